This design comes from an exercise in tuning for small area, a short achievable clock period and few clock cycles per item on the open sky130 flow, not from production work.
Where RTL was checked, it was by simulation tests only, not by an equivalence proof against the original.
The runs stand in the order in which they began. Some may have run side by side, so a run need not build on the results above it, and the first need not be the original design.
Not every run is shown, and edits may drop behaviour that the tests do not exercise.
Function not checked in runs 2 to 7, 10 to 13, 23 and 30: the RTL went through the layout flow alone.

==> flow/design.v <==
`timescale 1ns / 1ps
module gain_core #(
    parameter integer DWIDTH = 16,  
    parameter integer GWIDTH = 16,  
    parameter integer FBITS  = 12   
)(
    input  wire                     clk,
    input  wire                     rst_n,      
    input  wire                     ce,         
    input  wire                     en,         
    input  wire signed [DWIDTH-1:0] data_i,     
    input  wire signed [GWIDTH-1:0] data_gain,  
    output reg  signed [DWIDTH-1:0] data_o      
);
    wire signed [DWIDTH+GWIDTH-1:0] mult_raw;
    wire signed [DWIDTH+GWIDTH-1:0] mult_rounded;
    wire signed [DWIDTH+GWIDTH-1-FBITS:0] mult_scaled;
    localparam signed [DWIDTH-1:0] MAX_VAL = {1'b0, {(DWIDTH-1){1'b1}}};  
    localparam signed [DWIDTH-1:0] MIN_VAL = {1'b1, {(DWIDTH-1){1'b0}}};  
    assign mult_raw = data_i * data_gain;
    assign mult_rounded = mult_raw + (1 << (FBITS-1));
    assign mult_scaled = mult_rounded >>> FBITS;
    always @(posedge clk) begin
        if (!rst_n) begin
            data_o <= 0;
        end else if (ce) begin
            if (!en) begin
                data_o <= data_i;
            end else begin
                if (mult_scaled > MAX_VAL) begin
                    data_o <= MAX_VAL;
                end else if (mult_scaled < MIN_VAL) begin
                    data_o <= MIN_VAL;
                end else begin
                    data_o <= mult_scaled[DWIDTH-1:0];
                end
            end
        end
    end
endmodule
`timescale 1ns / 1ps
module axis_gain_wrapper #(
    parameter integer C_S_AXI_DATA_WIDTH = 32,
    parameter integer C_S_AXI_ADDR_WIDTH = 4,
    parameter integer AUDIO_WIDTH        = 16,
    parameter integer GAIN_FBITS         = 12
)(
    input  wire aclk,
    input  wire aresetn,
    input  wire [31:0] s_axis_tdata,
    input  wire        s_axis_tlast,
    input  wire        s_axis_tvalid,
    output wire        s_axis_tready,
    output wire [31:0] m_axis_tdata,
    output wire        m_axis_tlast,
    output wire        m_axis_tvalid,
    input  wire        m_axis_tready,
    input  wire [C_S_AXI_ADDR_WIDTH-1:0] s_axi_awaddr,
    input  wire                          s_axi_awvalid,
    output reg                           s_axi_awready,
    input  wire [C_S_AXI_DATA_WIDTH-1:0] s_axi_wdata,
    input  wire [3:0]                    s_axi_wstrb,
    input  wire                          s_axi_wvalid,
    output reg                           s_axi_wready,
    output reg  [1:0]                    s_axi_bresp,
    output reg                           s_axi_bvalid,
    input  wire                          s_axi_bready,
    input  wire [C_S_AXI_ADDR_WIDTH-1:0] s_axi_araddr,
    input  wire                          s_axi_arvalid,
    output reg                           s_axi_arready,
    output reg  [C_S_AXI_DATA_WIDTH-1:0] s_axi_rdata,
    output reg  [1:0]                    s_axi_rresp,
    output reg                           s_axi_rvalid,
    input  wire                          s_axi_rready
);
    reg [31:0] reg_control;
    reg [31:0] reg_gain_l;
    reg [31:0] reg_gain_r;
    wire [1:0] addr_w = s_axi_awaddr[3:2];
    wire [1:0] addr_r = s_axi_araddr[3:2];
    always @(posedge aclk) begin
        if (!aresetn) begin
            s_axi_awready <= 1'b0;
            s_axi_wready  <= 1'b0;
            s_axi_bvalid  <= 1'b0;
            s_axi_bresp   <= 2'b00;
            reg_control <= 32'b0;
            reg_gain_l  <= 32'h0000_1000;  
            reg_gain_r  <= 32'h0000_1000;
        end else begin
            if (!s_axi_awready && s_axi_awvalid && s_axi_wvalid) begin
                s_axi_awready <= 1'b1;
                s_axi_wready  <= 1'b1;
                case (addr_w)
                    2'h0: reg_control <= s_axi_wdata;
                    2'h1: reg_gain_l  <= s_axi_wdata;
                    2'h2: reg_gain_r  <= s_axi_wdata;
                    default: ;
                endcase
            end else begin
                s_axi_awready <= 1'b0;
                s_axi_wready  <= 1'b0;
            end
            if (s_axi_awready && !s_axi_bvalid) begin
                s_axi_bvalid <= 1'b1;
                s_axi_bresp  <= 2'b00;
            end else if (s_axi_bready) begin
                s_axi_bvalid <= 1'b0;
            end
        end
    end
    always @(posedge aclk) begin
        if (!aresetn) begin
            s_axi_arready <= 1'b0;
            s_axi_rvalid  <= 1'b0;
            s_axi_rdata   <= 32'b0;
            s_axi_rresp   <= 2'b00;
        end else begin
            if (!s_axi_arready && s_axi_arvalid) begin
                s_axi_arready <= 1'b1;
                s_axi_rvalid  <= 1'b1;
                case (addr_r)
                    2'h0: s_axi_rdata <= reg_control;
                    2'h1: s_axi_rdata <= reg_gain_l;
                    2'h2: s_axi_rdata <= reg_gain_r;
                    default: s_axi_rdata <= 32'b0;
                endcase
            end else begin
                s_axi_arready <= 1'b0;
                if (s_axi_rvalid && s_axi_rready)
                    s_axi_rvalid <= 1'b0;
            end
        end
    end
    reg valid_d;
    reg last_d;
    wire stream_ready = m_axis_tready || !valid_d;
    assign s_axis_tready = stream_ready;
    assign m_axis_tvalid = valid_d;
    assign m_axis_tlast  = last_d;
    wire core_ce     = stream_ready;
    wire gain_enable = reg_control[0];
    gain_core #(
        .DWIDTH(AUDIO_WIDTH),
        .GWIDTH(16),
        .FBITS (GAIN_FBITS)
    ) u_gain_l (
        .clk       (aclk),
        .rst_n     (aresetn),
        .ce        (core_ce),
        .en        (gain_enable),
        .data_i    (s_axis_tdata[15:0]),
        .data_gain (reg_gain_l[15:0]),
        .data_o    (m_axis_tdata[15:0])
    );
    gain_core #(
        .DWIDTH(AUDIO_WIDTH),
        .GWIDTH(16),
        .FBITS (GAIN_FBITS)
    ) u_gain_r (
        .clk       (aclk),
        .rst_n     (aresetn),
        .ce        (core_ce),
        .en        (gain_enable),
        .data_i    (s_axis_tdata[31:16]),
        .data_gain (reg_gain_r[15:0]),
        .data_o    (m_axis_tdata[31:16])
    );
    always @(posedge aclk) begin
        if (!aresetn) begin
            valid_d <= 1'b0;
            last_d  <= 1'b0;
        end else if (stream_ready) begin
            valid_d <= s_axis_tvalid;
            last_d  <= s_axis_tlast;
        end
    end
endmodule
==> flow/run.sh <==
#!/bin/bash
# synth_recipe.tcl (not shown) runs the flow's synth.tcl, then flattens the netlist and writes it again
# the make line also repeats each setting of config.mk as NAME=value (left out here)
make -C /OpenROAD-flow-scripts/flow DESIGN_CONFIG=/design/flow/config.mk WORK_HOME=/design/flow/orfs CLKGATE_MAP_FILE= SYNTH_SCRIPT=/design/flow/synth_recipe.tcl finish
==> flow/config.mk <==
export PLATFORM = sky130hd
export DESIGN_NAME = axis_gain_wrapper
export DESIGN_NICKNAME = axis_gain_wrapper
export VERILOG_FILES = /design/flow/design.v
export SDC_FILE = /design/flow/constraint.sdc
export NUM_CORES = 4
export LEC_CHECK = 0
export CAP_MARGIN = 20
export CORE_MARGIN = 2
export CORE_UTILIZATION = 40
export SLEW_MARGIN = 20
==> flow/constraint.sdc <==
create_clock -name core_clock -period 8.0 [get_ports {aclk}]
set_input_delay 1.6000 -clock core_clock [delete_from_list [all_inputs] [get_ports {aclk}]]
set_output_delay 1.6000 -clock core_clock [all_outputs]
set_load 0.01 [all_outputs]
==> results of run 1 <==
[per-layer routing]
| layer | share of wire | global-route usage | up-vias |
|---|---|---|---|
| met3 | 0.054 | 0.0344 | 86 |
| li1 | - | - | 9632 |
| met1 | 0.45 | 0.300 | 10200 |
| met2 | 0.47 | 0.354 | 482 |
| met4 | 0.025 | 0.0639 | 6 |
| met5 | 0.00066 | 0 | - |
[area by class of cell]
cell class,count,area share
inverters,581,0.0705
diodes,1,0.0000808
multi-input cells,2092,0.647
clock buffers,19,0.0143
well taps,855,0.0345
repair buffers,422,0.122
clock inverters,12,0.00440
flip-flops and latches,166,0.107
[kinds of logic after synthesis]
group,after synthesis
buf+inv,747
compound gates,396
xor+xnor,62
mux,34
fa+ha+maj,678
flops,166
simple gates,918
other cells,1
[sequential cells by signal, indices dropped and copies added (netlist names)]
name	flops
reg_control	32
u_gain_l.data_o	16
s_axi_arready	1
s_axi_wready	1
valid_d	1
s_axi_bvalid	1
s_axi_rdata	32
reg_gain_l	32
reg_gain_r	32
s_axi_rvalid	1
u_gain_r.data_o	16
last_d	1
[worst reg2reg max path, delay by kind of cell, from the launching register on]
family	cells	cell delay, ns
compound gates	5	0.95
xor+xnor	1	0.15
fa+ha+maj	7	3.36
buf+inv	6	0.63
flops	1	0.88
simple gates	3	0.85
[worst paths after layout]
path / depth (start not counted) / startpoint / slack [ns] / end
worst max-delay path: 25 / s_axis_tdata[7] / 0.28 / u_gain_l.data_o[1]
worst max register to register: 22 / reg_gain_l[4] / 1.07 / u_gain_l.data_o[1]
worst min-delay path: 2 / u_gain_l.data_o[7] / 0.45 / u_gain_l.data_o[7]
worst min register to register: 2 / u_gain_l.data_o[7] / 0.45 / u_gain_l.data_o[7]
[stage by stage]
stage / util / setup slack [ns] / std cells / setup TNS [ns] / instance area, sq um
finish: 0.481 / 0.281 / 4148 / 0 / 31000
floorplan: - / 0.0105 / 3005 / 0 / 26100
CTS: 0.478 / 0.103 / 4144 / 0 / 30800
global route: 0.481 / -0.0306 / 4147 / -0.115 / 31000
detailed placement: 0.469 / -0.405 / 4113 / -9.81 / 30200
global placement: 0.469 / -0.363 / 4113 / -9.20 / 30200
[cells in the mapped netlist (21+ instances only)]
library cell	number
inv_1	581
fa_1	524
nand2_1	490
and2_1	237
a21oi_1	188
dfxtp_1	166
ha_1	154
clkbuf_1	149
nor2_1	118
o21ai_0	52
xnor2_1	43
a211oi_1	39
mux2i_1	34
a21o_1	24
o21ai_1	21
[layout by cell type, fill, tap and decap left out, types with 5 or more instances in the layout]
master             n
inv_1            578
fa_1             522
nand2_1          489
buf_4            248
and2_1           237
a21oi_1          188
dfxtp_1          166
ha_1             154
clkdlybuf4s50_1  144
nor2_1           115
o21ai_0           49
xnor2_1           41
a211oi_1          38
mux2i_1           34
a21o_1            24
o21ai_1           22
xor2_1            19
clkbuf_16         17
o21a_1            16
nand2b_1          14
nand4_1           14
buf_12            14
nand3_1           12
a31oi_1            9
buf_6              9
or2_2              7
o211ai_1           6
o21bai_1           5
[timing repair]
action	4_1_cts	5_1_grt
endpoints found under the setup margin	0	32
setup buffers	0	4
resized for setup	0	39
hold endpoints to repair	0	0
==> flow_metrics.env, run 1 <==
export IMPL_yosysWarnings=2
export IMPL_grt_max_degree=53
export IMPL_row_count=93
export IMPL_clockRootBuffer="clkbuf_16"
export IMPL_fin_crit_sh=0.965
export IMPL_status="timing/DRC/antenna clean"
export IMPL_yosys_area_share_simple=0.162
export IMPL_start_util=0.405
export IMPL_crit_type="input pin to register"
export IMPL_grt_pass1_vias=21300
export IMPL_cts_tree="built"
export IMPL_hold_viol=0
export IMPL_routed_via_density=4.91
export IMPL_hold_class="register to register"
export IMPL_netlist_top_cells_area="fa_1 (40%), dfxtp_1 (13%), inv_1 (8.4%)"
export IMPL_via_count=20400
export IMPL_cts_sinks=166
export IMPL_cp_common_cell="fa_1"
export IMPL_min_period_ns=7.72
export IMPL_cts_max_path_buffers=2
export IMPL_synth_compound_area_frac=0.0920
export IMPL_cp_top_family="adder cells"
export IMPL_ys_flop_type="dfxtp_1"
export IMPL_slew_viol_final=0
export IMPL_startpoint_type="input pin"
export IMPL_totalWireLength_microns=69700
export IMPL_crit_fanout=11
export IMPL_fin_skew_ns=0.0206
export IMPL_worst_setup_path_end_kind="register"
export IMPL_tightestPinTransition_ns=0.897
export IMPL_synthXorXnorAreaFrac=0.0208
export IMPL_syn_area_sq_um=26100
export IMPL_worst_path_buf_inv=9
export IMPL_multi_input_area_sq_um=20100
export IMPL_synthAdderAreaFrac=0.475
export IMPL_routedWlPerCell_microns=16.8
export IMPL_synthCells=3002
export IMPL_core_sq_um=64500
export IMPL_port_buffers=149
export IMPL_regArea_sq_um=3320
export IMPL_dr_pass1_iters=5
export IMPL_max_stage_delay_ns=0.54
export IMPL_place_congestion=0.860
export IMPL_area_growth_pct=18.6
export IMPL_drtIter0Drc=1001
export IMPL_grt_use_total=0.218
export IMPL_path_clk_slew_ns=0.07
export IMPL_dieHeight_microns=260
export IMPL_overflow=0
export IMPL_synth_top_cell_area_share=0.402
export IMPL_dieWidth_microns=260
export IMPL_ys_seq_elements=166
export IMPL_h_tree_depth=4
export IMPL_antenna_found_initial=4
export IMPL_dp_hpwl_microns=56300
export IMPL_n_fill_cell=6228
export IMPL_synth_largest_area_cell="fa_1"
export IMPL_cp_arrival_ns=8.08
export IMPL_fin_hold_ws_ns=0.449
export IMPL_synth_mux_area_frac=0.0130
export IMPL_critPathSlowestCell="or4_1"
export IMPL_io_pins=162
export IMPL_dieArea_sq_um=67300
export IMPL_fmax_mhz=130
export IMPL_maxCapViolCount=0
export IMPL_syn_avg_cell_area_sq_um=8.70
export IMPL_synth_edff_count=0
export IMPL_drive_above_1_share=0.107
export IMPL_synth_top_family_by_area="adder cells"
export IMPL_synth_cell_types=64
export IMPL_nets=4044
export IMPL_ant_nets=0
export IMPL_drc=0
export IMPL_seq_area_frac_synth=0.127
export IMPL_clk_latency_ns=0.49
export IMPL_async_flop_share=0
export IMPL_cp_data_required_time_ns=8.36
export IMPL_grt_pass1_wl_microns=115000
export IMPL_setup_violations=0
export IMPL_numCtsBuffers=17
export IMPL_maxSlewHeadroom=0.402
export IMPL_ctsHoldBuffers=0
Testbench counts, summed over its fixed seeds: cycles 16,416, samples 16,384.
Power of run 1 is not shown: the default activity estimate is doubtful for this run.
==> inputs of run 2 (changes only) <==
==> flow/design.v (replaced) <==
`timescale 1ns / 1ps
module gain_core (
    input  wire [15:0] data_i,
    input  wire [15:0] gain_i,
    output wire [15:0] data_o
);
    wire [16:0] gx = {gain_i, 1'b0};
    wire [16:0] dx = {data_i[15], data_i};
    reg [31:0] acc;
    reg [31:0] k;
    reg [17:0] row;
    reg        neg, one, two;
    integer    j;
    always @* begin
        k = 32'd2048;
        for (j = 0; j < 8; j = j + 1) k = k - (32'd1 << (17 + 2*j));
        acc = k;
        for (j = 0; j < 8; j = j + 1) begin
            neg = gx[2*j+2];
            one = gx[2*j+1] ^ gx[2*j];
            two = (gx[2*j+2] & ~gx[2*j+1] & ~gx[2*j]) | (~gx[2*j+2] & gx[2*j+1] & gx[2*j]);
            row = ({18{one}} & {dx[16], dx}) | ({18{two}} & {dx, 1'b0});
            row = row ^ {18{neg}};
            row[17] = ~row[17];
            acc = acc + ({14'd0, row} << (2*j)) + ({31'd0, neg} << (2*j));
        end
    end
    wire ovf = ~(&acc[31:27] | ~|acc[31:27]);
    assign data_o = ovf ? {acc[31], {15{~acc[31]}}} : acc[27:12];
endmodule
`timescale 1ns / 1ps
module axis_gain_wrapper #(
    parameter integer C_S_AXI_DATA_WIDTH = 32,
    parameter integer C_S_AXI_ADDR_WIDTH = 4,
    parameter integer AUDIO_WIDTH        = 16,
    parameter integer GAIN_FBITS         = 12
)(
    input  wire aclk,
    input  wire aresetn,
    input  wire [31:0] s_axis_tdata,
    input  wire        s_axis_tlast,
    input  wire        s_axis_tvalid,
    output wire        s_axis_tready,
    output wire [31:0] m_axis_tdata,
    output wire        m_axis_tlast,
    output wire        m_axis_tvalid,
    input  wire        m_axis_tready,
    input  wire [C_S_AXI_ADDR_WIDTH-1:0] s_axi_awaddr,
    input  wire                          s_axi_awvalid,
    output wire                          s_axi_awready,
    input  wire [C_S_AXI_DATA_WIDTH-1:0] s_axi_wdata,
    input  wire [3:0]                    s_axi_wstrb,
    input  wire                          s_axi_wvalid,
    output wire                          s_axi_wready,
    output wire [1:0]                    s_axi_bresp,
    output reg                           s_axi_bvalid,
    input  wire                          s_axi_bready,
    input  wire [C_S_AXI_ADDR_WIDTH-1:0] s_axi_araddr,
    input  wire                          s_axi_arvalid,
    output wire                          s_axi_arready,
    output reg  [C_S_AXI_DATA_WIDTH-1:0] s_axi_rdata,
    output wire [1:0]                    s_axi_rresp,
    output reg                           s_axi_rvalid,
    input  wire                          s_axi_rready
);
    reg [31:0] reg_control;
    reg [31:0] reg_gain_l;
    reg [31:0] reg_gain_r;
    reg        wack;       
    reg [1:0]  rsel;       
    assign s_axi_awready = wack;
    assign s_axi_wready  = wack;
    assign s_axi_bresp   = 2'b00;
    assign s_axi_rresp   = 2'b00;
    assign s_axi_arready = !s_axi_rvalid;
    wire wgo = s_axi_awvalid && s_axi_wvalid && !wack && !s_axi_bvalid && !s_axi_rvalid;
    wire [1:0] addr_w = s_axi_awaddr[3:2];
    wire [31:0] wd_ctl = s_axi_wdata & {32{aresetn}};
    wire [31:0] wd_gn  = {wd_ctl[31:13], s_axi_wdata[12] | !aresetn, wd_ctl[11:0]};
    wire we_ctl = (wgo && addr_w == 2'd0) || !aresetn;
    wire we_gl  = (wgo && addr_w == 2'd1) || !aresetn;
    wire we_gr  = (wgo && addr_w == 2'd2) || !aresetn;
    always @(posedge aclk) begin
        if (we_ctl) reg_control <= wd_ctl;
        if (we_gl)  reg_gain_l  <= wd_gn;
        if (we_gr)  reg_gain_r  <= wd_gn;
    end
    always @(posedge aclk) begin
        if (!aresetn) begin
            wack         <= 1'b0;
            s_axi_bvalid <= 1'b0;
        end else begin
            wack <= wgo;
            if (wack)
                s_axi_bvalid <= 1'b1;
            else if (s_axi_bready)
                s_axi_bvalid <= 1'b0;
        end
    end
    wire rgo = s_axi_arvalid && !s_axi_rvalid;
    always @(posedge aclk) begin
        if (!aresetn) begin
            s_axi_rvalid <= 1'b0;
        end else begin
            if (rgo)
                s_axi_rvalid <= 1'b1;
            else if (s_axi_rready)
                s_axi_rvalid <= 1'b0;
        end
    end
    always @(posedge aclk) begin
        if (rgo) rsel <= s_axi_araddr[3:2];
    end
    always @* begin
        case (rsel)
            2'd0:    s_axi_rdata = reg_control;
            2'd1:    s_axi_rdata = reg_gain_l;
            2'd2:    s_axi_rdata = reg_gain_r;
            default: s_axi_rdata = 32'b0;
        endcase
    end
    reg        v0, l0;
    reg [31:0] d0;
    reg [15:0] g0l, g0r;    
    reg        v1, l1;
    reg [31:0] o1;
    wire ce = m_axis_tready || !v1;
    assign s_axis_tready = ce;
    assign m_axis_tvalid = v1;
    assign m_axis_tlast  = l1;
    assign m_axis_tdata  = o1;
    wire [15:0] res_l, res_r;
    gain_core u_gain_l (.data_i(d0[15:0]),  .gain_i(g0l), .data_o(res_l));
    gain_core u_gain_r (.data_i(d0[31:16]), .gain_i(g0r), .data_o(res_r));
    always @(posedge aclk) begin
        if (ce) begin
            d0  <= s_axis_tdata;
            l0  <= s_axis_tlast;
            g0l <= reg_control[0] ? reg_gain_l[15:0] : 16'h1000;
            g0r <= reg_control[0] ? reg_gain_r[15:0] : 16'h1000;
            o1  <= {res_r, res_l};
            l1  <= l0;
        end
    end
    always @(posedge aclk) begin
        if (!aresetn) begin
            v0 <= 1'b0;
            v1 <= 1'b0;
        end else if (ce) begin
            v0 <= s_axis_tvalid;
            v1 <= v0;
        end
    end
endmodule
==> run 2 against run 1 <==
Net effect: cell area decreased by 12%; sequential share of layout area increased by 11 points; register-to-register slack got worse by 0.34 ns; critical endpoint is now o1[1].
==> flow_metrics.env, run 2 <==
export IMPL_grt_most_used_layer="met2"
export IMPL_synth_top_cell_area_share=0.240
export IMPL_port_buffers=149
export IMPL_ctsHoldBuffers=0
export IMPL_cp_arrival_ns=7.59
export IMPL_n_antenna_cell=0
export IMPL_dieArea_sq_um=63200
export IMPL_grt_setup_unrepaired="no"
export IMPL_critPathSlowestCell="edfxtp_1"
export IMPL_use_met3=0.0230
export IMPL_globalRouteMet2Util=0.369
export IMPL_hold_end="l1"
export IMPL_clockRootBuffer="clkbuf_16"
export IMPL_yosys_area_share_simple=0.136
export IMPL_syn_area_sq_um=24500
export IMPL_synthCells=2955
export IMPL_numCtsBuffers=25
export IMPL_dp_hpwl_microns=51100
export IMPL_grt_max_degree=72
export IMPL_async_flop_share=0
export IMPL_synth_compound_area_frac=0.230
export IMPL_cts_resized=0
export IMPL_regArea_sq_um=5990
export IMPL_regToRegSetupSlack_ns=0.73
export IMPL_final_util=0.452
export IMPL_syn_avg_cell_area_sq_um=8.29
export IMPL_cp_common_cell="fa_1"
export IMPL_crit_reg2reg_capture="o1[1]"
export IMPL_fin_crit_sh=0.909
export IMPL_tightestPinTransition_ns=1.08
export IMPL_ant_nets=0
export IMPL_crit_type="register to register"
export IMPL_drtIter0Drc=1889
export IMPL_synth_cell_types=70
export IMPL_ff2ff_path_depth=20
export IMPL_dieWidth_microns=251
export IMPL_ys_flop_type="edfxtp_1"
export IMPL_cp_data_required_time_ns=8.32
export IMPL_area_growth_pct=11.5
export IMPL_grt_pass1_wl_microns=111000
export IMPL_path_clk_slew_ns=0.06
export IMPL_antenna_found_initial=0
export IMPL_cts_setup_buffers=0
export IMPL_critical_path_cell_chain="xor2_1 > and2_1 > a221oi_1 > fa_1 > fa_1 > fa_1 > inv_1 > fa_1 > inv_1 > ha_1 > a21oi_1 > and3_1 > a221o_1 > nor4_1 > o21ai_0 > o21ai_0 > a21oi_1 > xnor2_1 > a31o_2 > a31o_2"
export IMPL_worst_setup_path_end_kind="register"
export IMPL_startpoint_type="register"
export IMPL_dieHeight_microns=251
export IMPL_synth_top_family_by_area="adder cells"
export IMPL_synth_largest_area_cell="edfxtp_1"
export IMPL_routedWlPerCell_microns=18.6
export IMPL_holdPathStages=0
export IMPL_h_tree_depth=1
export IMPL_min_period_ns=7.27
export IMPL_synthXorXnorAreaFrac=0.0229
export IMPL_via_count=21500
export IMPL_final_cell_mix="nand2_1 (314), a21oi_1 (280), inv_1 (246)"
export IMPL_layout_commonest_cell="nand2_1"
export IMPL_min_from="l0"
export IMPL_hold_class="register to register"
export IMPL_totalWireLength_microns=69100
export IMPL_maxSlewHeadroom=0.277
export IMPL_grt_util_met1=0.278
export IMPL_max_stage_delay_ns=0.77
export IMPL_overflow=0
export IMPL_synth_commonest_cells="nand2_1 (314), a21oi_1 (280), clkbuf_1 (259)"
export IMPL_netlist_top_cells_area="edfxtp_1 (24%), fa_1 (15%), ha_1 (7.8%)"
export IMPL_slew_viol_final=0
export IMPL_dr_pass1_iters=6
export IMPL_drc=0
export IMPL_fin_skew_ns=0.0179
export IMPL_status="timing/DRC/antenna clean"
export IMPL_cts_sinks=201
export IMPL_setup_violations=0
export IMPL_worstReg2RegStart="g0l[10]"
export IMPL_grt_use_total=0.214
export IMPL_start_util=0.405
export IMPL_nets=3322
export IMPL_ys_seq_elements=201
export IMPL_cts_tree="built"
export IMPL_crit_fanout=18
export IMPL_fmax_mhz=137
export IMPL_grt_pass1_vias=20800
export IMPL_row_count=90
export IMPL_io_pins=162
export IMPL_tns_ns=0
export IMPL_maxCapViolCount=0
export IMPL_synth_mux_area_frac=0.0293
export IMPL_clk_latency_ns=0.58
export IMPL_hold_viol=0
export IMPL_synth_edff_count=196
export IMPL_synth_most_common_cell="nand2_1"
export IMPL_multi_input_area_sq_um=16300
export IMPL_seq_area_frac_synth=0.244
export IMPL_core_sq_um=60500
export IMPL_place_congestion=0.910
export IMPL_routed_via_density=5.79
export IMPL_drive_above_1_share=0.0550
export IMPL_cts_max_path_buffers=3
export IMPL_n_fill_cell=5833
export IMPL_synthAdderAreaFrac=0.247
export IMPL_yosysWarnings=2
## run 2: cell types whose count changed after synthesis, moves of 75 or more
cell	change
o22ai_1	+117
clkbuf_1	+110
edfxtp_1	+196
a221oi_1	+86
dfxtp_1	-161
a22oi_1	+75
and2_1	-156
nand2_1	-176
fa_1	-346
nor2_1	+118
a21oi_1	+92
o21ai_0	+135
inv_1	-335
## run 2: per-stage QoR
| stage | hold slack, ns | cells | cell area (sq um) | setup slack (ns) |
|---|---|---|---|---|
| 2_1_floorplan | 0.400 | 2958 | 24500 | 1.77 |
| 3_3_place_gp | 0.402 | 3660 | 26400 | 0.885 |
| 3_5_place_dp | 0.407 | 3660 | 26400 | 0.796 |
| 4_1_cts | 0.422 | 3706 | 27300 | 0.779 |
| 5_1_grt | 0.428 | 3707 | 27300 | 0.263 |
| 6_report | 0.424 | 3707 | 27300 | 0.727 |
## run 2: worst max-delay path, delay by kind of cell, from the launching register on
family                     cells  cell delay (ns)
and+or+nand+nor                3             1.23
adders and majority gates      5             2.42
AOI/OAI and AO/OA              8             2.09
xor gates and xnor gates       2             0.41
buffers and inverters          2             0.09
DFF                            1             0.77
## run 2: worst max-delay path by stage
stage            start     end
3_5_place_dp   g0l[10]   o1[1]
4_1_cts         g0l[1]   o1[1]
5_1_grt         g0r[1]  o1[21]
2_1_floorplan   g0l[7]  o1[10]
3_3_place_gp    g0l[1]   o1[1]
6_report       g0l[10]   o1[1]
## run 2: area by class of cell
cell class / count / area share
clock buffers: 34 / 0.0252
inverters: 247 / 0.0339
repair buffers: 247 / 0.0818
well taps: 782 / 0.0358
clock inverters: 12 / 0.00586
flip-flops and latches: 201 / 0.219
multi-input cells: 2184 / 0.598
## run 2: metal layers
| metal | vias up | part of all wire |
|---|---|---|
| li1 | 10200 | - |
| met1 | 10400 | 0.43 |
| met2 | 712 | 0.48 |
| met3 | 120 | 0.053 |
| met4 | 0 | 0.037 |
| met5 | - | 0 |
## run 2: logic make-up after synthesis
| kind of cell | Yosys count |
|---|---|
| DFF | 201 |
| adders and majority gates | 388 |
| and+or+nand+nor | 756 |
| xor gates and xnor gates | 64 |
| muxes | 71 |
| AOI/OAI and AO/OA | 901 |
| buffers and inverters | 573 |
| other | 1 |
Power of run 2 is not shown: the default activity estimate is doubtful for this run.
==> inputs of run 3 (changes only) <==
--- a/flow/config.mk
+++ b/flow/config.mk
@@ -7,2 +7,3 @@
 export LEC_CHECK = 0
+export ABC_AREA = 1
 export CAP_MARGIN = 20
==> run 3 against run 2 <==
Net effect: global-route usage shrank 1.0 points; cell area shrank 11%; largest cell class unchanged; die area shrank 13%; register-to-register slack gained 0.68 ns; cell count shrank 12%; worst setup slack gained 0.68 ns; still clean; sequential cell count is the same; clock skew shrank 0.0078 ns; via count shrank 20%.
==> flow_metrics.env, run 3 <==
export IMPL_min_from="l0"
export IMPL_final_design_area_no_fill_sq_um=24200
export IMPL_start_util=0.406
export IMPL_grt_pass1_wl_microns=91800
export IMPL_port_buffers=149
export IMPL_crit_type="register to register"
export IMPL_antenna_found_initial=2
export IMPL_place_congestion=0.945
export IMPL_synth_most_common_cell="nand2_1"
export IMPL_dieHeight_microns=235
export IMPL_synth_compound_area_frac=0.113
export IMPL_grt_setup_unrepaired="no"
export IMPL_layout_commonest_cell="nand2_1"
export IMPL_dieArea_sq_um=55300
export IMPL_dr_pass1_iters=5
export IMPL_tightestPinTransition_ns=0.958
export IMPL_setup_violations=0
export IMPL_tns_ns=0
export IMPL_synth_mux_area_frac=0
export IMPL_startpoint_type="register"
export IMPL_cts_max_path_buffers=3
export IMPL_holdPathStages=0
export IMPL_grt_pass1_vias=17200
export IMPL_core_sq_um=52700
export IMPL_syn_avg_cell_area_sq_um=8.64
export IMPL_dieWidth_microns=235
export IMPL_fmax_mhz=152
export IMPL_drc=0
export IMPL_numCtsBuffers=24
export IMPL_totalWireLength_microns=57600
export IMPL_drtIter0Drc=1580
export IMPL_fin_skew_ns=0.0101
export IMPL_synthXorXnorAreaFrac=0.114
export IMPL_synthAdderAreaFrac=0.256
export IMPL_min_period_ns=6.59
export IMPL_hold_end="l1"
export IMPL_synth_commonest_cells="nand2_1 (470), inv_1 (416), xor2_1 (260)"
export IMPL_postPlaceCellArea_sq_um=23500
export IMPL_ant_nets=0
export IMPL_final_cell_mix="nand2_1 (470), inv_1 (415), xor2_1 (260)"
export IMPL_maxSlewHeadroom=0.361
export IMPL_slew_viol_final=0
export IMPL_overflow=0
export IMPL_yosys_area_share_simple=0.137
export IMPL_syn_area_sq_um=21400
export IMPL_worst_setup_path_end_kind="register"
export IMPL_cts_tree="built"
export IMPL_nets=2972
export IMPL_via_count=17100
export IMPL_ys_seq_elements=201
export IMPL_clk_latency_ns=0.55
export IMPL_crit_fanout=15
export IMPL_cp_data_required_time_ns=8.30
export IMPL_synth_cell_types=41
export IMPL_crit_reg2reg_capture="o1[22]"
export IMPL_maxCapViolCount=0
export IMPL_cp_arrival_ns=6.89
export IMPL_hold_viol=0
export IMPL_h_tree_depth=1
export IMPL_synth_top_family_by_area="adder cells"
export IMPL_cts_resized=0
export IMPL_async_flop_share=0
export IMPL_synth_top_cell_area_share=0.275
export IMPL_yosysWarnings=2
export IMPL_clockRootBuffer="clkbuf_16"
export IMPL_n_antenna_cell=0
export IMPL_synth_largest_area_cell="edfxtp_1"
export IMPL_grt_max_degree=52
export IMPL_cts_sinks=201
export IMPL_ys_flop_type="edfxtp_1"
export IMPL_synth_edff_count=196
export IMPL_hold_class="register to register"
export IMPL_drive_above_1_share=0.0416
export IMPL_netlist_top_cells_area="edfxtp_1 (28%), fa_1 (17%), xor2_1 (11%)"
export IMPL_row_count=84
export IMPL_status="timing/DRC/antenna clean"
export IMPL_seq_area_frac_synth=0.280
export IMPL_routedWlPerCell_microns=17.7
export IMPL_path_clk_slew_ns=0.06
export IMPL_ff2ff_path_depth=24
export IMPL_cts_setup_buffers=0
export IMPL_dp_hpwl_microns=43800
export IMPL_ctsHoldBuffers=0
export IMPL_io_pins=162
export IMPL_regToRegSetupSlack_ns=1.41
export IMPL_final_util=0.460
export IMPL_synthCells=2474
export IMPL_grt_use_total=0.204
export IMPL_area_growth_pct=13.2
export IMPL_routed_via_density=5.24
export IMPL_fin_crit_sh=0.824
export IMPL_worstReg2RegStart="g0r[11]"
export IMPL_critPathLaunch="g0r[11]"
[run 3: cell count changes in the layout (fill, tap and decap cells not counted), sizes merged, moves of 66 or more]
cell / delta
a21oi: -211
a221oi: -90
a22oi: -75
and2: -81
buf: -75
inv: +187
mux2i: -66
nand2: +171
nor2: -129
o21ai: -136
o22ai: +114
xor2: +228
[run 3: cells by family (layout without fill, tap and decap cells)]
family / count (synthesis) / in the layout
AND/OR/NAND/NOR: 707 / 707
adder cells (fa/ha/maj): 330 / 330
flip-flops: 201 / 201
buffers and inverters: 554 / 648
other: 1 / 4
AO/OA/AOI/OAI: 404 / 404
XOR/XNOR: 277 / 277
[run 3: stage by stage]
step                      hold slack, ns  setup slack (ns)  cells
after floorplan                    0.400              2.31   2477
after global placement             0.407              1.33   3218
after detailed placement           0.411              1.32   3218
after CTS                          0.426              1.31   3259
after global routing               0.441             0.968   3259
final                              0.422              1.41   3259
[run 3: layout make-up]
type,instances,area (sq um)
Inverter,435,1640
Fill cell,5080,28500
Clock buffer,28,616
Sequential cell,201,5990
Multi-Input combinational cell,1722,13300
Tap cell,688,861
Clock inverter,13,125
Timing Repair Buffer,172,1660
[run 3: how the worst max path moves through the flow]
stage | to | cells after the start | slack, ns
finish | o1[22] | 24 | 1.41
global placement | o1[11] | 24 | 1.33
CTS | o1[0] | 24 | 1.31
floorplan | o1[10] | 26 | 2.31
global route | o1[24] | 27 | 0.97
detailed placement | o1[0] | 24 | 1.32
[run 3: layer usage]
layer / vias to the layer above / global-route usage / share of wire / wire [microns]
li1: 8232 / - / - / -
met1: 8093 / 0.280 / 0.45 / 25800
met2: 661 / 0.324 / 0.44 / 25600
met3: 94 / 0.0444 / 0.084 / 4820
met4: 4 / 0.0554 / 0.024 / 1370
met5: - / 0 / 0.00050 / 29
[run 3: worst max-delay path, cell delays in order, from the launching register on]
cell and delay, ns:
edfxtp_1 0.90, nor2_1 0.19, o21ai_1 0.50, buf_4 0.27, o22ai_1 0.10, xor2_1 0.20
fa_1 0.52, inv_1 0.06, fa_1 0.54, inv_1 0.07, fa_1 0.48, inv_1 0.05
fa_1 0.52, inv_1 0.05, ha_1 0.36, a21oi_1 0.28, o21a_1 0.19, o21ai_0 0.14
a21oi_1 0.22, nand3_1 0.10, nand2_1 0.08, and2_0 0.12, nand2_1 0.07, nand2_2 0.22
nand2_1 0.10
Power of run 3 is left out: the tool's default activity adds up to more than one toggle a clock period on the data nets, which glitch-free logic cannot reach.
==> inputs of run 4 (changes only) <==
--- a/flow/config.mk
+++ b/flow/config.mk
@@ -7,3 +7,3 @@
 export LEC_CHECK = 0
-export ABC_AREA = 1
+export ABC_CLOCK_PERIOD_IN_PS = 4000
 export CAP_MARGIN = 20
@@ -11,2 +11,3 @@
 export CORE_UTILIZATION = 40
+export SETUP_SLACK_MARGIN = 4
 export SLEW_MARGIN = 20
==> run 4 against run 3 <==
Net effect: hold slack gained 0.013 ns; sequential share of layout area decreased by 5.5 points; clock skew increased by 0.029 ns; die area increased by 14%; cell area grew 28%; routed wire length is 39% higher; highest routed layer unchanged.
==> flow_metrics.env, run 4 <==
export IMPL_holdPathStages=0
export IMPL_synth_top_cell_area_share=0.240
export IMPL_drc=0
export IMPL_fmax_mhz=161
export IMPL_crit_reg2reg_capture="o1[16]"
export IMPL_cp_arrival_ns=6.54
export IMPL_totalWireLength_microns=79900
export IMPL_cts_max_path_buffers=3
export IMPL_fin_skew_ns=0.0393
export IMPL_synth_commonest_cells="nand2_1 (314), a21oi_1 (280), clkbuf_1 (259)"
export IMPL_cts_sinks=201
export IMPL_grt_max_degree=82
export IMPL_n_fill_cell=5413
export IMPL_syn_area_sq_um=24500
export IMPL_dieArea_sq_um=63200
export IMPL_synth_most_common_cell="nand2_1"
export IMPL_dr_pass1_iters=7
export IMPL_core_sq_um=60500
export IMPL_critical_path_cell_chain="buf_6 > buf_12 > and2_4 > buf_6 > a221oi_4 > fa_1 > fa_1 > fa_1 > ha_4 > ha_4 > nand4b_1 > or4_4 > a211oi_4 > o21ai_4 > a21boi_2 > o21ai_2 > o21ai_2 > xor2_2 > o41a_1 > buf_6 > a31o_2"
export IMPL_multi_input_area_sq_um=17700
export IMPL_drive_above_1_share=0.190
export IMPL_nets=3562
export IMPL_numCtsBuffers=25
export IMPL_path_clk_slew_ns=0.06
export IMPL_yosysWarnings=2
export IMPL_port_buffers=149
export IMPL_antenna_found_initial=1
export IMPL_routedWlPerCell_microns=20.2
export IMPL_hold_viol=0
export IMPL_via_count=23300
export IMPL_dp_hpwl_microns=50200
export IMPL_place_congestion=0.871
export IMPL_synthCells=2955
export IMPL_drtIter0Drc=2249
export IMPL_area_growth_pct=26.7
export IMPL_ff2ff_path_depth=21
export IMPL_final_design_area_no_fill_sq_um=31000
export IMPL_ys_flop_type="edfxtp_1"
export IMPL_fin_crit_sh=0.777
export IMPL_clockRootBuffer="clkbuf_16"
export IMPL_final_cell_count_no_fill=3945
export IMPL_fin_hold_ws_ns=0.435
export IMPL_startpoint_type="register"
export IMPL_crit_type="register to register"
export IMPL_dieHeight_microns=251
export IMPL_start_util=0.405
export IMPL_io_pins=162
export IMPL_overflow=0
export IMPL_seq_area_frac_synth=0.244
export IMPL_critPathSlowestCell="fa_1"
export IMPL_grt_pass1_vias=22300
export IMPL_syn_avg_cell_area_sq_um=8.29
export IMPL_postPlaceCellArea_sq_um=26600
export IMPL_critPathLaunch="g0r[3]"
export IMPL_h_tree_depth=1
export IMPL_setup_violations=0
export IMPL_n_antenna_cell=0
export IMPL_dieWidth_microns=251
export IMPL_worst_setup_path_end_kind="register"
export IMPL_max_stage_delay_ns=0.55
export IMPL_min_period_ns=6.22
export IMPL_worstReg2RegStart="g0r[3]"
export IMPL_netlist_top_cells_area="edfxtp_1 (24%), fa_1 (15%), ha_1 (7.8%)"
export IMPL_regArea_sq_um=5990
export IMPL_slew_viol_final=0
export IMPL_grt_use_total=0.242
export IMPL_synth_cell_types=70
export IMPL_status="timing/DRC/antenna clean"
export IMPL_tightestPinTransition_ns=0.916
export IMPL_grt_pass1_wl_microns=123000
export IMPL_maxCapViolCount=0
export IMPL_ant_nets=0
export IMPL_cp_data_required_time_ns=8.32
export IMPL_row_count=90
export IMPL_synth_edff_count=196
export IMPL_async_flop_share=0
export IMPL_maxSlewHeadroom=0.389
export IMPL_crit_fanout=8
export IMPL_cts_tree="built"
export IMPL_synth_largest_area_cell="edfxtp_1"
export IMPL_final_cell_mix="nand2_1 (300), a21oi_1 (264), buf_4 (249)"
export IMPL_grt_setup_unrepaired="yes"
export IMPL_routed_via_density=5.91
export IMPL_tns_ns=0
export IMPL_hold_class="register to register"
export IMPL_ys_seq_elements=201
export IMPL_clk_latency_ns=0.59
export IMPL_layout_commonest_cell="nand2_1"
export IMPL_regToRegSetupSlack_ns=1.78
export IMPL_dpl_cell_count=3646
export IMPL_endpoint="o1[16]"
==> run 4: worst min-delay path by stage <==
stage,start,endpoint,slack (ns)
floorplan,l0,l1,0.40
global placement,l0,l1,0.42
detailed placement,l0,l1,0.43
CTS,l0,l1,0.44
global route,l0,l1,0.44
finish,l0,l1,0.44
==> run 4: final cells by class <==
cell class                 instances  share of cell area
clock inverter                    15             0.00605
multi-input combinational       2192               0.571
clock buffer                      29              0.0206
timing repair buffer             479               0.148
sequential                       201               0.193
inverter                         247              0.0301
tap                              782              0.0315
==> run 4: critical path, delay by kind of cell, from the launching register on <==
kind	cells	cell delay, ns
xor gates and xnor gates	1	0.13
and+or+nand+nor	3	0.81
AOI/OAI and AO/OA	8	1.82
adders and majority gates	5	2.00
DFF	1	0.51
buffers and inverters	4	0.64
==> run 4: per-stage QoR <==
step / util / setup slack (ns)
after global placement: 0.440 / 1.12
after global routing: 0.513 / 1.65
after floorplan: - / 2.09
final: 0.513 / 1.78
after detailed placement: 0.440 / 1.01
after CTS: 0.500 / 1.85
==> run 4: cells by family (layout without fill, tap and decap cells) <==
family | count (synthesis) | in the layout | synth area share
muxes | 71 | 71 | 0.0293
buffers and inverters | 573 | 770 | 0.0902
adders and majority gates | 388 | 388 | 0.247
and+or+nand+nor | 756 | 761 | 0.136
xor gates and xnor gates | 64 | 64 | 0.0229
other | 1 | 4 | 0.000153
DFF | 201 | 201 | 0.244
AOI/OAI and AO/OA | 901 | 904 | 0.230
==> run 4: timing repair <==
action | 4_1_cts | 5_1_grt
hold buffers | 0 | 0
gates resized for setup | 230 | 116
pin swaps | 44 | 41
cloned | 11 | 4
endpoints found under the hold margin | 0 | 0
setup endpoints to repair | 65 | 38
buffers inserted | 204 | 36
==> run 4: routing by layer <==
layer / GRT usage / share of wire / vias to the layer above
met3: 0.0383 / 0.091 / 193
li1: - / - / 10700
met4: 0.0765 / 0.033 / 2
met5: 0 / 0.00016 / -
met1: 0.330 / 0.42 / 11200
met2: 0.394 / 0.46 / 1157
Power of run 4 is not shown: the default activity estimate is doubtful for this run.
==> inputs of run 5 (changes only) <==
--- a/flow/config.mk
+++ b/flow/config.mk
@@ -7,3 +7,3 @@
 export LEC_CHECK = 0
-export ABC_CLOCK_PERIOD_IN_PS = 4000
+export ABC_AREA = 1
 export CAP_MARGIN = 20
==> run 5 against run 4 <==
Net effect: still clean; fmax is 12% higher; sequential share of layout area up 1.9 points; clock skew shrank 0.015 ns; cell count shrank 12%; synthesized cell count shrank 16%.
==> flow_metrics.env, run 5 <==
export IMPL_drive_above_1_share=0.233
export IMPL_regToRegSetupSlack_ns=2.45
export IMPL_crit_reg2reg_capture="o1[1]"
export IMPL_drtIter0Drc=1422
export IMPL_dieWidth_microns=235
export IMPL_row_count=84
export IMPL_ant_nets=0
export IMPL_path_clk_slew_ns=0.06
export IMPL_worst_setup_path_end_kind="register"
export IMPL_grt_setup_unrepaired="yes"
export IMPL_tns_ns=0
export IMPL_grt_pass1_vias=18800
export IMPL_grt_pass1_wl_microns=102000
export IMPL_ys_flop_type="edfxtp_1"
export IMPL_cts_max_path_buffers=3
export IMPL_regArea_sq_um=5990
export IMPL_multi_input_area_sq_um=15200
export IMPL_overflow=0
export IMPL_startpoint_type="register"
export IMPL_crit_type="register to register"
export IMPL_drc=0
export IMPL_cts_tree="built"
export IMPL_ff2ff_path_depth=24
export IMPL_synthCells=2474
export IMPL_final_cell_count_no_fill=3480
export IMPL_yosysWarnings=2
export IMPL_hold_viol=0
export IMPL_dp_hpwl_microns=44300
export IMPL_final_cell_mix="inv_1 (368), nand2_1 (360), xor2_1 (256)"
export IMPL_status="timing/DRC/antenna clean"
export IMPL_crit_fanout=16
export IMPL_synth_top_cell_area_share=0.275
export IMPL_critPathLaunch="d0[7]"
export IMPL_synth_largest_area_cell="edfxtp_1"
export IMPL_routed_via_density=5.39
export IMPL_fin_crit_sh=0.693
export IMPL_dieArea_sq_um=55300
export IMPL_netlist_top_cells_area="edfxtp_1 (28%), fa_1 (17%), xor2_1 (11%)"
export IMPL_core_sq_um=52700
export IMPL_routedWlPerCell_microns=18.6
export IMPL_area_growth_pct=32.2
export IMPL_setup_violations=0
export IMPL_cp_data_required_time_ns=8.32
export IMPL_ys_seq_elements=201
export IMPL_port_buffers=149
export IMPL_nets=3191
export IMPL_dr_pass1_iters=5
export IMPL_n_fill_cell=4677
export IMPL_io_pins=162
export IMPL_synth_cell_types=41
export IMPL_place_ws_ns=1.59
export IMPL_dieHeight_microns=235
export IMPL_maxSlewHeadroom=0.502
export IMPL_clockRootBuffer="clkbuf_16"
export IMPL_cp_arrival_ns=5.86
export IMPL_maxCapViolCount=0
export IMPL_place_congestion=0.919
export IMPL_grt_max_degree=50
export IMPL_synth_most_common_cell="nand2_1"
export IMPL_slew_viol_final=0
export IMPL_syn_avg_cell_area_sq_um=8.64
export IMPL_layout_commonest_cell="inv_1"
export IMPL_tightestPinTransition_ns=0.748
export IMPL_clk_latency_ns=0.57
export IMPL_via_count=18800
export IMPL_setup_ws_ns=2.45
export IMPL_fin_hold_ws_ns=0.424
export IMPL_synth_commonest_cells="nand2_1 (470), inv_1 (416), xor2_1 (260)"
export IMPL_hold_class="register to register"
export IMPL_totalWireLength_microns=64800
export IMPL_numCtsBuffers=25
export IMPL_seq_area_frac_synth=0.280
export IMPL_h_tree_depth=1
export IMPL_synth_edff_count=196
export IMPL_start_util=0.406
export IMPL_syn_area_sq_um=21400
export IMPL_antenna_found_initial=0
export IMPL_min_period_ns=5.55
export IMPL_endpoint="o1[1]"
export IMPL_fin_skew_ns=0.0246
export IMPL_async_flop_share=0
export IMPL_n_antenna_cell=0
export IMPL_dpl_cell_count=3205
export IMPL_worstReg2RegStart="d0[7]"
export IMPL_grt_use_total=0.228
export IMPL_cts_sinks=201
export IMPL_fmax_mhz=180
==> run 5: how the worst min path moves through the flow <==
| stage | startpoint | to | slack (ns) | cells past startpoint |
|---|---|---|---|---|
| global route | l0 | l1 | 0.44 | 0 |
| CTS | l0 | l1 | 0.42 | 0 |
| finish | l0 | l1 | 0.42 | 0 |
| global placement | l0 | l1 | 0.41 | 0 |
| floorplan | l0 | l1 | 0.40 | 0 |
| detailed placement | l0 | l1 | 0.42 | 0 |
==> run 5: worst max-delay path: stages (launching register included) <==
cell,delay (ns)
edfxtp_1,0.37
inv_1,0.51
o22ai_1,0.23
xor2_1,0.21
fa_1,0.56
inv_2,0.05
fa_1,0.51
fa_1,0.52
inv_1,0.05
fa_1,0.47
inv_1,0.06
ha_4,0.26
nand2_1,0.08
nand2_2,0.06
o21bai_4,0.18
a21oi_2,0.16
nor2_1,0.06
nor2_1,0.16
nand2_1,0.09
nand2_1,0.06
nand2_1,0.06
a21oi_2,0.16
nand3_4,0.16
nand3_4,0.18
nand2_1,0.07
==> run 5: per-layer routing <==
| layer | vias to the layer above | wire length (microns) | global-route usage |
|---|---|---|---|
| met5 | - | 0 | 0 |
| met4 | 0 | 2370 | 0.0779 |
| met3 | 165 | 5310 | 0.0352 |
| met2 | 896 | 30100 | 0.377 |
| met1 | 8981 | 27100 | 0.306 |
| li1 | 8727 | - | - |
==> run 5: final cells by class <==
class                      count  share of cell area
clock buffer                  30              0.0228
clock inverter                14             0.00483
inverter                     435              0.0642
multi-input combinational   1733               0.539
sequential                   201               0.212
tap                          688              0.0305
timing repair buffer         378               0.126
timing repair inverter         1            0.000310
==> run 5: what timing repair did <==
action,in CTS,in global routing
hold buffers,0,0
gates cloned,13,1
endpoints found under the setup margin,65,46
buffers inserted,180,37
pin swaps,159,115
resized for setup,271,106
==> run 5: cells by family after synthesis <==
logic type                 Yosys count  share of synthesized area
AOI/OAI and AO/OA                  404                      0.113
xor gates and xnor gates           277                      0.114
adders and majority gates          330                      0.256
buffers and inverters              554                      0.100
DFF                                201                      0.280
other                                1                   0.000176
and+or+nand+nor                    707                      0.137
==> run 5: through the flow <==
step	utilization	area, sq um
2_1_floorplan	-	22300
3_3_place_gp	0.455	24000
3_5_place_dp	0.455	24000
4_1_cts	0.521	27400
5_1_grt	0.536	28200
6_report	0.536	28200
Power of run 5 is not shown: default switching activity piles up to over one toggle a cycle in this logic, so the estimate is an artifact.
==> inputs of run 6 (changes only) <==
--- a/flow/design.v
+++ b/flow/design.v
@@ -1,2 +1,523 @@
 `timescale 1ns / 1ps
+module gain_core_s1 (
+    input  wire [15:0] d,
+    input  wire [15:0] g,
+    output wire [19:0] ra,
+    output wire [19:0] rb,
+    output wire        cin
+);
+    wire neg0 = g[1];
+    wire one0 = g[0] ^ 1'b0;
+    wire two0 = (g[1] & ~g[0] & ~1'b0) | (~g[1] & g[0] & 1'b0);
+    wire neg1 = g[3];
+    wire one1 = g[2] ^ g[1];
+    wire two1 = (g[3] & ~g[2] & ~g[1]) | (~g[3] & g[2] & g[1]);
+    wire neg2 = g[5];
+    wire one2 = g[4] ^ g[3];
+    wire two2 = (g[5] & ~g[4] & ~g[3]) | (~g[5] & g[4] & g[3]);
+    wire neg3 = g[7];
+    wire one3 = g[6] ^ g[5];
+    wire two3 = (g[7] & ~g[6] & ~g[5]) | (~g[7] & g[6] & g[5]);
+    wire neg4 = g[9];
+    wire one4 = g[8] ^ g[7];
+    wire two4 = (g[9] & ~g[8] & ~g[7]) | (~g[9] & g[8] & g[7]);
+    wire neg5 = g[11];
+    wire one5 = g[10] ^ g[9];
+    wire two5 = (g[11] & ~g[10] & ~g[9]) | (~g[11] & g[10] & g[9]);
+    wire neg6 = g[13];
+    wire one6 = g[12] ^ g[11];
+    wire two6 = (g[13] & ~g[12] & ~g[11]) | (~g[13] & g[12] & g[11]);
+    wire neg7 = g[15];
+    wire one7 = g[14] ^ g[13];
+    wire two7 = (g[15] & ~g[14] & ~g[13]) | (~g[15] & g[14] & g[13]);
+    wire [16:0] dx = {d[15], d};
+    wire pp0_0 = (one0 & dx[0]) ^ neg0;
+    wire pp0_1 = ((one0 & dx[1]) | (two0 & dx[0])) ^ neg0;
+    wire pp0_2 = ((one0 & dx[2]) | (two0 & dx[1])) ^ neg0;
+    wire pp0_3 = ((one0 & dx[3]) | (two0 & dx[2])) ^ neg0;
+    wire pp0_4 = ((one0 & dx[4]) | (two0 & dx[3])) ^ neg0;
+    wire pp0_5 = ((one0 & dx[5]) | (two0 & dx[4])) ^ neg0;
+    wire pp0_6 = ((one0 & dx[6]) | (two0 & dx[5])) ^ neg0;
+    wire pp0_7 = ((one0 & dx[7]) | (two0 & dx[6])) ^ neg0;
+    wire pp0_8 = ((one0 & dx[8]) | (two0 & dx[7])) ^ neg0;
+    wire pp0_9 = ((one0 & dx[9]) | (two0 & dx[8])) ^ neg0;
+    wire pp0_10 = ((one0 & dx[10]) | (two0 & dx[9])) ^ neg0;
+    wire pp0_11 = ((one0 & dx[11]) | (two0 & dx[10])) ^ neg0;
+    wire pp0_12 = ((one0 & dx[12]) | (two0 & dx[11])) ^ neg0;
+    wire pp0_13 = ((one0 & dx[13]) | (two0 & dx[12])) ^ neg0;
+    wire pp0_14 = ((one0 & dx[14]) | (two0 & dx[13])) ^ neg0;
+    wire pp0_15 = ((one0 & dx[15]) | (two0 & dx[14])) ^ neg0;
+    wire pp0_16 = ~(((one0 & dx[16]) | (two0 & dx[15])) ^ neg0);
+    wire pp1_0 = (one1 & dx[0]) ^ neg1;
+    wire pp1_1 = ((one1 & dx[1]) | (two1 & dx[0])) ^ neg1;
+    wire pp1_2 = ((one1 & dx[2]) | (two1 & dx[1])) ^ neg1;
+    wire pp1_3 = ((one1 & dx[3]) | (two1 & dx[2])) ^ neg1;
+    wire pp1_4 = ((one1 & dx[4]) | (two1 & dx[3])) ^ neg1;
+    wire pp1_5 = ((one1 & dx[5]) | (two1 & dx[4])) ^ neg1;
+    wire pp1_6 = ((one1 & dx[6]) | (two1 & dx[5])) ^ neg1;
+    wire pp1_7 = ((one1 & dx[7]) | (two1 & dx[6])) ^ neg1;
+    wire pp1_8 = ((one1 & dx[8]) | (two1 & dx[7])) ^ neg1;
+    wire pp1_9 = ((one1 & dx[9]) | (two1 & dx[8])) ^ neg1;
+    wire pp1_10 = ((one1 & dx[10]) | (two1 & dx[9])) ^ neg1;
+    wire pp1_11 = ((one1 & dx[11]) | (two1 & dx[10])) ^ neg1;
+    wire pp1_12 = ((one1 & dx[12]) | (two1 & dx[11])) ^ neg1;
+    wire pp1_13 = ((one1 & dx[13]) | (two1 & dx[12])) ^ neg1;
+    wire pp1_14 = ((one1 & dx[14]) | (two1 & dx[13])) ^ neg1;
+    wire pp1_15 = ((one1 & dx[15]) | (two1 & dx[14])) ^ neg1;
+    wire pp1_16 = ~(((one1 & dx[16]) | (two1 & dx[15])) ^ neg1);
+    wire pp2_0 = (one2 & dx[0]) ^ neg2;
+    wire pp2_1 = ((one2 & dx[1]) | (two2 & dx[0])) ^ neg2;
+    wire pp2_2 = ((one2 & dx[2]) | (two2 & dx[1])) ^ neg2;
+    wire pp2_3 = ((one2 & dx[3]) | (two2 & dx[2])) ^ neg2;
+    wire pp2_4 = ((one2 & dx[4]) | (two2 & dx[3])) ^ neg2;
+    wire pp2_5 = ((one2 & dx[5]) | (two2 & dx[4])) ^ neg2;
+    wire pp2_6 = ((one2 & dx[6]) | (two2 & dx[5])) ^ neg2;
+    wire pp2_7 = ((one2 & dx[7]) | (two2 & dx[6])) ^ neg2;
+    wire pp2_8 = ((one2 & dx[8]) | (two2 & dx[7])) ^ neg2;
+    wire pp2_9 = ((one2 & dx[9]) | (two2 & dx[8])) ^ neg2;
+    wire pp2_10 = ((one2 & dx[10]) | (two2 & dx[9])) ^ neg2;
+    wire pp2_11 = ((one2 & dx[11]) | (two2 & dx[10])) ^ neg2;
+    wire pp2_12 = ((one2 & dx[12]) | (two2 & dx[11])) ^ neg2;
+    wire pp2_13 = ((one2 & dx[13]) | (two2 & dx[12])) ^ neg2;
+    wire pp2_14 = ((one2 & dx[14]) | (two2 & dx[13])) ^ neg2;
+    wire pp2_15 = ((one2 & dx[15]) | (two2 & dx[14])) ^ neg2;
+    wire pp2_16 = ~(((one2 & dx[16]) | (two2 & dx[15])) ^ neg2);
+    wire pp3_0 = (one3 & dx[0]) ^ neg3;
+    wire pp3_1 = ((one3 & dx[1]) | (two3 & dx[0])) ^ neg3;
+    wire pp3_2 = ((one3 & dx[2]) | (two3 & dx[1])) ^ neg3;
+    wire pp3_3 = ((one3 & dx[3]) | (two3 & dx[2])) ^ neg3;
+    wire pp3_4 = ((one3 & dx[4]) | (two3 & dx[3])) ^ neg3;
+    wire pp3_5 = ((one3 & dx[5]) | (two3 & dx[4])) ^ neg3;
+    wire pp3_6 = ((one3 & dx[6]) | (two3 & dx[5])) ^ neg3;
+    wire pp3_7 = ((one3 & dx[7]) | (two3 & dx[6])) ^ neg3;
+    wire pp3_8 = ((one3 & dx[8]) | (two3 & dx[7])) ^ neg3;
+    wire pp3_9 = ((one3 & dx[9]) | (two3 & dx[8])) ^ neg3;
+    wire pp3_10 = ((one3 & dx[10]) | (two3 & dx[9])) ^ neg3;
+    wire pp3_11 = ((one3 & dx[11]) | (two3 & dx[10])) ^ neg3;
+    wire pp3_12 = ((one3 & dx[12]) | (two3 & dx[11])) ^ neg3;
+    wire pp3_13 = ((one3 & dx[13]) | (two3 & dx[12])) ^ neg3;
+    wire pp3_14 = ((one3 & dx[14]) | (two3 & dx[13])) ^ neg3;
+    wire pp3_15 = ((one3 & dx[15]) | (two3 & dx[14])) ^ neg3;
+    wire pp3_16 = ~(((one3 & dx[16]) | (two3 & dx[15])) ^ neg3);
+    wire pp4_0 = (one4 & dx[0]) ^ neg4;
+    wire pp4_1 = ((one4 & dx[1]) | (two4 & dx[0])) ^ neg4;
+    wire pp4_2 = ((one4 & dx[2]) | (two4 & dx[1])) ^ neg4;
+    wire pp4_3 = ((one4 & dx[3]) | (two4 & dx[2])) ^ neg4;
+    wire pp4_4 = ((one4 & dx[4]) | (two4 & dx[3])) ^ neg4;
+    wire pp4_5 = ((one4 & dx[5]) | (two4 & dx[4])) ^ neg4;
+    wire pp4_6 = ((one4 & dx[6]) | (two4 & dx[5])) ^ neg4;
+    wire pp4_7 = ((one4 & dx[7]) | (two4 & dx[6])) ^ neg4;
+    wire pp4_8 = ((one4 & dx[8]) | (two4 & dx[7])) ^ neg4;
+    wire pp4_9 = ((one4 & dx[9]) | (two4 & dx[8])) ^ neg4;
+    wire pp4_10 = ((one4 & dx[10]) | (two4 & dx[9])) ^ neg4;
+    wire pp4_11 = ((one4 & dx[11]) | (two4 & dx[10])) ^ neg4;
+    wire pp4_12 = ((one4 & dx[12]) | (two4 & dx[11])) ^ neg4;
+    wire pp4_13 = ((one4 & dx[13]) | (two4 & dx[12])) ^ neg4;
+    wire pp4_14 = ((one4 & dx[14]) | (two4 & dx[13])) ^ neg4;
+    wire pp4_15 = ((one4 & dx[15]) | (two4 & dx[14])) ^ neg4;
+    wire pp4_16 = ~(((one4 & dx[16]) | (two4 & dx[15])) ^ neg4);
+    wire pp5_0 = (one5 & dx[0]) ^ neg5;
+    wire pp5_1 = ((one5 & dx[1]) | (two5 & dx[0])) ^ neg5;
+    wire pp5_2 = ((one5 & dx[2]) | (two5 & dx[1])) ^ neg5;
+    wire pp5_3 = ((one5 & dx[3]) | (two5 & dx[2])) ^ neg5;
+    wire pp5_4 = ((one5 & dx[4]) | (two5 & dx[3])) ^ neg5;
+    wire pp5_5 = ((one5 & dx[5]) | (two5 & dx[4])) ^ neg5;
+    wire pp5_6 = ((one5 & dx[6]) | (two5 & dx[5])) ^ neg5;
+    wire pp5_7 = ((one5 & dx[7]) | (two5 & dx[6])) ^ neg5;
+    wire pp5_8 = ((one5 & dx[8]) | (two5 & dx[7])) ^ neg5;
+    wire pp5_9 = ((one5 & dx[9]) | (two5 & dx[8])) ^ neg5;
+    wire pp5_10 = ((one5 & dx[10]) | (two5 & dx[9])) ^ neg5;
+    wire pp5_11 = ((one5 & dx[11]) | (two5 & dx[10])) ^ neg5;
+    wire pp5_12 = ((one5 & dx[12]) | (two5 & dx[11])) ^ neg5;
+    wire pp5_13 = ((one5 & dx[13]) | (two5 & dx[12])) ^ neg5;
+    wire pp5_14 = ((one5 & dx[14]) | (two5 & dx[13])) ^ neg5;
+    wire pp5_15 = ((one5 & dx[15]) | (two5 & dx[14])) ^ neg5;
+    wire pp5_16 = ~(((one5 & dx[16]) | (two5 & dx[15])) ^ neg5);
+    wire pp6_0 = (one6 & dx[0]) ^ neg6;
+    wire pp6_1 = ((one6 & dx[1]) | (two6 & dx[0])) ^ neg6;
+    wire pp6_2 = ((one6 & dx[2]) | (two6 & dx[1])) ^ neg6;
+    wire pp6_3 = ((one6 & dx[3]) | (two6 & dx[2])) ^ neg6;
+    wire pp6_4 = ((one6 & dx[4]) | (two6 & dx[3])) ^ neg6;
+    wire pp6_5 = ((one6 & dx[5]) | (two6 & dx[4])) ^ neg6;
+    wire pp6_6 = ((one6 & dx[6]) | (two6 & dx[5])) ^ neg6;
+    wire pp6_7 = ((one6 & dx[7]) | (two6 & dx[6])) ^ neg6;
+    wire pp6_8 = ((one6 & dx[8]) | (two6 & dx[7])) ^ neg6;
+    wire pp6_9 = ((one6 & dx[9]) | (two6 & dx[8])) ^ neg6;
+    wire pp6_10 = ((one6 & dx[10]) | (two6 & dx[9])) ^ neg6;
+    wire pp6_11 = ((one6 & dx[11]) | (two6 & dx[10])) ^ neg6;
+    wire pp6_12 = ((one6 & dx[12]) | (two6 & dx[11])) ^ neg6;
+    wire pp6_13 = ((one6 & dx[13]) | (two6 & dx[12])) ^ neg6;
+    wire pp6_14 = ((one6 & dx[14]) | (two6 & dx[13])) ^ neg6;
+    wire pp6_15 = ((one6 & dx[15]) | (two6 & dx[14])) ^ neg6;
+    wire pp6_16 = ~(((one6 & dx[16]) | (two6 & dx[15])) ^ neg6);
+    wire pp7_0 = (one7 & dx[0]) ^ neg7;
+    wire pp7_1 = ((one7 & dx[1]) | (two7 & dx[0])) ^ neg7;
+    wire pp7_2 = ((one7 & dx[2]) | (two7 & dx[1])) ^ neg7;
+    wire pp7_3 = ((one7 & dx[3]) | (two7 & dx[2])) ^ neg7;
+    wire pp7_4 = ((one7 & dx[4]) | (two7 & dx[3])) ^ neg7;
+    wire pp7_5 = ((one7 & dx[5]) | (two7 & dx[4])) ^ neg7;
+    wire pp7_6 = ((one7 & dx[6]) | (two7 & dx[5])) ^ neg7;
+    wire pp7_7 = ((one7 & dx[7]) | (two7 & dx[6])) ^ neg7;
+    wire pp7_8 = ((one7 & dx[8]) | (two7 & dx[7])) ^ neg7;
+    wire pp7_9 = ((one7 & dx[9]) | (two7 & dx[8])) ^ neg7;
+    wire pp7_10 = ((one7 & dx[10]) | (two7 & dx[9])) ^ neg7;
+    wire pp7_11 = ((one7 & dx[11]) | (two7 & dx[10])) ^ neg7;
+    wire pp7_12 = ((one7 & dx[12]) | (two7 & dx[11])) ^ neg7;
+    wire pp7_13 = ((one7 & dx[13]) | (two7 & dx[12])) ^ neg7;
+    wire pp7_14 = ((one7 & dx[14]) | (two7 & dx[13])) ^ neg7;
+    wire pp7_15 = ((one7 & dx[15]) | (two7 & dx[14])) ^ neg7;
+    wire pp7_16 = ~(((one7 & dx[16]) | (two7 & dx[15])) ^ neg7);
+    wire s1, c2;
+    assign s1 = pp0_10 ^ pp1_8;
+    assign c2 = pp0_10 & pp1_8;
+    wire s3, c4;
+    assign s3 = pp0_11 ^ pp1_9 ^ pp2_7;
+    assign c4 = (pp0_11 & pp1_9) | (pp2_7 & (pp0_11 ^ pp1_9));
+    wire s5, c6;
+    assign s5 = pp0_12 ^ pp1_10 ^ pp2_8;
+    assign c6 = (pp0_12 & pp1_10) | (pp2_8 & (pp0_12 ^ pp1_10));
+    wire s7, c8;
+    assign s7 = pp3_6 ^ pp4_4;
+    assign c8 = pp3_6 & pp4_4;
+    wire s9, c10;
+    assign s9 = pp0_13 ^ pp1_11 ^ pp2_9;
+    assign c10 = (pp0_13 & pp1_11) | (pp2_9 & (pp0_13 ^ pp1_11));
+    wire s11, c12;
+    assign s11 = pp3_7 ^ pp4_5;
+    assign c12 = pp3_7 & pp4_5;
+    wire s13, c14;
+    assign s13 = pp0_14 ^ pp1_12 ^ pp2_10;
+    assign c14 = (pp0_14 & pp1_12) | (pp2_10 & (pp0_14 ^ pp1_12));
+    wire s15, c16;
+    assign s15 = pp3_8 ^ pp4_6 ^ pp5_4;
+    assign c16 = (pp3_8 & pp4_6) | (pp5_4 & (pp3_8 ^ pp4_6));
+    wire s17, c18;
+    assign s17 = pp6_2 ^ pp7_0;
+    assign c18 = pp6_2 & pp7_0;
+    wire s19, c20;
+    assign s19 = pp0_15 ^ pp1_13 ^ pp2_11;
+    assign c20 = (pp0_15 & pp1_13) | (pp2_11 & (pp0_15 ^ pp1_13));
+    wire s21, c22;
+    assign s21 = pp3_9 ^ pp4_7 ^ pp5_5;
+    assign c22 = (pp3_9 & pp4_7) | (pp5_5 & (pp3_9 ^ pp4_7));
+    wire s23, c24;
+    assign s23 = pp6_3 ^ pp7_1;
+    assign c24 = pp6_3 & pp7_1;
+    wire s25, c26;
+    assign s25 = pp0_16 ^ pp1_14 ^ pp2_12;
+    assign c26 = (pp0_16 & pp1_14) | (pp2_12 & (pp0_16 ^ pp1_14));
+    wire s27, c28;
+    assign s27 = pp3_10 ^ pp4_8 ^ pp5_6;
+    assign c28 = (pp3_10 & pp4_8) | (pp5_6 & (pp3_10 ^ pp4_8));
+    wire s29, c30;
+    assign s29 = pp6_4 ^ pp7_2 ^ 1'b1;
+    assign c30 = (pp6_4 & pp7_2) | (1'b1 & (pp6_4 ^ pp7_2));
+    wire s31, c32;
+    assign s31 = pp1_15 ^ pp2_13 ^ pp3_11;
+    assign c32 = (pp1_15 & pp2_13) | (pp3_11 & (pp1_15 ^ pp2_13));
+    wire s33, c34;
+    assign s33 = pp4_9 ^ pp5_7 ^ pp6_5;
+    assign c34 = (pp4_9 & pp5_7) | (pp6_5 & (pp4_9 ^ pp5_7));
+    wire s35, c36;
+    assign s35 = pp7_3 ^ 1'b1;
+    assign c36 = pp7_3 & 1'b1;
+    wire s37, c38;
+    assign s37 = pp1_16 ^ pp2_14 ^ pp3_12;
+    assign c38 = (pp1_16 & pp2_14) | (pp3_12 & (pp1_16 ^ pp2_14));
+    wire s39, c40;
+    assign s39 = pp4_10 ^ pp5_8 ^ pp6_6;
+    assign c40 = (pp4_10 & pp5_8) | (pp6_6 & (pp4_10 ^ pp5_8));
+    wire s41, c42;
+    assign s41 = pp2_15 ^ pp3_13 ^ pp4_11;
+    assign c42 = (pp2_15 & pp3_13) | (pp4_11 & (pp2_15 ^ pp3_13));
+    wire s43, c44;
+    assign s43 = pp5_9 ^ pp6_7;
+    assign c44 = pp5_9 & pp6_7;
+    wire s45, c46;
+    assign s45 = pp2_16 ^ pp3_14 ^ pp4_12;
+    assign c46 = (pp2_16 & pp3_14) | (pp4_12 & (pp2_16 ^ pp3_14));
+    wire s47, c48;
+    assign s47 = pp3_15 ^ pp4_13;
+    assign c48 = pp3_15 & pp4_13;
+    wire s49, c50;
+    assign s49 = pp0_6 ^ pp1_4;
+    assign c50 = pp0_6 & pp1_4;
+    wire s51, c52;
+    assign s51 = pp0_7 ^ pp1_5;
+    assign c52 = pp0_7 & pp1_5;
+    wire s53, c54;
+    assign s53 = pp0_8 ^ pp1_6 ^ pp2_4;
+    assign c54 = (pp0_8 & pp1_6) | (pp2_4 & (pp0_8 ^ pp1_6));
+    wire s55, c56;
+    assign s55 = pp3_2 ^ pp4_0;
+    assign c56 = pp3_2 & pp4_0;
+    wire s57, c58;
+    assign s57 = pp0_9 ^ pp1_7 ^ pp2_5;
+    assign c58 = (pp0_9 & pp1_7) | (pp2_5 & (pp0_9 ^ pp1_7));
+    wire s59, c60;
+    assign s59 = pp3_3 ^ pp4_1;
+    assign c60 = pp3_3 & pp4_1;
+    wire s61, c62;
+    assign s61 = s1 ^ pp2_6 ^ pp3_4;
+    assign c62 = (s1 & pp2_6) | (pp3_4 & (s1 ^ pp2_6));
+    wire s63, c64;
+    assign s63 = pp4_2 ^ pp5_0 ^ neg5;
+    assign c64 = (pp4_2 & pp5_0) | (neg5 & (pp4_2 ^ pp5_0));
+    wire s65, c66;
+    assign s65 = c2 ^ s3 ^ pp3_5;
+    assign c66 = (c2 & s3) | (pp3_5 & (c2 ^ s3));
+    wire s67, c68;
+    assign s67 = pp4_3 ^ pp5_1 ^ 1'b1;
+    assign c68 = (pp4_3 & pp5_1) | (1'b1 & (pp4_3 ^ pp5_1));
+    wire s69, c70;
+    assign s69 = c4 ^ s5 ^ s7;
+    assign c70 = (c4 & s5) | (s7 & (c4 ^ s5));
+    wire s71, c72;
+    assign s71 = pp5_2 ^ pp6_0 ^ neg6;
+    assign c72 = (pp5_2 & pp6_0) | (neg6 & (pp5_2 ^ pp6_0));
+    wire s73, c74;
+    assign s73 = c6 ^ c8 ^ s9;
+    assign c74 = (c6 & c8) | (s9 & (c6 ^ c8));
+    wire s75, c76;
+    assign s75 = s11 ^ pp5_3 ^ pp6_1;
+    assign c76 = (s11 & pp5_3) | (pp6_1 & (s11 ^ pp5_3));
+    wire s77, c78;
+    assign s77 = c10 ^ c12 ^ s13;
+    assign c78 = (c10 & c12) | (s13 & (c10 ^ c12));
+    wire s79, c80;
+    assign s79 = s15 ^ s17 ^ neg7;
+    assign c80 = (s15 & s17) | (neg7 & (s15 ^ s17));
+    wire s81, c82;
+    assign s81 = c14 ^ c16 ^ c18;
+    assign c82 = (c14 & c16) | (c18 & (c14 ^ c16));
+    wire s83, c84;
+    assign s83 = s19 ^ s21 ^ s23;
+    assign c84 = (s19 & s21) | (s23 & (s19 ^ s21));
+    wire s85, c86;
+    assign s85 = c20 ^ c22 ^ c24;
+    assign c86 = (c20 & c22) | (c24 & (c20 ^ c22));
+    wire s87, c88;
+    assign s87 = s25 ^ s27 ^ s29;
+    assign c88 = (s25 & s27) | (s29 & (s25 ^ s27));
+    wire s89, c90;
+    assign s89 = c26 ^ c28 ^ c30;
+    assign c90 = (c26 & c28) | (c30 & (c26 ^ c28));
+    wire s91, c92;
+    assign s91 = s31 ^ s33 ^ s35;
+    assign c92 = (s31 & s33) | (s35 & (s31 ^ s33));
+    wire s93, c94;
+    assign s93 = c32 ^ c34 ^ c36;
+    assign c94 = (c32 & c34) | (c36 & (c32 ^ c34));
+    wire s95, c96;
+    assign s95 = s37 ^ s39 ^ pp7_4;
+    assign c96 = (s37 & s39) | (pp7_4 & (s37 ^ s39));
+    wire s97, c98;
+    assign s97 = c38 ^ c40 ^ s41;
+    assign c98 = (c38 & c40) | (s41 & (c38 ^ c40));
+    wire s99, c100;
+    assign s99 = s43 ^ pp7_5 ^ 1'b1;
+    assign c100 = (s43 & pp7_5) | (1'b1 & (s43 ^ pp7_5));
+    wire s101, c102;
+    assign s101 = c42 ^ c44 ^ s45;
+    assign c102 = (c42 & c44) | (s45 & (c42 ^ c44));
+    wire s103, c104;
+    assign s103 = pp5_10 ^ pp6_8 ^ pp7_6;
+    assign c104 = (pp5_10 & pp6_8) | (pp7_6 & (pp5_10 ^ pp6_8));
+    wire s105, c106;
+    assign s105 = c46 ^ s47 ^ pp5_11;
+    assign c106 = (c46 & s47) | (pp5_11 & (c46 ^ s47));
+    wire s107, c108;
+    assign s107 = pp6_9 ^ pp7_7 ^ 1'b1;
+    assign c108 = (pp6_9 & pp7_7) | (1'b1 & (pp6_9 ^ pp7_7));
+    wire s109, c110;
+    assign s109 = c48 ^ pp3_16 ^ pp4_14;
+    assign c110 = (c48 & pp3_16) | (pp4_14 & (c48 ^ pp3_16));
+    wire s111, c112;
+    assign s111 = pp5_12 ^ pp6_10 ^ pp7_8;
+    assign c112 = (pp5_12 & pp6_10) | (pp7_8 & (pp5_12 ^ pp6_10));
+    wire s113, c114;
+    assign s113 = pp4_15 ^ pp5_13 ^ pp6_11;
+    assign c114 = (pp4_15 & pp5_13) | (pp6_11 & (pp4_15 ^ pp5_13));
+    wire s115, c116;
+    assign s115 = pp7_9 ^ 1'b1;
+    assign c116 = pp7_9 & 1'b1;
+    wire s117, c118;
+    assign s117 = pp4_16 ^ pp5_14 ^ pp6_12;
+    assign c118 = (pp4_16 & pp5_14) | (pp6_12 & (pp4_16 ^ pp5_14));
+    wire s119, c120;
+    assign s119 = pp5_15 ^ pp6_13;
+    assign c120 = pp5_15 & pp6_13;
+    wire s121, c122;
+    assign s121 = pp0_4 ^ pp1_2;
+    assign c122 = pp0_4 & pp1_2;
+    wire s123, c124;
+    assign s123 = pp0_5 ^ pp1_3;
+    assign c124 = pp0_5 & pp1_3;
+    wire s125, c126;
+    assign s125 = s49 ^ pp2_2 ^ pp3_0;
+    assign c126 = (s49 & pp2_2) | (pp3_0 & (s49 ^ pp2_2));
+    wire s127, c128;
+    assign s127 = c50 ^ s51 ^ pp2_3;
+    assign c128 = (c50 & s51) | (pp2_3 & (c50 ^ s51));
+    wire s129, c130;
+    assign s129 = c52 ^ s53 ^ s55;
+    assign c130 = (c52 & s53) | (s55 & (c52 ^ s53));
+    wire s131, c132;
+    assign s131 = c54 ^ c56 ^ s57;
+    assign c132 = (c54 & c56) | (s57 & (c54 ^ c56));
+    wire s133, c134;
+    assign s133 = c58 ^ c60 ^ s61;
+    assign c134 = (c58 & c60) | (s61 & (c58 ^ c60));
+    wire s135, c136;
+    assign s135 = c62 ^ c64 ^ s65;
+    assign c136 = (c62 & c64) | (s65 & (c62 ^ c64));
+    wire s137, c138;
+    assign s137 = c66 ^ c68 ^ s69;
+    assign c138 = (c66 & c68) | (s69 & (c66 ^ c68));
+    wire s139, c140;
+    assign s139 = c70 ^ c72 ^ s73;
+    assign c140 = (c70 & c72) | (s73 & (c70 ^ c72));
+    wire s141, c142;
+    assign s141 = c74 ^ c76 ^ s77;
+    assign c142 = (c74 & c76) | (s77 & (c74 ^ c76));
+    wire s143, c144;
+    assign s143 = c78 ^ c80 ^ s81;
+    assign c144 = (c78 & c80) | (s81 & (c78 ^ c80));
+    wire s145, c146;
+    assign s145 = c82 ^ c84 ^ s85;
+    assign c146 = (c82 & c84) | (s85 & (c82 ^ c84));
+    wire s147, c148;
+    assign s147 = c86 ^ c88 ^ s89;
+    assign c148 = (c86 & c88) | (s89 & (c86 ^ c88));
+    wire s149, c150;
+    assign s149 = c90 ^ c92 ^ s93;
+    assign c150 = (c90 & c92) | (s93 & (c90 ^ c92));
+    wire s151, c152;
+    assign s151 = c94 ^ c96 ^ s97;
+    assign c152 = (c94 & c96) | (s97 & (c94 ^ c96));
+    wire s153, c154;
+    assign s153 = c98 ^ c100 ^ s101;
+    assign c154 = (c98 & c100) | (s101 & (c98 ^ c100));
+    wire s155, c156;
+    assign s155 = c102 ^ c104 ^ s105;
+    assign c156 = (c102 & c104) | (s105 & (c102 ^ c104));
+    wire s157, c158;
+    assign s157 = c106 ^ c108 ^ s109;
+    assign c158 = (c106 & c108) | (s109 & (c106 ^ c108));
+    wire s159, c160;
+    assign s159 = c110 ^ c112 ^ s113;
+    assign c160 = (c110 & c112) | (s113 & (c110 ^ c112));
+    wire s161, c162;
+    assign s161 = c114 ^ c116 ^ s117;
+    assign c162 = (c114 & c116) | (s117 & (c114 ^ c116));
+    wire s163, c164;
+    assign s163 = c118 ^ s119 ^ pp7_11;
+    assign c164 = (c118 & s119) | (pp7_11 & (c118 ^ s119));
+    wire s165, c166;
+    assign s165 = c120 ^ pp5_16 ^ pp6_14;
+    assign c166 = (c120 & pp5_16) | (pp6_14 & (c120 ^ pp5_16));
+    wire s167, c168;
+    assign s167 = pp6_15 ^ pp7_13;
+    assign c168 = pp6_15 & pp7_13;
+    wire s169, c170;
+    assign s169 = pp0_2 ^ pp1_0;
+    assign c170 = pp0_2 & pp1_0;
+    wire s171, c172;
+    assign s171 = pp0_3 ^ pp1_1;
+    assign c172 = pp0_3 & pp1_1;
+    wire s173, c174;
+    assign s173 = s121 ^ pp2_0 ^ neg2;
+    assign c174 = (s121 & pp2_0) | (neg2 & (s121 ^ pp2_0));
+    wire s175, c176;
+    assign s175 = c122 ^ s123 ^ pp2_1;
+    assign c176 = (c122 & s123) | (pp2_1 & (c122 ^ s123));
+    wire s177, c178;
+    assign s177 = c124 ^ s125 ^ neg3;
+    assign c178 = (c124 & s125) | (neg3 & (c124 ^ s125));
+    wire s179, c180;
+    assign s179 = c126 ^ s127 ^ pp3_1;
+    assign c180 = (c126 & s127) | (pp3_1 & (c126 ^ s127));
+    wire s181, c182;
+    assign s181 = c128 ^ s129 ^ neg4;
+    assign c182 = (c128 & s129) | (neg4 & (c128 ^ s129));
+    wire s183, c184;
+    assign s183 = c130 ^ s131 ^ s59;
+    assign c184 = (c130 & s131) | (s59 & (c130 ^ s131));
+    wire s185, c186;
+    assign s185 = c132 ^ s133 ^ s63;
+    assign c186 = (c132 & s133) | (s63 & (c132 ^ s133));
+    wire s187, c188;
+    assign s187 = c134 ^ s135 ^ s67;
+    assign c188 = (c134 & s135) | (s67 & (c134 ^ s135));
+    wire s189, c190;
+    assign s189 = c136 ^ s137 ^ s71;
+    assign c190 = (c136 & s137) | (s71 & (c136 ^ s137));
+    wire s191, c192;
+    assign s191 = c138 ^ s139 ^ s75;
+    assign c192 = (c138 & s139) | (s75 & (c138 ^ s139));
+    wire s193, c194;
+    assign s193 = c140 ^ s141 ^ s79;
+    assign c194 = (c140 & s141) | (s79 & (c140 ^ s141));
+    wire s195, c196;
+    assign s195 = c142 ^ s143 ^ s83;
+    assign c196 = (c142 & s143) | (s83 & (c142 ^ s143));
+    wire s197, c198;
+    assign s197 = c144 ^ s145 ^ s87;
+    assign c198 = (c144 & s145) | (s87 & (c144 ^ s145));
+    wire s199, c200;
+    assign s199 = c146 ^ s147 ^ s91;
+    assign c200 = (c146 & s147) | (s91 & (c146 ^ s147));
+    wire s201, c202;
+    assign s201 = c148 ^ s149 ^ s95;
+    assign c202 = (c148 & s149) | (s95 & (c148 ^ s149));
+    wire s203, c204;
+    assign s203 = c150 ^ s151 ^ s99;
+    assign c204 = (c150 & s151) | (s99 & (c150 ^ s151));
+    wire s205, c206;
+    assign s205 = c152 ^ s153 ^ s103;
+    assign c206 = (c152 & s153) | (s103 & (c152 ^ s153));
+    wire s207, c208;
+    assign s207 = c154 ^ s155 ^ s107;
+    assign c208 = (c154 & s155) | (s107 & (c154 ^ s155));
+    wire s209, c210;
+    assign s209 = c156 ^ s157 ^ s111;
+    assign c210 = (c156 & s157) | (s111 & (c156 ^ s157));
+    wire s211, c212;
+    assign s211 = c158 ^ s159 ^ s115;
+    assign c212 = (c158 & s159) | (s115 & (c158 ^ s159));
+    wire s213, c214;
+    assign s213 = c160 ^ s161 ^ pp7_10;
+    assign c214 = (c160 & s161) | (pp7_10 & (c160 ^ s161));
+    wire s215, c216;
+    assign s215 = c162 ^ s163 ^ 1'b1;
+    assign c216 = (c162 & s163) | (1'b1 & (c162 ^ s163));
+    wire s217, c218;
+    assign s217 = c164 ^ s165 ^ pp7_12;
+    assign c218 = (c164 & s165) | (pp7_12 & (c164 ^ s165));
+    wire s219, c220;
+    assign s219 = c166 ^ s167 ^ 1'b1;
+    assign c220 = (c166 & s167) | (1'b1 & (c166 ^ s167));
+    wire s221, c222;
+    assign s221 = c168 ^ pp6_16 ^ pp7_14;
+    assign c222 = (c168 & pp6_16) | (pp7_14 & (c168 ^ pp6_16));
+    wire s223, c224;
+    assign s223 = pp7_15 ^ 1'b1;
+    assign c224 = pp7_15 & 1'b1;
+    wire [11:0] la = {c186, c184, c182, c180, c178, c176, c174, c172, c170, s169, pp0_1, pp0_0};
+    wire [11:0] lb = {s187, s185, s183, s181, s179, s177, s175, s173, s171, neg1, 1'b0, neg0};
+    wire [12:0] ls = {1'b0, la} + {1'b0, lb};
+    assign cin = ls[12];
+    assign ra = {1'b1, c224, c222, c220, c218, c216, c214, c212, c210, c208, c206, c204, c202, c200, c198, c196, c194, c192, c190, c188};
+    assign rb = {1'b0, pp7_16, s223, s221, s219, s217, s215, s213, s211, s209, s207, s205, s203, s201, s199, s197, s195, s193, s191, s189};
+endmodule
+module gain_core_s2 (
+    input  wire [19:0] ra,
+    input  wire [19:0] rb,
+    input  wire        cin,
+    output wire [15:0] data_o
+);
+    wire [19:0] r = ra + rb + {19'd0, cin};
+    wire ovf = ~(&r[19:15] | ~|r[19:15]);
+    assign data_o = ovf ? {r[19], {15{~r[19]}}} : r[15:0];
+endmodule
 module gain_core (
@@ -6,25 +527,6 @@
 );
-    wire [16:0] gx = {gain_i, 1'b0};
-    wire [16:0] dx = {data_i[15], data_i};
-    reg [31:0] acc;
-    reg [31:0] k;
-    reg [17:0] row;
-    reg        neg, one, two;
-    integer    j;
-    always @* begin
-        k = 32'd2048;
-        for (j = 0; j < 8; j = j + 1) k = k - (32'd1 << (17 + 2*j));
-        acc = k;
-        for (j = 0; j < 8; j = j + 1) begin
-            neg = gx[2*j+2];
-            one = gx[2*j+1] ^ gx[2*j];
-            two = (gx[2*j+2] & ~gx[2*j+1] & ~gx[2*j]) | (~gx[2*j+2] & gx[2*j+1] & gx[2*j]);
-            row = ({18{one}} & {dx[16], dx}) | ({18{two}} & {dx, 1'b0});
-            row = row ^ {18{neg}};
-            row[17] = ~row[17];
-            acc = acc + ({14'd0, row} << (2*j)) + ({31'd0, neg} << (2*j));
-        end
-    end
-    wire ovf = ~(&acc[31:27] | ~|acc[31:27]);
-    assign data_o = ovf ? {acc[31], {15{~acc[31]}}} : acc[27:12];
+    wire [19:0] ra, rb;
+    wire cin;
+    gain_core_s1 u_s1 (.d(data_i), .g(gain_i), .ra(ra), .rb(rb), .cin(cin));
+    gain_core_s2 u_s2 (.ra(ra), .rb(rb), .cin(cin), .data_o(data_o));
 endmodule
@@ -125,3 +627,4 @@
     reg        v1, l1;
-    reg [31:0] o1;
+    reg [19:0] ral, rbl, rar, rbr;    
+    reg        cil, cir;
     wire ce = m_axis_tready || !v1;
@@ -130,6 +633,8 @@
     assign m_axis_tlast  = l1;
-    assign m_axis_tdata  = o1;
-    wire [15:0] res_l, res_r;
-    gain_core u_gain_l (.data_i(d0[15:0]),  .gain_i(g0l), .data_o(res_l));
-    gain_core u_gain_r (.data_i(d0[31:16]), .gain_i(g0r), .data_o(res_r));
+    wire [19:0] ral_d, rbl_d, rar_d, rbr_d;
+    wire        cil_d, cir_d;
+    gain_core_s1 u_s1_l (.d(d0[15:0]),  .g(g0l), .ra(ral_d), .rb(rbl_d), .cin(cil_d));
+    gain_core_s1 u_s1_r (.d(d0[31:16]), .g(g0r), .ra(rar_d), .rb(rbr_d), .cin(cir_d));
+    gain_core_s2 u_s2_l (.ra(ral), .rb(rbl), .cin(cil), .data_o(m_axis_tdata[15:0]));
+    gain_core_s2 u_s2_r (.ra(rar), .rb(rbr), .cin(cir), .data_o(m_axis_tdata[31:16]));
     always @(posedge aclk) begin
@@ -140,3 +645,8 @@
             g0r <= reg_control[0] ? reg_gain_r[15:0] : 16'h1000;
-            o1  <= {res_r, res_l};
+            ral <= ral_d;
+            rbl <= rbl_d;
+            cil <= cil_d;
+            rar <= rar_d;
+            rbr <= rbr_d;
+            cir <= cir_d;
             l1  <= l0;
--- a/flow/config.mk
+++ b/flow/config.mk
@@ -11,3 +11,3 @@
 export CORE_UTILIZATION = 40
-export SETUP_SLACK_MARGIN = 4
+export SETUP_SLACK_MARGIN = 4.5
 export SLEW_MARGIN = 20
==> run 6 against run 5 <==
Net effect: still clean on timing, DRC and antenna; synthesized area up 0.50%; non-clock buffer count up 35; critical path depth down 4; clock skew up 0.0029 ns; sequential cell count up 46; clock-buffer cell count down 1; utilization up 0.40 points; worst setup slack better by 0.86 ns; critical endpoint is now m_axis_tdata[23]; highest routed layer is now met5.
==> flow_metrics.env, run 6 <==
export IMPL_hold_class="register to register"
export IMPL_worst_setup_path_end_kind="primary output"
export IMPL_fin_crit_sh=0.585
export IMPL_place_congestion=0.872
export IMPL_ys_flop_type="edfxtp_1"
export IMPL_cts_max_path_buffers=3
export IMPL_via_count=17600
export IMPL_routed_wl_met2_microns=29100
export IMPL_dp_hpwl_microns=39400
export IMPL_totalWireLength_microns=61500
export IMPL_drtIter0Drc=1293
export IMPL_dieWidth_microns=236
export IMPL_crit_type="register to primary output"
export IMPL_min_period_ns=4.68
export IMPL_nets=2992
export IMPL_dieArea_sq_um=55600
export IMPL_synth_commonest_cells="inv_1 (449), nand2_1 (363), xor2_1 (264)"
export IMPL_n_antenna_cell=0
export IMPL_synth_most_common_cell="inv_1"
export IMPL_synth_edff_count=242
export IMPL_port_buffers=149
export IMPL_ant_nets=0
export IMPL_synth_top_cell_area_share=0.338
export IMPL_crit_fanout=3
export IMPL_cp_arrival_ns=3.08
export IMPL_dieHeight_microns=236
export IMPL_fmax_mhz=214
export IMPL_maxCapViolCount=0
export IMPL_dr_pass1_iters=6
export IMPL_clk_latency_ns=0.59
export IMPL_setup_violations=0
export IMPL_grt_pass1_wl_microns=96900
export IMPL_overflow=0
export IMPL_hold_viol=0
export IMPL_maxSlewHeadroom=0.513
export IMPL_area_growth_pct=33.1
export IMPL_cts_sinks=247
export IMPL_routed_via_density=5.25
export IMPL_route_met3_wl_microns=4300
export IMPL_drive_above_1_share=0.297
export IMPL_fin_skew_ns=0.0276
export IMPL_io_pins=162
export IMPL_tightestPinTransition_ns=0.730
export IMPL_startpoint_type="register"
export IMPL_tns_ns=0
export IMPL_core_sq_um=52900
export IMPL_synth_largest_area_cell="edfxtp_1"
export IMPL_grt_use_total=0.216
export IMPL_path_clk_slew_ns=0.07
export IMPL_synthCells=2307
export IMPL_multi_input_area_sq_um=13600
export IMPL_yosysWarnings=1
export IMPL_antenna_found_initial=3
export IMPL_clockRootBuffer="clkbuf_16"
export IMPL_routed_top_layer="met5"
export IMPL_slew_viol_final=0
export IMPL_numCtsBuffers=27
export IMPL_final_util=0.540
export IMPL_syn_area_sq_um=21500
export IMPL_grt_pass1_vias=17900
export IMPL_n_fill_cell=4565
export IMPL_grt_max_degree=73
export IMPL_regToRegSetupSlack_ns=3.76
export IMPL_wl_met1_microns=25500
export IMPL_cts_tree="built"
export IMPL_netlist_top_cells_area="edfxtp_1 (34%), fa_1 (16%), xor2_1 (11%)"
export IMPL_start_util=0.406
export IMPL_ys_seq_elements=247
export IMPL_syn_avg_cell_area_sq_um=9.31
export IMPL_status="timing/DRC/antenna clean"
export IMPL_row_count=84
export IMPL_regArea_sq_um=7370
export IMPL_h_tree_depth=1
export IMPL_seq_area_frac_synth=0.343
export IMPL_layout_commonest_cell="inv_1"
export IMPL_final_cell_mix="inv_1 (373), nand2_1 (249), xor2_1 (247)"
export IMPL_drc=0
export IMPL_async_flop_share=0
export IMPL_routedWlPerCell_microns=18.4
export IMPL_synth_cell_types=44
export IMPL_grt_setup_unrepaired="yes"
export IMPL_cp_data_required_time_ns=6.40
==> run 6: changes by cell type after synthesis, sizes merged, moves of 13 or more <==
| cell | previous run | this run |
|---|---|---|
| a21oi | 71 | 52 |
| inv | 432 | 458 |
| buf | 22 | 45 |
| nand3 | 87 | 74 |
| nand2 | 485 | 386 |
| nor2 | 108 | 61 |
| clkbuf | 97 | 80 |
| edfxtp | 196 | 242 |
| o211ai | 3 | 32 |
| ha | 152 | 102 |
==> run 6: cells by family (layout without fill, tap and decap cells) <==
logic type	Yosys count	after routing	share of synthesized area
fa+ha+maj	272	272	0.218
buf+inv	585	923	0.106
simple gates	538	544	0.107
xor+xnor	274	274	0.112
other cells	1	4	0.000175
compound gates	388	389	0.112
mux	2	2	0.000932
flops	247	247	0.343
==> run 6: repair_timing <==
action                     CTS  global route
gates cloned                 9             2
pin swaps                  154           131
hold buffers                 0             0
gates resized for setup    574           159
setup endpoints to repair  202           186
buffers inserted           187            56
==> run 6: path summary, 6_finish.rpt <==
path / startpoint / cells past startpoint / end
max: cir / 20 / m_axis_tdata[23]
min: l0 / 0 / l1
max reg2reg: d0[26] / 15 / cir
min reg2reg: l0 / 0 / l1
==> run 6: routing by layer <==
layer / vias up / track usage
li1: 8189 / -
met1: 8507 / 0.276
met2: 695 / 0.361
met3: 165 / 0.0419
met4: 6 / 0.0845
met5: - / 0
==> run 6: worst max-delay path, stage by stage (launching register included) <==
cell and delay [ns]:
edfxtp_1 0.46, inv_2 0.09, fa_2 0.21, inv_2 0.05, fa_2 0.36, nand3_2 0.07
nand3_2 0.08, nand2_2 0.07, nand2_2 0.07, nand2_2 0.07, nand2_1 0.05, nand2_1 0.07
nand2_2 0.08, nor2_4 0.10, nand3_4 0.15, nand2_4 0.13, buf_4 0.11, buf_6 0.08
nand2_2 0.04, nand2_2 0.06, buf_6 0.09
==> run 6: layout make-up <==
type	instances	area share
clock buffers	29	0.0239
clock inverters	21	0.00731
inverters	460	0.0649
multi-input cells	1485	0.474
flip-flops and latches	247	0.258
well taps	688	0.0301
repair buffers	413	0.142
==> run 6: metrics by stage <==
stage          area, sq um  setup slack [ns]  hold slack [ns]  std cells
3_3_place_gp         23900              2.89            0.404       3039
5_1_grt              28600              3.15            0.423       3343
2_1_floorplan        22200              3.04            0.400       2310
3_5_place_dp         23900              2.85            0.409       3039
6_report             28600              3.32            0.421       3343
4_1_cts              27400              3.20            0.424       3285
Power of run 6 is not shown: the default activity estimate is doubtful for this run.
==> inputs of run 7 (changes only) <==
--- a/flow/config.mk
+++ b/flow/config.mk
@@ -11,3 +11,2 @@
 export CORE_UTILIZATION = 40
-export SETUP_SLACK_MARGIN = 4.5
 export SLEW_MARGIN = 20
==> run 7 against run 6 <==
Net effect: synthesized area did not move; global-route usage fell by 2.5 points; clock-buffer cell count rose by 1; non-clock buffer count fell by 242; sequential share of layout area rose by 4.3 points; first-iteration DRC count fell by 4.5%; still clean on timing, DRC and antenna; critical path type is now register to register; register-to-register slack got worse by 1.1 ns; clock skew fell by 0.013 ns; sequential cell count did not move.
==> flow_metrics.env, run 7 <==
export IMPL_final_cell_mix="inv_1 (448), nand2_1 (363), xor2_1 (264)"
export IMPL_synth_commonest_cells="inv_1 (449), nand2_1 (363), xor2_1 (264)"
export IMPL_cts_max_path_buffers=3
export IMPL_fin_skew_ns=0.0141
export IMPL_dieArea_sq_um=55600
export IMPL_syn_area_sq_um=21500
export IMPL_cp_data_required_time_ns=8.41
export IMPL_synth_compound_area_frac=0.112
export IMPL_n_fill_cell=4960
export IMPL_fin_crit_sh=0.665
export IMPL_layout_commonest_cell="inv_1"
export IMPL_synthXorXnorAreaFrac=0.112
export IMPL_totalWireLength_microns=53000
export IMPL_synth_mux_area_frac=0.000932
export IMPL_slew_viol_final=0
export IMPL_async_flop_share=0
export IMPL_grt_pass1_vias=16500
export IMPL_drtIter0Drc=1235
export IMPL_area_growth_pct=14.1
export IMPL_yosysWarnings=1
export IMPL_route_met3_wl_microns=3590
export IMPL_dr_pass1_iters=6
export IMPL_via_count=15900
export IMPL_grt_setup_unrepaired="no"
export IMPL_cts_sinks=247
export IMPL_grt_max_degree=70
export IMPL_seq_area_frac_synth=0.343
export IMPL_synth_top_family_by_area="adder cells"
export IMPL_grt_use_total=0.191
export IMPL_min_period_ns=5.32
export IMPL_dp_hpwl_microns=39000
export IMPL_routed_via_density=5.13
export IMPL_cts_setup_buffers=0
export IMPL_crit_fanout=15
export IMPL_grt_pass1_wl_microns=86800
export IMPL_startpoint_type="register"
export IMPL_synth_largest_area_cell="edfxtp_1"
export IMPL_core_sq_um=52900
export IMPL_maxSlewHeadroom=0.394
export IMPL_ys_seq_elements=247
export IMPL_synth_cell_types=44
export IMPL_routed_wl_met2_microns=24700
export IMPL_numCtsBuffers=28
export IMPL_cts_tree="built"
export IMPL_status="timing/DRC/antenna clean"
export IMPL_crit_type="register to register"
export IMPL_cp_arrival_ns=5.73
export IMPL_path_clk_slew_ns=0.06
export IMPL_setup_violations=0
export IMPL_critical_path_cell_chain="inv_1 > o21ai_1 > buf_4 > o22ai_1 > xor2_1 > fa_1 > fa_1 > inv_1 > fa_1 > inv_1 > fa_1 > inv_1 > ha_1 > nand2_1 > nor4_1 > o21ai_0 > o2111ai_1"
export IMPL_ys_flop_type="edfxtp_1"
export IMPL_netlist_top_cells_area="edfxtp_1 (34%), fa_1 (16%), xor2_1 (11%)"
export IMPL_n_antenna_cell=0
export IMPL_hold_class="register to register"
export IMPL_maxCapViolCount=0
export IMPL_worst_setup_path_end_kind="register"
export IMPL_dieWidth_microns=236
export IMPL_drive_above_1_share=0.0556
export IMPL_syn_avg_cell_area_sq_um=9.31
export IMPL_routedWlPerCell_microns=17.1
export IMPL_nets=2744
export IMPL_drc=0
export IMPL_ctsHoldBuffers=0
export IMPL_cp_top_family="adder cells"
export IMPL_antenna_found_initial=2
export IMPL_fmax_mhz=188
export IMPL_port_buffers=149
export IMPL_clk_latency_ns=0.57
export IMPL_yosys_area_share_simple=0.107
export IMPL_critPathSlowestCell="edfxtp_1"
export IMPL_synthAdderAreaFrac=0.218
export IMPL_row_count=84
export IMPL_tightestPinTransition_ns=0.909
export IMPL_max_stage_delay_ns=0.76
export IMPL_synthCells=2307
export IMPL_place_congestion=0.863
export IMPL_h_tree_depth=1
export IMPL_synth_edff_count=242
export IMPL_ant_nets=0
export IMPL_cts_resized=0
export IMPL_io_pins=162
export IMPL_hold_viol=0
export IMPL_routed_top_layer="met5"
export IMPL_worst_path_buf_inv=5
export IMPL_synth_top_cell_area_share=0.338
export IMPL_tns_ns=0
export IMPL_start_util=0.406
export IMPL_wl_met1_microns=23400
export IMPL_overflow=0
export IMPL_synth_most_common_cell="inv_1"
export IMPL_clockRootBuffer="clkbuf_16"
export IMPL_dieHeight_microns=236
## run 7: cell counts after synthesis
No cell type changed its count.
## run 7: worst register-to-register path, stage by stage (launching register included)
cell	delay, ns
edfxtp_1	0.76
inv_1	0.44
o21ai_1	0.23
buf_4	0.25
o22ai_1	0.11
xor2_1	0.19
fa_1	0.55
fa_1	0.53
inv_1	0.06
fa_1	0.53
inv_1	0.05
fa_1	0.51
inv_1	0.06
ha_1	0.29
nand2_1	0.09
nor4_1	0.29
o21ai_0	0.13
o2111ai_1	0.09
## run 7: cell type report
cell class                 instances  area, sq um  share of cell area
inverter                         460         1730              0.0706
multi-input combinational       1478        11900               0.485
clock inverter                    22          289              0.0118
tap                              688          861              0.0351
sequential                       247         7370               0.301
clock buffer                      30          729              0.0298
timing repair buffer             171         1660              0.0676
## run 7: final timing paths
kind,startpoint,cells after the start,to,slack (ns)
setup / recovery,g0l[5],17,cil,2.68
hold / removal,l0,0,l1,0.42
setup reg to reg,g0l[5],17,cil,2.68
hold reg to reg,l0,0,l1,0.42
## run 7: cell families (layout without fill, tap and decap cells)
logic type / after synthesis / in the layout
adders and majority gates: 272 / 272
and+or+nand+nor: 538 / 538
xor gates and xnor gates: 274 / 274
DFF: 247 / 247
AOI/OAI and AO/OA: 388 / 388
other: 1 / 4
buffers and inverters: 585 / 683
muxes: 2 / 2
## run 7: metal layers
layer  vias up  global-route usage
li1       7693                   -
met1      7653               0.247
met2       449               0.320
met3        82              0.0423
met4         4              0.0558
met5         -                   0
## run 7: per-stage QoR
stage	setup slack, ns	util	instances	hold WS (ns)	instance area [sq um]
finish	2.68	0.464	3096	0.421	24500
global route	2.38	0.464	3096	0.429	24500
CTS	2.66	0.464	3096	0.426	24500
detailed placement	2.75	0.444	3044	0.409	23500
global placement	2.83	0.444	3044	0.403	23500
floorplan	1.90	-	2310	0.400	21500
Power of run 7 is not shown: the default activity estimate is doubtful for this run.
==> inputs of run 8 (changes only) <==
--- a/flow/design.v
+++ b/flow/design.v
@@ -3,3 +3,3 @@
     input  wire [15:0] d,
-    input  wire [15:0] g,
+    input  wire [23:0] bg,      
     output wire [19:0] ra,
@@ -8,26 +8,26 @@
 );
-    wire neg0 = g[1];
-    wire one0 = g[0] ^ 1'b0;
-    wire two0 = (g[1] & ~g[0] & ~1'b0) | (~g[1] & g[0] & 1'b0);
-    wire neg1 = g[3];
-    wire one1 = g[2] ^ g[1];
-    wire two1 = (g[3] & ~g[2] & ~g[1]) | (~g[3] & g[2] & g[1]);
-    wire neg2 = g[5];
-    wire one2 = g[4] ^ g[3];
-    wire two2 = (g[5] & ~g[4] & ~g[3]) | (~g[5] & g[4] & g[3]);
-    wire neg3 = g[7];
-    wire one3 = g[6] ^ g[5];
-    wire two3 = (g[7] & ~g[6] & ~g[5]) | (~g[7] & g[6] & g[5]);
-    wire neg4 = g[9];
-    wire one4 = g[8] ^ g[7];
-    wire two4 = (g[9] & ~g[8] & ~g[7]) | (~g[9] & g[8] & g[7]);
-    wire neg5 = g[11];
-    wire one5 = g[10] ^ g[9];
-    wire two5 = (g[11] & ~g[10] & ~g[9]) | (~g[11] & g[10] & g[9]);
-    wire neg6 = g[13];
-    wire one6 = g[12] ^ g[11];
-    wire two6 = (g[13] & ~g[12] & ~g[11]) | (~g[13] & g[12] & g[11]);
-    wire neg7 = g[15];
-    wire one7 = g[14] ^ g[13];
-    wire two7 = (g[15] & ~g[14] & ~g[13]) | (~g[15] & g[14] & g[13]);
+    wire neg0 = bg[2];
+    wire two0 = bg[1];
+    wire one0 = bg[0];
+    wire neg1 = bg[5];
+    wire two1 = bg[4];
+    wire one1 = bg[3];
+    wire neg2 = bg[8];
+    wire two2 = bg[7];
+    wire one2 = bg[6];
+    wire neg3 = bg[11];
+    wire two3 = bg[10];
+    wire one3 = bg[9];
+    wire neg4 = bg[14];
+    wire two4 = bg[13];
+    wire one4 = bg[12];
+    wire neg5 = bg[17];
+    wire two5 = bg[16];
+    wire one5 = bg[15];
+    wire neg6 = bg[20];
+    wire two6 = bg[19];
+    wire one6 = bg[18];
+    wire neg7 = bg[23];
+    wire two7 = bg[22];
+    wire one7 = bg[21];
     wire [16:0] dx = {d[15], d};
@@ -512,2 +512,31 @@
 endmodule
+module gain_recode (
+    input  wire [15:0] g,
+    output wire [23:0] bg
+);
+    assign bg[2] = g[1];
+    assign bg[1] = (g[1] & ~g[0] & ~1'b0) | (~g[1] & g[0] & 1'b0);
+    assign bg[0] = g[0] ^ 1'b0;
+    assign bg[5] = g[3];
+    assign bg[4] = (g[3] & ~g[2] & ~g[1]) | (~g[3] & g[2] & g[1]);
+    assign bg[3] = g[2] ^ g[1];
+    assign bg[8] = g[5];
+    assign bg[7] = (g[5] & ~g[4] & ~g[3]) | (~g[5] & g[4] & g[3]);
+    assign bg[6] = g[4] ^ g[3];
+    assign bg[11] = g[7];
+    assign bg[10] = (g[7] & ~g[6] & ~g[5]) | (~g[7] & g[6] & g[5]);
+    assign bg[9] = g[6] ^ g[5];
+    assign bg[14] = g[9];
+    assign bg[13] = (g[9] & ~g[8] & ~g[7]) | (~g[9] & g[8] & g[7]);
+    assign bg[12] = g[8] ^ g[7];
+    assign bg[17] = g[11];
+    assign bg[16] = (g[11] & ~g[10] & ~g[9]) | (~g[11] & g[10] & g[9]);
+    assign bg[15] = g[10] ^ g[9];
+    assign bg[20] = g[13];
+    assign bg[19] = (g[13] & ~g[12] & ~g[11]) | (~g[13] & g[12] & g[11]);
+    assign bg[18] = g[12] ^ g[11];
+    assign bg[23] = g[15];
+    assign bg[22] = (g[15] & ~g[14] & ~g[13]) | (~g[15] & g[14] & g[13]);
+    assign bg[21] = g[14] ^ g[13];
+endmodule
 module gain_core_s2 (
@@ -529,3 +558,5 @@
     wire cin;
-    gain_core_s1 u_s1 (.d(data_i), .g(gain_i), .ra(ra), .rb(rb), .cin(cin));
+    wire [23:0] bg;
+    gain_recode  u_rc (.g(gain_i), .bg(bg));
+    gain_core_s1 u_s1 (.d(data_i), .bg(bg), .ra(ra), .rb(rb), .cin(cin));
     gain_core_s2 u_s2 (.ra(ra), .rb(rb), .cin(cin), .data_o(data_o));
@@ -625,3 +656,3 @@
     reg [31:0] d0;
-    reg [15:0] g0l, g0r;    
+    reg [23:0] b0l, b0r;              
     reg        v1, l1;
@@ -629,12 +660,21 @@
     reg        cil, cir;
-    wire ce = m_axis_tready || !v1;
+    reg        v2, l2;
+    reg [31:0] o2;
+    wire ce = m_axis_tready || !v2;
     assign s_axis_tready = ce;
-    assign m_axis_tvalid = v1;
-    assign m_axis_tlast  = l1;
+    assign m_axis_tvalid = v2;
+    assign m_axis_tlast  = l2;
+    assign m_axis_tdata  = o2;
+    wire [15:0] gl = reg_control[0] ? reg_gain_l[15:0] : 16'h1000;
+    wire [15:0] gr = reg_control[0] ? reg_gain_r[15:0] : 16'h1000;
+    wire [23:0] bgl, bgr;
+    gain_recode u_rc_l (.g(gl), .bg(bgl));
+    gain_recode u_rc_r (.g(gr), .bg(bgr));
     wire [19:0] ral_d, rbl_d, rar_d, rbr_d;
     wire        cil_d, cir_d;
-    gain_core_s1 u_s1_l (.d(d0[15:0]),  .g(g0l), .ra(ral_d), .rb(rbl_d), .cin(cil_d));
-    gain_core_s1 u_s1_r (.d(d0[31:16]), .g(g0r), .ra(rar_d), .rb(rbr_d), .cin(cir_d));
-    gain_core_s2 u_s2_l (.ra(ral), .rb(rbl), .cin(cil), .data_o(m_axis_tdata[15:0]));
-    gain_core_s2 u_s2_r (.ra(rar), .rb(rbr), .cin(cir), .data_o(m_axis_tdata[31:16]));
+    wire [15:0] ol_d, or_d;
+    gain_core_s1 u_s1_l (.d(d0[15:0]),  .bg(b0l), .ra(ral_d), .rb(rbl_d), .cin(cil_d));
+    gain_core_s1 u_s1_r (.d(d0[31:16]), .bg(b0r), .ra(rar_d), .rb(rbr_d), .cin(cir_d));
+    gain_core_s2 u_s2_l (.ra(ral), .rb(rbl), .cin(cil), .data_o(ol_d));
+    gain_core_s2 u_s2_r (.ra(rar), .rb(rbr), .cin(cir), .data_o(or_d));
     always @(posedge aclk) begin
@@ -643,4 +683,4 @@
             l0  <= s_axis_tlast;
-            g0l <= reg_control[0] ? reg_gain_l[15:0] : 16'h1000;
-            g0r <= reg_control[0] ? reg_gain_r[15:0] : 16'h1000;
+            b0l <= bgl;
+            b0r <= bgr;
             ral <= ral_d;
@@ -652,2 +692,4 @@
             l1  <= l0;
+            o2  <= {or_d, ol_d};
+            l2  <= l1;
         end
@@ -658,2 +700,3 @@
             v1 <= 1'b0;
+            v2 <= 1'b0;
         end else if (ce) begin
@@ -661,2 +704,3 @@
             v1 <= v0;
+            v2 <= v1;
         end
==> run 8 against run 7 <==
Net effect: utilization increased by 0.11 points; cell count increased by 3.7%; hold slack got worse by 0.0015 ns; die area increased by 6.5%; register-to-register slack improved by 0.47 ns; sequential cell count increased by 50; sequential share of layout area increased by 3.7 points; non-clock buffer count decreased by 12; first-iteration DRC count decreased by 9.0%.
==> flow_metrics.env, run 8 <==
export IMPL_holdPathStages=0
export IMPL_ys_seq_elements=297
export IMPL_crit_type="input pin to primary output"
export IMPL_synth_top_family_by_area="adder cells"
export IMPL_io_pins=162
export IMPL_syn_area_sq_um=22900
export IMPL_dr_pass1_iters=6
export IMPL_hold_viol=0
export IMPL_synth_cell_types=45
export IMPL_path_clk_slew_ns=0.06
export IMPL_critPathLaunch="m_axis_tready"
export IMPL_grt_use_total=0.190
export IMPL_place_congestion=0.878
export IMPL_synthCells=2336
export IMPL_start_util=0.405
export IMPL_row_count=87
export IMPL_routedWlPerCell_microns=17.3
export IMPL_worst_path_buf_inv=3
export IMPL_worstReg2RegStart="b0l[2]"
export IMPL_n_antenna_cell=0
export IMPL_cp_top_family="buffers and inverters"
export IMPL_port_buffers=149
export IMPL_synth_most_common_cell="inv_1"
export IMPL_yosysWarnings=1
export IMPL_critPathSlowestCell="clkdlybuf4s50_1"
export IMPL_ys_flop_type="edfxtp_1"
export IMPL_synthAdderAreaFrac=0.204
export IMPL_h_tree_depth=2
export IMPL_clockRootBuffer="clkbuf_16"
export IMPL_dieArea_sq_um=59200
export IMPL_drtIter0Drc=1124
export IMPL_setup_violations=0
export IMPL_ff2ff_path_depth=14
export IMPL_async_flop_share=0
export IMPL_synth_compound_area_frac=0.109
export IMPL_fmax_mhz=205
export IMPL_min_period_ns=4.88
export IMPL_grt_pass1_wl_microns=90500
export IMPL_yosys_area_share_simple=0.0882
export IMPL_ant_nets=0
export IMPL_synthXorXnorAreaFrac=0.112
export IMPL_core_sq_um=56500
export IMPL_cts_tree="built"
export IMPL_cts_resized=0
export IMPL_final_cell_mix="inv_1 (466), nand2_1 (324), edfxtp_1 (291)"
export IMPL_max_stage_delay_ns=0.56
export IMPL_layout_commonest_cell="inv_1"
export IMPL_dp_hpwl_microns=40900
export IMPL_synth_edff_count=291
export IMPL_netlist_top_cells_area="edfxtp_1 (38%), fa_1 (15%), xor2_1 (11%)"
export IMPL_cts_max_path_buffers=3
export IMPL_synth_commonest_cells="inv_1 (467), nand2_1 (324), edfxtp_1 (291)"
export IMPL_synth_top_cell_area_share=0.382
export IMPL_synth_largest_area_cell="edfxtp_1"
export IMPL_final_design_area_no_fill_sq_um=26300
export IMPL_syn_avg_cell_area_sq_um=9.80
export IMPL_fin_skew_ns=0.0284
export IMPL_grt_pass1_vias=16800
export IMPL_maxSlewHeadroom=0.354
export IMPL_nets=2785
export IMPL_postPlaceCellArea_sq_um=25000
export IMPL_crit_fanout=58
export IMPL_overflow=0
export IMPL_via_count=16400
export IMPL_ctsHoldBuffers=0
export IMPL_grt_max_degree=78
export IMPL_tightestPinTransition_ns=0.968
export IMPL_cp_data_required_time_ns=6.40
export IMPL_synth_mux_area_frac=0
export IMPL_antenna_found_initial=0
export IMPL_n_fill_cell=5274
export IMPL_totalWireLength_microns=55400
export IMPL_startpoint_type="input pin"
export IMPL_tns_ns=0
export IMPL_drc=0
export IMPL_cts_sinks=297
export IMPL_cp_common_cell="clkdlybuf4s50_1"
export IMPL_grt_setup_unrepaired="no"
export IMPL_min_from="l1"
export IMPL_seq_area_frac_synth=0.387
export IMPL_cp_arrival_ns=3.28
export IMPL_cts_setup_buffers=0
export IMPL_dieHeight_microns=243
export IMPL_area_growth_pct=14.7
export IMPL_status="timing/DRC/antenna clean"
export IMPL_dpl_cell_count=3143
export IMPL_maxCapViolCount=0
export IMPL_multi_input_area_sq_um=11800
export IMPL_clk_latency_ns=0.56
export IMPL_numCtsBuffers=38
export IMPL_critical_path_cell_chain="clkdlybuf4s50_1 > nor2_1 > inv_8 > clkdlybuf4s50_1"
export IMPL_dieWidth_microns=243
export IMPL_final_cell_count_no_fill=3211
export IMPL_slew_viol_final=0
export IMPL_routed_via_density=5.10
export IMPL_worst_setup_path_end_kind="primary output"
export IMPL_fin_crit_sh=0.610
export IMPL_drive_above_1_share=0.0444
export IMPL_hold_class="register to register"
export IMPL_path_depth=4
export IMPL_regArea_sq_um=8860
run 8: area by class of cell:
class	instances	area share
Multi-Input combinational cell	1449	0.449
Clock inverter	22	0.0101
Timing Repair Buffer	159	0.0597
Sequential cell	297	0.337
Tap cell	756	0.0360
Clock buffer	46	0.0385
Inverter	482	0.0692
run 8: per-layer routing:
metal | wire, microns | GRT usage | vias to the layer above
met5 | 0 | 0 | -
met4 | 1760 | 0.0696 | 0
met3 | 4030 | 0.0427 | 118
met2 | 24700 | 0.297 | 572
met1 | 24900 | 0.257 | 7787
li1 | - | - | 7891
run 8: cell families after synthesis:
| kind of cell | Yosys count |
|---|---|
| XOR/XNOR | 292 |
| AO/OA/AOI/OAI | 399 |
| adder cells (fa/ha/maj) | 272 |
| other | 1 |
| AND/OR/NAND/NOR | 482 |
| flip-flops | 297 |
| buffers and inverters | 593 |
run 8: path summary, 6_finish.rpt:
kind                                       to  slack [ns]
worst max-delay path            s_axis_tready        3.12
worst min-delay path                       l2        0.42
worst max register to register            cil        3.15
worst min register to register             l2        0.42
run 8: worst register-to-register path, stage by stage, from the launching register on:
cell and delay (ns):
edfxtp_1 0.70, clkinv_1 0.41, xor2_1 0.28, fa_1 0.49
fa_1 0.53, inv_1 0.06, fa_1 0.52, inv_1 0.06
fa_1 0.52, inv_1 0.06, ha_1 0.28, nand2_1 0.09
nor4_1 0.27, o21ai_0 0.14, o2111ai_1 0.19
run 8: stage by stage:
stage                     hold WS (ns)   util  setup WS [ns]
after floorplan                  0.400      -          0.932
after global placement           0.408  0.442           3.12
after detailed placement         0.405  0.442           3.08
after CTS                        0.422  0.465           3.07
after global routing             0.433  0.465           2.83
final                            0.419  0.465           3.12
Testbench counts for the RTL of run 8, summed over its fixed seeds: cycles 16,480, samples 16,384.
Power of run 8 is not shown: the default activity estimate is doubtful for this run.
==> inputs of run 9 (changes only) <==
--- a/flow/config.mk
+++ b/flow/config.mk
@@ -11,2 +11,3 @@
 export CORE_UTILIZATION = 40
+export SETUP_SLACK_MARGIN = 4.2
 export SLEW_MARGIN = 20
==> run 9 against run 8 <==
Net effect: die area stayed put; via count rose by 2.1%; still clean; highest routed layer unchanged; utilization up 1.3 points; critical path depth grew 11; cell count increased by 2.0%; routed wire length grew 5.2%; cell area up 2.8%; synthesized cell count is the same; global-route usage is 0.71 points higher; fmax up 20%; sequential cell count is the same; hold slack better by 0.00085 ns.
==> flow_metrics.env, run 9 <==
export IMPL_synth_largest_area_cell="edfxtp_1"
export IMPL_tns_ns=0
export IMPL_routed_via_density=5.10
export IMPL_clk_latency_ns=0.56
export IMPL_final_cell_mix="inv_1 (434), nand2_1 (321), edfxtp_1 (291)"
export IMPL_dr_pass1_iters=5
export IMPL_cts_max_path_buffers=3
export IMPL_ctsHoldBuffers=0
export IMPL_regToRegSetupSlack_ns=3.94
export IMPL_row_count=87
export IMPL_cp_arrival_ns=4.39
export IMPL_place_congestion=0.886
export IMPL_syn_area_sq_um=22900
export IMPL_crit_reg2reg_capture="cil"
export IMPL_tightestPinTransition_ns=0.808
export IMPL_synth_most_common_cell="inv_1"
export IMPL_ff2ff_path_depth=15
export IMPL_h_tree_depth=2
export IMPL_setup_violations=0
export IMPL_routedWlPerCell_microns=17.8
export IMPL_syn_avg_cell_area_sq_um=9.80
export IMPL_port_buffers=149
export IMPL_hold_class="register to register"
export IMPL_synth_cell_types=45
export IMPL_synth_commonest_cells="inv_1 (467), nand2_1 (324), edfxtp_1 (291)"
export IMPL_numCtsBuffers=37
export IMPL_n_fill_cell=5264
export IMPL_fin_hold_ws_ns=0.420
export IMPL_grt_pass1_vias=17300
export IMPL_totalWireLength_microns=58300
export IMPL_start_util=0.405
export IMPL_clockRootBuffer="clkbuf_16"
export IMPL_layout_commonest_cell="inv_1"
export IMPL_worst_setup_path_end_kind="register"
export IMPL_async_flop_share=0
export IMPL_path_clk_slew_ns=0.06
export IMPL_cp_data_required_time_ns=8.33
export IMPL_dieHeight_microns=243
export IMPL_ys_flop_type="edfxtp_1"
export IMPL_slew_viol_final=0
export IMPL_crit_fanout=3
export IMPL_dieArea_sq_um=59200
export IMPL_hold_end="l2"
export IMPL_drtIter0Drc=1202
export IMPL_synth_top_cell_area_share=0.382
export IMPL_area_growth_pct=18.0
export IMPL_io_pins=162
export IMPL_synth_edff_count=291
export IMPL_final_cell_count_no_fill=3276
export IMPL_grt_use_total=0.197
export IMPL_maxCapViolCount=0
export IMPL_dpl_cell_count=3143
export IMPL_min_from="l1"
export IMPL_overflow=0
export IMPL_crit_type="register to register"
export IMPL_maxSlewHeadroom=0.461
export IMPL_core_sq_um=56500
export IMPL_grt_setup_unrepaired="yes"
export IMPL_holdPathStages=0
export IMPL_ant_nets=0
export IMPL_min_period_ns=4.06
export IMPL_antenna_found_initial=3
export IMPL_synthCells=2336
export IMPL_dp_hpwl_microns=41000
export IMPL_drive_above_1_share=0.0953
export IMPL_cts_sinks=297
export IMPL_drc=0
export IMPL_seq_area_frac_synth=0.387
export IMPL_grt_max_degree=143
export IMPL_cts_tree="built"
export IMPL_grt_pass1_wl_microns=93800
export IMPL_hold_viol=0
export IMPL_yosysWarnings=1
export IMPL_fmax_mhz=246
export IMPL_nets=2849
export IMPL_dieWidth_microns=243
export IMPL_status="timing/DRC/antenna clean"
export IMPL_worstReg2RegStart="b0l[4]"
export IMPL_via_count=16700
export IMPL_fin_crit_sh=0.508
export IMPL_netlist_top_cells_area="edfxtp_1 (38%), fa_1 (15%), xor2_1 (11%)"
export IMPL_startpoint_type="register"
export IMPL_fin_skew_ns=0.0243
export IMPL_ys_seq_elements=297
run 9: critical path, stage by stage, from the launching register on:
cell	delay, ns
edfxtp_1	0.39
clkinvlp_4	0.14
o22ai_2	0.12
xor2_1	0.19
fa_1	0.47
fa_1	0.50
inv_1	0.05
fa_1	0.47
inv_1	0.05
fa_1	0.55
inv_1	0.08
ha_4	0.27
nand2_2	0.07
nor4_2	0.18
o21ai_1	0.13
o2111ai_2	0.16
run 9: stage by stage:
step           utilization  setup slack (ns)  area [sq um]
3_3_place_gp         0.443              3.23         25000
2_1_floorplan            -              2.50         23100
3_5_place_dp         0.443              3.22         25000
5_1_grt              0.478              3.77         27000
4_1_cts              0.475              3.92         26900
6_report             0.478              3.94         27000
run 9: layout make-up:
class                      instances  area (sq um)  share of cell area
multi-input combinational       1451         12000               0.444
sequential                       297          8860               0.328
timing repair buffer             222          2050              0.0760
inverter                         482          1920              0.0711
clock buffer                      47           973              0.0361
tap                              756           946              0.0350
clock inverter                    20           267             0.00987
antenna                            1          2.50           0.0000927
run 9: kinds of logic (layout without fill, tap and decap cells):
family	count (synthesis)	count (layout)	share of synthesized area
flops	297	297	0.387
simple gates	482	484	0.0882
buf+inv	593	771	0.0997
compound gates	399	399	0.109
other cells	1	5	0.000164
xor+xnor	292	292	0.112
fa+ha+maj	272	272	0.204
run 9: how the worst max path moves through the flow:
stage / from / endpoint / slack, ns / depth (start not counted)
6_report: b0l[4] / cil / 3.94 / 15
5_1_grt: b0l[0] / cil / 3.77 / 15
4_1_cts: m_axis_tready / s_axis_tready / 3.92 / 5
3_5_place_dp: m_axis_tready / s_axis_tready / 3.22 / 4
3_3_place_gp: m_axis_tready / s_axis_tready / 3.23 / 4
2_1_floorplan: m_axis_tready / s_axis_tready / 2.50 / 2
run 9: routing by layer:
metal,global-route usage,wire (microns),vias up
li1,-,-,8012
met1,0.264,26100,8038
met2,0.311,26400,572
met3,0.0499,4440,91
met4,0.0637,1410,0
met5,0,0,-
run 9: timing repair:
action | in CTS | in global routing
endpoints found under the hold margin | 0 | 0
setup buffers | 52 | 11
setup endpoints to repair | 37 | 21
gates cloned | 2 | 0
pin swaps | 14 | 6
gates resized for setup | 93 | 40
Power of run 9 is not shown: the default activity estimate is doubtful for this run.
==> inputs of run 10 (changes only) <==
--- a/flow/design.v
+++ b/flow/design.v
@@ -6,3 +6,3 @@
     output wire [19:0] rb,
-    output wire        cin
+    output wire [2:0]  cin      
 );
@@ -507,4 +507,8 @@
     wire [11:0] lb = {s187, s185, s183, s181, s179, s177, s175, s173, s171, neg1, 1'b0, neg0};
-    wire [12:0] ls = {1'b0, la} + {1'b0, lb};
-    assign cin = ls[12];
+    wire [8:0] ls = {1'b0, la[7:0]} + {1'b0, lb[7:0]};
+    assign cin[0] = ls[8];
+    wire [3:0] lg = la[11:8] & lb[11:8];
+    wire [3:0] lp = la[11:8] ^ lb[11:8];
+    assign cin[1] = lg[3] | (lp[3] & lg[2]) | (lp[3] & lp[2] & lg[1]) | (lp[3] & lp[2] & lp[1] & lg[0]);
+    assign cin[2] = &lp;
     assign ra = {1'b1, c224, c222, c220, c218, c216, c214, c212, c210, c208, c206, c204, c202, c200, c198, c196, c194, c192, c190, c188};
@@ -544,6 +548,7 @@
     input  wire [19:0] rb,
-    input  wire        cin,
+    input  wire [2:0]  cin,
     output wire [15:0] data_o
 );
-    wire [19:0] r = ra + rb + {19'd0, cin};
+    wire c = cin[1] | (cin[2] & cin[0]);
+    wire [19:0] r = ra + rb + {19'd0, c};
     wire ovf = ~(&r[19:15] | ~|r[19:15]);
@@ -557,3 +562,3 @@
     wire [19:0] ra, rb;
-    wire cin;
+    wire [2:0] cin;
     wire [23:0] bg;
@@ -659,3 +664,3 @@
     reg [19:0] ral, rbl, rar, rbr;    
-    reg        cil, cir;
+    reg [2:0]  cil, cir;      
     reg        v2, l2;
@@ -673,3 +678,3 @@
     wire [19:0] ral_d, rbl_d, rar_d, rbr_d;
-    wire        cil_d, cir_d;
+    wire [2:0]  cil_d, cir_d;
     wire [15:0] ol_d, or_d;
--- a/flow/config.mk
+++ b/flow/config.mk
@@ -11,3 +11,3 @@
 export CORE_UTILIZATION = 40
-export SETUP_SLACK_MARGIN = 4.2
+export SETUP_SLACK_MARGIN = 4.3
 export SLEW_MARGIN = 20
==> run 10 against run 9 <==
Net effect: non-clock buffer count rose by 32; via count rose by 1.6%; utilization rose by 0.36 points; largest cell class unchanged.
==> flow_metrics.env, run 10 <==
export IMPL_area_growth_pct=19.7
export IMPL_ant_nets=0
export IMPL_ys_flop_type="edfxtp_1"
export IMPL_async_flop_share=0
export IMPL_seq_area_frac_synth=0.389
export IMPL_routedWlPerCell_microns=18.1
export IMPL_grt_setup_unrepaired="yes"
export IMPL_synthCells=2328
export IMPL_max_stage_delay_ns=0.19
export IMPL_grt_use_total=0.200
export IMPL_synth_top_cell_area_share=0.384
export IMPL_place_congestion=0.875
export IMPL_clockRootBuffer="clkbuf_16"
export IMPL_tns_ns=0
export IMPL_via_count=17000
export IMPL_synth_edff_count=295
export IMPL_cp_top_family="buffers and inverters"
export IMPL_regArea_sq_um=8980
export IMPL_cp_arrival_ns=2.20
export IMPL_worst_path_buf_inv=3
export IMPL_crit_fanout=2
export IMPL_grt_max_degree=136
export IMPL_path_clk_slew_ns=0.05
export IMPL_overflow=0
export IMPL_fin_crit_sh=0.475
export IMPL_maxCapViolCount=0
export IMPL_io_pins=162
export IMPL_row_count=88
export IMPL_h_tree_depth=2
export IMPL_n_antenna_cell=0
export IMPL_min_period_ns=3.80
export IMPL_setup_violations=0
export IMPL_cp_data_required_time_ns=6.40
export IMPL_syn_avg_cell_area_sq_um=9.91
export IMPL_worst_setup_path_end_kind="primary output"
export IMPL_fmax_mhz=263
export IMPL_multi_input_area_sq_um=12100
export IMPL_cts_sinks=301
export IMPL_tightestPinTransition_ns=0.870
export IMPL_nets=2875
export IMPL_cp_common_cell="buf_6"
export IMPL_cts_tree="built"
export IMPL_crit_type="input pin to primary output"
export IMPL_drtIter0Drc=1261
export IMPL_status="timing/DRC/antenna clean"
export IMPL_maxSlewHeadroom=0.420
export IMPL_synth_cell_types=46
export IMPL_critical_path_cell_chain="buf_6 > nor2_4 > clkinvlp_4 > buf_6"
export IMPL_grt_pass1_wl_microns=94800
export IMPL_routed_via_density=5.13
export IMPL_ys_seq_elements=301
export IMPL_start_util=0.402
export IMPL_drive_above_1_share=0.119
export IMPL_startpoint_type="input pin"
export IMPL_numCtsBuffers=38
export IMPL_dr_pass1_iters=7
export IMPL_final_cell_mix="inv_1 (412), nand2_1 (309), edfxtp_1 (295)"
export IMPL_n_fill_cell=5324
export IMPL_synth_most_common_cell="inv_1"
export IMPL_layout_commonest_cell="inv_1"
export IMPL_netlist_top_cells_area="edfxtp_1 (38%), fa_1 (15%), xor2_1 (11%)"
export IMPL_drc=0
export IMPL_syn_area_sq_um=23100
export IMPL_slew_viol_final=0
export IMPL_antenna_found_initial=2
export IMPL_clk_latency_ns=0.56
export IMPL_critPathSlowestCell="clkinvlp_4"
export IMPL_grt_pass1_vias=17400
export IMPL_synth_largest_area_cell="edfxtp_1"
export IMPL_hold_class="register to register"
export IMPL_ctsHoldBuffers=0
export IMPL_dieArea_sq_um=59600
export IMPL_synth_commonest_cells="inv_1 (445), nand2_1 (310), edfxtp_1 (295)"
export IMPL_cts_max_path_buffers=3
export IMPL_yosysWarnings=1
export IMPL_dp_hpwl_microns=42100
export IMPL_hold_viol=0
export IMPL_totalWireLength_microns=59900
export IMPL_dieHeight_microns=244
export IMPL_fin_skew_ns=0.0120
export IMPL_dieWidth_microns=244
export IMPL_port_buffers=149
export IMPL_core_sq_um=57400
run 10: worst paths after layout:
kind,start,to,slack [ns],depth (start not counted)
setup / recovery,m_axis_tready,s_axis_tready,4.20,4
hold / removal,l1,l2,0.42,0
setup reg to reg,b0r[3],cir[1],4.33,11
hold reg to reg,l1,l2,0.42,0
run 10: cells by family after synthesis:
group,synth area share
mux,0.000488
other cells,0.000163
simple gates,0.0900
compound gates,0.110
fa+ha+maj,0.203
flops,0.389
buf+inv,0.0960
xor+xnor,0.111
run 10: per-layer routing:
layer | vias up | global-route usage | wire length [microns]
met5 | - | 0 | 29
met4 | 4 | 0.0622 | 1560
met3 | 115 | 0.0475 | 3990
met2 | 490 | 0.322 | 27700
met1 | 8273 | 0.265 | 26600
li1 | 8093 | - | -
run 10: area by class of cell:
cell class                 instances  area share
multi-input combinational       1458       0.439
timing repair inverter             1    0.000181
clock inverter                    21     0.00911
clock buffer                      49      0.0382
timing repair buffer             254      0.0855
inverter                         463      0.0677
sequential                       301       0.325
tap                              765      0.0347
run 10: timing repair:
action                                  CTS  global route
gates resized for setup                 138            48
endpoints found under the setup margin   45            49
hold endpoints to repair                  0             0
cloned                                    4             3
pin swaps                                 8            20
buffers inserted                         58            33
run 10: per-stage QoR:
stage	setup slack, ns	cell area (sq um)	hold slack, ns	util	std cells
after global routing	4.18	27600	0.424	0.481	3312
final	4.20	27600	0.419	0.481	3312
after global placement	3.28	25200	0.409	0.439	3144
after CTS	4.16	27200	0.423	0.474	3276
after floorplan	2.46	23200	0.400	-	2331
after detailed placement	3.27	25200	0.408	0.439	3144
Power of run 10 is not shown: the default activity estimate is doubtful for this run.
==> inputs of run 11 (changes only) <==
--- a/flow/config.mk
+++ b/flow/config.mk
@@ -11,2 +11,3 @@
 export CORE_UTILIZATION = 40
+export CTS_BUF_LIST = sky130_fd_sc_hd__clkbuf_4 sky130_fd_sc_hd__clkbuf_8
 export SETUP_SLACK_MARGIN = 4.3
==> run 11 against run 10 <==
Net effect: sequential cell count unchanged; critical endpoint unchanged; global-route usage up 0.17 points; clock skew up 0.022 ns; utilization down 0.39 points; non-clock buffer count up 4; via count up 1.2%; fmax up 0.24%; largest cell class unchanged; first-iteration DRC count down 0.56%; synthesized cell count unchanged; highest routed layer unchanged; worst setup slack better by 0.0089 ns; cell count up 1.1%.
==> flow_metrics.env, run 11 <==
export IMPL_status="timing/DRC/antenna clean"
export IMPL_layout_commonest_cell="inv_1"
export IMPL_seq_area_frac_synth=0.389
export IMPL_setup_ws_ns=4.21
export IMPL_grt_pass1_vias=17600
export IMPL_wl_met1_microns=26500
export IMPL_cp_top_family="buffers and inverters"
export IMPL_dieArea_sq_um=59600
export IMPL_crit_type="input pin to primary output"
export IMPL_synth_largest_area_cell="edfxtp_1"
export IMPL_place_congestion=0.875
export IMPL_netlist_top_cells_area="edfxtp_1 (38%), fa_1 (15%), xor2_1 (11%)"
export IMPL_grt_pass1_wl_microns=95600
export IMPL_hold_class="register to register"
export IMPL_port_buffers=149
export IMPL_routed_top_layer="met5"
export IMPL_core_sq_um=57400
export IMPL_path_depth=4
export IMPL_dieHeight_microns=244
export IMPL_grt_max_degree=136
export IMPL_grt_setup_unrepaired="yes"
export IMPL_dr_pass1_iters=6
export IMPL_startpoint_type="input pin"
export IMPL_clk_latency_ns=0.66
export IMPL_overflow=0
export IMPL_drive_above_1_share=0.136
export IMPL_final_design_area_no_fill_sq_um=27400
export IMPL_routed_via_density=5.13
export IMPL_ant_nets=0
export IMPL_tns_ns=0
export IMPL_cts_max_path_buffers=3
export IMPL_cp_common_cell="buf_6"
export IMPL_min_from="l1"
export IMPL_routed_wl_met2_microns=27800
export IMPL_dieWidth_microns=244
export IMPL_row_count=88
export IMPL_postPlaceCellArea_sq_um=25200
export IMPL_dp_hpwl_microns=42100
export IMPL_crit_fanout=2
export IMPL_slew_viol_final=0
export IMPL_dpl_cell_count=3144
export IMPL_worst_path_buf_inv=3
export IMPL_maxSlewHeadroom=0.423
export IMPL_ff2ff_path_depth=11
export IMPL_via_count=17200
export IMPL_io_pins=162
export IMPL_ys_seq_elements=301
export IMPL_nets=2895
export IMPL_holdPathStages=0
export IMPL_setup_violations=0
export IMPL_worst_setup_path_end_kind="primary output"
export IMPL_totalWireLength_microns=60300
export IMPL_syn_area_sq_um=23100
export IMPL_critPathLaunch="m_axis_tready"
export IMPL_grt_use_total=0.201
export IMPL_yosysWarnings=1
export IMPL_path_clk_slew_ns=0.05
export IMPL_tightestPinTransition_ns=0.865
export IMPL_final_cell_count_no_fill=3348
export IMPL_synthCells=2328
export IMPL_n_fill_cell=5348
export IMPL_hold_viol=0
export IMPL_cp_data_required_time_ns=6.40
export IMPL_final_cell_mix="inv_1 (412), nand2_1 (309), edfxtp_1 (295)"
export IMPL_fin_crit_sh=0.474
export IMPL_multi_input_area_sq_um=12100
export IMPL_fin_skew_ns=0.0340
export IMPL_maxCapViolCount=0
export IMPL_regArea_sq_um=8980
export IMPL_place_ws_ns=3.27
export IMPL_critPathSlowestCell="clkinvlp_4"
export IMPL_drtIter0Drc=1254
export IMPL_synth_edff_count=295
export IMPL_max_stage_delay_ns=0.19
export IMPL_h_tree_depth=2
export IMPL_ys_flop_type="edfxtp_1"
export IMPL_fmax_mhz=264
export IMPL_drc=0
export IMPL_antenna_found_initial=3
export IMPL_async_flop_share=0
export IMPL_cts_tree="built"
export IMPL_min_period_ns=3.79
export IMPL_ctsHoldBuffers=0
export IMPL_clockRootBuffer="clkbuf_8"
export IMPL_synth_top_cell_area_share=0.384
export IMPL_regToRegSetupSlack_ns=4.31
export IMPL_syn_avg_cell_area_sq_um=9.91
export IMPL_routedWlPerCell_microns=18.0
export IMPL_synth_cell_types=46
export IMPL_cp_arrival_ns=2.19
export IMPL_critical_path_cell_chain="buf_6 > nor2_4 > clkinvlp_4 > buf_6"
export IMPL_route_met3_wl_microns=4390
export IMPL_numCtsBuffers=54
export IMPL_worstReg2RegStart="b0r[3]"
export IMPL_cts_sinks=301
export IMPL_start_util=0.402
export IMPL_area_growth_pct=18.8
export IMPL_synth_commonest_cells="inv_1 (445), nand2_1 (310), edfxtp_1 (295)"
export IMPL_synth_most_common_cell="inv_1"
## run 11: cell counts after synthesis
No cell type changed its count.
## run 11: cell type report
type                       count  share of cell area
multi-input combinational   1458               0.442
timing repair buffer         258              0.0877
tap                          765              0.0349
inverter                     463              0.0683
clock buffer                  76              0.0332
clock inverter                24             0.00530
antenna                        2            0.000183
sequential                   301               0.328
timing repair inverter         1            0.000183
## run 11: path summary, 6_finish.rpt
kind,end
max,s_axis_tready
min,l2
min reg2reg,l2
max reg2reg,cir[1]
## run 11: cell families after synthesis
logic type               after synthesis  synth area share
AO/OA/AOI/OAI                        408             0.110
XOR/XNOR                             292             0.111
adder cells (fa/ha/maj)              272             0.203
buffers and inverters                574            0.0960
flip-flops                           301             0.389
multiplexers                           1          0.000488
other                                  1          0.000163
AND/OR/NAND/NOR                      479            0.0900
## run 11: repair_timing
action | in CTS | in global routing
gates cloned | 6 | 1
setup endpoints to repair | 43 | 54
buffers inserted | 63 | 32
pin swaps | 12 | 18
gates resized for setup | 200 | 31
## run 11: per-stage QoR
step                utilization  hold slack (ns)
floorplan                     -            0.400
global placement          0.439            0.409
detailed placement        0.439            0.408
CTS                       0.471            0.422
global route              0.477            0.423
finish                    0.477            0.418
## run 11: per-layer routing
| metal | vias to the layer above | global-route usage |
|---|---|---|
| met5 | - | 0 |
| met4 | 4 | 0.0689 |
| met3 | 120 | 0.0475 |
| met2 | 622 | 0.325 |
| met1 | 8281 | 0.266 |
| li1 | 8149 | - |
Power of run 11 is not shown: the default activity estimate is doubtful for this run.
==> inputs of run 12 (changes only) <==
--- a/flow/config.mk
+++ b/flow/config.mk
@@ -11,3 +11,3 @@
 export CORE_UTILIZATION = 40
-export CTS_BUF_LIST = sky130_fd_sc_hd__clkbuf_4 sky130_fd_sc_hd__clkbuf_8
+export CTS_BUF_LIST = sky130_fd_sc_hd__clkbuf_2 sky130_fd_sc_hd__clkbuf_4
 export SETUP_SLACK_MARGIN = 4.3
==> run 12 against run 11 <==
Net effect: first-iteration DRC count increased by 2.6%; still clean on timing, DRC and antenna; highest routed layer unchanged; non-clock buffer count increased by 4; fmax decreased by 1.8%; cell count increased by 1.3%.
==> flow_metrics.env, run 12 <==
export IMPL_status="timing/DRC/antenna clean"
export IMPL_seq_area_frac_synth=0.389
export IMPL_final_cell_count_no_fill=3393
export IMPL_drtIter0Drc=1286
export IMPL_grt_max_degree=136
export IMPL_grt_pass1_wl_microns=95900
export IMPL_grt_pass1_vias=17800
export IMPL_synth_cell_types=46
export IMPL_place_ws_ns=3.27
export IMPL_tightestPinTransition_ns=0.869
export IMPL_use_met3=0.0520
export IMPL_fmax_mhz=259
export IMPL_hold_class="register to register"
export IMPL_yosys_area_share_simple=0.0900
export IMPL_ys_flop_type="edfxtp_1"
export IMPL_ant_nets=0
export IMPL_tns_ns=0
export IMPL_synth_compound_area_frac=0.110
export IMPL_final_design_area_no_fill_sq_um=27600
export IMPL_worst_setup_path_end_kind="primary output"
export IMPL_antenna_found_initial=3
export IMPL_min_period_ns=3.86
export IMPL_synthXorXnorAreaFrac=0.111
export IMPL_netlist_top_cells_area="edfxtp_1 (38%), fa_1 (15%), xor2_1 (11%)"
export IMPL_cp_arrival_ns=2.26
export IMPL_startpoint_type="register"
export IMPL_synth_top_family_by_area="adder cells"
export IMPL_place_congestion=0.875
export IMPL_ctsHoldBuffers=0
export IMPL_async_flop_share=0
export IMPL_synth_edff_count=295
export IMPL_synthCells=2328
export IMPL_grt_setup_unrepaired="yes"
export IMPL_start_util=0.402
export IMPL_maxCapViolCount=0
export IMPL_cts_tree="built"
export IMPL_slew_viol_final=0
export IMPL_layout_commonest_cell="inv_1"
export IMPL_drc=0
export IMPL_path_clk_slew_ns=0.07
export IMPL_fin_crit_sh=0.483
export IMPL_grt_most_used_layer="met2"
export IMPL_synthAdderAreaFrac=0.203
export IMPL_grt_util_met1=0.265
export IMPL_syn_area_sq_um=23100
export IMPL_synth_most_common_cell="inv_1"
export IMPL_overflow=0
export IMPL_drive_above_1_share=0.158
export IMPL_maxSlewHeadroom=0.421
export IMPL_yosysWarnings=1
export IMPL_crit_type="register to primary output"
export IMPL_synth_commonest_cells="inv_1 (445), nand2_1 (310), edfxtp_1 (295)"
export IMPL_n_fill_cell=5355
export IMPL_postPlaceCellArea_sq_um=25200
export IMPL_setup_violations=0
export IMPL_numCtsBuffers=82
export IMPL_crit_fanout=7
export IMPL_core_sq_um=57400
export IMPL_clockRootBuffer="clkbuf_4"
export IMPL_io_pins=162
export IMPL_dpl_cell_count=3144
export IMPL_final_cell_mix="inv_1 (410), nand2_1 (299), edfxtp_1 (295)"
export IMPL_synth_largest_area_cell="edfxtp_1"
export IMPL_hold_viol=0
export IMPL_synth_mux_area_frac=0.000488
export IMPL_fin_skew_ns=0.0717
export IMPL_setup_ws_ns=4.14
export IMPL_via_count=17300
export IMPL_area_growth_pct=19.5
export IMPL_port_buffers=149
export IMPL_routedWlPerCell_microns=17.8
export IMPL_dieHeight_microns=244
export IMPL_dieWidth_microns=244
export IMPL_clk_latency_ns=0.81
export IMPL_grt_use_total=0.202
export IMPL_ys_seq_elements=301
export IMPL_row_count=88
export IMPL_cts_sinks=301
export IMPL_dieArea_sq_um=59600
export IMPL_dr_pass1_iters=6
export IMPL_globalRouteMet2Util=0.324
export IMPL_nets=2926
export IMPL_cp_data_required_time_ns=6.40
export IMPL_totalWireLength_microns=60300
export IMPL_routed_via_density=5.11
export IMPL_cts_max_path_buffers=3
export IMPL_h_tree_depth=3
export IMPL_synth_top_cell_area_share=0.384
export IMPL_syn_avg_cell_area_sq_um=9.91
export IMPL_dp_hpwl_microns=42100
-- run 12: cell count changes in the layout (fill, tap and decap cells not counted), sizes merged --
cell           before  now
buf               137  145
bufinv              1    2
clkbuf             76  119
clkdlybuf4s15       4    0
clkinvlp           38   35
diode               2    3
inv               426  425
-- run 12: layout make-up --
type,instances,area [sq um],share of cell area
clock inverters,22,166,0.00604
flip-flops and latches,301,8980,0.326
multi-input cells,1458,12200,0.444
inverters,463,1870,0.0680
well taps,765,957,0.0347
diodes,3,7.51,0.000272
clock buffers,119,893,0.0324
repair buffers,262,2450,0.0890
-- run 12: cells by family (layout without fill, tap and decap cells) --
| logic type | count (synthesis) | in the layout |
|---|---|---|
| other cells | 1 | 7 |
| buf+inv | 574 | 866 |
| fa+ha+maj | 272 | 272 |
| simple gates | 479 | 481 |
| xor+xnor | 292 | 292 |
| compound gates | 408 | 408 |
| mux | 1 | 1 |
| flops | 301 | 301 |
-- run 12: critical path: stages, from the launching register on --
cell and delay, ns:
edfxtp_1 0.44, buf_12 0.17, or2_4 0.29, buf_6 0.14, o211ai_1 0.23, buf_2 0.19
-- run 12: repair_timing --
item	4_1_cts	5_1_grt
endpoints found under the setup margin	45	57
buffers inserted	65	33
pin swaps	14	27
cloned	7	0
gates resized for setup	212	58
hold endpoints to repair	0	0
-- run 12: path summary, 6_finish.rpt --
path / from / end / slack [ns] / depth (start not counted)
setup reg to reg: b0r[3] / cir[1] / 4.31 / 11
hold / removal: l1 / l2 / 0.42 / 0
hold reg to reg: l1 / l2 / 0.42 / 0
setup / recovery: rsel[0] / s_axi_rdata[30] / 4.14 / 5
-- run 12: routing by layer --
layer	wire, microns	vias to the layer above
li1	-	8252
met1	26000	8309
met2	27800	645
met3	4900	118
met4	1650	2
met5	14	-
-- run 12: stage by stage --
| step | util | hold slack [ns] |
|---|---|---|
| 2_1_floorplan | - | 0.400 |
| 3_3_place_gp | 0.439 | 0.409 |
| 3_5_place_dp | 0.439 | 0.408 |
| 4_1_cts | 0.473 | 0.425 |
| 5_1_grt | 0.480 | 0.428 |
| 6_report | 0.480 | 0.422 |
Power of run 12 is not shown: the default activity estimate is doubtful for this run.
==> inputs of run 13 (changes only) <==
==> flow/flow/run.sh (new file) <==
#!/bin/bash
set -euo pipefail
export BUFFER_PORTS_ARGS="-buffer_cell sky130_fd_sc_hd__buf_1"
bash standard.sh > standard_flow.log 2>&1
==> flow/standard.sh (new file) <==
#!/bin/bash
# synth_recipe.tcl (not shown) runs the flow's synth.tcl, then flattens the netlist and writes it again
# the make line also repeats each setting of config.mk as NAME=value (left out here)
make -C /OpenROAD-flow-scripts/flow DESIGN_CONFIG=/design/flow/config.mk WORK_HOME=/design/flow/orfs CLKGATE_MAP_FILE= SYNTH_SCRIPT=/design/flow/synth_recipe.tcl "${@:-finish}"
--- a/flow/config.mk
+++ b/flow/config.mk
@@ -11,3 +11,3 @@
 export CORE_UTILIZATION = 40
-export CTS_BUF_LIST = sky130_fd_sc_hd__clkbuf_2 sky130_fd_sc_hd__clkbuf_4
+export CTS_BUF_LIST = sky130_fd_sc_hd__clkbuf_4 sky130_fd_sc_hd__clkbuf_8
 export SETUP_SLACK_MARGIN = 4.3
removed: flow/run.sh
==> run 13 against run 12 <==
Net effect: still clean on timing, DRC and antenna; critical path depth unchanged; sequential cell count unchanged; cell area down 2.6%; synthesized cell count unchanged; via count down 0.77%; register-to-register slack worse by 0.06 ns; critical endpoint is now s_axis_tready; highest routed layer unchanged.
==> flow_metrics.env, run 13 <==
export IMPL_routedWlPerCell_microns=18.0
export IMPL_postPlaceCellArea_sq_um=24300
export IMPL_port_buffers=149
export IMPL_slew_viol_final=0
export IMPL_fin_hold_ws_ns=0.421
export IMPL_yosysWarnings=1
export IMPL_place_congestion=0.892
export IMPL_final_design_area_no_fill_sq_um=26900
export IMPL_ys_seq_elements=301
export IMPL_routed_via_density=5.14
export IMPL_totalWireLength_microns=60400
export IMPL_dieHeight_microns=244
export IMPL_antenna_found_initial=4
export IMPL_async_flop_share=0
export IMPL_clk_latency_ns=0.67
export IMPL_syn_area_sq_um=23100
export IMPL_synth_most_common_cell="inv_1"
export IMPL_cp_top_family="buffers and inverters"
export IMPL_ys_flop_type="edfxtp_1"
export IMPL_cp_data_required_time_ns=6.40
export IMPL_final_util=0.468
export IMPL_io_pins=162
export IMPL_via_count=17200
export IMPL_synth_largest_area_cell="edfxtp_1"
export IMPL_cp_common_cell="buf_6"
export IMPL_cp_arrival_ns=2.19
export IMPL_final_cell_mix="inv_1 (413), nand2_1 (303), edfxtp_1 (295)"
export IMPL_start_util=0.402
export IMPL_min_period_ns=3.79
export IMPL_layout_commonest_cell="inv_1"
export IMPL_crit_fanout=2
export IMPL_nets=2897
export IMPL_cts_max_path_buffers=3
export IMPL_critPathSlowestCell="buf_12"
export IMPL_regToRegSetupSlack_ns=4.25
export IMPL_overflow=0
export IMPL_clockRootBuffer="clkbuf_8"
export IMPL_dr_pass1_iters=5
export IMPL_netlist_top_cells_area="edfxtp_1 (38%), fa_1 (15%), xor2_1 (11%)"
export IMPL_synthCells=2328
export IMPL_critical_path_cell_chain="buf_6 > nor2_4 > clkinvlp_4 > buf_12 > buf_6"
export IMPL_grt_pass1_wl_microns=95700
export IMPL_n_fill_cell=5301
export IMPL_drive_above_1_share=0.143
export IMPL_startpoint_type="input pin"
export IMPL_worst_path_buf_inv=4
export IMPL_drc=0
export IMPL_dieArea_sq_um=59600
export IMPL_grt_use_total=0.201
export IMPL_synth_top_cell_area_share=0.384
export IMPL_status="timing/DRC/antenna clean"
export IMPL_cts_sinks=301
export IMPL_ant_nets=0
export IMPL_max_stage_delay_ns=0.15
export IMPL_syn_avg_cell_area_sq_um=9.91
export IMPL_synth_cell_types=46
export IMPL_core_sq_um=57400
export IMPL_worst_setup_path_end_kind="primary output"
export IMPL_maxSlewHeadroom=0.367
export IMPL_path_clk_slew_ns=0.06
export IMPL_drtIter0Drc=1171
export IMPL_h_tree_depth=2
export IMPL_grt_pass1_vias=17500
export IMPL_maxCapViolCount=0
export IMPL_tightestPinTransition_ns=0.949
export IMPL_numCtsBuffers=54
export IMPL_hold_class="register to register"
export IMPL_grt_max_degree=122
export IMPL_fin_crit_sh=0.474
export IMPL_dp_hpwl_microns=41800
export IMPL_fin_skew_ns=0.0382
export IMPL_synth_edff_count=295
export IMPL_synth_commonest_cells="inv_1 (445), nand2_1 (310), edfxtp_1 (295)"
export IMPL_seq_area_frac_synth=0.389
export IMPL_tns_ns=0
export IMPL_crit_type="input pin to primary output"
export IMPL_grt_setup_unrepaired="yes"
export IMPL_row_count=88
export IMPL_area_growth_pct=16.4
export IMPL_setup_violations=0
export IMPL_dieWidth_microns=244
export IMPL_cts_tree="built"
export IMPL_fmax_mhz=264
export IMPL_hold_viol=0
-- run 13: changes by cell type in the layout (fill, tap and decap cells not counted), sizes merged --
cell,delta
buf,+109
clkbuf,-39
clkdlybuf4s50,-115
clkinv,-5
clkinvlp,+1
diode,-2
inv,+4
-- run 13: worst register-to-register path, stage by stage, from the launching register on --
cell and delay (ns):
edfxtp_1 0.41, clkinvlp_4 0.16, o22ai_2 0.22, xor2_2 0.10, fa_1 0.54, inv_1 0.05, fa_1 0.53, fa_1 0.46
fa_2 0.60, ha_4 0.22, a21oi_2 0.12, nand3_1 0.08
-- run 13: kinds of logic after synthesis --
logic type | count (synthesis) | synth area share
AO/OA/AOI/OAI | 408 | 0.110
flip-flops | 301 | 0.389
multiplexers | 1 | 0.000488
other | 1 | 0.000163
adder cells (fa/ha/maj) | 272 | 0.203
XOR/XNOR | 292 | 0.111
AND/OR/NAND/NOR | 479 | 0.0900
buffers and inverters | 574 | 0.0960
-- run 13: area by class of cell --
type | count | area [sq um] | share of cell area
inverters | 463 | 1870 | 0.0697
clock buffers | 76 | 946 | 0.0352
well taps | 765 | 957 | 0.0356
repair inverters | 1 | 5.00 | 0.000186
diodes | 1 | 2.50 | 0.0000932
repair buffers | 260 | 1650 | 0.0614
flip-flops and latches | 301 | 8980 | 0.334
clock inverters | 21 | 165 | 0.00615
multi-input cells | 1458 | 12300 | 0.457
-- run 13: what timing repair did --
action / 4_1_cts / 5_1_grt
buffers inserted: 66 / 31
gates cloned: 6 / 1
gates resized for setup: 95 / 47
endpoints found under the hold margin: 0 / 0
setup endpoints to repair: 42 / 59
pin swaps: 18 / 37
hold buffers: 0 / 0
-- run 13: final timing paths --
path                      start       endpoint  cells past startpoint
hold / removal               l1             l2                      0
setup / recovery  m_axis_tready  s_axis_tready                      5
setup reg to reg         b0l[6]         cil[1]                     11
hold reg to reg              l1             l2                      0
-- run 13: per-layer routing --
layer  part of all wire  vias to the layer above  GRT usage
met2               0.46                      607      0.319
met1               0.44                     8316      0.271
met3              0.075                      123     0.0487
li1                   -                     8141          -
met4              0.027                        6     0.0653
met5            0.00068                        -          0
-- run 13: metrics by stage --
step,std cells,setup slack (ns)
6_report,3346,4.21
5_1_grt,3346,4.17
2_1_floorplan,2331,2.46
4_1_cts,3313,4.18
3_5_place_dp,3144,3.81
3_3_place_gp,3144,3.86
Power of run 13 is not shown: the default activity estimate is doubtful for this run.
==> inputs of run 14 (changes only) <==
--- a/flow/design.v
+++ b/flow/design.v
@@ -507,4 +507,34 @@
     wire [11:0] lb = {s187, s185, s183, s181, s179, s177, s175, s173, s171, neg1, 1'b0, neg0};
-    wire [8:0] ls = {1'b0, la[7:0]} + {1'b0, lb[7:0]};
-    assign cin[0] = ls[8];
+    wire lgi0 = la[0] & lb[0];
+    wire lpi0 = la[0] ^ lb[0];
+    wire lgi1 = la[1] & lb[1];
+    wire lpi1 = la[1] ^ lb[1];
+    wire lgi2 = la[2] & lb[2];
+    wire lpi2 = la[2] ^ lb[2];
+    wire lgi3 = la[3] & lb[3];
+    wire lpi3 = la[3] ^ lb[3];
+    wire lgi4 = la[4] & lb[4];
+    wire lpi4 = la[4] ^ lb[4];
+    wire lgi5 = la[5] & lb[5];
+    wire lpi5 = la[5] ^ lb[5];
+    wire lgi6 = la[6] & lb[6];
+    wire lpi6 = la[6] ^ lb[6];
+    wire lgi7 = la[7] & lb[7];
+    wire lpi7 = la[7] ^ lb[7];
+    wire qgu0_1 = lgi1 | (lpi1 & lgi0);
+    wire qgu0_3 = lgi3 | (lpi3 & lgi2);
+    wire qpu0_3 = lpi3 & lpi2;
+    wire qgu0_5 = lgi5 | (lpi5 & lgi4);
+    wire qpu0_5 = lpi5 & lpi4;
+    wire qgu0_7 = lgi7 | (lpi7 & lgi6);
+    wire qpu0_7 = lpi7 & lpi6;
+    wire qgu1_3 = qgu0_3 | (qpu0_3 & qgu0_1);
+    wire qgu1_7 = qgu0_7 | (qpu0_7 & qgu0_5);
+    wire qpu1_7 = qpu0_7 & qpu0_5;
+    wire qgu2_7 = qgu1_7 | (qpu1_7 & qgu1_3);
+    wire qgd4_5 = qgu0_5 | (qpu0_5 & qgu1_3);
+    wire qgd5_2 = lgi2 | (lpi2 & qgu0_1);
+    wire qgd5_4 = lgi4 | (lpi4 & qgu1_3);
+    wire qgd5_6 = lgi6 | (lpi6 & qgd4_5);
+    assign cin[0] = qgu2_7;
     wire [3:0] lg = la[11:8] & lb[11:8];
@@ -521,25 +551,25 @@
     assign bg[2] = g[1];
-    assign bg[1] = (g[1] & ~g[0] & ~1'b0) | (~g[1] & g[0] & 1'b0);
-    assign bg[0] = g[0] ^ 1'b0;
+    assign bg[1] = ((g[1] & ~g[0] & ~1'b0) | (~g[1] & g[0] & 1'b0));
+    assign bg[0] = (g[0] ^ 1'b0);
     assign bg[5] = g[3];
-    assign bg[4] = (g[3] & ~g[2] & ~g[1]) | (~g[3] & g[2] & g[1]);
-    assign bg[3] = g[2] ^ g[1];
+    assign bg[4] = ((g[3] & ~g[2] & ~g[1]) | (~g[3] & g[2] & g[1]));
+    assign bg[3] = (g[2] ^ g[1]);
     assign bg[8] = g[5];
-    assign bg[7] = (g[5] & ~g[4] & ~g[3]) | (~g[5] & g[4] & g[3]);
-    assign bg[6] = g[4] ^ g[3];
+    assign bg[7] = ((g[5] & ~g[4] & ~g[3]) | (~g[5] & g[4] & g[3]));
+    assign bg[6] = (g[4] ^ g[3]);
     assign bg[11] = g[7];
-    assign bg[10] = (g[7] & ~g[6] & ~g[5]) | (~g[7] & g[6] & g[5]);
-    assign bg[9] = g[6] ^ g[5];
+    assign bg[10] = ((g[7] & ~g[6] & ~g[5]) | (~g[7] & g[6] & g[5]));
+    assign bg[9] = (g[6] ^ g[5]);
     assign bg[14] = g[9];
-    assign bg[13] = (g[9] & ~g[8] & ~g[7]) | (~g[9] & g[8] & g[7]);
-    assign bg[12] = g[8] ^ g[7];
+    assign bg[13] = ((g[9] & ~g[8] & ~g[7]) | (~g[9] & g[8] & g[7]));
+    assign bg[12] = (g[8] ^ g[7]);
     assign bg[17] = g[11];
-    assign bg[16] = (g[11] & ~g[10] & ~g[9]) | (~g[11] & g[10] & g[9]);
-    assign bg[15] = g[10] ^ g[9];
+    assign bg[16] = ((g[11] & ~g[10] & ~g[9]) | (~g[11] & g[10] & g[9]));
+    assign bg[15] = (g[10] ^ g[9]);
     assign bg[20] = g[13];
-    assign bg[19] = (g[13] & ~g[12] & ~g[11]) | (~g[13] & g[12] & g[11]);
-    assign bg[18] = g[12] ^ g[11];
+    assign bg[19] = ((g[13] & ~g[12] & ~g[11]) | (~g[13] & g[12] & g[11]));
+    assign bg[18] = (g[12] ^ g[11]);
     assign bg[23] = g[15];
-    assign bg[22] = (g[15] & ~g[14] & ~g[13]) | (~g[15] & g[14] & g[13]);
-    assign bg[21] = g[14] ^ g[13];
+    assign bg[22] = ((g[15] & ~g[14] & ~g[13]) | (~g[15] & g[14] & g[13]));
+    assign bg[21] = (g[14] ^ g[13]);
 endmodule
@@ -552,3 +582,111 @@
     wire c = cin[1] | (cin[2] & cin[0]);
-    wire [19:0] r = ra + rb + {19'd0, c};
+    wire g0 = ra[0] & rb[0];
+    wire p0 = ra[0] ^ rb[0];
+    wire g1 = ra[1] & rb[1];
+    wire p1 = ra[1] ^ rb[1];
+    wire g2 = ra[2] & rb[2];
+    wire p2 = ra[2] ^ rb[2];
+    wire g3 = ra[3] & rb[3];
+    wire p3 = ra[3] ^ rb[3];
+    wire g4 = ra[4] & rb[4];
+    wire p4 = ra[4] ^ rb[4];
+    wire g5 = ra[5] & rb[5];
+    wire p5 = ra[5] ^ rb[5];
+    wire g6 = ra[6] & rb[6];
+    wire p6 = ra[6] ^ rb[6];
+    wire g7 = ra[7] & rb[7];
+    wire p7 = ra[7] ^ rb[7];
+    wire g8 = ra[8] & rb[8];
+    wire p8 = ra[8] ^ rb[8];
+    wire g9 = ra[9] & rb[9];
+    wire p9 = ra[9] ^ rb[9];
+    wire g10 = ra[10] & rb[10];
+    wire p10 = ra[10] ^ rb[10];
+    wire g11 = ra[11] & rb[11];
+    wire p11 = ra[11] ^ rb[11];
+    wire g12 = ra[12] & rb[12];
+    wire p12 = ra[12] ^ rb[12];
+    wire g13 = ra[13] & rb[13];
+    wire p13 = ra[13] ^ rb[13];
+    wire g14 = ra[14] & rb[14];
+    wire p14 = ra[14] ^ rb[14];
+    wire g15 = ra[15] & rb[15];
+    wire p15 = ra[15] ^ rb[15];
+    wire g16 = ra[16] & rb[16];
+    wire p16 = ra[16] ^ rb[16];
+    wire g17 = ra[17] & rb[17];
+    wire p17 = ra[17] ^ rb[17];
+    wire g18 = ra[18] & rb[18];
+    wire p18 = ra[18] ^ rb[18];
+    wire g19 = ra[19] & rb[19];
+    wire p19 = ra[19] ^ rb[19];
+    wire kgu0_1 = g0 | (p0 & c);
+    wire kgu0_3 = g2 | (p2 & g1);
+    wire kpu0_3 = p2 & p1;
+    wire kgu0_5 = g4 | (p4 & g3);
+    wire kpu0_5 = p4 & p3;
+    wire kgu0_7 = g6 | (p6 & g5);
+    wire kpu0_7 = p6 & p5;
+    wire kgu0_9 = g8 | (p8 & g7);
+    wire kpu0_9 = p8 & p7;
+    wire kgu0_11 = g10 | (p10 & g9);
+    wire kpu0_11 = p10 & p9;
+    wire kgu0_13 = g12 | (p12 & g11);
+    wire kpu0_13 = p12 & p11;
+    wire kgu0_15 = g14 | (p14 & g13);
+    wire kpu0_15 = p14 & p13;
+    wire kgu0_17 = g16 | (p16 & g15);
+    wire kpu0_17 = p16 & p15;
+    wire kgu0_19 = g18 | (p18 & g17);
+    wire kpu0_19 = p18 & p17;
+    wire kgu1_3 = kgu0_3 | (kpu0_3 & kgu0_1);
+    wire kgu1_7 = kgu0_7 | (kpu0_7 & kgu0_5);
+    wire kpu1_7 = kpu0_7 & kpu0_5;
+    wire kgu1_11 = kgu0_11 | (kpu0_11 & kgu0_9);
+    wire kpu1_11 = kpu0_11 & kpu0_9;
+    wire kgu1_15 = kgu0_15 | (kpu0_15 & kgu0_13);
+    wire kpu1_15 = kpu0_15 & kpu0_13;
+    wire kgu1_19 = kgu0_19 | (kpu0_19 & kgu0_17);
+    wire kpu1_19 = kpu0_19 & kpu0_17;
+    wire kgu2_7 = kgu1_7 | (kpu1_7 & kgu1_3);
+    wire kgu2_15 = kgu1_15 | (kpu1_15 & kgu1_11);
+    wire kpu2_15 = kpu1_15 & kpu1_11;
+    wire kgu3_15 = kgu2_15 | (kpu2_15 & kgu2_7);
+    wire kgd7_11 = kgu1_11 | (kpu1_11 & kgu2_7);
+    wire kgd7_19 = kgu1_19 | (kpu1_19 & kgu3_15);
+    wire kgd8_5 = kgu0_5 | (kpu0_5 & kgu1_3);
+    wire kgd8_9 = kgu0_9 | (kpu0_9 & kgu2_7);
+    wire kgd8_13 = kgu0_13 | (kpu0_13 & kgd7_11);
+    wire kgd8_17 = kgu0_17 | (kpu0_17 & kgu3_15);
+    wire kgd9_2 = g1 | (p1 & kgu0_1);
+    wire kgd9_4 = g3 | (p3 & kgu1_3);
+    wire kgd9_6 = g5 | (p5 & kgd8_5);
+    wire kgd9_8 = g7 | (p7 & kgu2_7);
+    wire kgd9_10 = g9 | (p9 & kgd8_9);
+    wire kgd9_12 = g11 | (p11 & kgd7_11);
+    wire kgd9_14 = g13 | (p13 & kgd8_13);
+    wire kgd9_16 = g15 | (p15 & kgu3_15);
+    wire kgd9_18 = g17 | (p17 & kgd8_17);
+    wire kgd9_20 = g19 | (p19 & kgd7_19);
+    wire [19:0] r;
+    assign r[0] = p0 ^ c;
+    assign r[1] = p1 ^ kgu0_1;
+    assign r[2] = p2 ^ kgd9_2;
+    assign r[3] = p3 ^ kgu1_3;
+    assign r[4] = p4 ^ kgd9_4;
+    assign r[5] = p5 ^ kgd8_5;
+    assign r[6] = p6 ^ kgd9_6;
+    assign r[7] = p7 ^ kgu2_7;
+    assign r[8] = p8 ^ kgd9_8;
+    assign r[9] = p9 ^ kgd8_9;
+    assign r[10] = p10 ^ kgd9_10;
+    assign r[11] = p11 ^ kgd7_11;
+    assign r[12] = p12 ^ kgd9_12;
+    assign r[13] = p13 ^ kgd8_13;
+    assign r[14] = p14 ^ kgd9_14;
+    assign r[15] = p15 ^ kgu3_15;
+    assign r[16] = p16 ^ kgd9_16;
+    assign r[17] = p17 ^ kgd8_17;
+    assign r[18] = p18 ^ kgd9_18;
+    assign r[19] = p19 ^ kgd7_19;
     wire ovf = ~(&r[19:15] | ~|r[19:15]);
--- a/flow/config.mk
+++ b/flow/config.mk
@@ -11,3 +11,5 @@
 export CORE_UTILIZATION = 40
-export CTS_BUF_LIST = sky130_fd_sc_hd__clkbuf_4 sky130_fd_sc_hd__clkbuf_8
+export CTS_BUF_LIST = sky130_fd_sc_hd__clkbuf_8 sky130_fd_sc_hd__clkbuf_16
+export CTS_CLUSTER_DIAMETER = 50
+export CTS_CLUSTER_SIZE = 20
 export SETUP_SLACK_MARGIN = 4.3
==> run 14 against run 13 <==
Net effect: still clean; synthesized cell count is 8.3% lower; die area is 2.7% lower; critical path depth is 6 higher; synthesized area is 2.8% lower; first-iteration DRC count is 2.9% lower; cell area is 1.8% lower; routed wire length is 10% lower; sequential cell count stayed put; hold slack worse by 0.0026 ns; cell count is 6.9% lower; highest routed layer unchanged.
==> flow_metrics.env, run 14 <==
export IMPL_critical_path_cell_chain="clkinvlp_4 > o22ai_2 > xor2_1 > fa_1 > inv_1 > fa_1 > fa_1 > fa_1 > ha_4 > a21oi_1 > nand3_1"
export IMPL_syn_area_sq_um=22400
export IMPL_cts_sinks=301
export IMPL_regToRegSetupSlack_ns=4.26
export IMPL_holdPathStages=0
export IMPL_fin_skew_ns=0.0452
export IMPL_crit_reg2reg_capture="cil[1]"
export IMPL_cp_common_cell="fa_1"
export IMPL_maxCapViolCount=0
export IMPL_grt_pass1_wl_microns=86300
export IMPL_synth_commonest_cells="inv_1 (435), edfxtp_1 (295), xor2_1 (274)"
export IMPL_dieWidth_microns=241
export IMPL_max_stage_delay_ns=0.56
export IMPL_seq_area_frac_synth=0.400
export IMPL_final_util=0.477
export IMPL_hold_class="register to register"
export IMPL_setup_violations=0
export IMPL_grt_setup_unrepaired="yes"
export IMPL_grt_use_total=0.188
export IMPL_yosysWarnings=1
export IMPL_min_period_ns=3.74
export IMPL_ctsHoldBuffers=0
export IMPL_place_congestion=0.876
export IMPL_drive_above_1_share=0.129
export IMPL_drtIter0Drc=1137
export IMPL_port_buffers=149
export IMPL_min_from="l1"
export IMPL_critPathSlowestCell="fa_1"
export IMPL_dieHeight_microns=241
export IMPL_status="timing/DRC/antenna clean"
export IMPL_numCtsBuffers=40
export IMPL_dpl_cell_count=2931
export IMPL_cts_tree="built"
export IMPL_grt_pass1_vias=15800
export IMPL_worst_setup_path_end_kind="register"
export IMPL_dp_hpwl_microns=37900
export IMPL_routed_via_density=5.10
export IMPL_via_count=15900
export IMPL_grt_max_degree=89
export IMPL_cp_arrival_ns=4.06
export IMPL_io_pins=162
export IMPL_final_cell_count_no_fill=3116
export IMPL_nets=2709
export IMPL_hold_end="l2"
export IMPL_startpoint_type="register"
export IMPL_syn_avg_cell_area_sq_um=10.5
export IMPL_cp_data_required_time_ns=8.32
export IMPL_maxSlewHeadroom=0.375
export IMPL_ys_flop_type="edfxtp_1"
export IMPL_path_clk_slew_ns=0.07
export IMPL_overflow=0
export IMPL_synth_largest_area_cell="edfxtp_1"
export IMPL_synth_most_common_cell="inv_1"
export IMPL_h_tree_depth=2
export IMPL_area_growth_pct=17.6
export IMPL_routedWlPerCell_microns=17.4
export IMPL_layout_commonest_cell="inv_1"
export IMPL_async_flop_share=0
export IMPL_slew_viol_final=0
export IMPL_core_sq_um=55300
export IMPL_clk_latency_ns=0.58
export IMPL_cts_max_path_buffers=3
export IMPL_row_count=86
export IMPL_synth_edff_count=295
export IMPL_postPlaceCellArea_sq_um=23600
export IMPL_synth_cell_types=42
export IMPL_totalWireLength_microns=54200
export IMPL_dieArea_sq_um=58000
export IMPL_final_cell_mix="inv_1 (388), edfxtp_1 (295), xor2_1 (273)"
export IMPL_start_util=0.406
export IMPL_antenna_found_initial=4
export IMPL_fmax_mhz=267
export IMPL_dr_pass1_iters=5
export IMPL_crit_type="register to register"
export IMPL_crit_fanout=4
export IMPL_ys_seq_elements=301
export IMPL_final_design_area_no_fill_sq_um=26400
export IMPL_hold_viol=0
export IMPL_ff2ff_path_depth=11
export IMPL_synth_top_cell_area_share=0.395
export IMPL_drc=0
export IMPL_worstReg2RegStart="b0l[0]"
export IMPL_fin_crit_sh=0.468
export IMPL_synthCells=2135
export IMPL_ant_nets=0
export IMPL_tns_ns=0
export IMPL_tightestPinTransition_ns=0.938
export IMPL_netlist_top_cells_area="edfxtp_1 (39%), fa_1 (17%), xor2_1 (11%)"
export IMPL_clockRootBuffer="clkbuf_16"
run 14: changes by cell type after synthesis, sizes merged, moves of 9 or more:
cell / delta
nand2: -122
nor2: -26
a21oi: -20
fa: +16
inv: -15
buf: +13
clkbuf: -11
o21ai: -9
run 14: critical path: cells and delay by family (launching register included):
family / cells / cell delay, ns
compound gates: 2 / 0.33
xor+xnor: 1 / 0.11
fa+ha+maj: 5 / 2.30
buf+inv: 2 / 0.22
flops: 1 / 0.42
simple gates: 1 / 0.10
run 14: cells by family after synthesis:
group                      Yosys count  synth area share
buffers and inverters              562            0.0972
AOI/OAI and AO/OA                  382             0.107
other                                1          0.000167
muxes                                1          0.000502
xor gates and xnor gates           284             0.111
adders and majority gates          288             0.223
and+or+nand+nor                    316            0.0610
DFF                                301             0.400
run 14: area by class of cell:
| cell class | instances | area [sq um] |
|---|---|---|
| Inverter | 449 | 1870 |
| Antenna cell | 1 | 2.50 |
| Sequential cell | 301 | 8980 |
| Clock buffer | 42 | 1050 |
| Fill cell | 5109 | 28900 |
| Timing Repair Buffer | 265 | 1560 |
| Multi-Input combinational cell | 1277 | 11500 |
| Timing Repair inverter | 1 | 5.00 |
| Tap cell | 748 | 936 |
| Clock inverter | 32 | 445 |
run 14: how the worst max path moves through the flow:
| stage | startpoint | endpoint | slack (ns) | cells past startpoint |
|---|---|---|---|---|
| 2_1_floorplan | m_axis_tready | s_axis_tready | 2.46 | 2 |
| 3_3_place_gp | m_axis_tready | o2[17] | 3.44 | 6 |
| 3_5_place_dp | m_axis_tready | rbr[0] | 3.37 | 6 |
| 4_1_cts | b0l[0] | cil[1] | 4.24 | 11 |
| 5_1_grt | d0[23] | cir[1] | 4.09 | 11 |
| 6_report | b0l[0] | cil[1] | 4.26 | 11 |
run 14: repair_timing:
item,CTS,global route
endpoints found under the setup margin,168,72
buffers inserted,50,56
resized for setup,56,46
pin swaps,4,13
gates cloned,3,1
run 14: routing by layer:
layer	routed length, microns	up-vias	part of all wire	track usage
met3	4570	105	0.084	0.0463
met5	37	-	0.00068	0
li1	-	7516	-	-
met4	1540	6	0.028	0.0679
met2	24600	642	0.45	0.293
met1	23500	7633	0.43	0.256
run 14: metrics by stage:
| stage | hold slack, ns | setup slack, ns |
|---|---|---|
| 4_1_cts | 0.420 | 4.24 |
| 2_1_floorplan | 0.400 | 2.46 |
| 3_5_place_dp | 0.409 | 3.37 |
| 5_1_grt | 0.434 | 4.09 |
| 3_3_place_gp | 0.407 | 3.44 |
| 6_report | 0.418 | 4.26 |
Testbench counts for the RTL of run 14, summed over its fixed seeds: cycles 16,480, samples 16,384.
Power of run 14 is not shown: the default activity estimate is doubtful for this run.
==> inputs of run 15 (changes only) <==
--- a/flow/config.mk
+++ b/flow/config.mk
@@ -11,5 +11,3 @@
 export CORE_UTILIZATION = 40
-export CTS_BUF_LIST = sky130_fd_sc_hd__clkbuf_8 sky130_fd_sc_hd__clkbuf_16
-export CTS_CLUSTER_DIAMETER = 50
-export CTS_CLUSTER_SIZE = 20
+export CTS_BUF_LIST = sky130_fd_sc_hd__clkbuf_4 sky130_fd_sc_hd__clkbuf_8
 export SETUP_SLACK_MARGIN = 4.3
==> run 15 against run 14 <==
Net effect: still clean; cell count is 0.71% higher; utilization is 0.42 points lower; via count is 0.48% higher; first-iteration DRC count is 2.6% higher; fmax is 0.61% lower; synthesized area stayed put; largest cell class unchanged.
==> flow_metrics.env, run 15 <==
export IMPL_async_flop_share=0
export IMPL_routed_via_density=5.09
export IMPL_dr_pass1_iters=5
export IMPL_synthXorXnorAreaFrac=0.111
export IMPL_syn_avg_cell_area_sq_um=10.5
export IMPL_synth_edff_count=295
export IMPL_min_period_ns=3.76
export IMPL_hold_viol=0
export IMPL_netlist_top_cells_area="edfxtp_1 (39%), fa_1 (17%), xor2_1 (11%)"
export IMPL_multi_input_area_sq_um=11600
export IMPL_crit_fanout=6
export IMPL_dieArea_sq_um=58000
export IMPL_ctsHoldBuffers=0
export IMPL_synth_top_cell_area_share=0.395
export IMPL_start_util=0.406
export IMPL_grt_pass1_vias=15900
export IMPL_synthAdderAreaFrac=0.223
export IMPL_synth_commonest_cells="inv_1 (435), edfxtp_1 (295), xor2_1 (274)"
export IMPL_n_fill_cell=5156
export IMPL_grt_use_total=0.190
export IMPL_slew_viol_final=0
export IMPL_startpoint_type="register"
export IMPL_final_cell_mix="inv_1 (393), edfxtp_1 (295), xor2_1 (273)"
export IMPL_drc=0
export IMPL_clockRootBuffer="clkbuf_8"
export IMPL_row_count=86
export IMPL_regArea_sq_um=8980
export IMPL_grt_setup_unrepaired="yes"
export IMPL_place_congestion=0.876
export IMPL_fin_hold_ws_ns=0.419
export IMPL_nets=2719
export IMPL_yosysWarnings=1
export IMPL_numCtsBuffers=55
export IMPL_grt_pass1_wl_microns=86900
export IMPL_final_util=0.473
export IMPL_synth_compound_area_frac=0.107
export IMPL_status="timing/DRC/antenna clean"
export IMPL_syn_area_sq_um=22400
export IMPL_fin_crit_sh=0.471
export IMPL_place_ws_ns=3.37
export IMPL_port_buffers=149
export IMPL_dieHeight_microns=241
export IMPL_dieWidth_microns=241
export IMPL_synth_mux_area_frac=0.000502
export IMPL_drive_above_1_share=0.144
export IMPL_grt_max_degree=89
export IMPL_core_sq_um=55300
export IMPL_io_pins=162
export IMPL_cts_tree="built"
export IMPL_setup_violations=0
export IMPL_h_tree_depth=2
export IMPL_synth_cell_types=42
export IMPL_cp_arrival_ns=4.13
export IMPL_maxSlewHeadroom=0.382
export IMPL_synthCells=2135
export IMPL_hold_class="register to register"
export IMPL_setup_ws_ns=4.24
export IMPL_layout_commonest_cell="inv_1"
export IMPL_drtIter0Drc=1167
export IMPL_synth_most_common_cell="inv_1"
export IMPL_seq_area_frac_synth=0.400
export IMPL_antenna_found_initial=5
export IMPL_totalWireLength_microns=54700
export IMPL_worst_setup_path_end_kind="register"
export IMPL_fmax_mhz=266
export IMPL_cp_data_required_time_ns=8.36
export IMPL_crit_type="register to register"
export IMPL_fin_skew_ns=0.0345
export IMPL_maxCapViolCount=0
export IMPL_synth_top_family_by_area="adder cells"
export IMPL_ant_nets=0
export IMPL_tns_ns=0
export IMPL_clk_latency_ns=0.65
export IMPL_cts_sinks=301
export IMPL_yosys_area_share_simple=0.0610
export IMPL_cts_max_path_buffers=3
export IMPL_via_count=16000
export IMPL_dp_hpwl_microns=37900
export IMPL_synth_largest_area_cell="edfxtp_1"
export IMPL_area_growth_pct=16.5
export IMPL_path_clk_slew_ns=0.06
export IMPL_routedWlPerCell_microns=17.4
export IMPL_overflow=0
export IMPL_ys_seq_elements=301
export IMPL_ys_flop_type="edfxtp_1"
export IMPL_tightestPinTransition_ns=0.927
## run 15: cell counts after synthesis
No cell type changed its count.
## run 15: cell type report
| cell class | count | area share |
|---|---|---|
| clock buffer | 69 | 0.0330 |
| timing repair inverter | 1 | 0.000191 |
| clock inverter | 31 | 0.0121 |
| sequential | 301 | 0.344 |
| tap | 748 | 0.0358 |
| inverter | 449 | 0.0706 |
| antenna | 2 | 0.000191 |
| multi-input combinational | 1277 | 0.444 |
| timing repair buffer | 260 | 0.0608 |
## run 15: final timing paths
path	cells past startpoint	startpoint	slack, ns	end
min	0	l1	0.42	l2
max reg2reg	10	b0l[5]	4.24	cil[1]
max	10	b0l[5]	4.24	cil[1]
min reg2reg	0	l1	0.42	l2
## run 15: worst max-delay path, cell delays in order (launching register included)
cell and delay (ns):
edfxtp_1 0.40, clkinv_1 0.27, xor2_1 0.26, fa_1 0.51, inv_1 0.06, fa_1 0.52
fa_1 0.44, fa_1 0.55, ha_4 0.22, a21oi_1 0.16, nand3_1 0.11
## run 15: what timing repair did
action                     in CTS  in global routing
cloned                          4                  2
setup endpoints to repair     163                153
buffers inserted               49                 50
pin swaps                       6                 16
gates resized for setup        59                 91
## run 15: layer usage
layer  vias up  track usage  wire (microns)
met3       112       0.0459            4560
met4         6       0.0694            1620
met2       628        0.296           24700
li1       7526            -               -
met5         -            0              47
met1      7706        0.257           23700
## run 15: cells by family after synthesis
| group | Yosys count |
|---|---|
| buf+inv | 562 |
| compound gates | 382 |
| simple gates | 316 |
| flops | 301 |
| fa+ha+maj | 288 |
| xor+xnor | 284 |
| other cells | 1 |
| mux | 1 |
## run 15: stage by stage
step	area [sq um]	cells
after floorplan	22500	2138
after global placement	23600	2931
after detailed placement	23600	2931
after CTS	25400	3084
after global routing	26100	3138
final	26100	3138
Power of run 15 is not shown: the default activity estimate is doubtful for this run.
==> inputs of run 16 (changes only) <==
--- a/flow/config.mk
+++ b/flow/config.mk
@@ -11,3 +11,5 @@
 export CORE_UTILIZATION = 40
-export CTS_BUF_LIST = sky130_fd_sc_hd__clkbuf_4 sky130_fd_sc_hd__clkbuf_8
+export CTS_BUF_LIST = sky130_fd_sc_hd__clkbuf_8
+export CTS_CLUSTER_DIAMETER = 60
+export CTS_CLUSTER_SIZE = 14
 export SETUP_SLACK_MARGIN = 4.3
==> run 16 against run 15 <==
Net effect: still clean; register-to-register slack got worse by 0.05 ns; critical path depth increased by 1; highest routed layer unchanged; worst setup slack got worse by 0.050 ns; clock-buffer cell count decreased by 30; first-iteration DRC count decreased by 9.2%; clock skew increased by 0.0079 ns; synthesized cell count unchanged.
==> flow_metrics.env, run 16 <==
export IMPL_io_pins=162
export IMPL_ys_seq_elements=301
export IMPL_area_growth_pct=15.4
export IMPL_dp_hpwl_microns=37900
export IMPL_synth_top_cell_area_share=0.395
export IMPL_tightestPinTransition_ns=0.931
export IMPL_cp_data_required_time_ns=8.36
export IMPL_nets=2715
export IMPL_synth_cell_types=42
export IMPL_routedWlPerCell_microns=17.5
export IMPL_totalWireLength_microns=54700
export IMPL_final_design_area_no_fill_sq_um=25900
export IMPL_setup_violations=0
export IMPL_grt_setup_unrepaired="yes"
export IMPL_async_flop_share=0
export IMPL_cp_arrival_ns=4.18
export IMPL_cts_sinks=301
export IMPL_path_clk_slew_ns=0.07
export IMPL_hold_class="register to register"
export IMPL_cts_tree="built"
export IMPL_slew_viol_final=0
export IMPL_syn_area_sq_um=22400
export IMPL_grt_pass1_vias=15800
export IMPL_status="timing/DRC/antenna clean"
export IMPL_synth_most_common_cell="inv_1"
export IMPL_tns_ns=0
export IMPL_clk_latency_ns=0.64
export IMPL_cp_top_family="adder cells"
export IMPL_synthCells=2135
export IMPL_postPlaceCellArea_sq_um=23600
export IMPL_row_count=86
export IMPL_routed_via_density=5.09
export IMPL_maxSlewHeadroom=0.379
export IMPL_fin_hold_ws_ns=0.420
export IMPL_syn_avg_cell_area_sq_um=10.5
export IMPL_layout_commonest_cell="inv_1"
export IMPL_ctsHoldBuffers=0
export IMPL_ant_nets=0
export IMPL_port_buffers=149
export IMPL_seq_area_frac_synth=0.400
export IMPL_clockRootBuffer="clkbuf_8"
export IMPL_dr_pass1_iters=5
export IMPL_fmax_mhz=262
export IMPL_start_util=0.406
export IMPL_yosysWarnings=1
export IMPL_drive_above_1_share=0.141
export IMPL_min_period_ns=3.81
export IMPL_overflow=0
export IMPL_crit_type="register to register"
export IMPL_hold_viol=0
export IMPL_max_stage_delay_ns=0.59
export IMPL_worst_path_buf_inv=2
export IMPL_via_count=15800
export IMPL_drc=0
export IMPL_fin_crit_sh=0.477
export IMPL_crit_fanout=4
export IMPL_ys_flop_type="edfxtp_1"
export IMPL_grt_pass1_wl_microns=86500
export IMPL_dieWidth_microns=241
export IMPL_dieHeight_microns=241
export IMPL_synth_edff_count=295
export IMPL_maxCapViolCount=0
export IMPL_core_sq_um=55300
export IMPL_worst_setup_path_end_kind="register"
export IMPL_critical_path_cell_chain="clkinvlp_4 > o22ai_2 > xor2_1 > fa_1 > inv_2 > fa_1 > fa_1 > fa_1 > ha_4 > a21oi_1 > nand3_1"
export IMPL_dieArea_sq_um=58000
export IMPL_numCtsBuffers=38
export IMPL_synth_commonest_cells="inv_1 (435), edfxtp_1 (295), xor2_1 (274)"
export IMPL_cp_common_cell="fa_1"
export IMPL_netlist_top_cells_area="edfxtp_1 (39%), fa_1 (17%), xor2_1 (11%)"
export IMPL_drtIter0Drc=1060
export IMPL_antenna_found_initial=6
export IMPL_critPathSlowestCell="fa_1"
export IMPL_final_cell_mix="inv_1 (390), edfxtp_1 (295), xor2_1 (273)"
export IMPL_startpoint_type="register"
export IMPL_h_tree_depth=2
export IMPL_synth_largest_area_cell="edfxtp_1"
export IMPL_regToRegSetupSlack_ns=4.19
export IMPL_cts_max_path_buffers=3
export IMPL_fin_skew_ns=0.0424
export IMPL_grt_max_degree=89
export IMPL_place_congestion=0.876
export IMPL_grt_use_total=0.189
run 16: cell count changes in the layout (fill, tap and decap cells not counted), moves of 4 or more:
cell / previous run / this run
clkinvlp_4: 43 / 48
nand2_2: 16 / 11
nand2_1: 187 / 194
clkbuf_8: 55 / 39
clkbuf_4: 14 / 0
clkinv_2: 10 / 3
bufinv_16: 6 / 2
buf_4: 98 / 109
inv_6: 1 / 9
clkinv_1: 15 / 5
run 16: final timing paths:
path	from	to	cells after the start
worst min-delay path	l1	l2	0
worst min register to register	l1	l2	0
worst max register to register	b0l[3]	cil[1]	11
worst max-delay path	b0l[3]	cil[1]	11
run 16: stage by stage:
stage	util	std cells	setup WS (ns)
finish	0.468	3116	4.19
global route	0.468	3116	4.08
CTS	0.453	3053	4.20
detailed placement	0.426	2931	3.37
global placement	0.426	2931	3.44
floorplan	-	2138	2.46
run 16: cell type report:
cell class	count	area [sq um]
Fill cell	5195	29400
Tap cell	748	936
Clock inverter	26	258
Inverter	449	1870
Multi-Input combinational cell	1277	11600
Antenna cell	2	5.00
Sequential cell	301	8980
Timing Repair Buffer	273	1710
Timing Repair inverter	1	5.00
Clock buffer	39	537
run 16: timing repair:
| item | 4_1_cts | 5_1_grt |
|---|---|---|
| buffers inserted | 53 | 59 |
| gates resized for setup | 64 | 85 |
| gates cloned | 4 | 2 |
| pin swaps | 5 | 20 |
| setup endpoints to repair | 168 | 170 |
run 16: cells by family after synthesis:
logic type | share of synthesized area
fa+ha+maj | 0.223
compound gates | 0.107
other cells | 0.000167
xor+xnor | 0.111
buf+inv | 0.0972
mux | 0.000502
simple gates | 0.0610
flops | 0.400
run 16: metal layers:
layer	vias to the layer above	part of all wire	routed length (microns)	global-route usage
li1	7505	-	-	-
met1	7636	0.44	23900	0.258
met2	597	0.45	24700	0.294
met3	101	0.082	4470	0.0484
met4	8	0.029	1560	0.0627
met5	-	0.00091	50	0
Power of run 16 is not shown: the default activity estimate is doubtful for this run.
==> inputs of run 17 (changes only) <==
--- a/flow/config.mk
+++ b/flow/config.mk
@@ -11,6 +11,4 @@
 export CORE_UTILIZATION = 40
-export CTS_BUF_LIST = sky130_fd_sc_hd__clkbuf_8
-export CTS_CLUSTER_DIAMETER = 60
-export CTS_CLUSTER_SIZE = 14
-export SETUP_SLACK_MARGIN = 4.3
+export CTS_BUF_LIST = sky130_fd_sc_hd__clkbuf_4 sky130_fd_sc_hd__clkbuf_8
+export SETUP_SLACK_MARGIN = 4.0
 export SLEW_MARGIN = 20
==> run 17 against run 16 <==
Net effect: cell area is 2.3% lower; via count is 0.83% lower; critical path depth is 7 lower; synthesized cell count stayed put; routed wire length is 2.3% lower; utilization is 1.1 points lower; register-to-register slack worse by 0.06 ns; clock-buffer cell count is 31 higher; sequential cell count stayed put.
==> flow_metrics.env, run 17 <==
export IMPL_dieHeight_microns=241
export IMPL_wl_met1_microns=23200
export IMPL_routed_top_layer="met5"
export IMPL_totalWireLength_microns=53400
export IMPL_ys_seq_elements=301
export IMPL_synth_cell_types=42
export IMPL_grt_setup_unrepaired="yes"
export IMPL_layout_commonest_cell="inv_1"
export IMPL_ys_flop_type="edfxtp_1"
export IMPL_dieArea_sq_um=58000
export IMPL_synth_most_common_cell="inv_1"
export IMPL_maxCapViolCount=0
export IMPL_crit_fanout=26
export IMPL_hold_viol=0
export IMPL_final_util=0.457
export IMPL_via_count=15700
export IMPL_async_flop_share=0
export IMPL_fin_skew_ns=0.0428
export IMPL_core_sq_um=55300
export IMPL_start_util=0.406
export IMPL_dieWidth_microns=241
export IMPL_status="timing/DRC/antenna clean"
export IMPL_min_period_ns=3.88
export IMPL_place_congestion=0.869
export IMPL_grt_pass1_wl_microns=84700
export IMPL_numCtsBuffers=54
export IMPL_grt_pass1_vias=15800
export IMPL_io_pins=162
export IMPL_critPathLaunch="rsel[1]"
export IMPL_drtIter0Drc=1098
export IMPL_path_clk_slew_ns=0.06
export IMPL_route_met3_wl_microns=4550
export IMPL_crit_type="register to primary output"
export IMPL_routedWlPerCell_microns=17.2
export IMPL_routed_wl_met2_microns=24100
export IMPL_h_tree_depth=2
export IMPL_syn_avg_cell_area_sq_um=10.5
export IMPL_slew_viol_final=0
export IMPL_drc=0
export IMPL_grt_use_total=0.184
export IMPL_hold_end="l2"
export IMPL_overflow=0
export IMPL_hold_class="register to register"
export IMPL_synth_edff_count=295
export IMPL_cts_tree="built"
export IMPL_worst_setup_path_end_kind="primary output"
export IMPL_clk_latency_ns=0.66
export IMPL_grt_max_degree=85
export IMPL_ff2ff_path_depth=11
export IMPL_seq_area_frac_synth=0.400
export IMPL_maxSlewHeadroom=0.367
export IMPL_fmax_mhz=258
export IMPL_worstReg2RegStart="b0r[0]"
export IMPL_dp_hpwl_microns=38000
export IMPL_crit_reg2reg_capture="cir[1]"
export IMPL_dr_pass1_iters=5
export IMPL_routed_via_density=5.07
export IMPL_fin_crit_sh=0.485
export IMPL_final_cell_mix="inv_1 (408), edfxtp_1 (295), xor2_1 (274)"
export IMPL_netlist_top_cells_area="edfxtp_1 (39%), fa_1 (17%), xor2_1 (11%)"
export IMPL_cp_data_required_time_ns=6.40
export IMPL_fin_hold_ws_ns=0.417
export IMPL_ant_nets=0
export IMPL_area_growth_pct=12.8
export IMPL_ctsHoldBuffers=0
export IMPL_dpl_cell_count=2930
export IMPL_synth_top_cell_area_share=0.395
export IMPL_holdPathStages=0
export IMPL_syn_area_sq_um=22400
export IMPL_antenna_found_initial=5
export IMPL_cts_sinks=301
export IMPL_setup_violations=0
export IMPL_startpoint_type="register"
export IMPL_min_from="l1"
export IMPL_yosysWarnings=1
export IMPL_regToRegSetupSlack_ns=4.12
export IMPL_synthCells=2135
export IMPL_nets=2679
export IMPL_row_count=86
export IMPL_tns_ns=0
export IMPL_cp_arrival_ns=2.28
export IMPL_cts_max_path_buffers=3
export IMPL_port_buffers=149
export IMPL_clockRootBuffer="clkbuf_8"
export IMPL_synth_largest_area_cell="edfxtp_1"
export IMPL_synth_commonest_cells="inv_1 (435), edfxtp_1 (295), xor2_1 (274)"
export IMPL_drive_above_1_share=0.0988
export IMPL_final_cell_count_no_fill=3099
export IMPL_tightestPinTransition_ns=0.949
run 17: worst max path at each step:
| stage | endpoint | slack [ns] | cells past startpoint |
|---|---|---|---|
| floorplan | s_axis_tready | 2.46 | 2 |
| global placement | o2[17] | 3.48 | 6 |
| detailed placement | rbr[0] | 3.39 | 6 |
| CTS | s_axi_rdata[14] | 4.00 | 4 |
| global route | cil[1] | 3.96 | 11 |
| finish | s_axi_rdata[12] | 4.12 | 4 |
run 17: per-layer routing:
metal | up-vias | track usage
met5 | - | 0
met2 | 599 | 0.286
li1 | 7445 | -
met1 | 7554 | 0.249
met3 | 112 | 0.0485
met4 | 6 | 0.0690
run 17: final cells by class:
class                      instances  area (sq um)
fill                            5248         30000
multi-input combinational       1276         11400
sequential                       301          8980
inverter                         449          1790
timing repair buffer             223          1120
tap                              748           936
clock buffer                      70           882
clock inverter                    30           233
antenna                            2          5.00
run 17: logic make-up (layout without fill, tap and decap cells):
group,count (synthesis),in the layout,synth area share
flip-flops,301,301,0.400
adder cells (fa/ha/maj),288,288,0.223
XOR/XNOR,284,284,0.111
buffers and inverters,562,772,0.0972
multiplexers,1,1,0.000502
AND/OR/NAND/NOR,316,317,0.0610
other,1,6,0.000167
AO/OA/AOI/OAI,382,382,0.107
run 17: what timing repair did:
| item | in CTS | in global routing |
|---|---|---|
| setup buffers | 24 | 42 |
| gates resized for setup | 30 | 4 |
| pin swaps | 1 | 0 |
| setup endpoints to repair | 37 | 107 |
| cloned | 0 | 1 |
run 17: stage by stage:
stage	setup slack [ns]	area [sq um]
global route	3.96	25300
detailed placement	3.39	23500
CTS	4.00	25000
finish	4.12	25300
floorplan	2.46	22500
global placement	3.48	23500
run 17: critical path, cell delays in order, from the launching register on:
cell	delay (ns)
edfxtp_1	0.46
clkinv_4	0.22
nand2_1	0.31
o221ai_2	0.42
buf_1	0.23
Power of run 17 is not shown: the default activity estimate is doubtful for this run.
==> inputs of run 18 (changes only) <==
--- a/flow/config.mk
+++ b/flow/config.mk
@@ -12,3 +12,3 @@
 export CTS_BUF_LIST = sky130_fd_sc_hd__clkbuf_4 sky130_fd_sc_hd__clkbuf_8
-export SETUP_SLACK_MARGIN = 4.0
+export SETUP_SLACK_MARGIN = 4.6
 export SLEW_MARGIN = 20
==> run 18 against run 17 <==
Net effect: via count is 7.2% higher; cell count rose by 5.4%; register-to-register slack gained 0.13 ns; critical endpoint is now rbl[7]; largest cell class unchanged.
==> flow_metrics.env, run 18 <==
export IMPL_status="timing/DRC/antenna clean"
export IMPL_synth_largest_area_cell="edfxtp_1"
export IMPL_crit_fanout=6
export IMPL_place_congestion=0.879
export IMPL_layout_commonest_cell="inv_1"
export IMPL_netlist_top_cells_area="edfxtp_1 (39%), fa_1 (17%), xor2_1 (11%)"
export IMPL_synth_cell_types=42
export IMPL_async_flop_share=0
export IMPL_drive_above_1_share=0.245
export IMPL_core_sq_um=55300
export IMPL_synth_edff_count=295
export IMPL_io_pins=162
export IMPL_overflow=0
export IMPL_antenna_found_initial=5
export IMPL_grt_max_degree=78
export IMPL_min_from="l1"
export IMPL_row_count=86
export IMPL_fin_crit_sh=0.469
export IMPL_dieArea_sq_um=58000
export IMPL_hold_class="register to register"
export IMPL_dieWidth_microns=241
export IMPL_ctsHoldBuffers=0
export IMPL_dp_hpwl_microns=38000
export IMPL_cp_data_required_time_ns=8.40
export IMPL_dieHeight_microns=241
export IMPL_worstReg2RegStart="d0[11]"
export IMPL_ant_nets=0
export IMPL_place_ws_ns=3.55
export IMPL_nets=2847
export IMPL_clk_latency_ns=0.65
export IMPL_setup_ws_ns=4.25
export IMPL_grt_setup_unrepaired="yes"
export IMPL_syn_area_sq_um=22400
export IMPL_setup_violations=0
export IMPL_synth_commonest_cells="inv_1 (435), edfxtp_1 (295), xor2_1 (274)"
export IMPL_final_cell_mix="inv_1 (358), edfxtp_1 (295), xor2_1 (262)"
export IMPL_critPathLaunch="d0[11]"
export IMPL_slew_viol_final=0
export IMPL_fin_skew_ns=0.0363
export IMPL_min_period_ns=3.75
export IMPL_routedWlPerCell_microns=18.3
export IMPL_dr_pass1_iters=6
export IMPL_clockRootBuffer="clkbuf_8"
export IMPL_grt_pass1_vias=16900
export IMPL_hold_viol=0
export IMPL_ys_flop_type="edfxtp_1"
export IMPL_startpoint_type="register"
export IMPL_routed_via_density=5.16
export IMPL_crit_type="register to register"
export IMPL_synthCells=2135
export IMPL_path_clk_slew_ns=0.08
export IMPL_cts_tree="built"
export IMPL_worst_setup_path_end_kind="register"
export IMPL_drtIter0Drc=1257
export IMPL_tns_ns=0
export IMPL_start_util=0.406
export IMPL_maxCapViolCount=0
export IMPL_yosysWarnings=1
export IMPL_area_growth_pct=25.1
export IMPL_drc=0
export IMPL_fmax_mhz=266
export IMPL_ys_seq_elements=301
export IMPL_synth_most_common_cell="inv_1"
export IMPL_cp_arrival_ns=4.15
export IMPL_grt_pass1_wl_microns=91200
export IMPL_dpl_cell_count=2930
export IMPL_final_cell_count_no_fill=3267
export IMPL_synth_top_cell_area_share=0.395
export IMPL_totalWireLength_microns=59700
export IMPL_final_util=0.507
export IMPL_syn_avg_cell_area_sq_um=10.5
export IMPL_via_count=16900
export IMPL_cts_sinks=301
export IMPL_tightestPinTransition_ns=0.946
export IMPL_h_tree_depth=2
export IMPL_cts_max_path_buffers=3
export IMPL_numCtsBuffers=54
export IMPL_maxSlewHeadroom=0.370
export IMPL_port_buffers=149
export IMPL_seq_area_frac_synth=0.400
export IMPL_grt_use_total=0.200
-- run 18: cell counts after synthesis --
Identical to the previous run, type by type.
-- run 18: final cells by class --
class,count,area [sq um]
antenna,1,2.50
clock inverter,30,219
clock buffer,71,877
multi-input combinational,1280,12300
sequential,301,8980
fill,4819,27200
tap,748,936
timing repair inverter,6,42.5
timing repair buffer,381,2860
inverter,449,1900
-- run 18: worst paths after layout --
check / endpoint / slack (ns) / cells after the start
worst max register to register: rbl[7] / 4.25 / 14
worst min-delay path: l2 / 0.40 / 0
worst max-delay path: rbl[7] / 4.25 / 14
worst min register to register: l2 / 0.40 / 0
-- run 18: what timing repair did --
item / 4_1_cts / 5_1_grt
pin swaps: 25 / 83
endpoints found under the setup margin: 105 / 186
resized for setup: 174 / 199
cloned: 7 / 7
setup buffers: 154 / 67
-- run 18: metal layers --
| layer | GRT usage | part of all wire | up-vias |
|---|---|---|---|
| met5 | 0 | 0.00092 | - |
| met4 | 0.0810 | 0.038 | 8 |
| met3 | 0.0525 | 0.087 | 173 |
| met2 | 0.315 | 0.46 | 723 |
| met1 | 0.262 | 0.42 | 8148 |
| li1 | - | - | 7803 |
-- run 18: kinds of logic (layout without fill, tap and decap cells) --
group,count (synthesis),count (layout),share of synthesized area
buffers and inverters,562,937,0.0972
AO/OA/AOI/OAI,382,382,0.107
other,1,5,0.000167
adder cells (fa/ha/maj),288,288,0.223
flip-flops,301,301,0.400
multiplexers,1,1,0.000502
AND/OR/NAND/NOR,316,321,0.0610
XOR/XNOR,284,284,0.111
-- run 18: through the flow --
step                      hold slack, ns  cell area (sq um)
final                              0.403              28100
after global routing               0.417              28100
after CTS                          0.412              26600
after detailed placement           0.419              23600
after global placement             0.409              23600
after floorplan                    0.400              22700
-- run 18: worst max-delay path: stages (launching register included) --
cell and delay [ns]:
edfxtp_1 0.37, clkinvlp_4 0.14, buf_6 0.14, buf_6 0.10
buf_6 0.12, buf_12 0.14, o22ai_1 0.18, xor2_1 0.12
fa_1 0.44, fa_1 0.58, inv_1 0.06, fa_2 0.52
inv_2 0.04, fa_2 0.51, inv_1 0.03
Power of run 18 is not shown: the default activity estimate is doubtful for this run.
==> inputs of run 19 (changes only) <==
==> flow/flow/run.sh (replaced) <==
#!/bin/bash
# Standard layout with two changes:
#  - the port buffers use the smallest buffer cell;
#  - after the standard synthesis, flow/flip_fa.py removes inverters around
#    full adders (a full adder is self-dual, so some adders take the
#    complements of their inputs instead); registers are not touched.
# Each step's output goes to its own log file in this folder.
set -euo pipefail
export BUFFER_PORTS_ARGS="-buffer_cell sky130_fd_sc_hd__buf_1"
RES=orfs/results/sky130hd/axis_gain_wrapper/base
bash standard.sh synth > synth_flow.log 2>&1
cp "$RES/1_2_yosys.v" synth_netlist_standard.v
python3 flow/flip_fa.py synth_netlist_standard.v "$RES/1_2_yosys.v" > flip_fa.log 2>&1
touch "$RES/1_2_yosys.v"
bash standard.sh > layout_flow.log 2>&1
==> flow/flow/flip_fa.py (new file) <==
#!/usr/bin/env python3
"""Post-synthesis clean-up of inverters around full adders.

A full adder is self-dual: FA(~a, ~b, ~c) = (~sum, ~cout). Synthesis often
leaves inverters between full adders. This script chooses a set of full
adders to "flip" (feed them the complements of their inputs; their outputs
then carry the complements of the original values) so that fewer signals
need an inverted copy, then rebuilds the inverters: one inverter per signal
that some input needs inverted. Registers and all other cells are left as
they are; the logic function of every register input and output port is
unchanged.

usage: flip_fa.py IN.v OUT.v
"""
import re, sys, collections

OUTP = {'X', 'Y', 'Q', 'Q_N', 'SUM', 'COUT', 'HI', 'LO'}

def is_inv(t):
    return re.match(r'sky130_fd_sc_hd__(inv|clkinv)_\d+$', t) is not None

def is_fa(t):
    return re.match(r'sky130_fd_sc_hd__fa_\d+$', t) is not None

def norm(n):
    return n.strip()

def emit_net(n):
    return n + ' ' if n.startswith('\\') else n

def main():
    src, dst = sys.argv[1], sys.argv[2]
    text = open(src).read()
    cell_re = re.compile(r'^  (sky130_fd_sc_hd__\w+) (\S+)\s+\((.*?)\n  \);\n', re.S | re.M)
    cells = []
    first = None; last = None
    for m in cell_re.finditer(text):
        if first is None: first = m.start()
        last = m.end()
        pins = [(p, norm(n)) for p, n in re.findall(r'\.(\w+)\(([^()]*)\)', m.group(3))]
        cells.append([m.group(1), m.group(2), pins])
    head, tail = text[:first], text[last:]
    assert tail.strip().startswith('endmodule'), 'unexpected netlist layout'
    assert 'assign' not in head and 'assign' not in tail, 'assign statements not handled'
    # port bits
    ports = set()
    for kind, rng, names in re.findall(r'^\s*(input|output|inout)\s*(\[[^\]]*\])?\s*([^;]*);', head, re.M):
        for nm in names.split(','):
            nm = nm.strip()
            if rng:
                hi, lo = [int(x) for x in rng[1:-1].split(':')]
                for b in range(min(hi, lo), max(hi, lo) + 1):
                    ports.add(f'{nm}[{b}]')
            ports.add(nm)
    drv = {}
    for i, (t, nm, pins) in enumerate(cells):
        for p, n in pins:
            if p in OUTP:
                drv[n] = (i, p)
    removable = [is_inv(t) and dict(pins)['Y'] not in ports for t, nm, pins in cells]
    fa = [is_fa(t) for t, nm, pins in cells]

    def root(n):
        par = 0
        while n in drv and removable[drv[n][0]]:
            n = dict(cells[drv[n][0]][2])['A']
            par ^= 1
        return n, par

    # consumer pins: (cell, pin index, root, parity)
    cons = collections.defaultdict(list)
    for i, (t, nm, pins) in enumerate(cells):
        if removable[i]: continue
        for k, (p, n) in enumerate(pins):
            if p in OUTP: continue
            r, q = root(n)
            cons[r].append((i, k, q))

    def rdrv(r):
        if r in drv and fa[drv[r][0]]:
            return drv[r][0]
        return None

    flip = [0] * len(cells)

    def need(r):
        d = rdrv(r)
        fd = flip[d] if d is not None else 0
        return any(q ^ fd ^ (flip[i] if fa[i] else 0) for i, k, q in cons[r])

    touch = collections.defaultdict(set)
    for r, lst in cons.items():
        for i, k, q in lst:
            touch[i].add(r)
        d = rdrv(r)
        if d is not None:
            touch[d].add(r)
    before = sum(need(r) for r in cons)
    improved = True
    while improved:
        improved = False
        for i in range(len(cells)):
            if not fa[i]: continue
            rs = touch[i]
            b = sum(need(r) for r in rs)
            flip[i] ^= 1
            a = sum(need(r) for r in rs)
            if a < b:
                improved = True
            else:
                flip[i] ^= 1
    after = sum(need(r) for r in cons)

    # the outputs of flipped adders now carry complemented values: rename them
    ren = {}
    for i in range(len(cells)):
        if flip[i]:
            for k, (p, n) in enumerate(cells[i][2]):
                if p in OUTP:
                    assert n not in ports
                    ren[n] = f'_ff{len(ren)}_'
                    cells[i][2][k] = (p, ren[n])
    # rebuild
    invnet = {}
    newcells = []
    wires = []
    for r in sorted(cons):
        if need(r):
            n = f'_fi{len(invnet)}_'
            invnet[r] = n
            wires.append(f'  wire {n};\n')
            newcells.append(f'  sky130_fd_sc_hd__inv_1 _fic{len(newcells)}_ (\n    .A({emit_net(ren.get(r, r))}),\n    .Y({n})\n  );\n')
    for r, lst in cons.items():
        d = rdrv(r)
        fd = flip[d] if d is not None else 0
        for i, k, q in lst:
            par = q ^ fd ^ (flip[i] if fa[i] else 0)
            p, n = cells[i][2][k]
            cells[i][2][k] = (p, invnet[r] if par else ren.get(r, r))
    # drop declarations of wires no cell uses any more (the removed inverters' outputs)
    used = set()
    for i, (t, nm, pins) in enumerate(cells):
        if removable[i]: continue
        for p, n in pins:
            used.add(n)
            used.add(re.sub(r'\[\d+\]$', '', n))
    def keep(line):
        m = re.match(r'^  wire (\S+) ?;$', line)
        if not m: return True
        return m.group(1) in used or m.group(1) in ports
    head = '\n'.join(l for l in head.split('\n') if keep(l))
    out = [head.rstrip('\n') + '\n']
    out.extend(wires)
    out.extend(f'  wire {n};\n' for n in ren.values())
    for i, (t, nm, pins) in enumerate(cells):
        if removable[i]: continue
        body = ',\n'.join(f'    .{p}({emit_net(n)})' for p, n in pins)
        out.append(f'  {t} {emit_net(nm)} (\n{body}\n  );\n')
    out.extend(newcells)
    out.append(tail)
    open(dst, 'w').write(''.join(out))
    nrem = sum(removable)
    sys.stderr.write(f'flip_fa: removed {nrem} inverters, added {len(newcells)}; '
                     f'flipped {sum(flip)} of {sum(fa)} full adders '
                     f'(inverted signals {before} -> {after})\n')

main()
--- a/flow/config.mk
+++ b/flow/config.mk
@@ -12,3 +12,3 @@
 export CTS_BUF_LIST = sky130_fd_sc_hd__clkbuf_4 sky130_fd_sc_hd__clkbuf_8
-export SETUP_SLACK_MARGIN = 4.6
+export SETUP_SLACK_MARGIN = 4.0
 export SLEW_MARGIN = 20
==> run 19 against run 18 <==
Net effect: clock skew is 0.013 ns lower; register-to-register slack worse by 0.15 ns; clock-buffer cell count is 1 lower; largest cell class unchanged; still clean; synthesized area is 1.7% lower; worst setup slack worse by 0.16 ns; cell area is 11% lower; global-route usage is 0.68 points lower; critical endpoint is now s_axis_tready; cell count is 9.5% lower; highest routed layer unchanged; utilization is 5.0 points lower; synthesized cell count is 4.8% lower.
==> flow_metrics.env, run 19 <==
export IMPL_port_buffers=149
export IMPL_core_sq_um=54800
export IMPL_fmax_mhz=256
export IMPL_drive_above_1_share=0.106
export IMPL_io_pins=162
export IMPL_cts_tree="built"
export IMPL_grt_pass1_wl_microns=86900
export IMPL_regArea_sq_um=8980
export IMPL_final_cell_mix="inv_1 (318), edfxtp_1 (295), xor2_1 (274)"
export IMPL_layout_commonest_cell="inv_1"
export IMPL_h_tree_depth=2
export IMPL_syn_area_sq_um=22000
export IMPL_row_count=86
export IMPL_n_antenna_cell=0
export IMPL_cp_arrival_ns=2.31
export IMPL_cp_data_required_time_ns=6.40
export IMPL_routed_via_density=5.26
export IMPL_status="timing/DRC/antenna clean"
export IMPL_cts_sinks=301
export IMPL_slew_viol_final=0
export IMPL_holdPathStages=0
export IMPL_fin_crit_sh=0.489
export IMPL_setup_violations=0
export IMPL_via_count=15600
export IMPL_drc=0
export IMPL_hold_viol=0
export IMPL_path_clk_slew_ns=0.05
export IMPL_tns_ns=0
export IMPL_place_congestion=0.887
export IMPL_use_met3=0.0495
export IMPL_ant_nets=0
export IMPL_maxCapViolCount=0
export IMPL_clockRootBuffer="clkbuf_8"
export IMPL_grt_util_met1=0.255
export IMPL_crit_type="input pin to primary output"
export IMPL_clk_latency_ns=0.65
export IMPL_antenna_found_initial=5
export IMPL_startpoint_type="input pin"
export IMPL_grt_max_degree=138
export IMPL_grt_most_used_layer="met2"
export IMPL_dieHeight_microns=239
export IMPL_totalWireLength_microns=54500
export IMPL_grt_setup_unrepaired="yes"
export IMPL_min_period_ns=3.91
export IMPL_grt_use_total=0.193
export IMPL_yosysWarnings=1
export IMPL_tightestPinTransition_ns=0.985
export IMPL_nets=2579
export IMPL_area_growth_pct=13.7
export IMPL_dr_pass1_iters=5
export IMPL_start_util=0.402
export IMPL_numCtsBuffers=56
export IMPL_grt_pass1_vias=16000
export IMPL_multi_input_area_sq_um=11400
export IMPL_fin_skew_ns=0.0232
export IMPL_overflow=0
export IMPL_n_fill_cell=5067
export IMPL_ctsHoldBuffers=0
export IMPL_maxSlewHeadroom=0.343
export IMPL_dieArea_sq_um=57000
export IMPL_dp_hpwl_microns=37900
export IMPL_ff2ff_path_depth=11
export IMPL_cts_max_path_buffers=3
export IMPL_globalRouteMet2Util=0.298
export IMPL_worst_setup_path_end_kind="primary output"
export IMPL_syn_avg_cell_area_sq_um=10.8
export IMPL_drtIter0Drc=1357
export IMPL_hold_class="register to register"
export IMPL_routedWlPerCell_microns=18.4
export IMPL_dieWidth_microns=239
export IMPL_synthCells=2032
export IMPL_crit_fanout=4
==> run 19: changes by cell type in the layout (fill, tap and decap cells not counted), sizes merged <==
cell,delta
or2,-2
bufinv,+3
clkinvlp,-21
buf,-153
nand3,-1
clkbuf,-5
diode,-1
bufbuf,-1
clkinv,-6
inv,-80
==> run 19: what timing repair did <==
action	CTS	global route
cloned	2	0
endpoints found under the setup margin	37	28
buffers inserted	36	30
pin swaps	1	1
gates resized for setup	35	5
==> run 19: layout make-up <==
type / count / area share
Sequential cell: 301 / 0.358
Multi-Input combinational cell: 1277 / 0.455
Clock buffer: 70 / 0.0360
Tap cell: 704 / 0.0352
Inverter: 346 / 0.0560
Clock inverter: 35 / 0.0136
Timing Repair Buffer: 223 / 0.0456
==> run 19: critical path, stage by stage <==
cell and delay (ns):
buf_1 0.10, nor2_4 0.14, clkinvlp_4 0.22, buf_2 0.23
==> run 19: stage by stage <==
stage / area (sq um) / hold slack (ns) / worst slack, ns / std cells / utilization
3_5_place_dp: 23100 / 0.405 / 3.61 / 2783 / 0.422
3_3_place_gp: 23100 / 0.406 / 3.68 / 2783 / 0.422
2_1_floorplan: 22100 / 0.400 / 2.46 / 2035 / -
4_1_cts: 24800 / 0.418 / 4.00 / 2926 / 0.453
5_1_grt: 25100 / 0.434 / 3.93 / 2956 / 0.457
6_report: 25100 / 0.417 / 4.09 / 2956 / 0.457
==> run 19: worst paths after layout <==
kind	startpoint	endpoint	slack, ns
worst max-delay path	m_axis_tready	s_axis_tready	4.09
worst min-delay path	l0	l1	0.42
worst max register to register	b0l[1]	cil[1]	4.10
worst min register to register	l0	l1	0.42
==> run 19: layer usage <==
metal / part of all wire / vias to the layer above
li1: - / 7249
met2: 0.44 / 635
met1: 0.43 / 7510
met3: 0.082 / 147
met5: 0.0013 / -
met4: 0.040 / 10
Power of run 19 is not shown: the default activity estimate is doubtful for this run.
==> inputs of run 20 (changes only) <==
--- a/flow/config.mk
+++ b/flow/config.mk
@@ -12,3 +12,3 @@
 export CTS_BUF_LIST = sky130_fd_sc_hd__clkbuf_4 sky130_fd_sc_hd__clkbuf_8
-export SETUP_SLACK_MARGIN = 4.0
+export SETUP_SLACK_MARGIN = 4.3
 export SLEW_MARGIN = 20
==> run 20 against run 19 <==
Net effect: hold slack is essentially flat; non-clock buffer count grew 12; first-iteration DRC count shrank 1.3%; routed wire length grew 2.9%; critical path depth is the same; sequential share of layout area shrank 0.20 points; global-route usage grew 0.31 points; synthesized area is the same; synthesized cell count is the same; cell count is essentially flat; clock skew grew 0.021 ns; worst setup slack gained 0.10 ns; highest routed layer unchanged.
==> flow_metrics.env, run 20 <==
export IMPL_multi_input_area_sq_um=11600
export IMPL_drc=0
export IMPL_nets=2590
export IMPL_grt_max_degree=143
export IMPL_regArea_sq_um=8980
export IMPL_row_count=86
export IMPL_tns_ns=0
export IMPL_cts_max_path_buffers=3
export IMPL_h_tree_depth=2
export IMPL_regToRegSetupSlack_ns=4.21
export IMPL_numCtsBuffers=53
export IMPL_min_period_ns=3.81
export IMPL_dieHeight_microns=239
export IMPL_slew_viol_final=0
export IMPL_io_pins=162
export IMPL_overflow=0
export IMPL_routed_via_density=5.29
export IMPL_n_fill_cell=4996
export IMPL_worst_setup_path_end_kind="primary output"
export IMPL_core_sq_um=54800
export IMPL_hold_class="register to register"
export IMPL_maxSlewHeadroom=0.455
export IMPL_cts_sinks=301
export IMPL_crit_type="input pin to primary output"
export IMPL_critPathLaunch="m_axis_tready"
export IMPL_via_count=15600
export IMPL_cts_tree="built"
export IMPL_worstReg2RegStart="b0r[0]"
export IMPL_syn_area_sq_um=22000
export IMPL_syn_avg_cell_area_sq_um=10.8
export IMPL_tightestPinTransition_ns=0.818
export IMPL_synthCells=2032
export IMPL_grt_pass1_vias=16100
export IMPL_ctsHoldBuffers=0
export IMPL_fin_skew_ns=0.0441
export IMPL_fmax_mhz=262
export IMPL_dp_hpwl_microns=38200
export IMPL_dr_pass1_iters=5
export IMPL_hold_viol=0
export IMPL_grt_setup_unrepaired="yes"
export IMPL_path_clk_slew_ns=0.06
export IMPL_place_congestion=0.904
export IMPL_totalWireLength_microns=56100
export IMPL_endpoint="s_axis_tready"
export IMPL_port_buffers=149
export IMPL_status="timing/DRC/antenna clean"
export IMPL_routedWlPerCell_microns=19.0
export IMPL_startpoint_type="input pin"
export IMPL_dieArea_sq_um=57000
export IMPL_fin_hold_ws_ns=0.416
export IMPL_cp_data_required_time_ns=6.40
export IMPL_final_cell_mix="inv_1 (317), edfxtp_1 (295), xor2_1 (274)"
export IMPL_dieWidth_microns=239
export IMPL_antenna_found_initial=4
export IMPL_clk_latency_ns=0.64
export IMPL_area_growth_pct=14.3
export IMPL_fin_crit_sh=0.476
export IMPL_cp_arrival_ns=2.21
export IMPL_clockRootBuffer="clkbuf_8"
export IMPL_start_util=0.402
export IMPL_grt_pass1_wl_microns=87600
export IMPL_ant_nets=0
export IMPL_grt_use_total=0.196
export IMPL_yosysWarnings=1
export IMPL_setup_violations=0
export IMPL_drtIter0Drc=1339
export IMPL_drive_above_1_share=0.119
export IMPL_crit_reg2reg_capture="cir[1]"
export IMPL_layout_commonest_cell="inv_1"
export IMPL_crit_fanout=2
export IMPL_ff2ff_path_depth=11
export IMPL_maxCapViolCount=0
==> run 20: cell count changes in the layout (fill, tap and decap cells not counted), sizes merged <==
| cell | delta |
|---|---|
| or2 | +2 |
| bufinv | -3 |
| inv | -1 |
| diode | +1 |
| clkbuf | +6 |
| clkinv | -5 |
| buf | +4 |
| clkinvlp | -2 |
==> run 20: worst min-delay path by stage <==
| stage | start | slack, ns | to | cells past startpoint |
|---|---|---|---|---|
| floorplan | l0 | 0.40 | l1 | 0 |
| global placement | l0 | 0.41 | l1 | 0 |
| detailed placement | l0 | 0.40 | l1 | 0 |
| CTS | l1 | 0.42 | l2 | 0 |
| global route | l1 | 0.44 | l2 | 0 |
| finish | l1 | 0.42 | l2 | 0 |
==> run 20: critical path: stages <==
cell	delay, ns
buf_6	0.09
nor2_4	0.10
clkinvlp_4	0.21
buf_6	0.20
==> run 20: routing by layer <==
metal / vias up / global-route usage / part of all wire
li1: 7266 / - / -
met5: - / 0 / 0.00075
met3: 147 / 0.0521 / 0.090
met1: 7535 / 0.255 / 0.42
met2: 680 / 0.306 / 0.45
met4: 6 / 0.0890 / 0.041
==> run 20: cell type report <==
class	instances	area share
diodes	1	0.0000993
clock buffers	68	0.0334
clock inverters	24	0.00735
inverters	346	0.0558
multi-input cells	1279	0.459
flip-flops and latches	301	0.356
well taps	704	0.0350
repair buffers	235	0.0531
==> run 20: what timing repair did <==
item,CTS,global route
setup buffers,54,22
endpoints found under the setup margin,72,70
cloned,3,2
pin swaps,8,10
resized for setup,64,38
==> run 20: metrics by stage <==
stage	util	instance area, sq um	std cells	setup WS, ns
6_report	0.460	25200	2958	4.19
2_1_floorplan	-	22100	2035	2.46
3_3_place_gp	0.422	23100	2784	3.70
5_1_grt	0.460	25200	2957	4.11
3_5_place_dp	0.422	23100	2784	3.60
4_1_cts	0.454	24900	2933	4.15
Power of run 20 is not shown: the default activity estimate is doubtful for this run.
==> inputs of run 21 (changes only) <==
--- a/flow/config.mk
+++ b/flow/config.mk
@@ -10,3 +10,3 @@
 export CORE_MARGIN = 2
-export CORE_UTILIZATION = 40
+export CORE_UTILIZATION = 60
 export CTS_BUF_LIST = sky130_fd_sc_hd__clkbuf_4 sky130_fd_sc_hd__clkbuf_8
==> run 21 against run 20 <==
Net effect: global-route usage increased by 9.3 points; critical path depth increased by 1; synthesized area is the same; utilization rose by 23 points; non-clock buffer count shrank 12.
==> flow_metrics.env, run 21 <==
export IMPL_cp_arrival_ns=2.19
export IMPL_routed_via_density=5.82
export IMPL_port_buffers=149
export IMPL_via_count=15800
export IMPL_final_cell_mix="inv_1 (313), edfxtp_1 (295), xor2_1 (272)"
export IMPL_dp_hpwl_microns=35800
export IMPL_maxSlewHeadroom=0.403
export IMPL_grt_pass1_wl_microns=85600
export IMPL_grt_pass1_vias=15900
export IMPL_numCtsBuffers=52
export IMPL_antenna_found_initial=0
export IMPL_syn_area_sq_um=22000
export IMPL_startpoint_type="input pin"
export IMPL_routedWlPerCell_microns=20.0
export IMPL_place_ws_ns=3.68
export IMPL_worst_setup_path_end_kind="primary output"
export IMPL_grt_use_total=0.288
export IMPL_core_sq_um=36400
export IMPL_grt_setup_unrepaired="yes"
export IMPL_hold_viol=0
export IMPL_drc=0
export IMPL_setup_violations=0
export IMPL_yosysWarnings=1
export IMPL_drtIter0Drc=1457
export IMPL_fin_skew_ns=0.0431
export IMPL_place_congestion=0.889
export IMPL_tightestPinTransition_ns=0.895
export IMPL_slew_viol_final=0
export IMPL_ant_nets=0
export IMPL_tns_ns=0
export IMPL_min_from="l0"
export IMPL_crit_type="input pin to primary output"
export IMPL_cp_data_required_time_ns=6.40
export IMPL_dieArea_sq_um=38300
export IMPL_dieWidth_microns=196
export IMPL_drive_above_1_share=0.126
export IMPL_fin_crit_sh=0.474
export IMPL_clockRootBuffer="clkbuf_8"
export IMPL_cts_max_path_buffers=3
export IMPL_setup_ws_ns=4.21
export IMPL_grt_max_degree=154
export IMPL_min_period_ns=3.79
export IMPL_critPathLaunch="m_axis_tready"
export IMPL_cts_sinks=301
export IMPL_syn_avg_cell_area_sq_um=10.8
export IMPL_start_util=0.605
export IMPL_worstReg2RegStart="d0[10]"
export IMPL_fin_hold_ws_ns=0.420
export IMPL_hold_class="register to register"
export IMPL_crit_fanout=2
export IMPL_cts_tree="built"
export IMPL_layout_commonest_cell="inv_1"
export IMPL_maxCapViolCount=0
export IMPL_ctsHoldBuffers=0
export IMPL_synthCells=2032
export IMPL_dieHeight_microns=196
export IMPL_nets=2578
export IMPL_io_pins=162
export IMPL_status="timing/DRC/antenna clean"
export IMPL_clk_latency_ns=0.67
export IMPL_h_tree_depth=2
export IMPL_path_clk_slew_ns=0.06
export IMPL_n_antenna_cell=0
export IMPL_overflow=0
export IMPL_row_count=70
export IMPL_totalWireLength_microns=54200
export IMPL_dr_pass1_iters=6
export IMPL_area_growth_pct=13.8
export IMPL_fmax_mhz=264
-- run 21: routing by layer --
metal | global-route usage | routed length, microns
met2 | 0.451 | 24600
met4 | 0.0819 | 1430
met3 | 0.0627 | 4560
met5 | 0 | 0
met1 | 0.411 | 23700
-- run 21: final cells by class --
class | count | area, sq um
Clock buffer | 74 | 900
Clock inverter | 24 | 248
Fill cell | 2799 | 11400
Inverter | 346 | 1410
Multi-Input combinational cell | 1279 | 11600
Sequential cell | 301 | 8980
Tap cell | 468 | 586
Timing Repair Buffer | 223 | 1320
Timing Repair inverter | 1 | 7.51
-- run 21: through the flow --
stage	cells	util	area, sq um
2_1_floorplan	2035	-	22100
3_3_place_gp	2547	0.627	22800
3_5_place_dp	2547	0.627	22800
4_1_cts	2706	0.679	24800
5_1_grt	2716	0.688	25100
6_report	2716	0.688	25100
-- run 21: path summary, 6_finish.rpt --
check,slack (ns),cells after the start,end
min reg2reg,0.42,0,l1
max reg2reg,4.25,11,cil[1]
min,0.42,0,l1
max,4.21,5,s_axis_tready
-- run 21: worst max-delay path, cell delays in order --
cell and delay, ns:
buf_6 0.10, nor2_4 0.11, clkinvlp_4 0.12, buf_12 0.14, buf_6 0.11
-- run 21: what timing repair did --
item / 4_1_cts / 5_1_grt
cloned: 7 / 1
resized for setup: 68 / 56
pin swaps: 8 / 10
endpoints found under the setup margin: 71 / 65
setup buffers: 54 / 9
Power of run 21 is not shown: the default activity estimate is doubtful for this run.
==> inputs of run 22 (changes only) <==
--- a/flow/flow/run.sh
+++ b/flow/flow/run.sh
@@ -3,2 +3,3 @@
 #  - the port buffers use the smallest buffer cell;
+#  - m_axis_tready and s_axis_tready sit next to each other (flow/io.tcl);
 #  - after the standard synthesis, flow/flip_fa.py removes inverters around
@@ -9,2 +10,3 @@
 export BUFFER_PORTS_ARGS="-buffer_cell sky130_fd_sc_hd__buf_1"
+export IO_CONSTRAINTS="$PWD/flow/io.tcl"
 RES=orfs/results/sky130hd/axis_gain_wrapper/base
==> flow/flow/io.tcl (new file) <==
# Keep the two ready pins of the stream side by side: s_axis_tready is a
# combinational function of m_axis_tready (the only input-to-output path).
set_io_pin_constraint -group -order -pin_names {m_axis_tready s_axis_tready}
--- a/flow/config.mk
+++ b/flow/config.mk
@@ -10,3 +10,3 @@
 export CORE_MARGIN = 2
-export CORE_UTILIZATION = 60
+export CORE_UTILIZATION = 40
 export CTS_BUF_LIST = sky130_fd_sc_hd__clkbuf_4 sky130_fd_sc_hd__clkbuf_8
==> run 22 against run 21 <==
Net effect: still clean on timing, DRC and antenna; fmax is 1.0% higher; cell count is 9.3% higher; global-route usage is 8.8 points lower; highest routed layer is now met5.
==> flow_metrics.env, run 22 <==
export IMPL_tightestPinTransition_ns=0.884
export IMPL_fin_crit_sh=0.469
export IMPL_critical_path_cell_chain="clkinvlp_4 > o22ai_2 > xor2_1 > fa_1 > inv_1 > fa_1 > fa_1 > fa_1 > ha_4 > a21oi_1 > nand3_1"
export IMPL_fin_hold_ws_ns=0.422
export IMPL_worst_setup_path_end_kind="register"
export IMPL_place_congestion=0.882
export IMPL_core_sq_um=54800
export IMPL_routed_via_density=5.29
export IMPL_layout_commonest_cell="inv_1"
export IMPL_area_growth_pct=14.9
export IMPL_slew_viol_final=0
export IMPL_totalWireLength_microns=57000
export IMPL_crit_fanout=4
export IMPL_cts_sinks=301
export IMPL_critPathSlowestCell="fa_1"
export IMPL_worst_path_buf_inv=2
export IMPL_maxCapViolCount=0
export IMPL_hold_viol=0
export IMPL_routedWlPerCell_microns=19.2
export IMPL_route_met3_wl_microns=4720
export IMPL_cp_common_cell="fa_1"
export IMPL_grt_use_total=0.200
export IMPL_hold_class="register to register"
export IMPL_maxSlewHeadroom=0.410
export IMPL_n_fill_cell=5013
export IMPL_antenna_found_initial=7
export IMPL_cts_tree="built"
export IMPL_dr_pass1_iters=7
export IMPL_cp_data_required_time_ns=8.37
export IMPL_tns_ns=0
export IMPL_h_tree_depth=2
export IMPL_io_pins=162
export IMPL_clk_latency_ns=0.66
export IMPL_dp_hpwl_microns=38500
export IMPL_cts_max_path_buffers=3
export IMPL_row_count=86
export IMPL_postPlaceCellArea_sq_um=23100
export IMPL_via_count=15700
export IMPL_ant_nets=0
export IMPL_dieArea_sq_um=57000
export IMPL_routed_wl_met2_microns=25800
export IMPL_wl_met1_microns=24100
export IMPL_grt_pass1_vias=16200
export IMPL_syn_avg_cell_area_sq_um=10.8
export IMPL_syn_area_sq_um=22000
export IMPL_max_stage_delay_ns=0.57
export IMPL_final_design_area_no_fill_sq_um=25300
export IMPL_grt_setup_unrepaired="yes"
export IMPL_nets=2594
export IMPL_grt_pass1_wl_microns=89500
export IMPL_cp_top_family="adder cells"
export IMPL_port_buffers=149
export IMPL_final_cell_mix="inv_1 (311), edfxtp_1 (295), xor2_1 (272)"
export IMPL_yosysWarnings=1
export IMPL_min_period_ns=3.76
export IMPL_setup_violations=0
export IMPL_startpoint_type="register"
export IMPL_dieHeight_microns=239
export IMPL_cp_arrival_ns=4.13
export IMPL_start_util=0.402
export IMPL_status="timing/DRC/antenna clean"
export IMPL_dieWidth_microns=239
export IMPL_drtIter0Drc=1270
export IMPL_fmax_mhz=266
export IMPL_path_clk_slew_ns=0.06
export IMPL_synthCells=2032
export IMPL_grt_max_degree=61
export IMPL_crit_type="register to register"
export IMPL_routed_top_layer="met5"
export IMPL_numCtsBuffers=54
export IMPL_clockRootBuffer="clkbuf_8"
export IMPL_fin_skew_ns=0.0352
export IMPL_drive_above_1_share=0.124
export IMPL_overflow=0
export IMPL_final_util=0.462
export IMPL_drc=0
[run 22: cell count changes in the layout (fill, tap and decap cells not counted), sizes merged]
| cell | change |
|---|---|
| buf | +14 |
| bufbuf | -2 |
| bufinv | -1 |
| clkbuf | +6 |
| clkinv | -4 |
| clkinvlp | +4 |
| diode | +2 |
| inv | -1 |
| or2 | -1 |
[run 22: metrics by stage]
stage | std cells | setup WS [ns]
after floorplan | 2035 | 2.46
after global placement | 2785 | 3.60
after detailed placement | 2785 | 3.58
after CTS | 2946 | 4.30
after global routing | 2968 | 4.11
final | 2969 | 4.24
[run 22: cell type report]
class                           count  area, sq um  share of cell area
Sequential cell                   301         8980               0.354
Antenna cell                        2         5.00            0.000198
Timing Repair Buffer              238         1330              0.0527
Timing Repair inverter              1         5.00            0.000198
Tap cell                          704          881              0.0348
Inverter                          346         1420              0.0561
Multi-Input combinational cell   1278        11600               0.457
Clock buffer                       77          922              0.0364
Clock inverter                     22          204             0.00805
[run 22: routing by layer]
metal | up-vias | global-route usage
met5 | - | 0
met4 | 10 | 0.0903
met3 | 157 | 0.0521
met2 | 644 | 0.312
met1 | 7599 | 0.262
li1 | 7283 | -
[run 22: what timing repair did]
item                       4_1_cts  5_1_grt
setup endpoints to repair       73       56
gates cloned                     4        2
buffers inserted                58       19
pin swaps                        7       13
hold buffers                     0        0
resized for setup               48       46
[run 22: worst paths after layout]
path                              from  endpoint  slack, ns  cells after the start
worst max-delay path            b0l[3]    cil[1]       4.24                     11
worst min-delay path                l1        l2       0.42                      0
worst max register to register  b0l[3]    cil[1]       4.24                     11
worst min register to register      l1        l2       0.42                      0
Power of run 22 is not shown: the default activity estimate is doubtful for this run.
==> inputs of run 23 (changes only) <==
--- a/flow/design.v
+++ b/flow/design.v
@@ -523,2 +523,6 @@
     wire lpi7 = la[7] ^ lb[7];
+    wire lgi8 = la[8] & lb[8];
+    wire lpi8 = la[8] ^ lb[8];
+    wire lgi9 = la[9] & lb[9];
+    wire lpi9 = la[9] ^ lb[9];
     wire qgu0_1 = lgi1 | (lpi1 & lgi0);
@@ -530,2 +534,4 @@
     wire qpu0_7 = lpi7 & lpi6;
+    wire qgu0_9 = lgi9 | (lpi9 & lgi8);
+    wire qpu0_9 = lpi9 & lpi8;
     wire qgu1_3 = qgu0_3 | (qpu0_3 & qgu0_1);
@@ -534,10 +540,12 @@
     wire qgu2_7 = qgu1_7 | (qpu1_7 & qgu1_3);
-    wire qgd4_5 = qgu0_5 | (qpu0_5 & qgu1_3);
-    wire qgd5_2 = lgi2 | (lpi2 & qgu0_1);
-    wire qgd5_4 = lgi4 | (lpi4 & qgu1_3);
-    wire qgd5_6 = lgi6 | (lpi6 & qgd4_5);
-    assign cin[0] = qgu2_7;
-    wire [3:0] lg = la[11:8] & lb[11:8];
-    wire [3:0] lp = la[11:8] ^ lb[11:8];
-    assign cin[1] = lg[3] | (lp[3] & lg[2]) | (lp[3] & lp[2] & lg[1]) | (lp[3] & lp[2] & lp[1] & lg[0]);
+    wire qgd6_5 = qgu0_5 | (qpu0_5 & qgu1_3);
+    wire qgd6_9 = qgu0_9 | (qpu0_9 & qgu2_7);
+    wire qgd7_2 = lgi2 | (lpi2 & qgu0_1);
+    wire qgd7_4 = lgi4 | (lpi4 & qgu1_3);
+    wire qgd7_6 = lgi6 | (lpi6 & qgd6_5);
+    wire qgd7_8 = lgi8 | (lpi8 & qgu2_7);
+    assign cin[0] = qgd6_9;
+    wire [1:0] lg = la[11:10] & lb[11:10];
+    wire [1:0] lp = la[11:10] ^ lb[11:10];
+    assign cin[1] = lg[1] | (lp[1] & lg[0]);
     assign cin[2] = &lp;
==> run 23 against run 22 <==
Net effect: synthesized area grew 0.93%; still clean on timing, DRC and antenna; cell area up 2.2%; utilization grew 0.74 points; fmax shrank 0.33%; clock skew up 0.0035 ns; die area rose by 0.92%; via count shrank 0.26%.
==> flow_metrics.env, run 23 <==
export IMPL_status="timing/DRC/antenna clean"
export IMPL_cp_data_required_time_ns=6.40
export IMPL_setup_violations=0
export IMPL_dieArea_sq_um=57500
export IMPL_grt_max_degree=153
export IMPL_cts_max_path_buffers=3
export IMPL_tns_ns=0
export IMPL_crit_fanout=8
export IMPL_fmax_mhz=265
export IMPL_slew_viol_final=0
export IMPL_hold_end="l2"
export IMPL_routedWlPerCell_microns=18.6
export IMPL_startpoint_type="register"
export IMPL_cp_arrival_ns=2.17
export IMPL_n_fill_cell=5131
export IMPL_worstReg2RegStart="b0r[0]"
export IMPL_via_count=15700
export IMPL_syn_avg_cell_area_sq_um=10.9
export IMPL_worst_setup_path_end_kind="primary output"
export IMPL_io_pins=162
export IMPL_core_sq_um=55100
export IMPL_dpl_cell_count=2845
export IMPL_grt_pass1_vias=16100
export IMPL_ctsHoldBuffers=0
export IMPL_final_cell_mix="inv_1 (315), edfxtp_1 (295), xor2_1 (271)"
export IMPL_totalWireLength_microns=56300
export IMPL_dp_hpwl_microns=37900
export IMPL_min_from="l1"
export IMPL_nets=2613
export IMPL_crit_reg2reg_capture="cir[1]"
export IMPL_fin_skew_ns=0.0387
export IMPL_numCtsBuffers=54
export IMPL_ant_nets=0
export IMPL_drive_above_1_share=0.143
export IMPL_holdPathStages=0
export IMPL_row_count=86
export IMPL_hold_class="register to register"
export IMPL_ff2ff_path_depth=10
export IMPL_min_period_ns=3.77
export IMPL_dieWidth_microns=240
export IMPL_port_buffers=149
export IMPL_h_tree_depth=2
export IMPL_place_congestion=0.881
export IMPL_setup_ws_ns=4.23
export IMPL_grt_setup_unrepaired="yes"
export IMPL_drc=0
export IMPL_grt_pass1_wl_microns=88600
export IMPL_clk_latency_ns=0.65
export IMPL_path_clk_slew_ns=0.06
export IMPL_yosysWarnings=1
export IMPL_start_util=0.404
export IMPL_maxCapViolCount=0
export IMPL_regToRegSetupSlack_ns=4.32
export IMPL_syn_area_sq_um=22200
export IMPL_fin_crit_sh=0.471
export IMPL_area_growth_pct=16.4
export IMPL_layout_commonest_cell="inv_1"
export IMPL_tightestPinTransition_ns=1.01
export IMPL_routed_via_density=5.16
export IMPL_maxSlewHeadroom=0.330
export IMPL_dieHeight_microns=240
export IMPL_crit_type="register to primary output"
export IMPL_antenna_found_initial=5
export IMPL_clockRootBuffer="clkbuf_8"
export IMPL_grt_use_total=0.198
export IMPL_cts_tree="built"
export IMPL_cts_sinks=301
export IMPL_place_ws_ns=3.80
export IMPL_overflow=0
export IMPL_synthCells=2047
export IMPL_dr_pass1_iters=8
export IMPL_drtIter0Drc=1146
export IMPL_hold_viol=0
export IMPL_final_cell_count_no_fill=3033
run 23: timing repair:
action,in CTS,in global routing
setup endpoints to repair,61,49
resized for setup,101,34
endpoints found under the hold margin,0,0
cloned,6,2
pin swaps,10,24
buffers inserted,61,17
run 23: metal layers:
| layer | up-vias | GRT usage | part of all wire |
|---|---|---|---|
| li1 | 7293 | - | - |
| met4 | 4 | 0.102 | 0.044 |
| met5 | - | 0 | 0.00057 |
| met1 | 7509 | 0.257 | 0.42 |
| met3 | 166 | 0.0492 | 0.085 |
| met2 | 680 | 0.306 | 0.45 |
run 23: worst max-delay path by stage:
stage | startpoint | cells after the start | slack [ns] | end
after global placement | b0l[5] | 9 | 3.83 | cil[1]
after CTS | rsel[0] | 5 | 4.22 | s_axi_rdata[8]
after detailed placement | b0l[5] | 9 | 3.80 | cil[1]
final | rsel[0] | 5 | 4.23 | s_axi_rdata[10]
after global routing | rsel[0] | 5 | 4.19 | s_axi_rdata[10]
after floorplan | m_axis_tready | 2 | 2.46 | s_axis_tready
run 23: layout make-up:
class | count | area, sq um | area share
Clock buffer | 66 | 833 | 0.0322
Timing Repair Buffer | 245 | 1640 | 0.0635
Clock inverter | 34 | 295 | 0.0114
Multi-Input combinational cell | 1289 | 11800 | 0.455
Antenna cell | 2 | 5.00 | 0.000193
Sequential cell | 301 | 8980 | 0.347
Inverter | 348 | 1430 | 0.0551
Tap cell | 748 | 936 | 0.0362
run 23: stage by stage:
step	util	hold WS [ns]	cell area, sq um
after global placement	0.425	0.408	23400
after CTS	0.463	0.420	25500
after floorplan	-	0.400	22300
final	0.470	0.417	25900
after detailed placement	0.425	0.406	23400
after global routing	0.470	0.426	25900
run 23: critical path: stages, from the launching register on:
cell	delay, ns
edfxtp_1	0.44
buf_12	0.16
or2_4	0.33
buf_16	0.18
o211ai_1	0.23
buf_4	0.20
Power of run 23 is not shown: the default activity estimate is doubtful for this run.
==> inputs of run 24 (changes only) <==
--- a/flow/design.v
+++ b/flow/design.v
@@ -753,3 +753,3 @@
     reg        wack;       
-    reg [1:0]  rsel;       
+    reg [2:0]  rsel;       
     assign s_axi_awready = wack;
@@ -795,11 +795,12 @@
     always @(posedge aclk) begin
-        if (rgo) rsel <= s_axi_araddr[3:2];
+        if (rgo) begin
+            rsel[0] <= s_axi_araddr[3:2] == 2'd0;
+            rsel[1] <= s_axi_araddr[3:2] == 2'd1;
+            rsel[2] <= s_axi_araddr[3:2] == 2'd2;
+        end
     end
     always @* begin
-        case (rsel)
-            2'd0:    s_axi_rdata = reg_control;
-            2'd1:    s_axi_rdata = reg_gain_l;
-            2'd2:    s_axi_rdata = reg_gain_r;
-            default: s_axi_rdata = 32'b0;
-        endcase
+        s_axi_rdata = ({32{rsel[0]}} & reg_control) |
+                      ({32{rsel[1]}} & reg_gain_l) |
+                      ({32{rsel[2]}} & reg_gain_r);
     end
--- a/flow/config.mk
+++ b/flow/config.mk
@@ -8,3 +8,3 @@
 export ABC_AREA = 1
-export CAP_MARGIN = 20
+export CAP_MARGIN = 5
 export CORE_MARGIN = 2
@@ -12,3 +12,3 @@
 export CTS_BUF_LIST = sky130_fd_sc_hd__clkbuf_4 sky130_fd_sc_hd__clkbuf_8
-export SETUP_SLACK_MARGIN = 4.3
-export SLEW_MARGIN = 20
+export SETUP_SLACK_MARGIN = 4.35
+export SLEW_MARGIN = 5
==> run 24 against run 23 <==
Net effect: still clean on timing, DRC and antenna; synthesized cell count is 0.59% higher; worst setup slack improved by 0.13 ns; cell count fell by 1.8%; sequential share of layout area increased by 1.3 points; highest routed layer unchanged.
==> flow_metrics.env, run 24 <==
export IMPL_clk_latency_ns=0.66
export IMPL_yosysWarnings=1
export IMPL_overflow=0
export IMPL_regArea_sq_um=9010
export IMPL_startpoint_type="input pin"
export IMPL_antenna_found_initial=7
export IMPL_drtIter0Drc=1074
export IMPL_dieWidth_microns=239
export IMPL_layout_commonest_cell="nand2_1"
export IMPL_drive_above_1_share=0.112
export IMPL_grt_pass1_vias=15800
export IMPL_row_count=86
export IMPL_slew_viol_final=0
export IMPL_totalWireLength_microns=52700
export IMPL_syn_area_sq_um=22100
export IMPL_grt_pass1_wl_microns=84700
export IMPL_min_period_ns=3.64
export IMPL_io_pins=162
export IMPL_cts_tree="built"
export IMPL_final_cell_mix="nand2_1 (297), edfxtp_1 (296), inv_1 (286)"
export IMPL_cts_sinks=302
export IMPL_crit_type="input pin to primary output"
export IMPL_path_clk_slew_ns=0.06
export IMPL_port_buffers=149
export IMPL_place_congestion=0.890
export IMPL_n_fill_cell=5117
export IMPL_routed_via_density=5.12
export IMPL_hold_viol=0
export IMPL_h_tree_depth=2
export IMPL_hold_class="register to register"
export IMPL_crit_fanout=2
export IMPL_tns_ns=0
export IMPL_dp_hpwl_microns=36500
export IMPL_fin_hold_ws_ns=0.406
export IMPL_fmax_mhz=275
export IMPL_dieHeight_microns=239
export IMPL_via_count=15200
export IMPL_multi_input_area_sq_um=11600
export IMPL_clockRootBuffer="clkbuf_8"
export IMPL_maxSlewHeadroom=0.438
export IMPL_ctsHoldBuffers=0
export IMPL_cp_data_required_time_ns=6.40
export IMPL_numCtsBuffers=54
export IMPL_maxCapViolCount=0
export IMPL_synthCells=2059
export IMPL_drc=0
export IMPL_grt_setup_unrepaired="yes"
export IMPL_start_util=0.403
export IMPL_fin_crit_sh=0.455
export IMPL_dr_pass1_iters=5
export IMPL_fin_skew_ns=0.0340
export IMPL_cts_max_path_buffers=3
export IMPL_grt_max_degree=148
export IMPL_nets=2605
export IMPL_status="timing/DRC/antenna clean"
export IMPL_dieArea_sq_um=57200
export IMPL_ant_nets=0
export IMPL_setup_violations=0
export IMPL_syn_avg_cell_area_sq_um=10.7
export IMPL_grt_use_total=0.187
export IMPL_area_growth_pct=13.3
export IMPL_tightestPinTransition_ns=0.844
export IMPL_cp_arrival_ns=2.04
export IMPL_core_sq_um=54900
export IMPL_routedWlPerCell_microns=17.7
export IMPL_worst_setup_path_end_kind="primary output"
## run 24: layer usage
| metal | wire length [microns] | vias to the layer above | GRT usage |
|---|---|---|---|
| li1 | - | 7238 | - |
| met4 | 1790 | 6 | 0.0784 |
| met3 | 4510 | 120 | 0.0525 |
| met5 | 40 | - | 0 |
| met1 | 23000 | 7333 | 0.253 |
| met2 | 23300 | 552 | 0.282 |
## run 24: metrics by stage
step	setup WS (ns)	area, sq um	cells	utilization
after global placement	3.82	23200	2816	0.423
after floorplan	2.46	22200	2062	-
after CTS	4.32	24800	2961	0.452
final	4.36	25100	2979	0.457
after global routing	4.27	25000	2975	0.456
after detailed placement	3.78	23200	2816	0.423
## run 24: final cells by class
| class | count | share of cell area |
|---|---|---|
| clock buffers | 75 | 0.0372 |
| clock inverters | 20 | 0.00734 |
| multi-input cells | 1335 | 0.463 |
| repair buffers | 222 | 0.0455 |
| diodes | 5 | 0.000499 |
| well taps | 704 | 0.0352 |
| flip-flops and latches | 302 | 0.360 |
| inverters | 316 | 0.0517 |
## run 24: worst paths after layout
| check | from | cells after the start | endpoint | slack [ns] |
|---|---|---|---|---|
| worst min-delay path | l1 | 0 | l2 | 0.41 |
| worst max register to register | b0l[0] | 10 | cil[1] | 4.39 |
| worst max-delay path | m_axis_tready | 4 | s_axis_tready | 4.36 |
| worst min register to register | l1 | 0 | l2 | 0.41 |
## run 24: repair_timing
item | CTS | global route
pin swaps | 1 | 14
setup buffers | 50 | 13
gates resized for setup | 29 | 23
endpoints found under the setup margin | 69 | 21
## run 24: worst max-delay path, cell delays in order
cell	delay [ns]
buf_6	0.10
nor2_4	0.10
clkinvlp_4	0.11
buf_6	0.13
Testbench counts for the RTL of run 24, summed over its fixed seeds: cycles 16,480, samples 16,384.
Power of run 24 is not shown: the default activity estimate is doubtful for this run.
==> inputs of run 25 (changes only) <==
--- a/flow/config.mk
+++ b/flow/config.mk
@@ -8,3 +8,3 @@
 export ABC_AREA = 1
-export CAP_MARGIN = 5
+export CAP_MARGIN = 20
 export CORE_MARGIN = 2
@@ -13,2 +13,2 @@
 export SETUP_SLACK_MARGIN = 4.35
-export SLEW_MARGIN = 5
+export SLEW_MARGIN = 20
==> run 25 against run 24 <==
Net effect: critical path depth stayed put; clock skew unchanged; worst setup slack did not move; first-iteration DRC count did not move; cell area unchanged; routed wire length stayed put; global-route usage unchanged; still clean; sequential cell count is the same; non-clock buffer count did not move; fmax unchanged; clock-buffer cell count is the same.
==> flow_metrics.env, run 25 <==
export IMPL_status="timing/DRC/antenna clean"
export IMPL_place_congestion=0.890
export IMPL_cp_common_cell="buf_6"
export IMPL_layout_commonest_cell="nand2_1"
export IMPL_hold_viol=0
export IMPL_clk_latency_ns=0.66
export IMPL_grt_setup_unrepaired="yes"
export IMPL_drtIter0Drc=1074
export IMPL_fin_crit_sh=0.455
export IMPL_port_buffers=149
export IMPL_dieHeight_microns=239
export IMPL_dr_pass1_iters=5
export IMPL_io_pins=162
export IMPL_crit_reg2reg_capture="cil[1]"
export IMPL_antenna_found_initial=7
export IMPL_cts_max_path_buffers=3
export IMPL_ff2ff_path_depth=10
export IMPL_cts_tree="built"
export IMPL_grt_use_total=0.187
export IMPL_nets=2605
export IMPL_start_util=0.403
export IMPL_maxCapViolCount=0
export IMPL_final_cell_count_no_fill=2979
export IMPL_max_stage_delay_ns=0.13
export IMPL_slew_viol_final=0
export IMPL_h_tree_depth=2
export IMPL_critical_path_cell_chain="buf_6 > nor2_4 > clkinvlp_4 > buf_6"
export IMPL_routedWlPerCell_microns=17.7
export IMPL_cp_arrival_ns=2.04
export IMPL_grt_pass1_vias=15800
export IMPL_dieWidth_microns=239
export IMPL_overflow=0
export IMPL_syn_area_sq_um=22100
export IMPL_startpoint_type="input pin"
export IMPL_hold_class="register to register"
export IMPL_fmax_mhz=275
export IMPL_core_sq_um=54900
export IMPL_holdPathStages=0
export IMPL_crit_fanout=2
export IMPL_crit_type="input pin to primary output"
export IMPL_area_growth_pct=13.3
export IMPL_worst_setup_path_end_kind="primary output"
export IMPL_tns_ns=0
export IMPL_ctsHoldBuffers=0
export IMPL_synthCells=2059
export IMPL_drive_above_1_share=0.112
export IMPL_clockRootBuffer="clkbuf_8"
export IMPL_dieArea_sq_um=57200
export IMPL_critPathSlowestCell="buf_6"
export IMPL_hold_end="l2"
export IMPL_cts_sinks=302
export IMPL_ant_nets=0
export IMPL_min_from="l1"
export IMPL_yosysWarnings=1
export IMPL_syn_avg_cell_area_sq_um=10.7
export IMPL_tightestPinTransition_ns=0.844
export IMPL_grt_max_degree=148
export IMPL_grt_pass1_wl_microns=84700
export IMPL_fin_skew_ns=0.0340
export IMPL_maxSlewHeadroom=0.438
export IMPL_numCtsBuffers=54
export IMPL_drc=0
export IMPL_final_cell_mix="nand2_1 (297), edfxtp_1 (296), inv_1 (286)"
export IMPL_min_period_ns=3.64
export IMPL_dpl_cell_count=2816
export IMPL_totalWireLength_microns=52700
export IMPL_row_count=86
export IMPL_routed_via_density=5.12
export IMPL_setup_violations=0
export IMPL_path_clk_slew_ns=0.06
export IMPL_regToRegSetupSlack_ns=4.39
export IMPL_dp_hpwl_microns=36500
export IMPL_worstReg2RegStart="b0l[0]"
export IMPL_via_count=15200
export IMPL_cp_data_required_time_ns=6.40
[run 25: cell counts in the layout (fill, tap and decap cells not counted)]
Identical to the previous run, type by type.
[run 25: repair_timing]
item	4_1_cts	5_1_grt
setup endpoints to repair	69	21
pin swaps	1	14
buffers inserted	50	13
hold endpoints to repair	0	0
gates resized for setup	29	23
cloned	0	0
[run 25: final cells by class]
class | count | area (sq um)
tap | 704 | 881
inverter | 316 | 1290
fill | 5117 | 29800
sequential | 302 | 9010
multi-input combinational | 1335 | 11600
antenna | 5 | 12.5
timing repair buffer | 222 | 1140
clock inverter | 20 | 184
clock buffer | 75 | 932
[run 25: how the worst max path moves through the flow]
stage / slack, ns / endpoint / start
after floorplan: 2.46 / s_axis_tready / m_axis_tready
after global placement: 3.82 / cir[1] / b0r[5]
after detailed placement: 3.78 / cil[1] / b0l[5]
after CTS: 4.32 / cil[1] / b0l[8]
after global routing: 4.27 / cil[1] / b0l[3]
final: 4.36 / s_axis_tready / m_axis_tready
[run 25: critical path: cells and delay by family]
family                 cells  cell delay (ns)
and+or+nand+nor            1             0.10
buffers and inverters      3             0.34
[run 25: through the flow]
stage / cell area, sq um / worst slack [ns] / util / hold slack, ns
after global routing: 25000 / 4.27 / 0.456 / 0.405
final: 25100 / 4.36 / 0.457 / 0.406
after CTS: 24800 / 4.32 / 0.452 / 0.404
after floorplan: 22200 / 2.46 / - / 0.400
after global placement: 23200 / 3.82 / 0.423 / 0.408
after detailed placement: 23200 / 3.78 / 0.423 / 0.411
[run 25: metal layers]
layer,share of wire,wire length [microns],GRT usage,up-vias
li1,-,-,-,7238
met1,0.44,23000,0.253,7333
met2,0.44,23300,0.282,552
met3,0.086,4510,0.0525,120
met4,0.034,1790,0.0784,6
met5,0.00076,40,0,-
Power of run 25 is not shown: the default activity estimate is doubtful for this run.
==> inputs of run 26 (changes only) <==
--- a/flow/config.mk
+++ b/flow/config.mk
@@ -12,3 +12,3 @@
 export CTS_BUF_LIST = sky130_fd_sc_hd__clkbuf_4 sky130_fd_sc_hd__clkbuf_8
-export SETUP_SLACK_MARGIN = 4.35
+export SETUP_SLACK_MARGIN = 4.45
 export SLEW_MARGIN = 20
==> run 26 against run 25 <==
Net effect: synthesized cell count is the same; clock-buffer cell count shrank 8; utilization grew 0.51 points; sequential share of layout area is 0.39 points lower; cell area increased by 1.1%; non-clock buffer count rose by 35; cell count rose by 0.84%; via count increased by 1.2%; die area did not move; global-route usage is 0.12 points lower.
==> flow_metrics.env, run 26 <==
export IMPL_status="timing/DRC/antenna clean"
export IMPL_cts_tree="built"
export IMPL_grt_use_total=0.186
export IMPL_routed_via_density=5.14
export IMPL_cts_max_path_buffers=3
export IMPL_syn_area_sq_um=22100
export IMPL_antenna_found_initial=1
export IMPL_tightestPinTransition_ns=0.845
export IMPL_ant_nets=0
export IMPL_dr_pass1_iters=5
export IMPL_slew_viol_final=0
export IMPL_yosysWarnings=1
export IMPL_routedWlPerCell_microns=17.6
export IMPL_tns_ns=0
export IMPL_clockRootBuffer="clkbuf_8"
export IMPL_grt_setup_unrepaired="yes"
export IMPL_cp_arrival_ns=2.03
export IMPL_cts_sinks=302
export IMPL_grt_pass1_vias=15800
export IMPL_worst_setup_path_end_kind="primary output"
export IMPL_drive_above_1_share=0.130
export IMPL_core_sq_um=54900
export IMPL_setup_violations=0
export IMPL_dp_hpwl_microns=36600
export IMPL_fmax_mhz=275
export IMPL_totalWireLength_microns=52800
export IMPL_synthCells=2059
export IMPL_maxSlewHeadroom=0.437
export IMPL_io_pins=162
export IMPL_clk_latency_ns=0.64
export IMPL_holdPathStages=0
export IMPL_layout_commonest_cell="nand2_1"
export IMPL_fin_hold_ws_ns=0.413
export IMPL_dieHeight_microns=239
export IMPL_area_growth_pct=14.5
export IMPL_syn_avg_cell_area_sq_um=10.7
export IMPL_ff2ff_path_depth=10
export IMPL_startpoint_type="input pin"
export IMPL_crit_fanout=2
export IMPL_min_period_ns=3.63
export IMPL_place_congestion=0.882
export IMPL_via_count=15400
export IMPL_dieArea_sq_um=57200
export IMPL_grt_pass1_wl_microns=84300
export IMPL_start_util=0.403
export IMPL_port_buffers=149
export IMPL_h_tree_depth=2
export IMPL_dieWidth_microns=239
export IMPL_drtIter0Drc=1064
export IMPL_maxCapViolCount=0
export IMPL_drc=0
export IMPL_grt_max_degree=147
export IMPL_hold_viol=0
export IMPL_nets=2638
export IMPL_crit_type="input pin to primary output"
export IMPL_fin_skew_ns=0.0278
export IMPL_fin_crit_sh=0.454
export IMPL_cp_data_required_time_ns=6.40
export IMPL_hold_class="register to register"
export IMPL_overflow=0
export IMPL_path_clk_slew_ns=0.06
export IMPL_numCtsBuffers=52
export IMPL_final_cell_mix="nand2_1 (297), edfxtp_1 (296), xor2_1 (279)"
export IMPL_row_count=86
## run 26: routing by layer
layer	vias up	wire, microns	GRT usage
met5	-	0	0
met4	0	1840	0.0765
met3	126	4180	0.0432
met2	594	23700	0.290
met1	7419	23100	0.249
li1	7297	-	-
## run 26: area by class of cell
| class | instances | area (sq um) |
|---|---|---|
| Tap cell | 704 | 881 |
| Multi-Input combinational cell | 1335 | 11600 |
| Inverter | 316 | 1360 |
| Fill cell | 5106 | 29500 |
| Clock buffer | 67 | 835 |
| Sequential cell | 302 | 9010 |
| Clock inverter | 22 | 235 |
| Antenna cell | 1 | 2.50 |
| Timing Repair Buffer | 257 | 1420 |
## run 26: path summary, 6_finish.rpt
path	start	to	slack [ns]
worst max-delay path	m_axis_tready	s_axis_tready	4.37
worst min-delay path	l0	l1	0.41
worst max register to register	d0[27]	cir[1]	4.37
worst min register to register	l0	l1	0.41
## run 26: worst max-delay path: stages
cell,delay [ns]
buf_6,0.10
nor2_4,0.11
clkinvlp_4,0.11
buf_6,0.12
## run 26: per-stage QoR
stage | cell area [sq um] | util | std cells | setup slack, ns
2_1_floorplan | 22200 | - | 2062 | 2.46
3_3_place_gp | 23200 | 0.423 | 2816 | 3.84
3_5_place_dp | 23200 | 0.423 | 2816 | 3.78
4_1_cts | 24800 | 0.451 | 2950 | 4.33
5_1_grt | 25300 | 0.462 | 3004 | 4.29
6_report | 25300 | 0.462 | 3004 | 4.37
## run 26: timing repair
action	CTS	global route
setup buffers	45	53
endpoints found under the setup margin	75	39
resized for setup	35	41
pin swaps	6	8
endpoints found under the hold margin	0	0
hold buffers	0	0
Power of run 26 is not shown: the default activity estimate is doubtful for this run.
==> inputs of run 27 (changes only) <==
--- a/flow/config.mk
+++ b/flow/config.mk
@@ -11,4 +11,6 @@
 export CORE_UTILIZATION = 40
-export CTS_BUF_LIST = sky130_fd_sc_hd__clkbuf_4 sky130_fd_sc_hd__clkbuf_8
-export SETUP_SLACK_MARGIN = 4.45
+export CTS_BUF_LIST = sky130_fd_sc_hd__clkbuf_8
+export CTS_CLUSTER_DIAMETER = 60
+export CTS_CLUSTER_SIZE = 14
+export SETUP_SLACK_MARGIN = 4.35
 export SLEW_MARGIN = 20
==> run 27 against run 26 <==
Net effect: die area stayed put; via count is 1.6% lower; utilization is 1.2 points lower; non-clock buffer count is 34 lower; global-route usage hardly changed; sequential cell count stayed put; fmax is 0.60% lower; critical endpoint is now cil[1]; largest cell class unchanged.
==> flow_metrics.env, run 27 <==
export IMPL_slew_viol_final=0
export IMPL_multi_input_area_sq_um=11600
export IMPL_grt_most_used_layer="met2"
export IMPL_crit_type="register to register"
export IMPL_antenna_found_initial=7
export IMPL_maxSlewHeadroom=0.429
export IMPL_hold_viol=0
export IMPL_place_congestion=0.890
export IMPL_critical_path_cell_chain="inv_1 > xor2_1 > fa_1 > inv_2 > fa_1 > fa_1 > fa_1 > ha_1 > a21o_1"
export IMPL_h_tree_depth=2
export IMPL_path_clk_slew_ns=0.07
export IMPL_routedWlPerCell_microns=17.7
export IMPL_layout_commonest_cell="nand2_1"
export IMPL_cp_top_family="adder cells"
export IMPL_core_sq_um=54900
export IMPL_overflow=0
export IMPL_row_count=86
export IMPL_min_period_ns=3.66
export IMPL_routed_via_density=5.15
export IMPL_grt_setup_unrepaired="yes"
export IMPL_cts_tree="built"
export IMPL_syn_avg_cell_area_sq_um=10.7
export IMPL_globalRouteMet2Util=0.285
export IMPL_startpoint_type="register"
export IMPL_synthCells=2059
export IMPL_grt_util_met1=0.254
export IMPL_tightestPinTransition_ns=0.857
export IMPL_yosysWarnings=1
export IMPL_dr_pass1_iters=5
export IMPL_maxCapViolCount=0
export IMPL_cp_arrival_ns=4.02
export IMPL_clockRootBuffer="clkbuf_8"
export IMPL_cts_max_path_buffers=3
export IMPL_start_util=0.403
export IMPL_hold_class="register to register"
export IMPL_port_buffers=149
export IMPL_dieWidth_microns=239
export IMPL_totalWireLength_microns=52200
export IMPL_grt_pass1_vias=15500
export IMPL_drtIter0Drc=972
export IMPL_dieArea_sq_um=57200
export IMPL_fmax_mhz=273
export IMPL_cp_common_cell="fa_1"
export IMPL_n_fill_cell=5154
export IMPL_ant_nets=0
export IMPL_dp_hpwl_microns=36500
export IMPL_fin_crit_sh=0.457
export IMPL_syn_area_sq_um=22100
export IMPL_cts_sinks=302
export IMPL_status="timing/DRC/antenna clean"
export IMPL_grt_max_degree=148
export IMPL_worst_setup_path_end_kind="register"
export IMPL_ctsHoldBuffers=0
export IMPL_crit_fanout=8
export IMPL_max_stage_delay_ns=0.56
export IMPL_worst_path_buf_inv=2
export IMPL_area_growth_pct=11.5
export IMPL_drc=0
export IMPL_regArea_sq_um=9010
export IMPL_io_pins=162
export IMPL_grt_use_total=0.185
export IMPL_drive_above_1_share=0.101
export IMPL_use_met3=0.0471
export IMPL_clk_latency_ns=0.63
export IMPL_cp_data_required_time_ns=8.37
export IMPL_tns_ns=0
export IMPL_nets=2589
export IMPL_final_cell_mix="nand2_1 (297), edfxtp_1 (296), inv_1 (279), xor2_1 (279), o22ai_1 (233)"
export IMPL_fin_skew_ns=0.0568
export IMPL_numCtsBuffers=37
export IMPL_setup_violations=0
export IMPL_via_count=15200
export IMPL_grt_pass1_wl_microns=84100
export IMPL_dieHeight_microns=239
export IMPL_critPathSlowestCell="fa_1"
==> run 27: path summary, 6_finish.rpt <==
check / slack [ns] / depth (start not counted) / end / from
max: 4.34 / 9 / cil[1] / b0l[8]
min reg2reg: 0.42 / 0 / l2 / l1
min: 0.42 / 0 / l2 / l1
max reg2reg: 4.34 / 9 / cil[1] / b0l[8]
==> run 27: what timing repair did <==
item	4_1_cts	5_1_grt
buffers inserted	46	18
pin swaps	2	5
resized for setup	29	26
endpoints found under the setup margin	70	23
==> run 27: area by class of cell <==
cell class | instances | share of cell area
diodes | 5 | 0.000507
well taps | 704 | 0.0357
clock inverters | 26 | 0.00878
clock buffers | 37 | 0.0207
flip-flops and latches | 302 | 0.365
repair buffers | 223 | 0.0465
inverters | 316 | 0.0539
multi-input cells | 1335 | 0.469
==> run 27: metal layers <==
layer  part of all wire  up-vias
met1               0.44     7316
li1                   -     7187
met2               0.45      571
met4              0.029        6
met5            0.00082        -
met3              0.081      102
==> run 27: stage by stage <==
step / hold WS (ns) / worst slack, ns / cell area [sq um] / instances / utilization
detailed placement: 0.411 / 3.78 / 23200 / 2816 / 0.423
global route: 0.437 / 4.23 / 24600 / 2944 / 0.449
global placement: 0.408 / 3.82 / 23200 / 2816 / 0.423
floorplan: 0.400 / 2.46 / 22200 / 2062 / -
CTS: 0.427 / 4.32 / 24400 / 2925 / 0.445
finish: 0.419 / 4.34 / 24700 / 2948 / 0.449
Power of run 27 is not shown: the default activity estimate is doubtful for this run.
==> inputs of run 28 (changes only) <==
--- a/flow/flow/run.sh
+++ b/flow/flow/run.sh
@@ -5,4 +5,6 @@
 #  - after the standard synthesis, flow/flip_fa.py removes inverters around
-#    full adders (a full adder is self-dual, so some adders take the
-#    complements of their inputs instead); registers are not touched.
+#    full adders and xor gates (a full adder is self-dual, so some adders
+#    take the complements of their inputs instead; an xor2 absorbs an
+#    inverted input or output by becoming an xnor2); registers are not
+#    touched.
 # Each step's output goes to its own log file in this folder.
--- a/flow/flow/flip_fa.py
+++ b/flow/flow/flip_fa.py
@@ -23,2 +23,10 @@
     return re.match(r'sky130_fd_sc_hd__fa_\d+$', t) is not None
+
+XOR_SWAP = {}
+for k in (1, 2, 4):
+    XOR_SWAP[f'sky130_fd_sc_hd__xor2_{k}'] = f'sky130_fd_sc_hd__xnor2_{k}'
+    XOR_SWAP[f'sky130_fd_sc_hd__xnor2_{k}'] = f'sky130_fd_sc_hd__xor2_{k}'
+
+def is_xor(t):
+    return t in XOR_SWAP
 
@@ -61,2 +69,4 @@
     fa = [is_fa(t) for t, nm, pins in cells]
+    xo = [is_xor(t) for t, nm, pins in cells]
+    flex = [a or b for a, b in zip(fa, xo)]
 
@@ -79,3 +89,3 @@
     def rdrv(r):
-        if r in drv and fa[drv[r][0]]:
+        if r in drv and flex[drv[r][0]]:
             return drv[r][0]
@@ -88,3 +98,3 @@
         fd = flip[d] if d is not None else 0
-        return any(q ^ fd ^ (flip[i] if fa[i] else 0) for i, k, q in cons[r])
+        return any(q ^ fd ^ (flip[i] if fa[i] else 0) for i, k, q in cons[r] if not xo[i])
 
@@ -98,15 +108,34 @@
     before = sum(need(r) for r in cons)
-    improved = True
-    while improved:
-        improved = False
-        for i in range(len(cells)):
-            if not fa[i]: continue
-            rs = touch[i]
-            b = sum(need(r) for r in rs)
+    # greedy single flips, then a few rounds of random perturbation kept
+    # only when they lower the count (deterministic seed)
+    def descend(order):
+        improved = True
+        while improved:
+            improved = False
+            for i in order:
+                rs = touch[i]
+                b = sum(need(r) for r in rs)
+                flip[i] ^= 1
+                a = sum(need(r) for r in rs)
+                if a < b:
+                    improved = True
+                else:
+                    flip[i] ^= 1
+    import random
+    rng = random.Random(1)
+    idx = [i for i in range(len(cells)) if flex[i]]
+    descend(idx)
+    best = sum(need(r) for r in cons)
+    best_flip = list(flip)
+    for it in range(600):
+        for i in rng.sample(idx, max(1, len(idx) // 10)):
             flip[i] ^= 1
-            a = sum(need(r) for r in rs)
-            if a < b:
-                improved = True
-            else:
-                flip[i] ^= 1
+        order = list(idx)
+        rng.shuffle(order)
+        descend(order)
+        cur = sum(need(r) for r in cons)
+        if cur < best:
+            best, best_flip = cur, list(flip)
+        else:
+            flip[:] = best_flip
     after = sum(need(r) for r in cons)
@@ -116,3 +145,3 @@
     for i in range(len(cells)):
-        if flip[i]:
+        if flip[i] and flex[i]:
             for k, (p, n) in enumerate(cells[i][2]):
@@ -132,2 +161,3 @@
             newcells.append(f'  sky130_fd_sc_hd__inv_1 _fic{len(newcells)}_ (\n    .A({emit_net(ren.get(r, r))}),\n    .Y({n})\n  );\n')
+    xpar = [0] * len(cells)
     for r, lst in cons.items():
@@ -136,5 +166,19 @@
         for i, k, q in lst:
+            p, n = cells[i][2][k]
+            if xo[i]:
+                # an xor takes the signal as it is; its type absorbs the parity
+                xpar[i] ^= q ^ fd
+                cells[i][2][k] = (p, ren.get(r, r))
+                continue
             par = q ^ fd ^ (flip[i] if fa[i] else 0)
-            p, n = cells[i][2][k]
             cells[i][2][k] = (p, invnet[r] if par else ren.get(r, r))
+    nswap = 0
+    for i in range(len(cells)):
+        if xo[i] and (xpar[i] ^ flip[i]):
+            new_t = XOR_SWAP[cells[i][0]]
+            opin = 'Y' if 'xnor' in new_t else 'X'
+            cells[i][0] = new_t
+            cells[i][2] = [(opin if p in ('X', 'Y') else p, n) for p, n in cells[i][2]]
+            nswap += 1
+
     # drop declarations of wires no cell uses any more (the removed inverters' outputs)
@@ -163,3 +207,3 @@
     sys.stderr.write(f'flip_fa: removed {nrem} inverters, added {len(newcells)}; '
-                     f'flipped {sum(flip)} of {sum(fa)} full adders '
+                     f'flipped {sum(f for f, a in zip(flip, fa) if a)} of {sum(fa)} full adders and {sum(f for f, x in zip(flip, xo) if x)} of {sum(xo)} xors, {nswap} xor/xnor swaps '
                      f'(inverted signals {before} -> {after})\n')
--- a/flow/config.mk
+++ b/flow/config.mk
@@ -11,5 +11,3 @@
 export CORE_UTILIZATION = 40
-export CTS_BUF_LIST = sky130_fd_sc_hd__clkbuf_8
-export CTS_CLUSTER_DIAMETER = 60
-export CTS_CLUSTER_SIZE = 14
+export CTS_BUF_LIST = sky130_fd_sc_hd__clkbuf_4 sky130_fd_sc_hd__clkbuf_8
 export SETUP_SLACK_MARGIN = 4.35
==> run 28 against run 27 <==
Net effect: still clean; clock-buffer cell count is 32 higher; critical path depth is 4 lower; cell count is 2.2% lower; via count is 0.86% lower; critical endpoint is now s_axis_tready; largest cell class unchanged.
==> flow_metrics.env, run 28 <==
export IMPL_totalWireLength_microns=52200
export IMPL_grt_setup_unrepaired="yes"
export IMPL_antenna_found_initial=5
export IMPL_h_tree_depth=2
export IMPL_maxCapViolCount=0
export IMPL_maxSlewHeadroom=0.271
export IMPL_area_growth_pct=14.6
export IMPL_clk_latency_ns=0.63
export IMPL_status="timing/DRC/antenna clean"
export IMPL_setup_ws_ns=4.22
export IMPL_hold_class="register to register"
export IMPL_fin_crit_sh=0.472
export IMPL_io_pins=162
export IMPL_dp_hpwl_microns=35300
export IMPL_routedWlPerCell_microns=18.1
export IMPL_routed_via_density=5.22
export IMPL_place_congestion=0.881
export IMPL_place_ws_ns=3.32
export IMPL_numCtsBuffers=53
export IMPL_drtIter0Drc=1065
export IMPL_drc=0
export IMPL_final_cell_count_no_fill=2883
export IMPL_overflow=0
export IMPL_path_clk_slew_ns=0.06
export IMPL_syn_area_sq_um=21800
export IMPL_cp_data_required_time_ns=6.40
export IMPL_grt_pass1_vias=15500
export IMPL_slew_viol_final=0
export IMPL_tightestPinTransition_ns=1.09
export IMPL_crit_type="input pin to primary output"
export IMPL_nets=2516
export IMPL_grt_pass1_wl_microns=83700
export IMPL_cp_arrival_ns=2.18
export IMPL_max_stage_delay_ns=0.15
export IMPL_cts_tree="built"
export IMPL_grt_max_degree=70
export IMPL_dieHeight_microns=237
export IMPL_fmax_mhz=265
export IMPL_dr_pass1_iters=5
export IMPL_min_period_ns=3.78
export IMPL_tns_ns=0
export IMPL_fin_skew_ns=0.0290
export IMPL_via_count=15100
export IMPL_startpoint_type="input pin"
export IMPL_clockRootBuffer="clkbuf_8"
export IMPL_yosysWarnings=1
export IMPL_ant_nets=0
export IMPL_fin_hold_ws_ns=0.419
export IMPL_worst_setup_path_end_kind="primary output"
export IMPL_critPathSlowestCell="clkbuf_16"
export IMPL_ctsHoldBuffers=0
export IMPL_final_cell_mix="nand2_1 (296), edfxtp_1 (296), xor2_1 (237)"
export IMPL_cts_sinks=302
export IMPL_dieArea_sq_um=56300
export IMPL_synthCells=1962
export IMPL_dieWidth_microns=237
export IMPL_crit_fanout=2
export IMPL_start_util=0.404
export IMPL_drive_above_1_share=0.125
export IMPL_row_count=85
export IMPL_hold_viol=0
export IMPL_critical_path_cell_chain="buf_8 > nor2_4 > clkinvlp_4 > clkbuf_16 > buf_6"
export IMPL_grt_use_total=0.186
export IMPL_setup_violations=0
export IMPL_port_buffers=149
export IMPL_core_sq_um=53800
export IMPL_dpl_cell_count=2719
export IMPL_cts_max_path_buffers=3
export IMPL_syn_avg_cell_area_sq_um=11.1
[run 28: area by class of cell]
type	count	area (sq um)
well taps	696	871
fillers	5008	28900
clock buffers	69	868
clock inverters	28	295
diodes	3	7.51
multi-input cells	1335	11700
repair buffers	231	1290
flip-flops and latches	302	9010
inverters	219	931
[run 28: path summary, 6_finish.rpt]
path	start	slack (ns)	endpoint	depth (start not counted)
worst max-delay path	m_axis_tready	4.22	s_axis_tready	5
worst min-delay path	l0	0.42	l1	0
worst max register to register	b0r[3]	4.33	cir[1]	9
worst min register to register	l0	0.42	l1	0
[run 28: per-stage QoR]
step,area (sq um),utilization
after floorplan,21800,-
after global placement,22900,0.425
after detailed placement,22900,0.425
after CTS,24600,0.458
after global routing,24900,0.463
final,24900,0.463
[run 28: critical path: cells and delay by family]
| kind | cells | cell delay (ns) |
|---|---|---|
| buffers and inverters | 4 | 0.47 |
| AND/OR/NAND/NOR | 1 | 0.10 |
[run 28: metal layers]
layer	global-route usage	wire length, microns
met2	0.288	23200
met3	0.0506	4860
met4	0.0726	1780
met5	0	18
met1	0.250	22400
[run 28: timing repair]
action	4_1_cts	5_1_grt
gates resized for setup	29	44
endpoints found under the setup margin	97	15
setup buffers	51	11
gates cloned	2	0
pin swaps	3	18
Power of run 28 is not shown: the default activity estimate is doubtful for this run.
==> inputs of run 29 (changes only) <==
--- a/flow/flow/run.sh
+++ b/flow/flow/run.sh
@@ -8,3 +8,4 @@
 #    inverted input or output by becoming an xnor2); registers are not
-#    touched.
+#    touched. The gate that drives s_axis_tready (and s_axi_arready) is
+#    copied for the loads inside, so the port does not share their fanout.
 # Each step's output goes to its own log file in this folder.
--- a/flow/flow/flip_fa.py
+++ b/flow/flow/flip_fa.py
@@ -1,11 +1,13 @@
 #!/usr/bin/env python3
-"""Post-synthesis clean-up of inverters around full adders.
-
-A full adder is self-dual: FA(~a, ~b, ~c) = (~sum, ~cout). Synthesis often
-leaves inverters between full adders. This script chooses a set of full
-adders to "flip" (feed them the complements of their inputs; their outputs
-then carry the complements of the original values) so that fewer signals
-need an inverted copy, then rebuilds the inverters: one inverter per signal
-that some input needs inverted. Registers and all other cells are left as
-they are; the logic function of every register input and output port is
+"""Post-synthesis clean-up of inverters around full adders and xor gates.
+
+A full adder is self-dual: FA(~a, ~b, ~c) = (~sum, ~cout). An xor2 takes an
+inverted input, or gives an inverted output, by becoming an xnor2 (and back).
+Synthesis often leaves inverters between such cells. This script chooses a
+set of full adders and xors to "flip" (a flipped adder takes the complements
+of its inputs and its outputs carry the complements of the original values;
+a flipped xor gives the complement of its original output) so that fewer
+signals need an inverted copy, then rebuilds the inverters: one inverter per
+signal that some input needs inverted. Registers and all other cells are left
+as they are; the logic function of every register input and output port is
 unchanged.
@@ -195,2 +197,26 @@
     head = '\n'.join(l for l in head.split('\n') if keep(l))
+    # an output port driven by a single-input/simple gate that also feeds
+    # logic inside: give the inside loads their own copy of the gate, so the
+    # port's path does not carry the inside fanout
+    ndup = 0
+    for i, (t, nm, pins) in enumerate(cells):
+        if removable[i] or cells[i][0] in XOR_SWAP or fa[i]: continue
+        if not re.match(r'sky130_fd_sc_hd__(inv|clkinv|nand2|nor2|or2|and2|buf|clkbuf)_\d+$', t): continue
+        outs = [(k, n) for k, (p, n) in enumerate(pins) if p in OUTP]
+        if len(outs) != 1: continue
+        k, n = outs[0]
+        if n not in ports: continue
+        inside = [(j, kk) for j, (tt, nn, pp) in enumerate(cells) if not removable[j]
+                  for kk, (p2, n2) in enumerate(pp) if p2 not in OUTP and n2 == n]
+        if not inside: continue
+        nn = f'_fd{ndup}_'
+        ndup += 1
+        wires.append(f'  wire {nn};\n')
+        newpins = [(p, nn if kk == k else x) for kk, (p, x) in enumerate(pins)]
+        body = ',\n'.join(f'    .{p}({emit_net(x)})' for p, x in newpins)
+        newcells.append(f'  {t} _fdc{ndup}_ (\n{body}\n  );\n')
+        for j, kk in inside:
+            p2, n2 = cells[j][2][kk]
+            cells[j][2][kk] = (p2, nn)
+    sys.stderr.write(f'flip_fa: {ndup} output port drivers duplicated for inside loads\n')
     out = [head.rstrip('\n') + '\n']
==> run 29 against run 28 <==
Net effect: first-iteration DRC count increased by 1.1%; synthesized cell count increased by 0.10%; critical path type is now register to register; utilization decreased by 0.80 points; via count decreased by 0.31%; cell area decreased by 1.7%; die area about the same; synthesized area about the same; routed wire length decreased by 1.3%.
==> flow_metrics.env, run 29 <==
export IMPL_routedWlPerCell_microns=18.0
export IMPL_layout_commonest_cell="nand2_1"
export IMPL_clk_latency_ns=0.63
export IMPL_dieArea_sq_um=56300
export IMPL_endpoint="cir[1]"
export IMPL_crit_type="register to register"
export IMPL_critPathSlowestCell="fa_1"
export IMPL_crit_reg2reg_capture="cir[1]"
export IMPL_totalWireLength_microns=51500
export IMPL_startpoint_type="register"
export IMPL_ff2ff_path_depth=9
export IMPL_worstReg2RegStart="b0r[0]"
export IMPL_area_growth_pct=12.6
export IMPL_worst_setup_path_end_kind="register"
export IMPL_critical_path_cell_chain="clkinvlp_4 > o22ai_2 > xor2_1 > fa_1 > fa_1 > fa_1 > fa_1 > ha_1 > a21o_1"
export IMPL_nets=2507
export IMPL_synthCells=1964
export IMPL_antenna_found_initial=1
export IMPL_dieWidth_microns=237
export IMPL_cp_data_required_time_ns=8.37
export IMPL_syn_avg_cell_area_sq_um=11.1
export IMPL_clockRootBuffer="clkbuf_8"
export IMPL_hold_viol=0
export IMPL_h_tree_depth=2
export IMPL_max_stage_delay_ns=0.54
export IMPL_grt_pass1_wl_microns=82900
export IMPL_syn_area_sq_um=21800
export IMPL_fmax_mhz=273
export IMPL_dieHeight_microns=237
export IMPL_tightestPinTransition_ns=1.23
export IMPL_drc=0
export IMPL_port_buffers=149
export IMPL_drive_above_1_share=0.111
export IMPL_status="timing/DRC/antenna clean"
export IMPL_cp_arrival_ns=4.03
export IMPL_grt_pass1_vias=15400
export IMPL_core_sq_um=53800
export IMPL_ant_nets=0
export IMPL_maxCapViolCount=0
export IMPL_dr_pass1_iters=5
export IMPL_overflow=0
export IMPL_critPathLaunch="b0r[0]"
export IMPL_routed_via_density=5.24
export IMPL_io_pins=162
export IMPL_dp_hpwl_microns=35200
export IMPL_cts_sinks=302
export IMPL_grt_max_degree=197
export IMPL_regToRegSetupSlack_ns=4.34
export IMPL_grt_use_total=0.184
export IMPL_fin_crit_sh=0.457
export IMPL_worst_path_buf_inv=1
export IMPL_grt_setup_unrepaired="yes"
export IMPL_maxSlewHeadroom=0.180
export IMPL_place_congestion=0.857
export IMPL_path_depth=9
export IMPL_final_cell_mix="nand2_1 (297), edfxtp_1 (296), xor2_1 (236)"
export IMPL_hold_class="register to register"
export IMPL_slew_viol_final=0
export IMPL_start_util=0.404
export IMPL_fin_skew_ns=0.0236
export IMPL_crit_fanout=4
export IMPL_path_clk_slew_ns=0.06
export IMPL_tns_ns=0
export IMPL_cts_max_path_buffers=3
export IMPL_ctsHoldBuffers=0
export IMPL_yosysWarnings=1
export IMPL_cp_common_cell="fa_1"
export IMPL_cp_top_family="adder cells"
export IMPL_n_fill_cell=5066
export IMPL_numCtsBuffers=53
export IMPL_min_period_ns=3.66
export IMPL_row_count=85
export IMPL_drtIter0Drc=1077
export IMPL_setup_violations=0
export IMPL_cts_tree="built"
export IMPL_via_count=15000
run 29: cell count changes in the layout (fill, tap and decap cells not counted), moves of 2 or more:
cell,delta
clkbuf_8,-3
buf_6,-5
o22ai_1,+5
buf_4,-5
bufbuf_16,-2
clkinv_1,+8
bufinv_16,-6
clkinv_2,-6
diode_2,-2
inv_1,+4
o22ai_2,-5
clkinvlp_4,+2
run 29: area by class of cell:
class	instances	area, sq um	share of cell area
clock inverters	25	116	0.00475
repair buffers	220	1120	0.0458
flip-flops and latches	302	9010	0.368
multi-input cells	1335	11600	0.474
well taps	696	871	0.0355
inverters	221	931	0.0380
clock buffers	66	827	0.0337
diodes	1	2.50	0.000102
run 29: stage by stage:
step	worst slack [ns]	instance area (sq um)	instances	utilization	hold WS, ns
global route	4.26	24500	2866	0.455	0.446
detailed placement	4.04	22900	2718	0.425	0.406
global placement	4.01	22900	2718	0.425	0.402
finish	4.34	24500	2866	0.455	0.422
floorplan	2.92	21800	1967	-	0.400
CTS	4.29	24200	2848	0.450	0.425
run 29: worst min path at each step:
stage	from	endpoint	slack, ns	cells after the start
floorplan	l0	l1	0.40	0
global placement	l1	l2	0.40	0
detailed placement	l0	l1	0.41	0
CTS	l1	l2	0.43	0
global route	l1	l2	0.45	0
finish	l1	l2	0.42	0
run 29: metal layers:
layer / GRT usage / vias to the layer above / part of all wire
met1: 0.251 / 7214 / 0.43
met4: 0.0699 / 0 / 0.033
met2: 0.290 / 642 / 0.45
met5: 0 / - / 0
li1: - / 7029 / -
met3: 0.0396 / 120 / 0.084
run 29: what timing repair did:
action                                 in CTS  in global routing
pin swaps                                   0                 11
setup endpoints to repair                  13                 13
resized for setup                          24                 27
endpoints found under the hold margin       0                  0
setup buffers                              39                 17
Power of run 29 is not shown: the default activity estimate is doubtful for this run.
==> inputs of run 30 (changes only) <==
--- a/flow/design.v
+++ b/flow/design.v
@@ -6,3 +6,3 @@
     output wire [19:0] rb,
-    output wire [2:0]  cin      
+    output wire [4:0]  cin      
 );
@@ -547,6 +547,3 @@
     assign cin[0] = qgd6_9;
-    wire [1:0] lg = la[11:10] & lb[11:10];
-    wire [1:0] lp = la[11:10] ^ lb[11:10];
-    assign cin[1] = lg[1] | (lp[1] & lg[0]);
-    assign cin[2] = &lp;
+    assign cin[4:1] = {lb[11:10], la[11:10]};
     assign ra = {1'b1, c224, c222, c220, c218, c216, c214, c212, c210, c208, c206, c204, c202, c200, c198, c196, c194, c192, c190, c188};
@@ -586,6 +583,7 @@
     input  wire [19:0] rb,
-    input  wire [2:0]  cin,
+    input  wire [4:0]  cin,
     output wire [15:0] data_o
 );
-    wire c = cin[1] | (cin[2] & cin[0]);
+    wire [2:0] lsum = {1'b0, cin[4:3]} + {1'b0, cin[2:1]} + {2'd0, cin[0]};
+    wire c = lsum[2];
     wire g0 = ra[0] & rb[0];
@@ -708,3 +706,3 @@
     wire [19:0] ra, rb;
-    wire [2:0] cin;
+    wire [4:0] cin;
     wire [23:0] bg;
@@ -811,3 +809,3 @@
     reg [19:0] ral, rbl, rar, rbr;    
-    reg [2:0]  cil, cir;      
+    reg [4:0]  cil, cir;      
     reg        v2, l2;
@@ -825,3 +823,3 @@
     wire [19:0] ral_d, rbl_d, rar_d, rbr_d;
-    wire [2:0]  cil_d, cir_d;
+    wire [4:0]  cil_d, cir_d;
     wire [15:0] ol_d, or_d;
--- a/flow/flow/run.sh
+++ b/flow/flow/run.sh
@@ -1,3 +1,3 @@
 #!/bin/bash
-# Standard layout with two changes:
+# Standard layout with these changes:
 #  - the port buffers use the smallest buffer cell;
==> run 30 against run 29 <==
Net effect: worst setup slack better by 0.018 ns; critical path depth grew 10; largest cell class unchanged; first-iteration DRC count is 6.2% lower; highest routed layer is now met5; hold slack improved by 0.0053 ns; critical endpoint is now o2[14].
==> flow_metrics.env, run 30 <==
export IMPL_final_util=0.465
export IMPL_slew_viol_final=0
export IMPL_dieWidth_microns=238
export IMPL_start_util=0.406
export IMPL_routedWlPerCell_microns=18.1
export IMPL_fin_crit_sh=0.455
export IMPL_tns_ns=0
export IMPL_dieHeight_microns=238
export IMPL_path_clk_slew_ns=0.06
export IMPL_hold_viol=0
export IMPL_core_sq_um=54000
export IMPL_synthCells=1966
export IMPL_antenna_found_initial=2
export IMPL_row_count=85
export IMPL_io_pins=162
export IMPL_postPlaceCellArea_sq_um=23000
export IMPL_min_period_ns=3.64
export IMPL_grt_max_degree=152
export IMPL_grt_setup_unrepaired="yes"
export IMPL_drc=0
export IMPL_fmax_mhz=275
export IMPL_drtIter0Drc=1010
export IMPL_final_cell_mix="edfxtp_1 (300), nand2_1 (244), o22ai_1 (240)"
export IMPL_tightestPinTransition_ns=0.966
export IMPL_n_fill_cell=5003
export IMPL_maxSlewHeadroom=0.356
export IMPL_syn_avg_cell_area_sq_um=11.2
export IMPL_overflow=0
export IMPL_clk_latency_ns=0.65
export IMPL_grt_pass1_wl_microns=82700
export IMPL_drive_above_1_share=0.130
export IMPL_h_tree_depth=2
export IMPL_startpoint_type="register"
export IMPL_area_growth_pct=14.6
export IMPL_cts_tree="built"
export IMPL_multi_input_area_sq_um=11700
export IMPL_place_congestion=0.872
export IMPL_numCtsBuffers=53
export IMPL_cts_max_path_buffers=3
export IMPL_max_stage_delay_ns=0.48
export IMPL_via_count=15300
export IMPL_setup_violations=0
export IMPL_cp_data_required_time_ns=8.41
export IMPL_grt_use_total=0.181
export IMPL_critical_path_cell_chain="ha_1 > a21oi_2 > o21bai_4 > fa_2 > nand2_2 > nand2_2 > nand2_2 > inv_2 > nand2_4 > nand2_4 > nand2_4 > nand2_4 > nand3_2 > nand2_2 > fa_1 > or3_4 > o21ai_4 > clkbuf_16 > nand2_2"
export IMPL_layout_commonest_cell="edfxtp_1"
export IMPL_dr_pass1_iters=5
export IMPL_crit_type="register to register"
export IMPL_port_buffers=149
export IMPL_grt_pass1_vias=15400
export IMPL_final_design_area_no_fill_sq_um=25100
export IMPL_regArea_sq_um=9130
export IMPL_ant_nets=0
export IMPL_status="timing/DRC/antenna clean"
export IMPL_ctsHoldBuffers=0
export IMPL_clockRootBuffer="clkbuf_8"
export IMPL_maxCapViolCount=0
export IMPL_critPathSlowestCell="fa_1"
export IMPL_nets=2527
export IMPL_cp_common_cell="nand2_2"
export IMPL_cts_sinks=306
export IMPL_totalWireLength_microns=52200
export IMPL_worst_setup_path_end_kind="register"
export IMPL_fin_skew_ns=0.0299
export IMPL_dieArea_sq_um=56800
export IMPL_cp_arrival_ns=4.05
export IMPL_dp_hpwl_microns=36000
export IMPL_syn_area_sq_um=21900
export IMPL_crit_fanout=7
export IMPL_hold_class="register to register"
export IMPL_routed_via_density=5.28
export IMPL_yosysWarnings=1
==> run 30: routing by layer <==
metal  share of wire  GRT usage  routed length [microns]
met5         0.00027          0                       14
met4           0.021     0.0530                     1100
met3           0.081     0.0449                     4240
met2            0.46      0.285                    23900
met1            0.44      0.249                    23000
==> run 30: final cells by class <==
type                    instances  area share
clock inverters                27      0.0101
flip-flops and latches        306       0.363
repair buffers                240      0.0551
multi-input cells            1326       0.465
well taps                     696      0.0346
clock buffers                  70      0.0348
repair inverters                1    0.000299
diodes                          1   0.0000995
inverters                     225      0.0370
==> run 30: final timing paths <==
path	startpoint	endpoint	slack, ns	cells past startpoint
max	cil[3]	o2[14]	4.36	19
min	l0	l1	0.43	0
min reg2reg	l0	l1	0.43	0
max reg2reg	cil[3]	o2[14]	4.36	19
==> run 30: through the flow <==
step	std cells	hold slack, ns	worst slack [ns]
4_1_cts	2825	0.433	4.36
3_5_place_dp	2714	0.407	4.02
5_1_grt	2892	0.454	4.15
3_3_place_gp	2714	0.409	4.13
2_1_floorplan	1969	0.400	2.86
6_report	2892	0.427	4.36
==> run 30: critical path: cells and delay by family, from the launching register on <==
| kind | cells | cell delay, ns |
|---|---|---|
| AOI/OAI and AO/OA | 3 | 0.51 |
| and+or+nand+nor | 11 | 1.09 |
| adders and majority gates | 3 | 1.18 |
| buffers and inverters | 2 | 0.25 |
| DFF | 1 | 0.37 |
==> run 30: repair_timing <==
action | 4_1_cts | 5_1_grt
gates resized for setup | 5 | 58
setup endpoints to repair | 65 | 48
pin swaps | 2 | 27
setup buffers | 14 | 63
gates cloned | 0 | 3
Power of run 30 is not shown: the default activity estimate is doubtful for this run.
==> inputs of run 31 (changes only) <==
--- a/flow/design.v
+++ b/flow/design.v
@@ -6,3 +6,3 @@
     output wire [19:0] rb,
-    output wire [4:0]  cin      
+    output wire [2:0]  cin      
 );
@@ -547,3 +547,6 @@
     assign cin[0] = qgd6_9;
-    assign cin[4:1] = {lb[11:10], la[11:10]};
+    wire [1:0] lg = la[11:10] & lb[11:10];
+    wire [1:0] lp = la[11:10] ^ lb[11:10];
+    assign cin[1] = lg[1] | (lp[1] & lg[0]);
+    assign cin[2] = &lp;
     assign ra = {1'b1, c224, c222, c220, c218, c216, c214, c212, c210, c208, c206, c204, c202, c200, c198, c196, c194, c192, c190, c188};
@@ -583,7 +586,6 @@
     input  wire [19:0] rb,
-    input  wire [4:0]  cin,
+    input  wire [2:0]  cin,
     output wire [15:0] data_o
 );
-    wire [2:0] lsum = {1'b0, cin[4:3]} + {1'b0, cin[2:1]} + {2'd0, cin[0]};
-    wire c = lsum[2];
+    wire c = cin[1] | (cin[2] & cin[0]);
     wire g0 = ra[0] & rb[0];
@@ -706,3 +708,3 @@
     wire [19:0] ra, rb;
-    wire [4:0] cin;
+    wire [2:0] cin;
     wire [23:0] bg;
@@ -809,3 +811,3 @@
     reg [19:0] ral, rbl, rar, rbr;    
-    reg [4:0]  cil, cir;      
+    reg [2:0]  cil, cir;      
     reg        v2, l2;
@@ -823,3 +825,3 @@
     wire [19:0] ral_d, rbl_d, rar_d, rbr_d;
-    wire [4:0]  cil_d, cir_d;
+    wire [2:0]  cil_d, cir_d;
     wire [15:0] ol_d, or_d;
==> run 31 against run 30 <==
Net effect: cell count down 0.90%; clock-buffer cell count fell by 4; global-route usage up 0.31 points; largest cell class unchanged; hold slack worse by 0.0053 ns; utilization decreased by 1.0 points; still clean; critical endpoint is now cir[1]; highest routed layer is now met4.
==> flow_metrics.env, run 31 <==
export IMPL_status="timing/DRC/antenna clean"
export IMPL_antenna_found_initial=1
export IMPL_dieWidth_microns=237
export IMPL_clockRootBuffer="clkbuf_8"
export IMPL_setup_violations=0
export IMPL_io_pins=162
export IMPL_hold_class="register to register"
export IMPL_worst_setup_path_end_kind="register"
export IMPL_fin_skew_ns=0.0236
export IMPL_syn_avg_cell_area_sq_um=11.1
export IMPL_path_clk_slew_ns=0.06
export IMPL_fmax_mhz=273
export IMPL_yosysWarnings=1
export IMPL_maxSlewHeadroom=0.180
export IMPL_drtIter0Drc=1077
export IMPL_routedWlPerCell_microns=18.0
export IMPL_routed_via_density=5.24
export IMPL_dieArea_sq_um=56300
export IMPL_holdPathStages=0
export IMPL_place_congestion=0.857
export IMPL_area_growth_pct=12.6
export IMPL_grt_pass1_wl_microns=82900
export IMPL_crit_reg2reg_capture="cir[1]"
export IMPL_overflow=0
export IMPL_crit_type="register to register"
export IMPL_core_sq_um=53800
export IMPL_critical_path_cell_chain="clkinvlp_4 > o22ai_2 > xor2_1 > fa_1 > fa_1 > fa_1 > fa_1 > ha_1 > a21o_1"
export IMPL_tns_ns=0
export IMPL_cp_arrival_ns=4.03
export IMPL_dr_pass1_iters=5
export IMPL_start_util=0.404
export IMPL_min_from="l1"
export IMPL_nets=2507
export IMPL_fin_crit_sh=0.457
export IMPL_hold_end="l2"
export IMPL_min_period_ns=3.66
export IMPL_grt_max_degree=197
export IMPL_hold_viol=0
export IMPL_ctsHoldBuffers=0
export IMPL_maxCapViolCount=0
export IMPL_worstReg2RegStart="b0r[0]"
export IMPL_ff2ff_path_depth=9
export IMPL_cp_top_family="adder cells"
export IMPL_numCtsBuffers=53
export IMPL_layout_commonest_cell="nand2_1"
export IMPL_grt_setup_unrepaired="yes"
export IMPL_dp_hpwl_microns=35200
export IMPL_grt_use_total=0.184
export IMPL_fin_hold_ws_ns=0.422
export IMPL_final_cell_mix="nand2_1 (297), edfxtp_1 (296), xor2_1 (236)"
export IMPL_max_stage_delay_ns=0.54
export IMPL_drc=0
export IMPL_cts_tree="built"
export IMPL_critPathSlowestCell="fa_1"
export IMPL_final_util=0.455
export IMPL_cp_data_required_time_ns=8.37
export IMPL_dieHeight_microns=237
export IMPL_drive_above_1_share=0.111
export IMPL_h_tree_depth=2
export IMPL_syn_area_sq_um=21800
export IMPL_ant_nets=0
export IMPL_clk_latency_ns=0.63
export IMPL_cts_max_path_buffers=3
export IMPL_totalWireLength_microns=51500
export IMPL_via_count=15000
export IMPL_grt_pass1_vias=15400
export IMPL_synthCells=1964
export IMPL_startpoint_type="register"
export IMPL_row_count=85
export IMPL_slew_viol_final=0
export IMPL_cp_common_cell="fa_1"
export IMPL_critPathLaunch="b0r[0]"
export IMPL_port_buffers=149
export IMPL_tightestPinTransition_ns=1.23
export IMPL_regToRegSetupSlack_ns=4.34
export IMPL_cts_sinks=302
export IMPL_crit_fanout=4
export IMPL_worst_path_buf_inv=1
==> run 31: per-stage QoR <==
step	setup slack, ns	instance area [sq um]	std cells
after floorplan	2.92	21800	1967
after global placement	4.01	22900	2718
after detailed placement	4.04	22900	2718
after CTS	4.29	24200	2848
after global routing	4.26	24500	2866
final	4.34	24500	2866
==> run 31: timing repair <==
action	in CTS	in global routing
setup endpoints to repair	13	13
pin swaps	0	11
gates resized for setup	24	27
cloned	0	0
buffers inserted	39	17
==> run 31: worst max path at each step <==
| stage | cells after the start | slack, ns | end |
|---|---|---|---|
| global placement | 9 | 4.01 | cir[1] |
| CTS | 9 | 4.29 | cir[1] |
| detailed placement | 9 | 4.04 | cir[1] |
| global route | 9 | 4.26 | cir[1] |
| floorplan | 2 | 2.92 | b0l[0] |
| finish | 9 | 4.34 | cir[1] |
==> run 31: cell type report <==
class,instances,area [sq um]
Multi-Input combinational cell,1335,11600
Timing Repair Buffer,220,1120
Clock inverter,25,116
Inverter,221,931
Sequential cell,302,9010
Antenna cell,1,2.50
Tap cell,696,871
Clock buffer,66,827
Fill cell,5066,29300
==> run 31: layer usage <==
layer  wire length [microns]  vias up  track usage
met1                   22400     7214        0.251
met4                    1690        0       0.0699
met3                    4350      120       0.0396
met2                   23100      642        0.290
li1                        -     7029            -
met5                       0        -            0
Testbench counts for the RTL of run 31, summed over its fixed seeds: cycles 16,480, samples 16,384.
Power of run 31 is not shown: the default activity estimate is doubtful for this run.
==> inputs of run 32 (changes only) <==
--- a/flow/design.v
+++ b/flow/design.v
@@ -4,5 +4,5 @@
     input  wire [23:0] bg,      
-    output wire [19:0] ra,
-    output wire [19:0] rb,
-    output wire [2:0]  cin      
+    output wire [21:0] ra,
+    output wire [21:0] rb,
+    output wire        cin      
 );
@@ -505,4 +505,4 @@
     assign c224 = pp7_15 & 1'b1;
-    wire [11:0] la = {c186, c184, c182, c180, c178, c176, c174, c172, c170, s169, pp0_1, pp0_0};
-    wire [11:0] lb = {s187, s185, s183, s181, s179, s177, s175, s173, s171, neg1, 1'b0, neg0};
+    wire [9:0] la = {c182, c180, c178, c176, c174, c172, c170, s169, pp0_1, pp0_0};
+    wire [9:0] lb = {s183, s181, s179, s177, s175, s173, s171, neg1, 1'b0, neg0};
     wire lgi0 = la[0] & lb[0];
@@ -546,9 +546,5 @@
     wire qgd7_8 = lgi8 | (lpi8 & qgu2_7);
-    assign cin[0] = qgd6_9;
-    wire [1:0] lg = la[11:10] & lb[11:10];
-    wire [1:0] lp = la[11:10] ^ lb[11:10];
-    assign cin[1] = lg[1] | (lp[1] & lg[0]);
-    assign cin[2] = &lp;
-    assign ra = {1'b1, c224, c222, c220, c218, c216, c214, c212, c210, c208, c206, c204, c202, c200, c198, c196, c194, c192, c190, c188};
-    assign rb = {1'b0, pp7_16, s223, s221, s219, s217, s215, s213, s211, s209, s207, s205, s203, s201, s199, s197, s195, s193, s191, s189};
+    assign cin = qgd6_9;
+    assign ra = {1'b1, c224, c222, c220, c218, c216, c214, c212, c210, c208, c206, c204, c202, c200, c198, c196, c194, c192, c190, c188, c186, c184};
+    assign rb = {1'b0, pp7_16, s223, s221, s219, s217, s215, s213, s211, s209, s207, s205, s203, s201, s199, s197, s195, s193, s191, s189, s187, s185};
 endmodule
@@ -584,8 +580,8 @@
 module gain_core_s2 (
-    input  wire [19:0] ra,
-    input  wire [19:0] rb,
-    input  wire [2:0]  cin,
+    input  wire [21:0] ra,
+    input  wire [21:0] rb,
+    input  wire        cin,
     output wire [15:0] data_o
 );
-    wire c = cin[1] | (cin[2] & cin[0]);
+    wire c = cin;
     wire g0 = ra[0] & rb[0];
@@ -630,2 +626,6 @@
     wire p19 = ra[19] ^ rb[19];
+    wire g20 = ra[20] & rb[20];
+    wire p20 = ra[20] ^ rb[20];
+    wire g21 = ra[21] & rb[21];
+    wire p21 = ra[21] ^ rb[21];
     wire kgu0_1 = g0 | (p0 & c);
@@ -649,2 +649,4 @@
     wire kpu0_19 = p18 & p17;
+    wire kgu0_21 = g20 | (p20 & g19);
+    wire kpu0_21 = p20 & p19;
     wire kgu1_3 = kgu0_3 | (kpu0_3 & kgu0_1);
@@ -668,2 +670,3 @@
     wire kgd8_17 = kgu0_17 | (kpu0_17 & kgu3_15);
+    wire kgd8_21 = kgu0_21 | (kpu0_21 & kgd7_19);
     wire kgd9_2 = g1 | (p1 & kgu0_1);
@@ -678,3 +681,4 @@
     wire kgd9_20 = g19 | (p19 & kgd7_19);
-    wire [19:0] r;
+    wire kgd9_22 = g21 | (p21 & kgd8_21);
+    wire [21:0] r;
     assign r[0] = p0 ^ c;
@@ -699,4 +703,6 @@
     assign r[19] = p19 ^ kgd7_19;
-    wire ovf = ~(&r[19:15] | ~|r[19:15]);
-    assign data_o = ovf ? {r[19], {15{~r[19]}}} : r[15:0];
+    assign r[20] = p20 ^ kgd9_20;
+    assign r[21] = p21 ^ kgd8_21;
+    wire ovf = ~(&r[21:17] | ~|r[21:17]);
+    assign data_o = ovf ? {r[21], {15{~r[21]}}} : r[17:2];
 endmodule
@@ -707,4 +713,4 @@
 );
-    wire [19:0] ra, rb;
-    wire [2:0] cin;
+    wire [21:0] ra, rb;
+    wire cin;
     wire [23:0] bg;
@@ -810,4 +816,4 @@
     reg        v1, l1;
-    reg [19:0] ral, rbl, rar, rbr;    
-    reg [2:0]  cil, cir;      
+    reg [21:0] ral, rbl, rar, rbr;    
+    reg        cil, cir;      
     reg        v2, l2;
@@ -824,4 +830,4 @@
     gain_recode u_rc_r (.g(gr), .bg(bgr));
-    wire [19:0] ral_d, rbl_d, rar_d, rbr_d;
-    wire [2:0]  cil_d, cir_d;
+    wire [21:0] ral_d, rbl_d, rar_d, rbr_d;
+    wire        cil_d, cir_d;
     wire [15:0] ol_d, or_d;
==> run 32 against run 31 <==
Net effect: still clean; register-to-register slack better by 0.11 ns; fmax is 2.2% higher; cell count shrank 0.91%; critical path depth fell by 5; non-clock buffer count fell by 32; routed wire length down 4.1%; via count decreased by 1.6%; clock-buffer cell count shrank 5; worst setup slack improved by 0.078 ns; clock skew shrank 0.0069 ns; utilization shrank 0.28 points; critical path type is now input pin to primary output; critical endpoint is now s_axis_tready; highest routed layer is now met5.
==> flow_metrics.env, run 32 <==
export IMPL_status="timing/DRC/antenna clean"
export IMPL_nets=2473
export IMPL_hold_viol=0
export IMPL_numCtsBuffers=53
export IMPL_startpoint_type="input pin"
export IMPL_tns_ns=0
export IMPL_setup_violations=0
export IMPL_grt_max_degree=154
export IMPL_cts_tree="built"
export IMPL_fin_skew_ns=0.0167
export IMPL_fin_crit_sh=0.447
export IMPL_critPathSlowestCell="buf_1"
export IMPL_via_count=14800
export IMPL_maxCapViolCount=0
export IMPL_ant_nets=0
export IMPL_totalWireLength_microns=49400
export IMPL_yosysWarnings=1
export IMPL_critical_path_cell_chain="buf_1 > nor2_4 > inv_1 > buf_1"
export IMPL_hold_end="l1"
export IMPL_cp_data_required_time_ns=6.40
export IMPL_grt_pass1_wl_microns=79700
export IMPL_min_from="l0"
export IMPL_crit_fanout=2
export IMPL_path_depth=4
export IMPL_drive_above_1_share=0.0952
export IMPL_drc=0
export IMPL_clockRootBuffer="clkbuf_8"
export IMPL_layout_commonest_cell="edfxtp_1"
export IMPL_cts_sinks=306
export IMPL_grt_use_total=0.174
export IMPL_drtIter0Drc=1028
export IMPL_wl_met1_microns=22000
export IMPL_grt_setup_unrepaired="yes"
export IMPL_dr_pass1_iters=7
export IMPL_dpl_cell_count=2710
export IMPL_fmax_mhz=279
export IMPL_final_cell_count_no_fill=2840
export IMPL_worst_path_buf_inv=3
export IMPL_holdPathStages=0
export IMPL_final_design_area_no_fill_sq_um=24500
export IMPL_antenna_found_initial=3
export IMPL_routed_top_layer="met5"
export IMPL_dp_hpwl_microns=35300
export IMPL_cp_arrival_ns=1.98
export IMPL_hold_class="register to register"
export IMPL_row_count=85
export IMPL_dieArea_sq_um=56700
export IMPL_h_tree_depth=2
export IMPL_place_congestion=0.839
export IMPL_cp_top_family="buffers and inverters"
export IMPL_crit_reg2reg_capture="cil"
export IMPL_io_pins=162
export IMPL_min_period_ns=3.58
export IMPL_dieWidth_microns=238
export IMPL_critPathLaunch="m_axis_tready"
export IMPL_maxSlewHeadroom=0.295
export IMPL_postPlaceCellArea_sq_um=23000
export IMPL_overflow=0
export IMPL_worstReg2RegStart="d0[7]"
export IMPL_port_buffers=149
export IMPL_grt_pass1_vias=14800
export IMPL_routed_via_density=5.20
export IMPL_slew_viol_final=0
export IMPL_start_util=0.406
export IMPL_ctsHoldBuffers=0
export IMPL_final_util=0.453
export IMPL_dieHeight_microns=238
export IMPL_syn_avg_cell_area_sq_um=11.2
export IMPL_syn_area_sq_um=21900
export IMPL_routed_wl_met2_microns=22200
export IMPL_max_stage_delay_ns=0.15
export IMPL_path_clk_slew_ns=0.07
export IMPL_ff2ff_path_depth=9
export IMPL_final_cell_mix="edfxtp_1 (300), nand2_1 (271), xor2_1 (257)"
export IMPL_routedWlPerCell_microns=17.4
export IMPL_cp_common_cell="buf_1"
export IMPL_crit_type="input pin to primary output"
export IMPL_core_sq_um=54000
export IMPL_worst_setup_path_end_kind="primary output"
export IMPL_route_met3_wl_microns=4030
export IMPL_synthCells=1960
export IMPL_clk_latency_ns=0.63
export IMPL_cts_max_path_buffers=3
export IMPL_area_growth_pct=11.5
export IMPL_regToRegSetupSlack_ns=4.45
export IMPL_tightestPinTransition_ns=1.06
[run 32: how the worst max path moves through the flow]
stage,endpoint
2_1_floorplan,b0l[0]
3_3_place_gp,rar[2]
3_5_place_dp,rbr[2]
4_1_cts,s_axis_tready
5_1_grt,cil
6_report,s_axis_tready
[run 32: cell type report]
class / instances / area (sq um)
inverters: 211 / 852
well taps: 696 / 871
clock buffers: 61 / 815
flip-flops and latches: 306 / 9130
fillers: 5021 / 29600
multi-input cells: 1339 / 11600
diodes: 1 / 2.50
repair buffers: 188 / 940
clock inverters: 38 / 269
[run 32: per-layer routing]
layer / vias to the layer above / track usage
met2: 548 / 0.269
met1: 7121 / 0.244
met4: 4 / 0.0574
li1: 6999 / -
met3: 90 / 0.0404
met5: - / 0
[run 32: worst reg2reg max path, delay by kind of cell (launching register included)]
kind | cells | cell delay (ns)
xor+xnor | 1 | 0.20
fa+ha+maj | 4 | 1.83
buf+inv | 1 | 0.46
simple gates | 1 | 0.09
compound gates | 2 | 0.36
flops | 1 | 0.35
[run 32: per-stage QoR]
step	worst slack (ns)	hold slack, ns
after floorplan	2.86	0.400
after global placement	4.22	0.415
after detailed placement	4.11	0.411
after CTS	4.41	0.440
after global routing	4.29	0.447
final	4.42	0.436
[run 32: what timing repair did]
item,CTS,global route
pin swaps,1,0
endpoints found under the setup margin,20,12
setup buffers,2,27
resized for setup,0,15
Testbench counts for the RTL of run 32, summed over its fixed seeds: cycles 16,480, samples 16,384.
Power of run 32 is not shown: the default activity estimate is doubtful for this run.
==> inputs of run 33 (changes only) <==
--- a/flow/config.mk
+++ b/flow/config.mk
@@ -12,3 +12,3 @@
 export CTS_BUF_LIST = sky130_fd_sc_hd__clkbuf_4 sky130_fd_sc_hd__clkbuf_8
-export SETUP_SLACK_MARGIN = 4.35
+export SETUP_SLACK_MARGIN = 4.5
 export SLEW_MARGIN = 20
==> run 33 against run 32 <==
Net effect: clock-buffer cell count stayed put; largest cell class unchanged; cell count increased by 5.5%; critical endpoint unchanged; cell area increased by 6.8%; register-to-register slack gained 0.06 ns; synthesized cell count unchanged; global-route usage increased by 0.14 points; non-clock buffer count up 149; die area stayed put.
==> flow_metrics.env, run 33 <==
export IMPL_area_growth_pct=19.1
export IMPL_dr_pass1_iters=7
export IMPL_port_buffers=149
export IMPL_place_congestion=0.839
export IMPL_cts_sinks=306
export IMPL_ctsHoldBuffers=0
export IMPL_dieWidth_microns=238
export IMPL_slew_viol_final=0
export IMPL_grt_max_degree=154
export IMPL_worst_setup_path_end_kind="primary output"
export IMPL_totalWireLength_microns=52200
export IMPL_h_tree_depth=2
export IMPL_maxCapViolCount=0
export IMPL_syn_avg_cell_area_sq_um=11.2
export IMPL_routedWlPerCell_microns=17.4
export IMPL_layout_commonest_cell="edfxtp_1"
export IMPL_cp_data_required_time_ns=6.40
export IMPL_worst_path_buf_inv=3
export IMPL_via_count=15600
export IMPL_io_pins=162
export IMPL_clockRootBuffer="clkbuf_8"
export IMPL_start_util=0.406
export IMPL_crit_fanout=2
export IMPL_final_cell_mix="edfxtp_1 (300), nand2_1 (271), xor2_1 (257)"
export IMPL_tns_ns=0
export IMPL_drtIter0Drc=1098
export IMPL_routed_via_density=5.21
export IMPL_clk_latency_ns=0.63
export IMPL_cts_max_path_buffers=3
export IMPL_crit_type="input pin to primary output"
export IMPL_numCtsBuffers=53
export IMPL_status="timing/DRC/antenna clean"
export IMPL_nets=2629
export IMPL_ant_nets=0
export IMPL_dp_hpwl_microns=35300
export IMPL_overflow=0
export IMPL_core_sq_um=54000
export IMPL_syn_area_sq_um=21900
export IMPL_grt_use_total=0.176
export IMPL_grt_pass1_wl_microns=80300
export IMPL_tightestPinTransition_ns=1.00
export IMPL_fin_crit_sh=0.443
export IMPL_row_count=85
export IMPL_drc=0
export IMPL_dieArea_sq_um=56700
export IMPL_startpoint_type="input pin"
export IMPL_min_period_ns=3.54
export IMPL_hold_viol=0
export IMPL_critPathSlowestCell="buf_2"
export IMPL_grt_pass1_vias=15000
export IMPL_critical_path_cell_chain="buf_6 > nor2_4 > inv_1 > buf_2"
export IMPL_cp_arrival_ns=1.94
export IMPL_cp_top_family="buffers and inverters"
export IMPL_cts_tree="built"
export IMPL_hold_class="register to register"
export IMPL_yosysWarnings=1
export IMPL_setup_violations=0
export IMPL_max_stage_delay_ns=0.13
export IMPL_grt_setup_unrepaired="yes"
export IMPL_synthCells=1960
export IMPL_maxSlewHeadroom=0.332
export IMPL_fmax_mhz=282
export IMPL_path_clk_slew_ns=0.07
export IMPL_dieHeight_microns=238
export IMPL_antenna_found_initial=3
export IMPL_drive_above_1_share=0.178
export IMPL_fin_skew_ns=0.0170
[run 33: changes by cell type in the layout (fill, tap and decap cells not counted), sizes merged]
cell      previous run  this run
buf                188       337
clkinvlp            18        60
inv                197       162
[run 33: layout make-up]
type	count	area (sq um)
Clock buffer	61	815
Sequential cell	306	9130
Fill cell	4833	27900
Timing Repair Buffer	337	2360
Tap cell	696	871
Inverter	211	983
Multi-Input combinational cell	1339	11600
Antenna cell	1	2.50
Clock inverter	38	269
Timing Repair inverter	7	45.0
[run 33: worst paths after layout]
check | from | end | slack, ns | cells after the start
setup / recovery | m_axis_tready | s_axis_tready | 4.46 | 4
hold reg to reg | l0 | l1 | 0.44 | 0
setup reg to reg | b0r[12] | rbr[10] | 4.51 | 8
hold / removal | l0 | l1 | 0.44 | 0
[run 33: routing by layer]
metal | vias up | global-route usage | part of all wire
met4 | 4 | 0.0587 | 0.025
met3 | 99 | 0.0399 | 0.083
met1 | 7532 | 0.243 | 0.43
li1 | 7324 | - | -
met5 | - | 0 | 0.00052
met2 | 652 | 0.274 | 0.46
[run 33: worst register-to-register path, stage by stage (launching register included)]
cell        delay (ns)
edfxtp_1          0.47
buf_4             0.17
clkinvlp_4        0.20
o22ai_2           0.24
xor2_1            0.21
fa_1              0.51
fa_2              0.56
fa_1              0.43
fa_1              0.46
[run 33: through the flow]
step | util | hold slack (ns) | instance area (sq um) | instances | setup slack [ns]
after floorplan | - | 0.400 | 22000 | 1963 | 2.86
after global placement | 0.426 | 0.415 | 23000 | 2710 | 4.22
after detailed placement | 0.426 | 0.411 | 23000 | 2710 | 4.11
after CTS | 0.453 | 0.440 | 24500 | 2837 | 4.43
after global routing | 0.483 | 0.447 | 26100 | 2996 | 4.42
final | 0.483 | 0.437 | 26100 | 2996 | 4.46
[run 33: repair_timing]
item,4_1_cts,5_1_grt
setup buffers,28,150
resized for setup,14,57
endpoints found under the setup margin,40,57
gates cloned,0,7
pin swaps,1,20
Power of run 33 is not shown: the default activity estimate is doubtful for this run.
==> inputs of run 34 (changes only) <==
--- a/flow/config.mk
+++ b/flow/config.mk
@@ -11,4 +11,6 @@
 export CORE_UTILIZATION = 40
-export CTS_BUF_LIST = sky130_fd_sc_hd__clkbuf_4 sky130_fd_sc_hd__clkbuf_8
-export SETUP_SLACK_MARGIN = 4.5
+export CTS_BUF_LIST = sky130_fd_sc_hd__clkbuf_8
+export CTS_CLUSTER_DIAMETER = 60
+export CTS_CLUSTER_SIZE = 14
+export SETUP_SLACK_MARGIN = 4.35
 export SLEW_MARGIN = 20
==> run 34 against run 33 <==
Net effect: register-to-register slack lost 0.06 ns; hold slack lost 0.00069 ns; clock-buffer cell count shrank 29; routed wire length shrank 5.6%; clock skew grew 0.014 ns; sequential cell count is the same; cell count shrank 6.5%; non-clock buffer count shrank 139; critical path type unchanged; highest routed layer unchanged.
==> flow_metrics.env, run 34 <==
export IMPL_final_util=0.446
export IMPL_fmax_mhz=279
export IMPL_hold_viol=0
export IMPL_tns_ns=0
export IMPL_clockRootBuffer="clkbuf_8"
export IMPL_grt_pass1_vias=14500
export IMPL_dieHeight_microns=238
export IMPL_setup_violations=0
export IMPL_route_met3_wl_microns=3830
export IMPL_synthCells=1960
export IMPL_syn_avg_cell_area_sq_um=11.2
export IMPL_start_util=0.406
export IMPL_ant_nets=0
export IMPL_path_clk_slew_ns=0.09
export IMPL_antenna_found_initial=3
export IMPL_grt_max_degree=154
export IMPL_row_count=85
export IMPL_routed_wl_met2_microns=22200
export IMPL_crit_reg2reg_capture="cil"
export IMPL_cp_arrival_ns=1.98
export IMPL_core_sq_um=54000
export IMPL_yosysWarnings=1
export IMPL_wl_met1_microns=22100
export IMPL_drtIter0Drc=944
export IMPL_area_growth_pct=9.95
export IMPL_tightestPinTransition_ns=1.08
export IMPL_nets=2460
export IMPL_h_tree_depth=1
export IMPL_routed_top_layer="met5"
export IMPL_final_cell_mix="edfxtp_1 (300), nand2_1 (271), xor2_1 (257)"
export IMPL_regToRegSetupSlack_ns=4.45
export IMPL_endpoint="s_axis_tready"
export IMPL_grt_pass1_wl_microns=79100
export IMPL_via_count=14700
export IMPL_port_buffers=149
export IMPL_clk_latency_ns=0.65
export IMPL_place_congestion=0.839
export IMPL_worstReg2RegStart="b0l[1]"
export IMPL_cp_data_required_time_ns=6.40
export IMPL_n_fill_cell=5013
export IMPL_ff2ff_path_depth=12
export IMPL_grt_setup_unrepaired="yes"
export IMPL_cts_tree="built"
export IMPL_status="timing/DRC/antenna clean"
export IMPL_routedWlPerCell_microns=17.6
export IMPL_maxSlewHeadroom=0.277
export IMPL_cts_sinks=306
export IMPL_dr_pass1_iters=5
export IMPL_layout_commonest_cell="edfxtp_1"
export IMPL_crit_fanout=2
export IMPL_cts_max_path_buffers=3
export IMPL_syn_area_sq_um=21900
export IMPL_slew_viol_final=0
export IMPL_dieArea_sq_um=56700
export IMPL_crit_type="input pin to primary output"
export IMPL_maxCapViolCount=0
export IMPL_overflow=0
export IMPL_fin_crit_sh=0.448
export IMPL_startpoint_type="input pin"
export IMPL_routed_via_density=5.25
export IMPL_dieWidth_microns=238
export IMPL_numCtsBuffers=30
export IMPL_drc=0
export IMPL_fin_skew_ns=0.0306
export IMPL_critPathLaunch="m_axis_tready"
export IMPL_drive_above_1_share=0.0827
export IMPL_min_period_ns=3.58
export IMPL_hold_class="register to register"
export IMPL_worst_setup_path_end_kind="primary output"
export IMPL_place_ws_ns=4.11
export IMPL_dp_hpwl_microns=35300
export IMPL_totalWireLength_microns=49300
export IMPL_setup_ws_ns=4.42
export IMPL_io_pins=162
export IMPL_grt_use_total=0.172
[run 34: worst min path at each step]
| stage | from | slack, ns | depth (start not counted) | end |
|---|---|---|---|---|
| floorplan | l0 | 0.40 | 0 | l1 |
| global placement | l1 | 0.42 | 0 | l2 |
| detailed placement | l0 | 0.41 | 0 | l1 |
| CTS | l0 | 0.44 | 0 | l1 |
| global route | l0 | 0.45 | 0 | l1 |
| finish | l0 | 0.44 | 0 | l1 |
[run 34: per-stage QoR]
step           hold WS (ns)  cell area, sq um  instances
5_1_grt               0.451             24100       2802
4_1_cts               0.445             23600       2763
6_report              0.436             24100       2802
2_1_floorplan         0.400             22000       1963
3_5_place_dp          0.411             23000       2710
3_3_place_gp          0.415             23000       2710
[run 34: worst max-delay path, cell delays in order]
cell and delay, ns:
buf_1 0.13, nor2_4 0.06, inv_1 0.05, buf_1 0.15
[run 34: timing repair]
action / 4_1_cts / 5_1_grt
pin swaps: 1 / 0
hold buffers: 0 / 0
endpoints found under the setup margin: 20 / 13
setup buffers: 2 / 37
gates resized for setup: 0 / 18
[run 34: cell type report]
type	instances	area, sq um	area share
multi-input combinational	1339	11600	0.480
sequential	306	9130	0.379
timing repair buffer	198	1050	0.0437
tap	696	871	0.0361
inverter	211	863	0.0358
clock buffer	32	440	0.0183
clock inverter	19	171	0.00711
antenna	1	2.50	0.000104
[run 34: per-layer routing]
metal	track usage	vias to the layer above
li1	-	6952
met1	0.245	7176
met2	0.267	519
met3	0.0363	70
met4	0.0477	4
met5	0	-
Power of run 34 is not shown: the default activity estimate is doubtful for this run.

-- what the ideal ports hide --
The results above use ideal ports. As a check the final layouts listed here were re-extracted and re-timed, cells and wires unchanged.
Step 1: set_driving_cell puts a clkbuf_16 on aclk and a buf_2 on each other input, an assumption about the parent block.
Step 2 times the ports against the registers' clock, not the clock port: input delays grow and output delays shrink by t, the midpoint of the rising clock arrivals with the driver on.
Slacks: ideal ports / drivers / drivers and shift; pairs: ideal ports / drivers.
run	shift t [ns]	setup slack, ns	hold slack, ns	clock arrival spread, ns	slew at the worst register clock pin (ns)
run 1	0.536	0.281 / 0.312 / -0.224	0.449 / 0.449 / 0.449	0.021 / 0.021	0.09 / 0.09
run 2	0.635	0.727 / 0.727 / 0.727	0.424 / 0.424 / 0.424	0.019 / 0.019	0.06 / 0.06
run 3	0.601	1.408 / 1.408 / 1.408	0.422 / 0.422 / 0.422	0.010 / 0.010	0.06 / 0.06
run 4	0.628	1.784 / 1.784 / 1.784	0.435 / 0.435 / 0.435	0.040 / 0.040	0.08 / 0.08
run 5	0.612	2.454 / 2.454 / 2.454	0.424 / 0.424 / 0.424	0.026 / 0.026	0.06 / 0.06
run 6	0.629	3.319 / 3.261 / 3.757	0.421 / 0.421 / 0.421	0.029 / 0.029	0.07 / 0.07
run 7	0.617	2.678 / 2.643 / 2.678	0.421 / 0.421 / 0.421	0.017 / 0.017	0.07 / 0.07
run 8	0.607	3.117 / 3.096 / 3.096	0.419 / 0.419 / 0.419	0.031 / 0.031	0.07 / 0.07
run 9	0.607	3.940 / 3.940 / 3.940	0.420 / 0.420 / 0.420	0.030 / 0.031	0.06 / 0.06
run 10	0.617	4.201 / 4.170 / 4.170	0.419 / 0.419 / 0.419	0.013 / 0.013	0.06 / 0.06
run 11	0.702	4.210 / 4.179 / 4.179	0.418 / 0.418 / 0.418	0.047 / 0.047	0.07 / 0.07
run 12	0.839	4.139 / 4.079 / 4.179	0.422 / 0.422 / 0.422	0.080 / 0.081	0.07 / 0.07
run 13	0.709	4.209 / 4.176 / 3.876	0.421 / 0.421 / 0.421	0.046 / 0.046	0.07 / 0.07
run 14	0.616	4.258 / 4.258 / 3.955	0.418 / 0.418 / 0.418	0.054 / 0.054	0.08 / 0.08
run 15	0.693	4.235 / 4.235 / 3.969	0.419 / 0.419 / 0.419	0.036 / 0.036	0.08 / 0.08
run 16	0.667	4.185 / 4.185 / 3.960	0.420 / 0.420 / 0.420	0.049 / 0.049	0.09 / 0.09
run 17	0.693	4.121 / 4.064 / 3.707	0.417 / 0.417 / 0.417	0.044 / 0.043	0.07 / 0.07
run 18	0.688	4.246 / 4.246 / 4.156	0.403 / 0.403 / 0.403	0.038 / 0.038	0.08 / 0.08
run 19	0.689	4.086 / 4.061 / 4.061	0.417 / 0.417 / 0.417	0.026 / 0.026	0.06 / 0.06
run 20	0.669	4.188 / 4.151 / 4.117	0.416 / 0.416 / 0.416	0.044 / 0.044	0.07 / 0.07
run 21	0.698	4.206 / 4.165 / 4.165	0.420 / 0.420 / 0.420	0.047 / 0.047	0.07 / 0.07
run 22	0.697	4.244 / 4.244 / 4.244	0.422 / 0.422 / 0.422	0.041 / 0.041	0.06 / 0.06
run 23	0.688	4.232 / 4.175 / 4.305	0.417 / 0.417 / 0.417	0.047 / 0.047	0.07 / 0.07
run 24	0.698	4.364 / 4.315 / 4.315	0.406 / 0.406 / 0.406	0.041 / 0.041	0.07 / 0.07
run 25	0.698	4.364 / 4.315 / 4.315	0.406 / 0.406 / 0.406	0.041 / 0.041	0.07 / 0.07
run 26	0.680	4.365 / 4.321 / 4.321	0.413 / 0.413 / 0.413	0.029 / 0.029	0.07 / 0.07
run 27	0.659	4.343 / 4.313 / 4.313	0.419 / 0.419 / 0.419	0.057 / 0.057	0.10 / 0.10
run 28	0.669	4.222 / 4.184 / 4.046	0.419 / 0.419 / 0.419	0.034 / 0.034	0.07 / 0.07
run 29	0.676	4.343 / 4.343 / 4.343	0.422 / 0.422 / 0.422	0.026 / 0.025	0.07 / 0.07
run 30	0.692	4.361 / 4.361 / 4.361	0.427 / 0.427 / 0.427	0.030 / 0.030	0.07 / 0.07
run 31	0.676	4.343 / 4.343 / 4.343	0.422 / 0.422 / 0.422	0.026 / 0.025	0.07 / 0.07
run 32	0.676	4.420 / 4.386 / 4.386	0.436 / 0.436 / 0.436	0.026 / 0.026	0.07 / 0.07
run 33	0.681	4.457 / 4.419 / 4.419	0.437 / 0.437 / 0.437	0.028 / 0.028	0.07 / 0.07
run 34	0.689	4.419 / 4.384 / 4.384	0.436 / 0.436 / 0.436	0.032 / 0.032	0.09 / 0.09
Met with ideal ports but missed after step 2: setup timing in run 1. For run 1, which loses most, drivers alone change the setup slack by +0.031 ns; drivers and shift together by -0.505 ns.
